Context: an optimization exercise on an open-source flow, tuned for small area, a short achievable clock period and few clock cycles. The choices shown serve that exercise and are no tape-out recipe. At most, simulation tests tie the RTL to the original design; equivalence was not proved. Runs are listed by start time; runs that overlapped did not see each other's results, and the first one shown may already differ from the original design. Not every run is shown, and edits may drop behaviour that the tests do not exercise. Function not checked in runs 2 to 11, 13 to 16, 20, 28, 29 and 31 to 34: the RTL went through the layout flow alone. No activity file was given, so power comes from the tool's default toggle rates.

### flow/design.v
`timescale 1ns / 1ps
module knn_distance_cal #(
    parameter DATA_WIDTH = 8,
    parameter FEATURES   = 8,
    parameter K          = 5
    )
    (
    input                           clk,
    input                           rst_n,
    input [DATA_WIDTH*FEATURES-1:0] train_data,
    input                           train_label,
    input                           data_valid,
    input [DATA_WIDTH*FEATURES-1:0] test_data,
    output [DATA_WIDTH-1:0]         distance_o,
    output                          label_o
    );
    reg [DATA_WIDTH-1:0]    train_data_feature  [0:FEATURES-1];
    reg [DATA_WIDTH-1:0]    test_data_feature   [0:FEATURES-1];
    reg [DATA_WIDTH-1:0]    distance            [0:FEATURES-1];
    reg [DATA_WIDTH*2-1:0]  distance_cal                      ;
    integer i;
    reg [ (2*DATA_WIDTH)-1 : 0] diff;
    always @(*)
        begin
        distance_cal = 0;
        if(data_valid & rst_n)
            begin
            for (i = 0; i < FEATURES; i = i + 1)
                begin
                train_data_feature[i] = train_data[i * DATA_WIDTH +: DATA_WIDTH];
                test_data_feature [i] = test_data [i * DATA_WIDTH +: DATA_WIDTH];
                if (train_data_feature[i] > test_data_feature[i])
                    diff = train_data_feature[i] - test_data_feature[i];
                else
                    diff = test_data_feature[i] - train_data_feature[i];
                    distance[i]     = diff;
                end
                distance_cal = distance[0];
                for (i = 1; i < FEATURES; i = i + 1)
                    begin
                    if (distance[i] > distance_cal)
                        distance_cal = distance[i];
                    end
            end
        end
    assign distance_o = distance_cal;
    assign label_o    = train_label;
endmodule
`timescale 1ns / 1ps
module knn_distance_comporator #(
    parameter DATA_WIDTH = 8,
    parameter K          = 5
    )
    (
    input                           clk             ,
    input                           rst_n           ,
    input [DATA_WIDTH-1:0]          distance_i      ,
    input                           label_i         ,
    input                           training_done   ,
    input                           data_valid      ,
    output                          valid_o         ,
    output                          label_o
    );
    reg [DATA_WIDTH-1:0] top_dist [0:K-1] ;
    reg                  top_label [0:K-1];
    reg                  out_valid;
    wire [3:0]           label_sum;
    reg  [3:0]           label_reg;
    wire                 training_posedge;
    reg                  training_done_d0;
    reg                  training_done_d1;
    reg                  training_done_d2;
    always @(posedge clk )
        begin
        if (!rst_n) 
            begin
            training_done_d0 <= 1'b0;
            training_done_d1 <= 1'b0;
            training_done_d2 <= 1'b0;
            end
        else
            begin
            training_done_d0 <= training_done;
            training_done_d1 <= training_done_d0;
            training_done_d2 <= training_done_d1;
            end
        end
    assign training_posedge = training_done && ~training_done_d1;
    integer i, j;
    always @(posedge clk)
        begin
        if (!rst_n)
            begin
            out_valid <= 0;
            for (i = 0; i < K; i = i + 1)
                begin
                top_dist[i]  <= {DATA_WIDTH{1'b1}};
                top_label[i] <= 0;
                end
            end
            else if (data_valid && !training_done)
            begin
            if (distance_i < top_dist[0]) 
                begin
                top_dist[0]  <= distance_i;
                top_label[0] <= label_i;
                end
            for (i = 1; i < K; i = i + 1) 
                begin
                if (distance_i < top_dist[i-1])
                    begin
                    top_dist[i]  <= top_dist[i-1];
                    top_label[i] <= top_label[i-1];
                    end
                else if (distance_i < top_dist[i])
                    begin
                    top_dist[i]  <= distance_i;
                    top_label[i] <= label_i;
                    end
                end
            end
            else if (training_done_d2) 
                begin
                out_valid <= 1;
                end 
            else if (out_valid) 
                begin
                out_valid <= 0;
            for (i = 0; i < K; i = i + 1)
                begin
                top_dist[i]  <= {DATA_WIDTH{1'b1}};
                top_label[i] <= 0;
                end
            end
        end
    assign label_sum = top_label[0] + top_label[1] + top_label[2] + top_label[3] + top_label[4];
    always @(posedge clk )
        begin
            if (!rst_n)
                begin
                    label_reg <= 0;
                end
            else if (training_posedge)
                begin
                    label_reg <= label_sum;
                end
        end
    assign valid_o = out_valid;
    assign label_o = out_valid ? (label_reg > (K/2)) ? 1'b1 : 1'b0 : 1'b0;
endmodule
`timescale 1ns / 1ps
module knn_top #(
    parameter DATA_WIDTH = 8,
    parameter FEATURES   = 8,
    parameter K          = 5
    )(
    input                           clk                 ,
    input                           rst_n               ,
    input [DATA_WIDTH*FEATURES-1:0] train_data          ,
    input                           train_label         ,
    input                           data_valid          ,
    input                           training_done       ,
    input [DATA_WIDTH*FEATURES-1:0] test_data           ,
    output                          predicted_valid_o   ,
    output                          predicted_label_o
    );
    wire [DATA_WIDTH-1:0] distance_cal;
    wire label;
    knn_distance_cal #(
        .DATA_WIDTH (DATA_WIDTH     ),
        .FEATURES   (FEATURES       ),
        .K          (K              )
    ) knn_distance_cal_inst (
        .clk         (clk           ),
        .rst_n       (rst_n         ),
        .train_data  (train_data    ),
        .train_label (train_label   ),
        .data_valid  (data_valid    ),
        .test_data   (test_data     ),
        .distance_o  (distance_cal  ),
        .label_o     (label         )
        );
    knn_distance_comporator #(
        .DATA_WIDTH         (DATA_WIDTH     ),
        .K                  (K              )
    ) knn_distance_comparator_inst (
        .clk                (clk                    ),
        .rst_n              (rst_n                  ),
        .distance_i         (distance_cal           ),
        .label_i            (label                  ),
        .data_valid         (data_valid             ),
        .training_done      (training_done          ),
        .valid_o            (predicted_valid_o      ),
        .label_o            (predicted_label_o      )
        );
endmodule
### flow/config.mk
export PLATFORM = sky130hd
export DESIGN_NAME = knn_top
export DESIGN_NICKNAME = knn_top
export VERILOG_FILES = /design/flow/design.v
export SDC_FILE = /design/flow/constraint.sdc
export NUM_CORES = 4
export LEC_CHECK = 0
export CAP_MARGIN = 20
export CORE_MARGIN = 2
export CORE_UTILIZATION = 40
export SLEW_MARGIN = 20
### flow/run.sh
#!/bin/bash
# synth_recipe.tcl (not shown) runs the flow's synth.tcl, then flattens the netlist and writes it again
# the make line also repeats each setting of config.mk as NAME=value (left out here)
make -C /OpenROAD-flow-scripts/flow DESIGN_CONFIG=/design/flow/config.mk WORK_HOME=/design/flow/orfs CLKGATE_MAP_FILE= SYNTH_SCRIPT=/design/flow/synth_recipe.tcl finish
### flow/constraint.sdc
create_clock -name core_clock -period 21.0 [get_ports {clk}]
set_input_delay 4.2000 -clock core_clock [delete_from_list [all_inputs] [get_ports {clk}]]
set_output_delay 4.2000 -clock core_clock [all_outputs]
set_load 0.01 [all_outputs]
==> reports/results.tsv, run 1 <==
metric	value	unit
status	complete, no violations	
ys_ff_latch	52	
cts_buffers	5	
viasPerCell	5.305	
setup_viol	0	
yosysUniqueCellTypes	82	
final_cell_mix	inv_1, ha_1, clkdlybuf4s50_1	
required	21230	ps
num_rows	59	
slowest_delay	490	ps
dieWidth	166.1	um
pre_cts_ws	-513.8	ps
drv_cap	0	
dp_hpwl	21.97	mm
first_pass_iters	6	
postRouteAntennaNets	0	
async_reset_ff_frac	0	
n_antenna_cell	0	
critical_path.max_fanout	8	
routed_wl	27.09	mm
drive_above_1_share	0.1289	
slowest_stage	clkdlybuf4s50_1	
h-tree-depth	2	
core_area	0.02591	mm2
fin_nets	1866	
via_count	9804	
gp_congestion	0.8600	
worst_pin_slew	977.8	ps
antenna_found_initial	0	
hold_buffers	0	
die-area	0.02760	mm2
io_buffers	134	
worst_slack	852.7	ps
grt_max_degree	20	
critPathKind	primary input to flip-flop	
initial_core_util	0.4058	
finalSetupTns	0	ps
finalHoldViolCount	0	
grt_pass1_vias	9297	
largest_register_ffs	40	
final_common_cell	inv_1	
maxSlewViolCount	0	
min_period	20150	ps
critPathArrivalTime	20380	ps
drt_iter0_drc	472	
cts_tree	done	
min_period_over_period	0.9594	
track_usage	0.1830	
synth_seq_area_share	0.09900	
avgSynthCellArea	7.859	um2
ys.flop_type	dfxtp_1	
synth-edff-count	0	
grt_pass1_wl	43.66	mm
synthToLayoutAreaGrowth	25.37	%
syn_area	0.01052	mm2
startpoint_type	primary input	
fmaxAchievable	0.04963	GHz
hold_class	flip-flop to flip-flop	
io-pin-count	135	
end_kind	flip-flop	
path_common_cell	ha_1	
clk_latency	300	ps
clk_pin_slew_worst_paths	70	ps
clockBufferDepth	2	
relSlewSlack	0.3461	
skew	3.925	ps
cts_root_buffer	clkbuf_16	
synth_cells	1338	
chipHeight	166.1	um
syn_nets	1692	
wl_per_cell	14.66	um
yosysWarnings	7	
clock_sinks	52	
overflow	0	
drc	0	
-- layer usage --
layer,up-vias,wire [um],GRT usage
met5,-,0,0
met4,0,310,0.02836
met2,187,13060,0.3260
li1,5075,-,-
met3,21,858,0.01907
met1,4521,12860,0.2430
-- final timing paths --
kind,cells after the start,slack (ps),start,endpoint
worst max-delay path,96,850,train_data[0],knn_distance_comparator_inst.top_dist[1][0]
worst min-delay path,1,440,knn_distance_comparator_inst.training_done_d0,knn_distance_comparator_inst.training_done_d1
worst max register to register,10,18560,knn_distance_comparator_inst.top_dist[1][5],knn_distance_comparator_inst.top_dist[2][3]
worst min register to register,1,440,knn_distance_comparator_inst.training_done_d0,knn_distance_comparator_inst.training_done_d1
-- cells by family (layout without fill, tap and decap cells) --
| family | after synthesis | count (layout) | share of synthesized area |
|---|---|---|---|
| compound gates | 408 | 409 | 0.2809 |
| simple gates | 275 | 276 | 0.1351 |
| buf+inv | 258 | 431 | 0.09317 |
| fa+ha+maj | 222 | 222 | 0.2768 |
| mux | 71 | 71 | 0.07175 |
| xor+xnor | 52 | 52 | 0.04331 |
| flops | 52 | 52 | 0.09900 |
-- worst max-delay path: cells and delay by family --
family,cells,cell delay (ps)
AO/OA/AOI/OAI,45,7520
adder cells (fa/ha/maj),10,2620
buffers and inverters,16,2330
multiplexers,2,540
AND/OR/NAND/NOR,23,3130
-- cell type report --
class / instances / area [um2]
Timing Repair Buffer: 199 / 1903
Sequential cell: 52 / 1041
Fill cell: 2542 / 12730
Multi-Input combinational cell: 1030 / 8832
Clock inverter: 3 / 21.27
Inverter: 224 / 840.8
Tap cell: 335 / 419.2
Clock buffer: 5 / 125.1
-- per-stage QoR --
stage,std cells,hold slack [ps],cell area [um2],util
5_1_grt,1848,466.0,13180,0.5088
6_report,1848,438.6,13180,0.5088
4_1_cts,1811,440.5,12520,0.4832
2_1_floorplan,1338,411.9,10520,-
3_3_place_gp,1803,414.8,12360,0.4771
3_5_place_dp,1803,420.3,12360,0.4772
-- Yosys cell counts, types with 19 or more instances --
master	n	area [um2]
dfxtp_1	52	1041
mux2i_1	47	470.5
xor2_1	19	166.4
a21o_1	65	488.0
nor2b_1	42	262.8
a21oi_1	108	540.5
clkbuf_1	26	97.59
xnor2_1	33	289.0
o21ai_0	56	280.3
nor2_1	59	221.5
ha_1	203	2540
inv_1	224	840.8
nand2_1	67	251.5
mux2_2	19	214.0
nand3_1	27	135.1
-- what timing repair did --
| action | CTS | global route |
|---|---|---|
| buffers inserted | 0 | 34 |
| setup endpoints to repair | 34 | 45 |
| resized for setup | 4 | 89 |
| pin swaps | 0 | 16 |
| hold endpoints to repair | 0 | 0 |
| cloned | 0 | 3 |
Testbench counts, summed over its fixed seeds: cycles 49,728.
Power of run 1 is left out: the tool's default activity adds up to more than one toggle a clock period on the data nets, which glitch-free logic cannot reach.
==> run 2, diff against run 1 <==
==> flow/design.v (replaced) <==
`timescale 1ns / 1ps
module knn_distance_cal #(
    parameter DATA_WIDTH = 8,
    parameter FEATURES   = 8
    )
    (
    input                           clk,
    input                           rst_n,
    input [DATA_WIDTH*FEATURES-1:0] train_data,
    input                           train_label,
    input                           sample_valid,
    input [DATA_WIDTH*FEATURES-1:0] test_data,
    output reg [DATA_WIDTH-1:0]     distance_o,
    output reg                      label_o,
    output reg                      valid_o
    );
    reg [DATA_WIDTH*FEATURES-1:0] diff_q;
    reg                           label_q;
    reg                           valid_q;
    integer i;
    reg [DATA_WIDTH-1:0] a, b;
    reg [DATA_WIDTH*FEATURES-1:0] diff_d;
    always @(*) begin
        for (i = 0; i < FEATURES; i = i + 1) begin
            a = train_data[i*DATA_WIDTH +: DATA_WIDTH];
            b = test_data [i*DATA_WIDTH +: DATA_WIDTH];
            diff_d[i*DATA_WIDTH +: DATA_WIDTH] = (a > b) ? (a - b) : (b - a);
        end
    end
    always @(posedge clk) begin
        diff_q  <= diff_d;
        label_q <= train_label;
        if (!rst_n) valid_q <= 1'b0;
        else        valid_q <= sample_valid;
    end
    function [DATA_WIDTH-1:0] max2(input [DATA_WIDTH-1:0] x, input [DATA_WIDTH-1:0] y);
        max2 = (x > y) ? x : y;
    endfunction
    wire [DATA_WIDTH-1:0] m0 = max2(diff_q[0*DATA_WIDTH +: DATA_WIDTH], diff_q[1*DATA_WIDTH +: DATA_WIDTH]);
    wire [DATA_WIDTH-1:0] m1 = max2(diff_q[2*DATA_WIDTH +: DATA_WIDTH], diff_q[3*DATA_WIDTH +: DATA_WIDTH]);
    wire [DATA_WIDTH-1:0] m2 = max2(diff_q[4*DATA_WIDTH +: DATA_WIDTH], diff_q[5*DATA_WIDTH +: DATA_WIDTH]);
    wire [DATA_WIDTH-1:0] m3 = max2(diff_q[6*DATA_WIDTH +: DATA_WIDTH], diff_q[7*DATA_WIDTH +: DATA_WIDTH]);
    wire [DATA_WIDTH-1:0] m01 = max2(m0, m1);
    wire [DATA_WIDTH-1:0] m23 = max2(m2, m3);
    always @(posedge clk) begin
        distance_o <= max2(m01, m23);
        label_o    <= label_q;
        if (!rst_n) valid_o <= 1'b0;
        else        valid_o <= valid_q;
    end
endmodule
`timescale 1ns / 1ps
module knn_distance_comporator #(
    parameter DATA_WIDTH = 8,
    parameter K          = 5
    )
    (
    input                           clk,
    input                           rst_n,
    input [DATA_WIDTH-1:0]          distance_i,
    input                           label_i,
    input                           valid_i,         
    input                           clear_i,         
    input                           show_i,          
    output reg                      valid_o,
    output reg                      label_o
    );
    reg [DATA_WIDTH-1:0] top_dist  [0:K-1];
    reg                  top_label [0:K-1];
    reg [DATA_WIDTH-1:0] nxt_dist  [0:K-1];
    reg                  nxt_label [0:K-1];
    reg [K-1:0]          lt;
    reg [3:0]            sum;
    integer i;
    always @(*) begin
        for (i = 0; i < K; i = i + 1)
            lt[i] = valid_i && (distance_i < top_dist[i]);
        for (i = 0; i < K; i = i + 1) begin
            if (i > 0 && lt[i > 0 ? i-1 : 0]) begin
                nxt_dist[i]  = top_dist[i > 0 ? i-1 : 0];
                nxt_label[i] = top_label[i > 0 ? i-1 : 0];
            end else if (lt[i]) begin
                nxt_dist[i]  = distance_i;
                nxt_label[i] = label_i;
            end else begin
                nxt_dist[i]  = top_dist[i];
                nxt_label[i] = top_label[i];
            end
        end
        sum = 0;
        for (i = 0; i < K; i = i + 1)
            sum = sum + nxt_label[i];
    end
    always @(posedge clk) begin
        for (i = 0; i < K; i = i + 1) begin
            if (!rst_n || clear_i) begin
                top_dist[i]  <= {DATA_WIDTH{1'b1}};
                top_label[i] <= 1'b0;
            end else begin
                top_dist[i]  <= nxt_dist[i];
                top_label[i] <= nxt_label[i];
            end
        end
        if (!rst_n) begin
            valid_o <= 1'b0;
            label_o <= 1'b0;
        end else begin
            valid_o <= show_i;
            label_o <= show_i && (sum > (K/2));
        end
    end
endmodule
`timescale 1ns / 1ps
module knn_top #(
    parameter DATA_WIDTH = 8,
    parameter FEATURES   = 8,
    parameter K          = 5
    )(
    input                           clk                 ,
    input                           rst_n               ,
    input [DATA_WIDTH*FEATURES-1:0] train_data          ,
    input                           train_label         ,
    input                           data_valid          ,
    input                           training_done       ,
    input [DATA_WIDTH*FEATURES-1:0] test_data           ,
    output                          predicted_valid_o   ,
    output                          predicted_label_o
    );
    wire [DATA_WIDTH-1:0] distance;
    wire                  label;
    wire                  dvalid;
    reg td1;
    always @(posedge clk) begin
        if (!rst_n) td1 <= 1'b0;
        else        td1 <= training_done;
    end
    knn_distance_cal #(
        .DATA_WIDTH (DATA_WIDTH),
        .FEATURES   (FEATURES  )
    ) knn_distance_cal_inst (
        .clk          (clk                          ),
        .rst_n        (rst_n                        ),
        .train_data   (train_data                   ),
        .train_label  (train_label                  ),
        .sample_valid (data_valid & ~training_done  ),
        .test_data    (test_data                    ),
        .distance_o   (distance                     ),
        .label_o      (label                        ),
        .valid_o      (dvalid                       )
    );
    knn_distance_comporator #(
        .DATA_WIDTH (DATA_WIDTH),
        .K          (K         )
    ) knn_distance_comparator_inst (
        .clk        (clk                                        ),
        .rst_n      (rst_n                                      ),
        .distance_i (distance                                   ),
        .label_i    (label                                      ),
        .valid_i    (dvalid                                     ),
        .clear_i    (predicted_valid_o & ~training_done         ),
        .show_i     (training_done & td1                        ),
        .valid_o    (predicted_valid_o                          ),
        .label_o    (predicted_label_o                          )
    );
endmodule
==> run 2 against run 1 <==
Effect of this change:
- hold slack worse by 110 ps
- flip-flop and latch count up 72
- synthesized area up 19%
- cell count up 8.5%
- synthesized cell count up 11%
- clock skew up 5.3 ps
- non-clock buffer count down 61
- global-route usage down 1.4 points
- highest routed layer unchanged
==> reports/results.tsv, run 2 <==
metric	value	unit
overflow	0	
synth_simple_gate_area_share	0.1338	
status	complete, no violations	
crit_chain	clkdlybuf4s50_1 > inv_1 > ha_1 > fa_1 > nor2b_1 > o31a_1 > o21ai_1 > o21ai_1 > mux2_2 > nor3_1 > o21ai_1 > xor2_1	
clock_sinks	124	
post_cts.repair.setup_buffers	0	
maxSlewViolCount	0	
ys.flop_type	dfxtp_1	
yosys.area.top_type	ha_1	
top_register	knn_distance_cal_inst.diff_q	
synth-edff-count	0	
finalSetupTns	0	ps
setup_viol	0	
skew	9.184	ps
core_area	0.03067	mm2
synth.area.mux_share	0.08129	
synth-adder-area-share	0.2411	
synth_area_leaders	ha_1, dfxtp_1, inv_1	
worst_pin_slew	976.5	ps
yosysUniqueCellTypes	68	
rsz0062_at_grt	no	
largest_register_ffs	64	
drt_iter0_drc	498	
syn_nets	1846	
p_per_area	123.0	mW/mm2
gp_congestion	0.8556	
routed_wl	27.40	mm
path_common_cell	o21ai_1	
grt_pass1_vias	10316	
p_sw_frac	0.4664	
power_frac_comb	0.650	
synth_top_family_by_area	adder cells	
num_rows	64	
clk_latency	410	ps
synth_compound_area_frac	0.2194	
drv_cap	0	
dieWidth	180.8	um
synth_seq_area_share	0.1986	
finalHoldViolCount	0	
ir_drop	0.1872	mV
cts_root_buffer	clkbuf_16	
synth_cells	1483	
hold_buffers	0	
sequentialPowerShare	0.190	
initial_core_util	0.4075	
track_usage	0.1687	
viasPerCell	5.234	
synth_top_area_share	0.2122	
cts_buffers	17	
ys_ff_latch	124	
startpoint_type	primary input	
post_cts_resized	0	
n_antenna_cell	0	
io-pin-count	135	
fin_nets	1959	
synth_top_cells_by_count	inv_1, ha_1, dfxtp_1, nand2_1, nor3_1	
relSlewSlack	0.3446	
die-area	0.03268	mm2
placed_area	0.01411	mm2
yosysWarnings	7	
hold_class	flip-flop to flip-flop	
power_frac_clock	0.160	
critical_path.max_fanout	13	
final_cell_mix	inv_1, ha_1, clkdlybuf4s50_1	
slowest_stage	o21ai_1	
hold_ws	330.8	ps
switchingPower	0.0008435	W
first_pass_iters	7	
via_count	10494	
chipHeight	180.8	um
dp_hpwl	22.03	mm
synthToLayoutAreaGrowth	17.66	%
fmaxAchievable	0.1370	GHz
min_period_over_period	0.3477	
min_period	7302	ps
clockBufferDepth	2	
cts_tree	done	
finish.utilization	0.4795	
io_buffers	134	
p_int	0.0009651	W
final_area	0.01471	mm2
grt_pass1_wl	47.52	mm
yosysMostFrequentCell	inv_1	
wl_per_cell	13.66	um
async_reset_ff_frac	0	
critPathKind	primary input to flip-flop	
drive_above_1_share	0.06464	
slowest_delay	780	ps
h-tree-depth	4	
syn_area	0.01250	mm2
postRouteAntennaNets	0	
drc	0	
synth_xor_area_frac	0.03364	
crit_buf_inv	2	
avgSynthCellArea	8.428	um2
critPathArrivalTime	7600	ps
final_common_cell	inv_1	
clk_pin_slew_worst_paths	60	ps
p_leak	7.396	nW
required	21290	ps
grt_max_degree	46	
end_kind	flip-flop	
cp_top_family	compound AO/OA/AOI/OAI gates	
antenna_found_initial	0	
==> run 2: cell types whose count changed after synthesis, sizes merged, moves of 20 or more <==
cell,delta
dfxtp,+72
nor3,+55
a21oi,-48
o211ai,+45
buf,+27
a2bb2oi,-24
nor2,-24
nor2b,-20
==> run 2: logic make-up after synthesis <==
group                    count (synthesis)
adder cells (fa/ha/maj)                230
flip-flops                             124
XOR/XNOR                                48
buffers and inverters                  281
multiplexers                            96
AO/OA/AOI/OAI                          381
AND/OR/NAND/NOR                        323
==> run 2: worst paths after layout <==
path | start | end | slack [ps] | cells past startpoint
worst max register to register | knn_distance_cal_inst.diff_q[14] | knn_distance_cal_inst.distance_o[6] | 14900 | 22
worst max-delay path | train_data[32] | knn_distance_cal_inst.diff_q[37] | 13700 | 12
worst min-delay path | knn_distance_cal_inst.label_q | knn_distance_cal_inst.label_o | 330 | 0
worst min register to register | knn_distance_cal_inst.label_q | knn_distance_cal_inst.label_o | 330 | 0
==> run 2: through the flow <==
step / instances / power (W) / setup slack [ps]
floorplan: 1483 / 0.001253 / 14560
global placement: 1973 / 0.001495 / 13410
detailed placement: 1973 / 0.001510 / 13300
CTS: 2005 / 0.001815 / 13750
global route: 2005 / 0.001981 / 13380
finish: 2005 / 0.001809 / 13700
==> run 2: power by group through the flow <==
stage          registers [W]  clock network, W  logic, W
6_report            0.000344          0.000289   0.00118
4_1_cts             0.000345          0.000297   0.00117
3_3_place_gp        0.000349                 0   0.00115
3_5_place_dp        0.000350                 0   0.00116
2_1_floorplan       0.000327                 0  0.000926
5_1_grt             0.000352          0.000309   0.00132
==> run 2: layer usage <==
metal | part of all wire | global-route usage | routed length [um]
met5 | 0 | 0 | 0
met4 | 0.0077 | 0.02968 | 212
met3 | 0.031 | 0.02641 | 841
met2 | 0.46 | 0.2891 | 12730
met1 | 0.50 | 0.2258 | 13620
==> run 2: final cells by class <==
| class | count | area (um2) |
|---|---|---|
| multi-input combinational | 1078 | 8881 |
| tap | 396 | 495.5 |
| fill | 3023 | 15960 |
| clock inverter | 13 | 142.6 |
| inverter | 237 | 889.6 |
| clock buffer | 19 | 442.9 |
| timing repair buffer | 138 | 1371 |
| sequential | 124 | 2482 |
==> run 3, diff against run 2 <==
==> flow/design.v (replaced) <==
`timescale 1ns / 1ps
module knn_distance_cal (
    input             clk,
    input             rst_n,
    input      [63:0] train_data,
    input             train_label,
    input             sample_valid,
    input      [63:0] test_data,
    output     [7:0]  distance_o,
    output            label_o,
    output            valid_o
    );
    reg  [71:0] s1_q;                  
    reg         label_q;
    reg         valid_q;
    reg  [71:0] s1_d;
    integer f, i;
    reg c;
    always @(*) begin
        for (f = 0; f < 8; f = f + 1) begin
            c = 1'b0;
            for (i = 0; i < 8; i = i + 1) begin
                s1_d[f*9+i] = train_data[f*8+i] ^ ~test_data[f*8+i] ^ c;
                c = (train_data[f*8+i] & ~test_data[f*8+i]) |
                    (c & (train_data[f*8+i] | ~test_data[f*8+i]));
            end
            s1_d[f*9+8] = c;
        end
    end
    always @(posedge clk) begin
        s1_q    <= s1_d;
        label_q <= train_label;
        if (!rst_n) valid_q <= 1'b0;
        else        valid_q <= sample_valid;
    end
    reg [71:0] key;
    always @(*)
        for (f = 0; f < 8; f = f + 1)
            key[f*9 +: 9] = {s1_q[f*9 +: 8] ^ {8{~s1_q[f*9+8]}}, s1_q[f*9+8]};
    function gt(input [8:0] a, input [8:0] b);
        integer j; reg g;
        begin
            g = 1'b0;
            for (j = 0; j < 9; j = j + 1)
                g = (a[j] & ~b[j]) | (~(a[j] ^ b[j]) & g);
            gt = g;
        end
    endfunction
    function [8:0] mx(input [8:0] a, input [8:0] b);
        mx = (a > b) ? a : b;
    endfunction
    wire [8:0] m0 = mx(key[0*9 +: 9], key[1*9 +: 9]);
    wire [8:0] m1 = mx(key[2*9 +: 9], key[3*9 +: 9]);
    wire [8:0] m2 = mx(key[4*9 +: 9], key[5*9 +: 9]);
    wire [8:0] m3 = mx(key[6*9 +: 9], key[7*9 +: 9]);
    wire [8:0] kmax = mx(mx(m0, m1), mx(m2, m3));
    wire [7:0] cheb = kmax[8:1] + kmax[0];
    reg [7:0] dist_q;
    reg       label_q2;
    reg       valid_q2;
    always @(posedge clk) begin
        dist_q   <= cheb;
        label_q2 <= label_q;
        if (!rst_n) valid_q2 <= 1'b0;
        else        valid_q2 <= valid_q;
    end
    assign distance_o = dist_q;
    assign label_o    = label_q2;
    assign valid_o    = valid_q2;
endmodule
`timescale 1ns / 1ps
module knn_distance_comporator #(
    parameter K = 5
    )
    (
    input             clk,
    input             rst_n,
    input      [7:0]  distance_i,
    input             label_i,
    input             valid_i,         
    input             clear_i,         
    input             show_i,          
    output reg        valid_o,
    output reg        label_o
    );
    reg [7:0] top_dist  [0:K-1];
    reg       top_label [0:K-1];
    reg [7:0] nxt_dist  [0:K-1];
    reg       nxt_label [0:K-1];
    reg [K-1:0] lt;
    reg [3:0]   sum;
    function lt8(input [7:0] a, input [7:0] b);
        integer j; reg l;
        begin
            l = 1'b0;
            for (j = 0; j < 8; j = j + 1)
                l = (~a[j] & b[j]) | (~(a[j] ^ b[j]) & l);
            lt8 = l;
        end
    endfunction
    integer i;
    always @(*) begin
        for (i = 0; i < K; i = i + 1)
            lt[i] = valid_i && lt8(distance_i, top_dist[i]);
        for (i = 0; i < K; i = i + 1) begin
            if (i > 0 && lt[i > 0 ? i-1 : 0]) begin
                nxt_dist[i]  = top_dist[i > 0 ? i-1 : 0];
                nxt_label[i] = top_label[i > 0 ? i-1 : 0];
            end else if (lt[i]) begin
                nxt_dist[i]  = distance_i;
                nxt_label[i] = label_i;
            end else begin
                nxt_dist[i]  = top_dist[i];
                nxt_label[i] = top_label[i];
            end
        end
        sum = 4'd0;
        for (i = 0; i < K; i = i + 1)
            sum = sum + nxt_label[i];
    end
    always @(posedge clk) begin
        for (i = 0; i < K; i = i + 1) begin
            if (!rst_n || clear_i) begin
                top_dist[i]  <= 8'hff;
                top_label[i] <= 1'b0;
            end else begin
                top_dist[i]  <= nxt_dist[i];
                top_label[i] <= nxt_label[i];
            end
        end
        if (!rst_n) begin
            valid_o <= 1'b0;
            label_o <= 1'b0;
        end else begin
            valid_o <= show_i;
            label_o <= show_i && (sum > (K/2));
        end
    end
endmodule
`timescale 1ns / 1ps
module knn_top #(
    parameter DATA_WIDTH = 8,
    parameter FEATURES   = 8,
    parameter K          = 5
    )(
    input                           clk                 ,
    input                           rst_n               ,
    input [DATA_WIDTH*FEATURES-1:0] train_data          ,
    input                           train_label         ,
    input                           data_valid          ,
    input                           training_done       ,
    input [DATA_WIDTH*FEATURES-1:0] test_data           ,
    output                          predicted_valid_o   ,
    output                          predicted_label_o
    );
    wire [7:0] distance;
    wire       label;
    wire       dvalid;
    reg td1;
    always @(posedge clk) begin
        if (!rst_n) td1 <= 1'b0;
        else        td1 <= training_done;
    end
    knn_distance_cal knn_distance_cal_inst (
        .clk          (clk                          ),
        .rst_n        (rst_n                        ),
        .train_data   (train_data                   ),
        .train_label  (train_label                  ),
        .sample_valid (data_valid & ~training_done  ),
        .test_data    (test_data                    ),
        .distance_o   (distance                     ),
        .label_o      (label                        ),
        .valid_o      (dvalid                       )
    );
    knn_distance_comporator #(
        .K (K)
    ) knn_distance_comparator_inst (
        .clk        (clk                                ),
        .rst_n      (rst_n                              ),
        .distance_i (distance                           ),
        .label_i    (label                              ),
        .valid_i    (dvalid                             ),
        .clear_i    (predicted_valid_o & ~training_done ),
        .show_i     (training_done & td1                ),
        .valid_o    (predicted_valid_o                  ),
        .label_o    (predicted_label_o                  )
    );
endmodule
==> run 3 against run 2 <==
Effect of this change:
- synthesized cell count fell by 32%
- total power shrank 2.1%
- synthesized area fell by 25%
- critical path type is now flip-flop to flip-flop
- highest routed layer unchanged
==> reports/results.tsv, run 3 <==
metric	value	unit
finalHoldViolCount	0	
clockBufferDepth	2	
synth_simple_gate_area_share	0.09835	
power_frac_clock	0.170	
synth-adder-area-share	0.2714	
track_usage	0.1591	
synth_xor_area_frac	0.06557	
synth_top_cells_by_count	inv_1, dfxtp_1, ha_1, a21oi_1, fa_1	
cts_tree	done	
p_leak	5.360	nW
min_period_over_period	0.3711	
first_pass_iters	4	
worst_pin_slew	801.9	ps
fillCellCount	2160	
yosysWarnings	7	
chipHeight	156.9	um
end_kind	flip-flop	
ys.flop_type	dfxtp_1	
synthToLayoutAreaGrowth	23.71	%
maxSlewViolCount	0	
critPathArrivalTime	8140	ps
syn_area	0.009350	mm2
critical_path.max_fanout	14	
synth_compound_area_frac	0.1390	
min_path_cells	0	
wl_per_cell	12.65	um
cts_buffers	17	
drv_cap	0	
power_frac_comb	0.645	
p_int	0.0009727	W
status	complete, no violations	
synth.area.mux_share	0.05420	
p_per_area	153.1	mW/mm2
final_common_cell	inv_1	
yosysUniqueCellTypes	62	
slowest_stage	dfxtp_1	
hold_buffers	0	
yosysMostFrequentCell	inv_1	
io-pin-count	135	
die-area	0.02461	mm2
ir_drop	0.1439	mV
rr_worst_depth	30	
num_rows	55	
overflow	0	
ys_ff_latch	132	
critPathKind	flip-flop to flip-flop	
slowest_delay	630	ps
switchingPower	0.0007985	W
via_count	6912	
final_cell_mix	inv_1, clkdlybuf4s50_1, dfxtp_1	
cts_root_buffer	clkbuf_16	
h-tree-depth	4	
largest_register_ffs	72	
grt_max_degree	36	
drc	0	
sequentialPowerShare	0.185	
drive_above_1_share	0.06440	
placed_area	0.01097	mm2
fmaxAchievable	0.1283	GHz
core_area	0.02278	mm2
synth_seq_area_share	0.2826	
synth_cells	1012	
rsz0062_at_grt	no	
hold_ws	329.3	ps
post_cts_resized	0	
async_reset_ff_frac	0	
p_sw_frac	0.4508	
dp_hpwl	14.93	mm
final_area	0.01157	mm2
synth_area_leaders	dfxtp_1, ha_1, fa_1	
grt_pass1_vias	6942	
avgSynthCellArea	9.239	um2
startpoint_type	flip-flop	
clock_sinks	132	
yosys.area.top_type	dfxtp_1	
syn_nets	1313	
n_antenna_cell	0	
clk_latency	430	ps
synth_top_area_share	0.2826	
fin_nets	1437	
viasPerCell	4.728	
gp_congestion	0.8390	
hold_class	flip-flop to flip-flop	
power	0.001771	W
skew	14.82	ps
setup_viol	0	
dieWidth	156.9	um
antenna_found_initial	0	
grt_pass1_wl	31.51	mm
postRouteAntennaNets	0	
drt_iter0_drc	295	
initial_core_util	0.4105	
top_register	knn_distance_cal_inst.s1_q	
synth_top_family_by_area	adder cells	
post_cts.repair.setup_buffers	0	
path_common_cell	ha_1	
routed_wl	18.50	mm
min_period	7794	ps
required	21340	ps
relSlewSlack	0.4654	
io_buffers	134	
finalSetupTns	0	ps
synth-edff-count	0	
clk_pin_slew_worst_paths	60	ps
run 3: power groups by stage:
stage | Sequential (W) | Combinational, W | Clock [W]
after floorplan | 0.000319 | 0.000908 | 0
after global placement | 0.000334 | 0.00112 | 0
after detailed placement | 0.000335 | 0.00114 | 0
after CTS | 0.000329 | 0.00115 | 0.000309
after global routing | 0.000333 | 0.00130 | 0.000320
final | 0.000329 | 0.00114 | 0.000301
run 3: cell families after synthesis:
kind of cell,after synthesis
buf+inv,212
xor+xnor,70
simple gates,185
compound gates,196
mux,49
flops,132
fa+ha+maj,168
run 3: final cells by class:
type,count,area (um2),share of cell area
clock buffer,17,425.4,0.03678
tap,313,391.6,0.03386
clock inverter,15,172.7,0.01493
timing repair buffer,141,1394,0.1205
multi-input combinational,668,5881,0.5084
sequential,132,2643,0.2284
inverter,176,660.6,0.05711
run 3: path summary, 6_finish.rpt:
check                                     to  slack (ps)                           from
min           knn_distance_cal_inst.label_q2         330  knn_distance_cal_inst.label_q
max reg2reg  knn_distance_cal_inst.dist_q[7]       13210  knn_distance_cal_inst.s1_q[8]
max          knn_distance_cal_inst.dist_q[7]       13210  knn_distance_cal_inst.s1_q[8]
min reg2reg   knn_distance_cal_inst.label_q2         330  knn_distance_cal_inst.label_q
run 3: per-stage QoR:
| step | worst slack, ps | std cells | util |
|---|---|---|---|
| after floorplan | 13990 | 1012 | - |
| after global placement | 13310 | 1430 | 0.4816 |
| after detailed placement | 13250 | 1430 | 0.4816 |
| after CTS | 13180 | 1462 | 0.5078 |
| after global routing | 12560 | 1462 | 0.5078 |
| final | 13210 | 1462 | 0.5078 |
run 3: routing by layer:
layer  share of wire  GRT usage
met1            0.46     0.1955
met2            0.49     0.2776
met3           0.034    0.03607
met4           0.014    0.04806
met5               0          0
run 3: worst max-delay path, delay by kind of cell, from the launching register on:
family / cells / cell delay, ps
buf+inv: 4 / 510
simple gates: 6 / 1450
flops: 1 / 630
mux: 2 / 750
compound gates: 12 / 2760
xor+xnor: 2 / 450
fa+ha+maj: 4 / 1140
==> run 4, diff against run 3 <==
==> flow/flow/run.sh (new file) <==
#!/bin/bash
# Standard ORFS layout, with two changes to how it is made (the SDC, the clock
# period and the standard synthesis are the standard flow's, unchanged):
#  - port buffers are sky130_fd_sc_hd__buf_1 instead of the delay buffer that
#    buffer_ports picks by default;
#  - timing repair aims for extra setup slack (SETUP_SLACK_MARGIN), so that the
#    achieved period, not just the 21 ns clock, is what repair works on.
set -euo pipefail
bash standard.sh synth > synth.log 2>&1
bash standard.sh SETUP_SLACK_MARGIN=15 TNS_END_PERCENT=100 \
    BUFFER_PORTS_ARGS="-buffer_cell sky130_fd_sc_hd__buf_1"  finish > layout.log 2>&1
==> flow/standard.sh (new file) <==
#!/bin/bash
# synth_recipe.tcl (not shown) runs the flow's synth.tcl, then flattens the netlist and writes it again
# the make line also repeats each setting of config.mk as NAME=value (left out here)
make -C /OpenROAD-flow-scripts/flow DESIGN_CONFIG=/design/flow/config.mk WORK_HOME=/design/flow/orfs CLKGATE_MAP_FILE= SYNTH_SCRIPT=/design/flow/synth_recipe.tcl "${@:-finish}"
removed: flow/run.sh
==> run 4 against run 3 <==
Effect of this change:
- synthesized cell count unchanged
- routed wire length is 8.9% higher
- sequential share of layout area is 2.1 points lower
- clock-buffer cell count rose by 3
- non-clock buffer count rose by 68
- register-to-register slack improved by 1300 ps
- synthesized area unchanged
==> reports/results.tsv, run 4 <==
metric	value	unit
status	complete, no violations	
clk_latency	420	ps
critical_path.max_fanout	1	
synthToLayoutAreaGrowth	38.00	%
cp-startpoint	test_data[8]	
first_pass_iters	4	
end_kind	flip-flop	
drv_cap	0	
num_rows	55	
required	21290	ps
worst_slack	14400	ps
postRouteAntennaNets	0	
skew	12.71	ps
ys.flop_type	dfxtp_1	
via_count	7294	
core_area	0.02278	mm2
multi_input_area	0.007118	mm2
relSlewSlack	0.4890	
hold_ws	325.4	ps
final_cell_mix	inv_1, dfxtp_1, buf_1	
io-pin-count	135	
synth_top_cells_by_count	inv_1, dfxtp_1, ha_1, a21oi_1, fa_1	
initial_core_util	0.4105	
drive_above_1_share	0.3066	
gp_congestion	0.8016	
clock_sinks	132	
maxSlewViolCount	0	
synth_seq_area_share	0.2826	
grt_pass1_wl	31.68	mm
hold_class	flip-flop to flip-flop	
yosysUniqueCellTypes	62	
critPathKind	primary input to flip-flop	
synth_area_leaders	dfxtp_1, ha_1, fa_1	
viasPerCell	4.758	
top_register	knn_distance_cal_inst.s1_q	
r2r_setup_slack	14530	ps
routed_wl	20.15	mm
drc	0	
cts_tree	done	
synth_cells	1012	
syn_nets	1313	
rsz0062_at_grt	yes	
path_common_cell	fa_2	
cts_root_buffer	clkbuf_16	
h-tree-depth	4	
pre_cts_ws	13470	ps
avgSynthCellArea	9.239	um2
track_usage	0.1589	
drt_iter0_drc	257	
r2r-start	knn_distance_cal_inst.s1_q[71]	
io_buffers	134	
n_antenna_cell	0	
slowest_stage	fa_2	
wl_per_cell	13.14	um
overflow	0	
syn_area	0.009350	mm2
synth_top_area_share	0.2826	
yosys.area.top_type	dfxtp_1	
rr_worst_depth	29	
fmaxAchievable	0.1515	GHz
final_common_cell	inv_1	
dp_hpwl	14.70	mm
ys_ff_latch	132	
critPathCapture	knn_distance_cal_inst.s1_q[16]	
worst_pin_slew	766.6	ps
largest_register_ffs	72	
finalSetupTns	0	ps
async_reset_ff_frac	0	
finalHoldViolCount	0	
cts_buffers	17	
die-area	0.02461	mm2
slowest_delay	420	ps
grt_pass1_vias	6876	
antenna_found_initial	0	
finish.utilization	0.5665	
grt_max_degree	36	
fillCellCount	2002	
crit_chain	buf_8 > inv_12 > ha_4 > fa_2 > inv_2 > fa_2 > fa_2 > fa_2 > fa_2 > fa_2 > inv_2 > fa_2	
yosysWarnings	7	
yosysMostFrequentCell	inv_1	
setup_viol	0	
startpoint_type	primary input	
min_period	6601	ps
dieWidth	156.9	um
clk_pin_slew_worst_paths	60	ps
r2r-end	knn_distance_cal_inst.dist_q[7]	
ff_latch_area	0.002673	mm2
critPathArrivalTime	6890	ps
min_period_over_period	0.3143	
synth-edff-count	0	
fin_nets	1508	
chipHeight	156.9	um
min_path_cells	0	
clockBufferDepth	2	
==> run 4: cell counts after synthesis <==
Identical to the previous run, type by type.
==> run 4: how the worst min path moves through the flow <==
stage,startpoint,end,slack [ps]
finish,knn_distance_cal_inst.label_q,knn_distance_cal_inst.label_q2,330
global route,knn_distance_cal_inst.label_q,knn_distance_cal_inst.label_q2,330
CTS,knn_distance_cal_inst.label_q,knn_distance_cal_inst.label_q2,330
detailed placement,knn_distance_cal_inst.label_q,knn_distance_cal_inst.label_q2,310
global placement,knn_distance_cal_inst.label_q,knn_distance_cal_inst.label_q2,310
floorplan,knn_distance_cal_inst.label_q,knn_distance_cal_inst.label_q2,310
==> run 4: what timing repair did <==
item                       CTS  global route
setup endpoints to repair   40            37
resized for setup           63           130
cloned                       0             4
buffers inserted            11            58
hold buffers                 0             0
pin swaps                    8            41
==> run 4: per-layer routing <==
metal,vias to the layer above,wire length [um],track usage
li1,3748,-,-
met1,3389,9201,0.2074
met2,138,10000,0.2701
met3,19,712,0.03304
met4,0,235,0.03713
met5,-,0,0
==> run 4: logic make-up after synthesis <==
logic type,Yosys count,share of synthesized area
buffers and inverters,212,0.08885
adder cells (fa/ha/maj),168,0.2714
flip-flops,132,0.2826
AND/OR/NAND/NOR,185,0.09835
XOR/XNOR,70,0.06557
AO/OA/AOI/OAI,196,0.1390
multiplexers,49,0.05419
==> run 4: area by class of cell <==
class,instances,share of cell area
multi-input cells,671,0.5516
flip-flops and latches,132,0.2071
repair buffers,209,0.1002
inverters,176,0.05895
clock buffers,20,0.03617
well taps,313,0.03035
clock inverters,12,0.01561
==> run 4: stage by stage <==
| stage | instances | area, um2 |
|---|---|---|
| final | 1533 | 12900 |
| after global routing | 1533 | 12900 |
| after CTS | 1471 | 11700 |
| after detailed placement | 1428 | 10750 |
| after global placement | 1428 | 10750 |
| after floorplan | 1012 | 10070 |
==> run 4: worst max-delay path, delay by kind of cell <==
kind	cells	cell delay, ps
buffers and inverters	4	250
adder cells (fa/ha/maj)	8	2450
Power of run 4 is not shown: the default activity estimate is doubtful for this run.
==> run 5, diff against run 4 <==
==> flow/design.v (replaced) <==
`timescale 1ns / 1ps
module knn_distance_cal (
    input             clk,
    input             rst_n,
    input      [63:0] train_data,
    input             train_label,
    input             sample_valid,
    input      [63:0] test_data,
    output     [7:0]  distance_o,
    output            label_o,
    output            valid_o
    );
    function [7:0] absdiff(input [7:0] a, input [7:0] b);
        reg [7:0] p, g, G, P;
        reg       c;
        integer i;
        begin
            p = ~(a ^ b);
            g = a & ~b;
            G[0] = g[0];
            P[0] = p[0];
            for (i = 1; i < 8; i = i + 1) begin
                G[i] = g[i] | (p[i] & G[i-1]);
                P[i] = p[i] & P[i-1];
            end
            c = G[7];
            absdiff[0] = ~p[0];
            for (i = 1; i < 8; i = i + 1)
                absdiff[i] = p[i] ^ ~c ^ (G[i-1] | (c & P[i-1]));
        end
    endfunction
    reg  [63:0] diff_q;
    reg         label_q;
    reg         valid_q;
    reg  [63:0] diff_d;
    integer f;
    always @(*)
        for (f = 0; f < 8; f = f + 1)
            diff_d[f*8 +: 8] = absdiff(train_data[f*8 +: 8], test_data[f*8 +: 8]);
    always @(posedge clk) begin
        diff_q  <= diff_d;
        label_q <= train_label;
        if (!rst_n) valid_q <= 1'b0;
        else        valid_q <= sample_valid;
    end
    function gt8(input [7:0] a, input [7:0] b);
        integer j; reg r;
        begin
            r = 1'b0;
            for (j = 0; j < 8; j = j + 1)
                r = (a[j] & ~b[j]) | (~(a[j] ^ b[j]) & r);
            gt8 = r;
        end
    endfunction
    function [7:0] max2(input [7:0] a, input [7:0] b);
        max2 = (a > b) ? a : b;
    endfunction
    wire [7:0] m0  = max2(diff_q[ 7: 0], diff_q[15: 8]);
    wire [7:0] m1  = max2(diff_q[23:16], diff_q[31:24]);
    wire [7:0] m2  = max2(diff_q[39:32], diff_q[47:40]);
    wire [7:0] m3  = max2(diff_q[55:48], diff_q[63:56]);
    wire [7:0] m01 = max2(m0, m1);
    wire [7:0] m23 = max2(m2, m3);
    wire [7:0] cheb = max2(m01, m23);
    assign distance_o = cheb;
    assign label_o    = label_q;
    assign valid_o    = valid_q;
endmodule
`timescale 1ns / 1ps
module knn_distance_comporator #(
    parameter K = 5
    )
    (
    input             clk,
    input             rst_n,
    input      [7:0]  distance_i,
    input             label_i,
    input             valid_i,         
    input             clear_i,         
    input             show_i,          
    output reg        valid_o,
    output reg        label_o
    );
    reg [8*K-1:0] ndist;               
    reg [K-1:0]   lab;
    reg [8*K-1:0] ndist_d;
    reg [K-1:0]   lab_d;
    reg [K-1:0]   lt;                  
    reg [K-1:0]   take_prev, take_new, keep;
    reg [3:0]     sum;
    wire          clr = ~rst_n | clear_i;
    function lt8(input [7:0] a, input [7:0] b);
        integer j; reg r;
        begin
            r = 1'b0;
            for (j = 0; j < 8; j = j + 1)
                r = (~a[j] & b[j]) | (~(a[j] ^ b[j]) & r);
            lt8 = r;
        end
    endfunction
    function [7:0] top_dist(input integer i);
        top_dist = ~ndist[8*i +: 8];
    endfunction
    integer i;
    always @(*) begin
        for (i = 0; i < K; i = i + 1)
            lt[i] = valid_i & (distance_i < top_dist(i));
        for (i = 0; i < K; i = i + 1) begin
            take_prev[i] = ~clr & (i > 0 ? lt[i > 0 ? i-1 : 0] : 1'b0);
            take_new[i]  = ~clr & lt[i] & (i > 0 ? ~lt[i > 0 ? i-1 : 0] : 1'b1);
            keep[i]      = ~clr & ~lt[i];
        end
        for (i = 0; i < K; i = i + 1) begin
            ndist_d[8*i +: 8] = ({8{take_prev[i]}} & (i > 0 ? ndist[8*(i > 0 ? i-1 : 0) +: 8] : 8'h00))
                              | ({8{take_new[i]}}  & ~distance_i)
                              | ({8{keep[i]}}      & ndist[8*i +: 8]);
            lab_d[i] = (take_prev[i] & (i > 0 ? lab[i > 0 ? i-1 : 0] : 1'b0))
                     | (take_new[i]  & label_i)
                     | (keep[i]      & lab[i]);
        end
        sum = 4'd0;
        for (i = 0; i < K; i = i + 1)
            sum = sum + lab_d[i];
    end
    always @(posedge clk) begin
        ndist <= ndist_d;
        lab   <= lab_d;
        if (!rst_n) begin
            valid_o <= 1'b0;
            label_o <= 1'b0;
        end else begin
            valid_o <= show_i;
            label_o <= show_i & (sum > (K/2));
        end
    end
endmodule
`timescale 1ns / 1ps
module knn_top #(
    parameter DATA_WIDTH = 8,
    parameter FEATURES   = 8,
    parameter K          = 5
    )(
    input                           clk                 ,
    input                           rst_n               ,
    input [DATA_WIDTH*FEATURES-1:0] train_data          ,
    input                           train_label         ,
    input                           data_valid          ,
    input                           training_done       ,
    input [DATA_WIDTH*FEATURES-1:0] test_data           ,
    output                          predicted_valid_o   ,
    output                          predicted_label_o
    );
    wire [7:0] distance;
    wire       label;
    wire       dvalid;
    knn_distance_cal knn_distance_cal_inst (
        .clk          (clk                          ),
        .rst_n        (rst_n                        ),
        .train_data   (train_data                   ),
        .train_label  (train_label                  ),
        .sample_valid (data_valid & ~training_done  ),
        .test_data    (test_data                    ),
        .distance_o   (distance                     ),
        .label_o      (label                        ),
        .valid_o      (dvalid                       )
    );
    knn_distance_comporator #(
        .K (K)
    ) knn_distance_comparator_inst (
        .clk        (clk                                ),
        .rst_n      (rst_n                              ),
        .distance_i (distance                           ),
        .label_i    (label                              ),
        .valid_i    (dvalid                             ),
        .clear_i    (predicted_valid_o & ~training_done ),
        .show_i     (training_done),
        .valid_o    (predicted_valid_o                  ),
        .label_o    (predicted_label_o                  )
    );
endmodule
--- a/flow/flow/run.sh
+++ b/flow/flow/run.sh
@@ -7,5 +7,5 @@
 #    achieved period, not just the 21 ns clock, is what repair works on.
 set -euo pipefail
 bash standard.sh synth > synth.log 2>&1
-bash standard.sh SETUP_SLACK_MARGIN=15 TNS_END_PERCENT=100 \
+bash standard.sh SETUP_SLACK_MARGIN=16 TNS_END_PERCENT=100 \
     BUFFER_PORTS_ARGS="-buffer_cell sky130_fd_sc_hd__buf_1"  finish > layout.log 2>&1
==> run 5 against run 4 <==
Effect of this change:
- synthesized cell count is 12% higher
- first-iteration DRC count is 140% higher
- core utilization is 7.4 points higher
- critical endpoint is now knn_distance_comparator_inst.label_o
- clock-buffer cell count is 2 lower
- flip-flop and latch count is 19 lower
- still clean
- sequential share of layout area is 5.5 points lower
==> reports/results.tsv, run 5 <==
metric	value	unit
status	complete, no violations	
slowest_stage	fa_1	
relSlewSlack	0.5855	
startpoint_type	flip-flop	
end_kind	flip-flop	
die-area	0.02514	mm2
cts_buffers	17	
h-tree-depth	4	
postRouteAntennaNets	0	
yosysMostFrequentCell	inv_1	
rsz0062_at_grt	yes	
syn_nets	1424	
setup_viol	0	
track_usage	0.2208	
clk_latency	430	ps
dp_hpwl	17.60	mm
overflow	0	
synthToLayoutAreaGrowth	57.28	%
finalSetupTns	0	ps
avgSynthCellArea	8.442	um2
async_reset_ff_frac	0	
via_count	9874	
drive_above_1_share	0.3796	
synth_top_cells_by_count	inv_1, ha_1, dfxtp_1, mux2i_1, a21oi_1	
wl_per_cell	17.00	um
antenna_found_initial	0	
grt_pass1_vias	9077	
synth_top_area_share	0.2367	
top_register	knn_distance_cal_inst.diff_q	
initial_core_util	0.4071	
critical_path.max_fanout	7	
num_rows	56	
multi_input_area	0.008412	mm2
dieWidth	158.6	um
worst_pin_slew	621.3	ps
critPathKind	flip-flop to flip-flop	
critPathArrivalTime	8690	ps
core_area	0.02347	mm2
drv_cap	0	
final_cell_mix	buf_4, inv_1, buf_1	
skew	12.47	ps
finalHoldViolCount	0	
yosys.area.top_type	dfxtp_1	
clk_pin_slew_worst_paths	60	ps
grt_pass1_wl	43.99	mm
yosysUniqueCellTypes	59	
gp_congestion	0.8481	
largest_register_ffs	64	
clockBufferDepth	2	
fillCellCount	1800	
io-pin-count	135	
synth_area_leaders	dfxtp_1, ha_1, mux2i_1	
hold_class	flip-flop to flip-flop	
maxSlewViolCount	0	
cts_tree	done	
required	21320	ps
drc	0	
synth-edff-count	0	
ff_latch_area	0.002285	mm2
path_common_cell	a21oi_2	
slowest_delay	520	ps
clock_sinks	113	
fmaxAchievable	0.1194	GHz
ys.flop_type	dfxtp_1	
n_antenna_cell	0	
ys_ff_latch	113	
viasPerCell	5.495	
grt_max_degree	48	
final_common_cell	buf_4	
io_buffers	134	
first_pass_iters	7	
drt_iter0_drc	628	
yosysWarnings	2	
fin_nets	1757	
min_period	8376	ps
routed_wl	30.54	mm
syn_area	0.009557	mm2
min_period_over_period	0.3989	
synth_cells	1132	
hold_buffers	0	
synth_seq_area_share	0.2367	
chipHeight	158.6	um
cts_root_buffer	clkbuf_16	
-- run 5: cell count changes in the layout (fill, tap and decap cells not counted), sizes merged, moves of 19 or more --
cell   before  now
buf       207  329
fa         58    2
mux2i      39   89
ha        110  157
o21ai      20   62
a31oi       2   38
nor3       42   10
nand2      34   64
nand4      12   42
nand3       6   35
nor2       51   27
a21o        9   31
dfxtp     132  113
-- run 5: what timing repair did --
action | CTS | global route
pin swaps | 155 | 167
endpoints found under the setup margin | 104 | 104
gates cloned | 7 | 0
setup buffers | 117 | 73
gates resized for setup | 225 | 153
-- run 5: through the flow --
stage | setup WS, ps | utilization | area [um2] | hold WS, ps | instances
finish | 12620 | 0.6404 | 15030 | 498.3 | 1797
global route | 12290 | 0.6404 | 15030 | 512.9 | 1797
CTS | 12860 | 0.5862 | 13760 | 502.2 | 1724
detailed placement | 11780 | 0.4706 | 11050 | 491.6 | 1568
global placement | 11940 | 0.4706 | 11050 | 486.3 | 1568
floorplan | 12950 | - | 10260 | 463.2 | 1132
-- run 5: cell type report --
type                            instances  share of cell area
Multi-Input combinational cell        830              0.5596
Timing Repair Buffer                  334              0.1713
Sequential cell                       113              0.1520
Inverter                              169             0.04720
Clock buffer                           18             0.02922
Tap cell                              319             0.02655
Clock inverter                         14             0.01407
-- run 5: worst max-delay path: cells and delay by family (launching register included) --
kind                     cells  cell delay [ps]
AO/OA/AOI/OAI               15             2310
adder cells (fa/ha/maj)      8             2440
buffers and inverters        8              940
flip-flops                   1              360
multiplexers                 3              950
AND/OR/NAND/NOR              8             1220
-- run 5: cell families after synthesis --
| kind of cell | synth area share |
|---|---|
| AOI/OAI and AO/OA | 0.2090 |
| and+or+nand+nor | 0.1206 |
| xor gates and xnor gates | 0.05132 |
| adders and majority gates | 0.2097 |
| DFF | 0.2367 |
| muxes | 0.09440 |
| buffers and inverters | 0.07829 |
-- run 5: layer usage --
layer / wire length, um / part of all wire / global-route usage / up-vias
li1: - / - / - / 4760
met4: 1559 / 0.051 / 0.1081 / 0
met2: 14920 / 0.49 / 0.3869 / 368
met5: 0 / 0 / 0 / -
met3: 1696 / 0.056 / 0.04219 / 125
met1: 12360 / 0.40 / 0.2576 / 4621
-- run 5: final timing paths --
| kind | cells after the start | startpoint | slack [ps] | to |
|---|---|---|---|---|
| setup / recovery | 42 | knn_distance_cal_inst.diff_q[1] | 12620 | knn_distance_comparator_inst.label_o |
| hold / removal | 2 | knn_distance_comparator_inst.ndist[35] | 500 | knn_distance_comparator_inst.ndist[35] |
| setup reg to reg | 42 | knn_distance_cal_inst.diff_q[1] | 12620 | knn_distance_comparator_inst.label_o |
| hold reg to reg | 2 | knn_distance_comparator_inst.ndist[35] | 500 | knn_distance_comparator_inst.ndist[35] |
Power of run 5 is not shown: the default activity estimate is doubtful for this run.
==> run 6, diff against run 5 <==
--- a/flow/design.v
+++ b/flow/design.v
@@ -62,9 +62,18 @@
     wire [7:0] m01 = max2(m0, m1);
     wire [7:0] m23 = max2(m2, m3);
     wire [7:0] cheb = max2(m01, m23);
-    assign distance_o = cheb;
-    assign label_o    = label_q;
-    assign valid_o    = valid_q;
+    reg [7:0] cheb_q;
+    reg       label_q2;
+    reg       valid_q2;
+    always @(posedge clk) begin
+        cheb_q   <= cheb;
+        label_q2 <= label_q;
+        if (!rst_n) valid_q2 <= 1'b0;
+        else        valid_q2 <= valid_q;
+    end
+    assign distance_o = cheb_q;
+    assign label_o    = label_q2;
+    assign valid_o    = valid_q2;
 endmodule
 `timescale 1ns / 1ps
 module knn_distance_comporator #(
@@ -153,6 +162,11 @@
     wire [7:0] distance;
     wire       label;
     wire       dvalid;
+    reg td1;
+    always @(posedge clk) begin
+        if (!rst_n) td1 <= 1'b0;
+        else        td1 <= training_done;
+    end
     knn_distance_cal knn_distance_cal_inst (
         .clk          (clk                          ),
         .rst_n        (rst_n                        ),
@@ -173,7 +187,7 @@
         .label_i    (label                              ),
         .valid_i    (dvalid                             ),
         .clear_i    (predicted_valid_o & ~training_done ),
-        .show_i     (training_done),
+        .show_i     (training_done & td1),
         .valid_o    (predicted_valid_o                  ),
         .label_o    (predicted_label_o                  )
     );
==> run 6 against run 5 <==
Effect of this change:
- synthesized area rose by 0.17%
- synthesized cell count down 1.1%
- global-route usage fell by 3.5 points
- flip-flop and latch count grew 11
- sequential share of layout area grew 2.7 points
- clock-buffer cell count is 1 higher
- clock skew decreased by 1.7 ps
- cell count shrank 6.0%
- fmax increased by 35%
==> reports/results.tsv, run 6 <==
metric	value	unit
status	complete, no violations	
yosysUniqueCellTypes	54	
worst_pin_slew	881.1	ps
startpoint_type	primary input	
track_usage	0.1859	
async_reset_ff_frac	0	
fin_nets	1649	
min_period	6182	ps
synthToLayoutAreaGrowth	44.57	%
skew	10.79	ps
syn_area	0.009573	mm2
end_kind	flip-flop	
fmaxAchievable	0.1618	GHz
ys_ff_latch	124	
maxSlewViolCount	0	
slowest_delay	530	ps
ys.flop_type	dfxtp_1	
final_common_cell	dfxtp_1	
yosysWarnings	3	
grt_pass1_wl	39.81	mm
die-area	0.02519	mm2
syn_nets	1412	
overflow	0	
critPathKind	primary input to flip-flop	
grt_pass1_vias	8651	
via_count	8797	
drv_cap	0	
cts_buffers	17	
ir_drop	0.06490	mV
wl_met2	11.90	mm
synth_seq_area_share	0.2593	
path_common_cell	fa_1	
io_buffers	134	
relSlewSlack	0.4126	
grt_max_degree	33	
initial_core_util	0.4078	
ff_latch_area	0.002484	mm2
clk_pin_slew_worst_paths	60	ps
required	21310	ps
crit_chain	buf_6 > inv_4 > a21boi_4 > buf_12 > buf_4 > nand2_2 > o221a_4 > fa_1 > inv_1 > ha_2 > fa_1 > a21oi_1 > nor2b_1	
n_antenna_cell	0	
drc	0	
cts_tree	done	
clk_latency	410	ps
hold_class	flip-flop to flip-flop	
drt_iter0_drc	358	
postRouteAntennaNets	0	
p_per_area	104.6	mW/mm2
multi_input_area	0.007998	mm2
top_register	knn_distance_cal_inst.diff_q	
cts_root_buffer	clkbuf_16	
dp_hpwl	16.07	mm
drive_above_1_share	0.2993	
hold_buffers	0	
synth_cells	1120	
slowest_stage	fa_1	
h-tree-depth	4	
critPathArrivalTime	6490	ps
setup_viol	0	
synth_top_area_share	0.2593	
crit_buf_inv	5	
finalSetupTns	0	ps
clock_sinks	124	
finalHoldViolCount	0	
avgSynthCellArea	8.547	um2
routed_wl	24.10	mm
cp_top_family	adder cells	
synth-edff-count	0	
antenna_found_initial	0	
wl_per_cell	14.27	um
min_period_over_period	0.2944	
critical_path.max_fanout	6	
largest_register_ffs	64	
viasPerCell	5.208	
p_leak	6.111	nW
synth_area_leaders	dfxtp_1, ha_1, mux2i_1	
gp_congestion	0.8265	
chipHeight	158.7	um
num_rows	56	
dieWidth	158.7	um
rsz0062_at_grt	yes	
fillCellCount	2057	
yosys.area.top_type	dfxtp_1	
clockBufferDepth	2	
top_layer	met4	
power	0.001448	W
wl_met3	801	um
core_area	0.02347	mm2
synth_top_cells_by_count	ha_1, inv_1, dfxtp_1, a21oi_1	
wl_met1	11.09	mm
first_pass_iters	4	
final_cell_mix	dfxtp_1, ha_1, inv_1	
yosysMostFrequentCell	ha_1	
io-pin-count	135	
==> run 6: changes by cell type in the layout (fill, tap and decap cells not counted), sizes merged, moves of 27 or more <==
cell   previous run  this run
nor2             27        58
nor3             10        42
buf             329       233
a31oi            38        11
inv             169       142
mux2i            89        58
nand4            42        11
o21a              4        32
==> run 6: metal layers <==
metal  vias up  GRT usage
met5         -          0
met4         0    0.04128
met3        19    0.03501
met2       152     0.3224
met1      4116     0.2390
li1       4510          -
==> run 6: power by group <==
group | switching [W] | internal (W) | total [W]
combinational | 0.000399 | 0.000419 | 0.000818
sequential | 0.0000510 | 0.000288 | 0.000339
clock | 0.000109 | 0.000181 | 0.000290
total | 0.000559 | 0.000889 | 0.00145
==> run 6: path summary, 6_finish.rpt <==
kind,from,end,slack [ps],cells after the start
max,training_done,knn_distance_comparator_inst.label_o,14820,13
min,knn_distance_cal_inst.label_q,knn_distance_cal_inst.label_q2,330,0
max reg2reg,knn_distance_cal_inst.diff_q[41],knn_distance_cal_inst.cheb_q[0],16320,22
min reg2reg,knn_distance_cal_inst.label_q,knn_distance_cal_inst.label_q2,330,0
==> run 6: stage by stage <==
step / worst slack [ps] / utilization / hold slack [ps] / cell area (um2) / instances
6_report: 14820 / 0.5896 / 329.1 / 13840 / 1689
3_3_place_gp: 13880 / 0.4732 / 312.3 / 11110 / 1553
2_1_floorplan: 14460 / - / 309.6 / 10330 / 1120
3_5_place_dp: 13800 / 0.4732 / 318.4 / 11110 / 1553
4_1_cts: 14850 / 0.5580 / 332.7 / 13100 / 1658
5_1_grt: 14750 / 0.5896 / 339.5 / 13840 / 1689
==> run 6: what timing repair did <==
| item | CTS | global route |
|---|---|---|
| resized for setup | 156 | 104 |
| cloned | 7 | 0 |
| endpoints found under the setup margin | 90 | 67 |
| buffers inserted | 66 | 31 |
| endpoints found under the hold margin | 0 | 0 |
| pin swaps | 98 | 87 |
==> run 6: logic make-up after synthesis <==
logic type / synth area share
simple gates: 0.1268
flops: 0.2593
buf+inv: 0.06548
compound gates: 0.2141
xor+xnor: 0.04392
mux: 0.08104
fa+ha+maj: 0.2094
==> run 6: cell type report <==
type | count | area share
Sequential cell | 124 | 0.1795
Timing Repair Buffer | 238 | 0.1249
Clock buffer | 19 | 0.03273
Inverter | 140 | 0.04593
Tap cell | 319 | 0.02884
Clock inverter | 13 | 0.01022
Multi-Input combinational cell | 836 | 0.5779
==> run 7, diff against run 6 <==
--- a/flow/design.v
+++ b/flow/design.v
@@ -11,22 +11,25 @@
     output            valid_o
     );
     function [7:0] absdiff(input [7:0] a, input [7:0] b);
-        reg [7:0] p, g, G, P;
+        reg [7:0] g, t, G, T;
         reg       c;
-        integer i;
+        integer i, j, k;
         begin
-            p = ~(a ^ b);
             g = a & ~b;
-            G[0] = g[0];
-            P[0] = p[0];
-            for (i = 1; i < 8; i = i + 1) begin
-                G[i] = g[i] | (p[i] & G[i-1]);
-                P[i] = p[i] & P[i-1];
-            end
+            t = a | ~b;
+            G = g;
+            T = t;
+            for (k = 0; k < 3; k = k + 1)
+                for (i = 0; i < 8; i = i + 1)
+                    if (i & (1 << k)) begin
+                        j = ((i >> k) << k) - 1;
+                        G[i] = G[i] | (T[i] & G[j]);
+                        T[i] = T[i] & T[j];
+                    end
             c = G[7];
-            absdiff[0] = ~p[0];
+            absdiff[0] = a[0] ^ b[0];
             for (i = 1; i < 8; i = i + 1)
-                absdiff[i] = p[i] ^ ~c ^ (G[i-1] | (c & P[i-1]));
+                absdiff[i] = a[i] ^ b[i] ^ c ^ (G[i-1] | (c & T[i-1]));
         end
     endfunction
     reg  [63:0] diff_q;
@@ -44,23 +47,24 @@
         else        valid_q <= sample_valid;
     end
     function gt8(input [7:0] a, input [7:0] b);
-        integer j; reg r;
+        integer j;
+        reg r;
         begin
             r = 1'b0;
             for (j = 0; j < 8; j = j + 1)
-                r = (a[j] & ~b[j]) | (~(a[j] ^ b[j]) & r);
+                r = (a[j] & ~b[j]) | ((a[j] | ~b[j]) & r);
             gt8 = r;
         end
     endfunction
     function [7:0] max2(input [7:0] a, input [7:0] b);
-        max2 = (a > b) ? a : b;
-    endfunction
-    wire [7:0] m0  = max2(diff_q[ 7: 0], diff_q[15: 8]);
-    wire [7:0] m1  = max2(diff_q[23:16], diff_q[31:24]);
-    wire [7:0] m2  = max2(diff_q[39:32], diff_q[47:40]);
-    wire [7:0] m3  = max2(diff_q[55:48], diff_q[63:56]);
-    wire [7:0] m01 = max2(m0, m1);
-    wire [7:0] m23 = max2(m2, m3);
+        max2 = gt8(a, b) ? a : b;
+    endfunction
+    wire [7:0] m0   = max2(diff_q[ 7: 0], diff_q[15: 8]);
+    wire [7:0] m1   = max2(diff_q[23:16], diff_q[31:24]);
+    wire [7:0] m2   = max2(diff_q[39:32], diff_q[47:40]);
+    wire [7:0] m3   = max2(diff_q[55:48], diff_q[63:56]);
+    wire [7:0] m01  = max2(m0, m1);
+    wire [7:0] m23  = max2(m2, m3);
     wire [7:0] cheb = max2(m01, m23);
     reg [7:0] cheb_q;
     reg       label_q2;
@@ -96,14 +100,14 @@
     reg [K-1:0]   lab_d;
     reg [K-1:0]   lt;                  
     reg [K-1:0]   take_prev, take_new, keep;
-    reg [3:0]     sum;
     wire          clr = ~rst_n | clear_i;
     function lt8(input [7:0] a, input [7:0] b);
-        integer j; reg r;
+        integer j;
+        reg r;
         begin
             r = 1'b0;
             for (j = 0; j < 8; j = j + 1)
-                r = (~a[j] & b[j]) | (~(a[j] ^ b[j]) & r);
+                r = (~a[j] & b[j]) | ((~a[j] | b[j]) & r);
             lt8 = r;
         end
     endfunction
@@ -113,7 +117,7 @@
     integer i;
     always @(*) begin
         for (i = 0; i < K; i = i + 1)
-            lt[i] = valid_i & (distance_i < top_dist(i));
+            lt[i] = valid_i & lt8(distance_i, top_dist(i));
         for (i = 0; i < K; i = i + 1) begin
             take_prev[i] = ~clr & (i > 0 ? lt[i > 0 ? i-1 : 0] : 1'b0);
             take_new[i]  = ~clr & lt[i] & (i > 0 ? ~lt[i > 0 ? i-1 : 0] : 1'b1);
@@ -127,10 +131,16 @@
                      | (take_new[i]  & label_i)
                      | (keep[i]      & lab[i]);
         end
-        sum = 4'd0;
-        for (i = 0; i < K; i = i + 1)
-            sum = sum + lab_d[i];
-    end
+    end
+    reg [2:0] sum4;
+    reg       last;
+    always @(*) begin
+        sum4 = 3'd0;
+        for (i = 0; i < K-1; i = i + 1)
+            sum4 = sum4 + lab[i];
+        last = lt[K-1] ? label_i : lab[K-1];
+    end
+    wire vote = (sum4 > (K/2)) | ((sum4 == (K/2)) & last);
     always @(posedge clk) begin
         ndist <= ndist_d;
         lab   <= lab_d;
@@ -139,7 +149,7 @@
             label_o <= 1'b0;
         end else begin
             valid_o <= show_i;
-            label_o <= show_i & (sum > (K/2));
+            label_o <= show_i & vote;
         end
     end
 endmodule
@@ -187,7 +197,7 @@
         .label_i    (label                              ),
         .valid_i    (dvalid                             ),
         .clear_i    (predicted_valid_o & ~training_done ),
-        .show_i     (training_done & td1),
+        .show_i     (training_done & td1                ),
         .valid_o    (predicted_valid_o                  ),
         .label_o    (predicted_label_o                  )
     );
==> run 7 against run 6 <==
Effect of this change:
- still clean on timing, DRC and antenna
- sequential share of layout area up 0.75 points
- clock skew down 4.0 ps
- fmax up 9.7%
- non-clock buffer count down 36
- synthesized cell count up 13%
- flip-flop and latch count unchanged
- synthesized area up 5.3%
- die area up 5.2%
- clock-buffer cell count up 6
- largest cell class unchanged
- largest power group unchanged
==> reports/results.tsv, run 7 <==
metric	value	unit
status	complete, no violations	
yosysUniqueCellTypes	78	
grt_pass1_vias	8574	
switchingPower	0.0005392	W
postRouteAntennaNets	0	
ys_ff_latch	124	
hold_buffers	0	
power_frac_comb	0.532	
core_area	0.02496	mm2
drt_iter0_drc	433	
io-pin-count	135	
p_int	0.0007643	W
grt_max_degree	46	
h-tree-depth	4	
async_reset_ff_frac	0	
critPathArrivalTime	5970	ps
cts_tree	done	
top_register	knn_distance_cal_inst.diff_q	
p_sw_frac	0.4136	
fin_nets	1737	
drive_above_1_share	0.2123	
r2r-start	knn_distance_cal_inst.diff_q[37]	
cts_buffers	17	
startpoint_type	primary input	
rsz0062_at_grt	yes	
final_cell_mix	nor2_1, inv_1, dfxtp_1	
r2r_setup_slack	16550	ps
synth_cells	1270	
hold_ws	345.1	ps
cts_root_buffer	clkbuf_16	
first_pass_iters	5	
synthToLayoutAreaGrowth	31.78	%
synth_top_cells_by_count	nor2_1, inv_1, ha_1, dfxtp_1, a21oi_1	
clk_latency	420	ps
syn_area	0.01008	mm2
drc	0	
worst_pin_slew	948.7	ps
min_period_over_period	0.2683	
synth-edff-count	0	
chipHeight	162.8	um
synth_area_leaders	dfxtp_1, ha_1, nor2_1	
p_leak	5.988	nW
sequentialPowerShare	0.256	
setup_viol	0	
required	21340	ps
critPathKind	primary input to flip-flop	
fillCellCount	2332	
initial_core_util	0.4039	
gp_congestion	0.8463	
finalHoldViolCount	0	
yosys.area.top_type	dfxtp_1	
power	0.001303	W
min_period	5634	ps
hold_path.startpoint	knn_distance_cal_inst.label_q	
die-area	0.02649	mm2
clockBufferDepth	2	
finalSetupTns	0	ps
maxSlewViolCount	0	
p_per_area	98.10	mW/mm2
yosysMostFrequentCell	nor2_1	
num_rows	58	
final_common_cell	nor2_1	
end_kind	flip-flop	
yosysWarnings	3	
final_area	0.01329	mm2
ys.flop_type	dfxtp_1	
routed_wl	23.37	mm
via_count	9070	
largest_register_ffs	64	
dp_hpwl	16.97	mm
clock_sinks	124	
overflow	0	
relSlewSlack	0.3662	
n_antenna_cell	0	
wl_per_cell	12.88	um
antenna_found_initial	0	
critical_path.max_fanout	5	
syn_nets	1535	
ir_drop	0.07330	mV
io_buffers	134	
viasPerCell	5.000	
synth_top_area_share	0.2462	
finish.utilization	0.5322	
drv_cap	0	
synth_seq_area_share	0.2462	
avgSynthCellArea	7.939	um2
grt_pass1_wl	38.24	mm
dieWidth	162.8	um
clk_pin_slew_worst_paths	60	ps
skew	6.822	ps
cp-startpoint	train_data[41]	
power_frac_clock	0.213	
hold_class	flip-flop to flip-flop	
track_usage	0.1714	
fmaxAchievable	0.1775	GHz
placed_area	0.01141	mm2
-- run 7: cell count changes after synthesis, moves of 24 or more --
cell,change
nor2_1,+146
inv_1,+60
a221oi_1,+33
o21a_1,-30
maj3_1,+28
nor3_1,-28
ha_1,-26
a21oi_1,-24
o221ai_1,-24
-- run 7: power groups by stage --
stage               clock [W]  combinational (W)  sequential, W
floorplan                   0           0.000555       0.000307
global placement            0           0.000641       0.000337
detailed placement          0           0.000647       0.000337
CTS                  0.000283           0.000670       0.000333
global route         0.000294           0.000770       0.000342
finish               0.000277           0.000693       0.000334
-- run 7: cell families after synthesis --
kind of cell,share of synthesized area
mux,0.06267
flops,0.2462
compound gates,0.1940
buf+inv,0.08637
simple gates,0.1664
xor+xnor,0.04865
fa+ha+maj,0.1957
-- run 7: worst paths after layout --
check                                           to  depth (start not counted)
setup / recovery  knn_distance_cal_inst.diff_q[41]                         13
hold / removal      knn_distance_cal_inst.label_q2                          0
setup reg to reg   knn_distance_cal_inst.cheb_q[5]                         15
hold reg to reg     knn_distance_cal_inst.label_q2                          0
-- run 7: cell type report --
class                   count  area, um2  area share
clock buffers              25      495.5     0.03729
clock inverters             6      61.31    0.004614
inverters                 200      935.9     0.07044
multi-input cells         927       7528      0.5666
flip-flops and latches    124       2484      0.1869
well taps                 330      412.9     0.03108
repair buffers            202       1369      0.1030
-- run 7: critical path: stages --
cell,delay (ps)
buf_8,90
clkinv_8,40
ha_4,150
inv_2,40
a21o_1,140
a21oi_2,70
o21bai_2,190
a21boi_2,100
nor2_2,170
nor2_4,90
o21bai_4,240
mux2i_1,260
xor2_1,190
-- run 7: through the flow --
stage                     setup slack [ps]  std cells
after floorplan                      15200       1270
after global placement               14670       1708
after detailed placement             14670       1708
after CTS                            15440       1788
after global routing                 15290       1814
final                                15370       1814
-- run 7: per-layer routing --
metal  track usage  vias to the layer above  share of wire
met5             0                        -              0
met4       0.03902                        0         0.0085
met3       0.03030                       16          0.035
met2        0.2987                      140           0.49
met1        0.2202                     4178           0.47
li1              -                     4736              -
-- run 7: timing repair --
action	CTS	global route
resized for setup	94	120
gates cloned	8	0
pin swaps	102	91
setup buffers	41	26
setup endpoints to repair	58	58
==> run 8, diff against run 7 <==
--- a/flow/design.v
+++ b/flow/design.v
@@ -11,25 +11,22 @@
     output            valid_o
     );
     function [7:0] absdiff(input [7:0] a, input [7:0] b);
-        reg [7:0] g, t, G, T;
+        reg [7:0] p, g, G, P;
         reg       c;
-        integer i, j, k;
+        integer i;
         begin
+            p = ~(a ^ b);
             g = a & ~b;
-            t = a | ~b;
-            G = g;
-            T = t;
-            for (k = 0; k < 3; k = k + 1)
-                for (i = 0; i < 8; i = i + 1)
-                    if (i & (1 << k)) begin
-                        j = ((i >> k) << k) - 1;
-                        G[i] = G[i] | (T[i] & G[j]);
-                        T[i] = T[i] & T[j];
-                    end
+            G[0] = g[0];
+            P[0] = p[0];
+            for (i = 1; i < 8; i = i + 1) begin
+                G[i] = g[i] | (p[i] & G[i-1]);
+                P[i] = p[i] & P[i-1];
+            end
             c = G[7];
-            absdiff[0] = a[0] ^ b[0];
+            absdiff[0] = ~p[0];
             for (i = 1; i < 8; i = i + 1)
-                absdiff[i] = a[i] ^ b[i] ^ c ^ (G[i-1] | (c & T[i-1]));
+                absdiff[i] = p[i] ^ ~c ^ (G[i-1] | (c & P[i-1]));
         end
     endfunction
     reg  [63:0] diff_q;
@@ -47,8 +44,7 @@
         else        valid_q <= sample_valid;
     end
     function gt8(input [7:0] a, input [7:0] b);
-        integer j;
-        reg r;
+        integer j; reg r;
         begin
             r = 1'b0;
             for (j = 0; j < 8; j = j + 1)
@@ -59,12 +55,12 @@
     function [7:0] max2(input [7:0] a, input [7:0] b);
         max2 = gt8(a, b) ? a : b;
     endfunction
-    wire [7:0] m0   = max2(diff_q[ 7: 0], diff_q[15: 8]);
-    wire [7:0] m1   = max2(diff_q[23:16], diff_q[31:24]);
-    wire [7:0] m2   = max2(diff_q[39:32], diff_q[47:40]);
-    wire [7:0] m3   = max2(diff_q[55:48], diff_q[63:56]);
-    wire [7:0] m01  = max2(m0, m1);
-    wire [7:0] m23  = max2(m2, m3);
+    wire [7:0] m0  = max2(diff_q[ 7: 0], diff_q[15: 8]);
+    wire [7:0] m1  = max2(diff_q[23:16], diff_q[31:24]);
+    wire [7:0] m2  = max2(diff_q[39:32], diff_q[47:40]);
+    wire [7:0] m3  = max2(diff_q[55:48], diff_q[63:56]);
+    wire [7:0] m01 = max2(m0, m1);
+    wire [7:0] m23 = max2(m2, m3);
     wire [7:0] cheb = max2(m01, m23);
     reg [7:0] cheb_q;
     reg       label_q2;
@@ -100,10 +96,10 @@
     reg [K-1:0]   lab_d;
     reg [K-1:0]   lt;                  
     reg [K-1:0]   take_prev, take_new, keep;
+    reg [3:0]     sum;
     wire          clr = ~rst_n | clear_i;
     function lt8(input [7:0] a, input [7:0] b);
-        integer j;
-        reg r;
+        integer j; reg r;
         begin
             r = 1'b0;
             for (j = 0; j < 8; j = j + 1)
@@ -131,16 +127,10 @@
                      | (take_new[i]  & label_i)
                      | (keep[i]      & lab[i]);
         end
+        sum = 4'd0;
+        for (i = 0; i < K; i = i + 1)
+            sum = sum + lab_d[i];
     end
-    reg [2:0] sum4;
-    reg       last;
-    always @(*) begin
-        sum4 = 3'd0;
-        for (i = 0; i < K-1; i = i + 1)
-            sum4 = sum4 + lab[i];
-        last = lt[K-1] ? label_i : lab[K-1];
-    end
-    wire vote = (sum4 > (K/2)) | ((sum4 == (K/2)) & last);
     always @(posedge clk) begin
         ndist <= ndist_d;
         lab   <= lab_d;
@@ -149,7 +139,7 @@
             label_o <= 1'b0;
         end else begin
             valid_o <= show_i;
-            label_o <= show_i & vote;
+            label_o <= show_i & (sum > (K/2));
         end
     end
 endmodule
@@ -197,7 +187,7 @@
         .label_i    (label                              ),
         .valid_i    (dvalid                             ),
         .clear_i    (predicted_valid_o & ~training_done ),
-        .show_i     (training_done & td1                ),
+        .show_i     (training_done & td1),
         .valid_o    (predicted_valid_o                  ),
         .label_o    (predicted_label_o                  )
     );
==> run 8 against run 7 <==
Effect of this change:
- highest routed layer unchanged
- clock-buffer cell count down 6
- critical path depth is the same
- core utilization rose by 5.5 points
- via count fell by 5.5%
- critical path type unchanged
- non-clock buffer count is 73 higher
- synthesized area is 15% lower
==> reports/results.tsv, run 8 <==
metric	value	unit
status	complete, no violations	
end_kind	flip-flop	
ys_ff_latch	124	
drive_above_1_share	0.2813	
clk_latency	420	ps
rr_worst_depth	18	
critPathArrivalTime	6350	ps
p_leak	5.405	nW
grt_max_degree	26	
antenna_found_initial	0	
synth-edff-count	0	
final_cell_mix	dfxtp_1, inv_1, buf_1	
rsz0062_at_grt	yes	
yosysMostFrequentCell	inv_1	
power	0.001188	W
grt_pass1_vias	8017	
sequentialPowerShare	0.276	
top_register	knn_distance_cal_inst.diff_q	
routed_wl	23.61	mm
yosysWarnings	3	
hold_path.startpoint	knn_distance_cal_inst.label_q	
min_period_over_period	0.2880	
final_common_cell	dfxtp_1	
synthToLayoutAreaGrowth	44.24	%
drv_cap	0	
finish.utilization	0.5870	
yosys.area.top_type	dfxtp_1	
viasPerCell	5.328	
placed_area	0.009622	mm2
r2r_setup_slack	15800	ps
min_period	6048	ps
cts_tree	done	
overflow	0	
yosysUniqueCellTypes	72	
ir_drop	0.06464	mV
dp_hpwl	14.31	mm
clk_pin_slew_worst_paths	60	ps
fmaxAchievable	0.1654	GHz
fin_nets	1521	
power_frac_comb	0.477	
required	21300	ps
postRouteAntennaNets	0	
avgSynthCellArea	8.211	um2
r2r-end	knn_distance_comparator_inst.label_o	
core_area	0.02102	mm2
largest_register_ffs	64	
grt_pass1_wl	36.40	mm
clockBufferDepth	2	
critPathKind	primary input to flip-flop	
synth_top_cells_by_count	inv_1, dfxtp_1, nor2_1, a21oi_1, ha_1	
syn_area	0.008556	mm2
gp_congestion	0.8287	
final_area	0.01234	mm2
ys.flop_type	dfxtp_1	
maxSlewViolCount	0	
cts_root_buffer	clkbuf_16	
hold_path_end	knn_distance_cal_inst.label_q2	
track_usage	0.1959	
p_int	0.0007254	W
wl_per_cell	14.68	um
hold_class	flip-flop to flip-flop	
power_frac_clock	0.247	
finalSetupTns	0	ps
first_pass_iters	5	
synth_area_leaders	dfxtp_1, ha_1, inv_1	
worst_pin_slew	840.8	ps
n_antenna_cell	0	
dieWidth	150.3	um
skew	6.785	ps
io_buffers	134	
io-pin-count	135	
setup_viol	0	
chipHeight	150.3	um
clock_sinks	124	
synth_seq_area_share	0.2901	
drt_iter0_drc	340	
drc	0	
via_count	8568	
finalHoldViolCount	0	
hold_buffers	0	
synth_cells	1042	
cp-startpoint	test_data[25]	
synth_top_area_share	0.2901	
r2r-start	knn_distance_cal_inst.cheb_q[0]	
min_path_cells	0	
p_sw_frac	0.3896	
critical_path.max_fanout	5	
switchingPower	0.0004630	W
num_rows	53	
startpoint_type	primary input	
die-area	0.02258	mm2
p_per_area	96.30	mW/mm2
initial_core_util	0.4070	
cts_buffers	17	
h-tree-depth	4	
syn_nets	1243	
async_reset_ff_frac	0	
relSlewSlack	0.4394	
==> run 8: cell types whose count changed after synthesis, sizes merged, moves of 11 or more <==
cell / change
nor2b: -13
o21a: +11
a211oi: +14
nand3: -13
inv: -66
a21o: +32
a21boi: -18
ha: -65
a21oi: +19
xnor2: +14
nor2: -101
xor2: -22
==> run 8: final cells by class <==
| cell class | count | area [um2] |
|---|---|---|
| fillers | 1802 | 8681 |
| multi-input cells | 767 | 6481 |
| flip-flops and latches | 124 | 2484 |
| repair buffers | 275 | 1881 |
| inverters | 135 | 556.8 |
| clock buffers | 19 | 452.9 |
| well taps | 275 | 344.1 |
| clock inverters | 13 | 141.4 |
==> run 8: metal layers <==
| metal | vias to the layer above | wire (um) | track usage | share of wire |
|---|---|---|---|---|
| met5 | - | 0 | 0 | 0 |
| met3 | 42 | 693 | 0.03606 | 0.029 |
| met4 | 0 | 457 | 0.05189 | 0.019 |
| met1 | 4026 | 9936 | 0.2297 | 0.42 |
| li1 | 4332 | - | - | - |
| met2 | 168 | 12520 | 0.3644 | 0.53 |
==> run 8: power by group through the flow <==
stage	logic (W)	registers (W)	clock network [W]
after floorplan	0.000405	0.000304	0
after global placement	0.000468	0.000332	0
after detailed placement	0.000472	0.000332	0
after CTS	0.000522	0.000328	0.000298
after global routing	0.000622	0.000336	0.000309
final	0.000566	0.000328	0.000294
==> run 8: repair_timing <==
item	CTS	global route
cloned	10	0
buffers inserted	107	33
endpoints found under the setup margin	104	72
pin swaps	100	106
endpoints found under the hold margin	0	0
gates resized for setup	98	131
==> run 8: how the worst max path moves through the flow <==
stage	endpoint	slack [ps]	depth (start not counted)
after detailed placement	knn_distance_comparator_inst.label_o	14150	10
after global placement	knn_distance_comparator_inst.label_o	14190	9
after global routing	knn_distance_cal_inst.diff_q[30]	14860	13
after CTS	knn_distance_cal_inst.diff_q[14]	15020	13
final	knn_distance_cal_inst.diff_q[30]	14950	13
after floorplan	knn_distance_cal_inst.diff_q[20]	14900	12
==> run 8: metrics by stage <==
stage	hold WS, ps	std cells	setup slack (ps)
after floorplan	309.6	1042	14900
after global placement	311.8	1426	14190
after detailed placement	315.0	1426	14150
after CTS	328.5	1575	15020
after global routing	339.7	1608	14860
final	326.7	1608	14950
==> run 8: cell families after synthesis <==
| family | share of synthesized area |
|---|---|
| compound gates | 0.2727 |
| simple gates | 0.1221 |
| buf+inv | 0.07093 |
| flops | 0.2901 |
| fa+ha+maj | 0.1376 |
| xor+xnor | 0.04914 |
| mux | 0.05733 |
==> run 8: critical path, cell delays in order <==
cell      delay (ps)
buf_8            110
inv_12            40
ha_4             180
a21o_1           190
a21o_1           190
a21oi_2          210
o21bai_2         120
a21oi_2          180
inv_2             70
a21o_4           230
a21oi_4          250
mux2i_1          280
xnor2_1          100
==> run 9, diff against run 8 <==
==> flow/design.v: back to that of run 7 <==
--- a/flow/flow/run.sh
+++ b/flow/flow/run.sh
@@ -7,5 +7,5 @@
 #    achieved period, not just the 21 ns clock, is what repair works on.
 set -euo pipefail
 bash standard.sh synth > synth.log 2>&1
-bash standard.sh SETUP_SLACK_MARGIN=16 TNS_END_PERCENT=100 \
+bash standard.sh SETUP_SLACK_MARGIN=0 TNS_END_PERCENT=100 \
     BUFFER_PORTS_ARGS="-buffer_cell sky130_fd_sc_hd__buf_1"  finish > layout.log 2>&1
--- a/flow/config.mk
+++ b/flow/config.mk
@@ -7,5 +7,8 @@
 export LEC_CHECK = 0
 export CAP_MARGIN = 20
 export CORE_MARGIN = 2
-export CORE_UTILIZATION = 40
+export CORE_UTILIZATION = 65
+export CTS_BUF_LIST = sky130_fd_sc_hd__clkbuf_8
+export CTS_CLUSTER_DIAMETER = 80
+export CTS_CLUSTER_SIZE = 40
 export SLEW_MARGIN = 20
==> run 9 against run 8 <==
Effect of this change:
- still clean on timing, DRC and antenna
- total power rose by 1.6%
- clock skew up 1.2 ps
- cell count decreased by 0.68%
- clock power fell by 19%
- critical path depth rose by 1
- die area down 27%
- highest routed layer unchanged
==> reports/results.tsv, run 9 <==
metric	value	unit
cts_tree	done	
setup_viol	0	
clockBufferDepth	2	
ys_ff_latch	124	
grt_max_degree	46	
cp-startpoint	train_data[57]	
antenna_found_initial	0	
fmaxAchievable	0.1599	GHz
finalNonFillerCells	1597	
pre_cts_ws	14290	ps
slowest_stage	o21bai_1	
synthToLayoutAreaGrowth	10.72	%
dieWidth	128.5	um
grt_pass1_wl	34.60	mm
yosysWarnings	3	
cp_top_family	compound AO/OA/AOI/OAI gates	
wl_per_cell	12.47	um
status	complete, no violations	
r2r-start	knn_distance_cal_inst.diff_q[37]	
core_area	0.01520	mm2
track_usage	0.2494	
synth_seq_area_share	0.2462	
avgSynthCellArea	7.939	um2
yosysUniqueCellTypes	78	
required	21370	ps
crit_buf_inv	3	
r2r_setup_slack	16500	ps
dp_hpwl	15.81	mm
num_rows	45	
gp_congestion	0.8727	
synth_cells	1270	
drive_above_1_share	0.04542	
synth-edff-count	0	
worst_slack	14740	ps
grt_pass1_vias	7946	
hold_path.startpoint	knn_distance_cal_inst.label_q	
n_antenna_cell	0	
io-pin-count	135	
postRouteAntennaNets	0	
critical_path.max_fanout	9	
clk_pin_slew_worst_paths	70	ps
die-area	0.01652	mm2
rsz0062_at_grt	no	
final_common_cell	inv_1	
drt_iter0_drc	507	
relSlewSlack	0.3880	
worst_pin_slew	916.0	ps
first_pass_iters	7	
viasPerCell	5.460	
yosysMostFrequentCell	nor2_1	
synth_top_area_share	0.2462	
final_cell_mix	inv_1, nor2_1, buf_1	
cts_root_buffer	clkbuf_8	
drc	0	
p_per_area	108.1	mW/mm2
overflow	0	
hold_class	flip-flop to flip-flop	
synth_top_cells_by_count	nor2_1, inv_1, ha_1, dfxtp_1, a21oi_1	
clock_sinks	124	
min_period_over_period	0.2979	
initial_core_util	0.6632	
crit_chain	buf_1 > inv_1 > ha_1 > inv_1 > a21o_1 > a21oi_1 > o21bai_1 > a21boi_0 > nor2_1 > nor2_1 > o21bai_1 > o311ai_0 > o21ai_0 > xnor2_1	
fin_nets	1662	
finalHoldViolCount	0	
top_register	knn_distance_cal_inst.diff_q	
via_count	8720	
skew	7.974	ps
io_buffers	134	
end_kind	flip-flop	
maxSlewViolCount	0	
h-tree-depth	4	
place_inst	1566	
post_cts.repair.setup_buffers	0	
ir_drop	0.08392	mV
drv_cap	0	
startpoint_type	primary input	
hold_buffers	0	
ys.flop_type	dfxtp_1	
syn_nets	1535	
critPathKind	primary input to flip-flop	
clk_latency	440	ps
critPathArrivalTime	6630	ps
p_leak	5.287	nW
routed_wl	19.92	mm
yosys.area.top_type	dfxtp_1	
syn_area	0.01008	mm2
synth_area_leaders	dfxtp_1, ha_1, nor2_1	
chipHeight	128.5	um
finalSetupTns	0	ps
async_reset_ff_frac	0	
min_period	6255	ps
cts_buffers	17	
largest_register_ffs	64	
slowest_delay	580	ps
power	0.001207	W
post_cts_resized	0	
## run 9: through the flow
step	area (um2)	hold WS [ps]	util
final	11160	335.0	0.7343
after CTS	11160	337.8	0.7343
after detailed placement	10710	316.1	0.7046
after global routing	11160	343.0	0.7343
after global placement	10710	312.8	0.7046
after floorplan	10080	309.6	-
## run 9: power breakdown
part           internal (W)  total, W  switching, W
clock              0.000148  0.000238     0.0000896
combinational      0.000274  0.000635      0.000361
sequential         0.000280  0.000334     0.0000542
## run 9: layer usage
| layer | track usage | wire (um) | vias up |
|---|---|---|---|
| li1 | - | - | 4568 |
| met1 | 0.3256 | 9501 | 3956 |
| met2 | 0.4309 | 9446 | 178 |
| met3 | 0.04449 | 768 | 18 |
| met4 | 0.05882 | 199 | 0 |
| met5 | 0 | 0 | - |
## run 9: cell type report
type | instances | area [um2]
clock buffer | 20 | 275.3
clock inverter | 11 | 176.4
fill | 1252 | 4039
inverter | 200 | 750.7
multi-input combinational | 919 | 6733
sequential | 124 | 2482
tap | 188 | 235.2
timing repair buffer | 135 | 510.5
## run 9: worst paths after layout
check,to,cells past startpoint
worst min-delay path,knn_distance_cal_inst.label_q2,0
worst max register to register,knn_distance_cal_inst.cheb_q[5],15
worst max-delay path,knn_distance_cal_inst.diff_q[62],14
worst min register to register,knn_distance_cal_inst.label_q2,0
## run 9: cell families (layout without fill, tap and decap cells)
logic type / after synthesis / after routing / synth area share
adder cells (fa/ha/maj): 163 / 163 / 0.1957
flip-flops: 124 / 124 / 0.2462
AND/OR/NAND/NOR: 366 / 366 / 0.1664
multiplexers: 60 / 60 / 0.06267
buffers and inverters: 227 / 366 / 0.08637
XOR/XNOR: 56 / 56 / 0.04865
AO/OA/AOI/OAI: 274 / 274 / 0.1940
==> run 10, diff against run 9 <==
--- a/flow/flow/run.sh
+++ b/flow/flow/run.sh
@@ -7,5 +7,5 @@
 #    achieved period, not just the 21 ns clock, is what repair works on.
 set -euo pipefail
 bash standard.sh synth > synth.log 2>&1
-bash standard.sh SETUP_SLACK_MARGIN=0 TNS_END_PERCENT=100 \
+bash standard.sh SETUP_SLACK_MARGIN=16 TNS_END_PERCENT=100 \
     BUFFER_PORTS_ARGS="-buffer_cell sky130_fd_sc_hd__buf_1"  finish > layout.log 2>&1
==> run 10 against run 9 <==
Effect of this change:
- still clean
- total power grew 5.9%
- combinational power grew 14%
- hold slack lost 6.8 ps
- flip-flop and latch count is the same
- routed wire length grew 43%
- sequential power is essentially flat
- first-iteration DRC count grew 14%
- clock skew grew 3.4 ps
- clock power shrank 7%
- non-clock buffer count grew 70
- synthesized cell count is the same
- die area is the same
- largest cell class unchanged
==> reports/results.tsv, run 10 <==
metric	value	unit
status	complete, no violations	
r2r_setup_slack	16540	ps
first_pass_iters	5	
synth_top_cells_by_count	nor2_1, inv_1, ha_1, dfxtp_1, a21oi_1	
cts_buffers	17	
via_count	9860	
r2r-start	knn_distance_cal_inst.diff_q[22]	
io_buffers	134	
postRouteAntennaNets	0	
antenna_found_initial	0	
hold_path.startpoint	knn_distance_cal_inst.label_q	
finalHoldViolCount	0	
io-pin-count	135	
place_inst	1566	
slowest_stage	mux2i_2	
clk_pin_slew_worst_paths	70	ps
largest_register_ffs	64	
end_kind	flip-flop	
top_register	knn_distance_cal_inst.diff_q	
drc	0	
async_reset_ff_frac	0	
setup_viol	0	
hold_class	flip-flop to flip-flop	
cp_top_family	compound AO/OA/AOI/OAI gates	
grt_max_degree	46	
overflow	0	
syn_area	0.01008	mm2
crit_chain	buf_6 > inv_2 > ha_2 > a21o_1 > a21oi_2 > o21bai_2 > a21boi_2 > nor2_2 > nor2_4 > o21bai_4 > mux2i_2 > xor2_1	
chipHeight	128.5	um
num_rows	45	
maxSlewViolCount	0	
p_leak	5.939	nW
min_path_cells	0	
hold_buffers	0	
dieWidth	128.5	um
startpoint_type	primary input	
required	21370	ps
avgSynthCellArea	7.939	um2
die-area	0.01652	mm2
cts_tree	done	
critPathKind	primary input to flip-flop	
synth_area_leaders	dfxtp_1, ha_1, nor2_1	
ys_ff_latch	124	
fin_nets	1740	
critical_path.max_fanout	5	
drive_above_1_share	0.2265	
finish.utilization	0.8606	
p_per_area	97.75	mW/mm2
crit_buf_inv	2	
clock_sinks	124	
track_usage	0.2851	
final_common_cell	nor2_1	
relSlewSlack	0.3212	
syn_nets	1535	
cts_root_buffer	clkbuf_8	
yosysUniqueCellTypes	78	
finalNonFillerCells	1676	
drt_iter0_drc	580	
hold_path_end	knn_distance_cal_inst.label_q2	
final_cell_mix	nor2_1, inv_1, dfxtp_1	
rsz0062_at_grt	yes	
wl_per_cell	17.00	um
min_period_over_period	0.2731	
synthToLayoutAreaGrowth	29.76	%
drv_cap	0	
viasPerCell	5.883	
dp_hpwl	16.46	mm
h-tree-depth	4	
yosys.area.top_type	dfxtp_1	
core_area	0.01520	mm2
routed_wl	28.49	mm
r2r-end	knn_distance_cal_inst.cheb_q[5]	
clockBufferDepth	2	
clk_latency	450	ps
ys.flop_type	dfxtp_1	
synth_cells	1270	
synth_seq_area_share	0.2462	
slowest_delay	300	ps
ir_drop	0.07654	mV
synth-edff-count	0	
critPathArrivalTime	6110	ps
rr_worst_depth	15	
grt_pass1_vias	8997	
yosysWarnings	3	
skew	11.38	ps
n_antenna_cell	0	
grt_pass1_wl	39.05	mm
synth_top_area_share	0.2462	
initial_core_util	0.6632	
gp_congestion	0.8372	
finalSetupTns	0	ps
yosysMostFrequentCell	nor2_1	
min_period	5735	ps
fmaxAchievable	0.1744	GHz
worst_pin_slew	1016	ps
==> run 10: cell counts after synthesis <==
No cell type changed its count.
==> run 10: worst max path at each step <==
stage          slack, ps  depth (start not counted)            from                               end
3_3_place_gp       14660                         13   test_data[56]  knn_distance_cal_inst.diff_q[62]
6_report           15270                         12    test_data[1]   knn_distance_cal_inst.diff_q[2]
3_5_place_dp       14600                         13  train_data[57]  knn_distance_cal_inst.diff_q[60]
2_1_floorplan      15200                         12    test_data[8]  knn_distance_cal_inst.diff_q[14]
5_1_grt            15220                         11  train_data[21]  knn_distance_cal_inst.diff_q[20]
4_1_cts            15490                         14   train_data[9]  knn_distance_cal_inst.diff_q[15]
==> run 10: report_power, final <==
| group | total [W] | leakage (nW) | internal (W) | switching (W) |
|---|---|---|---|---|
| clock network | 0.000222 | 0.218 | 0.000126 | 0.0000962 |
| logic | 0.000723 | 4.69 | 0.000314 | 0.000409 |
| registers | 0.000334 | 1.03 | 0.000280 | 0.0000538 |
| total | 0.00128 | 5.94 | 0.000720 | 0.000559 |
==> run 10: timing repair <==
action                                  4_1_cts  5_1_grt
gates cloned                                  8        0
setup buffers                                46       24
endpoints found under the setup margin       58       58
pin swaps                                    97       84
hold endpoints to repair                      0        0
gates resized for setup                     107      113
==> run 10: cell type report <==
| cell class | instances | area, um2 |
|---|---|---|
| Clock buffer | 20 | 275.3 |
| Clock inverter | 12 | 145.1 |
| Fill cell | 823 | 2120 |
| Inverter | 200 | 935.9 |
| Multi-Input combinational cell | 927 | 7655 |
| Sequential cell | 124 | 2484 |
| Tap cell | 188 | 235.2 |
| Timing Repair Buffer | 205 | 1353 |
==> run 10: kinds of logic (layout without fill, tap and decap cells) <==
logic type / after synthesis / after routing / synth area share
AOI/OAI and AO/OA: 274 / 282 / 0.1940
xor gates and xnor gates: 56 / 56 / 0.04865
adders and majority gates: 163 / 163 / 0.1957
buffers and inverters: 227 / 437 / 0.08637
DFF: 124 / 124 / 0.2462
muxes: 60 / 60 / 0.06267
and+or+nand+nor: 366 / 366 / 0.1664
==> run 10: stage by stage <==
step	hold WS [ps]	cell area (um2)	setup slack [ps]	power, W
5_1_grt	335.3	13080	15220	0.001361
4_1_cts	329.7	12430	15490	0.001229
2_1_floorplan	309.6	10610	15200	0.0008616
3_3_place_gp	314.6	11230	14660	0.0009674
3_5_place_dp	318.8	11230	14600	0.0009816
6_report	328.3	13080	15270	0.001279
==> run 10: per-layer routing <==
metal  vias to the layer above  GRT usage  routed length [um]
met2                       400     0.5300               14770
met5                         -          0                   0
li1                       4748          -                   -
met3                       104    0.05447                1406
met4                         0    0.07673                1035
met1                      4608     0.3354               11280
==> run 11, diff against run 10 <==
--- a/flow/design.v
+++ b/flow/design.v
@@ -10,62 +10,63 @@
     output            label_o,
     output            valid_o
     );
-    function [7:0] absdiff(input [7:0] a, input [7:0] b);
+    function [8:0] addnot(input [7:0] a, input [7:0] b);
         reg [7:0] g, t, G, T;
-        reg       c;
         integer i, j, k;
         begin
             g = a & ~b;
             t = a | ~b;
-            G = g;
-            T = t;
-            for (k = 0; k < 3; k = k + 1)
-                for (i = 0; i < 8; i = i + 1)
-                    if (i & (1 << k)) begin
-                        j = ((i >> k) << k) - 1;
-                        G[i] = G[i] | (T[i] & G[j]);
-                        T[i] = T[i] & T[j];
-                    end
-            c = G[7];
-            absdiff[0] = a[0] ^ b[0];
+            G[0] = g[0];
+            T[0] = t[0];
+            for (i = 1; i < 8; i = i + 1) begin
+                G[i] = g[i] | (t[i] & G[i-1]);
+                T[i] = t[i] & T[i-1];
+            end
+            addnot[0] = ~(a[0] ^ b[0]);
             for (i = 1; i < 8; i = i + 1)
-                absdiff[i] = a[i] ^ b[i] ^ c ^ (G[i-1] | (c & T[i-1]));
-        end
-    endfunction
-    reg  [63:0] diff_q;
+                addnot[i] = ~(a[i] ^ b[i]) ^ G[i-1];
+            addnot[8] = G[7];
+        end
+    endfunction
+    reg  [71:0] s_q;                   
     reg         label_q;
     reg         valid_q;
-    reg  [63:0] diff_d;
+    reg  [71:0] s_d;
     integer f;
     always @(*)
         for (f = 0; f < 8; f = f + 1)
-            diff_d[f*8 +: 8] = absdiff(train_data[f*8 +: 8], test_data[f*8 +: 8]);
-    always @(posedge clk) begin
-        diff_q  <= diff_d;
+            s_d[f*9 +: 9] = addnot(train_data[f*8 +: 8], test_data[f*8 +: 8]);
+    always @(posedge clk) begin
+        s_q     <= s_d;
         label_q <= train_label;
         if (!rst_n) valid_q <= 1'b0;
         else        valid_q <= sample_valid;
     end
-    function gt8(input [7:0] a, input [7:0] b);
+    function gt9(input [8:0] a, input [8:0] b);
         integer j;
         reg r;
         begin
             r = 1'b0;
-            for (j = 0; j < 8; j = j + 1)
+            for (j = 0; j < 9; j = j + 1)
                 r = (a[j] & ~b[j]) | ((a[j] | ~b[j]) & r);
-            gt8 = r;
-        end
-    endfunction
-    function [7:0] max2(input [7:0] a, input [7:0] b);
-        max2 = gt8(a, b) ? a : b;
-    endfunction
-    wire [7:0] m0   = max2(diff_q[ 7: 0], diff_q[15: 8]);
-    wire [7:0] m1   = max2(diff_q[23:16], diff_q[31:24]);
-    wire [7:0] m2   = max2(diff_q[39:32], diff_q[47:40]);
-    wire [7:0] m3   = max2(diff_q[55:48], diff_q[63:56]);
-    wire [7:0] m01  = max2(m0, m1);
-    wire [7:0] m23  = max2(m2, m3);
-    wire [7:0] cheb = max2(m01, m23);
+            gt9 = r;
+        end
+    endfunction
+    function [8:0] max2(input [8:0] a, input [8:0] b);
+        max2 = gt9(a, b) ? a : b;
+    endfunction
+    function [8:0] key(input [8:0] cs);
+        key = {cs[7:0] ^ {8{~cs[8]}}, cs[8]};
+    endfunction
+    wire [8:0] k0   = max2(key(s_q[ 8: 0]), key(s_q[17: 9]));
+    wire [8:0] k1   = max2(key(s_q[26:18]), key(s_q[35:27]));
+    wire [8:0] k2   = max2(key(s_q[44:36]), key(s_q[53:45]));
+    wire [8:0] k3   = max2(key(s_q[62:54]), key(s_q[71:63]));
+    wire [8:0] k01  = max2(k0, k1);
+    wire [8:0] k23  = max2(k2, k3);
+    wire [7:0] d01  = k01[8:1] + k01[0];
+    wire [7:0] d23  = k23[8:1] + k23[0];
+    wire [7:0] cheb = gt9(k01, k23) ? d01 : d23;
     reg [7:0] cheb_q;
     reg       label_q2;
     reg       valid_q2;
--- a/flow/flow/run.sh
+++ b/flow/flow/run.sh
@@ -7,5 +7,5 @@
 #    achieved period, not just the 21 ns clock, is what repair works on.
 set -euo pipefail
 bash standard.sh synth > synth.log 2>&1
-bash standard.sh SETUP_SLACK_MARGIN=16 TNS_END_PERCENT=100 \
+bash standard.sh SETUP_SLACK_MARGIN=0 TNS_END_PERCENT=100 \
     BUFFER_PORTS_ARGS="-buffer_cell sky130_fd_sc_hd__buf_1"  finish > layout.log 2>&1
==> run 11 against run 10 <==
Effect of this change:
- still clean on timing, DRC and antenna
- hold slack got worse by 0.73 ps
- global-route usage fell by 3.5 points
- critical path depth did not move
- cell count fell by 21%
- clock power is essentially flat
- sequential power is 6.0% higher
- clock-buffer cell count down 1
- flip-flop and latch count is 8 higher
- total power grew 2.0%
- via count fell by 27%
- critical path type unchanged
- largest power group unchanged
==> reports/results.tsv, run 11 <==
metric	value	unit
yosysUniqueCellTypes	73	
maxSlewViolCount	0	
grt_pass1_vias	6850	
finalHoldViolCount	0	
wl_per_cell	13.13	um
synth_seq_area_share	0.2946	
clk_pin_slew_worst_paths	80	ps
grt_max_degree	46	
yosys.area.top_type	dfxtp_1	
async_reset_ff_frac	0	
postRouteAntennaNets	0	
die-area	0.01476	mm2
antenna_found_initial	0	
synth_top_cells_by_count	inv_1, dfxtp_1, nor2_1, fa_1, nand2_1	
multi_input_area	0.005503	mm2
core_area	0.01335	mm2
placed_area	0.009458	mm2
track_usage	0.2501	
clockBufferDepth	2	
skew	12.48	ps
crit_buf_inv	4	
num_rows	42	
slowest_delay	420	ps
n_antenna_cell	0	
setup_viol	0	
avgSynthCellArea	8.701	um2
ir_drop	0.08531	mV
dp_hpwl	13.18	mm
fillCellCount	1052	
fmaxAchievable	0.1475	GHz
clk_latency	450	ps
synth-edff-count	0	
p_leak	4.269	nW
synthToLayoutAreaGrowth	10.07	%
routed_wl	17.41	mm
drc	0	
clock_sinks	132	
cts_root_buffer	clkbuf_8	
synth_cells	1031	
top_register	knn_distance_cal_inst.s_q	
yosysWarnings	3	
post_cts.repair.setup_buffers	0	
syn_nets	1236	
hold_buffers	0	
post_cts_resized	0	
synth_area_leaders	dfxtp_1, fa_1, inv_1	
syn_area	0.008971	mm2
io_buffers	134	
final_cell_mix	inv_1, buf_1, dfxtp_1	
overflow	0	
min_period	6779	ps
cts_buffers	17	
h-tree-depth	4	
rsz0062_at_grt	no	
largest_register_ffs	72	
end_kind	flip-flop	
chipHeight	121.5	um
ff_latch_area	0.002643	mm2
dieWidth	121.5	um
ys_ff_latch	132	
p_per_area	132.1	mW/mm2
critPathKind	primary input to flip-flop	
fin_nets	1343	
slowest_stage	fa_1	
ys.flop_type	dfxtp_1	
final_common_cell	inv_1	
drv_cap	0	
critical_path.max_fanout	1	
via_count	7179	
first_pass_iters	5	
grt_pass1_wl	29.77	mm
path_common_cell	fa_1	
status	complete, no violations	
cts_tree	done	
initial_core_util	0.6721	
synth_top_area_share	0.2946	
min_period_over_period	0.3228	
startpoint_type	primary input	
yosysMostFrequentCell	inv_1	
drive_above_1_share	0.05304	
viasPerCell	5.414	
critPathArrivalTime	7110	ps
required	21330	ps
worst_pin_slew	856.5	ps
drt_iter0_drc	382	
gp_congestion	0.8964	
cp_top_family	adder cells	
relSlewSlack	0.4282	
hold_class	flip-flop to flip-flop	
final_area	0.009874	mm2
finalSetupTns	0	ps
crit_chain	buf_1 > inv_1 > ha_1 > fa_1 > inv_1 > fa_1 > fa_1 > fa_1 > fa_1 > fa_1 > inv_1 > fa_1	
io-pin-count	135	
==> run 11: changes by cell type in the layout (fill, tap and decap cells not counted), moves of 19 or more <==
cell / change
nor2_1: -52
buf_4: -68
fa_1: +56
inv_1: -19
a21oi_2: -20
xnor2_1: +30
ha_1: -85
buf_1: +36
==> run 11: where the power goes <==
group          total, W  switching (W)  internal (W)
Sequential     0.000354      0.0000609      0.000293
Clock          0.000223      0.0000994      0.000123
Combinational  0.000728       0.000396      0.000332
==> run 11: final cells by class <==
cell class,instances,share of cell area
Inverter,155,0.05892
Sequential cell,132,0.2676
Clock buffer,19,0.02648
Multi-Input combinational cell,697,0.5573
Clock inverter,12,0.01571
Tap cell,176,0.02230
Timing Repair Buffer,135,0.05170
==> run 11: cells by family (layout without fill, tap and decap cells) <==
family / after synthesis / count (layout) / synth area share
AND/OR/NAND/NOR: 266 / 266 / 0.1360
adder cells (fa/ha/maj): 96 / 96 / 0.1749
XOR/XNOR: 78 / 78 / 0.07699
multiplexers: 42 / 42 / 0.05160
AO/OA/AOI/OAI: 215 / 215 / 0.1735
flip-flops: 132 / 132 / 0.2946
buffers and inverters: 202 / 321 / 0.09247
==> run 11: through the flow <==
step                total power, W  std cells    util  setup slack, ps  hold WS, ps
floorplan                0.0009699       1031       -            13990        309.6
global placement          0.001074       1295  0.7086            13820        314.0
detailed placement        0.001085       1295  0.7086            13750        317.8
CTS                       0.001311       1326  0.7398            14240        325.5
global route              0.001417       1326  0.7398            14110        335.6
finish                    0.001304       1326  0.7398            14220        327.5
==> run 11: path summary, 6_finish.rpt <==
check | slack, ps | cells past startpoint | start | endpoint
worst min-delay path | 330 | 0 | knn_distance_cal_inst.label_q | knn_distance_cal_inst.label_q2
worst min register to register | 330 | 0 | knn_distance_cal_inst.label_q | knn_distance_cal_inst.label_q2
worst max-delay path | 14220 | 12 | test_data[0] | knn_distance_cal_inst.s_q[7]
worst max register to register | 15090 | 17 | knn_distance_cal_inst.s_q[8] | knn_distance_cal_inst.cheb_q[1]
==> run 11: routing by layer <==
metal	vias up	global-route usage	wire length, um
met2	186	0.4308	8321
met4	0	0.08405	369
li1	3675	-	-
met1	3282	0.3103	7892
met3	36	0.05498	821
met5	-	0	0
==> run 12, diff against run 11 <==
--- a/flow/design.v
+++ b/flow/design.v
@@ -16,12 +16,15 @@
         begin
             g = a & ~b;
             t = a | ~b;
-            G[0] = g[0];
-            T[0] = t[0];
-            for (i = 1; i < 8; i = i + 1) begin
-                G[i] = g[i] | (t[i] & G[i-1]);
-                T[i] = t[i] & T[i-1];
-            end
+            G = g;
+            T = t;
+            for (k = 0; k < 3; k = k + 1)
+                for (i = 0; i < 8; i = i + 1)
+                    if (i & (1 << k)) begin
+                        j = ((i >> k) << k) - 1;
+                        G[i] = G[i] | (T[i] & G[j]);
+                        T[i] = T[i] & T[j];
+                    end
             addnot[0] = ~(a[0] ^ b[0]);
             for (i = 1; i < 8; i = i + 1)
                 addnot[i] = ~(a[i] ^ b[i]) ^ G[i-1];
==> run 12 against run 11 <==
Effect of this change:
- still clean on timing, DRC and antenna
- flip-flop and latch count unchanged
- clock power fell by 19%
- register-to-register slack better by 100 ps
- routed wire length rose by 6.3%
- first-iteration DRC count grew 23%
- largest cell class unchanged
- highest routed layer unchanged
==> reports/results.tsv, run 12 <==
metric	value	unit
status	complete, no violations	
drive_above_1_share	0.04116	
synth_seq_area_share	0.2603	
r2r-end	knn_distance_cal_inst.cheb_q[0]	
synth_top_area_share	0.2603	
async_reset_ff_frac	0	
cp-startpoint	knn_distance_cal_inst.s_q[8]	
io-pin-count	135	
fmaxAchievable	0.1722	GHz
r2r-start	knn_distance_cal_inst.s_q[8]	
viasPerCell	5.292	
startpoint_type	flip-flop	
cts_buffers	17	
synth_cells	1190	
post_cts_resized	0	
r2r_setup_slack	15190	ps
fillCellCount	1256	
synth_area_leaders	dfxtp_1, ha_1, xnor2_1	
syn_nets	1459	
final_common_cell	inv_1	
worst_slack	15190	ps
drt_iter0_drc	469	
crit_chain	xnor2_1 > a222oi_1 > o21ai_0 > a21o_1 > o21bai_1 > mux2i_1 > a222oi_1 > o21ai_1 > a21oi_1 > o21ai_1 > mux2i_1 > o2111ai_1 > a31oi_1 > nor4b_4 > a211oi_4 > mux2_4	
cp_num_cells	16	
maxSlewViolCount	0	
postRouteAntennaNets	0	
overflow	0	
track_usage	0.2291	
dp_hpwl	14.68	mm
n_antenna_cell	0	
yosys.area.top_type	dfxtp_1	
p_per_area	118.5	mW/mm2
pre_cts_ws	14960	ps
ys.flop_type	dfxtp_1	
hold_class	flip-flop to flip-flop	
post_cts.repair.setup_buffers	0	
hold_path.startpoint	knn_distance_cal_inst.label_q	
fin_nets	1569	
top_register	knn_distance_cal_inst.s_q	
synthToLayoutAreaGrowth	8.775	%
routed_wl	18.51	mm
finalHoldViolCount	0	
final_cell_mix	inv_1, nor2_1, buf_1	
min_period_over_period	0.2765	
rr_worst_depth	16	
synth_top_cells_by_count	inv_1, nor2_1, dfxtp_1, ha_1, xnor2_1	
critPathCapture	knn_distance_cal_inst.cheb_q[0]	
hold_buffers	0	
dieWidth	129.0	um
drv_cap	0	
io_buffers	134	
yosysMostFrequentCell	inv_1	
critPathKind	flip-flop to flip-flop	
slowest_delay	830	ps
core_area	0.01526	mm2
required	21320	ps
end_kind	flip-flop	
clock_sinks	132	
slowest_stage	dfxtp_1	
grt_pass1_wl	31.24	mm
critical_path.max_fanout	19	
antenna_found_initial	0	
clk_pin_slew_worst_paths	70	ps
wl_per_cell	12.15	um
ir_drop	0.09505	mV
finalSetupTns	0	ps
setup_viol	0	
num_rows	45	
worst_pin_slew	792.7	ps
p_leak	5.080	nW
critPathArrivalTime	6130	ps
via_count	8059	
skew	15.31	ps
yosysUniqueCellTypes	75	
drc	0	
clockBufferDepth	2	
cts_tree	done	
grt_max_degree	46	
synth-edff-count	0	
largest_register_ffs	72	
min_period	5807	ps
relSlewSlack	0.4705	
first_pass_iters	6	
cp_top_family	compound AO/OA/AOI/OAI gates	
initial_core_util	0.6654	
clk_latency	450	ps
ys_ff_latch	132	
chipHeight	129.0	um
cts_root_buffer	clkbuf_8	
syn_area	0.01015	mm2
yosysWarnings	3	
grt_pass1_vias	7347	
crit_buf_inv	0	
avgSynthCellArea	8.531	um2
gp_congestion	0.8457	
h-tree-depth	4	
rsz0062_at_grt	no	
die-area	0.01663	mm2
==> run 12: cell count changes after synthesis, sizes merged, moves of 6 or more <==
cell,delta
xnor2,+34
mux2i,+7
a21oi,+7
xor2,+10
o21bai,+8
fa,-32
nor2b,-6
o21ai,-20
ha,+96
nor2,+40
inv,+16
o221ai,+6
==> run 12: how the worst min path moves through the flow <==
stage	endpoint	slack, ps	cells after the start
floorplan	knn_distance_cal_inst.label_q2	310	0
global placement	knn_distance_cal_inst.label_q2	340	0
detailed placement	knn_distance_cal_inst.label_q2	320	0
CTS	knn_distance_cal_inst.label_q2	350	0
global route	knn_distance_cal_inst.label_q2	350	0
finish	knn_distance_cal_inst.label_q2	340	0
==> run 12: area by class of cell <==
| type | count | area, um2 | share of cell area |
|---|---|---|---|
| Sequential cell | 132 | 2643 | 0.2393 |
| Timing Repair Buffer | 135 | 510.5 | 0.04623 |
| Multi-Input combinational cell | 843 | 6655 | 0.6027 |
| Clock buffer | 18 | 247.7 | 0.02243 |
| Clock inverter | 13 | 81.33 | 0.007365 |
| Inverter | 171 | 641.9 | 0.05812 |
| Tap cell | 211 | 264.0 | 0.02391 |
==> run 12: kinds of logic (layout without fill, tap and decap cells) <==
logic type / after synthesis / count (layout) / synth area share
and+or+nand+nor: 298 / 298 / 0.1319
buffers and inverters: 215 / 337 / 0.08454
muxes: 46 / 46 / 0.04917
AOI/OAI and AO/OA: 213 / 213 / 0.1548
DFF: 132 / 132 / 0.2603
xor gates and xnor gates: 122 / 122 / 0.1052
adders and majority gates: 164 / 164 / 0.2141
==> run 12: worst reg2reg max path, stage by stage (launching register included) <==
cell and delay, ps:
dfxtp_1 830, xnor2_1 220, a222oi_1 390, o21ai_0 140, a21o_1 190, o21bai_1 640, mux2i_1 470, a222oi_1 180
o21ai_1 120, a21oi_1 110, o21ai_1 520, mux2i_1 380, o2111ai_1 180, a31oi_1 330, nor4b_4 90, a211oi_4 550
mux2_4 350
==> run 12: layer usage <==
layer	global-route usage	wire, um	up-vias
met1	0.2829	8451	3692
met2	0.4034	9087	167
li1	-	-	4185
met4	0.05499	134	0
met3	0.05572	832	15
met5	0	0	-
==> run 12: stage by stage <==
step                        util  instance area (um2)  total power (W)  instances  hold WS, ps
final                     0.7237                11040         0.001308       1523        337.1
after global routing      0.7237                11040         0.001419       1523        351.5
after CTS                 0.7237                11040         0.001317       1523        345.6
after detailed placement  0.7022                10710         0.001134       1492        323.4
after global placement    0.7022                10710         0.001120       1492        338.4
after floorplan                -                10150         0.001002       1190        309.6
==> run 12: power by group <==
group	switching, W	internal (W)	leakage, nW	total [W]
Combinational	0.000417	0.000358	3.78	0.000775
Clock	0.0000891	0.0000915	0.200	0.000181
Sequential	0.0000588	0.000293	1.10	0.000352
Total	0.000565	0.000743	5.08	0.00131
Testbench counts for the RTL of run 12, summed over its fixed seeds: cycles 49,352.
==> run 13, diff against run 12 <==
--- a/flow/design.v
+++ b/flow/design.v
@@ -27,7 +27,7 @@
                     end
             addnot[0] = ~(a[0] ^ b[0]);
             for (i = 1; i < 8; i = i + 1)
-                addnot[i] = ~(a[i] ^ b[i]) ^ G[i-1];
+                addnot[i] = a[i] ^ ~(b[i] ^ G[i-1]);
             addnot[8] = G[7];
         end
     endfunction
==> run 13 against run 12 <==
Effect of this change:
- critical path depth down 2
- non-clock buffer count up 2
- synthesized area about the same
- sequential share of layout area down 0.051 points
- worst setup slack worse by 410 ps
- sequential power about the same
- total power up 25%
==> reports/results.tsv, run 13 <==
metric	value	unit
status	complete, no violations	
hold_buffers	0	
via_count	8809	
dieWidth	129.0	um
wl_per_cell	13.85	um
min_period	6214	ps
final_common_cell	nor2_1	
yosysMostFrequentCell	nor2_1	
num_rows	45	
yosysWarnings	3	
avgSynthCellArea	8.445	um2
die-area	0.01665	mm2
h-tree-depth	4	
core_area	0.01526	mm2
cts_root_buffer	clkbuf_8	
yosysUniqueCellTypes	101	
viasPerCell	5.754	
clk_pin_slew_worst_paths	80	ps
end_kind	flip-flop	
final_cell_mix	nor2_1, buf_1, dfxtp_1	
gp_congestion	0.8974	
syn_nets	1376	
ff_latch_area	0.002643	mm2
grt_pass1_wl	35.50	mm
maxSlewViolCount	0	
required	21410	ps
r2r_setup_slack	15010	ps
synth-edff-count	0	
rr_worst_depth	16	
antenna_found_initial	0	
p_per_area	147.4	mW/mm2
wl_met3	966	um
r2r-end	knn_distance_cal_inst.cheb_q[0]	
synth_area_leaders	dfxtp_1, xnor2_1, nor2_1	
grt_max_degree	46	
fin_nets	1482	
drive_above_1_share	0.06515	
initial_core_util	0.6658	
chipHeight	129.0	um
ys_ff_latch	132	
hold_ws	335.4	ps
first_pass_iters	5	
slowest_stage	maj3_1	
p_leak	4.348	nW
rsz0062_at_grt	no	
drv_cap	0	
worst_pin_slew	1079	ps
wl_met1	10.05	mm
cts_buffers	17	
ys.flop_type	dfxtp_1	
hold_class	flip-flop to flip-flop	
post_cts.repair.setup_buffers	0	
top_layer	met4	
fillCellCount	1235	
synth_cells	1203	
fmaxAchievable	0.1609	GHz
cp-startpoint	test_data[56]	
async_reset_ff_frac	0	
relSlewSlack	0.2791	
hold_path_end	knn_distance_cal_inst.label_q2	
post_cts_resized	0	
finalHoldViolCount	0	
min_period_over_period	0.2959	
min_path_cells	0	
clockBufferDepth	2	
dp_hpwl	16.03	mm
overflow	0	
track_usage	0.2577	
setup_viol	0	
io_buffers	134	
clock_sinks	132	
placed_area	0.01064	mm2
largest_register_ffs	72	
clk_latency	460	ps
critPathArrivalTime	6620	ps
grt_pass1_vias	7938	
postRouteAntennaNets	0	
ir_drop	0.1082	mV
drc	0	
synthToLayoutAreaGrowth	8.929	%
n_antenna_cell	0	
startpoint_type	primary input	
io-pin-count	135	
cts_tree	done	
crit_chain	buf_1 > inv_1 > ha_1 > fa_1 > inv_1 > maj3_1 > maj3_1 > nor2_1 > nor2_1 > a221o_1 > o21ai_0 > nor2_1 > o21ai_0 > maj3_1	
top_register	knn_distance_cal_inst.s_q	
finalSetupTns	0	ps
syn_area	0.01016	mm2
critical_path.max_fanout	3	
synth_top_area_share	0.2601	
final_area	0.01107	mm2
r2r-start	knn_distance_cal_inst.s_q[35]	
multi_input_area	0.006822	mm2
critPathKind	primary input to flip-flop	
slowest_delay	420	ps
drt_iter0_drc	681	
yosys.area.top_type	dfxtp_1	
synth_seq_area_share	0.2601	
routed_wl	21.20	mm
wl_met2	9.914	mm
skew	11.65	ps
hold_path.startpoint	knn_distance_cal_inst.label_q	
synth_top_cells_by_count	nor2_1, dfxtp_1, inv_1, xnor2_1, nand2_1	
==> run 13: changes by cell type in the layout (fill, tap and decap cells not counted), moves of 13 or more <==
cell	delta
o211ai_1	+14
inv_1	-75
nor3_1	+13
mux2i_1	-16
o21ai_0	+31
xnor2_1	+15
maj3_1	+27
ha_1	-96
nand2_1	+19
nor2_1	-19
==> run 13: critical path, delay by kind of cell <==
kind / cells / cell delay, ps
and+or+nand+nor: 3 / 220
buffers and inverters: 3 / 170
AOI/OAI and AO/OA: 3 / 710
adders and majority gates: 5 / 1310
==> run 13: layer usage <==
metal,track usage,vias to the layer above
met5,0,-
met4,0.06905,0
met3,0.05409,22
met2,0.4251,246
met1,0.3455,4059
li1,-,4482
==> run 13: layout make-up <==
| cell class | instances | share of cell area |
|---|---|---|
| Multi-Input combinational cell | 918 | 0.6164 |
| Sequential cell | 132 | 0.2388 |
| Timing Repair Buffer | 137 | 0.04748 |
| Inverter | 103 | 0.03493 |
| Tap cell | 211 | 0.02386 |
| Clock buffer | 18 | 0.02239 |
| Clock inverter | 12 | 0.01617 |
==> run 13: logic make-up after synthesis <==
group           Yosys count  share of synthesized area
compound gates          309                     0.2315
xor+xnor                151                     0.1361
fa+ha+maj                93                     0.1201
buf+inv                 153                    0.06884
flops                   132                     0.2601
mux                      28                    0.02956
simple gates            337                     0.1538
==> run 13: worst max path at each step <==
stage / endpoint / slack (ps) / depth (start not counted)
global placement: knn_distance_cal_inst.s_q[71] / 14420 / 14
detailed placement: knn_distance_cal_inst.s_q[71] / 14320 / 14
floorplan: knn_distance_cal_inst.s_q[71] / 14590 / 13
finish: knn_distance_cal_inst.s_q[71] / 14790 / 14
global route: knn_distance_cal_inst.cheb_q[0] / 14560 / 16
CTS: knn_distance_cal_inst.s_q[71] / 14800 / 14
==> run 13: per-stage QoR <==
step	setup WS [ps]	util	cells	power, W
2_1_floorplan	14590	-	1203	0.001227
3_3_place_gp	14420	0.6973	1501	0.001371
3_5_place_dp	14320	0.6973	1501	0.001388
4_1_cts	14800	0.7253	1531	0.001628
5_1_grt	14560	0.7253	1531	0.001758
6_report	14790	0.7253	1531	0.001631
==> run 13: power by group <==
part           leakage (nW)  switching (W)  internal [W]  total (W)
Combinational          3.03       0.000587      0.000455    0.00104
Clock                 0.219       0.000104      0.000132   0.000236
Sequential             1.10      0.0000589      0.000294   0.000353
==> run 14, diff against run 13 <==
--- a/flow/design.v
+++ b/flow/design.v
@@ -10,8 +10,9 @@
     output            label_o,
     output            valid_o
     );
-    function [8:0] addnot(input [7:0] a, input [7:0] b);
+    function [7:0] absdiff(input [7:0] a, input [7:0] b);
         reg [7:0] g, t, G, T;
+        reg       c;
         integer i, j, k;
         begin
             g = a & ~b;
@@ -25,51 +26,46 @@
                         G[i] = G[i] | (T[i] & G[j]);
                         T[i] = T[i] & T[j];
                     end
-            addnot[0] = ~(a[0] ^ b[0]);
+            c = G[7];
+            absdiff[0] = a[0] ^ b[0];
             for (i = 1; i < 8; i = i + 1)
-                addnot[i] = a[i] ^ ~(b[i] ^ G[i-1]);
-            addnot[8] = G[7];
-        end
-    endfunction
-    reg  [71:0] s_q;                   
+                absdiff[i] = a[i] ^ (b[i] ^ (c ^ (G[i-1] | (c & T[i-1]))));
+        end
+    endfunction
+    reg  [63:0] diff_q;
     reg         label_q;
     reg         valid_q;
-    reg  [71:0] s_d;
+    reg  [63:0] diff_d;
     integer f;
     always @(*)
         for (f = 0; f < 8; f = f + 1)
-            s_d[f*9 +: 9] = addnot(train_data[f*8 +: 8], test_data[f*8 +: 8]);
-    always @(posedge clk) begin
-        s_q     <= s_d;
+            diff_d[f*8 +: 8] = absdiff(train_data[f*8 +: 8], test_data[f*8 +: 8]);
+    always @(posedge clk) begin
+        diff_q  <= diff_d;
         label_q <= train_label;
         if (!rst_n) valid_q <= 1'b0;
         else        valid_q <= sample_valid;
     end
-    function gt9(input [8:0] a, input [8:0] b);
+    function gt8(input [7:0] a, input [7:0] b);
         integer j;
         reg r;
         begin
             r = 1'b0;
-            for (j = 0; j < 9; j = j + 1)
+            for (j = 0; j < 8; j = j + 1)
                 r = (a[j] & ~b[j]) | ((a[j] | ~b[j]) & r);
-            gt9 = r;
-        end
-    endfunction
-    function [8:0] max2(input [8:0] a, input [8:0] b);
-        max2 = gt9(a, b) ? a : b;
-    endfunction
-    function [8:0] key(input [8:0] cs);
-        key = {cs[7:0] ^ {8{~cs[8]}}, cs[8]};
-    endfunction
-    wire [8:0] k0   = max2(key(s_q[ 8: 0]), key(s_q[17: 9]));
-    wire [8:0] k1   = max2(key(s_q[26:18]), key(s_q[35:27]));
-    wire [8:0] k2   = max2(key(s_q[44:36]), key(s_q[53:45]));
-    wire [8:0] k3   = max2(key(s_q[62:54]), key(s_q[71:63]));
-    wire [8:0] k01  = max2(k0, k1);
-    wire [8:0] k23  = max2(k2, k3);
-    wire [7:0] d01  = k01[8:1] + k01[0];
-    wire [7:0] d23  = k23[8:1] + k23[0];
-    wire [7:0] cheb = gt9(k01, k23) ? d01 : d23;
+            gt8 = r;
+        end
+    endfunction
+    function [7:0] max2(input [7:0] a, input [7:0] b);
+        max2 = gt8(a, b) ? a : b;
+    endfunction
+    wire [7:0] m0   = max2(diff_q[ 7: 0], diff_q[15: 8]);
+    wire [7:0] m1   = max2(diff_q[23:16], diff_q[31:24]);
+    wire [7:0] m2   = max2(diff_q[39:32], diff_q[47:40]);
+    wire [7:0] m3   = max2(diff_q[55:48], diff_q[63:56]);
+    wire [7:0] m01  = max2(m0, m1);
+    wire [7:0] m23  = max2(m2, m3);
+    wire [7:0] cheb = max2(m01, m23);
     reg [7:0] cheb_q;
     reg       label_q2;
     reg       valid_q2;
==> run 14 against run 13 <==
Effect of this change:
- die area fell by 11%
- fmax shrank 9.5%
- synthesized area fell by 11%
- worst setup slack got worse by 650 ps
- via count is 11% lower
- first-iteration DRC count is 48% lower
- critical path depth did not move
- register-to-register slack better by 1600 ps
- core utilization increased by 0.38 points
- sequential share of layout area up 0.94 points
- total power is 36% lower
- largest cell class unchanged
- highest routed layer unchanged
==> reports/results.tsv, run 14 <==
metric	value	unit
cts_tree	done	
drive_above_1_share	0.06371	
viasPerCell	5.546	
power	0.001036	W
clk_pin_slew_worst_paths	60	ps
rr_worst_depth	14	
yosysWarnings	3	
p_leak	4.212	nW
first_pass_iters	5	
setup_viol	0	
syn_nets	1254	
critPathArrivalTime	7250	ps
required	21380	ps
track_usage	0.2537	
async_reset_ff_frac	0	
finalHoldViolCount	0	
ys_ff_latch	124	
worst_slack	14140	ps
drt_iter0_drc	355	
via_count	7876	
hold_ws	327.0	ps
fin_nets	1385	
io_buffers	134	
multi_input_area	0.006071	mm2
finalSetupTns	0	ps
gp_congestion	0.8539	
slowest_delay	500	ps
clock_sinks	124	
hold_buffers	0	
clockBufferDepth	2	
synth_top_cells_by_count	nor2_1, dfxtp_1, inv_1, nand2_1, maj3_1	
finalNonFillerCells	1420	
maxSlewViolCount	0	
path_common_cell	maj3_1	
relSlewSlack	0.4391	
largest_register_ffs	64	
synth_top_area_share	0.2741	
yosys.area.top_type	dfxtp_1	
clk_latency	450	ps
ff_latch_area	0.002482	mm2
overflow	0	
rsz0062_at_grt	no	
synth_area_leaders	dfxtp_1, maj3_1, mux2i_1	
synth_cells	1101	
post_cts_resized	0	
worst_pin_slew	841.4	ps
cts_root_buffer	clkbuf_8	
place_inst	1393	
synth-edff-count	0	
critPathKind	primary input to flip-flop	
grt_max_degree	46	
min_period	6864	ps
routed_wl	18.34	mm
crit_chain	buf_1 > inv_1 > ha_1 > o21ai_0 > a21oi_1 > maj3_1 > maj3_1 > o21a_1 > a21oi_1 > maj3_1 > inv_1 > maj3_1 > mux2i_1 > xnor2_1	
h-tree-depth	4	
avgSynthCellArea	8.225	um2
num_rows	43	
wl_per_cell	12.92	um
final_common_cell	nor2_1	
synth_seq_area_share	0.2741	
r2r_setup_slack	16650	ps
hold_class	flip-flop to flip-flop	
synthToLayoutAreaGrowth	10.44	%
dieWidth	122.0	um
r2r-start	knn_distance_cal_inst.diff_q[19]	
yosysUniqueCellTypes	87	
critical_path.max_fanout	9	
r2r-end	knn_distance_cal_inst.cheb_q[5]	
yosysMostFrequentCell	nor2_1	
initial_core_util	0.6601	
final_cell_mix	nor2_1, buf_1, dfxtp_1	
antenna_found_initial	0	
top_register	knn_distance_cal_inst.diff_q	
fmaxAchievable	0.1457	GHz
drc	0	
die-area	0.01489	mm2
grt_pass1_wl	30.68	mm
min_period_over_period	0.3269	
cp-startpoint	test_data[16]	
p_per_area	103.6	mW/mm2
startpoint_type	primary input	
drv_cap	0	
skew	8.098	ps
fillCellCount	1126	
core_area	0.01372	mm2
status	complete, no violations	
post_cts.repair.setup_buffers	0	
io-pin-count	135	
postRouteAntennaNets	0	
grt_pass1_vias	7024	
chipHeight	122.0	um
end_kind	flip-flop	
cts_buffers	17	
syn_area	0.009056	mm2
ys.flop_type	dfxtp_1	
critPathCapture	knn_distance_cal_inst.diff_q[21]	
dp_hpwl	14.30	mm
n_antenna_cell	0	
pre_cts_ws	13700	ps
slowest_stage	maj3_1	
ir_drop	0.07706	mV
run 14: changes by cell type in the layout (fill, tap and decap cells not counted), moves of 15 or more:
cell / before / now
nand3_1: 20 / 2
xnor2_1: 90 / 51
nand2_1: 69 / 101
xor2_1: 53 / 38
fa_1: 25 / 1
nor3_1: 22 / 7
o21ai_0: 52 / 33
maj3_1: 52 / 76
nand2b_1: 13 / 31
mux2i_1: 21 / 60
run 14: critical path: cells and delay by family:
kind	cells	cell delay [ps]
AOI/OAI and AO/OA	4	720
xor gates and xnor gates	1	140
adders and majority gates	5	1730
buffers and inverters	3	200
muxes	1	270
run 14: metal layers:
layer / wire (um) / part of all wire / track usage
met2: 8462 / 0.46 / 0.4193
met1: 8874 / 0.48 / 0.3310
met4: 231 / 0.013 / 0.07902
met3: 774 / 0.042 / 0.05524
met5: 0 / 0 / 0
run 14: worst min-delay path by stage:
stage / slack [ps] / to / start / cells past startpoint
after floorplan: 310 / knn_distance_cal_inst.label_q2 / knn_distance_cal_inst.label_q / 0
after global placement: 310 / knn_distance_cal_inst.label_q2 / knn_distance_cal_inst.label_q / 0
after detailed placement: 320 / knn_distance_cal_inst.label_q2 / knn_distance_cal_inst.label_q / 0
after CTS: 330 / knn_distance_cal_inst.label_q2 / knn_distance_cal_inst.label_q / 0
after global routing: 330 / knn_distance_cal_inst.label_q2 / knn_distance_cal_inst.label_q / 0
final: 330 / knn_distance_cal_inst.label_q2 / knn_distance_cal_inst.label_q / 0
run 14: cell families after synthesis:
group,count (synthesis),share of synthesized area
compound gates,240,0.2077
xor+xnor,89,0.08607
fa+ha+maj,102,0.1199
buf+inv,132,0.05596
flops,124,0.2741
mux,75,0.08732
simple gates,339,0.1690
run 14: where the power goes:
part	total [W]	switching [W]	internal (W)
Combinational	0.000543	0.000294	0.000249
Clock	0.000167	0.0000852	0.0000815
Sequential	0.000326	0.0000504	0.000276
run 14: final cells by class:
cell class	instances	share of cell area
multi-input cells	845	0.6070
flip-flops and latches	124	0.2482
inverters	107	0.04016
repair buffers	137	0.05254
clock buffers	19	0.02614
well taps	180	0.02252
clock inverters	8	0.003503
run 14: through the flow:
| step | utilization | instance area, um2 |
|---|---|---|
| final | 0.7290 | 10000 |
| after global routing | 0.7290 | 10000 |
| after CTS | 0.7290 | 10000 |
| after detailed placement | 0.7074 | 9706 |
| after global placement | 0.7074 | 9706 |
| after floorplan | - | 9056 |
==> run 15, diff against run 14 <==
--- a/flow/flow/run.sh
+++ b/flow/flow/run.sh
@@ -7,5 +7,5 @@
 #    achieved period, not just the 21 ns clock, is what repair works on.
 set -euo pipefail
 bash standard.sh synth > synth.log 2>&1
-bash standard.sh SETUP_SLACK_MARGIN=0 TNS_END_PERCENT=100 \
+bash standard.sh SETUP_SLACK_MARGIN=15 TNS_END_PERCENT=100 \
     BUFFER_PORTS_ARGS="-buffer_cell sky130_fd_sc_hd__buf_1"  finish > layout.log 2>&1
==> run 15 against run 14 <==
Effect of this change:
- core utilization is 19 points higher
- register-to-register slack got worse by 640 ps
- hold slack gained 27 ps
- routed wire length increased by 110%
- non-clock buffer count up 137
- worst setup slack got worse by 150 ps
- via count is 34% higher
- sequential power grew 2%
- clock power grew about 40%
- global-route usage is 9.9 points higher
- highest routed layer unchanged
==> reports/results.tsv, run 15 <==
metric	value	unit
routed_wl	38.04	mm
p_leak	5.223	nW
syn_area	0.009056	mm2
finalSetupTns	0	ps
path_common_cell	a21oi_4	
cts_buffers	17	
slowest_delay	520	ps
first_pass_iters	12	
drive_above_1_share	0.3319	
fin_nets	1523	
min_period_over_period	0.3338	
final_common_cell	dfxtp_1	
synth_top_area_share	0.2741	
wl_per_cell	24.34	um
relSlewSlack	0.3781	
dp_hpwl	14.94	mm
startpoint_type	primary input	
hold_buffers	0	
io-pin-count	135	
yosys.area.top_type	dfxtp_1	
ir_drop	0.07667	mV
syn_nets	1254	
yosysWarnings	3	
gp_congestion	0.8334	
required	21340	ps
avgSynthCellArea	8.225	um2
rr_worst_depth	14	
clk_latency	470	ps
min_path_cells	0	
cts_tree	done	
rsz0062_at_grt	yes	
status	complete, no violations	
maxSlewViolCount	0	
viasPerCell	6.769	
initial_core_util	0.6601	
fillCellCount	472	
h-tree-depth	4	
async_reset_ff_frac	0	
synth_area_leaders	dfxtp_1, maj3_1, mux2i_1	
postRouteAntennaNets	0	
n_antenna_cell	0	
ys_ff_latch	124	
finish.utilization	0.9180	
synth_top_cells_by_count	nor2_1, dfxtp_1, inv_1, nand2_1, maj3_1	
drv_cap	0	
synthToLayoutAreaGrowth	39.07	%
skew	12.48	ps
critPathArrivalTime	7350	ps
track_usage	0.3528	
overflow	0	
io_buffers	134	
crit_chain	buf_12 > inv_12 > ha_4 > nor2_2 > o21ai_2 > a21bo_2 > nand2_2 > a21oi_4 > buf_6 > nand2_4 > a21oi_4 > nand2_2 > a21oi_4 > nor2_2 > o21ai_2 > maj3_2 > mux2i_1 > xnor2_1	
yosysUniqueCellTypes	87	
p_per_area	101.9	mW/mm2
antenna_found_initial	0	
hold_class	flip-flop to flip-flop	
finalHoldViolCount	0	
drt_iter0_drc	1452	
clockBufferDepth	2	
clock_sinks	124	
via_count	10580	
die-area	0.01489	mm2
synth_cells	1101	
clk_pin_slew_worst_paths	80	ps
synth-edff-count	0	
num_rows	43	
core_area	0.01372	mm2
largest_register_ffs	64	
critPathKind	primary input to flip-flop	
worst_pin_slew	930.9	ps
drc	0	
dieWidth	122.0	um
top_register	knn_distance_cal_inst.diff_q	
grt_max_degree	46	
fmaxAchievable	0.1427	GHz
grt_pass1_wl	41.93	mm
ys.flop_type	dfxtp_1	
critical_path.max_fanout	6	
chipHeight	122.0	um
setup_viol	0	
final_cell_mix	dfxtp_1, buf_4, buf_1	
grt_pass1_vias	8907	
yosysMostFrequentCell	nor2_1	
min_period	7010	ps
cts_root_buffer	clkbuf_8	
synth_seq_area_share	0.2741	
slowest_stage	mux2i_1	
end_kind	flip-flop	
[run 15: cell counts after synthesis]
Identical to the previous run, type by type.
[run 15: power breakdown]
| part | leakage, nW | switching (W) | internal, W |
|---|---|---|---|
| Sequential | 1.03 | 0.0000571 | 0.000276 |
| Clock | 0.210 | 0.000105 | 0.000129 |
| Combinational | 3.99 | 0.000411 | 0.000306 |
| Total | 5.22 | 0.000572 | 0.000711 |
[run 15: per-layer routing]
layer / vias to the layer above / routed length [um] / track usage
met2: 985 / 17150 / 0.6233
met5: - / 0 / 0
li1: 4405 / - / -
met3: 385 / 4434 / 0.08333
met4: 0 / 3617 / 0.1983
met1: 4805 / 12840 / 0.3870
[run 15: worst paths after layout]
| check | from | end | slack (ps) |
|---|---|---|---|
| max reg2reg | knn_distance_cal_inst.diff_q[55] | knn_distance_cal_inst.cheb_q[3] | 16010 |
| min reg2reg | knn_distance_cal_inst.label_q | knn_distance_cal_inst.label_q2 | 350 |
| max | test_data[8] | knn_distance_cal_inst.diff_q[11] | 13990 |
| min | knn_distance_cal_inst.label_q | knn_distance_cal_inst.label_q2 | 350 |
[run 15: repair_timing]
item                       4_1_cts  5_1_grt
setup endpoints to repair       56       56
cloned                           1        0
gates resized for setup        104      129
setup buffers                   93       44
pin swaps                      150       93
[run 15: final cells by class]
type                            instances  area, um2  area share
Multi-Input combinational cell        846       7073      0.5616
Timing Repair Buffer                  274       1831      0.1453
Sequential cell                       124       2482      0.1971
Inverter                              107      554.3     0.04401
Tap cell                              180      225.2     0.01788
Clock inverter                         11      140.1     0.01113
Clock buffer                           21      289.0     0.02295
[run 15: cell families (layout without fill, tap and decap cells)]
family,after synthesis,in the layout,share of synthesized area
simple gates,339,339,0.1690
compound gates,240,240,0.2077
buf+inv,132,413,0.05596
flops,124,124,0.2741
fa+ha+maj,102,103,0.1199
xor+xnor,89,89,0.08607
mux,75,75,0.08732
[run 15: critical path: cells and delay by family]
| family | cells | cell delay, ps |
|---|---|---|
| xor gates and xnor gates | 1 | 150 |
| and+or+nand+nor | 5 | 400 |
| buffers and inverters | 3 | 290 |
| AOI/OAI and AO/OA | 6 | 1220 |
| adders and majority gates | 2 | 560 |
| muxes | 1 | 520 |
[run 15: stage by stage]
step | instances | instance area (um2) | hold WS, ps | worst slack, ps | total power [W]
after CTS | 1519 | 11720 | 340.6 | 14720 | 0.001147
after detailed placement | 1393 | 10250 | 329.8 | 13930 | 0.0008871
after global routing | 1563 | 12590 | 358.9 | 13980 | 0.001319
after global placement | 1393 | 10250 | 322.2 | 14020 | 0.0008763
after floorplan | 1101 | 9597 | 309.6 | 14450 | 0.0007810
final | 1563 | 12590 | 353.6 | 13990 | 0.001283
==> run 16, diff against run 15 <==
--- a/flow/flow/run.sh
+++ b/flow/flow/run.sh
@@ -7,5 +7,5 @@
 #    achieved period, not just the 21 ns clock, is what repair works on.
 set -euo pipefail
 bash standard.sh synth > synth.log 2>&1
-bash standard.sh SETUP_SLACK_MARGIN=15 TNS_END_PERCENT=100 \
+bash standard.sh SETUP_SLACK_MARGIN=15.5 TNS_END_PERCENT=100 \
     BUFFER_PORTS_ARGS="-buffer_cell sky130_fd_sc_hd__buf_1"  finish > layout.log 2>&1
==> run 16 against run 15 <==
Effect of this change:
- clock power hardly changed
- total power did not move
- register-to-register slack about the same
- first-iteration DRC count did not move
- core utilization stayed put
- hold slack unchanged
- worst setup slack stayed put
- die area unchanged
- critical path type unchanged
==> reports/results.tsv, run 16 <==
metric	value	unit
drv_cap	0	
grt_pass1_wl	41.93	mm
overflow	0	
first_pass_iters	12	
skew	12.48	ps
end_kind	flip-flop	
yosysWarnings	3	
slowest_stage	mux2i_1	
cts_buffers	17	
top_register	knn_distance_cal_inst.diff_q	
synth_seq_area_share	0.2741	
io_buffers	134	
grt_pass1_vias	8907	
status	complete, no violations	
viasPerCell	6.769	
async_reset_ff_frac	0	
synth_top_area_share	0.2741	
ir_drop	0.07667	mV
hold_path_end	knn_distance_cal_inst.label_q2	
min_path_cells	0	
syn_area	0.009056	mm2
core_area	0.01372	mm2
via_count	10580	
h-tree-depth	4	
final_area	0.01259	mm2
worst_pin_slew	930.9	ps
worst_slack	13990	ps
largest_register_ffs	64	
critPathKind	primary input to flip-flop	
synth-edff-count	0	
n_antenna_cell	0	
path_common_cell	a21oi_4	
pre_cts_ws	13930	ps
avgSynthCellArea	8.225	um2
maxSlewViolCount	0	
chipHeight	122.0	um
hold_buffers	0	
placed_area	0.01025	mm2
wl_per_cell	24.34	um
rr_worst_depth	14	
io-pin-count	135	
track_usage	0.3528	
finalHoldViolCount	0	
yosysMostFrequentCell	nor2_1	
syn_nets	1254	
startpoint_type	primary input	
postRouteAntennaNets	0	
critical_path.max_fanout	6	
final_common_cell	dfxtp_1	
critPathArrivalTime	7350	ps
clk_latency	470	ps
r2r-start	knn_distance_cal_inst.diff_q[55]	
num_rows	43	
synthToLayoutAreaGrowth	39.07	%
rsz0062_at_grt	yes	
p_leak	5.223	nW
synth_top_cells_by_count	nor2_1, dfxtp_1, inv_1, nand2_1, maj3_1	
synth_cells	1101	
yosys.area.top_type	dfxtp_1	
relSlewSlack	0.3781	
grt_max_degree	46	
hold_path.startpoint	knn_distance_cal_inst.label_q	
slowest_delay	520	ps
drt_iter0_drc	1452	
hold_class	flip-flop to flip-flop	
clockBufferDepth	2	
clk_pin_slew_worst_paths	80	ps
r2r-end	knn_distance_cal_inst.cheb_q[3]	
routed_wl	38.04	mm
ys_ff_latch	124	
yosysUniqueCellTypes	87	
min_period_over_period	0.3338	
crit_chain	buf_12 > inv_12 > ha_4 > nor2_2 > o21ai_2 > a21bo_2 > nand2_2 > a21oi_4 > buf_6 > nand2_4 > a21oi_4 > nand2_2 > a21oi_4 > nor2_2 > o21ai_2 > maj3_2 > mux2i_1 > xnor2_1	
drc	0	
required	21340	ps
cts_root_buffer	clkbuf_8	
initial_core_util	0.6601	
die-area	0.01489	mm2
final_cell_mix	dfxtp_1, buf_4, buf_1	
fillCellCount	472	
dp_hpwl	14.94	mm
setup_viol	0	
antenna_found_initial	0	
r2r_setup_slack	16010	ps
fmaxAchievable	0.1427	GHz
p_per_area	101.9	mW/mm2
clock_sinks	124	
fin_nets	1523	
gp_congestion	0.8334	
cts_tree	done	
drive_above_1_share	0.3319	
dieWidth	122.0	um
ys.flop_type	dfxtp_1	
min_period	7010	ps
synth_area_leaders	dfxtp_1, maj3_1, mux2i_1	
finalSetupTns	0	ps
## run 16: where the power goes
group / total, W / internal, W / leakage, nW / switching [W]
Clock: 0.000234 / 0.000129 / 0.210 / 0.000105
Combinational: 0.000717 / 0.000306 / 3.99 / 0.000411
Sequential: 0.000333 / 0.000276 / 1.03 / 0.0000571
Total: 0.00128 / 0.000711 / 5.22 / 0.000572
## run 16: worst max-delay path by stage
stage / from / to / cells after the start
2_1_floorplan: test_data[16] / knn_distance_cal_inst.diff_q[18] / 15
3_3_place_gp: test_data[16] / knn_distance_cal_inst.diff_q[20] / 17
3_5_place_dp: test_data[16] / knn_distance_cal_inst.diff_q[20] / 17
4_1_cts: test_data[16] / knn_distance_cal_inst.diff_q[19] / 17
5_1_grt: test_data[8] / knn_distance_cal_inst.diff_q[11] / 18
6_report: test_data[8] / knn_distance_cal_inst.diff_q[11] / 18
## run 16: kinds of logic after synthesis
kind of cell	share of synthesized area
simple gates	0.1690
compound gates	0.2077
buf+inv	0.05596
flops	0.2741
fa+ha+maj	0.1199
xor+xnor	0.08607
mux	0.08732
## run 16: worst max-delay path: cells and delay by family
family / cells / cell delay, ps
buf+inv: 3 / 290
simple gates: 5 / 400
mux: 1 / 520
fa+ha+maj: 2 / 560
xor+xnor: 1 / 150
compound gates: 6 / 1220
## run 16: repair_timing
item                                    CTS  global route
gates resized for setup                 104           129
endpoints found under the setup margin   56            56
gates cloned                              1             0
pin swaps                               150            93
buffers inserted                         93            44
endpoints found under the hold margin     0             0
## run 16: cell type report
cell class	count	area (um2)	area share
Timing Repair Buffer	274	1831	0.1453
Clock inverter	11	140.1	0.01113
Tap cell	180	225.2	0.01788
Clock buffer	21	289.0	0.02295
Inverter	107	554.3	0.04401
Multi-Input combinational cell	846	7073	0.5616
Sequential cell	124	2482	0.1971
## run 16: metrics by stage
| stage | hold slack [ps] | power (W) | instances | util |
|---|---|---|---|---|
| floorplan | 309.6 | 0.0007810 | 1101 | - |
| global placement | 322.2 | 0.0008763 | 1393 | 0.7468 |
| detailed placement | 329.8 | 0.0008871 | 1393 | 0.7468 |
| CTS | 340.6 | 0.001147 | 1519 | 0.8541 |
| global route | 358.9 | 0.001319 | 1563 | 0.9180 |
| finish | 353.6 | 0.001283 | 1563 | 0.9180 |
## run 16: layer usage
metal	vias up	global-route usage	wire, um
met5	-	0	0
met4	0	0.1983	3617
met3	385	0.08333	4434
met2	985	0.6233	17150
met1	4805	0.3870	12840
li1	4405	-	-
==> run 17, diff against run 16 <==
==> flow/design.v: back to that of run 12 <==
==> run 17 against run 16 <==
Effect of this change:
- total power increased by 9.3%
- largest power group unchanged
- critical path type unchanged
- still clean on timing, DRC and antenna
- clock power decreased by 8.5%
- highest routed layer unchanged
- global-route usage shrank 12 points
- register-to-register slack worse by 140 ps
- synthesized cell count grew 8.1%
- synthesized area grew 12%
==> reports/results.tsv, run 17 <==
metric	value	unit
p_leak	5.159	nW
setup_viol	0	
critPathArrivalTime	5780	ps
dieWidth	129.0	um
track_usage	0.2361	
final_common_cell	inv_1	
postRouteAntennaNets	0	
status	complete, no violations	
hold_ws	335.1	ps
dp_hpwl	15.00	mm
io_buffers	134	
drive_above_1_share	0.1073	
finalHoldViolCount	0	
min_path_cells	0	
hold_class	flip-flop to flip-flop	
p_sw_frac	0.4295	
worst_slack	15560	ps
via_count	8160	
finalSetupTns	0	ps
ys_ff_latch	132	
ff_latch_area	0.002650	mm2
power_frac_clock	0.153	
yosysWarnings	3	
sequentialPowerShare	0.252	
place_inst	1492	
min_period	5439	ps
drc	0	
clk_latency	460	ps
rr_worst_depth	17	
grt_pass1_wl	32.44	mm
synth_cells	1190	
first_pass_iters	5	
multi_input_area	0.006865	mm2
hold_buffers	0	
num_rows	45	
chipHeight	129.0	um
r2r_setup_slack	15870	ps
placed_area	0.01092	mm2
fillCellCount	1177	
switchingPower	0.0006021	W
r2r-end	knn_distance_cal_inst.cheb_q[0]	
pre_cts_ws	14950	ps
clk_pin_slew_worst_paths	80	ps
antenna_found_initial	0	
r2r-start	knn_distance_cal_inst.s_q[71]	
rsz0062_at_grt	yes	
worst_pin_slew	774.9	ps
io-pin-count	135	
cts_tree	done	
critPathKind	primary input to flip-flop	
gp_congestion	0.8599	
largest_register_ffs	72	
relSlewSlack	0.4827	
synth_seq_area_share	0.2603	
hold_path_end	knn_distance_cal_inst.label_q2	
clockBufferDepth	2	
maxSlewViolCount	0	
fin_nets	1579	
overflow	0	
avgSynthCellArea	8.531	um2
critical_path.max_fanout	2	
p_int	0.0007997	W
yosysMostFrequentCell	inv_1	
min_period_over_period	0.2590	
ys.flop_type	dfxtp_1	
synthToLayoutAreaGrowth	13.27	%
core_area	0.01526	mm2
power_frac_comb	0.596	
synth_top_cells_by_count	inv_1, nor2_1, dfxtp_1, ha_1, xnor2_1	
cts_buffers	17	
final_area	0.01150	mm2
syn_area	0.01015	mm2
final_cell_mix	inv_1, nor2_1, dfxtp_1	
grt_pass1_vias	7615	
synth_top_area_share	0.2603	
h-tree-depth	4	
drv_cap	0	
hold_path.startpoint	knn_distance_cal_inst.label_q	
clock_sinks	132	
top_register	knn_distance_cal_inst.s_q	
startpoint_type	primary input	
async_reset_ff_frac	0	
cts_root_buffer	clkbuf_8	
p_per_area	121.9	mW/mm2
yosysUniqueCellTypes	75	
yosys.area.top_type	dfxtp_1	
required	21340	ps
skew	13.19	ps
die-area	0.01663	mm2
fmaxAchievable	0.1838	GHz
synth_area_leaders	dfxtp_1, ha_1, xnor2_1	
grt_max_degree	46	
end_kind	flip-flop	
n_antenna_cell	0	
finalNonFillerCells	1534	
routed_wl	19.11	mm
synth-edff-count	0	
viasPerCell	5.319	
drt_iter0_drc	445	
initial_core_util	0.6654	
syn_nets	1459	
wl_per_cell	12.46	um
ir_drop	0.1077	mV
==> run 17: changes by cell type after synthesis, moves of 24 or more <==
cell | before | now
fa_1 | 1 | 25
inv_1 | 107 | 171
ha_1 | 19 | 111
nor2_1 | 143 | 169
xnor2_1 | 51 | 75
maj3_1 | 76 | 25
nand2_1 | 101 | 50
==> run 17: worst max path at each step <==
stage	startpoint	endpoint	slack, ps	cells past startpoint
CTS	test_data[56]	knn_distance_cal_inst.s_q[70]	15510	14
detailed placement	test_data[16]	knn_distance_cal_inst.s_q[25]	14950	14
finish	test_data[32]	knn_distance_cal_inst.s_q[44]	15560	14
global route	test_data[48]	knn_distance_cal_inst.s_q[61]	15460	14
floorplan	test_data[8]	knn_distance_cal_inst.s_q[17]	15350	13
global placement	test_data[0]	knn_distance_cal_inst.s_q[8]	15010	14
==> run 17: cells by family (layout without fill, tap and decap cells) <==
| kind of cell | after synthesis | after routing | share of synthesized area |
|---|---|---|---|
| xor+xnor | 122 | 122 | 0.1052 |
| fa+ha+maj | 164 | 164 | 0.2141 |
| simple gates | 298 | 298 | 0.1319 |
| flops | 132 | 132 | 0.2603 |
| compound gates | 213 | 213 | 0.1548 |
| buf+inv | 215 | 348 | 0.08454 |
| mux | 46 | 46 | 0.04917 |
==> run 17: worst max-delay path: stages <==
cell and delay (ps):
buf_2 130, inv_8 30, ha_4 150, fa_2 340
a21oi_2 140, nor2_1 70, nor2_2 110, nor2_1 50
nor2_1 90, nor2_1 60, nor2_2 120, nor2_1 50
nor2_1 160, o21bai_1 90
==> run 17: final cells by class <==
cell class              count  share of cell area
flip-flops and latches    132              0.2304
multi-input cells         843              0.5970
well taps                 211             0.02296
inverters                 171             0.06104
clock buffers              18             0.02154
clock inverters            14             0.01327
repair buffers            145             0.05375
==> run 17: power groups by stage <==
stage               Clock [W]  Sequential (W)  Combinational (W)
floorplan                   0        0.000319           0.000685
global placement            0        0.000357           0.000771
detailed placement          0        0.000358           0.000784
CTS                  0.000220        0.000353           0.000788
global route         0.000230        0.000361           0.000921
finish               0.000214        0.000353           0.000835
==> run 17: per-stage QoR <==
stage | utilization | power, W
3_3_place_gp | 0.7159 | 0.001128
5_1_grt | 0.7537 | 0.001512
4_1_cts | 0.7431 | 0.001361
2_1_floorplan | - | 0.001005
6_report | 0.7537 | 0.001402
3_5_place_dp | 0.7159 | 0.001142
==> run 17: layer usage <==
metal  share of wire  GRT usage  up-vias
met5               0          0        -
met2            0.48     0.4090      170
met1            0.46     0.2965     3771
met3           0.043    0.04449       17
li1                -          -     4202
met4           0.011    0.07864        0
==> run 17: timing repair <==
item                                    4_1_cts  5_1_grt
resized for setup                             9       37
endpoints found under the setup margin       20       24
pin swaps                                     0       22
buffers inserted                              0       10
hold endpoints to repair                      0        0
Testbench counts for the RTL of run 17, summed over its fixed seeds: cycles 49,352.
==> run 18, diff against run 17 <==
==> flow/flow/run.sh (replaced) <==
#!/bin/bash
set -euo pipefail
bash standard.sh synth > synth.log 2>&1
bash standard.sh BUFFER_PORTS_ARGS="-buffer_cell sky130_fd_sc_hd__buf_1"  finish > layout.log 2>&1
==> run 18 against run 17 <==
Effect of this change:
- hold slack better by 2.0 ps
- clock skew up 2.1 ps
- non-clock buffer count down 10
- register-to-register slack worse by 680 ps
- largest cell class unchanged
- largest power group unchanged
==> reports/results.tsv, run 18 <==
metric	value	unit
ys.flop_type	dfxtp_1	
status	complete, no violations	
synth_cells	1190	
n_antenna_cell	0	
drv_cap	0	
post_cts_resized	0	
hold_buffers	0	
final_common_cell	inv_1	
placed_area	0.01071	mm2
r2r_setup_slack	15190	ps
drt_iter0_drc	469	
rr_worst_depth	16	
async_reset_ff_frac	0	
routed_wl	18.51	mm
h-tree-depth	4	
yosys.area.top_type	dfxtp_1	
startpoint_type	flip-flop	
track_usage	0.2291	
avgSynthCellArea	8.531	um2
drc	0	
synth_area_leaders	dfxtp_1, ha_1, xnor2_1	
wl_per_cell	12.15	um
clk_pin_slew_worst_paths	70	ps
cts_root_buffer	clkbuf_8	
cts_buffers	17	
viasPerCell	5.292	
dp_hpwl	14.68	mm
syn_nets	1459	
dieWidth	129.0	um
via_count	8059	
grt_max_degree	46	
slowest_delay	830	ps
min_path_cells	0	
num_rows	45	
top_register	knn_distance_cal_inst.s_q	
ir_drop	0.09505	mV
end_kind	flip-flop	
postRouteAntennaNets	0	
drive_above_1_share	0.04116	
r2r-start	knn_distance_cal_inst.s_q[8]	
clockBufferDepth	2	
initial_core_util	0.6654	
yosysMostFrequentCell	inv_1	
io-pin-count	135	
post_cts.repair.setup_buffers	0	
critPathKind	flip-flop to flip-flop	
cp_num_cells	16	
hold_class	flip-flop to flip-flop	
die-area	0.01663	mm2
yosysUniqueCellTypes	75	
cts_tree	done	
r2r-end	knn_distance_cal_inst.cheb_q[0]	
crit_buf_inv	0	
maxSlewViolCount	0	
yosysWarnings	3	
ys_ff_latch	132	
skew	15.31	ps
p_per_area	118.5	mW/mm2
syn_area	0.01015	mm2
critPathArrivalTime	6130	ps
gp_congestion	0.8457	
place_inst	1492	
rsz0062_at_grt	no	
synth_seq_area_share	0.2603	
chipHeight	129.0	um
min_period	5807	ps
clk_latency	450	ps
synthToLayoutAreaGrowth	8.775	%
synth_top_cells_by_count	inv_1, nor2_1, dfxtp_1, ha_1, xnor2_1	
hold_path_end	knn_distance_cal_inst.label_q2	
relSlewSlack	0.4705	
finalSetupTns	0	ps
grt_pass1_vias	7347	
final_area	0.01104	mm2
required	21320	ps
finalHoldViolCount	0	
fin_nets	1569	
min_period_over_period	0.2765	
worst_pin_slew	792.7	ps
fmaxAchievable	0.1722	GHz
final_cell_mix	inv_1, nor2_1, buf_1	
hold_path.startpoint	knn_distance_cal_inst.label_q	
p_leak	5.080	nW
grt_pass1_wl	31.24	mm
io_buffers	134	
critical_path.max_fanout	19	
setup_viol	0	
finalNonFillerCells	1523	
clock_sinks	132	
cp_top_family	compound AO/OA/AOI/OAI gates	
first_pass_iters	6	
overflow	0	
core_area	0.01526	mm2
synth-edff-count	0	
slowest_stage	dfxtp_1	
largest_register_ffs	72	
synth_top_area_share	0.2603	
antenna_found_initial	0	
fillCellCount	1256	
crit_chain	xnor2_1 > a222oi_1 > o21ai_0 > a21o_1 > o21bai_1 > mux2i_1 > a222oi_1 > o21ai_1 > a21oi_1 > o21ai_1 > mux2i_1 > o2111ai_1 > a31oi_1 > nor4b_4 > a211oi_4 > mux2_4	
run 18: cell count changes in the layout (fill, tap and decap cells not counted), moves of 9 or more:
cell / before / now
inv_1: 163 / 178
nor2_2: 22 / 1
nor2_1: 148 / 169
buf_1: 125 / 134
buf_4: 13 / 1
run 18: final cells by class:
class | instances | area, um2 | area share
clock inverter | 13 | 81.33 | 0.007365
inverter | 171 | 641.9 | 0.05812
clock buffer | 18 | 247.7 | 0.02243
multi-input combinational | 843 | 6655 | 0.6027
timing repair buffer | 135 | 510.5 | 0.04623
sequential | 132 | 2643 | 0.2393
tap | 211 | 264.0 | 0.02391
run 18: metrics by stage:
step | utilization | power [W] | hold slack (ps) | setup WS [ps]
after floorplan | - | 0.001002 | 309.6 | 15260
after global placement | 0.7022 | 0.001120 | 338.4 | 15070
final | 0.7237 | 0.001308 | 337.1 | 15190
after CTS | 0.7237 | 0.001317 | 345.6 | 15170
after global routing | 0.7237 | 0.001419 | 351.5 | 14750
after detailed placement | 0.7022 | 0.001134 | 323.4 | 14960
run 18: kinds of logic after synthesis:
logic type / after synthesis / share of synthesized area
buffers and inverters: 215 / 0.08454
adders and majority gates: 164 / 0.2141
muxes: 46 / 0.04917
and+or+nand+nor: 298 / 0.1319
AOI/OAI and AO/OA: 213 / 0.1548
DFF: 132 / 0.2603
xor gates and xnor gates: 122 / 0.1052
run 18: report_power, final:
part / switching [W] / leakage, nW / internal [W]
sequential: 0.0000588 / 1.10 / 0.000293
combinational: 0.000417 / 3.78 / 0.000358
clock: 0.0000891 / 0.200 / 0.0000915
run 18: worst max path at each step:
stage	startpoint	to	slack, ps
finish	knn_distance_cal_inst.s_q[8]	knn_distance_cal_inst.cheb_q[0]	15190
global route	knn_distance_cal_inst.s_q[8]	knn_distance_cal_inst.cheb_q[1]	14750
CTS	knn_distance_cal_inst.s_q[8]	knn_distance_cal_inst.cheb_q[0]	15170
detailed placement	test_data[56]	knn_distance_cal_inst.s_q[70]	14960
global placement	test_data[56]	knn_distance_cal_inst.s_q[70]	15070
floorplan	test_data[8]	knn_distance_cal_inst.s_q[16]	15260
run 18: per-layer routing:
metal	part of all wire	GRT usage	wire, um
met2	0.49	0.4034	9087
met3	0.045	0.05572	832
met4	0.0072	0.05499	134
met1	0.46	0.2829	8451
met5	0	0	0
==> run 19, diff against run 18 <==
==> flow/flow/run.sh (replaced) <==
#!/bin/bash
set -euo pipefail
bash standard.sh synth > synth.log 2>&1
bash standard.sh SETUP_SLACK_MARGIN=15.5 TNS_END_PERCENT=100 \
    BUFFER_PORTS_ARGS="-buffer_cell sky130_fd_sc_hd__buf_1"  finish > layout.log 2>&1
==> run 19 against run 18 <==
Effect of this change:
- combinational power rose by 7.7%
- worst setup slack improved by 370 ps
- non-clock buffer count rose by 10
- register-to-register slack improved by 680 ps
- highest routed layer unchanged
- fmax rose by 6.8%
- still clean
- critical path depth fell by 2
- largest power group unchanged
- sequential power barely moved
- total power rose by 7.1%
- flip-flop and latch count did not move
- critical endpoint is now knn_distance_cal_inst.s_q[44]
- critical path type is now primary input to flip-flop
- first-iteration DRC count fell by 5.1%
==> reports/results.tsv, run 19 <==
metric	value	unit
status	complete, no violations	
switchingPower	0.0006021	W
drv_cap	0	
finalHoldViolCount	0	
sequentialPowerShare	0.252	
synth_cells	1190	
yosys.area.top_type	dfxtp_1	
clock_sinks	132	
gp_congestion	0.8599	
synth-edff-count	0	
critical_path.max_fanout	2	
top_register	knn_distance_cal_inst.s_q	
setup_viol	0	
n_antenna_cell	0	
fin_nets	1579	
yosysMostFrequentCell	inv_1	
rr_worst_depth	17	
fmaxAchievable	0.1838	GHz
hold_path.startpoint	knn_distance_cal_inst.label_q	
cts_buffers	17	
power_frac_clock	0.153	
p_per_area	121.9	mW/mm2
min_path_cells	0	
cp-startpoint	test_data[32]	
wl_per_cell	12.46	um
relSlewSlack	0.4827	
avgSynthCellArea	8.531	um2
synth_area_leaders	dfxtp_1, ha_1, xnor2_1	
synth_top_cells_by_count	inv_1, nor2_1, dfxtp_1, ha_1, xnor2_1	
r2r-start	knn_distance_cal_inst.s_q[71]	
track_usage	0.2361	
finalNonFillerCells	1534	
drc	0	
num_rows	45	
io-pin-count	135	
largest_register_ffs	72	
via_count	8160	
clockBufferDepth	2	
critPathArrivalTime	5780	ps
yosysUniqueCellTypes	75	
clk_latency	460	ps
p_sw_frac	0.4295	
p_int	0.0007997	W
wl_met2	9.226	mm
min_period_over_period	0.2590	
skew	13.19	ps
ys_ff_latch	132	
cts_tree	done	
end_kind	flip-flop	
r2r_setup_slack	15870	ps
die-area	0.01663	mm2
syn_nets	1459	
dp_hpwl	15.00	mm
io_buffers	134	
critPathKind	primary input to flip-flop	
antenna_found_initial	0	
viasPerCell	5.319	
wl_met1	8.848	mm
rsz0062_at_grt	yes	
overflow	0	
maxSlewViolCount	0	
routed_wl	19.11	mm
grt_pass1_wl	32.44	mm
drt_iter0_drc	445	
chipHeight	129.0	um
h-tree-depth	4	
ys.flop_type	dfxtp_1	
first_pass_iters	5	
required	21340	ps
grt_pass1_vias	7615	
power_frac_comb	0.596	
core_area	0.01526	mm2
dieWidth	129.0	um
initial_core_util	0.6654	
startpoint_type	primary input	
grt_max_degree	46	
min_period	5439	ps
hold_path_end	knn_distance_cal_inst.label_q2	
top_layer	met4	
ir_drop	0.1077	mV
finalSetupTns	0	ps
synth_top_area_share	0.2603	
p_leak	5.159	nW
hold_class	flip-flop to flip-flop	
async_reset_ff_frac	0	
final_common_cell	inv_1	
postRouteAntennaNets	0	
synth_seq_area_share	0.2603	
final_cell_mix	inv_1, nor2_1, dfxtp_1	
place_inst	1492	
cts_root_buffer	clkbuf_8	
drive_above_1_share	0.1073	
clk_pin_slew_worst_paths	80	ps
synthToLayoutAreaGrowth	13.27	%
fillCellCount	1177	
worst_pin_slew	774.9	ps
yosysWarnings	3	
r2r-end	knn_distance_cal_inst.cheb_q[0]	
wl_met3	826	um
syn_area	0.01015	mm2
## run 19: repair_timing
action / CTS / global route
setup buffers: 0 / 10
resized for setup: 9 / 37
endpoints found under the setup margin: 20 / 24
hold buffers: 0 / 0
pin swaps: 0 / 22
## run 19: metrics by stage
step / power, W / util / hold WS, ps / worst slack, ps / cell area [um2]
2_1_floorplan: 0.001005 / - / 309.6 / 15350 / 10360
3_3_place_gp: 0.001128 / 0.7159 / 317.8 / 15010 / 10920
3_5_place_dp: 0.001142 / 0.7159 / 314.3 / 14950 / 10920
4_1_cts: 0.001361 / 0.7431 / 336.9 / 15510 / 11340
5_1_grt: 0.001512 / 0.7537 / 356.5 / 15460 / 11500
6_report: 0.001402 / 0.7537 / 335.1 / 15560 / 11500
## run 19: cell type report
class / instances / area, um2 / share of cell area
timing repair buffer: 145 / 618.1 / 0.05375
clock inverter: 14 / 152.6 / 0.01327
inverter: 171 / 701.9 / 0.06104
sequential: 132 / 2650 / 0.2304
multi-input combinational: 843 / 6865 / 0.5970
clock buffer: 18 / 247.7 / 0.02154
tap: 211 / 264.0 / 0.02296
## run 19: routing by layer
| layer | GRT usage | up-vias |
|---|---|---|
| met5 | 0 | - |
| met4 | 0.07864 | 0 |
| met3 | 0.04449 | 17 |
| met2 | 0.4090 | 170 |
| met1 | 0.2965 | 3771 |
| li1 | - | 4202 |
## run 19: power groups by stage
stage | clock (W) | sequential (W) | combinational (W)
2_1_floorplan | 0 | 0.000319 | 0.000685
4_1_cts | 0.000220 | 0.000353 | 0.000788
5_1_grt | 0.000230 | 0.000361 | 0.000921
3_3_place_gp | 0 | 0.000357 | 0.000771
3_5_place_dp | 0 | 0.000358 | 0.000784
6_report | 0.000214 | 0.000353 | 0.000835
## run 19: logic make-up (layout without fill, tap and decap cells)
logic type / after synthesis / after routing / synth area share
simple gates: 298 / 298 / 0.1319
buf+inv: 215 / 348 / 0.08454
flops: 132 / 132 / 0.2603
compound gates: 213 / 213 / 0.1548
fa+ha+maj: 164 / 164 / 0.2141
mux: 46 / 46 / 0.04917
xor+xnor: 122 / 122 / 0.1052
## run 19: worst max-delay path: stages
cell and delay [ps]:
buf_2 130, inv_8 30, ha_4 150, fa_2 340, a21oi_2 140, nor2_1 70, nor2_2 110, nor2_1 50
nor2_1 90, nor2_1 60, nor2_2 120, nor2_1 50, nor2_1 160, o21bai_1 90
## run 19: how the worst max path moves through the flow
stage | cells after the start | to
after floorplan | 13 | knn_distance_cal_inst.s_q[17]
after global placement | 14 | knn_distance_cal_inst.s_q[8]
after CTS | 14 | knn_distance_cal_inst.s_q[70]
after global routing | 14 | knn_distance_cal_inst.s_q[61]
after detailed placement | 14 | knn_distance_cal_inst.s_q[25]
final | 14 | knn_distance_cal_inst.s_q[44]
==> run 20, diff against run 19 <==
--- a/flow/design.v
+++ b/flow/design.v
@@ -10,8 +10,9 @@
     output            label_o,
     output            valid_o
     );
-    function [8:0] addnot(input [7:0] a, input [7:0] b);
+    function [7:0] absdiff(input [7:0] a, input [7:0] b);
         reg [7:0] g, t, G, T;
+        reg       c;
         integer i, j, k;
         begin
             g = a & ~b;
@@ -25,59 +26,55 @@
                         G[i] = G[i] | (T[i] & G[j]);
                         T[i] = T[i] & T[j];
                     end
-            addnot[0] = ~(a[0] ^ b[0]);
+            c = G[7];
+            absdiff[0] = a[0] ^ b[0];
             for (i = 1; i < 8; i = i + 1)
-                addnot[i] = ~(a[i] ^ b[i]) ^ G[i-1];
-            addnot[8] = G[7];
-        end
-    endfunction
-    reg  [71:0] s_q;                   
-    reg         label_q;
-    reg         valid_q;
-    reg  [71:0] s_d;
-    integer f;
-    always @(*)
-        for (f = 0; f < 8; f = f + 1)
-            s_d[f*9 +: 9] = addnot(train_data[f*8 +: 8], test_data[f*8 +: 8]);
-    always @(posedge clk) begin
-        s_q     <= s_d;
-        label_q <= train_label;
-        if (!rst_n) valid_q <= 1'b0;
-        else        valid_q <= sample_valid;
-    end
-    function gt9(input [8:0] a, input [8:0] b);
+                absdiff[i] = a[i] ^ (b[i] ^ (c ^ (G[i-1] | (c & T[i-1]))));
+        end
+    endfunction
+    function gt8(input [7:0] a, input [7:0] b);
         integer j;
         reg r;
         begin
             r = 1'b0;
-            for (j = 0; j < 9; j = j + 1)
+            for (j = 0; j < 8; j = j + 1)
                 r = (a[j] & ~b[j]) | ((a[j] | ~b[j]) & r);
-            gt9 = r;
-        end
-    endfunction
-    function [8:0] max2(input [8:0] a, input [8:0] b);
-        max2 = gt9(a, b) ? a : b;
-    endfunction
-    function [8:0] key(input [8:0] cs);
-        key = {cs[7:0] ^ {8{~cs[8]}}, cs[8]};
-    endfunction
-    wire [8:0] k0   = max2(key(s_q[ 8: 0]), key(s_q[17: 9]));
-    wire [8:0] k1   = max2(key(s_q[26:18]), key(s_q[35:27]));
-    wire [8:0] k2   = max2(key(s_q[44:36]), key(s_q[53:45]));
-    wire [8:0] k3   = max2(key(s_q[62:54]), key(s_q[71:63]));
-    wire [8:0] k01  = max2(k0, k1);
-    wire [8:0] k23  = max2(k2, k3);
-    wire [7:0] d01  = k01[8:1] + k01[0];
-    wire [7:0] d23  = k23[8:1] + k23[0];
-    wire [7:0] cheb = gt9(k01, k23) ? d01 : d23;
+            gt8 = r;
+        end
+    endfunction
+    function [7:0] max2(input [7:0] a, input [7:0] b);
+        max2 = gt8(a, b) ? a : b;
+    endfunction
+    reg  [63:0] train_q, test_q;
+    reg         label_q0;
+    reg         valid_q0;
+    always @(posedge clk) begin
+        train_q  <= train_data;
+        test_q   <= test_data;
+        label_q0 <= train_label;
+        if (!rst_n) valid_q0 <= 1'b0;
+        else        valid_q0 <= sample_valid;
+    end
+    reg  [63:0] diff;
+    integer f;
+    always @(*)
+        for (f = 0; f < 8; f = f + 1)
+            diff[f*8 +: 8] = absdiff(train_q[f*8 +: 8], test_q[f*8 +: 8]);
+    wire [7:0] m0   = max2(diff[ 7: 0], diff[15: 8]);
+    wire [7:0] m1   = max2(diff[23:16], diff[31:24]);
+    wire [7:0] m2   = max2(diff[39:32], diff[47:40]);
+    wire [7:0] m3   = max2(diff[55:48], diff[63:56]);
+    wire [7:0] m01  = max2(m0, m1);
+    wire [7:0] m23  = max2(m2, m3);
+    wire [7:0] cheb = max2(m01, m23);
     reg [7:0] cheb_q;
     reg       label_q2;
     reg       valid_q2;
     always @(posedge clk) begin
         cheb_q   <= cheb;
-        label_q2 <= label_q;
+        label_q2 <= label_q0;
         if (!rst_n) valid_q2 <= 1'b0;
-        else        valid_q2 <= valid_q;
+        else        valid_q2 <= valid_q0;
     end
     assign distance_o = cheb_q;
     assign label_o    = label_q2;
==> flow/flow/run.sh (replaced) <==
#!/bin/bash
set -euo pipefail
bash standard.sh synth > synth.log 2>&1
bash standard.sh BUFFER_PORTS_ARGS="-buffer_cell sky130_fd_sc_hd__buf_1"  finish > layout.log 2>&1
--- a/flow/config.mk
+++ b/flow/config.mk
@@ -8,7 +8,4 @@
 export CAP_MARGIN = 20
 export CORE_MARGIN = 2
 export CORE_UTILIZATION = 65
-export CTS_BUF_LIST = sky130_fd_sc_hd__clkbuf_8
-export CTS_CLUSTER_DIAMETER = 80
-export CTS_CLUSTER_SIZE = 40
 export SLEW_MARGIN = 20
==> run 20 against run 19 <==
Effect of this change:
- still clean on timing, DRC and antenna
- first-iteration DRC count is 33% higher
- sequential share of layout area is 4.8 points higher
- combinational power is about 10% lower
- register-to-register slack worse by 1500 ps
- flip-flop and latch count is 56 higher
- fmax is 17% lower
- critical endpoint is now knn_distance_cal_inst.cheb_q[3]
==> reports/results.tsv, run 20 <==
metric	value	unit
critPathKind	flip-flop to flip-flop	
io-pin-count	135	
crit_buf_inv	1	
crit_chain	inv_1 > ha_1 > nand2_1 > a41oi_2 > maj3_2 > a221o_1 > and3_1 > xor2_1 > maj3_2 > maj3_2 > a211oi_2 > o211a_1 > nand2_2 > o21ai_1 > o22ai_1 > a311oi_2 > a31o_1 > mux2i_2 > a221oi_1 > o31ai_1 > nand4_2 > nor3_1 > a21oi_1 > o221a_1	
switchingPower	0.0006387	W
p_int	0.0008567	W
synth_top_cells_by_count	dfxtp_1, nor2_1, nand2_1, inv_1, nor2b_1	
synth_top_area_share	0.3068	
num_rows	50	
grt_pass1_vias	10502	
finalHoldViolCount	0	
syn_area	0.01227	mm2
post_cts.repair.setup_buffers	0	
sequentialPowerShare	0.282	
chipHeight	141.4	um
status	complete, no violations	
routed_wl	28.01	mm
relSlewSlack	0.3009	
required	21330	ps
via_count	11206	
cp_num_cells	24	
critPathArrivalTime	6920	ps
clock_sinks	188	
place_inst	1808	
fin_nets	1746	
final_common_cell	dfxtp_1	
finalSetupTns	0	ps
ys_ff_latch	188	
drv_cap	0	
synth_area_leaders	dfxtp_1, nor2_1, maj3_1	
die-area	0.01999	mm2
dp_hpwl	21.56	mm
p_leak	5.319	nW
hold_path_end	knn_distance_cal_inst.label_q2	
drt_iter0_drc	590	
drc	0	
viasPerCell	6.090	
cts_buffers	17	
rsz0062_at_grt	no	
worst_pin_slew	1022	ps
power_frac_clock	0.218	
critical_path.max_fanout	12	
maxSlewViolCount	0	
core_area	0.01858	mm2
slowest_delay	430	ps
cp_top_family	compound AO/OA/AOI/OAI gates	
hold_class	flip-flop to flip-flop	
r2r-end	knn_distance_cal_inst.cheb_q[3]	
initial_core_util	0.6601	
rr_worst_depth	24	
path_common_cell	maj3_2	
hold_path.startpoint	knn_distance_cal_inst.label_q0	
grt_max_degree	46	
min_period	6591	ps
first_pass_iters	6	
hold_buffers	0	
yosysUniqueCellTypes	119	
ir_drop	0.08057	mV
syn_nets	1626	
n_antenna_cell	0	
setup_viol	0	
clk_pin_slew_worst_paths	80	ps
yosys.area.top_type	dfxtp_1	
fmaxAchievable	0.1517	GHz
cp-startpoint	knn_distance_cal_inst.test_q[0]	
p_sw_frac	0.4271	
pre_cts_ws	14480	ps
postRouteAntennaNets	0	
post_cts_resized	0	
antenna_found_initial	0	
startpoint_type	flip-flop	
h-tree-depth	4	
finalNonFillerCells	1840	
avgSynthCellArea	8.327	um2
synth_cells	1473	
worst_slack	14410	ps
grt_pass1_wl	46.92	mm
clk_latency	450	ps
final_cell_mix	dfxtp_1, nor2_1, buf_1	
placed_area	0.01290	mm2
async_reset_ff_frac	0	
end_kind	flip-flop	
synth-edff-count	0	
yosysWarnings	3	
cts_tree	done	
p_per_area	110.7	mW/mm2
slowest_stage	a31o_1	
final_area	0.01351	mm2
dieWidth	141.4	um
overflow	0	
io_buffers	134	
clockBufferDepth	2	
min_period_over_period	0.3138	
ys.flop_type	dfxtp_1	
yosysMostFrequentCell	dfxtp_1	
wl_per_cell	15.22	um
min_path_cells	0	
track_usage	0.2790	
synthToLayoutAreaGrowth	10.13	%
drive_above_1_share	0.08095	
r2r_setup_slack	14410	ps
synth_seq_area_share	0.3068	
r2r-start	knn_distance_cal_inst.test_q[0]	
power_frac_comb	0.500	
cts_root_buffer	clkbuf_16	
skew	15.43	ps
gp_congestion	0.9169	
run 20: cell types whose count changed after synthesis, moves of 38 or more:
cell      change
o21ai_0      +38
nand2_1      +50
nor2b_1      +50
ha_1         -92
nand2b_1     +47
dfxtp_1      +56
inv_1        -85
run 20: worst max path at each step:
stage,endpoint,slack (ps)
2_1_floorplan,knn_distance_cal_inst.cheb_q[1],15320
3_3_place_gp,knn_distance_cal_inst.cheb_q[1],14600
3_5_place_dp,knn_distance_cal_inst.cheb_q[1],14480
4_1_cts,knn_distance_cal_inst.cheb_q[1],14470
5_1_grt,knn_distance_cal_inst.cheb_q[1],13940
6_report,knn_distance_cal_inst.cheb_q[3],14410
run 20: layer usage:
metal | track usage | wire (um)
met1 | 0.3402 | 12560
met2 | 0.5015 | 13830
met3 | 0.05164 | 1184
met4 | 0.08105 | 433
met5 | 0 | 0
run 20: stage by stage:
| step | utilization | power, W | hold slack (ps) |
|---|---|---|---|
| final | 0.7270 | 0.001495 | 335.5 |
| after global routing | 0.7270 | 0.001599 | 351.7 |
| after CTS | 0.7270 | 0.001490 | 339.0 |
| after detailed placement | 0.6945 | 0.001165 | 313.9 |
| after global placement | 0.6945 | 0.001153 | 315.7 |
| after floorplan | - | 0.001034 | 309.6 |
run 20: worst register-to-register path: stages (launching register included):
cell,delay [ps]
dfxtp_1,350
inv_1,50
ha_1,310
nand2_1,140
a41oi_2,140
maj3_2,330
a221o_1,340
and3_1,170
xor2_1,190
maj3_2,320
maj3_2,330
a211oi_2,310
o211a_1,270
nand2_2,180
o21ai_1,350
o22ai_1,210
a311oi_2,340
a31o_1,430
mux2i_2,390
a221oi_1,180
o31ai_1,320
nand4_2,190
nor3_1,390
a21oi_1,130
o221a_1,130
run 20: layout make-up:
class                   count  area, um2
fillers                  1517       5072
clock inverters            14      163.9
multi-input cells        1162       8000
flip-flops and latches    188       3764
inverters                  88      330.3
clock buffers              18      439.2
well taps                 234      292.8
repair buffers            136      518.0
run 20: power groups by stage:
stage	registers (W)	clock network (W)	logic [W]
global placement	0.000429	0	0.000724
finish	0.000422	0.000325	0.000748
detailed placement	0.000430	0	0.000735
floorplan	0.000407	0	0.000627
global route	0.000428	0.000345	0.000826
CTS	0.000422	0.000330	0.000739
run 20: cell families (layout without fill, tap and decap cells):
group / Yosys count / in the layout / synth area share
compound gates: 419 / 419 / 0.2602
xor+xnor: 83 / 83 / 0.06162
fa+ha+maj: 87 / 87 / 0.07712
buf+inv: 123 / 256 / 0.04121
flops: 188 / 188 / 0.3068
mux: 40 / 40 / 0.03519
simple gates: 533 / 533 / 0.2178
==> run 21, diff against run 20 <==
==> flow/design.v: back to that of run 12 <==
==> flow/flow/run.sh (replaced) <==
#!/bin/bash
set -euo pipefail
bash standard.sh synth > synth.log 2>&1
bash standard.sh SETUP_SLACK_MARGIN=16 TNS_END_PERCENT=100 \
    BUFFER_PORTS_ARGS="-buffer_cell sky130_fd_sc_hd__buf_1"  finish > layout.log 2>&1
--- a/flow/config.mk
+++ b/flow/config.mk
@@ -8,4 +8,7 @@
 export CAP_MARGIN = 20
 export CORE_MARGIN = 2
 export CORE_UTILIZATION = 65
+export CTS_BUF_LIST = sky130_fd_sc_hd__clkbuf_8
+export CTS_CLUSTER_DIAMETER = 80
+export CTS_CLUSTER_SIZE = 40
 export SLEW_MARGIN = 20
==> run 21 against run 20 <==
Effect of this change:
- hold slack worse by 4.3 ps
- core utilization grew 6.1 points
- synthesized cell count down 19%
- critical endpoint is now knn_distance_cal_inst.s_q[22]
- register-to-register slack improved by 1800 ps
- largest cell class unchanged
==> reports/results.tsv, run 21 <==
metric	value	unit
min_period_over_period	0.2592	
relSlewSlack	0.4862	
viasPerCell	5.389	
yosys.area.top_type	dfxtp_1	
io_buffers	134	
fin_nets	1602	
synth_top_area_share	0.2603	
finalSetupTns	0	ps
hold_buffers	0	
synth_seq_area_share	0.2603	
avgSynthCellArea	8.531	um2
async_reset_ff_frac	0	
setup_viol	0	
drt_iter0_drc	517	
p_per_area	120.2	mW/mm2
placed_area	0.01095	mm2
rsz0062_at_grt	yes	
num_rows	45	
syn_area	0.01015	mm2
track_usage	0.2503	
synth_area_leaders	dfxtp_1, ha_1, xnor2_1	
ff_latch_area	0.002664	mm2
grt_pass1_vias	7888	
antenna_found_initial	0	
cts_root_buffer	clkbuf_8	
multi_input_area	0.007030	mm2
drive_above_1_share	0.1649	
startpoint_type	primary input	
initial_core_util	0.6654	
worst_pin_slew	769.1	ps
drc	0	
die-area	0.01663	mm2
io-pin-count	135	
yosysUniqueCellTypes	75	
synthToLayoutAreaGrowth	18.46	%
clk_pin_slew_worst_paths	80	ps
yosysMostFrequentCell	inv_1	
core_area	0.01526	mm2
synth_top_cells_by_count	inv_1, nor2_1, dfxtp_1, ha_1, xnor2_1	
clk_latency	440	ps
dieWidth	129.0	um
min_period	5443	ps
required	21380	ps
via_count	8391	
yosysWarnings	3	
first_pass_iters	6	
chipHeight	129.0	um
finalNonFillerCells	1557	
clock_sinks	132	
ys_ff_latch	132	
ir_drop	0.1170	mV
h-tree-depth	4	
status	complete, no violations	
syn_nets	1459	
dp_hpwl	15.41	mm
maxSlewViolCount	0	
p_leak	5.407	nW
finalHoldViolCount	0	
n_antenna_cell	0	
synth-edff-count	0	
postRouteAntennaNets	0	
drv_cap	0	
ys.flop_type	dfxtp_1	
final_area	0.01203	mm2
routed_wl	20.74	mm
clockBufferDepth	2	
final_cell_mix	nor2_1, inv_1, dfxtp_1	
skew	11.45	ps
hold_ws	331.3	ps
end_kind	flip-flop	
fmaxAchievable	0.1837	GHz
wl_per_cell	13.32	um
top_register	knn_distance_cal_inst.s_q	
grt_pass1_wl	34.42	mm
critPathArrivalTime	5830	ps
fillCellCount	1072	
hold_class	flip-flop to flip-flop	
final_common_cell	nor2_1	
synth_cells	1190	
grt_max_degree	46	
critical_path.max_fanout	2	
place_inst	1493	
cts_buffers	17	
cts_tree	done	
overflow	0	
critPathKind	primary input to flip-flop	
gp_congestion	0.8751	
largest_register_ffs	72	
run 21: cell type report:
cell class,instances,share of cell area
well taps,211,0.02195
clock inverters,15,0.01196
repair buffers,168,0.08177
multi-input cells,843,0.5846
inverters,171,0.05878
flip-flops and latches,132,0.2215
clock buffers,17,0.01945
run 21: cell families (layout without fill, tap and decap cells):
group	Yosys count	after routing	synth area share
and+or+nand+nor	298	298	0.1319
muxes	46	46	0.04917
xor gates and xnor gates	122	122	0.1052
adders and majority gates	164	164	0.2141
buffers and inverters	215	371	0.08454
AOI/OAI and AO/OA	213	213	0.1548
DFF	132	132	0.2603
run 21: where the power goes:
group	total [W]	switching (W)	internal, W
clock network	0.000204	0.000100	0.000104
logic	0.000888	0.000465	0.000424
registers	0.000352	0.0000585	0.000294
run 21: final timing paths:
kind                                                         to  cells past startpoint                          start  slack [ps]
worst max-delay path              knn_distance_cal_inst.s_q[22]                     11                  test_data[16]       15560
worst min-delay path             knn_distance_cal_inst.label_q2                      0  knn_distance_cal_inst.label_q         330
worst max register to register  knn_distance_cal_inst.cheb_q[0]                     16  knn_distance_cal_inst.s_q[53]       16240
worst min register to register   knn_distance_cal_inst.label_q2                      0  knn_distance_cal_inst.label_q         330
run 21: worst max-delay path, stage by stage:
cell and delay, ps:
buf_8 80, inv_8 30, ha_4 140, fa_2 350, a21oi_2 130, nor2_1 50, nor2_1 150, buf_4 140
buf_6 80, fa_2 430, inv_2 50
run 21: layer usage:
| layer | wire [um] | vias up | global-route usage |
|---|---|---|---|
| met3 | 714 | 15 | 0.04574 |
| met5 | 0 | - | 0 |
| met2 | 10240 | 175 | 0.4367 |
| li1 | - | 4242 | - |
| met1 | 9636 | 3959 | 0.3207 |
| met4 | 152 | 0 | 0.06330 |
run 21: what timing repair did:
action,in CTS,in global routing
pin swaps,51,39
setup buffers,26,6
gates resized for setup,98,48
setup endpoints to repair,58,53
run 21: through the flow:
stage	power, W	utilization	setup WS, ps
final	0.001445	0.7882	15560
after CTS	0.001402	0.7744	15610
after global routing	0.001550	0.7882	15460
after global placement	0.001130	0.7178	15040
after detailed placement	0.001146	0.7178	14930
after floorplan	0.001005	-	15350
Testbench counts for the RTL of run 21, summed over its fixed seeds: cycles 49,352.
==> run 22, diff against run 21 <==
==> flow/flow/run.sh (replaced) <==
#!/bin/bash
set -euo pipefail
bash standard.sh synth > synth.log 2>&1
bash standard.sh SETUP_SLACK_MARGIN=15.5 TNS_END_PERCENT=100 \
    BUFFER_PORTS_ARGS="-buffer_cell sky130_fd_sc_hd__buf_1"  finish > layout.log 2>&1
--- a/flow/config.mk
+++ b/flow/config.mk
@@ -7,8 +7,8 @@
 export LEC_CHECK = 0
 export CAP_MARGIN = 20
 export CORE_MARGIN = 2
-export CORE_UTILIZATION = 65
-export CTS_BUF_LIST = sky130_fd_sc_hd__clkbuf_8
+export CORE_UTILIZATION = 75
+export CTS_BUF_LIST = sky130_fd_sc_hd__clkbuf_4
 export CTS_CLUSTER_DIAMETER = 80
 export CTS_CLUSTER_SIZE = 40
 export SLEW_MARGIN = 20
==> run 22 against run 21 <==
Effect of this change:
- first-iteration DRC count increased by 25%
- clock power shrank 29%
- routed wire length down 2.2%
- clock-buffer cell count increased by 3
- via count shrank 1.5%
- worst setup slack improved by 30 ps
- hold slack better by 9.2 ps
- still clean
- combinational power fell by 9.0%
- register-to-register slack got worse by 420 ps
- critical endpoint is now knn_distance_cal_inst.s_q[53]
- critical path depth grew 3
==> reports/results.tsv, run 22 <==
metric	value	unit
hold_path_end	knn_distance_cal_inst.label_q2	
postRouteAntennaNets	0	
ys_ff_latch	132	
ys.flop_type	dfxtp_1	
required	21420	ps
avgSynthCellArea	8.531	um2
r2r-start	knn_distance_cal_inst.s_q[62]	
skew	18.32	ps
n_antenna_cell	0	
sequentialPowerShare	0.270	
antenna_found_initial	0	
grt_max_degree	46	
setup_viol	0	
dieWidth	120.3	um
yosysWarnings	3	
cts_buffers	17	
gp_congestion	0.8290	
critPathKind	primary input to flip-flop	
final_area	0.01117	mm2
async_reset_ff_frac	0	
power_frac_clock	0.111	
dp_hpwl	15.79	mm
synth_cells	1190	
min_path_cells	0	
wl_per_cell	13.64	um
power_frac_comb	0.619	
clockBufferDepth	2	
grt_pass1_wl	34.36	mm
maxSlewViolCount	0	
routed_wl	20.29	mm
p_int	0.0007201	W
h-tree-depth	4	
worst_pin_slew	719.6	ps
core_area	0.01324	mm2
drc	0	
min_period_over_period	0.2578	
drive_above_1_share	0.09070	
via_count	8268	
cts_tree	done	
initial_core_util	0.7666	
hold_buffers	0	
chipHeight	120.3	um
synth_area_leaders	dfxtp_1, ha_1, xnor2_1	
hold_class	flip-flop to flip-flop	
final_common_cell	inv_1	
largest_register_ffs	72	
end_kind	flip-flop	
p_leak	5.042	nW
hold_path.startpoint	knn_distance_cal_inst.label_q	
synth_top_cells_by_count	inv_1, nor2_1, dfxtp_1, ha_1, xnor2_1	
clock_sinks	132	
r2r_setup_slack	15820	ps
yosysUniqueCellTypes	75	
status	complete, no violations	
clk_pin_slew_worst_paths	100	ps
relSlewSlack	0.5196	
rr_worst_depth	16	
critical_path.max_fanout	2	
overflow	0	
finalSetupTns	0	ps
switchingPower	0.0005858	W
fin_nets	1571	
synth_seq_area_share	0.2603	
track_usage	0.2857	
synthToLayoutAreaGrowth	10.07	%
finalHoldViolCount	0	
p_per_area	116.9	mW/mm2
viasPerCell	5.556	
min_period	5413	ps
yosysMostFrequentCell	inv_1	
critPathArrivalTime	5840	ps
startpoint_type	primary input	
yosys.area.top_type	dfxtp_1	
die-area	0.01448	mm2
final_cell_mix	inv_1, nor2_1, buf_1, dfxtp_1, ha_1	
fmaxAchievable	0.1847	GHz
rsz0062_at_grt	yes	
io-pin-count	135	
io_buffers	134	
first_pass_iters	5	
power	0.001306	W
drv_cap	0	
ir_drop	0.1067	mV
syn_area	0.01015	mm2
top_register	knn_distance_cal_inst.s_q	
pre_cts_ws	14890	ps
placed_area	0.01088	mm2
grt_pass1_vias	7967	
syn_nets	1459	
num_rows	42	
synth-edff-count	0	
drt_iter0_drc	645	
clk_latency	540	ps
r2r-end	knn_distance_cal_inst.cheb_q[1]	
synth_top_area_share	0.2603	
worst_slack	15590	ps
cts_root_buffer	clkbuf_4	
p_sw_frac	0.4486	
==> run 22: cell count changes in the layout (fill, tap and decap cells not counted), sizes merged <==
| cell | before | now |
|---|---|---|
| buf | 164 | 132 |
| clkbuf | 21 | 25 |
| inv | 175 | 171 |
| clkinvlp | 3 | 1 |
| bufinv | 2 | 1 |
| clkinv | 6 | 7 |
==> run 22: how the worst max path moves through the flow <==
stage | endpoint | depth (start not counted) | from | slack (ps)
6_report | knn_distance_cal_inst.s_q[53] | 14 | test_data[40] | 15590
4_1_cts | knn_distance_cal_inst.s_q[34] | 14 | test_data[24] | 15510
3_5_place_dp | knn_distance_cal_inst.s_q[17] | 14 | test_data[8] | 14890
3_3_place_gp | knn_distance_cal_inst.s_q[8] | 14 | test_data[0] | 15030
5_1_grt | knn_distance_cal_inst.s_q[7] | 14 | test_data[0] | 15480
2_1_floorplan | knn_distance_cal_inst.s_q[17] | 13 | test_data[8] | 15350
==> run 22: critical path, cell delays in order <==
cell and delay, ps:
clkbuf_2 140, inv_8 30, ha_4 140, fa_2 340, a21oi_2 130, nor2_1 50, nor2_1 150, nor2_1 60
nor2_1 80, nor2_1 60, nor2_2 140, nor2_1 60, nor2_1 140, o21bai_1 110
==> run 22: metrics by stage <==
stage	hold WS [ps]	cells	utilization
2_1_floorplan	309.6	1190	-
3_3_place_gp	311.6	1457	0.8216
3_5_place_dp	317.1	1457	0.8216
4_1_cts	342.6	1486	0.8389
5_1_grt	346.8	1488	0.8438
6_report	340.4	1488	0.8438
==> run 22: metal layers <==
metal / GRT usage / routed length, um / part of all wire / up-vias
met5: 0 / 0 / 0 / -
met2: 0.5107 / 10070 / 0.50 / 200
met3: 0.04858 / 863 / 0.043 / 27
met1: 0.3520 / 9050 / 0.45 / 3851
li1: - / - / - / 4190
met4: 0.08721 / 311 / 0.015 / 0
==> run 22: cell type report <==
type	count	area, um2
Clock buffer	20	150.1
Multi-Input combinational cell	843	6850
Timing Repair Buffer	137	535.5
Clock inverter	9	66.31
Fill cell	814	2068
Inverter	171	701.9
Sequential cell	132	2650
Tap cell	176	220.2
==> run 22: power by group through the flow <==
stage	logic (W)	clock network (W)	registers, W
global placement	0.000764	0	0.000356
detailed placement	0.000791	0	0.000358
CTS	0.000796	0.000146	0.000352
floorplan	0.000685	0	0.000319
finish	0.000808	0.000145	0.000353
global route	0.000888	0.000157	0.000360
==> run 22: cells by family (layout without fill, tap and decap cells) <==
logic type,Yosys count,after routing,share of synthesized area
flops,132,132,0.2603
mux,46,46,0.04917
buf+inv,215,337,0.08454
xor+xnor,122,122,0.1052
compound gates,213,213,0.1548
simple gates,298,298,0.1319
fa+ha+maj,164,164,0.2141
==> run 22: repair_timing <==
item | CTS | global route
pin swaps | 0 | 3
gates resized for setup | 7 | 24
endpoints found under the setup margin | 13 | 24
gates cloned | 0 | 0
setup buffers | 0 | 2
==> run 23, diff against run 22 <==
--- a/flow/config.mk
+++ b/flow/config.mk
@@ -7,7 +7,7 @@
 export LEC_CHECK = 0
 export CAP_MARGIN = 20
 export CORE_MARGIN = 2
-export CORE_UTILIZATION = 75
+export CORE_UTILIZATION = 82
 export CTS_BUF_LIST = sky130_fd_sc_hd__clkbuf_4
 export CTS_CLUSTER_DIAMETER = 80
 export CTS_CLUSTER_SIZE = 40
==> run 23 against run 22 <==
Effect of this change:
- the run now fails in global routing
- synthesized area unchanged
- synthesized cell count did not move
==> reports/results.tsv, run 23 <==
metric	value	unit
syn_area	0.01015	mm2
initial_core_util	0.8417	
clock_sinks	132	
postGrtWorstEndpoint	knn_distance_cal_inst.s_q[70]$_DFF_P_/D	
avgSynthCellArea	8.531	um2
error	[ERROR GRT-0232] Routing congestion too high. Check the congestion heatmap in the GUI.	
async_reset_ff_frac	0	
status	aborted with a tool error	
ys_ff_latch	132	
ys.flop_type	dfxtp_1	
synth_area_leaders	dfxtp_1, ha_1, xnor2_1	
synth_top_area_share	0.2603	
chipHeight	115.3	um
clockBufferDepth	2	
overflow	120	
syn_nets	1459	
yosysUniqueCellTypes	75	
grt_max_degree	46	
yosysMostFrequentCell	inv_1	
dieWidth	115.3	um
cts_buffers	17	
num_rows	40	
yosys.area.top_type	dfxtp_1	
gp_congestion	0.8597	
io_buffers	134	
h-tree-depth	4	
io-pin-count	135	
cts_root_buffer	clkbuf_4	
worst-ep-kind	register input	
hold_buffers	0	
lastStage	global routing	
track_usage	0.7488	
synth_top_cells_by_count	inv_1, nor2_1, dfxtp_1, ha_1, xnor2_1	
synth-edff-count	0	
dp_hpwl	18.42	mm
yosysWarnings	3	
synth_seq_area_share	0.2603	
synth_cells	1190	
-- run 23: cell counts after synthesis --
Identical to the previous run, type by type.
-- run 23: per-layer routing --
layer  GRT usage  GRT overflow
met1      0.7244             1
met5    0.007407             0
met4      0.8490            53
met2      0.9631            66
met3      0.5393             0
-- run 23: stage by stage --
stage / utilization / cells / area, um2 / setup slack (ps)
floorplan: - / 1190 / 10360 / 15350
detailed placement: 0.9012 / 1449 / 10870 / 14760
global placement: 0.9012 / 1449 / 10870 / 15050
CTS: 0.9405 / 1490 / 11340 / 15500
-- run 23: timing repair --
item,4_1_cts
pin swaps,13
buffers inserted,9
setup endpoints to repair,25
resized for setup,33
-- run 23: cells by family after synthesis --
logic type	share of synthesized area
AOI/OAI and AO/OA	0.1548
xor gates and xnor gates	0.1052
adders and majority gates	0.2141
buffers and inverters	0.08454
DFF	0.2603
muxes	0.04917
and+or+nand+nor	0.1319
-- run 23: how the worst min path moves through the flow --
stage	end	slack [ps]	cells after the start
2_1_floorplan	knn_distance_cal_inst.label_q2	310	0
3_3_place_gp	knn_distance_cal_inst.label_q2	310	0
3_5_place_dp	knn_distance_cal_inst.label_q2	320	0
4_1_cts	knn_distance_cal_inst.label_q2	350	0
==> run 24, diff against run 23 <==
==> flow/config.mk (replaced) <==
export PLATFORM = sky130hd
export DESIGN_NAME = knn_top
export DESIGN_NICKNAME = knn_top
export VERILOG_FILES = /design/flow/design.v
export SDC_FILE = /design/flow/constraint.sdc
export NUM_CORES = 4
export LEC_CHECK = 0
export CAP_MARGIN = 0
export CORE_MARGIN = 2
export CORE_UTILIZATION = 75
export CTS_BUF_LIST = sky130_fd_sc_hd__clkbuf_4
export CTS_CLUSTER_DIAMETER = 80
export CTS_CLUSTER_SIZE = 40
export SLEW_MARGIN = 0
==> run 24 against run 23 <==
Effect of this change:
- now clean on timing, DRC and antenna
- synthesized area stayed put
- synthesized cell count did not move
==> reports/results.tsv, run 24 <==
metric	value	unit
status	complete, no violations	
met1_usage	0.3520	
synth_top_area_share	0.2603	
min_period_over_period	0.2578	
yosys.area.top_type	dfxtp_1	
finalSetupTns	0	ps
busiest_layer	met2	
syn_area	0.01015	mm2
drt_iter0_drc	645	
dp_hpwl	15.79	mm
n_antenna_cell	0	
p_leak	5.042	nW
synth_top_family_by_area	adder cells	
crit_chain	clkbuf_2 > inv_8 > ha_4 > fa_2 > a21oi_2 > nor2_1 > nor2_1 > nor2_1 > nor2_1 > nor2_1 > nor2_2 > nor2_1 > nor2_1 > o21bai_1	
clk_pin_slew_worst_paths	100	ps
ir_drop	0.1067	mV
first_pass_iters	5	
rr_worst_depth	16	
critPathKind	primary input to flip-flop	
drive_above_1_share	0.09070	
synth_top_cells_by_count	inv_1, nor2_1, dfxtp_1, ha_1, xnor2_1	
r2r_setup_slack	15820	ps
setup_viol	0	
gr-usage-met3	0.04858	
cts_tree	done	
track_usage	0.2857	
grt_max_degree	46	
finalHoldViolCount	0	
synth_seq_area_share	0.2603	
synth_simple_gate_area_share	0.1319	
critical_path.max_fanout	2	
postRouteAntennaNets	0	
chipHeight	120.3	um
required	21420	ps
via_count	8268	
synth_area_leaders	dfxtp_1, ha_1, xnor2_1	
synthToLayoutAreaGrowth	10.07	%
min_period	5413	ps
yosysUniqueCellTypes	75	
hold_ws	340.4	ps
hold_class	flip-flop to flip-flop	
gp_congestion	0.8290	
die-area	0.01448	mm2
cp_top_family	simple AND/OR/NAND/NOR gates	
io_buffers	134	
yosysMostFrequentCell	inv_1	
synth-edff-count	0	
crit_buf_inv	2	
largest_register_ffs	72	
antenna_found_initial	0	
skew	18.32	ps
dieWidth	120.3	um
synth_compound_area_frac	0.1548	
slowest_delay	340	ps
top_register	knn_distance_cal_inst.s_q	
core_area	0.01324	mm2
fin_nets	1571	
wl_per_cell	13.64	um
grt_pass1_vias	7967	
synth_xor_area_frac	0.1053	
clock_sinks	132	
ys.flop_type	dfxtp_1	
use_met2	0.5107	
worst_pin_slew	719.6	ps
p_per_area	116.9	mW/mm2
maxSlewViolCount	0	
min_path_cells	0	
hold_path.startpoint	knn_distance_cal_inst.label_q	
num_rows	42	
r2r-end	knn_distance_cal_inst.cheb_q[1]	
routed_wl	20.29	mm
cts_root_buffer	clkbuf_4	
drc	0	
async_reset_ff_frac	0	
end_kind	flip-flop	
avgSynthCellArea	8.531	um2
initial_core_util	0.7666	
final_cell_mix	inv_1, nor2_1, buf_1, dfxtp_1, ha_1	
hold_buffers	0	
ys_ff_latch	132	
viasPerCell	5.556	
cp_num_cells	14	
clk_latency	540	ps
grt_pass1_wl	34.36	mm
startpoint_type	primary input	
h-tree-depth	4	
overflow	0	
drv_cap	0	
final_common_cell	inv_1	
synth.area.mux_share	0.04917	
syn_nets	1459	
synth_cells	1190	
clockBufferDepth	2	
hold_path_end	knn_distance_cal_inst.label_q2	
critPathArrivalTime	5840	ps
cts_buffers	17	
path_common_cell	nor2_1	
yosysWarnings	3	
slowest_stage	fa_2	
synth-adder-area-share	0.2141	
io-pin-count	135	
r2r-start	knn_distance_cal_inst.s_q[62]	
rsz0062_at_grt	yes	
fmaxAchievable	0.1847	GHz
relSlewSlack	0.5196	
[run 24: cell counts after synthesis]
Identical to the previous run, type by type.
[run 24: what timing repair did]
| action | in CTS | in global routing |
|---|---|---|
| buffers inserted | 0 | 2 |
| pin swaps | 0 | 3 |
| setup endpoints to repair | 13 | 24 |
| gates resized for setup | 7 | 24 |
[run 24: final cells by class]
cell class	instances	area, um2
clock buffers	20	150.1
clock inverters	9	66.31
fillers	814	2068
inverters	171	701.9
multi-input cells	843	6850
flip-flops and latches	132	2650
well taps	176	220.2
repair buffers	137	535.5
[run 24: kinds of logic after synthesis]
family | after synthesis
compound gates | 213
xor+xnor | 122
fa+ha+maj | 164
buf+inv | 215
simple gates | 298
flops | 132
mux | 46
[run 24: routing by layer]
layer | share of wire | routed length (um) | up-vias
met5 | 0 | 0 | -
met4 | 0.015 | 311 | 0
met3 | 0.043 | 863 | 27
met2 | 0.50 | 10070 | 200
met1 | 0.45 | 9050 | 3851
li1 | - | - | 4190
[run 24: how the worst max path moves through the flow]
| stage | start | slack [ps] | endpoint |
|---|---|---|---|
| final | test_data[40] | 15590 | knn_distance_cal_inst.s_q[53] |
| after global routing | test_data[0] | 15480 | knn_distance_cal_inst.s_q[7] |
| after CTS | test_data[24] | 15510 | knn_distance_cal_inst.s_q[34] |
| after detailed placement | test_data[8] | 14890 | knn_distance_cal_inst.s_q[17] |
| after global placement | test_data[0] | 15030 | knn_distance_cal_inst.s_q[8] |
| after floorplan | test_data[8] | 15350 | knn_distance_cal_inst.s_q[17] |
[run 24: power by group]
| part | internal [W] | switching [W] | total, W |
|---|---|---|---|
| logic | 0.000368 | 0.000440 | 0.000808 |
| clock network | 0.0000582 | 0.0000866 | 0.000145 |
| registers | 0.000293 | 0.0000596 | 0.000353 |
[run 24: per-stage QoR]
step	cell area [um2]	instances	setup WS, ps	power [W]	util
6_report	11170	1488	15590	0.001306	0.8438
4_1_cts	11110	1486	15510	0.001294	0.8389
5_1_grt	11170	1488	15480	0.001404	0.8438
3_3_place_gp	10880	1457	15030	0.001120	0.8216
3_5_place_dp	10880	1457	14890	0.001149	0.8216
2_1_floorplan	10360	1190	15350	0.001005	-
==> run 25, diff against run 24 <==
==> flow/flow/run.sh (replaced) <==
#!/bin/bash
set -euo pipefail
bash standard.sh synth > synth.log 2>&1
bash standard.sh SETUP_SLACK_MARGIN=15.5 TNS_END_PERCENT=10 \
    BUFFER_PORTS_ARGS="-buffer_cell sky130_fd_sc_hd__buf_1"  finish > layout.log 2>&1
--- a/flow/config.mk
+++ b/flow/config.mk
@@ -5,10 +5,10 @@
 export SDC_FILE = /design/flow/constraint.sdc
 export NUM_CORES = 4
 export LEC_CHECK = 0
-export CAP_MARGIN = 0
+export CAP_MARGIN = 20
 export CORE_MARGIN = 2
 export CORE_UTILIZATION = 75
 export CTS_BUF_LIST = sky130_fd_sc_hd__clkbuf_4
 export CTS_CLUSTER_DIAMETER = 80
 export CTS_CLUSTER_SIZE = 40
-export SLEW_MARGIN = 0
+export SLEW_MARGIN = 20
==> run 25 against run 24 <==
Effect of this change:
- largest cell class unchanged
- total power grew 3.1%
- synthesized area is the same
- sequential power is essentially flat
- first-iteration DRC count shrank 36%
- non-clock buffer count is the same
- combinational power is essentially flat
==> reports/results.tsv, run 25 <==
metric	value	unit
status	complete, no violations	
io_buffers	134	
hold_path.startpoint	knn_distance_cal_inst.label_q	
overflow	0	
grt_pass1_vias	7975	
place_inst	1457	
slowest_delay	350	ps
synthToLayoutAreaGrowth	8.960	%
cts_root_buffer	clkbuf_4	
cts_buffers	17	
largest_register_ffs	72	
synth_top_cells_by_count	inv_1, nor2_1, dfxtp_1, ha_1, xnor2_1	
cts_tree	done	
p_leak	5.058	nW
grt_pass1_wl	34.21	mm
maxSlewViolCount	0	
synth_seq_area_share	0.2603	
required	21470	ps
crit_chain	buf_1 > inv_1 > ha_1 > fa_2 > a21oi_1 > nor2_1 > nor2_1 > nor2_1 > nor2_1 > nor2_1 > nor2_1 > nor2_1 > nor2_2 > xnor2_1	
dieWidth	120.3	um
min_period_over_period	0.2600	
clk_pin_slew_worst_paths	110	ps
drt_iter0_drc	413	
synth_area_leaders	dfxtp_1, ha_1, xnor2_1	
viasPerCell	5.592	
pre_cts_ws	14880	ps
clk_latency	550	ps
slowest_stage	fa_2	
worst_slack	15540	ps
setup_viol	0	
drive_above_1_share	0.06773	
cp-startpoint	test_data[24]	
grt_max_degree	46	
placed_area	0.01067	mm2
clock_sinks	132	
yosysUniqueCellTypes	75	
finalNonFillerCells	1491	
syn_nets	1459	
hold_class	flip-flop to flip-flop	
io-pin-count	135	
track_usage	0.2873	
path_common_cell	nor2_1	
fin_nets	1571	
synth-edff-count	0	
h-tree-depth	4	
syn_area	0.01015	mm2
hold_buffers	0	
ys.flop_type	dfxtp_1	
fmaxAchievable	0.1831	GHz
gp_congestion	0.8833	
postRouteAntennaNets	0	
initial_core_util	0.7666	
min_period	5461	ps
yosysWarnings	3	
skew	21.62	ps
wl_per_cell	13.65	um
finalSetupTns	0	ps
rsz0062_at_grt	yes	
final_common_cell	inv_1	
die-area	0.01448	mm2
drc	0	
startpoint_type	primary input	
dp_hpwl	15.41	mm
synth_cells	1190	
core_area	0.01324	mm2
num_rows	42	
ir_drop	0.08894	mV
ys_ff_latch	132	
critPathArrivalTime	5930	ps
drv_cap	0	
synth_top_area_share	0.2603	
critical_path.max_fanout	2	
r2r-start	knn_distance_cal_inst.s_q[71]	
worst_pin_slew	771.4	ps
critPathKind	primary input to flip-flop	
top_register	knn_distance_cal_inst.s_q	
yosysMostFrequentCell	inv_1	
async_reset_ff_frac	0	
relSlewSlack	0.4851	
avgSynthCellArea	8.531	um2
clockBufferDepth	2	
via_count	8337	
antenna_found_initial	1	
end_kind	flip-flop	
final_area	0.01106	mm2
yosys.area.top_type	dfxtp_1	
routed_wl	20.35	mm
p_per_area	121.7	mW/mm2
final_cell_mix	inv_1, nor2_1, buf_1	
finalHoldViolCount	0	
chipHeight	120.3	um
first_pass_iters	7	
==> run 25: cell families (layout without fill, tap and decap cells) <==
kind of cell | Yosys count | count (layout) | share of synthesized area
AOI/OAI and AO/OA | 213 | 213 | 0.1548
xor gates and xnor gates | 122 | 122 | 0.1052
adders and majority gates | 164 | 164 | 0.2141
buffers and inverters | 215 | 339 | 0.08454
DFF | 132 | 132 | 0.2603
muxes | 46 | 46 | 0.04917
other | 0 | 1 | 0
and+or+nand+nor | 298 | 298 | 0.1319
==> run 25: per-layer routing <==
| metal | vias up | GRT usage | part of all wire |
|---|---|---|---|
| met5 | - | 0 | 0 |
| met4 | 0 | 0.1083 | 0.021 |
| met3 | 44 | 0.06038 | 0.042 |
| met2 | 215 | 0.5195 | 0.51 |
| met1 | 3892 | 0.3325 | 0.43 |
| li1 | 4186 | - | - |
==> run 25: layout make-up <==
cell class              instances  area, um2
multi-input cells             843       6716
diodes                          1      2.502
repair buffers                137      525.5
well taps                     176      220.2
fillers                       831       2181
inverters                     171      641.9
clock buffers                  19      142.6
flip-flops and latches        132       2650
clock inverters                12      162.7
==> run 25: path summary, 6_finish.rpt <==
kind	end	slack [ps]	depth (start not counted)
worst max-delay path	knn_distance_cal_inst.s_q[34]	15540	14
worst min register to register	knn_distance_cal_inst.label_q2	360	0
worst min-delay path	knn_distance_cal_inst.label_q2	360	0
worst max register to register	knn_distance_cal_inst.cheb_q[1]	15800	16
==> run 25: metrics by stage <==
stage          hold WS (ps)  total power (W)  utilization
2_1_floorplan         309.6         0.001002            -
3_3_place_gp          316.2         0.001123       0.8057
3_5_place_dp          312.8         0.001145       0.8057
4_1_cts               353.8         0.001334       0.8295
5_1_grt               360.0         0.001441       0.8353
6_report              357.8         0.001347       0.8353
==> run 25: report_power, final <==
group          switching, W  total, W  internal [W]
sequential        0.0000604  0.000354      0.000293
combinational      0.000443  0.000806      0.000364
clock             0.0000920  0.000187     0.0000947
==> run 25: timing repair <==
item | in CTS | in global routing
setup buffers | 0 | 2
gates resized for setup | 4 | 24
pin swaps | 0 | 8
setup endpoints to repair | 14 | 24
cloned | 0 | 0
==> run 25: critical path, delay by kind of cell <==
family / cells / cell delay [ps]
compound gates: 1 / 140
xor+xnor: 1 / 140
fa+ha+maj: 2 / 530
buf+inv: 2 / 110
simple gates: 8 / 810
==> run 26, diff against run 25 <==
==> flow/flow/run.sh (replaced) <==
#!/bin/bash
set -euo pipefail
bash standard.sh synth > synth.log 2>&1
bash standard.sh SETUP_SLACK_MARGIN=15.5 TNS_END_PERCENT=40 \
    BUFFER_PORTS_ARGS="-buffer_cell sky130_fd_sc_hd__buf_1"  finish > layout.log 2>&1
==> run 26 against run 25 <==
Effect of this change:
- routed wire length shrank 1.4%
- via count shrank 1.5%
- critical path depth is the same
- still clean on timing, DRC and antenna
- die area is the same
- highest routed layer unchanged
- combinational power shrank 1%
==> reports/results.tsv, run 26 <==
metric	value	unit
grt_max_degree	46	
dieWidth	120.3	um
grt_pass1_wl	33.43	mm
critPathArrivalTime	5960	ps
synth_seq_area_share	0.2603	
final_cell_mix	inv_1, nor2_1, buf_1	
synthToLayoutAreaGrowth	9.317	%
worst_pin_slew	740.1	ps
antenna_found_initial	0	
cts_root_buffer	clkbuf_4	
fillCellCount	845	
num_rows	42	
cts_buffers	17	
r2r-start	knn_distance_cal_inst.s_q[8]	
min_period	5472	ps
drv_cap	0	
syn_nets	1459	
via_count	8216	
status	complete, no violations	
fin_nets	1569	
syn_area	0.01015	mm2
hold_class	flip-flop to flip-flop	
ir_drop	0.1014	mV
p_leak	5.049	nW
largest_register_ffs	72	
viasPerCell	5.518	
critPathKind	primary input to flip-flop	
die-area	0.01448	mm2
path_common_cell	nor2_1	
min_period_over_period	0.2606	
slowest_delay	350	ps
clock_sinks	132	
synth-edff-count	0	
ys.flop_type	dfxtp_1	
relSlewSlack	0.5059	
hold_path.startpoint	knn_distance_cal_inst.label_q	
grt_pass1_vias	7810	
post_cts.repair.setup_buffers	0	
cts_tree	done	
io-pin-count	135	
synth_top_cells_by_count	inv_1, nor2_1, dfxtp_1, ha_1, xnor2_1	
track_usage	0.2800	
avgSynthCellArea	8.531	um2
clk_latency	560	ps
yosys.area.top_type	dfxtp_1	
drt_iter0_drc	523	
hold_buffers	0	
h-tree-depth	4	
slowest_stage	fa_2	
end_kind	flip-flop	
chipHeight	120.3	um
crit_chain	buf_1 > inv_8 > ha_4 > fa_2 > a21oi_2 > nor2_1 > nor2_1 > nor2_1 > nor2_1 > nor2_1 > nor2_1 > nor2_1 > nor2_1 > xnor2_1	
dp_hpwl	15.68	mm
hold_path_end	knn_distance_cal_inst.label_q2	
initial_core_util	0.7666	
postRouteAntennaNets	0	
critical_path.max_fanout	2	
placed_area	0.01078	mm2
drive_above_1_share	0.07007	
worst_slack	15530	ps
routed_wl	20.07	mm
yosysWarnings	3	
finalSetupTns	0	ps
core_area	0.01324	mm2
n_antenna_cell	0	
skew	16.47	ps
rr_worst_depth	16	
clk_pin_slew_worst_paths	120	ps
r2r_setup_slack	15820	ps
synth_top_area_share	0.2603	
final_area	0.01110	mm2
p_per_area	119.6	mW/mm2
io_buffers	134	
min_path_cells	0	
required	21490	ps
setup_viol	0	
synth_area_leaders	dfxtp_1, ha_1, xnor2_1	
maxSlewViolCount	0	
ys_ff_latch	132	
top_register	knn_distance_cal_inst.s_q	
fmaxAchievable	0.1827	GHz
finish.utilization	0.8381	
gp_congestion	0.8476	
drc	0	
startpoint_type	primary input	
pre_cts_ws	14930	ps
finalHoldViolCount	0	
clockBufferDepth	2	
rsz0062_at_grt	yes	
wl_per_cell	13.48	um
r2r-end	knn_distance_cal_inst.cheb_q[0]	
hold_ws	349.6	ps
synth_cells	1190	
final_common_cell	inv_1	
async_reset_ff_frac	0	
overflow	0	
first_pass_iters	5	
yosysMostFrequentCell	inv_1	
yosysUniqueCellTypes	75	
==> run 26: worst max path at each step <==
stage,cells after the start,startpoint,to
6_report,14,test_data[24],knn_distance_cal_inst.s_q[34]
4_1_cts,14,test_data[32],knn_distance_cal_inst.s_q[44]
5_1_grt,14,test_data[24],knn_distance_cal_inst.s_q[34]
3_3_place_gp,14,test_data[32],knn_distance_cal_inst.s_q[44]
2_1_floorplan,13,test_data[40],knn_distance_cal_inst.s_q[52]
3_5_place_dp,14,test_data[32],knn_distance_cal_inst.s_q[44]
==> run 26: cell families (layout without fill, tap and decap cells) <==
kind of cell	after synthesis	count (layout)	synth area share
AND/OR/NAND/NOR	298	298	0.1319
buffers and inverters	215	338	0.08454
AO/OA/AOI/OAI	213	213	0.1548
adder cells (fa/ha/maj)	164	164	0.2141
flip-flops	132	132	0.2603
XOR/XNOR	122	122	0.1052
multiplexers	46	46	0.04917
==> run 26: worst max-delay path: cells and delay by family <==
family | cells | cell delay, ps
AND/OR/NAND/NOR | 8 | 760
adder cells (fa/ha/maj) | 2 | 500
buffers and inverters | 2 | 240
XOR/XNOR | 1 | 140
AO/OA/AOI/OAI | 1 | 130
==> run 26: per-layer routing <==
layer / vias to the layer above / global-route usage / part of all wire
met5: - / 0 / 0
met4: 0 / 0.08794 / 0.013
met3: 29 / 0.05519 / 0.050
met2: 218 / 0.5050 / 0.51
met1: 3784 / 0.3351 / 0.43
li1: 4185 / - / -
==> run 26: stage by stage <==
step | power (W) | std cells
2_1_floorplan | 0.001003 | 1190
3_3_place_gp | 0.001116 | 1457
3_5_place_dp | 0.001142 | 1457
4_1_cts | 0.001321 | 1489
5_1_grt | 0.001422 | 1489
6_report | 0.001327 | 1489
==> run 26: final cells by class <==
cell class	instances	area (um2)	area share
inverters	171	671.9	0.06054
repair buffers	135	513.0	0.04622
clock inverters	15	165.2	0.01488
flip-flops and latches	132	2650	0.2388
clock buffers	17	127.6	0.01150
well taps	176	220.2	0.01984
multi-input cells	843	6750	0.6082
==> run 26: timing repair <==
action / CTS / global route
cloned: 0 / 0
setup endpoints to repair: 8 / 22
gates resized for setup: 3 / 12
==> run 26: report_power, final <==
| group | switching [W] | internal (W) | total [W] |
|---|---|---|---|
| clock | 0.0000957 | 0.0000811 | 0.000177 |
| sequential | 0.0000602 | 0.000293 | 0.000354 |
| combinational | 0.000435 | 0.000362 | 0.000797 |
==> run 27, diff against run 26 <==
==> flow/flow/run.sh (replaced) <==
#!/bin/bash
set -euo pipefail
bash standard.sh synth > synth.log 2>&1
bash standard.sh SETUP_SLACK_MARGIN=15.5 TNS_END_PERCENT=100 \
    BUFFER_PORTS_ARGS="-buffer_cell sky130_fd_sc_hd__buf_1"  finish > layout.log 2>&1
--- a/flow/config.mk
+++ b/flow/config.mk
@@ -8,7 +8,7 @@
 export CAP_MARGIN = 20
 export CORE_MARGIN = 2
 export CORE_UTILIZATION = 75
-export CTS_BUF_LIST = sky130_fd_sc_hd__clkbuf_4
+export CTS_BUF_LIST = sky130_fd_sc_hd__clkbuf_8
 export CTS_CLUSTER_DIAMETER = 80
 export CTS_CLUSTER_SIZE = 40
 export SLEW_MARGIN = 20
==> run 27 against run 26 <==
Effect of this change:
- via count is 8.2% higher
- core utilization is 3.1 points higher
- largest power group unchanged
- highest routed layer unchanged
- still clean
- die area stayed put
- synthesized cell count stayed put
- global-route usage is 2.1 points higher
- routed wire length is 26% higher
==> reports/results.tsv, run 27 <==
metric	value	unit
status	complete, no violations	
skew	19.07	ps
chipHeight	120.3	um
ys.flop_type	dfxtp_1	
io-pin-count	135	
synth_top_cells_by_count	inv_1, nor2_1, dfxtp_1, ha_1, xnor2_1	
ys_ff_latch	132	
io_buffers	134	
critPathArrivalTime	6210	ps
final_cell_mix	inv_1, nor2_1, dfxtp_1	
routed_wl	25.26	mm
viasPerCell	5.928	
fmaxAchievable	0.1715	GHz
synth_seq_area_share	0.2603	
die-area	0.01448	mm2
synthToLayoutAreaGrowth	13.36	%
grt_pass1_vias	8125	
overflow	0	
slowest_delay	380	ps
end_kind	flip-flop	
synth-edff-count	0	
clock_sinks	132	
slowest_stage	fa_2	
met1_usage	0.3574	
p_per_area	121.0	mW/mm2
dp_hpwl	15.79	mm
worst_slack	15170	ps
synth_cells	1190	
avgSynthCellArea	8.531	um2
critical_path.max_fanout	2	
drive_above_1_share	0.1073	
finalHoldViolCount	0	
largest_register_ffs	72	
min_path_cells	0	
clk_pin_slew_worst_paths	80	ps
grt_max_degree	46	
syn_nets	1459	
relSlewSlack	0.4782	
cts_tree	done	
fillCellCount	692	
syn_area	0.01015	mm2
finalSetupTns	0	ps
postRouteAntennaNets	0	
worst_pin_slew	781.7	ps
place_inst	1457	
required	21380	ps
hold_class	flip-flop to flip-flop	
hold_ws	336.1	ps
wl_per_cell	16.85	um
antenna_found_initial	0	
finalNonFillerCells	1499	
use_met2	0.5394	
track_usage	0.3007	
via_count	8886	
clockBufferDepth	2	
clk_latency	460	ps
fin_nets	1582	
yosys.area.top_type	dfxtp_1	
core_area	0.01324	mm2
gp_congestion	0.8290	
maxSlewViolCount	0	
h-tree-depth	4	
yosysMostFrequentCell	inv_1	
cts_root_buffer	clkbuf_8	
yosysUniqueCellTypes	75	
top_register	knn_distance_cal_inst.s_q	
drc	0	
rr_worst_depth	16	
synth_area_leaders	dfxtp_1, ha_1, xnor2_1	
first_pass_iters	6	
grt_pass1_wl	35.65	mm
path_common_cell	nor2_1	
rsz0062_at_grt	yes	
num_rows	42	
min_period_over_period	0.2777	
drv_cap	0	
gr-usage-met3	0.05094	
critPathKind	primary input to flip-flop	
crit_chain	buf_8 > inv_8 > ha_4 > fa_2 > a21oi_2 > nor2_1 > nor2_2 > nor2_1 > nor2_1 > nor2_1 > nor2_1 > nor2_1 > nor2_2 > xnor2_1	
min_period	5832	ps
pre_cts_ws	14890	ps
p_leak	5.212	nW
n_antenna_cell	0	
initial_core_util	0.7666	
final_common_cell	inv_1	
setup_viol	0	
busiest_layer	met2	
async_reset_ff_frac	0	
dieWidth	120.3	um
ir_drop	0.1063	mV
drt_iter0_drc	943	
yosysWarnings	3	
startpoint_type	primary input	
cts_buffers	17	
synth_top_area_share	0.2603	
-- run 27: final cells by class --
type	count	area [um2]	share of cell area
clock inverters	7	58.81	0.005110
inverters	171	701.9	0.06099
repair buffers	148	716.9	0.06230
flip-flops and latches	132	2650	0.2303
well taps	176	220.2	0.01913
multi-input cells	843	6858	0.5959
clock buffers	22	302.8	0.02631
-- run 27: routing by layer --
layer / routed length (um) / vias up
li1: - / 4208
met1: 10050 / 4187
met2: 12780 / 411
met3: 1522 / 80
met4: 898 / 0
met5: 0 / -
-- run 27: cells by family after synthesis --
logic type | after synthesis | synth area share
buffers and inverters | 215 | 0.08454
and+or+nand+nor | 298 | 0.1319
AOI/OAI and AO/OA | 213 | 0.1548
adders and majority gates | 164 | 0.2141
DFF | 132 | 0.2603
xor gates and xnor gates | 122 | 0.1052
muxes | 46 | 0.04917
-- run 27: worst paths after layout --
path                                 start                         endpoint  slack (ps)
max                          test_data[32]    knn_distance_cal_inst.s_q[43]       15170
min          knn_distance_cal_inst.label_q   knn_distance_cal_inst.label_q2         340
max reg2reg  knn_distance_cal_inst.s_q[62]  knn_distance_cal_inst.cheb_q[1]       15500
min reg2reg  knn_distance_cal_inst.label_q   knn_distance_cal_inst.label_q2         340
-- run 27: what timing repair did --
action | CTS | global route
resized for setup | 17 | 52
hold buffers | 0 | 0
pin swaps | 6 | 35
endpoints found under the hold margin | 0 | 0
endpoints found under the setup margin | 24 | 27
buffers inserted | 3 | 10
-- run 27: critical path: cells and delay by family --
family          cells  cell delay (ps)
fa+ha+maj           2              530
xor+xnor            1              160
simple gates        8             1010
compound gates      1              190
buf+inv             2              110
-- run 27: report_power, final --
part	leakage, nW	total (W)	internal [W]	switching, W
combinational	3.92	0.000834	0.000376	0.000458
sequential	1.10	0.000355	0.000294	0.0000611
clock	0.196	0.000203	0.000106	0.0000978
-- run 27: per-stage QoR --
step / utilization / power [W] / cell area (um2)
after detailed placement: 0.8216 / 0.001149 / 10880
after CTS: 0.8531 / 0.001356 / 11300
final: 0.8690 / 0.001392 / 11510
after global placement: 0.8216 / 0.001120 / 10880
after global routing: 0.8690 / 0.001481 / 11510
after floorplan: - / 0.001005 / 10360
==> run 28, diff against run 27 <==
--- a/flow/design.v
+++ b/flow/design.v
@@ -16,15 +16,12 @@
         begin
             g = a & ~b;
             t = a | ~b;
-            G = g;
-            T = t;
-            for (k = 0; k < 3; k = k + 1)
-                for (i = 0; i < 8; i = i + 1)
-                    if (i & (1 << k)) begin
-                        j = ((i >> k) << k) - 1;
-                        G[i] = G[i] | (T[i] & G[j]);
-                        T[i] = T[i] & T[j];
-                    end
+            G[0] = g[0];
+            T[0] = t[0];
+            for (i = 1; i < 8; i = i + 1) begin
+                G[i] = g[i] | (t[i] & G[i-1]);
+                T[i] = t[i] & T[i-1];
+            end
             addnot[0] = ~(a[0] ^ b[0]);
             for (i = 1; i < 8; i = i + 1)
                 addnot[i] = ~(a[i] ^ b[i]) ^ G[i-1];
==> run 28 against run 27 <==
Effect of this change:
- still clean on timing, DRC and antenna
- flip-flop and latch count stayed put
- fmax down 13%
- register-to-register slack better by 130 ps
- critical path type unchanged
- largest cell class unchanged
- largest power group unchanged
==> reports/results.tsv, run 28 <==
metric	value	unit
yosys.area.top_type	dfxtp_1	
drv_cap	0	
p_sw_frac	0.4409	
worst_slack	14270	ps
crit_buf_inv	4	
hold_path.startpoint	knn_distance_cal_inst.label_q	
status	complete, no violations	
crit_chain	buf_12 > inv_12 > ha_4 > fa_2 > inv_2 > fa_2 > fa_2 > fa_2 > fa_2 > fa_2 > inv_2 > fa_2	
yosysWarnings	3	
finalSetupTns	0	ps
avgSynthCellArea	8.701	um2
min_path_cells	0	
viasPerCell	6.162	
first_pass_iters	7	
synth_area_leaders	dfxtp_1, fa_1, inv_1	
grt_pass1_vias	7720	
clk_pin_slew_worst_paths	80	ps
clock_sinks	132	
h-tree-depth	4	
r2r-end	knn_distance_cal_inst.cheb_q[0]	
cp_top_family	adder cells	
path_common_cell	fa_2	
fmaxAchievable	0.1485	GHz
cts_root_buffer	clkbuf_8	
die-area	0.01285	mm2
top_register	knn_distance_cal_inst.s_q	
hold_buffers	0	
routed_wl	23.30	mm
dieWidth	113.4	um
fin_nets	1347	
cts_tree	done	
largest_register_ffs	72	
final_area	0.01037	mm2
postRouteAntennaNets	0	
end_kind	flip-flop	
clockBufferDepth	2	
hold_path_end	knn_distance_cal_inst.label_q2	
io-pin-count	135	
worst_pin_slew	751.2	ps
syn_area	0.008971	mm2
hold_class	flip-flop to flip-flop	
grt_max_degree	46	
p_leak	4.299	nW
r2r_setup_slack	15630	ps
synth_cells	1031	
min_period_over_period	0.3206	
p_int	0.0007780	W
critical_path.max_fanout	1	
grt_pass1_wl	34.64	mm
io_buffers	134	
track_usage	0.3351	
rsz0062_at_grt	yes	
yosysMostFrequentCell	inv_1	
gp_congestion	0.9060	
ys_ff_latch	132	
antenna_found_initial	0	
overflow	0	
drive_above_1_share	0.1706	
synth_top_cells_by_count	inv_1, dfxtp_1, nor2_1, fa_1, nand2_1	
setup_viol	0	
clk_latency	460	ps
synth_seq_area_share	0.2946	
p_per_area	134.2	mW/mm2
slowest_delay	410	ps
core_area	0.01156	mm2
final_common_cell	nor2_1	
slowest_stage	fa_2	
placed_area	0.009757	mm2
ys.flop_type	dfxtp_1	
power_frac_comb	0.582	
async_reset_ff_frac	0	
drt_iter0_drc	730	
pre_cts_ws	13820	ps
synth_top_area_share	0.2946	
startpoint_type	primary input	
final_cell_mix	nor2_1, dfxtp_1, buf_1	
maxSlewViolCount	0	
sequentialPowerShare	0.258	
syn_nets	1236	
dp_hpwl	14.53	mm
via_count	7998	
skew	8.894	ps
r2r-start	knn_distance_cal_inst.s_q[42]	
ir_drop	0.09438	mV
yosysUniqueCellTypes	73	
rr_worst_depth	17	
switchingPower	0.0006135	W
relSlewSlack	0.4958	
critPathArrivalTime	7080	ps
critPathKind	primary input to flip-flop	
finalHoldViolCount	0	
initial_core_util	0.7757	
n_antenna_cell	0	
wl_per_cell	17.95	um
synthToLayoutAreaGrowth	15.58	%
power	0.001392	W
chipHeight	113.4	um
required	21350	ps
synth-edff-count	0	
drc	0	
min_period	6733	ps
cts_buffers	17	
power_frac_clock	0.161	
num_rows	39	
[run 28: timing repair]
item,CTS,global route
setup endpoints to repair,48,48
pin swaps,2,3
gates resized for setup,50,22
setup buffers,0,4
[run 28: metal layers]
metal,track usage,routed length (um),vias to the layer above
li1,-,-,3695
met4,0.1236,1093,0
met1,0.3751,8652,3808
met5,0,0,-
met2,0.6248,12020,400
met3,0.07226,1537,95
[run 28: kinds of logic after synthesis]
family                   Yosys count  share of synthesized area
AND/OR/NAND/NOR                  266                     0.1360
AO/OA/AOI/OAI                    215                     0.1735
buffers and inverters            202                    0.09247
flip-flops                       132                     0.2946
adder cells (fa/ha/maj)           96                     0.1749
XOR/XNOR                          78                    0.07699
multiplexers                      42                    0.05160
[run 28: area by class of cell]
class                           instances  area (um2)
Sequential cell                       132        2655
Multi-Input combinational cell        697        5757
Inverter                              155       681.9
Timing Repair Buffer                  139       680.7
Clock buffer                           17       234.0
Fill cell                             543        1196
Tap cell                              143       178.9
Clock inverter                         15       181.4
[run 28: through the flow]
step,utilization,instances,hold WS [ps]
after floorplan,-,1031,309.6
after global placement,0.8437,1262,310.7
after detailed placement,0.8437,1262,312.1
after CTS,0.8886,1294,346.4
after global routing,0.8966,1298,366.0
final,0.8966,1298,347.8
[run 28: power by group through the flow]
stage                     sequential (W)  clock, W  combinational [W]
final                           0.000358  0.000224           0.000809
after global routing            0.000364  0.000236           0.000884
after CTS                       0.000355  0.000224           0.000752
after detailed placement        0.000359         0           0.000741
after global placement          0.000357         0           0.000718
after floorplan                 0.000319         0           0.000657
[run 28: how the worst max path moves through the flow]
stage	from	slack, ps	endpoint	cells past startpoint
floorplan	test_data[8]	14160	knn_distance_cal_inst.s_q[16]	11
global placement	test_data[8]	13900	knn_distance_cal_inst.s_q[16]	12
detailed placement	test_data[0]	13820	knn_distance_cal_inst.s_q[7]	12
CTS	test_data[48]	14380	knn_distance_cal_inst.s_q[61]	12
global route	test_data[32]	14270	knn_distance_cal_inst.s_q[43]	12
finish	test_data[32]	14270	knn_distance_cal_inst.s_q[43]	12
==> run 29, diff against run 28 <==
--- a/flow/design.v
+++ b/flow/design.v
@@ -11,16 +11,21 @@
     output            valid_o
     );
     function [8:0] addnot(input [7:0] a, input [7:0] b);
-        reg [7:0] g, t, G, T;
+        reg [7:0] g, t, G, T, Gp, Tp;
         integer i, j, k;
         begin
             g = a & ~b;
             t = a | ~b;
-            G[0] = g[0];
-            T[0] = t[0];
-            for (i = 1; i < 8; i = i + 1) begin
-                G[i] = g[i] | (t[i] & G[i-1]);
-                T[i] = t[i] & T[i-1];
+            G = g;
+            T = t;
+            for (k = 0; k < 3; k = k + 1) begin
+                Gp = G;
+                Tp = T;
+                for (i = 0; i < 8; i = i + 1)
+                    if (i >= (1 << k)) begin
+                        G[i] = Gp[i] | (Tp[i] & Gp[i - (1 << k)]);
+                        T[i] = Tp[i] & Tp[i - (1 << k)];
+                    end
             end
             addnot[0] = ~(a[0] ^ b[0]);
             for (i = 1; i < 8; i = i + 1)
--- a/flow/config.mk
+++ b/flow/config.mk
@@ -8,7 +8,7 @@
 export CAP_MARGIN = 20
 export CORE_MARGIN = 2
 export CORE_UTILIZATION = 75
-export CTS_BUF_LIST = sky130_fd_sc_hd__clkbuf_8
+export CTS_BUF_LIST = sky130_fd_sc_hd__clkbuf_4
 export CTS_CLUSTER_DIAMETER = 80
 export CTS_CLUSTER_SIZE = 40
 export SLEW_MARGIN = 20
==> run 29 against run 28 <==
Effect of this change:
- still clean on timing, DRC and antenna
- combinational power up 24%
- clock power down 29%
- global-route usage decreased by 4.3 points
- cell area grew 17%
- sequential share of layout area down 3.5 points
- via count is 20% higher
- first-iteration DRC count grew 3.3%
- clock-buffer cell count grew 1
- die area rose by 21%
- hold slack improved by 7.1 ps
- critical endpoint is now knn_distance_cal_inst.s_q[16]
- highest routed layer unchanged
==> reports/results.tsv, run 29 <==
metric	value	unit
status	complete, no violations	
initial_core_util	0.7591	
r2r-start	knn_distance_cal_inst.s_q[26]	
skew	18.26	ps
switchingPower	0.0007016	W
relSlewSlack	0.4636	
crit_buf_inv	3	
synth_top_cells_by_count	nor2_1, inv_1, dfxtp_1, ha_1, xnor2_1	
largest_register_ffs	72	
h-tree-depth	4	
yosysMostFrequentCell	nor2_1	
crit_chain	buf_1 > inv_1 > ha_1 > inv_1 > a21oi_1 > nor2_1 > nor2_1 > nor2_1 > nor2_1 > nor2_1 > nor2_1 > nor2_1 > nor2_1 > nor2_1 > nor2_1 > xnor2_1	
wl_per_cell	13.92	um
dieWidth	124.8	um
gp_congestion	0.8932	
hold_path.startpoint	knn_distance_cal_inst.label_q	
synth_area_leaders	dfxtp_1, ha_1, nor2_1	
critical_path.max_fanout	3	
cts_root_buffer	clkbuf_4	
fin_nets	1736	
startpoint_type	primary input	
p_int	0.0008209	W
final_common_cell	nor2_1	
async_reset_ff_frac	0	
viasPerCell	5.752	
drv_cap	0	
via_count	9565	
end_kind	flip-flop	
yosys.area.top_type	dfxtp_1	
r2r-end	knn_distance_cal_inst.cheb_q[1]	
drc	0	
avgSynthCellArea	8.069	um2
first_pass_iters	8	
slowest_stage	nor2_1	
clk_latency	560	ps
min_path_cells	0	
clock_sinks	132	
finalHoldViolCount	0	
io_buffers	134	
fmaxAchievable	0.1843	GHz
p_sw_frac	0.4608	
drive_above_1_share	0.09405	
hold_path_end	knn_distance_cal_inst.label_q2	
final_cell_mix	nor2_1, inv_1, buf_1	
syn_nets	1626	
synth_cells	1357	
hold_class	flip-flop to flip-flop	
track_usage	0.2922	
yosysWarnings	3	
maxSlewViolCount	0	
rsz0062_at_grt	no	
worst_slack	15570	ps
p_per_area	126.0	mW/mm2
die-area	0.01558	mm2
min_period	5427	ps
routed_wl	23.14	mm
postRouteAntennaNets	0	
final_area	0.01209	mm2
io-pin-count	135	
finalSetupTns	0	ps
power_frac_comb	0.660	
cp_top_family	simple AND/OR/NAND/NOR gates	
synth-edff-count	0	
p_leak	5.348	nW
rr_worst_depth	18	
grt_max_degree	46	
ir_drop	0.08740	mV
cp-startpoint	train_data[9]	
min_period_over_period	0.2584	
sequentialPowerShare	0.236	
worst_pin_slew	804.5	ps
critPathKind	primary input to flip-flop	
yosysUniqueCellTypes	83	
num_rows	44	
chipHeight	124.8	um
synth_seq_area_share	0.2413	
setup_viol	0	
power_frac_clock	0.104	
slowest_delay	170	ps
synth_top_area_share	0.2413	
pre_cts_ws	14920	ps
drt_iter0_drc	754	
antenna_found_initial	1	
required	21480	ps
grt_pass1_wl	38.80	mm
path_common_cell	nor2_1	
critPathArrivalTime	5910	ps
cts_tree	done	
grt_pass1_vias	9033	
r2r_setup_slack	15750	ps
clk_pin_slew_worst_paths	100	ps
overflow	0	
ys_ff_latch	132	
ys.flop_type	dfxtp_1	
placed_area	0.01164	mm2
core_area	0.01442	mm2
synthToLayoutAreaGrowth	10.40	%
syn_area	0.01095	mm2
clockBufferDepth	2	
cts_buffers	17	
dp_hpwl	17.50	mm
top_register	knn_distance_cal_inst.s_q	
power	0.001523	W
## run 29: changes by cell type in the layout (fill, tap and decap cells not counted), sizes merged, moves of 11 or more
cell,previous run,this run
fa,57,9
ha,15,127
nand2,51,62
nor2,130,269
nor2b,21,9
nor3,9,20
o21ai,47,31
xnor2,41,89
xor2,37,51
## run 29: cells by family (layout without fill, tap and decap cells)
logic type | count (synthesis) | count (layout) | synth area share
other | 0 | 1 | 0
adders and majority gates | 162 | 162 | 0.1857
buffers and inverters | 210 | 331 | 0.07965
muxes | 47 | 47 | 0.04639
AOI/OAI and AO/OA | 241 | 241 | 0.1682
DFF | 132 | 132 | 0.2413
and+or+nand+nor | 425 | 425 | 0.1633
xor gates and xnor gates | 140 | 140 | 0.1154
## run 29: through the flow
| stage | utilization | cells | hold WS (ps) |
|---|---|---|---|
| after global routing | 0.8380 | 1663 | 356.5 |
| after floorplan | - | 1357 | 309.6 |
| final | 0.8380 | 1663 | 354.9 |
| after detailed placement | 0.8073 | 1628 | 312.1 |
| after global placement | 0.8073 | 1628 | 322.7 |
| after CTS | 0.8281 | 1658 | 352.9 |
## run 29: final cells by class
type,instances,area [um2]
Tap cell,184,230.2
Inverter,161,664.4
Clock inverter,12,116.4
Sequential cell,132,2673
Antenna cell,1,2.502
Fill cell,915,2336
Multi-Input combinational cell,1015,7710
Clock buffer,18,135.1
Timing Repair Buffer,140,556.8
## run 29: what timing repair did
item / in CTS / in global routing
resized for setup: 15 / 35
hold buffers: 0 / 0
buffers inserted: 0 / 4
pin swaps: 0 / 2
endpoints found under the setup margin: 8 / 16
## run 29: per-layer routing
layer  up-vias  share of wire  GRT usage  wire (um)
met1      4417           0.43     0.3543       9864
met5         -              0          0          0
met3        55          0.051    0.06100       1174
li1       4786              -          -          -
met4         0          0.024    0.08627        544
met2       307           0.50     0.5214      11560
## run 29: how the worst max path moves through the flow
stage / endpoint / cells after the start / slack, ps
5_1_grt: knn_distance_cal_inst.s_q[16] / 16 / 15380
3_3_place_gp: knn_distance_cal_inst.s_q[8] / 14 / 15020
3_5_place_dp: knn_distance_cal_inst.s_q[8] / 14 / 14920
4_1_cts: knn_distance_cal_inst.s_q[8] / 14 / 15520
6_report: knn_distance_cal_inst.s_q[16] / 16 / 15570
2_1_floorplan: knn_distance_cal_inst.s_q[26] / 13 / 15390
## run 29: power by group through the flow
| stage | Sequential [W] | Combinational, W | Clock, W |
|---|---|---|---|
| final | 0.000359 | 0.00100 | 0.000159 |
| after global routing | 0.000367 | 0.00110 | 0.000171 |
| after CTS | 0.000357 | 0.000953 | 0.000161 |
| after detailed placement | 0.000362 | 0.000934 | 0 |
| after global placement | 0.000360 | 0.000914 | 0 |
| after floorplan | 0.000322 | 0.000832 | 0 |
==> run 30, diff against run 29 <==
--- a/flow/design.v
+++ b/flow/design.v
@@ -11,22 +11,20 @@
     output            valid_o
     );
     function [8:0] addnot(input [7:0] a, input [7:0] b);
-        reg [7:0] g, t, G, T, Gp, Tp;
+        reg [7:0] g, t, G, T;
         integer i, j, k;
         begin
             g = a & ~b;
             t = a | ~b;
             G = g;
             T = t;
-            for (k = 0; k < 3; k = k + 1) begin
-                Gp = G;
-                Tp = T;
+            for (k = 0; k < 3; k = k + 1)
                 for (i = 0; i < 8; i = i + 1)
-                    if (i >= (1 << k)) begin
-                        G[i] = Gp[i] | (Tp[i] & Gp[i - (1 << k)]);
-                        T[i] = Tp[i] & Tp[i - (1 << k)];
+                    if (i & (1 << k)) begin
+                        j = ((i >> k) << k) - 1;
+                        G[i] = G[i] | (T[i] & G[j]);
+                        T[i] = T[i] & T[j];
                     end
-            end
             addnot[0] = ~(a[0] ^ b[0]);
             for (i = 1; i < 8; i = i + 1)
                 addnot[i] = ~(a[i] ^ b[i]) ^ G[i-1];
--- a/flow/config.mk
+++ b/flow/config.mk
@@ -8,7 +8,4 @@
 export CAP_MARGIN = 20
 export CORE_MARGIN = 2
 export CORE_UTILIZATION = 75
-export CTS_BUF_LIST = sky130_fd_sc_hd__clkbuf_4
-export CTS_CLUSTER_DIAMETER = 80
-export CTS_CLUSTER_SIZE = 40
 export SLEW_MARGIN = 20
==> run 30 against run 29 <==
Effect of this change:
- flip-flop and latch count did not move
- non-clock buffer count up 20
- synthesized area decreased by 7.3%
- largest cell class unchanged
- highest routed layer unchanged
- register-to-register slack worse by 70 ps
- combinational power shrank 11%
- clock skew shrank 9.1 ps
- hold slack worse by 13 ps
- cell area fell by 1.5%
- still clean
- critical path depth down 3
- routed wire length increased by 28%
- sequential share of layout area increased by 0.15 points
- clock-buffer cell count increased by 7
==> reports/results.tsv, run 30 <==
metric	value	unit
yosysMostFrequentCell	inv_1	
grt_pass1_wl	39.48	mm
postRouteAntennaNets	0	
finalSetupTns	0	ps
drc	0	
critPathKind	primary input to flip-flop	
required	21300	ps
first_pass_iters	8	
gp_congestion	0.8290	
critical_path.max_fanout	2	
synth_area_leaders	dfxtp_1, ha_1, xnor2_1	
n_antenna_cell	0	
final_common_cell	inv_1	
viasPerCell	6.203	
end_kind	flip-flop	
cts_buffers	17	
status	complete, no violations	
synth.area.mux_share	0.04917	
via_count	9372	
initial_core_util	0.7666	
busiest_layer	met2	
worst_pin_slew	797.0	ps
syn_nets	1459	
synth_top_cells_by_count	inv_1, nor2_1, dfxtp_1, ha_1, xnor2_1	
grt_max_degree	46	
clk_latency	430	ps
clock_sinks	132	
clk_pin_slew_worst_paths	60	ps
drive_above_1_share	0.1303	
met1_usage	0.3857	
chipHeight	120.3	um
wl_per_cell	19.53	um
maxSlewViolCount	0	
hold_class	flip-flop to flip-flop	
track_usage	0.3358	
min_period_over_period	0.2768	
cts_tree	done	
avgSynthCellArea	8.531	um2
clockBufferDepth	2	
yosys.area.top_type	dfxtp_1	
ir_drop	0.1134	mV
finalHoldViolCount	0	
synth_xor_area_frac	0.1053	
synth_cells	1190	
p_leak	5.394	nW
yosysUniqueCellTypes	75	
synth_simple_gate_area_share	0.1319	
antenna_found_initial	0	
io-pin-count	135	
synth-adder-area-share	0.2141	
synth_top_family_by_area	adder cells	
ys_ff_latch	132	
fmaxAchievable	0.1721	GHz
largest_register_ffs	72	
gr-usage-met3	0.05708	
setup_viol	0	
rsz0062_at_grt	yes	
core_area	0.01324	mm2
h-tree-depth	4	
synthToLayoutAreaGrowth	17.28	%
die-area	0.01448	mm2
ys.flop_type	dfxtp_1	
async_reset_ff_frac	0	
drv_cap	0	
yosysWarnings	3	
synth_top_area_share	0.2603	
fillCellCount	566	
skew	9.135	ps
critPathArrivalTime	6110	ps
syn_area	0.01015	mm2
finalNonFillerCells	1511	
io_buffers	134	
cts_root_buffer	clkbuf_16	
fin_nets	1594	
top_register	knn_distance_cal_inst.s_q	
overflow	0	
synth-edff-count	0	
routed_wl	29.51	mm
drt_iter0_drc	1250	
dp_hpwl	15.79	mm
use_met2	0.6058	
min_period	5812	ps
p_per_area	128.7	mW/mm2
num_rows	42	
place_inst	1457	
hold_buffers	0	
synth_seq_area_share	0.2603	
grt_pass1_vias	8684	
startpoint_type	primary input	
synth_compound_area_frac	0.1548	
dieWidth	120.3	um
relSlewSlack	0.4680	
final_cell_mix	inv_1, nor2_1, dfxtp_1	
==> run 30: cell count changes after synthesis, moves of 10 or more <==
cell | before | now
inv_1 | 161 | 171
nor2_1 | 269 | 169
ha_1 | 127 | 111
nand2_1 | 62 | 50
fa_1 | 9 | 25
xnor2_1 | 86 | 75
nand3_1 | 21 | 11
nor3_1 | 20 | 9
==> run 30: power by group <==
part / switching (W) / total (W) / internal, W
Combinational: 0.000485 / 0.000890 / 0.000405
Sequential: 0.0000636 / 0.000358 / 0.000294
Clock: 0.000108 / 0.000284 / 0.000176
==> run 30: cell families after synthesis <==
family                   Yosys count
AND/OR/NAND/NOR                  298
XOR/XNOR                         122
AO/OA/AOI/OAI                    213
multiplexers                      46
adder cells (fa/ha/maj)          164
buffers and inverters            215
flip-flops                       132
==> run 30: per-layer routing <==
metal | vias to the layer above | part of all wire | wire length (um)
met2 | 569 | 0.49 | 14500
met4 | 0 | 0.061 | 1809
met1 | 4406 | 0.38 | 11230
li1 | 4239 | - | -
met5 | - | 0 | 0
met3 | 158 | 0.067 | 1967
==> run 30: layout make-up <==
class / count / area, um2 / area share
clock inverters: 4 / 47.55 / 0.003993
flip-flops and latches: 132 / 2650 / 0.2226
well taps: 176 / 220.2 / 0.01850
repair buffers: 160 / 853.3 / 0.07167
clock buffers: 25 / 505.5 / 0.04245
inverters: 171 / 701.9 / 0.05895
multi-input cells: 843 / 6928 / 0.5819
==> run 30: metrics by stage <==
step                      area [um2]  total power (W)  hold WS (ps)  setup slack [ps]    util
after floorplan                10360         0.001005         309.6             15350       -
after global placement         10880         0.001120         311.6             15030  0.8216
after detailed placement       10880         0.001149         317.1             14890  0.8216
after CTS                      11590         0.001441         344.0             15370  0.8749
after global routing           11910         0.001609         351.7             15120  0.8991
final                          11910         0.001532         341.8             15190  0.8991
==> run 30: what timing repair did <==
| item | in CTS | in global routing |
|---|---|---|
| gates resized for setup | 24 | 73 |
| buffers inserted | 13 | 12 |
| pin swaps | 23 | 46 |
| endpoints found under the setup margin | 24 | 34 |
==> run 30: path summary, 6_finish.rpt <==
| kind | slack, ps | endpoint | start | depth (start not counted) |
|---|---|---|---|---|
| max | 15190 | knn_distance_cal_inst.s_q[44] | test_data[33] | 13 |
| min | 340 | knn_distance_cal_inst.label_q2 | knn_distance_cal_inst.label_q | 0 |
| max reg2reg | 15680 | knn_distance_cal_inst.cheb_q[0] | knn_distance_cal_inst.s_q[62] | 17 |
| min reg2reg | 340 | knn_distance_cal_inst.label_q2 | knn_distance_cal_inst.label_q | 0 |
==> run 30: worst max-delay path, stage by stage <==
cell and delay, ps:
buf_1 140, inv_1 110, fa_2 400, a21oi_2 150
nor2_1 50, nor2_1 130, nor2_1 60, nor2_1 100
nor2_1 70, nor2_1 210, nor2_1 100, nor2_1 230
o21bai_1 140
Testbench counts for the RTL of run 30, summed over its fixed seeds: cycles 49,352.
==> run 31, diff against run 30 <==
--- a/flow/design.v
+++ b/flow/design.v
@@ -1,4 +1,62 @@
 `timescale 1ns / 1ps
+module knn_stage1 (
+    input      [63:0] train_data,
+    input      [63:0] test_data,
+    output reg [71:0] cs
+    );
+    function [8:0] addnot(input [7:0] a, input [7:0] b);
+        reg [7:0] g, t, G, T;
+        integer i, j, k;
+        begin
+            g = a & ~b;
+            t = a | ~b;
+            G[0] = g[0];
+            T[0] = t[0];
+            for (i = 1; i < 8; i = i + 1) begin
+                G[i] = g[i] | (t[i] & G[i-1]);
+                T[i] = t[i] & T[i-1];
+            end
+            addnot[0] = ~(a[0] ^ b[0]);
+            for (i = 1; i < 8; i = i + 1)
+                addnot[i] = ~(a[i] ^ b[i]) ^ G[i-1];
+            addnot[8] = G[7];
+        end
+    endfunction
+    integer f;
+    always @(*)
+        for (f = 0; f < 8; f = f + 1)
+            cs[f*9 +: 9] = addnot(train_data[f*8 +: 8], test_data[f*8 +: 8]);
+endmodule
+module knn_stage2 (
+    input      [71:0] cs,
+    output     [7:0]  cheb
+    );
+    function gt9(input [8:0] a, input [8:0] b);
+        integer j;
+        reg r;
+        begin
+            r = 1'b0;
+            for (j = 0; j < 9; j = j + 1)
+                r = (a[j] & ~b[j]) | ((a[j] | ~b[j]) & r);
+            gt9 = r;
+        end
+    endfunction
+    function [8:0] max2(input [8:0] a, input [8:0] b);
+        max2 = gt9(a, b) ? a : b;
+    endfunction
+    function [8:0] key(input [8:0] c_s);
+        key = {c_s[7:0] ^ {8{~c_s[8]}}, c_s[8]};
+    endfunction
+    wire [8:0] k0   = max2(key(cs[ 8: 0]), key(cs[17: 9]));
+    wire [8:0] k1   = max2(key(cs[26:18]), key(cs[35:27]));
+    wire [8:0] k2   = max2(key(cs[44:36]), key(cs[53:45]));
+    wire [8:0] k3   = max2(key(cs[62:54]), key(cs[71:63]));
+    wire [8:0] k01  = max2(k0, k1);
+    wire [8:0] k23  = max2(k2, k3);
+    wire [7:0] d01  = k01[8:1] + k01[0];
+    wire [7:0] d23  = k23[8:1] + k23[0];
+    assign     cheb = gt9(k01, k23) ? d01 : d23;
+endmodule
 module knn_distance_cal (
     input             clk,
     input             rst_n,
@@ -10,69 +68,29 @@
     output            label_o,
     output            valid_o
     );
-    function [8:0] addnot(input [7:0] a, input [7:0] b);
-        reg [7:0] g, t, G, T;
-        integer i, j, k;
-        begin
-            g = a & ~b;
-            t = a | ~b;
-            G = g;
-            T = t;
-            for (k = 0; k < 3; k = k + 1)
-                for (i = 0; i < 8; i = i + 1)
-                    if (i & (1 << k)) begin
-                        j = ((i >> k) << k) - 1;
-                        G[i] = G[i] | (T[i] & G[j]);
-                        T[i] = T[i] & T[j];
-                    end
-            addnot[0] = ~(a[0] ^ b[0]);
-            for (i = 1; i < 8; i = i + 1)
-                addnot[i] = ~(a[i] ^ b[i]) ^ G[i-1];
-            addnot[8] = G[7];
-        end
-    endfunction
+    wire [71:0] s_d;
     reg  [71:0] s_q;                   
     reg         label_q;
     reg         valid_q;
-    reg  [71:0] s_d;
-    integer f;
-    always @(*)
-        for (f = 0; f < 8; f = f + 1)
-            s_d[f*9 +: 9] = addnot(train_data[f*8 +: 8], test_data[f*8 +: 8]);
+    knn_stage1 stage1 (
+        .train_data (train_data),
+        .test_data  (test_data ),
+        .cs         (s_d       )
+    );
     always @(posedge clk) begin
         s_q     <= s_d;
         label_q <= train_label;
         if (!rst_n) valid_q <= 1'b0;
         else        valid_q <= sample_valid;
     end
-    function gt9(input [8:0] a, input [8:0] b);
-        integer j;
-        reg r;
-        begin
-            r = 1'b0;
-            for (j = 0; j < 9; j = j + 1)
-                r = (a[j] & ~b[j]) | ((a[j] | ~b[j]) & r);
-            gt9 = r;
-        end
-    endfunction
-    function [8:0] max2(input [8:0] a, input [8:0] b);
-        max2 = gt9(a, b) ? a : b;
-    endfunction
-    function [8:0] key(input [8:0] cs);
-        key = {cs[7:0] ^ {8{~cs[8]}}, cs[8]};
-    endfunction
-    wire [8:0] k0   = max2(key(s_q[ 8: 0]), key(s_q[17: 9]));
-    wire [8:0] k1   = max2(key(s_q[26:18]), key(s_q[35:27]));
-    wire [8:0] k2   = max2(key(s_q[44:36]), key(s_q[53:45]));
-    wire [8:0] k3   = max2(key(s_q[62:54]), key(s_q[71:63]));
-    wire [8:0] k01  = max2(k0, k1);
-    wire [8:0] k23  = max2(k2, k3);
-    wire [7:0] d01  = k01[8:1] + k01[0];
-    wire [7:0] d23  = k23[8:1] + k23[0];
-    wire [7:0] cheb = gt9(k01, k23) ? d01 : d23;
-    reg [7:0] cheb_q;
-    reg       label_q2;
-    reg       valid_q2;
+    wire [7:0] cheb;
+    reg  [7:0] cheb_q;
+    reg        label_q2;
+    reg        valid_q2;
+    knn_stage2 stage2 (
+        .cs   (s_q ),
+        .cheb (cheb)
+    );
     always @(posedge clk) begin
         cheb_q   <= cheb;
         label_q2 <= label_q;
--- a/flow/config.mk
+++ b/flow/config.mk
@@ -8,4 +8,8 @@
 export CAP_MARGIN = 20
 export CORE_MARGIN = 2
 export CORE_UTILIZATION = 75
+export CTS_BUF_LIST = sky130_fd_sc_hd__clkbuf_4
+export CTS_CLUSTER_DIAMETER = 80
+export CTS_CLUSTER_SIZE = 40
 export SLEW_MARGIN = 20
+export SYNTH_HIERARCHICAL = 1
==> run 31 against run 30 <==
Effect of this change:
- first-iteration DRC count shrank 33%
- die area shrank 3.6%
- via count shrank 6.8%
==> reports/results.tsv, run 31 <==
metric	value	unit
finalNonFillerCells	1436	
fin_nets	1457	
synth_seq_area_share	0.2705	
yosysMostFrequentCell	inv_1	
r2r-start	knn_distance_cal_inst.s_q[71]	
pre_cts_ws	13880	ps
initial_core_util	0.7710	
hold_buffers	0	
synth-edff-count	0	
avgSynthCellArea	8.495	um2
critical_path.max_fanout	1	
top_register	knn_distance_cal_inst.s_q	
synth_cells	1150	
rr_worst_depth	16	
grt_max_degree	41	
path_common_cell	fa_2	
async_reset_ff_frac	0	
critPathArrivalTime	6930	ps
ir_drop	0.1068	mV
relSlewSlack	0.3251	
place_inst	1404	
worst_slack	14540	ps
ys_ff_latch	132	
viasPerCell	6.086	
synth_top_area_share	0.2705	
synth_area_leaders	dfxtp_1, fa_1, inv_1	
finalHoldViolCount	0	
ys.flop_type	dfxtp_1	
drive_above_1_share	0.1821	
min_period	6460	ps
chipHeight	118.1	um
final_cell_mix	inv_1, dfxtp_1, buf_1	
worst_pin_slew	1012	ps
io_buffers	134	
hold_class	flip-flop to flip-flop	
cts_tree	done	
num_rows	41	
postRouteAntennaNets	0	
die-area	0.01395	mm2
fillCellCount	698	
required	21470	ps
cts_buffers	17	
final_common_cell	inv_1	
yosysWarnings	11	
antenna_found_initial	1	
critPathKind	primary input to flip-flop	
clk_latency	570	ps
drt_iter0_drc	832	
clockBufferDepth	2	
p_per_area	132.2	mW/mm2
dieWidth	118.1	um
p_leak	4.484	nW
min_path_cells	0	
drv_cap	0	
skew	14.58	ps
drc	0	
slowest_delay	530	ps
clk_pin_slew_worst_paths	110	ps
min_period_over_period	0.3076	
via_count	8739	
status	complete, no violations	
crit_buf_inv	6	
maxSlewViolCount	0	
core_area	0.01267	mm2
hold_path.startpoint	knn_distance_cal_inst.label_q	
synthToLayoutAreaGrowth	12.78	%
cp_top_family	adder cells	
cts_root_buffer	clkbuf_4	
slowest_stage	fa_2	
largest_register_ffs	72	
end_kind	flip-flop	
h-tree-depth	4	
syn_nets	1355	
hold_path_end	knn_distance_cal_inst.label_q2	
gp_congestion	0.9382	
track_usage	0.3446	
io-pin-count	135	
grt_pass1_vias	8617	
startpoint_type	primary input	
r2r-end	knn_distance_cal_inst.cheb_q[0]	
synth_top_cells_by_count	inv_1, dfxtp_1, nand2_1, a21oi_1, fa_1	
clock_sinks	132	
rsz0062_at_grt	yes	
overflow	0	
routed_wl	24.29	mm
dp_hpwl	16.76	mm
wl_per_cell	16.92	um
r2r_setup_slack	15700	ps
grt_pass1_wl	39.07	mm
finalSetupTns	0	ps
finish.utilization	0.8696	
yosysUniqueCellTypes	92	
first_pass_iters	6	
syn_area	0.009769	mm2
yosys.area.top_type	dfxtp_1	
fmaxAchievable	0.1548	GHz
crit_chain	buf_12 > inv_12 > ha_4 > fa_2 > inv_2 > fa_2 > fa_2 > fa_2 > inv_2 > fa_2 > inv_2 > fa_2 > fa_2 > inv_1	
setup_viol	0	
## run 31: cell count changes after synthesis, sizes merged, moves of 27 or more
cell | before | now
fa | 25 | 57
ha | 111 | 15
nand2 | 51 | 78
xnor2 | 75 | 38
nor2 | 170 | 55
o21ai | 27 | 65
a221oi | 34 | 5
## run 31: cell families (layout without fill, tap and decap cells)
| kind of cell | count (synthesis) | in the layout | synth area share |
|---|---|---|---|
| adders and majority gates | 81 | 81 | 0.1457 |
| buffers and inverters | 247 | 360 | 0.1060 |
| muxes | 44 | 44 | 0.04867 |
| AOI/OAI and AO/OA | 301 | 301 | 0.2228 |
| xor gates and xnor gates | 76 | 76 | 0.06890 |
| and+or+nand+nor | 269 | 269 | 0.1373 |
| other | 0 | 1 | 0 |
| DFF | 132 | 132 | 0.2705 |
## run 31: layout make-up
type | count | area (um2) | area share
inverter | 194 | 828.3 | 0.07518
timing repair buffer | 136 | 628.1 | 0.05701
clock inverter | 12 | 116.4 | 0.01056
sequential | 132 | 2655 | 0.2410
tap | 172 | 215.2 | 0.01953
clock buffer | 18 | 135.1 | 0.01226
multi-input combinational | 771 | 6437 | 0.5843
antenna | 1 | 2.502 | 0.0002271
## run 31: what timing repair did
action,in CTS,in global routing
resized for setup,61,30
setup endpoints to repair,84,67
setup buffers,0,1
pin swaps,1,2
## run 31: where the power goes
part	internal [W]	switching, W
logic	0.000408	0.000511
registers	0.000294	0.0000800
clock network	0.0000689	0.0000949
total	0.000771	0.000686
## run 31: how the worst max path moves through the flow
stage,start,to,cells after the start
after floorplan,test_data[8],knn_distance_cal_inst.s_q[16],13
after global placement,test_data[32],knn_distance_cal_inst.s_q[43],14
after detailed placement,test_data[56],knn_distance_cal_inst.s_q[70],14
after CTS,test_data[16],knn_distance_cal_inst.s_q[25],14
after global routing,test_data[56],knn_distance_cal_inst.s_q[70],14
final,test_data[16],knn_distance_cal_inst.s_q[25],14
## run 31: modules after synthesis, one instance, submodules excluded, excerpt
module / cell area, um2 / flops+latches
knn_distance_cal: 1694 / 84
knn_stage1: 1732 / 0
knn_stage2: 3650 / 0
knn_top: 45.04 / 1
## run 31: metal layers
metal	track usage	up-vias	part of all wire	wire length, um
met5	0	-	0	0
met4	0.1498	0	0.036	864
met3	0.07143	89	0.070	1696
met2	0.6232	418	0.52	12690
met1	0.3907	4103	0.37	9038
li1	-	4129	-	-
## run 31: through the flow
step / instance area (um2) / power, W / hold slack [ps]
6_report: 11020 / 0.001456 / 349.6
5_1_grt: 11020 / 0.001555 / 358.9
4_1_cts: 10930 / 0.001417 / 351.0
3_5_place_dp: 10510 / 0.001235 / 319.7
3_3_place_gp: 10510 / 0.001206 / 322.5
2_1_floorplan: 10090 / 0.001097 / 309.6
==> run 32, diff against run 31 <==
--- a/flow/design.v
+++ b/flow/design.v
@@ -10,15 +10,18 @@
         begin
             g = a & ~b;
             t = a | ~b;
-            G[0] = g[0];
-            T[0] = t[0];
-            for (i = 1; i < 8; i = i + 1) begin
-                G[i] = g[i] | (t[i] & G[i-1]);
-                T[i] = t[i] & T[i-1];
-            end
+            G = g;
+            T = t;
+            for (k = 0; k < 3; k = k + 1)
+                for (i = 0; i < 8; i = i + 1)
+                    if (i & (1 << k)) begin
+                        j = ((i >> k) << k) - 1;
+                        G[i] = G[i] | (T[i] & G[j]);
+                        T[i] = T[i] & T[j];
+                    end
             addnot[0] = ~(a[0] ^ b[0]);
             for (i = 1; i < 8; i = i + 1)
-                addnot[i] = ~(a[i] ^ b[i]) ^ G[i-1];
+                addnot[i] = a[i] ^ ~(b[i] ^ G[i-1]);
             addnot[8] = G[7];
         end
     endfunction
==> run 32 against run 31 <==
Effect of this change:
- still clean on timing, DRC and antenna
- routed wire length grew 11%
- fmax grew 13%
- via count grew 10%
- clock power grew 6%
- register-to-register slack is essentially flat
==> reports/results.tsv, run 32 <==
metric	value	unit
final_common_cell	dfxtp_1	
final_cell_mix	dfxtp_1, buf_1, inv_1	
num_rows	42	
drv_cap	0	
first_pass_iters	6	
synthToLayoutAreaGrowth	14.02	%
ff_latch_area	0.002651	mm2
status	complete, no violations	
chipHeight	120.6	um
io_buffers	134	
finalSetupTns	0	ps
power	0.001513	W
yosysMostFrequentCell	dfxtp_1	
synth_area_leaders	dfxtp_1, xnor2_1, fa_1	
fmaxAchievable	0.1750	GHz
avgSynthCellArea	8.570	um2
syn_area	0.01020	mm2
async_reset_ff_frac	0	
finalHoldViolCount	0	
dieWidth	120.6	um
min_period_over_period	0.2721	
clock_sinks	132	
grt_pass1_wl	41.17	mm
synth_seq_area_share	0.2591	
ir_drop	0.1204	mV
h-tree-depth	4	
ys.flop_type	dfxtp_1	
clockBufferDepth	2	
drc	0	
drive_above_1_share	0.1610	
worst_slack	15290	ps
synth_cells	1190	
synth-edff-count	0	
via_count	9620	
gp_congestion	0.9174	
hold_buffers	0	
relSlewSlack	0.4735	
grt_max_degree	41	
antenna_found_initial	0	
grt_pass1_vias	9024	
synth_top_cells_by_count	dfxtp_1, inv_1, xnor2_1, nor2_1, a21oi_1	
p_leak	4.599	nW
min_period	5715	ps
maxSlewViolCount	0	
skew	15.85	ps
cts_buffers	17	
fillCellCount	701	
viasPerCell	6.418	
yosysUniqueCellTypes	100	
finish.utilization	0.8781	
ys_ff_latch	132	
yosysWarnings	11	
startpoint_type	primary input	
core_area	0.01324	mm2
worst_pin_slew	788.7	ps
overflow	0	
critPathArrivalTime	6190	ps
rsz0062_at_grt	yes	
required	21470	ps
yosys.area.top_type	dfxtp_1	
dp_hpwl	16.99	mm
postRouteAntennaNets	0	
die-area	0.01455	mm2
hold_class	flip-flop to flip-flop	
clk_pin_slew_worst_paths	120	ps
multi_input_area	0.007122	mm2
wl_per_cell	18.02	um
largest_register_ffs	72	
finalNonFillerCells	1499	
syn_nets	1363	
cts_tree	done	
pre_cts_ws	14520	ps
initial_core_util	0.7701	
critPathKind	primary input to flip-flop	
fin_nets	1484	
setup_viol	0	
synth_top_area_share	0.2591	
end_kind	flip-flop	
p_per_area	130.1	mW/mm2
n_antenna_cell	0	
routed_wl	27.02	mm
clk_latency	570	ps
cts_root_buffer	clkbuf_4	
top_register	knn_distance_cal_inst.s_q	
place_inst	1446	
drt_iter0_drc	915	
io-pin-count	135	
critical_path.max_fanout	3	
track_usage	0.3443	
## run 32: cell types whose count changed after synthesis, sizes merged, moves of 16 or more
cell / delta
fa: -32
inv: -80
maj3: +25
nand2: -26
nand3: +27
nor2b: +32
xnor2: +46
xor2: +16
## run 32: repair_timing
| item | CTS | global route |
|---|---|---|
| pin swaps | 57 | 23 |
| setup endpoints to repair | 36 | 54 |
| gates cloned | 0 | 0 |
| setup buffers | 14 | 8 |
| gates resized for setup | 56 | 33 |
## run 32: kinds of logic after synthesis
family	Yosys count	share of synthesized area
flops	132	0.2591
xor+xnor	138	0.1193
compound gates	320	0.2352
buf+inv	170	0.07594
fa+ha+maj	74	0.1024
simple gates	312	0.1615
mux	44	0.04662
## run 32: area by class of cell
type                    instances  area share
clock buffers                  18     0.01162
multi-input cells             888      0.6124
inverters                     114     0.04541
well taps                     176     0.01894
repair buffers                158     0.07144
flip-flops and latches        132      0.2280
clock inverters                13     0.01216
## run 32: path summary, 6_finish.rpt
check	from	to	slack, ps	cells past startpoint
max	test_data[8]	knn_distance_cal_inst.s_q[17]	15290	10
min	knn_distance_cal_inst.label_q	knn_distance_cal_inst.label_q2	340	0
max reg2reg	knn_distance_cal_inst.s_q[62]	knn_distance_cal_inst.cheb_q[0]	15690	16
min reg2reg	knn_distance_cal_inst.label_q	knn_distance_cal_inst.label_q2	340	0
## run 32: worst max-delay path: stages
cell and delay (ps):
buf_8 90, inv_12 30, ha_4 140, fa_2 370
nor2b_1 200, o41a_1 200, maj3_2 230, o21ai_4 60
maj3_2 340, maj3_2 310
## run 32: per-module statistics from Yosys (local to each module, per instance), a selection
module	area [um2]	cells	copies in the design	flip-flops and latches
knn_stage2	3650	534	1	0
knn_stage1	2135	263	1	0
knn_distance_cal	1694	86	1	84
knn_top	45.04	5	1	1
## run 32: routing by layer
metal	wire, um	global-route usage	share of wire	vias up
li1	-	-	-	4476
met1	10410	0.4045	0.39	4518
met2	13710	0.6197	0.51	502
met3	1780	0.06792	0.066	124
met4	1113	0.1250	0.041	0
met5	0	0	0	-
## run 32: stage by stage
step	hold slack [ps]	area [um2]
2_1_floorplan	309.6	10450
3_3_place_gp	313.7	10840
3_5_place_dp	321.7	10840
4_1_cts	341.3	11420
5_1_grt	347.9	11630
6_report	337.8	11630
## run 32: where the power goes
group          total [W]  switching, W  internal (W)
Combinational   0.000972      0.000545      0.000427
Clock           0.000174     0.0000937     0.0000808
Sequential      0.000367     0.0000729      0.000295
Total            0.00151      0.000711      0.000802
==> run 33, diff against run 32 <==
--- a/flow/design.v
+++ b/flow/design.v
@@ -2,10 +2,11 @@
 module knn_stage1 (
     input      [63:0] train_data,
     input      [63:0] test_data,
-    output reg [71:0] cs
-    );
-    function [8:0] addnot(input [7:0] a, input [7:0] b);
+    output reg [63:0] diff
+    );
+    function [7:0] absdiff(input [7:0] a, input [7:0] b);
         reg [7:0] g, t, G, T;
+        reg       c;
         integer i, j, k;
         begin
             g = a & ~b;
@@ -19,46 +20,41 @@
                         G[i] = G[i] | (T[i] & G[j]);
                         T[i] = T[i] & T[j];
                     end
-            addnot[0] = ~(a[0] ^ b[0]);
+            c = G[7];
+            absdiff[0] = a[0] ^ b[0];
             for (i = 1; i < 8; i = i + 1)
-                addnot[i] = a[i] ^ ~(b[i] ^ G[i-1]);
-            addnot[8] = G[7];
+                absdiff[i] = a[i] ^ (b[i] ^ (c ^ (G[i-1] | (c & T[i-1]))));
         end
     endfunction
     integer f;
     always @(*)
         for (f = 0; f < 8; f = f + 1)
-            cs[f*9 +: 9] = addnot(train_data[f*8 +: 8], test_data[f*8 +: 8]);
+            diff[f*8 +: 8] = absdiff(train_data[f*8 +: 8], test_data[f*8 +: 8]);
 endmodule
 module knn_stage2 (
-    input      [71:0] cs,
+    input      [63:0] diff,
     output     [7:0]  cheb
     );
-    function gt9(input [8:0] a, input [8:0] b);
+    function gt8(input [7:0] a, input [7:0] b);
         integer j;
         reg r;
         begin
             r = 1'b0;
-            for (j = 0; j < 9; j = j + 1)
+            for (j = 0; j < 8; j = j + 1)
                 r = (a[j] & ~b[j]) | ((a[j] | ~b[j]) & r);
-            gt9 = r;
-        end
-    endfunction
-    function [8:0] max2(input [8:0] a, input [8:0] b);
-        max2 = gt9(a, b) ? a : b;
-    endfunction
-    function [8:0] key(input [8:0] c_s);
-        key = {c_s[7:0] ^ {8{~c_s[8]}}, c_s[8]};
-    endfunction
-    wire [8:0] k0   = max2(key(cs[ 8: 0]), key(cs[17: 9]));
-    wire [8:0] k1   = max2(key(cs[26:18]), key(cs[35:27]));
-    wire [8:0] k2   = max2(key(cs[44:36]), key(cs[53:45]));
-    wire [8:0] k3   = max2(key(cs[62:54]), key(cs[71:63]));
-    wire [8:0] k01  = max2(k0, k1);
-    wire [8:0] k23  = max2(k2, k3);
-    wire [7:0] d01  = k01[8:1] + k01[0];
-    wire [7:0] d23  = k23[8:1] + k23[0];
-    assign     cheb = gt9(k01, k23) ? d01 : d23;
+            gt8 = r;
+        end
+    endfunction
+    function [7:0] max2(input [7:0] a, input [7:0] b);
+        max2 = gt8(a, b) ? a : b;
+    endfunction
+    wire [7:0] m0   = max2(diff[ 7: 0], diff[15: 8]);
+    wire [7:0] m1   = max2(diff[23:16], diff[31:24]);
+    wire [7:0] m2   = max2(diff[39:32], diff[47:40]);
+    wire [7:0] m3   = max2(diff[55:48], diff[63:56]);
+    wire [7:0] m01  = max2(m0, m1);
+    wire [7:0] m23  = max2(m2, m3);
+    assign     cheb = max2(m01, m23);
 endmodule
 module knn_distance_cal (
     input             clk,
@@ -71,17 +67,17 @@
     output            label_o,
     output            valid_o
     );
-    wire [71:0] s_d;
-    reg  [71:0] s_q;                   
+    wire [63:0] diff_d;
+    reg  [63:0] diff_q;
     reg         label_q;
     reg         valid_q;
     knn_stage1 stage1 (
         .train_data (train_data),
         .test_data  (test_data ),
-        .cs         (s_d       )
-    );
-    always @(posedge clk) begin
-        s_q     <= s_d;
+        .diff       (diff_d    )
+    );
+    always @(posedge clk) begin
+        diff_q  <= diff_d;
         label_q <= train_label;
         if (!rst_n) valid_q <= 1'b0;
         else        valid_q <= sample_valid;
@@ -91,8 +87,8 @@
     reg        label_q2;
     reg        valid_q2;
     knn_stage2 stage2 (
-        .cs   (s_q ),
-        .cheb (cheb)
+        .diff (diff_q),
+        .cheb (cheb  )
     );
     always @(posedge clk) begin
         cheb_q   <= cheb;
==> run 33 against run 32 <==
Effect of this change:
- the run now fails in global routing
- synthesized area shrank 4.4%
- synthesized cell count shrank 0.84%
==> reports/results.tsv, run 33 <==
metric	value	unit
postGrtWorstEndpoint	knn_distance_cal_inst.diff_q[13]$_DFF_P_/D	
synth_top_area_share	0.2546	
synth_top_family_by_area	compound AO/OA/AOI/OAI gates	
async_reset_ff_frac	0	
yosys.area.top_type	dfxtp_1	
synth_seq_area_share	0.2546	
io-pin-count	135	
lastStage	global routing	
synth_compound_area_frac	0.2595	
cts_root_buffer	clkbuf_4	
clockBufferDepth	2	
synth_top_cells_by_count	dfxtp_1, inv_1, nor2_1, mux2i_1, a21oi_1	
synth_simple_gate_area_share	0.1861	
grt_max_degree	32	
initial_core_util	0.7695	
h-tree-depth	4	
track_usage	0.8107	
ys.flop_type	dfxtp_1	
syn_nets	1333	
synth.area.mux_share	0.07545	
ys_ff_latch	124	
yosysWarnings	11	
hold_buffers	0	
pre_cts_ws	14520	ps
io_buffers	134	
clock_sinks	124	
synth_cells	1180	
antenna_found_initial	3	
dp_hpwl	17.58	mm
num_rows	41	
synth_area_leaders	dfxtp_1, mux2i_1, inv_1	
worst-ep-kind	register input	
synth_xor_area_frac	0.07006	
cts_buffers	17	
chipHeight	118.0	um
gp_congestion	0.8988	
status	aborted with a tool error	
error	[ERROR GRT-0232] Routing congestion too high. Check the congestion heatmap in the GUI.	
avgSynthCellArea	8.263	um2
synth-edff-count	0	
synth-adder-area-share	0.09367	
dieWidth	118.0	um
syn_area	0.009751	mm2
yosysUniqueCellTypes	95	
overflow	165	
yosysMostFrequentCell	dfxtp_1	
run 33: changes by cell type after synthesis, moves of 12 or more:
cell,previous run,this run
nand2b_1,23,37
xor2_1,53,33
fa_1,25,1
a21boi_0,2,14
maj3_1,21,43
nor2_1,59,77
mux2i_1,34,60
xnor2_1,84,45
o21bai_1,2,18
run 33: layer usage:
layer,GRT overflow,GRT usage
met2,97,0.9949
met1,1,0.7951
met3,4,0.6114
met5,0,0.1103
met4,63,0.9209
run 33: worst min-delay path by stage:
stage	endpoint	slack, ps
2_1_floorplan	knn_distance_cal_inst.label_q2	310
4_1_cts	knn_distance_cal_inst.label_q2	340
3_3_place_gp	knn_distance_cal_inst.label_q2	320
3_5_place_dp	knn_distance_cal_inst.label_q2	320
run 33: repair_timing:
item | in CTS
pin swaps | 56
setup buffers | 35
gates resized for setup | 75
endpoints found under the setup margin | 58
run 33: logic make-up after synthesis:
logic type	count (synthesis)
buffers and inverters	142
and+or+nand+nor	349
DFF	124
xor gates and xnor gates	78
muxes	71
adders and majority gates	83
AOI/OAI and AO/OA	333
run 33: metrics by stage:
| stage | cells | hold WS, ps | instance area (um2) |
|---|---|---|---|
| detailed placement | 1464 | 316.1 | 10650 |
| CTS | 1530 | 339.9 | 11550 |
| floorplan | 1180 | 309.6 | 10060 |
| global placement | 1464 | 318.9 | 10650 |
run 33: Yosys stat by module (local to each module, per instance), excerpt:
| module | cells inside | area (um2) | copies in the design |
|---|---|---|---|
| knn_distance_cal | 78 | 1534 | 1 |
| knn_stage1 | 547 | 3727 | 1 |
| knn_stage2 | 248 | 1769 | 1 |
| knn_top | 5 | 45.04 | 1 |
==> run 34, diff against run 33 <==
--- a/flow/config.mk
+++ b/flow/config.mk
@@ -7,7 +7,7 @@
 export LEC_CHECK = 0
 export CAP_MARGIN = 20
 export CORE_MARGIN = 2
-export CORE_UTILIZATION = 75
+export CORE_UTILIZATION = 68
 export CTS_BUF_LIST = sky130_fd_sc_hd__clkbuf_4
 export CTS_CLUSTER_DIAMETER = 80
 export CTS_CLUSTER_SIZE = 40
==> run 34 against run 33 <==
Effect of this change:
- synthesized cell count did not move
- the run now finishes clean
- synthesized area did not move
==> reports/results.tsv, run 34 <==
metric	value	unit
status	complete, no violations	
cts_buffers	17	
routed_wl	28.80	mm
critPathCapture	knn_distance_cal_inst.diff_q[45]	
finalHoldViolCount	0	
finalSetupTns	0	ps
async_reset_ff_frac	0	
yosys.area.top_type	dfxtp_1	
die-area	0.01531	mm2
dp_hpwl	17.42	mm
core_area	0.01393	mm2
drt_iter0_drc	1035	
min_period_over_period	0.2750	
clock_sinks	124	
top_register	knn_distance_cal_inst.diff_q	
setup_viol	0	
grt_max_degree	32	
io_buffers	134	
ir_drop	0.06931	mV
p_leak	4.798	nW
drive_above_1_share	0.1865	
clk_latency	570	ps
slowest_delay	700	ps
first_pass_iters	6	
clk_pin_slew_worst_paths	100	ps
grt_pass1_vias	8535	
wl_met1	11.53	mm
r2r-end	knn_distance_cal_inst.cheb_q[2]	
synthToLayoutAreaGrowth	21.48	%
hold_buffers	0	
rr_worst_depth	14	
hold_ws	347.3	ps
final_common_cell	dfxtp_1	
synth_seq_area_share	0.2546	
io-pin-count	135	
slowest_stage	a2111oi_2	
r2r_setup_slack	16360	ps
p_per_area	87.38	mW/mm2
ys.flop_type	dfxtp_1	
cp-startpoint	train_data[40]	
yosysWarnings	11	
end_kind	flip-flop	
drv_cap	0	
fillCellCount	761	
track_usage	0.3151	
wl_per_cell	18.54	um
wl_met2	14.00	mm
syn_nets	1333	
startpoint_type	primary input	
via_count	9980	
fmaxAchievable	0.1732	GHz
fin_nets	1513	
initial_core_util	0.6997	
chipHeight	123.7	um
num_rows	43	
postRouteAntennaNets	0	
dieWidth	123.7	um
synth_top_cells_by_count	dfxtp_1, inv_1, nor2_1, mux2i_1, a21oi_1	
relSlewSlack	0.5158	
critical_path.max_fanout	4	
cts_tree	done	
yosysMostFrequentCell	dfxtp_1	
skew	15.74	ps
synth-edff-count	0	
required	21480	ps
critPathKind	primary input to flip-flop	
r2r-start	knn_distance_cal_inst.diff_q[2]	
overflow	0	
crit_chain	buf_6 > inv_1 > ha_1 > a2111oi_2 > nor2_1 > maj3_1 > mux2i_2 > xor2_1	
cts_root_buffer	clkbuf_4	
drc	0	
maxSlewViolCount	0	
critPathArrivalTime	6250	ps
hold_class	flip-flop to flip-flop	
min_period	5774	ps
worst_pin_slew	724.9	ps
gp_congestion	0.8968	
viasPerCell	6.422	
synth_top_area_share	0.2546	
largest_register_ffs	64	
h-tree-depth	4	
clockBufferDepth	2	
synth_cells	1180	
top_layer	met4	
final_cell_mix	dfxtp_1, inv_1, buf_1	
wl_met3	2.137	mm
antenna_found_initial	1	
rsz0062_at_grt	yes	
avgSynthCellArea	8.263	um2
yosysUniqueCellTypes	95	
synth_area_leaders	dfxtp_1, mux2i_1, inv_1	
ys_ff_latch	124	
grt_pass1_wl	39.00	mm
syn_area	0.009751	mm2
## run 34: cell counts after synthesis
No cell type changed its count.
## run 34: layout make-up
cell class	count	area, um2	area share
Antenna cell	1	2.502	0.0002113
Clock buffer	19	142.6	0.01204
Clock inverter	13	106.4	0.008979
Inverter	119	546.8	0.04616
Multi-Input combinational cell	914	7238	0.6111
Sequential cell	124	2482	0.2096
Tap cell	180	225.2	0.01901
Timing Repair Buffer	184	1101	0.09295
## run 34: worst min-delay path by stage
stage                                  startpoint                              to  slack (ps)  depth (start not counted)
global placement    knn_distance_cal_inst.label_q  knn_distance_cal_inst.label_q2         330                          0
global route        knn_distance_cal_inst.label_q  knn_distance_cal_inst.label_q2         370                          0
floorplan           knn_distance_cal_inst.label_q  knn_distance_cal_inst.label_q2         310                          0
finish              knn_distance_cal_inst.label_q  knn_distance_cal_inst.label_q2         350                          0
CTS                 knn_distance_cal_inst.label_q  knn_distance_cal_inst.label_q2         360                          0
detailed placement  knn_distance_cal_inst.label_q  knn_distance_cal_inst.label_q2         320                          0
## run 34: cells by family (layout without fill, tap and decap cells)
group | Yosys count | after routing | share of synthesized area
xor gates and xnor gates | 78 | 78 | 0.07006
DFF | 124 | 124 | 0.2546
and+or+nand+nor | 349 | 349 | 0.1861
buffers and inverters | 142 | 335 | 0.06069
AOI/OAI and AO/OA | 333 | 333 | 0.2595
other | 0 | 1 | 0
muxes | 71 | 71 | 0.07545
adders and majority gates | 83 | 83 | 0.09367
## run 34: stage by stage
step | setup slack [ps] | power, W | instance area [um2] | cells | util
floorplan | 15080 | 0.0007246 | 10060 | 1180 | -
global placement | 14670 | 0.0008144 | 10660 | 1472 | 0.7647
detailed placement | 14550 | 0.0008255 | 10660 | 1472 | 0.7647
CTS | 15480 | 0.0009938 | 11360 | 1534 | 0.8156
global route | 15270 | 0.001093 | 11850 | 1554 | 0.8500
finish | 15230 | 0.001035 | 11850 | 1554 | 0.8500
## run 34: modules after synthesis (local to each module, per instance), excerpt
module,times used,cells inside
knn_distance_cal,1,78
knn_stage1,1,547
knn_top,1,5
knn_stage2,1,248
## run 34: worst max-delay path: cells and delay by family
family,cells,cell delay [ps]
muxes,1,220
buffers and inverters,2,120
adders and majority gates,2,630
xor gates and xnor gates,1,230
and+or+nand+nor,1,140
AOI/OAI and AO/OA,1,700
## run 34: report_power, final
| group | leakage [nW] | switching, W | internal (W) |
|---|---|---|---|
| clock network | 0.134 | 0.0000888 | 0.0000693 |
| logic | 3.64 | 0.000300 | 0.000244 |
| registers | 1.03 | 0.0000574 | 0.000276 |
## run 34: routing by layer
layer,track usage,vias up
met5,0,-
met4,0.1143,0
met3,0.05403,116
met2,0.5484,553
met1,0.3901,4671
li1,-,4640
## run 34: what timing repair did
action / CTS / global route
endpoints found under the hold margin: 0 / 0
endpoints found under the setup margin: 55 / 70
buffers inserted: 30 / 19
gates cloned: 0 / 0
resized for setup: 54 / 90
pin swaps: 54 / 67
==> run 35, diff against run 34 <==
==> flow/design.v: back to that of run 12 <==
--- a/flow/config.mk
+++ b/flow/config.mk
@@ -7,9 +7,9 @@
 export LEC_CHECK = 0
 export CAP_MARGIN = 20
 export CORE_MARGIN = 2
-export CORE_UTILIZATION = 68
+export CORE_UTILIZATION = 75
 export CTS_BUF_LIST = sky130_fd_sc_hd__clkbuf_4
 export CTS_CLUSTER_DIAMETER = 80
 export CTS_CLUSTER_SIZE = 40
+export PLACE_DENSITY = 0.85
 export SLEW_MARGIN = 20
-export SYNTH_HIERARCHICAL = 1
==> run 35 against run 34 <==
Effect of this change:
- worst setup slack improved by 390 ps
- non-clock buffer count fell by 43
- cell count fell by 3.7%
- die area fell by 5.4%
- sequential power rose by 6.0%
- flip-flop and latch count rose by 8
- clock skew rose by 8.0 ps
- largest cell class unchanged
==> reports/results.tsv, run 35 <==
metric	value	unit
die-area	0.01448	mm2
syn_area	0.01015	mm2
antenna_found_initial	1	
drc	0	
cts_tree	done	
routed_wl	20.41	mm
via_count	8336	
hold_class	flip-flop to flip-flop	
ys_ff_latch	132	
h-tree-depth	4	
fmaxAchievable	0.1858	GHz
fin_nets	1575	
p_leak	5.083	nW
ff_latch_area	0.002649	mm2
track_usage	0.2885	
cp_top_family	simple AND/OR/NAND/NOR gates	
grt_pass1_wl	34.58	mm
synth_top_area_share	0.2603	
clockBufferDepth	2	
clock_sinks	132	
num_rows	42	
top_register	knn_distance_cal_inst.s_q	
min_period	5381	ps
final_common_cell	inv_1	
end_kind	flip-flop	
dp_hpwl	15.88	mm
synth-edff-count	0	
maxSlewViolCount	0	
slowest_stage	fa_2	
cts_root_buffer	clkbuf_4	
multi_input_area	0.006848	mm2
wl_per_cell	13.64	um
synth_cells	1190	
status	complete, no violations	
p_int	0.0007701	W
critPathKind	primary input to flip-flop	
io-pin-count	135	
yosysMostFrequentCell	inv_1	
drive_above_1_share	0.09401	
finalSetupTns	0	ps
initial_core_util	0.7666	
postRouteAntennaNets	0	
finish.utilization	0.8498	
synth_seq_area_share	0.2603	
chipHeight	120.3	um
synth_simple_gate_area_share	0.1319	
synth_xor_area_frac	0.1053	
critPathArrivalTime	5880	ps
syn_nets	1459	
core_area	0.01324	mm2
power_frac_clock	0.112	
setup_viol	0	
clk_pin_slew_worst_paths	100	ps
cts_buffers	17	
startpoint_type	primary input	
async_reset_ff_frac	0	
ys.flop_type	dfxtp_1	
largest_register_ffs	72	
synth-adder-area-share	0.2141	
crit_chain	clkbuf_2 > inv_8 > ha_4 > fa_2 > a21oi_2 > nor2_1 > nor2_1 > nor2_1 > nor2_1 > nor2_1 > nor2_2 > nor2_1 > nor2_1 > xnor2_1	
clk_latency	580	ps
avgSynthCellArea	8.531	um2
synth_area_leaders	dfxtp_1, ha_1, xnor2_1	
p_sw_frac	0.4454	
synth.area.mux_share	0.04917	
fillCellCount	810	
hold_ws	338.5	ps
synth_top_family_by_area	adder cells	
yosysWarnings	3	
yosys.area.top_type	dfxtp_1	
worst_pin_slew	714.4	ps
synth_compound_area_frac	0.1548	
rsz0062_at_grt	no	
drv_cap	0	
min_period_over_period	0.2563	
switchingPower	0.0006184	W
overflow	0	
path_common_cell	nor2_1	
io_buffers	134	
first_pass_iters	7	
slowest_delay	340	ps
hold_buffers	0	
p_per_area	123.4	mW/mm2
final_cell_mix	inv_1, nor2_1, dfxtp_1	
finalHoldViolCount	0	
drt_iter0_drc	602	
synth_top_cells_by_count	inv_1, nor2_1, dfxtp_1, ha_1, xnor2_1	
yosysUniqueCellTypes	75	
viasPerCell	5.572	
power_frac_comb	0.634	
sequentialPowerShare	0.254	
required	21500	ps
gp_congestion	0.8578	
grt_pass1_vias	7904	
synthToLayoutAreaGrowth	10.85	%
crit_buf_inv	2	
skew	23.78	ps
dieWidth	120.3	um
grt_max_degree	46	
critical_path.max_fanout	2	
ir_drop	0.1099	mV
relSlewSlack	0.5231	
==> run 35: changes by cell type in the layout (fill, tap and decap cells not counted), sizes merged, moves of 20 or more <==
cell | previous run | this run
a221oi | 3 | 34
nand2b | 38 | 12
mux2i | 60 | 40
ha | 19 | 111
buf | 177 | 133
nor2b | 54 | 15
nand3 | 43 | 11
xnor2 | 45 | 75
inv | 119 | 172
fa | 1 | 25
maj3 | 63 | 28
a21boi | 23 | 0
nor2 | 78 | 170
==> run 35: per-layer routing <==
metal / global-route usage / share of wire / vias up / routed length (um)
li1: - / - / 4193 / -
met1: 0.3506 / 0.43 / 3901 / 8845
met2: 0.5110 / 0.50 / 198 / 10260
met3: 0.05377 / 0.044 / 44 / 888
met4: 0.1017 / 0.020 / 0 / 413
met5: 0 / 0 / - / 0
==> run 35: repair_timing <==
| action | in CTS | in global routing |
|---|---|---|
| gates cloned | 0 | 0 |
| setup endpoints to repair | 8 | 24 |
| resized for setup | 4 | 23 |
| pin swaps | 0 | 2 |
| setup buffers | 0 | 6 |
==> run 35: worst paths after layout <==
kind                                  from                              end  slack (ps)  cells past startpoint
max                          test_data[16]    knn_distance_cal_inst.s_q[25]       15620                     14
min          knn_distance_cal_inst.label_q   knn_distance_cal_inst.label_q2         340                      0
max reg2reg  knn_distance_cal_inst.s_q[62]  knn_distance_cal_inst.cheb_q[0]       15830                     17
min reg2reg  knn_distance_cal_inst.label_q   knn_distance_cal_inst.label_q2         340                      0
==> run 35: logic make-up (layout without fill, tap and decap cells) <==
logic type | count (synthesis) | after routing
AO/OA/AOI/OAI | 213 | 213
adder cells (fa/ha/maj) | 164 | 164
AND/OR/NAND/NOR | 298 | 298
flip-flops | 132 | 132
multiplexers | 46 | 46
XOR/XNOR | 122 | 122
buffers and inverters | 215 | 344
other | 0 | 1
==> run 35: final cells by class <==
class | count | area share
multi-input cells | 843 | 0.6085
flip-flops and latches | 132 | 0.2354
inverters | 171 | 0.06237
repair buffers | 141 | 0.05137
well taps | 176 | 0.01957
clock buffers | 19 | 0.01268
clock inverters | 13 | 0.009895
diodes | 1 | 0.0002224
==> run 35: stage by stage <==
stage | instances | instance area [um2] | total power, W | worst slack [ps]
final | 1496 | 11250 | 0.001388 | 15620
after global placement | 1457 | 10880 | 0.001121 | 15030
after floorplan | 1190 | 10360 | 0.001005 | 15350
after CTS | 1489 | 11140 | 0.001306 | 15510
after global routing | 1496 | 11250 | 0.001490 | 15440
after detailed placement | 1457 | 10880 | 0.001146 | 14910
==> run 35: power groups by stage <==
stage               combinational [W]  clock [W]  sequential, W
finish                       0.000880   0.000156       0.000353
CTS                          0.000795   0.000159       0.000352
floorplan                    0.000685          0       0.000319
detailed placement           0.000788          0       0.000357
global placement             0.000766          0       0.000355
global route                 0.000960   0.000170       0.000360
Testbench counts for the RTL of run 35, summed over its fixed seeds: cycles 49,352.

[re-timing with driven ports]
The results above use ideal ports. As a check the final layouts listed here were re-extracted and re-timed, cells and wires unchanged.
Step 1 (the two cells are an assumption about what drives the block):
set clk [get_ports {clk}]
set_driving_cell -lib_cell sky130_fd_sc_hd__clkbuf_16 $clk
set_driving_cell -lib_cell sky130_fd_sc_hd__buf_2 [delete_from_list [all_inputs] $clk]
Step 2 also shifts input and output timing later by t, the mid clock arrival at the registers, as if the neighbouring blocks saw the same clock.
Slacks: ideal ports / drivers / drivers and shift; pairs: ideal ports / drivers.
| run | t, ns | setup WS [ns] | latest minus earliest clock arrival (ns) | worst slew at a driven data input, ns |
|---|---|---|---|---|
| run 1 | 0.332 | 0.853 / 0.858 / 0.526 | 0.004 / 0.005 | 0.08 |
| run 2 | 0.452 | 13.698 / 13.715 / 13.264 | 0.009 / 0.009 | 0.05 |
| run 3 | 0.466 | 13.206 / 13.206 / 13.206 | 0.016 / 0.016 | 0.06 |
| run 4 | 0.464 | 14.399 / 14.408 / 13.944 | 0.013 / 0.014 | 0.06 |
| run 5 | 0.461 | 12.624 / 12.624 / 12.624 | 0.013 / 0.012 | 0.07 |
| run 6 | 0.448 | 14.818 / 14.817 / 14.370 | 0.011 / 0.011 | 0.06 |
| run 7 | 0.460 | 15.366 / 15.362 / 14.903 | 0.007 / 0.007 | 0.08 |
| run 8 | 0.461 | 14.952 / 14.946 / 14.485 | 0.008 / 0.008 | 0.07 |
| run 9 | 0.472 | 14.745 / 14.758 / 14.286 | 0.010 / 0.010 | 0.05 |
| run 10 | 0.483 | 15.265 / 15.240 / 14.757 | 0.012 / 0.012 | 0.07 |
| run 11 | 0.481 | 14.221 / 14.238 / 13.757 | 0.015 / 0.016 | 0.05 |
| run 12 | 0.474 | 15.193 / 15.193 / 14.933 | 0.015 / 0.015 | 0.05 |
| run 13 | 0.499 | 14.786 / 14.806 / 14.307 | 0.016 / 0.016 | 0.03 |
| run 14 | 0.481 | 14.136 / 14.149 / 13.668 | 0.010 / 0.010 | 0.05 |
| run 15 | 0.502 | 13.990 / 13.974 / 13.472 | 0.015 / 0.014 | 0.08 |
| run 16 | 0.502 | 13.990 / 13.974 / 13.472 | 0.015 / 0.014 | 0.08 |
| run 17 | 0.490 | 15.561 / 15.573 / 15.083 | 0.014 / 0.014 | 0.05 |
| run 18 | 0.474 | 15.193 / 15.193 / 14.933 | 0.015 / 0.015 | 0.05 |
| run 19 | 0.490 | 15.561 / 15.573 / 15.083 | 0.014 / 0.014 | 0.05 |
| run 20 | 0.486 | 14.409 / 14.409 / 14.409 | 0.015 / 0.015 | 0.05 |
| run 21 | 0.469 | 15.557 / 15.536 / 15.068 | 0.012 / 0.011 | 0.05 |
| run 22 | 0.569 | 15.587 / 15.602 / 15.033 | 0.018 / 0.018 | 0.04 |
| run 24 | 0.569 | 15.587 / 15.602 / 15.033 | 0.018 / 0.018 | 0.04 |
| run 25 | 0.580 | 15.539 / 15.549 / 14.969 | 0.022 / 0.022 | 0.05 |
| run 26 | 0.582 | 15.528 / 15.530 / 14.948 | 0.020 / 0.020 | 0.06 |
| run 27 | 0.494 | 15.168 / 15.154 / 14.660 | 0.019 / 0.019 | 0.06 |
| run 28 | 0.490 | 14.268 / 14.233 / 13.743 | 0.009 / 0.008 | 0.09 |
| run 29 | 0.588 | 15.573 / 15.581 / 14.993 | 0.018 / 0.018 | 0.05 |
| run 30 | 0.470 | 15.188 / 15.169 / 14.699 | 0.010 / 0.010 | 0.07 |
| run 31 | 0.603 | 14.540 / 14.519 / 13.916 | 0.020 / 0.020 | 0.08 |
| run 32 | 0.597 | 15.285 / 15.273 / 14.675 | 0.021 / 0.021 | 0.06 |
| run 34 | 0.599 | 15.226 / 15.226 / 14.627 | 0.016 / 0.016 | 0.06 |
| run 35 | 0.609 | 15.619 / 15.637 / 15.029 | 0.024 / 0.023 | 0.06 |
After both steps every run listed still meets setup and hold. For run 31, which loses most, drivers alone change the setup slack by -0.021 ns; drivers and shift together by -0.624 ns.
